Source: an optimization exercise on an open RTL-to-GDS flow (aim: small area). Production flows keep margins and buffers that such runs may drop.
RTL that was checked went through simulation tests only; none was proved equivalent to the original.
The runs stand in the order in which they began. Some may have run side by side, so a run need not build on the results above it, and the first need not be the original design.
The series may have gaps, and a smaller design here may also do less where the tests do not look.
Only the layout flow was run in runs 2, 7, 18, 22, 24, 25, 27, 29 and 31; the RTL was not checked for function there.
In runs 5 to 31 the design's own scripts or RTL, not TritonCTS, make the clock network.
No driver is modelled on the clock port, so clock power and skew are understated where the tree is cut down; a real chip needs a root buffer or a tree.

[flow/run.sh]
#!/bin/bash
# synth_recipe.tcl (not shown) runs the flow's synth.tcl, then flattens the netlist and writes it again
# the make line also repeats each setting of config.mk as NAME=value (left out here)
make -C /OpenROAD-flow-scripts/flow DESIGN_CONFIG=/design/flow/config.mk WORK_HOME=/design/flow/orfs CLKGATE_MAP_FILE= SYNTH_SCRIPT=/design/flow/synth_recipe.tcl finish
[flow/config.mk]
export PLATFORM = sky130hd
export DESIGN_NAME = top_bcd
export DESIGN_NICKNAME = top_bcd
export VERILOG_FILES = /design/flow/design.v
export SDC_FILE = /design/flow/constraint.sdc
export NUM_CORES = 4
export LEC_CHECK = 0
export CAP_MARGIN = 20
export CORE_MARGIN = 2
export CORE_UTILIZATION = 40
export SLEW_MARGIN = 20
[flow/constraint.sdc]
create_clock -name core_clock -period 100.0 [get_ports {clk}]
set_input_delay 20.0000 -clock core_clock [delete_from_list [all_inputs] [get_ports {clk}]]
set_output_delay 20.0000 -clock core_clock [all_outputs]
set_load 0.01 [all_outputs]
[flow/design.v]
module counter(
    input clk,rst,
    output reg tick_1
);
    reg [26:0]count;
    parameter count_max=27'd99; 
     always@(posedge clk or posedge rst)
     begin
        if(rst)
        begin
            count<=27'd0000_0000;
            tick_1<=1'b0;
        end
        else if(count==count_max) 
        begin
            count<=27'd0000000;
            tick_1<=1'b1;
        end
        else begin
            count<=count+1;
            tick_1<=1'b0;
        end
     end
endmodule
module bcd(
    input wire clk,
    input wire reset,
    input wire button,
    output wire [3:0] tens,
    output wire [3:0] units,
    output wire [3:0] hund,
    output wire [3:0] thous
);
wire tick_1;
counter tick_gen (
        .clk(clk),
        .rst(reset),
        .tick_1(tick_1)
    );
    reg [15:0]count1;
    reg counting_down;
    reg reaction_done;
  always@(posedge clk or posedge reset)
    begin
        if(reset)
        begin   
            count1<=16'd3000;
            counting_down<=1'b1;
            reaction_done<=1'b1;
        end
        else if(tick_1==1'b1)
            begin
                 if(counting_down)
                 begin
                        if(count1==16'd0000)begin
                            counting_down<=1'b0;
                            count1<=16'd0000;
                        end
                        else 
                            count1<=count1-1;
                 end
                 else if(reaction_done)
                 begin
                            if(button==1'b1)
                            begin
                                reaction_done<=1'b0;
                            end
                            else if (count1<16'd9999)
                            begin
                                  count1<=count1+1;
                            end
                 end
        end
    end
   assign thous = (count1 / 1000) % 10;   
assign hund  = (count1 / 100) % 10;    
assign tens  = (count1 / 10) % 10;     
assign units = count1 % 10;            
endmodule
module top_bcd(
input clk,rst,button,
output reg[6:0]seg,
output reg[3:0] an
);
    wire [3:0] tens,units,hund,thous;
    bcd BC1(.clk(clk),.reset(rst),.button(button),.tens(tens),.units(units),.hund(hund),.thous(thous));
    reg [3:0]current_digits;
    reg [9:0] refresh;
    wire [1:0]scan;
    always@(posedge clk or posedge rst)
        if(rst)begin
            refresh<=10'd0;
        end
        else begin
            refresh<=refresh+1'b1;  
        end
     assign scan=refresh[9:8]; 
  always @(*) begin
        case(scan)
            2'b00: begin
                an = 4'b1110;
                current_digits = units;
            end
            2'b01: begin
                an = 4'b1101;
                current_digits = tens;
            end
            2'b10: begin
                an = 4'b1011;
                current_digits = hund;
            end
            2'b11: begin
                an = 4'b0111;
                current_digits = thous;
            end
        endcase
        seg=digit_seg(current_digits);
       end
    function [6:0] digit_seg;
        input [3:0] digit;
        reg  [6:0] seg;
         begin   
            case (digit)
            4'b0001 : seg = 7'b1111001;    
            4'b0010 : seg = 7'b0100100;    
            4'b0011 : seg = 7'b0110000;    
            4'b0100 : seg = 7'b0011001;    
            4'b0101 : seg = 7'b0010010;    
            4'b0110 : seg = 7'b0000010;    
            4'b0111 : seg = 7'b1111000;    
            4'b1000 : seg = 7'b0000000;    
            4'b1001 : seg = 7'b0010000;    
            default : seg = 7'b1000000;    
            endcase
            digit_seg=seg;
        end
   endfunction
endmodule
==> impl_results.rst, run 1 <==
.. list-table::
   :header-rows: 1

   * - Metric
     - Value
   * - Routed wire length per instance
     - approximately 20 um
   * - Die Outline Area
     - just under 80000 um2
   * - Total clock sinks
     - 56
   * - Floorplan row count
     - 100
   * - Global-route usage over all layers
     - 0.254
   * - Total negative setup slack
     - 0 ns
   * - X dimension of the die
     - between 200 and 300 um
   * - Worst-margin pin slew
     - roughly 1.0 ns
   * - Number of input and output port buffers inserted
     - 13
   * - Distinct cell type count after synthesis
     - ~170
   * - Total CTS buffers
     - 5
   * - Post-DR vias/cell
     - around 6.5
   * - Number of synthesized register bits
     - 56
   * - Drc violations
     - 0
   * - Outcome
     - complete, no violations
   * - Iteration-0 DRC count of the detailed router
     - approximately 3500
   * - Net count of the finished layout
     - 4515
   * - Crit-path slowest cell
     - sky130_fd_sc_hd__or4b_1
   * - Required time worst endpoint
     - roughly 80 ns
   * - Reported max-cap violation count
     - 0
   * - Reg2Reg Capture Point
     - BC1.count1[5]
   * - ANT cells
     - 0
   * - Data arrival, critical path
     - ~74 ns
   * - Initial core utilization
     - 0.404
   * - Commonest cells after routing, fill and taps aside
     - sky130_fd_sc_hd__nor2_1 (425), sky130_fd_sc_hd__nand2_1 (365), sky130_fd_sc_hd__a21oi_1 (318)
   * - Setup slack, reg-to-reg
     - 96.77 ns
   * - Hold Path End
     - BC1.reaction_done
   * - Clock skew
     - 0.0171 ns
   * - Yosys warnings
     - 3
   * - Final-report max-slew violation count
     - 0
   * - Maximum clock insertion buffer count
     - 2
   * - Leading cell type in the layout, fill and taps excluded
     - sky130_fd_sc_hd__nor2_1
   * - Fill cell instance count of the final layout
     - 7811
   * - Overall via count from detail_route
     - approximately 34000
   * - FMAX
     - ~0.011 GHz
   * - Worst-case headroom to the max-slew limit
     - 0.295
   * - Root buffer cell
     - sky130_fd_sc_hd__clkbuf_16
   * - Depth of the CTS H-tree
     - 2
   * - Seq. cell area
     - 1410 um2
   * - Setup violation total in the final timing report
     - 0
   * - Count of cells along the worst register-to-register path
     - 8
   * - Number of cells on the worst hold path
     - 1
   * - Iteration count of the initial detailed-routing pass
     - 6
   * - Maximum fanout count along the critical path
     - 29
   * - Period utilisation layout
     - 0.944
   * - Cells after synthesis
     - 4356
   * - Most common flop cell mapped by yosys
     - sky130_fd_sc_hd__dfrtp_1
   * - Routed wire length
     - just over 100000 um
   * - Largest delay share family, worst path
     - compound AO/OA/AOI/OAI gates
   * - Final hold vios
     - 0
   * - CTS hold repair buffers
     - 0
   * - TritonCTS clock tree
     - yes
   * - Count of nets left with antenna violations after detail routing
     - 0
   * - Area leader, netlist
     - sky130_fd_sc_hd__ha_1
   * - Post-synthesis area per instance
     - slightly below 7 um2
   * - Vias in the first global route
     - 31300
   * - Clk latency of the worst-skew pair
     - 0.31 ns
   * - Highest cell delay on the worst timing path
     - about 0.61 ns
   * - Total core area
     - approximately 74000 um2
   * - Worst Setup Path Type
     - flop to output pin
   * - Layout area overhead
     - 5.43%
   * - Remaining global-route overflow
     - 0
   * - Worst hold-check path type
     - flop to flop
   * - Critical Path End Type
     - output pin
   * - Post-synthesis cell area
     - 30000 um2
   * - Footprint of the multi-input gates
     - between 20000 and 30000 um2
   * - Library cell appearing most often on the critical path
     - sky130_fd_sc_hd__ha_1
   * - Clock-pin slew on the worst setup and hold paths
     - 0.09 ns
   * - Final weighted congestion in routability-driven placement
     - about 0.96
   * - Detailed placer's ending HPWL
     - 81300 um
   * - Worst Setup Start Kind
     - flop
   * - Share of post-route cells with drive strength above 1
     - 0.103
   * - Pin count of the biggest net entering global routing
     - between 50 and 60
   * - Hold_sp
     - BC1.reaction_done
   * - Startpoint of the worst register-to-register path
     - BC1.count1[6]
   * - Buffering stage count on the worst path with inverters included
     - 25
   * - Async set-reset flop share out of synthesis
     - 1.00
   * - Top area cells in the synthesized netlist
     - sky130_fd_sc_hd__ha_1 (9.4%), sky130_fd_sc_hd__a21oi_1 (5.5%), sky130_fd_sc_hd__nor2_1 (5.5%)
   * - Tmin final
     - 94.44 ns
   * - Global-route wire length before repair
     - 166000 um
   * - Number of enable flip-flop cells after synthesis
     - 0
   * - Die height
     - roughly 280 um
   * - I/O Pins
     - 14
   * - Share of the yosys chip area belonging to registers
     - 0.0471
   * - Share of Yosys cell area claimed by the top area cell type
     - 0.0939
   * - Antenna violations before repair
     - 0
## area by class of cell
cell class              instances  area share
clock buffers                   5     0.00396
clock inverters                 3    0.000712
inverters                     131      0.0156
multi-input cells            3993       0.872
flip-flops and latches         56      0.0447
well taps                     969      0.0383
repair buffers                100      0.0248
## worst max-delay path by stage
stage,startpoint,to,slack (ns),cells after the start
global route,refresh[9],seg[3],-0.09,335
global placement,refresh[9],seg[0],-0.42,317
detailed placement,refresh[8],seg[3],-1.36,306
finish,refresh[9],seg[3],5.56,324
CTS,refresh[9],seg[3],0.23,313
floorplan,refresh[9],seg[0],8.45,360
## metrics by stage
step / area (um2) / cells / worst slack, ns / hold slack (ns) / util
after floorplan: 30000 / 4371 / 8.45 / 0.410 / -
after global placement: 30800 / 5209 / -0.425 / 0.443 / 0.414
after detailed placement: 30800 / 5209 / -1.36 / 0.451 / 0.414
after CTS: 31000 / 5221 / 0.226 / 0.463 / 0.417
after global routing: 31600 / 5257 / -0.0859 / 0.475 / 0.425
final: 31600 / 5257 / 5.56 / 0.460 / 0.425
## Yosys cell counts (34+ instances only)
| master | count |
|---|---|
| sky130_fd_sc_hd__mux2_2 | 44 |
| sky130_fd_sc_hd__o211ai_1 | 68 |
| sky130_fd_sc_hd__o21ai_0 | 228 |
| sky130_fd_sc_hd__o21ai_1 | 44 |
| sky130_fd_sc_hd__nor2_1 | 437 |
| sky130_fd_sc_hd__nor3_1 | 166 |
| sky130_fd_sc_hd__xor2_1 | 82 |
| sky130_fd_sc_hd__nand2_1 | 372 |
| sky130_fd_sc_hd__inv_1 | 129 |
| sky130_fd_sc_hd__a31oi_1 | 73 |
| sky130_fd_sc_hd__and3_1 | 63 |
| sky130_fd_sc_hd__nand3_1 | 190 |
| sky130_fd_sc_hd__xnor2_1 | 182 |
| sky130_fd_sc_hd__nand4_1 | 78 |
| sky130_fd_sc_hd__and2_1 | 66 |
| sky130_fd_sc_hd__buf_2 | 40 |
| sky130_fd_sc_hd__or3_1 | 55 |
| sky130_fd_sc_hd__mux2i_1 | 64 |
| sky130_fd_sc_hd__or2_2 | 34 |
| sky130_fd_sc_hd__nand2b_1 | 62 |
| sky130_fd_sc_hd__ha_1 | 225 |
| sky130_fd_sc_hd__a21oi_1 | 328 |
| sky130_fd_sc_hd__a21o_1 | 105 |
| sky130_fd_sc_hd__dfrtp_1 | 47 |
| sky130_fd_sc_hd__clkbuf_1 | 101 |
| sky130_fd_sc_hd__nor4_1 | 45 |
| sky130_fd_sc_hd__a211oi_1 | 57 |
| sky130_fd_sc_hd__o21a_1 | 86 |
| sky130_fd_sc_hd__nor2b_1 | 45 |
| sky130_fd_sc_hd__o31ai_1 | 44 |
## flip-flops by register name, summed over array words and instances (netlist names)
name	flops
BC1.counting_down	1
BC1.count1	16
BC1.reaction_done	1
BC1.tick_gen.count	27
refresh	10
BC1.tick_gen.tick_1	1
## layer usage
layer	global-route usage	part of all wire	up-vias
met3	0.0184	0.064	176
met4	0.0674	0.024	0
met5	0	0	-
li1	-	-	16600
met1	0.365	0.47	16200
met2	0.406	0.44	1394
## repair_timing
item | CTS | global route
cloned | 0 | 1
gates resized for setup | 8 | 87
buffers inserted | 4 | 35
pin swaps | 1 | 13
endpoints found under the setup margin | 7 | 7
## cells by family after synthesis
| kind of cell | synth area share |
|---|---|
| AOI/OAI and AO/OA | 0.369 |
| xor gates and xnor gates | 0.0782 |
| adders and majority gates | 0.0939 |
| buffers and inverters | 0.0497 |
| DFF | 0.0471 |
| muxes | 0.0416 |
| other | 0.000125 |
| and+or+nand+nor | 0.320 |
Power of run 1 is left out: the tool's default activity adds up to more than one toggle a clock period on the data nets, which glitch-free logic cannot reach.
==> run 2, diff against run 1 <==
==> flow/design.v (replaced) <==
module counter(
    input clk, rst,
    output tick_1
);
    reg [6:0] s;
    assign tick_1 = s[6] & s[4] & s[3] & ~s[2] & ~s[1] & s[0];
    wire fb = ~(s[6] ^ s[3]) ^ tick_1;
    always @(posedge clk or posedge rst)
        if (rst) s <= 7'b0011001;
        else     s <= {s[5:0], fb};
endmodule
module bcd(
    input wire clk,
    input wire reset,
    input wire button,
    output wire [15:0] d,
    output wire down
);
    wire tick_1;
    counter tick_gen(.clk(clk), .rst(reset), .tick_1(tick_1));
    reg [3:0] d0, d1, d2, d3;
    reg counting_down, armed;
    assign d = {d3, d2, d1, d0};
    assign down = counting_down;
    wire n0 = d0 == 4'd9;
    wire n1 = d1 == 4'd9;
    wire n2 = d2 == 4'd9;
    wire n3 = d3 == 4'd9;
    wire all9 = n0 & n1 & n2 & n3;
    wire inc = tick_1 & (counting_down | (armed & ~button & ~all9));
    wire e1 = inc & n0;
    wire e2 = e1 & n1;
    wire e3 = e2 & n2;
    always @(posedge clk or posedge reset)
        if (reset) begin
            d0 <= 4'd9; d1 <= 4'd9; d2 <= 4'd9; d3 <= 4'd6;
            counting_down <= 1'b1;
            armed <= 1'b1;
        end else begin
            if (inc) d0 <= n0 ? 4'd0 : d0 + 4'd1;
            if (e1)  d1 <= n1 ? 4'd0 : d1 + 4'd1;
            if (e2)  d2 <= n2 ? 4'd0 : d2 + 4'd1;
            if (e3)  d3 <= n3 ? 4'd0 : d3 + 4'd1;
            if (tick_1 & counting_down & all9) counting_down <= 1'b0;
            if (tick_1 & ~counting_down & button) armed <= 1'b0;
        end
endmodule
module top_bcd(
    input clk, rst, button,
    output reg [6:0] seg,
    output reg [3:0] an
);
    wire [15:0] d;
    wire down;
    bcd BC1(.clk(clk), .reset(rst), .button(button), .d(d), .down(down));
    reg [9:0] refresh;
    always @(posedge clk or posedge rst)
        if (rst) refresh <= 10'd0;
        else     refresh <= refresh + 1'b1;
    wire [1:0] scan = refresh[9:8];
    reg [3:0] digit;
    always @(*) begin
        case (scan)
            2'b00: begin an = 4'b1110; digit = d[3:0];   end
            2'b01: begin an = 4'b1101; digit = d[7:4];   end
            2'b10: begin an = 4'b1011; digit = d[11:8];  end
            default: begin an = 4'b0111; digit = d[15:12]; end
        endcase
        case ({down, digit})
            5'h01, 5'h18: seg = 7'b1111001;
            5'h02, 5'h17: seg = 7'b0100100;
            5'h03, 5'h16: seg = 7'b0110000;
            5'h04, 5'h15: seg = 7'b0011001;
            5'h05, 5'h14: seg = 7'b0010010;
            5'h06, 5'h13: seg = 7'b0000010;
            5'h07, 5'h12: seg = 7'b1111000;
            5'h08, 5'h11: seg = 7'b0000000;
            5'h09, 5'h10: seg = 7'b0010000;
            default:      seg = 7'b1000000;
        endcase
    end
endmodule
==> run 2 against run 1 <==
  * Worst setup slack better by 72 ns
  * Global-route usage down 10 points
  * Utilization up 3.1 points
  * Critical path type unchanged
  * Non-clock buffer count down 86
  * Area after synthesis down 93%
  * Clock skew down 0.014 ns
  * Highest routed layer unchanged
  * Via count down 96%
  * Cell count down 94%
==> impl_results.rst, run 2 <==
.. list-table::
   :header-rows: 1

   * - Metric
     - Value
   * - Flip-flop count of the largest register after layout
     - 10 (-63%)
   * - Dominant cell by count in the synthesized netlist
     - sky130_fd_sc_hd__dfrtp_1
   * - X dimension of the die
     - 76.1 um (-73%)
   * - Crit-path slowest cell
     - sky130_fd_sc_hd__mux4_2
   * - Worst hold-check path type
     - flop to flop
   * - Required time worst endpoint
     - 80.00 ns (about the same)
   * - Post-synthesis area per instance
     - 10.1 um2 (+46%)
   * - Vias in the first global route
     - 1419 (-95%)
   * - Setup slack, reg-to-reg
     - 97.92 ns (+1.15 ns)
   * - Number of enable flip-flop cells after synthesis
     - 0 (unchanged)
   * - Final weighted congestion in routability-driven placement
     - 0.814 (-15%)
   * - Post-route core utilization
     - 0.457 (+0.0314)
   * - Number of input and output port buffers inserted
     - 13 (unchanged)
   * - Clock-pin slew on the worst setup and hold paths
     - 0.07 ns (-0.02 ns)
   * - Post-synthesis cell area
     - 2080 um2 (-93%)
   * - Area leader, netlist
     - sky130_fd_sc_hd__dfrtp_1
   * - TritonCTS clock tree
     - yes
   * - Total clock sinks
     - 35 (-38%)
   * - Period utilisation layout
     - 0.228 (-0.717)
   * - Routed wire length per instance
     - 13.3 um (-32%)
   * - Yosys warnings
     - 3 (unchanged)
   * - Final hold vios
     - 0 (unchanged)
   * - Global-route usage over all layers
     - 0.149 (-0.105)
   * - Pin count of the biggest net entering global routing
     - 36 (-37%)
   * - Iteration-0 DRC count of the detailed router
     - 102 (-97%)
   * - FMAX
     - 0.0439 GHz (+310%)
   * - Total negative setup slack
     - 0 ns (unchanged)
   * - Clock skew
     - 0.00321 ns (-0.0139 ns)
   * - Drc violations
     - 0 (unchanged)
   * - Leading cell type in the layout, fill and taps excluded
     - sky130_fd_sc_hd__dfrtp_1
   * - Depth of the CTS H-tree
     - 2 (unchanged)
   * - Root buffer cell
     - sky130_fd_sc_hd__clkbuf_8
   * - DR WL met2
     - 1740 um (-96%)
   * - Fill cell instance count of the final layout
     - 504 (-94%)
   * - Reported max-cap violation count
     - 0 (unchanged)
   * - Setup violation total in the final timing report
     - 0 (unchanged)
   * - Iteration count of the initial detailed-routing pass
     - 4 (-2)
   * - Critical Path End Type
     - output pin
   * - Worst Setup Path Type
     - flop to output pin
   * - Routed wire length
     - 3860 um (-96%)
   * - Outcome
     - complete, no violations
   * - Maximum clock insertion buffer count
     - 2 (unchanged)
   * - Setup fix buffers added after clock tree synthesis
     - 0 (-4)
   * - Reg2Reg Capture Point
     - BC1.d3[1]
   * - Floorplan row count
     - 26 (-74%)
   * - Top area cells in the synthesized netlist
     - sky130_fd_sc_hd__dfrtp_1 (26%), sky130_fd_sc_hd__dfstp_2 (16%), sky130_fd_sc_hd__xnor2_1 (5.1%)
   * - Worst Setup Start Kind
     - flop
   * - Die Outline Area
     - 5800 um2 (-92%)
   * - Highest cell delay on the worst timing path
     - 0.69 ns (+0.08 ns)
   * - Setup ws final
     - 77.21 ns (+71.65 ns)
   * - CP cell instances
     - mux4_2 -> nand2b_1 -> a21oi_2 -> nor3_1 -> o31ai_1 -> clkdlybuf4s50_1
   * - Final-report max-slew violation count
     - 0 (unchanged)
   * - Commonest cells after routing, fill and taps aside
     - sky130_fd_sc_hd__dfrtp_1 (22), sky130_fd_sc_hd__nand2_1 (17), sky130_fd_sc_hd__nor2_1 (14)
   * - Post-CTS resize count
     - 0 (-8)
   * - Count of nets left with antenna violations after detail routing
     - 0 (unchanged)
   * - Clk latency of the worst-skew pair
     - 0.28 ns (-0.03 ns)
   * - Net count of the finished layout
     - 223 (-95%)
   * - Die height
     - 76.1 um (-73%)
   * - Setup slack at placement
     - 77.50 ns (+78.85 ns)
   * - RSZ-0062 raised after global routing
     - no
   * - ANT cells
     - 0 (unchanged)
   * - Number of synthesized register bits
     - 35 (-38%)
   * - Overall via count from detail_route
     - 1543 (-96%)
   * - Total core area
     - 5070 um2 (-93%)
   * - Startpoint of the worst register-to-register path
     - BC1.d0[3]
   * - Async set-reset flop share out of synthesis
     - 1.00 (unchanged)
   * - I/O Pins
     - 14 (unchanged)
   * - Post-DR vias/cell
     - 5.32 (-19%)
   * - Worst-margin pin slew
     - 0.491 ns (-0.556 ns)
   * - Biggest registers after layout
     - refresh: 10 flops, BC1.tick_gen.s: 7 flops
   * - Initial core utilization
     - 0.410 (+0.00647)
   * - Reg with most FFs
     - refresh
   * - Met3 routed WL
     - 184 um (-97%)
   * - Ranking of synthesized cells by instance count
     - sky130_fd_sc_hd__dfrtp_1 (22), sky130_fd_sc_hd__nand2_1 (17), sky130_fd_sc_hd__nor2_1 (14)
   * - Tmin final
     - 22.79 ns (-71.65 ns)
   * - Share of post-route cells with drive strength above 1
     - 0.155 (+0.0515)
   * - Cells after synthesis
     - 207 (-95%)
   * - Share of the yosys chip area belonging to registers
     - 0.429 (+0.382)
   * - Total CTS buffers
     - 5 (unchanged)
   * - Detailed placer's ending HPWL
     - 2780 um (-97%)
   * - Worst-case headroom to the max-slew limit
     - 0.670 (+0.375)
   * - Remaining global-route overflow
     - 0 (unchanged)
   * - Global-route wire length before repair
     - 6930 um (-96%)
   * - Antenna violations before repair
     - 0 (unchanged)
   * - CTS hold repair buffers
     - 0 (unchanged)
   * - Routed metal-1 wire length
     - 1880 um (-96%)
   * - Most common flop cell mapped by yosys
     - sky130_fd_sc_hd__dfrtp_1
   * - Highest routing layer actually used
     - met4
   * - Start point of the critical path
     - refresh[8]
   * - Distinct cell type count after synthesis
     - 53 (-69%)
   * - Data arrival, critical path
     - 2.79 ns (-71.65 ns)
   * - Share of Yosys cell area claimed by the top area cell type
     - 0.265 (+0.171)
   * - Layout area overhead
     - 11.4%
   * - CP Capture Point
     - seg[3]
   * - Maximum fanout count along the critical path
     - 11 (-62%)
   * - Worst hold slack after final layout
     - 0.353 ns (-0.106 ns)
   * - Count of cells along the worst register-to-register path
     - 5 (-3)
[run 2: cell families (layout without fill, tap and decap cells)]
family	Yosys count	count (layout)	share of synthesized area
flops	35	35	0.429
fa+ha+maj	1	1	0.00601
compound gates	42	42	0.149
buf+inv	19	32	0.0529
simple gates	83	83	0.219
mux	8	8	0.0643
xor+xnor	19	19	0.0800
[run 2: worst min path at each step]
stage | start | end | slack (ns) | cells past startpoint
floorplan | BC1.tick_gen.s[5] | BC1.tick_gen.s[6] | 0.33 | 0
global placement | BC1.tick_gen.s[5] | BC1.tick_gen.s[6] | 0.33 | 0
detailed placement | BC1.tick_gen.s[5] | BC1.tick_gen.s[6] | 0.34 | 0
CTS | BC1.tick_gen.s[5] | BC1.tick_gen.s[6] | 0.36 | 0
global route | BC1.tick_gen.s[1] | BC1.tick_gen.s[2] | 0.38 | 0
finish | BC1.tick_gen.s[5] | BC1.tick_gen.s[6] | 0.35 | 0
[run 2: worst max-delay path: cells and delay by family (launching register included)]
kind / cells / cell delay, ns
and+or+nand+nor: 2 / 0.31
AOI/OAI and AO/OA: 2 / 0.37
buffers and inverters: 1 / 0.56
muxes: 1 / 0.69
DFF: 1 / 0.57
[run 2: area by class of cell]
class | count | area, um2 | area share
Inverter | 10 | 37.5 | 0.0162
Multi-Input combinational cell | 153 | 1080 | 0.465
Tap cell | 70 | 87.6 | 0.0378
Clock inverter | 2 | 12.5 | 0.00540
Clock buffer | 6 | 72.6 | 0.0313
Timing Repair Buffer | 14 | 138 | 0.0594
Sequential cell | 35 | 892 | 0.385
[run 2: through the flow]
stage	cells	cell area (um2)
6_report	290	2320
5_1_grt	290	2320
4_1_cts	290	2320
3_5_place_dp	282	2230
3_3_place_gp	282	2230
2_1_floorplan	207	2080
[run 2: layer usage]
metal  global-route usage  up-vias
li1                     -      766
met1                0.210      742
met2                0.227       30
met3               0.0355        5
met4               0.0491        0
met5                    0        -
Power of run 2 is not shown: the default activity estimate is doubtful for this run.
==> run 3, diff against run 2 <==
==> flow/design.v (replaced) <==
module counter(
    input clk, rst,
    output tick_1
);
    reg [6:0] s;
    assign tick_1 = s[6] & s[4] & s[3] & ~s[2] & ~s[1] & s[0];
    wire fb = ~(s[6] ^ s[3]) ^ tick_1;
    always @(posedge clk or posedge rst)
        if (rst) s <= 7'b0011001;
        else     s <= {s[5:0], fb};
endmodule
module bcd_digit(
    input clk, reset,
    input e,                 
    output reg [3:0] d,
    output nine
);
    parameter [3:0] INIT = 4'd9;
    wire a = e & d[0];
    assign nine = d[3] & d[0];    
    always @(posedge clk or posedge reset)
        if (reset) d <= INIT;
        else begin
            d[0] <= d[0] ^ e;
            d[1] <= d[1] ^ (a & ~d[3]);
            d[2] <= d[2] ^ (a & d[1]);
            d[3] <= a ? (~d[3] & d[1] & d[2]) : d[3];
        end
endmodule
module bcd(
    input wire clk,
    input wire reset,
    input wire button,
    output wire [15:0] d,
    output wire down
);
    wire tick_1;
    counter tick_gen(.clk(clk), .rst(reset), .tick_1(tick_1));
    reg counting_down, armed;
    assign down = counting_down;
    wire n0, n1, n2, n3;
    wire all9 = n0 & n1 & n2 & n3;
    wire inc = tick_1 & (counting_down | (armed & ~button & ~all9));
    wire e1 = inc & n0;
    wire e2 = e1 & n1;
    wire e3 = e2 & n2;
    bcd_digit #(4'd9) u0(.clk(clk), .reset(reset), .e(inc), .d(d[3:0]),   .nine(n0));
    bcd_digit #(4'd9) u1(.clk(clk), .reset(reset), .e(e1),  .d(d[7:4]),   .nine(n1));
    bcd_digit #(4'd9) u2(.clk(clk), .reset(reset), .e(e2),  .d(d[11:8]),  .nine(n2));
    bcd_digit #(4'd6) u3(.clk(clk), .reset(reset), .e(e3),  .d(d[15:12]), .nine(n3));
    always @(posedge clk or posedge reset)
        if (reset) begin
            counting_down <= 1'b1;
            armed <= 1'b1;
        end else begin
            if (tick_1 & counting_down & all9) counting_down <= 1'b0;
            if (tick_1 & ~counting_down & button) armed <= 1'b0;
        end
endmodule
module top_bcd(
    input clk, rst, button,
    output [6:0] seg,
    output [3:0] an
);
    wire [15:0] d;
    wire down;
    bcd BC1(.clk(clk), .reset(rst), .button(button), .d(d), .down(down));
    reg [7:0] r;
    reg [1:0] scan;
    wire z = ~|r[6:0];
    wire fb = r[7] ^ r[5] ^ r[4] ^ r[3] ^ z;
    wire wrap = r[7] & z;        
    always @(posedge clk or posedge rst)
        if (rst) begin
            r <= 8'd0;
            scan <= 2'd0;
        end else begin
            r <= {r[6:0], fb};
            scan[0] <= scan[0] ^ wrap;
            scan[1] <= scan[1] ^ (wrap & scan[0]);
        end
    assign an[0] = ~(~scan[1] & ~scan[0]);
    assign an[1] = ~(~scan[1] &  scan[0]);
    assign an[2] = ~( scan[1] & ~scan[0]);
    assign an[3] = ~( scan[1] &  scan[0]);
    wire [3:0] v = (d[3:0] | {4{an[0]}}) & (d[7:4] | {4{an[1]}})
                 & (d[11:8] | {4{an[2]}}) & (d[15:12] | {4{an[3]}});
    wire [3:0] x;
    assign x[0] = v[0] ^ down;
    assign x[1] = v[1];
    assign x[2] = v[2] ^ (down & v[1]);
    assign x[3] = down ? ~(v[3] | v[2] | v[1]) : v[3];
    reg [6:0] s;
    always @(*)
        case (x)
            4'd1: s = 7'b1111001;
            4'd2: s = 7'b0100100;
            4'd3: s = 7'b0110000;
            4'd4: s = 7'b0011001;
            4'd5: s = 7'b0010010;
            4'd6: s = 7'b0000010;
            4'd7: s = 7'b1111000;
            4'd8: s = 7'b0000000;
            4'd9: s = 7'b0010000;
            4'd0: s = 7'b1000000;
            default: s = 7'bx;
        endcase
    assign seg = s;
endmodule
==> flow/flow/run.sh (new file) <==
#!/bin/bash
bash standard.sh > standard.log 2>&1
==> flow/standard.sh (new file) <==
#!/bin/bash
# synth_recipe.tcl (not shown) runs the flow's synth.tcl, then flattens the netlist and writes it again
# the make line also repeats each setting of config.mk as NAME=value (left out here)
make -C /OpenROAD-flow-scripts/flow DESIGN_CONFIG=/design/flow/config.mk WORK_HOME=/design/flow/orfs CLKGATE_MAP_FILE= SYNTH_SCRIPT=/design/flow/synth_recipe.tcl "${@:-finish}"
removed: flow/run.sh
==> run 3 against run 2 <==
  * Global-route usage decreased by 0.52 points
  * Cell count decreased by 25%
  * Synthesized cell count fell by 29%
==> impl_results.rst, run 3 <==
.. list-table::
   :header-rows: 1

   * - Metric
     - Value
   * - Share of the yosys chip area belonging to registers
     - 0.497 (+0.0681)
   * - Setup fix buffers added after clock tree synthesis
     - 0 (unchanged)
   * - Post-DR vias/cell
     - 5.26 (-1.1%)
   * - Fill cell instance count of the final layout
     - 413 (-18%)
   * - FMAX
     - 0.0432 GHz (-1.6%)
   * - Antenna violations before repair
     - 0 (unchanged)
   * - Flip-flop count of the largest register after layout
     - 8 (-2)
   * - Post-synthesis area per instance
     - 12.1 um2 (+21%)
   * - Global-route usage over all layers
     - 0.144 (-0.00525)
   * - Cells after synthesis
     - 148 (-29%)
   * - Required time worst endpoint
     - 80.00 ns (about the same)
   * - CTS hold repair buffers
     - 0 (unchanged)
   * - RSZ-0062 raised after global routing
     - no
   * - Detailed placer's ending HPWL
     - 2430 um (-12%)
   * - TritonCTS clock tree
     - yes
   * - Count of nets left with antenna violations after detail routing
     - 0 (unchanged)
   * - Reg with most FFs
     - r
   * - Top area cells in the synthesized netlist
     - sky130_fd_sc_hd__dfrtp_1 (31%), sky130_fd_sc_hd__dfstp_2 (19%), sky130_fd_sc_hd__ha_1 (7.7%)
   * - Remaining global-route overflow
     - 0 (unchanged)
   * - Yosys warnings
     - 5 (+2)
   * - Dominant cell by count in the synthesized netlist
     - sky130_fd_sc_hd__dfrtp_1
   * - Leading cell type in the layout, fill and taps excluded
     - sky130_fd_sc_hd__dfrtp_1
   * - Root buffer cell
     - sky130_fd_sc_hd__clkbuf_8
   * - Net count of the finished layout
     - 179 (-20%)
   * - Post-place instance area
     - 1970 um2 (-12%)
   * - Async set-reset flop share out of synthesis
     - 1.00 (unchanged)
   * - Share of post-route cells with drive strength above 1
     - 0.217 (+0.0623)
   * - Worst hold-check path type
     - flop to flop
   * - Total CTS buffers
     - 5 (unchanged)
   * - Setup violation total in the final timing report
     - 0 (unchanged)
   * - Worst-margin pin slew
     - 0.441 ns (-0.0498 ns)
   * - Final weighted congestion in routability-driven placement
     - 0.845 (+3.8%)
   * - Maximum clock insertion buffer count
     - 2 (unchanged)
   * - Routed wire length
     - 3200 um (-17%)
   * - DR WL met2
     - 1610 um (-7.8%)
   * - I/O Pins
     - 14 (unchanged)
   * - Global-route wire length before repair
     - 5620 um (-19%)
   * - Initial core utilization
     - 0.415 (+0.00521)
   * - Total negative setup slack
     - 0 ns (unchanged)
   * - Total core area
     - 4320 um2 (-15%)
   * - Iteration count of the initial detailed-routing pass
     - 4 (unchanged)
   * - Share of Yosys cell area claimed by the top area cell type
     - 0.307 (+0.0420)
   * - Final hold vios
     - 0 (unchanged)
   * - Period utilisation layout
     - 0.232 (+0.00364)
   * - Biggest registers after layout
     - r: 8 flops, BC1.tick_gen.s: 7 flops
   * - Tmin final
     - 23.15 ns (+0.364 ns)
   * - Ranking of synthesized cells by instance count
     - sky130_fd_sc_hd__dfrtp_1 (22), sky130_fd_sc_hd__dfstp_2 (13), sky130_fd_sc_hd__nand2_1 (12)
   * - Commonest cells after routing, fill and taps aside
     - sky130_fd_sc_hd__dfrtp_1 (22), sky130_fd_sc_hd__dfstp_2 (13), sky130_fd_sc_hd__clkdlybuf4s50_1 (13)
   * - Number of synthesized register bits
     - 35 (unchanged)
   * - Floorplan row count
     - 24 (-7.7%)
   * - Final-report max-slew violation count
     - 0 (unchanged)
   * - Post-route core utilization
     - 0.482 (+0.0252)
   * - Overall via count from detail_route
     - 1147 (-26%)
   * - Pin count of the biggest net entering global routing
     - 35 (-2.8%)
   * - Outcome
     - complete, no violations
   * - Routed wire length per instance
     - 14.7 um (+10%)
   * - Number of input and output port buffers inserted
     - 13 (unchanged)
   * - Clk latency of the worst-skew pair
     - 0.28 ns (about the same)
   * - Number of enable flip-flop cells after synthesis
     - 0 (unchanged)
   * - Total clock sinks
     - 35 (unchanged)
   * - Worst Setup Start Kind
     - flop
   * - Die height
     - 71.0 um (-6.7%)
   * - Area leader, netlist
     - sky130_fd_sc_hd__dfrtp_1
   * - X dimension of the die
     - 71.0 um (-6.7%)
   * - Distinct cell type count after synthesis
     - 45 (-15%)
   * - Worst Setup Path Type
     - flop to output pin
   * - Vias in the first global route
     - 1213 (-15%)
   * - Post-synthesis cell area
     - 1800 um2 (-14%)
   * - ANT cells
     - 0 (unchanged)
   * - Routed metal-1 wire length
     - 1430 um (-24%)
   * - Clock-pin slew on the worst setup and hold paths
     - 0.07 ns (about the same)
   * - Met3 routed WL
     - 100 um (-46%)
   * - Most common flop cell mapped by yosys
     - sky130_fd_sc_hd__dfrtp_1
   * - Post-CTS resize count
     - 0 (unchanged)
   * - Reported max-cap violation count
     - 0 (unchanged)
   * - Clock skew
     - 0.00722 ns (+0.00401 ns)
   * - Drc violations
     - 0 (unchanged)
   * - Maximum fanout count along the critical path
     - 9 (-2)
   * - Iteration-0 DRC count of the detailed router
     - 37 (-64%)
   * - Data arrival, critical path
     - 3.15 ns (+0.36 ns)
   * - Depth of the CTS H-tree
     - 2 (unchanged)
   * - Highest routing layer actually used
     - met4
   * - Critical Path End Type
     - output pin
   * - Worst-case headroom to the max-slew limit
     - 0.704 (+0.0338)
   * - Die Outline Area
     - 5040 um2 (-13%)
   * - Layout area overhead
     - 16.1%
   * - Cell area after layout
     - 2080 um2 (-10%)
[run 3: path summary, 6_finish.rpt]
path | from | to | slack (ns) | depth (start not counted)
max in group asynchronous | rst | BC1.u1.d[0] | 79.51 | 3
worst min-delay path | BC1.tick_gen.s[5] | BC1.tick_gen.s[6] | 0.36 | 0
worst max-delay path | scan[0] | seg[3] | 76.85 | 7
worst min register to register | BC1.tick_gen.s[5] | BC1.tick_gen.s[6] | 0.36 | 0
worst max register to register | BC1.tick_gen.s[0] | BC1.u3.d[3] | 97.94 | 7
min in group asynchronous | rst | BC1.armed | 20.03 | 2
[run 3: worst max-delay path, cell delays in order, from the launching register on]
cell and delay (ns):
sky130_fd_sc_hd__dfrtp_1 0.52, sky130_fd_sc_hd__mux4_1 0.67, sky130_fd_sc_hd__xnor2_1 0.41, sky130_fd_sc_hd__ha_1 0.32
sky130_fd_sc_hd__inv_1 0.11, sky130_fd_sc_hd__mux2i_1 0.10, sky130_fd_sc_hd__o221ai_1 0.18, sky130_fd_sc_hd__clkdlybuf4s50_1 0.56
[run 3: layout make-up]
type                            instances  area, um2  share of cell area
Clock buffer                            6       82.6              0.0396
Multi-Input combinational cell        102        846               0.406
Sequential cell                        35        892               0.428
Inverter                                7       26.3              0.0126
Tap cell                               52       65.1              0.0312
Timing Repair Buffer                   14        138              0.0660
Clock inverter                          2       35.0              0.0168
[run 3: per-stage QoR]
stage | cells | worst slack [ns] | hold WS [ns]
final | 218 | 76.85 | 0.364
after global routing | 218 | 76.63 | 0.373
after CTS | 218 | 76.83 | 0.370
after detailed placement | 210 | 77.16 | 0.354
after global placement | 210 | 77.31 | 0.338
after floorplan | 148 | 77.92 | 0.331
[run 3: cells by family after synthesis]
kind of cell | count (synthesis) | share of synthesized area
compound gates | 21 | 0.0892
buf+inv | 11 | 0.0321
xor+xnor | 12 | 0.0627
fa+ha+maj | 11 | 0.0767
mux | 10 | 0.0913
flops | 35 | 0.497
simple gates | 48 | 0.151
[run 3: layer usage]
metal,track usage,vias to the layer above
met3,0.0399,8
met2,0.237,17
met5,0,-
met1,0.176,568
li1,-,554
met4,0.0650,0
Power of run 3 is not shown: the default activity estimate is doubtful for this run.
==> run 4, diff against run 3 <==
==> flow/flow/run.sh (replaced) <==
#!/bin/bash
# Own layout flow: the standard ORFS flow with three changes
#  - ABC maps the logic with an area-oriented script (flow/area.abc); the
#    rest of the synthesis (and so every register) is the standard flow's own
#  - input and output ports are buffered with buf_1
#  - CTS builds the tree from a small buffer list, without dummy loads
# Each tool's output goes to standard.log; ORFS's own logs are under orfs/.
set -uo pipefail
W=$PWD
F=$W/flow
{
  echo 'proc abc {args} {'
  echo '  set i [lsearch -exact $args -script]'
  echo "  if {\$i >= 0} { lset args [expr {\$i + 1}] $F/area.abc }"
  echo '  yosys abc {*}$args'
  echo '}'
  cat $W/synth_recipe.tcl
} > $W/my_synth.tcl
CTS="-sink_clustering_enable -repair_clock_nets -dont_use_dummy_load"
[ -f $F/cts_args ] && CTS=$(cat $F/cts_args)
bash $W/standard.sh SYNTH_SCRIPT=$W/my_synth.tcl \
  "BUFFER_PORTS_ARGS=-buffer_cell sky130_fd_sc_hd__buf_1" \
  "CTS_ARGS=$CTS" finish > $W/standard.log 2>&1
==> flow/flow/area.abc (new file) <==
&get -n; &st; &dch -f; &nf -R 1000; &put; topo
==> flow/flow/cts_args (new file) <==
-sink_clustering_enable -repair_clock_nets -dont_use_dummy_load -buf_list sky130_fd_sc_hd__clkbuf_8 -sink_clustering_size 50 -sink_clustering_max_diameter 500
==> run 4 against run 3 <==
  * Cell area is 17% lower
  * Critical endpoint is now seg[5]
  * Synthesized cell count is 10% lower
  * Critical path type unchanged
  * Worst hold slack worse by 0.015 ns
  * Worst setup slack improved by 0.36 ns
  * Cell count is 8.7% lower
  * Register-to-register slack worse by 0.17 ns
  * Fmax up 1.6%
  * Sequential cell count did not move
==> impl_results.rst, run 4 <==
.. list-table::
   :header-rows: 1

   * - Metric
     - Value
   * - Highest cell delay on the worst timing path
     - 0.42 ns (-0.25 ns)
   * - Routed wire length
     - 2830 um (-12%)
   * - Outcome
     - complete, no violations
   * - Clock-pin slew on the worst setup and hold paths
     - 0.06 ns (about the same)
   * - Final-report max-slew violation count
     - 0 (unchanged)
   * - Async set-reset flop share out of synthesis
     - 1.00 (unchanged)
   * - CTS hold repair buffers
     - 0 (unchanged)
   * - Data arrival, critical path
     - 2.79 ns (-0.36 ns)
   * - Maximum clock insertion buffer count
     - 2 (unchanged)
   * - Total negative setup slack
     - 0 ns (unchanged)
   * - Share of Yosys cell area claimed by the top area cell type
     - 0.357 (+0.0499)
   * - Crit-path slowest cell
     - sky130_fd_sc_hd__dfrtp_1
   * - Antenna violations before repair
     - 0 (unchanged)
   * - Pin count of the biggest net entering global routing
     - 36 (+2.9%)
   * - Iteration-0 DRC count of the detailed router
     - 39 (+5.4%)
   * - Iteration count of the initial detailed-routing pass
     - 4 (unchanged)
   * - Finished Layout Cells
     - 199 (-8.7%)
   * - FMAX
     - 0.0439 GHz (+1.6%)
   * - I/O Pins
     - 14 (unchanged)
   * - Remaining global-route overflow
     - 0 (unchanged)
   * - Leading cell type in the layout, fill and taps excluded
     - sky130_fd_sc_hd__dfrtp_1
   * - Count of nets left with antenna violations after detail routing
     - 0 (unchanged)
   * - Share of post-route cells with drive strength above 1
     - 0.126 (-0.0910)
   * - Post-place instance area
     - 1650 um2 (-16%)
   * - Period utilisation layout
     - 0.228 (-0.00356)
   * - ANT cells
     - 0 (unchanged)
   * - Biggest registers after layout
     - r: 8 flops, BC1.tick_gen.s: 7 flops
   * - Post-CTS resize count
     - 0 (unchanged)
   * - Total CTS buffers
     - 5 (unchanged)
   * - Worst-case headroom to the max-slew limit
     - 0.613 (-0.0915)
   * - Global-route wire length before repair
     - 4940 um (-12%)
   * - Drc violations
     - 0 (unchanged)
   * - Final weighted congestion in routability-driven placement
     - 0.761 (-9.9%)
   * - Die height
     - 66.1 um (-6.9%)
   * - TritonCTS clock tree
     - yes
   * - Cell area after layout
     - 1720 um2 (-17%)
   * - Total core area
     - 3690 um2 (-15%)
   * - Floorplan row count
     - 22 (-8.3%)
   * - Number of synthesized register bits
     - 35 (unchanged)
   * - Commonest cells after routing, fill and taps aside
     - sky130_fd_sc_hd__dfrtp_1 (22), sky130_fd_sc_hd__dfstp_2 (13), sky130_fd_sc_hd__xnor2_1 (13), sky130_fd_sc_hd__buf_1 (13), sky130_fd_sc_hd__ha_1 (11)
   * - Depth of the CTS H-tree
     - 2 (unchanged)
   * - Ranking of synthesized cells by instance count
     - sky130_fd_sc_hd__dfrtp_1 (22), sky130_fd_sc_hd__dfstp_2 (13), sky130_fd_sc_hd__xnor2_1 (13)
   * - Reported max-cap violation count
     - 0 (unchanged)
   * - Initial core utilization
     - 0.419 (+0.00337)
   * - Distinct cell type count after synthesis
     - 20 (-56%)
   * - Dominant cell by count in the synthesized netlist
     - sky130_fd_sc_hd__dfrtp_1
   * - Final hold vios
     - 0 (unchanged)
   * - Clk latency of the worst-skew pair
     - 0.29 ns (about the same)
   * - Post-DR vias/cell
     - 5.10 (-3.1%)
   * - Worst Setup Start Kind
     - flop
   * - Number of cells after detailed placement
     - 194 (-7.6%)
   * - Vias in the first global route
     - 1042 (-14%)
   * - Tmin final
     - 22.79 ns (-0.356 ns)
   * - Most common flop cell mapped by yosys
     - sky130_fd_sc_hd__dfrtp_1
   * - Worst hold slack after final layout
     - 0.348 ns (-0.0154 ns)
   * - Net count of the finished layout
     - 167 (-6.7%)
   * - Top area cells in the synthesized netlist
     - sky130_fd_sc_hd__dfrtp_1 (36%), sky130_fd_sc_hd__dfstp_2 (22%), sky130_fd_sc_hd__ha_1 (8.9%)
   * - Layout area overhead
     - 11.6%
   * - Number of input and output port buffers inserted
     - 13 (unchanged)
   * - Share of the yosys chip area belonging to registers
     - 0.578 (+0.0809)
   * - Area leader, netlist
     - sky130_fd_sc_hd__dfrtp_1
   * - Die Outline Area
     - 4370 um2 (-13%)
   * - Worst hold-check path type
     - flop to flop
   * - Cells after synthesis
     - 133 (-10%)
   * - Yosys warnings
     - 5 (unchanged)
   * - Overall via count from detail_route
     - 1015 (-12%)
   * - Clock skew
     - 0.0198 ns (+0.0126 ns)
   * - Global-route usage over all layers
     - 0.155 (+0.0109)
   * - Setup violation total in the final timing report
     - 0 (unchanged)
   * - Root buffer cell
     - sky130_fd_sc_hd__clkbuf_8
   * - Worst Setup Path Type
     - flop to output pin
   * - Worst-margin pin slew
     - 0.581 ns (+0.140 ns)
   * - Setup fix buffers added after clock tree synthesis
     - 0 (unchanged)
   * - Post-synthesis area per instance
     - 11.6 um2 (-4.3%)
   * - Flip-flop count of the largest register after layout
     - 8 (unchanged)
   * - Reg with most FFs
     - r
   * - Required time worst endpoint
     - 80.00 ns (about the same)
   * - CP cell instances
     - or2_0 -> o22a_1 -> o221ai_1 -> clkinv_1 -> nand2_1 -> xor2_1 -> o21ai_0 -> a21oi_1 -> buf_1
   * - Total clock sinks
     - 35 (unchanged)
   * - RSZ-0062 raised after global routing
     - no
   * - Maximum fanout count along the critical path
     - 6 (-3)
   * - Number of enable flip-flop cells after synthesis
     - 0 (unchanged)
   * - Routed wire length per instance
     - 14.2 um (-3.2%)
   * - X dimension of the die
     - 66.1 um (-6.9%)
   * - Post-synthesis cell area
     - 1540 um2 (-14%)
   * - Detailed placer's ending HPWL
     - 2030 um (-16%)
   * - Critical Path End Type
     - output pin
[run 4: changes by cell type after synthesis, sizes merged, moves of 4 or more]
cell,delta
a31oi,+4
a21oi,+4
o22ai,+6
inv,-7
clkinv,+6
nor2,+4
buf,-4
mux2i,-4
mux4,-4
[run 4: metal layers]
metal	GRT usage	up-vias	wire [um]
met3	0.0579	6	106
met1	0.184	495	1300
li1	-	496	-
met4	0.0689	0	57
met5	0	-	0
met2	0.249	18	1360
[run 4: worst max-delay path: cells and delay by family (launching register included)]
kind | cells | cell delay [ns]
AO/OA/AOI/OAI | 4 | 0.80
XOR/XNOR | 1 | 0.33
buffers and inverters | 2 | 0.45
flip-flops | 1 | 0.42
AND/OR/NAND/NOR | 2 | 0.51
[run 4: logic make-up (layout without fill, tap and decap cells)]
kind of cell               after synthesis  count (layout)  share of synthesized area
buffers and inverters                    6              24                     0.0146
DFF                                     35              35                      0.578
adders and majority gates               11              11                     0.0891
AOI/OAI and AO/OA                       25              25                     0.0940
xor gates and xnor gates                17              17                     0.0964
and+or+nand+nor                         39              39                      0.128
[run 4: path summary, 6_finish.rpt]
kind                            slack (ns)                 to         startpoint  cells past startpoint
worst min register to register        0.35  BC1.tick_gen.s[6]  BC1.tick_gen.s[5]                      0
worst min-delay path                  0.35  BC1.tick_gen.s[6]  BC1.tick_gen.s[5]                      0
worst max register to register       97.77        BC1.u3.d[3]  BC1.tick_gen.s[3]                      8
worst max-delay path                 77.21             seg[5]            scan[1]                      9
max in group asynchronous            79.87          BC1.armed                rst                      2
min in group asynchronous            19.73        BC1.u2.d[2]                rst                      2
[run 4: layout make-up]
class | count | area (um2)
well taps | 48 | 60.1
clock buffers | 5 | 68.8
flip-flops and latches | 35 | 892
inverters | 6 | 23.8
multi-input cells | 92 | 629
fillers | 361 | 1970
repair buffers | 13 | 48.8
[run 4: stage by stage]
stage               setup WS, ns   util
finish                     77.21  0.467
global route               76.99  0.467
CTS                        77.22  0.467
detailed placement         77.57  0.448
global placement           77.80  0.448
floorplan                  77.91      -
Power of run 4 is not shown: the default activity estimate is doubtful for this run.
==> run 5, diff against run 4 <==
==> flow/flow/run.sh (replaced) <==
#!/bin/bash
# Own layout flow: the standard ORFS flow (standard.sh) with these changes
#  - ABC maps the logic with an area-oriented script (flow/area.abc); the
#    rest of the synthesis, and so every register, is the standard flow's own
#  - input and output ports are buffered with buf_1
#  - the clock tree is a few clock buffers fed straight from the clock port,
#    each driving a cluster of registers (flow/kbuf.tcl, flow/pre_cts.tcl)
# settings come from flow/settings.sh. Each tool's output goes to standard.log
# in this folder; ORFS's own per-step logs are under orfs/logs.
set -uo pipefail
W=$PWD
F=$W/flow
export MY_FLOW_DIR=$F
MY_CLKBUF=sky130_fd_sc_hd__clkbuf_8
MY_NCLKBUF=3
EXTRA=()
[ -f $F/settings.sh ] && source $F/settings.sh
export MY_CLKBUF MY_NCLKBUF
{
  echo 'proc abc {args} {'
  echo '  set i [lsearch -exact $args -script]'
  echo "  if {\$i >= 0} { lset args [expr {\$i + 1}] $F/area.abc }"
  echo '  yosys abc {*}$args'
  echo '}'
  cat $W/synth_recipe.tcl
} > $W/my_synth.tcl
bash $W/standard.sh SYNTH_SCRIPT=$W/my_synth.tcl \
  "BUFFER_PORTS_ARGS=-buffer_cell sky130_fd_sc_hd__buf_1" \
  PRE_CTS_TCL=$F/pre_cts.tcl "${EXTRA[@]}" finish > $W/standard.log 2>&1
==> flow/flow/kbuf.tcl (new file) <==
proc kbuf_clock_tree {cell k} {
  set block [ord::get_db_block]
  set clk_net [$block findNet clk]
  set master [[ord::get_db] findMaster $cell]
  set pts {}
  foreach it [$clk_net getITerms] {
    set bb [[$it getInst] getBBox]
    lappend pts [list $it [expr {([$bb xMin] + [$bb xMax]) / 2}] [expr {([$bb yMin] + [$bb yMax]) / 2}]]
  }
  set pts [lsort -integer -index 1 $pts]
  set n [llength $pts]
  # initial centres: spread along x
  set cs {}
  for {set j 0} {$j < $k} {incr j} {
    set p [lindex $pts [expr {int(($j + 0.5) * $n / $k)}]]
    lappend cs [list [lindex $p 1] [lindex $p 2]]
  }
  for {set iter 0} {$iter < 20} {incr iter} {
    set groups {}
    for {set j 0} {$j < $k} {incr j} { lappend groups {} }
    foreach p $pts {
      set best 0; set bd 1e30
      for {set j 0} {$j < $k} {incr j} {
        set c [lindex $cs $j]
        set d [expr {abs([lindex $p 1] - [lindex $c 0]) + abs([lindex $p 2] - [lindex $c 1])}]
        if {$d < $bd} { set bd $d; set best $j }
      }
      lset groups $best [concat [lindex $groups $best] [list $p]]
    }
    set cs {}
    foreach g $groups {
      set sx 0; set sy 0
      foreach p $g { set sx [expr {$sx + [lindex $p 1]}]; set sy [expr {$sy + [lindex $p 2]}] }
      set m [llength $g]
      if {$m == 0} { set m 1 }
      lappend cs [list [expr {$sx / $m}] [expr {$sy / $m}]]
    }
  }
  for {set j 0} {$j < $k} {incr j} {
    set g [lindex $groups $j]
    if {[llength $g] == 0} { continue }
    set inst [odb::dbInst_create $block $master clkbuf_leaf_$j]
    set net [odb::dbNet_create $block clknet_leaf_$j]
    $net setSigType CLOCK
    foreach p $g {
      set it [lindex $p 0]
      $it disconnect
      $it connect $net
    }
    [$inst findITerm A] connect $clk_net
    [$inst findITerm X] connect $net
    set c [lindex $cs $j]
    $inst setLocation [lindex $c 0] [lindex $c 1]
    $inst setPlacementStatus PLACED
    puts "kbuf_clock_tree: $cell $j drives [llength $g] clock pins"
  }
}
==> flow/flow/pre_cts.tcl (new file) <==
# Replaces TritonCTS for this small design: see kbuf.tcl.
source $::env(MY_FLOW_DIR)/kbuf.tcl
rename clock_tree_synthesis _tritoncts_unused
proc clock_tree_synthesis {args} {
  kbuf_clock_tree $::env(MY_CLKBUF) $::env(MY_NCLKBUF)
  set_propagated_clock [all_clocks]
}
==> flow/flow/settings.sh (new file) <==
MY_CLKBUF=sky130_fd_sc_hd__clkbuf_8
MY_NCLKBUF=3
EXTRA=(ADDER_MAP_FILE=)
--- a/flow/config.mk
+++ b/flow/config.mk
@@ -9,3 +9,4 @@
 export CORE_MARGIN = 2
-export CORE_UTILIZATION = 40
+export CORE_UTILIZATION = 70
+export PLACE_DENSITY = 0.8
 export SLEW_MARGIN = 20
removed: flow/flow/cts_args
==> run 5 against run 4 <==
  * Still clean
  * First-iteration DRC count shrank 44%
  * Utilization rose by 35 points
  * Via count rose by 9.0%
  * Routed wire length is 1.1% higher
  * Sequential share of layout area increased by 3.1 points
  * Fmax grew 2.0%
  * Cell area fell by 5.6%
  * Clock skew increased by 0.0061 ns
  * Cell count down 7.5%
  * Sequential cell count unchanged
  * Critical path type unchanged
  * Critical endpoint is now seg[6]
==> impl_results.rst, run 5 <==
.. list-table::
   :header-rows: 1

   * - Metric
     - Value
   * - Total core area
     - 1980 um2 (-46%)
   * - FMAX
     - 0.0448 GHz (+2.0%)
   * - Final-report max-slew violation count
     - 0 (unchanged)
   * - Iteration count of the initial detailed-routing pass
     - 4 (unchanged)
   * - Routed wire length
     - 2860 um (+1.1%)
   * - Layout area overhead
     - 10.3%
   * - Number of input and output port buffers inserted
     - 13 (unchanged)
   * - Drc violations
     - 0 (unchanged)
   * - Global-route wire length before repair
     - 5160 um (+4.5%)
   * - Pin count of the biggest net entering global routing
     - 20 (-44%)
   * - Floorplan row count
     - 16 (-27%)
   * - Reg with most FFs
     - r
   * - Detailed placer's ending HPWL
     - 2150 um (+5.6%)
   * - Finished Layout Cells
     - 184 (-7.5%)
   * - Area leader, netlist
     - sky130_fd_sc_hd__dfrtp_1
   * - I/O Pins
     - 14 (unchanged)
   * - Number of cells after detailed placement
     - 181 (-6.7%)
   * - Buffering stage count on the worst path with inverters included
     - 1 (-1)
   * - Commonest cells after routing, fill and taps aside
     - sky130_fd_sc_hd__nor2_1 (23), sky130_fd_sc_hd__dfrtp_1 (22), sky130_fd_sc_hd__nand2_1 (16)
   * - Worst Setup Start Kind
     - flop
   * - Global-route usage over all layers
     - 0.267 (+0.112)
   * - RSZ-0062 raised after global routing
     - no
   * - Routed wire length per instance
     - 15.5 um (+9.3%)
   * - Post-DR vias/cell
     - 6.01 (+18%)
   * - Share of post-route cells with drive strength above 1
     - 0.108 (-0.0175)
   * - Ranking of synthesized cells by instance count
     - sky130_fd_sc_hd__nor2_1 (23), sky130_fd_sc_hd__dfrtp_1 (22), sky130_fd_sc_hd__nand2_1 (16)
   * - Crit-path slowest cell
     - sky130_fd_sc_hd__dfrtp_1
   * - Startpoint of the worst register-to-register path
     - BC1.tick_gen.s[3]
   * - Final hold vios
     - 0 (unchanged)
   * - Clock skew
     - 0.0259 ns (+0.00608 ns)
   * - Setup fix buffers added after clock tree synthesis
     - 0 (unchanged)
   * - Share of the yosys chip area belonging to registers
     - 0.605 (+0.0270)
   * - Yosys warnings
     - 5 (unchanged)
   * - Post-CTS resize count
     - 0 (unchanged)
   * - Iteration-0 DRC count of the detailed router
     - 22 (-44%)
   * - Number of cells on the worst hold path
     - 0 (unchanged)
   * - Distinct cell type count after synthesis
     - 25 (+25%)
   * - Largest delay share family, worst path
     - simple AND/OR/NAND/NOR gates
   * - Async set-reset flop share out of synthesis
     - 1.00 (unchanged)
   * - Top area cells in the synthesized netlist
     - sky130_fd_sc_hd__dfrtp_1 (37%), sky130_fd_sc_hd__dfstp_2 (23%), sky130_fd_sc_hd__xnor2_1 (5.9%)
   * - ANT cells
     - 0 (unchanged)
   * - Total negative setup slack
     - 0 ns (unchanged)
   * - Clk latency of the worst-skew pair
     - 0.15 ns (-0.14 ns)
   * - Worst-case headroom to the max-slew limit
     - 0.580 (-0.0323)
   * - Remaining global-route overflow
     - 0 (unchanged)
   * - Reg2Reg Capture Point
     - BC1.u3.d[3]
   * - Antenna violations before repair
     - 0 (unchanged)
   * - Cells after synthesis
     - 140 (+5.3%)
   * - Critical Path End Type
     - output pin
   * - Dominant cell by count in the synthesized netlist
     - sky130_fd_sc_hd__nor2_1
   * - Period utilisation layout
     - 0.223 (-0.00448)
   * - Worst-margin pin slew
     - 0.626 ns (+0.0453 ns)
   * - Count of nets left with antenna violations after detail routing
     - 0 (unchanged)
   * - Worst hold-check path type
     - flop to flop
   * - Setup slack, reg-to-reg
     - 97.45 ns (-0.32 ns)
   * - Worst Setup Path Type
     - flop to output pin
   * - Post-synthesis area per instance
     - 10.5 um2 (-9.2%)
   * - Die Outline Area
     - 2490 um2 (-43%)
   * - Leading cell type in the layout, fill and taps excluded
     - sky130_fd_sc_hd__nor2_1
   * - Hold_sp
     - BC1.tick_gen.s[5]
   * - Outcome
     - complete, no violations
   * - Count of cells along the worst register-to-register path
     - 9 (+1)
   * - Data arrival, critical path
     - 2.35 ns (-0.44 ns)
   * - Maximum fanout count along the critical path
     - 6 (unchanged)
   * - Most common flop cell mapped by yosys
     - sky130_fd_sc_hd__dfrtp_1
   * - Final weighted congestion in routability-driven placement
     - 0.835 (+9.7%)
   * - Vias in the first global route
     - 1119 (+7.4%)
   * - Biggest registers after layout
     - r: 8 flops, BC1.tick_gen.s: 7 flops
   * - Highest cell delay on the worst timing path
     - 0.44 ns (+0.02 ns)
   * - Fill cell instance count of the final layout
     - 123 (-66%)
   * - Hold Path End
     - BC1.tick_gen.s[6]
   * - Initial core utilization
     - 0.744 (+0.326)
   * - Required time worst endpoint
     - 80.00 ns (about the same)
   * - Share of Yosys cell area claimed by the top area cell type
     - 0.373 (+0.0166)
   * - Flip-flop count of the largest register after layout
     - 8 (unchanged)
   * - Tmin final
     - 22.35 ns (-0.448 ns)
   * - Number of synthesized register bits
     - 35 (unchanged)
   * - Cell area after layout
     - 1630 um2 (-5.6%)
   * - Clock-pin slew on the worst setup and hold paths
     - 0.09 ns (+0.03 ns)
   * - Post-synthesis cell area
     - 1480 um2 (-4.5%)
   * - Net count of the finished layout
     - 162 (-3.0%)
   * - Setup violation total in the final timing report
     - 0 (unchanged)
   * - X dimension of the die
     - 49.9 um (-25%)
   * - Reported max-cap violation count
     - 0 (unchanged)
   * - CTS hold repair buffers
     - 0 (unchanged)
   * - Number of enable flip-flop cells after synthesis
     - 0 (unchanged)
   * - CP cell instances
     - or2_0 -> o22ai_1 -> or3_1 -> nor2_1 -> xnor2_1 -> o21bai_1 -> nand2_1 -> a21oi_1 -> buf_1
   * - Overall via count from detail_route
     - 1106 (+9.0%)
   * - Die height
     - 49.9 um (-25%)
   * - Post-place instance area
     - 1590 um2 (-4.2%)
run 5: cell types whose count changed after synthesis, moves of 5 or more:
cell | before | now
sky130_fd_sc_hd__a21oi_1 | 8 | 3
sky130_fd_sc_hd__ha_1 | 11 | 0
sky130_fd_sc_hd__nand2_1 | 9 | 16
sky130_fd_sc_hd__nand2b_1 | 8 | 2
sky130_fd_sc_hd__nand3_1 | 0 | 8
sky130_fd_sc_hd__nor2_1 | 8 | 23
sky130_fd_sc_hd__xor2_1 | 4 | 9
run 5: cell type report:
class / instances / area (um2) / area share
buffer: 3 / 41.3 / 0.0254
inverter: 3 / 11.3 / 0.00692
multi-input combinational: 102 / 572 / 0.352
sequential: 35 / 892 / 0.548
tap: 27 / 33.8 / 0.0208
timing repair buffer: 14 / 76.3 / 0.0469
run 5: how the worst max path moves through the flow:
stage | start | to | cells past startpoint | slack, ns
final | scan[0] | seg[6] | 9 | 77.65
after global routing | scan[0] | seg[6] | 9 | 77.40
after CTS | scan[0] | seg[6] | 9 | 77.68
after detailed placement | scan[0] | seg[6] | 9 | 77.86
after global placement | scan[0] | seg[6] | 9 | 77.99
after floorplan | scan[0] | seg[1] | 7 | 78.01
run 5: stage by stage:
stage | util | hold WS, ns | worst slack [ns]
detailed placement | 0.800 | 0.360 | 77.86
floorplan | - | 0.331 | 78.01
finish | 0.821 | 0.367 | 77.65
CTS | 0.821 | 0.373 | 77.68
global placement | 0.786 | 0.339 | 77.99
global route | 0.821 | 0.385 | 77.40
run 5: cells by family after synthesis:
logic type	Yosys count	synth area share
AND/OR/NAND/NOR	68	0.212
XOR/XNOR	19	0.113
AO/OA/AOI/OAI	15	0.0628
buffers and inverters	3	0.00763
flip-flops	35	0.605
run 5: metal layers:
layer | vias up | routed length (um) | GRT usage
li1 | 512 | - | -
met1 | 555 | 1210 | 0.367
met2 | 33 | 1440 | 0.467
met3 | 6 | 164 | 0.0364
met4 | 0 | 44 | 0.0324
met5 | - | 0 | 0
Power of run 5 is not shown: the default activity estimate is doubtful for this run.
==> run 6, diff against run 5 <==
--- a/flow/config.mk
+++ b/flow/config.mk
@@ -9,4 +9,3 @@
 export CORE_MARGIN = 2
-export CORE_UTILIZATION = 70
-export PLACE_DENSITY = 0.8
+export CORE_UTILIZATION = 40
 export SLEW_MARGIN = 20
==> run 6 against run 5 <==
  * First-iteration DRC count increased by 120%
  * Critical path depth unchanged
  * Synthesized cell count unchanged
  * Fmax about the same
  * Die area increased by 68%
  * Clock skew increased by 0.00084 ns
==> impl_results.rst, run 6 <==
.. list-table::
   :header-rows: 1

   * - Metric
     - Value
   * - Final weighted congestion in routability-driven placement
     - 0.837 (+0.30%)
   * - Crit-path slowest cell
     - sky130_fd_sc_hd__dfrtp_1
   * - Distinct cell type count after synthesis
     - 25 (unchanged)
   * - Iteration-0 DRC count of the detailed router
     - 48 (+120%)
   * - Global-route wire length before repair
     - 4740 um (-8.2%)
   * - Reported max-cap violation count
     - 0 (unchanged)
   * - Reg with most FFs
     - r
   * - Met2 layer usage reported by global route
     - 0.238 (-0.228)
   * - Global routing usage on met3
     - 0.0104 (-0.0259)
   * - Overall via count from detail_route
     - 1039 (-6.1%)
   * - Cells after synthesis
     - 140 (unchanged)
   * - Busiest metal layer after global routing
     - met2
   * - Count of nets left with antenna violations after detail routing
     - 0 (unchanged)
   * - Post-synthesis area per instance
     - 10.5 um2 (unchanged)
   * - Net count of the finished layout
     - 161 (-0.62%)
   * - Routed wire length
     - 2620 um (-8.3%)
   * - Outcome
     - complete, no violations
   * - Die height
     - 64.7 um (+30%)
   * - Top area cells in the synthesized netlist
     - sky130_fd_sc_hd__dfrtp_1 (37%), sky130_fd_sc_hd__dfstp_2 (23%), sky130_fd_sc_hd__xnor2_1 (5.9%)
   * - Iteration count of the initial detailed-routing pass
     - 4 (unchanged)
   * - Flip-flop count of the largest register after layout
     - 8 (unchanged)
   * - Period utilisation layout
     - 0.223 (about the same)
   * - X dimension of the die
     - 64.7 um (+30%)
   * - Commonest cells after routing, fill and taps aside
     - sky130_fd_sc_hd__nor2_1 (23), sky130_fd_sc_hd__dfrtp_1 (22), sky130_fd_sc_hd__nand2_1 (16)
   * - Worst-margin pin slew
     - 0.610 ns (-0.0155 ns)
   * - Highest cell delay on the worst timing path
     - 0.43 ns (about the same)
   * - Worst-case headroom to the max-slew limit
     - 0.589 (+0.00916)
   * - Setup slack, reg-to-reg
     - 97.66 ns (+0.21 ns)
   * - Die Outline Area
     - 4190 um2 (+68%)
   * - Clock-pin slew on the worst setup and hold paths
     - 0.09 ns (about the same)
   * - CTS hold repair buffers
     - 0 (unchanged)
   * - Number of synthesized register bits
     - 35 (unchanged)
   * - Pin count of the biggest net entering global routing
     - 36 (+80%)
   * - Antenna violations before repair
     - 0 (unchanged)
   * - Share of the yosys chip area belonging to registers
     - 0.605 (unchanged)
   * - ANT cells
     - 0 (unchanged)
   * - Share of post-route cells with drive strength above 1
     - 0.109 (+0.000694)
   * - Number of enable flip-flop cells after synthesis
     - 0 (unchanged)
   * - Global-route usage over all layers
     - 0.136 (-0.131)
   * - Footprint of the multi-input gates
     - 572 um2 (unchanged)
   * - Layout area overhead
     - 10.3% (unchanged)
   * - Biggest registers after layout
     - r: 8 flops, BC1.tick_gen.s: 7 flops
   * - Routed wire length per instance
     - 12.8 um (-17%)
   * - RSZ-0062 raised after global routing
     - no
   * - Number of input and output port buffers inserted
     - 13 (unchanged)
   * - Async set-reset flop share out of synthesis
     - 1.00 (unchanged)
   * - Grt met1 use
     - 0.191 (-0.176)
   * - Setup ws final
     - 77.66 ns (+0.00120 ns)
   * - Leading cell type in the layout, fill and taps excluded
     - sky130_fd_sc_hd__nor2_1
   * - Ranking of synthesized cells by instance count
     - sky130_fd_sc_hd__nor2_1 (23), sky130_fd_sc_hd__dfrtp_1 (22), sky130_fd_sc_hd__nand2_1 (16)
   * - Drc violations
     - 0 (unchanged)
   * - Clock skew
     - 0.0268 ns (+0.000839 ns)
   * - Maximum fanout count along the critical path
     - 6 (unchanged)
   * - Worst Setup Start Kind
     - flop
   * - Setup violation total in the final timing report
     - 0 (unchanged)
   * - Final hold vios
     - 0 (unchanged)
   * - Total core area
     - 3610 um2 (+82%)
   * - Dominant cell by count in the synthesized netlist
     - sky130_fd_sc_hd__nor2_1
   * - Seq. cell area
     - 892 um2 (unchanged)
   * - Data arrival, critical path
     - 2.35 ns (about the same)
   * - Final-report max-slew violation count
     - 0 (unchanged)
   * - Setup slack at placement
     - 77.83 ns (-0.0330 ns)
   * - Critical Path End Type
     - output pin
   * - Yosys warnings
     - 5 (unchanged)
   * - Fill cell instance count of the final layout
     - 362 (+190%)
   * - Detailed placer's ending HPWL
     - 1970 um (-8.5%)
   * - Clk latency of the worst-skew pair
     - 0.15 ns (about the same)
   * - Area leader, netlist
     - sky130_fd_sc_hd__dfrtp_1
   * - Vias in the first global route
     - 1064 (-4.9%)
   * - Total negative setup slack
     - 0 ns (unchanged)
   * - Remaining global-route overflow
     - 0 (unchanged)
   * - Share of Yosys cell area claimed by the top area cell type
     - 0.373 (unchanged)
   * - Tmin final
     - 22.35 ns (-0.00120 ns)
   * - FMAX
     - 0.0448 GHz (about the same)
   * - Floorplan row count
     - 22 (+6)
   * - CP cell instances
     - or2_0 -> o22ai_1 -> or3_1 -> nor2_1 -> xnor2_1 -> o21bai_1 -> nand2_1 -> a21oi_1 -> buf_1
   * - Worst Setup Path Type
     - flop to output pin
   * - Worst hold-check path type
     - flop to flop
   * - I/O Pins
     - 14 (unchanged)
   * - Post-DR vias/cell
     - 5.09 (-15%)
   * - Required time worst endpoint
     - 80.00 ns (about the same)
   * - Most common flop cell mapped by yosys
     - sky130_fd_sc_hd__dfrtp_1
   * - Post-synthesis cell area
     - 1480 um2 (unchanged)
   * - Post-CTS resize count
     - 0 (unchanged)
   * - Setup fix buffers added after clock tree synthesis
     - 0 (unchanged)
   * - Initial core utilization
     - 0.409 (-0.335)
[run 6: logic make-up (layout without fill, tap and decap cells)]
group                     after synthesis  in the layout  synth area share
AOI/OAI and AO/OA                      15             15            0.0628
and+or+nand+nor                        68             68             0.212
buffers and inverters                   3             19           0.00763
xor gates and xnor gates               19             19             0.113
DFF                                    35             35             0.605
[run 6: final timing paths]
kind / from / end / cells past startpoint
max: scan[0] / seg[6] / 9
max in group asynchronous: rst / BC1.u2.d[0] / 2
max reg2reg: BC1.tick_gen.s[3] / BC1.u3.d[3] / 9
min reg2reg: BC1.tick_gen.s[5] / BC1.tick_gen.s[6] / 0
min in group asynchronous: rst / BC1.u0.d[2] / 2
min: BC1.tick_gen.s[5] / BC1.tick_gen.s[6] / 0
[run 6: worst max-delay path: cells and delay by family (launching register included)]
kind / cells / cell delay (ns)
xor gates and xnor gates: 1 / 0.22
AOI/OAI and AO/OA: 3 / 0.48
DFF: 1 / 0.43
and+or+nand+nor: 4 / 0.92
buffers and inverters: 1 / 0.16
[run 6: final cells by class]
| type | count | area share |
|---|---|---|
| Sequential cell | 35 | 0.548 |
| Multi-Input combinational cell | 102 | 0.352 |
| Tap cell | 48 | 0.0369 |
| Timing Repair Buffer | 13 | 0.0300 |
| Buffer | 3 | 0.0254 |
| Inverter | 3 | 0.00769 |
[run 6: metrics by stage]
stage	util	cells	hold slack, ns	cell area [um2]
floorplan	-	140	0.331	1480
global placement	0.439	201	0.333	1580
detailed placement	0.440	201	0.340	1590
CTS	0.451	204	0.367	1630
global route	0.451	204	0.379	1630
finish	0.451	204	0.362	1630
[run 6: routing by layer]
layer | vias to the layer above | share of wire
li1 | 511 | -
met1 | 502 | 0.48
met2 | 22 | 0.47
met3 | 4 | 0.036
met4 | 0 | 0.013
met5 | - | 0
Power of run 6 is not shown: the default activity estimate is doubtful for this run.
==> run 7, diff against run 6 <==
--- a/flow/design.v
+++ b/flow/design.v
@@ -17,3 +17,2 @@
 );
-    parameter [3:0] INIT = 4'd9;
     wire a = e & d[0];
@@ -21,3 +20,3 @@
     always @(posedge clk or posedge reset)
-        if (reset) d <= INIT;
+        if (reset) d <= 4'd9;
         else begin
@@ -38,7 +37,8 @@
     counter tick_gen(.clk(clk), .rst(reset), .tick_1(tick_1));
-    reg counting_down, armed;
-    assign down = counting_down;
-    wire n0, n1, n2, n3;
-    wire all9 = n0 & n1 & n2 & n3;
-    wire inc = tick_1 & (counting_down | (armed & ~button & ~all9));
+    reg [3:0] t;
+    reg armed;
+    assign down = t[3] & (t[2] | t[1]);
+    wire n0, n1, n2;
+    wire all9 = n0 & n1 & n2 & t[3] & t[0];
+    wire inc = tick_1 & (down | (armed & ~button & ~all9));
     wire e1 = inc & n0;
@@ -46,13 +46,14 @@
     wire e3 = e2 & n2;
-    bcd_digit #(4'd9) u0(.clk(clk), .reset(reset), .e(inc), .d(d[3:0]),   .nine(n0));
-    bcd_digit #(4'd9) u1(.clk(clk), .reset(reset), .e(e1),  .d(d[7:4]),   .nine(n1));
-    bcd_digit #(4'd9) u2(.clk(clk), .reset(reset), .e(e2),  .d(d[11:8]),  .nine(n2));
-    bcd_digit #(4'd6) u3(.clk(clk), .reset(reset), .e(e3),  .d(d[15:12]), .nine(n3));
+    bcd_digit u0(.clk(clk), .reset(reset), .e(inc), .d(d[3:0]),  .nine(n0));
+    bcd_digit u1(.clk(clk), .reset(reset), .e(e1),  .d(d[7:4]),  .nine(n1));
+    bcd_digit u2(.clk(clk), .reset(reset), .e(e2),  .d(d[11:8]), .nine(n2));
+    assign d[15:12] = t;
+    wire k9 = t[3] & t[2] & t[0];
     always @(posedge clk or posedge reset)
         if (reset) begin
-            counting_down <= 1'b1;
+            t <= 4'b1010;
             armed <= 1'b1;
         end else begin
-            if (tick_1 & counting_down & all9) counting_down <= 1'b0;
-            if (tick_1 & ~counting_down & button) armed <= 1'b0;
+            if (e3) t <= k9 ? 4'd0 : t + 4'd1;
+            if (tick_1 & ~down & button) armed <= 1'b0;
         end
@@ -69,5 +70,5 @@
     reg [1:0] scan;
-    wire z = ~|r[6:0];
-    wire fb = r[7] ^ r[5] ^ r[4] ^ r[3] ^ z;
-    wire wrap = r[7] & z;        
+    wire z = ~(r[1] | r[2] | r[3] | r[5] | r[6]);
+    wire fb = r[7] ^ (r[0] | r[4] | z);
+    wire wrap = r[7] & ~r[0] & ~r[4] & z;    
     always @(posedge clk or posedge rst)
@@ -90,3 +91,3 @@
     assign x[1] = v[1];
-    assign x[2] = v[2] ^ (down & v[1]);
+    assign x[2] = down ? (v[2] ^ v[1]) & ~v[3] : v[2];
     assign x[3] = down ? ~(v[3] | v[2] | v[1]) : v[3];
--- a/flow/flow/run.sh
+++ b/flow/flow/run.sh
@@ -2,3 +2,4 @@
 # Own layout flow: the standard ORFS flow (standard.sh) with these changes
-#  - ABC maps the logic with an area-oriented script (flow/area.abc); the
+#  - ABC maps the logic with each of a few area-oriented scripts
+#    (flow/abc*.abc) and the smallest result is kept (flow/abc_pick.tcl); the
 #    rest of the synthesis, and so every register, is the standard flow's own
@@ -19,7 +20,3 @@
 {
-  echo 'proc abc {args} {'
-  echo '  set i [lsearch -exact $args -script]'
-  echo "  if {\$i >= 0} { lset args [expr {\$i + 1}] $F/area.abc }"
-  echo '  yosys abc {*}$args'
-  echo '}'
+  echo "source $F/abc_pick.tcl"
   cat $W/synth_recipe.tcl
==> flow/flow/abc1.abc (new file) <==
&get -n; &st; &dch -f; &nf -R 1000; &put; topo
==> flow/flow/abc2.abc (new file) <==
&get -n; &st; &dch -f; &nf -R 1000; &put; strash; &get -n; &st; &dch -f; &nf -R 1000; &put; topo
==> flow/flow/abc3.abc (new file) <==
&get -n; &st; &dc2; &dc2; &dch -f; &nf -R 1000 -a; &put; topo
==> flow/flow/abc4.abc (new file) <==
strash; dch; map -a; topo
==> flow/flow/abc5.abc (new file) <==
&get -n; &st; &dc2; &dch -f; &nf -R 1000; &put; topo
==> flow/flow/abc_pick.tcl (new file) <==
# Replaces yosys's abc command in the standard flow's synthesis script: the logic is
# mapped with each ABC script in $::env(MY_FLOW_DIR)/abc*.abc and the
# smallest result (by liberty cell area) is kept. Only the combinational
# logic changes; registers are mapped before abc runs and are left alone.
proc abc {args} {
  set i [lsearch -exact $args -script]
  set libargs {}
  foreach {k v} $args { if {$k eq "-liberty"} { lappend libargs -liberty $v } }
  set scripts [lsort [glob $::env(MY_FLOW_DIR)/abc*.abc]]
  yosys design -save pre_abc
  set best ""
  set best_area 1e30
  foreach s $scripts {
    yosys design -load pre_abc
    set a $args
    lset a [expr {$i + 1}] $s
    yosys abc {*}$a
    set txt [yosys tee -q -s result.string stat {*}$libargs]
    set area 1e30
    foreach {m v} [regexp -all -inline {Chip area for [^:]*: ([0-9.]+)} $txt] { set area $v }
    puts "abc_pick: $s area $area"
    if {$area < $best_area} { set best_area $area; set best $s }
  }
  yosys design -load pre_abc
  set a $args
  lset a [expr {$i + 1}] $best
  puts "abc_pick: using $best ($best_area)"
  yosys abc {*}$a
}
removed: flow/flow/area.abc
==> run 7 against run 6 <==
  * Still clean
  * Sequential cell count shrank 1
  * Cell area shrank 1.5%
  * Fmax shrank 1.4%
  * Global-route usage shrank 0.091 points
  * Clock skew shrank 0.0044 ns
  * Worst hold slack lost 0.0072 ns
  * Critical path type unchanged
  * Largest cell class unchanged
  * Highest routed layer unchanged
==> impl_results.rst, run 7 <==
.. list-table::
   :header-rows: 1

   * - Metric
     - Value
   * - Remaining global-route overflow
     - 0 (unchanged)
   * - Yosys warnings
     - 4 (-1)
   * - Number of input and output port buffers inserted
     - 13 (unchanged)
   * - Top area cells in the synthesized netlist
     - sky130_fd_sc_hd__dfrtp_1 (38%), sky130_fd_sc_hd__dfstp_2 (22%), sky130_fd_sc_hd__xor2_1 (6.6%)
   * - RSZ-0062 raised after global routing
     - no
   * - Number of synthesized register bits
     - 34 (-2.9%)
   * - Buffering stage count on the worst path with inverters included
     - 2 (+1)
   * - Number of enable flip-flop cells after synthesis
     - 0 (unchanged)
   * - Iteration-0 DRC count of the detailed router
     - 76 (+58%)
   * - FMAX
     - 0.0441 GHz (-1.4%)
   * - Most common flop cell mapped by yosys
     - sky130_fd_sc_hd__dfrtp_1
   * - Biggest registers after layout
     - r: 8 flops, BC1.tick_gen.s: 7 flops
   * - Worst Setup Path Type
     - flop to output pin
   * - Worst Setup Start Kind
     - flop
   * - Async set-reset flop share out of synthesis
     - 1.00 (unchanged)
   * - Total negative setup slack
     - 0 ns (unchanged)
   * - Crit-path slowest cell
     - sky130_fd_sc_hd__dfrtp_1
   * - Global routing usage on met3
     - 0.0123 (+0.00191)
   * - Commonest cells after routing, fill and taps aside
     - sky130_fd_sc_hd__dfrtp_1 (22), sky130_fd_sc_hd__nor2_1 (18), sky130_fd_sc_hd__buf_1 (13)
   * - Distinct cell type count after synthesis
     - 26 (+4.0%)
   * - Total core area
     - 3420 um2 (-5.3%)
   * - Final hold vios
     - 0 (unchanged)
   * - Iteration count of the initial detailed-routing pass
     - 4 (unchanged)
   * - Setup violation total in the final timing report
     - 0 (unchanged)
   * - Highest cell delay on the worst timing path
     - 0.43 ns (about the same)
   * - Worst hold-check path type
     - flop to flop
   * - Worst-case headroom to the max-slew limit
     - 0.530 (-0.0598)
   * - Clk latency of the worst-skew pair
     - 0.15 ns (about the same)
   * - Routed wire length per instance
     - 12.7 um (-1.5%)
   * - Final-report max-slew violation count
     - 0 (unchanged)
   * - Overall via count from detail_route
     - 1035 (-0.38%)
   * - Cells after synthesis
     - 137 (-2.1%)
   * - CTS hold repair buffers
     - 0 (unchanged)
   * - Post-CTS resize count
     - 0 (unchanged)
   * - Count of nets left with antenna violations after detail routing
     - 0 (unchanged)
   * - CP cell instances
     - or2_0 -> o22ai_1 -> nor2_1 -> clkinv_1 -> nor2_1 -> xor2_1 -> o21ai_0 -> a21oi_1 -> nor2b_1 -> nor2b_1 -> buf_1
   * - Detailed placer's ending HPWL
     - 1870 um (-4.8%)
   * - Die Outline Area
     - 4130 um2 (-1.4%)
   * - Critical Path End Type
     - output pin
   * - Outcome
     - complete, no violations
   * - Post-synthesis area per instance
     - 10.6 um2 (+0.72%)
   * - Busiest metal layer after global routing
     - met2
   * - Share of the yosys chip area belonging to registers
     - 0.596 (-0.00922)
   * - I/O Pins
     - 14 (unchanged)
   * - Worst-margin pin slew
     - 0.698 ns (+0.0880 ns)
   * - Share of post-route cells with drive strength above 1
     - 0.105 (-0.00440)
   * - Initial core utilization
     - 0.426 (+0.0165)
   * - Area leader, netlist
     - sky130_fd_sc_hd__dfrtp_1
   * - X dimension of the die
     - 64.3 um (-0.68%)
   * - Flip-flop count of the largest register after layout
     - 8 (unchanged)
   * - Die height
     - 64.3 um (-0.68%)
   * - Clock skew
     - 0.0224 ns (-0.00437 ns)
   * - Setup fix buffers added after clock tree synthesis
     - 0 (unchanged)
   * - Routed wire length
     - 2520 um (-3.9%)
   * - Drc violations
     - 0 (unchanged)
   * - Net count of the finished layout
     - 158 (-1.9%)
   * - Met2 layer usage reported by global route
     - 0.232 (-0.00663)
   * - Data arrival, critical path
     - 2.67 ns (+0.32 ns)
   * - Vias in the first global route
     - 1027 (-3.5%)
   * - ANT cells
     - 0 (unchanged)
   * - Antenna violations before repair
     - 0 (unchanged)
   * - Global-route wire length before repair
     - 4710 um (-0.59%)
   * - Tmin final
     - 22.67 ns (+0.321 ns)
   * - Final weighted congestion in routability-driven placement
     - 0.789 (-5.7%)
   * - Floorplan row count
     - 21 (-4.5%)
   * - Global-route usage over all layers
     - 0.135 (-0.000907)
   * - Pin count of the biggest net entering global routing
     - 35 (-2.8%)
   * - Post-DR vias/cell
     - 5.20 (+2.1%)
   * - Ranking of synthesized cells by instance count
     - sky130_fd_sc_hd__dfrtp_1 (22), sky130_fd_sc_hd__nor2_1 (18), sky130_fd_sc_hd__dfstp_2 (12), sky130_fd_sc_hd__nand2_1 (12), sky130_fd_sc_hd__xor2_1 (11)
   * - Largest delay share family, worst path
     - simple AND/OR/NAND/NOR gates
   * - Clock-pin slew on the worst setup and hold paths
     - 0.09 ns (about the same)
   * - Period utilisation layout
     - 0.227 (+0.00321)
   * - Required time worst endpoint
     - 80.00 ns (about the same)
   * - Reg with most FFs
     - r
   * - Share of Yosys cell area claimed by the top area cell type
     - 0.379 (+0.00546)
   * - Grt met1 use
     - 0.192 (+0.00179)
   * - Dominant cell by count in the synthesized netlist
     - sky130_fd_sc_hd__dfrtp_1
   * - Reported max-cap violation count
     - 0 (unchanged)
   * - Layout area overhead
     - 10.2% (about the same)
   * - Maximum fanout count along the critical path
     - 6 (unchanged)
   * - Leading cell type in the layout, fill and taps excluded
     - sky130_fd_sc_hd__dfrtp_1
   * - Post-synthesis cell area
     - 1450 um2 (-1.4%)
[run 7: metal layers]
layer  vias to the layer above  wire [um]
met4                         0         38
met1                       495       1230
met3                         5        110
met2                        21       1140
li1                        514          -
met5                         -          0
[run 7: final cells by class]
class / count / area, um2
Buffer: 3 / 41.3
Fill cell: 333 / 1810
Multi-Input combinational cell: 100 / 577
Timing Repair Buffer: 13 / 48.8
Sequential cell: 34 / 866
Tap cell: 46 / 57.6
Inverter: 3 / 12.5
[run 7: worst paths after layout]
check,from,end,slack [ns],cells after the start
hold reg to reg,BC1.tick_gen.s[5],BC1.tick_gen.s[6],0.35,0
setup reg to reg,BC1.tick_gen.s[3],BC1.t[1],97.28,8
min in group asynchronous,rst,BC1.tick_gen.s[6],19.86,2
setup / recovery,scan[0],seg[1],77.33,11
max in group asynchronous,rst,BC1.u2.d[0],79.74,2
hold / removal,BC1.tick_gen.s[5],BC1.tick_gen.s[6],0.35,0
[run 7: kinds of logic after synthesis]
group / synth area share
flip-flops: 0.596
XOR/XNOR: 0.102
buffers and inverters: 0.00774
AND/OR/NAND/NOR: 0.200
AO/OA/AOI/OAI: 0.0947
[run 7: stage by stage]
step | area (um2) | utilization | hold slack [ns] | worst slack, ns | cells
2_1_floorplan | 1450 | - | 0.331 | 77.79 | 137
3_3_place_gp | 1560 | 0.457 | 0.338 | 77.73 | 196
3_5_place_dp | 1560 | 0.457 | 0.345 | 77.53 | 196
4_1_cts | 1600 | 0.469 | 0.355 | 77.35 | 199
5_1_grt | 1600 | 0.469 | 0.362 | 77.01 | 199
6_report | 1600 | 0.469 | 0.354 | 77.33 | 199
Power of run 7 is not shown: the default activity estimate is doubtful for this run.
==> run 8, diff against run 7 <==
--- a/flow/design.v
+++ b/flow/design.v
@@ -2,2 +2,3 @@
     input clk, rst,
+    input freeze,
     output tick_1
@@ -5,6 +6,7 @@
     reg [6:0] s;
-    assign tick_1 = s[6] & s[4] & s[3] & ~s[2] & ~s[1] & s[0];
-    wire fb = ~(s[6] ^ s[3]) ^ tick_1;
+    assign tick_1 = ~s[6] & s[5] & s[4] & s[3] & s[2] & s[1] & s[0];
+    wire jump = s[6] & ~s[5] & s[3] & ~s[2] & ~s[1] & s[0];
+    wire fb = (~(s[6] ^ s[3]) ^ jump) | freeze;
     always @(posedge clk or posedge rst)
-        if (rst) s <= 7'b0011001;
+        if (rst) s <= 7'b0010011;
         else     s <= {s[5:0], fb};
@@ -35,10 +37,10 @@
 );
+    reg [3:0] t;
+    assign down = t[3] & (t[2] | t[1]);
     wire tick_1;
-    counter tick_gen(.clk(clk), .rst(reset), .tick_1(tick_1));
-    reg [3:0] t;
-    reg armed;
-    assign down = t[3] & (t[2] | t[1]);
+    counter tick_gen(.clk(clk), .rst(reset), .freeze(tick_1 & ~down & button),
+                     .tick_1(tick_1));
     wire n0, n1, n2;
     wire all9 = n0 & n1 & n2 & t[3] & t[0];
-    wire inc = tick_1 & (down | (armed & ~button & ~all9));
+    wire inc = tick_1 & (down | (~button & ~all9));
     wire e1 = inc & n0;
@@ -52,9 +54,4 @@
     always @(posedge clk or posedge reset)
-        if (reset) begin
-            t <= 4'b1010;
-            armed <= 1'b1;
-        end else begin
-            if (e3) t <= k9 ? 4'd0 : t + 4'd1;
-            if (tick_1 & ~down & button) armed <= 1'b0;
-        end
+        if (reset) t <= 4'b1010;
+        else if (e3) t <= k9 ? 4'd0 : t + 4'd1;
 endmodule
==> run 8 against run 7 <==
  * Still clean on timing, DRC and antenna
  * Area after synthesis fell by 1.9%
  * Worst setup slack gained 0.30 ns
  * Via count increased by 4.3%
  * Worst hold slack better by 0.022 ns
  * Largest cell class unchanged
  * Global-route usage grew 0.44 points
  * Clock skew shrank 0.0056 ns
==> impl_results.rst, run 8 <==
.. list-table::
   :header-rows: 1

   * - Metric
     - Value
   * - Outcome
     - complete, no violations
   * - Most common flop cell mapped by yosys
     - sky130_fd_sc_hd__dfrtp_1
   * - Commonest cells after routing, fill and taps aside
     - sky130_fd_sc_hd__dfrtp_1 (22), sky130_fd_sc_hd__nor2_1 (21), sky130_fd_sc_hd__buf_1 (13)
   * - Tmin final
     - 22.36 ns (-0.303 ns)
   * - I/O Pins
     - 14 (unchanged)
   * - Ranking of synthesized cells by instance count
     - sky130_fd_sc_hd__dfrtp_1 (22), sky130_fd_sc_hd__nor2_1 (21), sky130_fd_sc_hd__nand2_1 (12)
   * - Clock skew
     - 0.0168 ns (-0.00561 ns)
   * - Post-DR vias/cell
     - 5.40 (+3.8%)
   * - Start point of the critical path
     - scan[0]
   * - Final-report max-slew violation count
     - 0 (unchanged)
   * - Required time worst endpoint
     - 80.00 ns (about the same)
   * - Setup violation total in the final timing report
     - 0 (unchanged)
   * - Biggest registers after layout
     - r: 8 flops, BC1.tick_gen.s: 7 flops
   * - Count of cells along the worst register-to-register path
     - 8 (unchanged)
   * - X dimension of the die
     - 63.7 um (-0.89%)
   * - Post-synthesis area per instance
     - 10.3 um2 (-2.6%)
   * - Hold_sp
     - r[2]
   * - Vias in the first global route
     - 1048 (+2.0%)
   * - Remaining global-route overflow
     - 0 (unchanged)
   * - Layout area overhead
     - 10.4% (about the same)
   * - Highest cell delay on the worst timing path
     - 0.44 ns (about the same)
   * - Data arrival, critical path
     - 2.36 ns (-0.31 ns)
   * - Initial core utilization
     - 0.421 (-0.00482)
   * - Dominant cell by count in the synthesized netlist
     - sky130_fd_sc_hd__dfrtp_1
   * - Clock-pin slew on the worst setup and hold paths
     - 0.07 ns (-0.02 ns)
   * - Period utilisation layout
     - 0.224 (-0.00303)
   * - Number of input and output port buffers inserted
     - 13 (unchanged)
   * - Number of enable flip-flop cells after synthesis
     - 0 (unchanged)
   * - Net count of the finished layout
     - 159 (+0.63%)
   * - Total core area
     - 3390 um2 (-0.77%)
   * - Finished Layout Cells
     - 200 (+0.50%)
   * - Cells after synthesis
     - 138 (+0.73%)
   * - Drc violations
     - 0 (unchanged)
   * - Clk latency of the worst-skew pair
     - 0.14 ns (about the same)
   * - Area leader, netlist
     - sky130_fd_sc_hd__dfrtp_1
   * - Reported max-cap violation count
     - 0 (unchanged)
   * - Reg2Reg Capture Point
     - BC1.t[2]
   * - Post-synthesis cell area
     - 1430 um2 (-1.9%)
   * - Number of cells after detailed placement
     - 197 (+0.51%)
   * - Share of Yosys cell area claimed by the top area cell type
     - 0.386 (+0.00731)
   * - Global-route wire length before repair
     - 4700 um (-0.30%)
   * - Distinct cell type count after synthesis
     - 26 (unchanged)
   * - Number of synthesized register bits
     - 33 (-2.9%)
   * - CP Capture Point
     - seg[1]
   * - Yosys warnings
     - 4 (unchanged)
   * - Total negative setup slack
     - 0 ns (unchanged)
   * - Async set-reset flop share out of synthesis
     - 1.00 (unchanged)
   * - Setup slack, reg-to-reg
     - 97.27 ns (about the same)
   * - Startpoint of the worst register-to-register path
     - BC1.t[2]
   * - CP cell instances
     - or2_0 -> nor2_1 -> or3_1 -> nor2_1 -> o22a_1 -> o21ai_0 -> nor2_1 -> and2_0 -> buf_1
   * - Pin count of the biggest net entering global routing
     - 34 (-2.9%)
   * - Floorplan row count
     - 21 (unchanged)
   * - Share of post-route cells with drive strength above 1
     - 0.0974 (-0.00717)
   * - Global-route usage over all layers
     - 0.140 (+0.00435)
   * - Final hold vios
     - 0 (unchanged)
   * - Setup fix buffers added after clock tree synthesis
     - 0 (unchanged)
   * - Reg with most FFs
     - r
   * - Iteration-0 DRC count of the detailed router
     - 64 (-16%)
   * - Worst Setup Path Type
     - flop to output pin
   * - Largest delay share family, worst path
     - simple AND/OR/NAND/NOR gates
   * - Top area cells in the synthesized netlist
     - sky130_fd_sc_hd__dfrtp_1 (39%), sky130_fd_sc_hd__dfstp_2 (20%), sky130_fd_sc_hd__nor2_1 (5.5%)
   * - Critical Path End Type
     - output pin
   * - Final weighted congestion in routability-driven placement
     - 0.839 (+6.3%)
   * - Antenna violations before repair
     - 0 (unchanged)
   * - ANT cells
     - 0 (unchanged)
   * - Routed wire length per instance
     - 13.4 um (+5.5%)
   * - Maximum fanout count along the critical path
     - 6 (unchanged)
   * - Post-CTS resize count
     - 0 (unchanged)
   * - Share of the yosys chip area belonging to registers
     - 0.589 (-0.00693)
   * - Routed wire length
     - 2670 um (+6.0%)
   * - Crit-path slowest cell
     - sky130_fd_sc_hd__dfrtp_1
   * - Count of nets left with antenna violations after detail routing
     - 0 (unchanged)
   * - RSZ-0062 raised after global routing
     - no
   * - Overall via count from detail_route
     - 1080 (+4.3%)
   * - Post-route core utilization
     - 0.464 (-0.00485)
   * - Die Outline Area
     - 4060 um2 (-1.8%)
   * - Worst hold-check path type
     - flop to flop
   * - Buffering stage count on the worst path with inverters included
     - 1 (-1)
   * - Total number of cells along the worst setup path
     - 9 (-2)
   * - Worst-margin pin slew
     - 0.732 ns (+0.0341 ns)
   * - Detailed placer's ending HPWL
     - 2000 um (+6.6%)
   * - Flip-flop count of the largest register after layout
     - 8 (unchanged)
   * - Worst-case headroom to the max-slew limit
     - 0.507 (-0.0230)
   * - Die height
     - 63.7 um (-0.89%)
   * - FMAX
     - 0.0447 GHz (+1.4%)
   * - Iteration count of the initial detailed-routing pass
     - 4 (unchanged)
   * - CTS hold repair buffers
     - 0 (unchanged)
   * - Leading cell type in the layout, fill and taps excluded
     - sky130_fd_sc_hd__dfrtp_1
   * - Library cell appearing most often on the critical path
     - sky130_fd_sc_hd__nor2_1
   * - Worst Setup Start Kind
     - flop
==> run 8: changes by cell type in the layout (fill, tap and decap cells not counted), moves of 3 or more <==
cell / before / now
sky130_fd_sc_hd__and2_0: 0 / 3
sky130_fd_sc_hd__xor2_1: 11 / 7
sky130_fd_sc_hd__nor2_1: 18 / 21
sky130_fd_sc_hd__a21oi_1: 2 / 5
sky130_fd_sc_hd__and3_1: 2 / 5
==> run 8: routing by layer <==
| metal | part of all wire | up-vias | track usage |
|---|---|---|---|
| met4 | 0.013 | 0 | 0.0136 |
| met5 | 0 | - | 0 |
| li1 | - | 519 | - |
| met3 | 0.054 | 4 | 0.0179 |
| met2 | 0.48 | 27 | 0.245 |
| met1 | 0.45 | 530 | 0.191 |
==> run 8: cell families after synthesis <==
family / share of synthesized area
AOI/OAI and AO/OA: 0.102
xor gates and xnor gates: 0.0860
buffers and inverters: 0.00527
DFF: 0.589
and+or+nand+nor: 0.218
==> run 8: worst min path at each step <==
stage / slack [ns] / end / depth (start not counted)
2_1_floorplan: 0.35 / r[6] / 0
3_3_place_gp: 0.35 / r[3] / 0
3_5_place_dp: 0.36 / r[6] / 0
4_1_cts: 0.38 / r[3] / 0
5_1_grt: 0.39 / r[3] / 0
6_report: 0.38 / r[3] / 0
==> run 8: final cells by class <==
cell class,count,area (um2)
inverter,2,7.51
buffer,3,41.3
sequential,33,840
multi-input combinational,103,579
tap,46,57.6
timing repair buffer,13,48.8
fill,333,1820
==> run 8: worst register-to-register path: cells and delay by family, from the launching register on <==
family          cells  cell delay [ns]
compound gates      3             0.94
simple gates        5             1.24
flops               1             0.43
==> run 8: metrics by stage <==
step                      area [um2]  setup slack (ns)  hold WS (ns)
after floorplan                 1430             78.14         0.346
after global placement          1530             77.94         0.354
after detailed placement        1530             77.80         0.357
after CTS                       1570             77.63         0.378
after global routing            1570             77.43         0.390
final                           1570             77.64         0.376
Power of run 8 is not shown: the default activity estimate is doubtful for this run.
==> run 9, diff against run 8 <==
==> flow/flow/settings.sh (replaced) <==
MY_CLKBUF=sky130_fd_sc_hd__clkbuf_16
MY_NCLKBUF=1
EXTRA=(ADDER_MAP_FILE=)
==> run 9 against run 8 <==
  * Largest cell class unchanged
  * Worst setup slack lost 0.051 ns
  * Register-to-register slack is essentially flat
  * Routed wire length shrank 1.2%
  * First-iteration DRC count shrank 6.3%
  * Cell area shrank 1.0%
  * Global-route usage shrank 0.23 points
==> impl_results.rst, run 9 <==
.. list-table::
   :header-rows: 1

   * - Metric
     - Value
   * - Outcome
     - complete, no violations
   * - Final hold vios
     - 0 (unchanged)
   * - Busiest metal layer after global routing
     - met2
   * - Crit-path slowest cell
     - sky130_fd_sc_hd__dfrtp_1
   * - Die height
     - 63.7 um (unchanged)
   * - Initial core utilization
     - 0.421 (unchanged)
   * - Biggest registers after layout
     - r: 8 flops, BC1.tick_gen.s: 7 flops
   * - Die Outline Area
     - 4060 um2 (unchanged)
   * - Adder-cell share of the synthesized area
     - 0 (unchanged)
   * - Worst hold-check path type
     - flop to flop
   * - Leading cell type in the layout, fill and taps excluded
     - sky130_fd_sc_hd__dfrtp_1
   * - Fill cell instance count of the final layout
     - 328 (-1.5%)
   * - Highest cell delay on the worst timing path
     - 0.46 ns (+0.02 ns)
   * - RSZ-0062 raised after global routing
     - no
   * - Remaining global-route overflow
     - 0 (unchanged)
   * - Library cell appearing most often on the critical path
     - sky130_fd_sc_hd__nor2_1
   * - Start point of the critical path
     - scan[0]
   * - Grt met1 use
     - 0.186 (-0.00580)
   * - Worst Setup Path Type
     - flop to output pin
   * - Final-report max-slew violation count
     - 0 (unchanged)
   * - FMAX
     - 0.0446 GHz (-0.23%)
   * - Reported max-cap violation count
     - 0 (unchanged)
   * - Required time worst endpoint
     - 80.00 ns (about the same)
   * - Clock skew
     - 0.00614 ns (-0.0106 ns)
   * - Critical Path End Type
     - output pin
   * - Startpoint of the worst register-to-register path
     - BC1.t[2]
   * - Number of cells after detailed placement
     - 197 (unchanged)
   * - Post-synthesis share of cell area spent on and, or, nand and nor gates
     - 0.218 (unchanged)
   * - Post-synthesis cell area
     - 1430 um2 (unchanged)
   * - Number of synthesized register bits
     - 33 (unchanged)
   * - Flip-flop count of the largest register after layout
     - 8 (unchanged)
   * - Antenna violations before repair
     - 0 (unchanged)
   * - Net count of the finished layout
     - 157 (-1.3%)
   * - Ranking of synthesized cells by instance count
     - sky130_fd_sc_hd__dfrtp_1 (22), sky130_fd_sc_hd__nor2_1 (21), sky130_fd_sc_hd__nand2_1 (12)
   * - Cells after synthesis
     - 138 (unchanged)
   * - Worst-case headroom to the max-slew limit
     - 0.511 (+0.00490)
   * - Number of enable flip-flop cells after synthesis
     - 0 (unchanged)
   * - Proportion of synthesized area in mux cells
     - 0 (unchanged)
   * - Footprint of the multi-input gates
     - 579 um2 (unchanged)
   * - Data arrival, critical path
     - 2.41 ns (+0.05 ns)
   * - Reg with most FFs
     - r
   * - Iteration count of the initial detailed-routing pass
     - 4 (unchanged)
   * - Commonest cells after routing, fill and taps aside
     - sky130_fd_sc_hd__dfrtp_1 (22), sky130_fd_sc_hd__nor2_1 (21), sky130_fd_sc_hd__buf_1 (13)
   * - Overall via count from detail_route
     - 1067 (-1.2%)
   * - Routed wire length per instance
     - 13.3 um (-0.20%)
   * - Setup violation total in the final timing report
     - 0 (unchanged)
   * - Final weighted congestion in routability-driven placement
     - 0.839 (unchanged)
   * - Post-CTS resize count
     - 0 (unchanged)
   * - Finished Layout Cells
     - 198 (-1.0%)
   * - Largest family of logic cells by synthesized area
     - simple AND/OR/NAND/NOR gates
   * - Count of nets left with antenna violations after detail routing
     - 0 (unchanged)
   * - Post-synthesis area per instance
     - 10.3 um2 (unchanged)
   * - Routed wire length
     - 2640 um (-1.2%)
   * - Layout area overhead
     - 9.21%
   * - Global-route usage over all layers
     - 0.137 (-0.00229)
   * - Vias in the first global route
     - 1052 (+0.38%)
   * - Period utilisation layout
     - 0.224 (+0.000514)
   * - Tmin final
     - 22.41 ns (+0.0514 ns)
   * - CTS hold repair buffers
     - 0 (unchanged)
   * - Pin count of the biggest net entering global routing
     - 34 (unchanged)
   * - Area leader, netlist
     - sky130_fd_sc_hd__dfrtp_1
   * - Maximum fanout count along the critical path
     - 6 (unchanged)
   * - Setup fix buffers added after clock tree synthesis
     - 0 (unchanged)
   * - Global routing usage on met3
     - 0.0107 (-0.00714)
   * - Worst Setup Start Kind
     - flop
   * - Seq. cell area
     - 840 um2 (unchanged)
   * - Global-route wire length before repair
     - 4640 um (-1.3%)
   * - CP cell instances
     - or2_0 -> nor2_1 -> or3_1 -> nor2_1 -> o22a_1 -> o21ai_0 -> nor2_1 -> and2_0 -> buf_1
   * - Distinct cell type count after synthesis
     - 26 (unchanged)
   * - I/O Pins
     - 14 (unchanged)
   * - Detailed placer's ending HPWL
     - 2000 um (unchanged)
   * - Dominant cell by count in the synthesized netlist
     - sky130_fd_sc_hd__dfrtp_1
   * - Most common flop cell mapped by yosys
     - sky130_fd_sc_hd__dfrtp_1
   * - Clk latency of the worst-skew pair
     - 0.18 ns (+0.04 ns)
   * - Clock-pin slew on the worst setup and hold paths
     - 0.12 ns (+0.05 ns)
   * - Worst-margin pin slew
     - 0.725 ns (-0.00728 ns)
   * - Share of Yosys cell area claimed by the top area cell type
     - 0.386 (unchanged)
   * - Share of the yosys chip area belonging to registers
     - 0.589 (unchanged)
   * - Number of input and output port buffers inserted
     - 13 (unchanged)
   * - Top area cells in the synthesized netlist
     - sky130_fd_sc_hd__dfrtp_1 (39%), sky130_fd_sc_hd__dfstp_2 (20%), sky130_fd_sc_hd__nor2_1 (5.5%)
   * - Post-DR vias/cell
     - 5.39 (-0.21%)
   * - ANT cells
     - 0 (unchanged)
   * - Hold_sp
     - BC1.tick_gen.s[0]
   * - Async set-reset flop share out of synthesis
     - 1.00 (unchanged)
   * - Total core area
     - 3390 um2 (unchanged)
   * - Drc violations
     - 0 (unchanged)
   * - Yosys warnings
     - 4 (unchanged)
   * - Synth Area in Compound Gates
     - 0.102 (unchanged)
   * - Met2 layer usage reported by global route
     - 0.243 (-0.00132)
   * - X dimension of the die
     - 63.7 um (unchanged)
   * - Total negative setup slack
     - 0 ns (unchanged)
   * - Share of post-route cells with drive strength above 1
     - 0.0855 (-0.0119)
   * - Iteration-0 DRC count of the detailed router
     - 60 (-6.3%)
   * - Floorplan row count
     - 21 (unchanged)
   * - Post-Synth XOR/XNOR Area
     - 0.0860 (unchanged)
[run 9: layout make-up]
cell class	count	area share
Buffer	1	0.0161
Tap cell	46	0.0369
Inverter	2	0.00482
Multi-Input combinational cell	103	0.372
Sequential cell	33	0.539
Timing Repair Buffer	13	0.0313
[run 9: per-stage QoR]
step	area (um2)	setup slack (ns)	util	hold WS [ns]
after floorplan	1430	78.14	-	0.346
after global placement	1530	77.94	0.452	0.354
after detailed placement	1530	77.80	0.452	0.357
after CTS	1560	77.58	0.460	0.388
after global routing	1560	77.38	0.460	0.400
final	1560	77.59	0.460	0.386
[run 9: cell families after synthesis]
| family | after synthesis |
|---|---|
| buffers and inverters | 2 |
| AND/OR/NAND/NOR | 66 |
| flip-flops | 33 |
| AO/OA/AOI/OAI | 23 |
| XOR/XNOR | 14 |
[run 9: layer usage]
metal  up-vias  wire (um)
li1        515          -
met1       524       1220
met2        24       1270
met3         4        106
met4         0         44
met5         -          0
[run 9: worst paths after layout]
path                       cells after the start                 to  slack [ns]
setup / recovery                               9             seg[1]       77.59
hold / removal                                 0  BC1.tick_gen.s[1]        0.39
setup reg to reg                               8           BC1.t[2]       97.27
hold reg to reg                                0  BC1.tick_gen.s[1]        0.39
max in group asynchronous                      2  BC1.tick_gen.s[3]       79.68
min in group asynchronous                      2               r[4]       19.88
[run 9: worst max-delay path, delay by kind of cell, from the launching register on]
family                 cells  cell delay [ns]
AOI/OAI and AO/OA          2             0.35
buffers and inverters      1             0.15
DFF                        1             0.46
and+or+nand+nor            6             1.28
Power of run 9 is not shown: the default activity estimate is doubtful for this run.
==> run 10, diff against run 9 <==
==> flow/flow/settings.sh (replaced) <==
MY_CLKBUF=sky130_fd_sc_hd__clkbuf_8
MY_NCLKBUF=2
EXTRA=(ADDER_MAP_FILE=)
==> run 10 against run 9 <==
  * Worst setup slack better by 0.011 ns
  * Die area stayed put
  * Synthesized cell count stayed put
  * Critical endpoint unchanged
  * Via count hardly changed
  * Routed wire length hardly changed
  * Sequential share of layout area is 0.087 points lower
  * Utilization is 0.074 points higher
  * Global-route usage is 0.076 points higher
  * Critical path type unchanged
  * Highest routed layer unchanged
  * Still clean on timing, DRC and antenna
  * First-iteration DRC count is 1.7% higher
  * Clock skew is 0.0020 ns higher
  * Largest cell class unchanged
==> impl_results.rst, run 10 <==
.. list-table::
   :header-rows: 1

   * - Metric
     - Value
   * - Remaining global-route overflow
     - 0 (unchanged)
   * - Initial core utilization
     - 0.421 (unchanged)
   * - Data arrival, critical path
     - 2.40 ns (about the same)
   * - Distinct cell type count after synthesis
     - 26 (unchanged)
   * - Die Outline Area
     - 4060 um2 (unchanged)
   * - Count of nets left with antenna violations after detail routing
     - 0 (unchanged)
   * - Biggest registers after layout
     - r: 8 flops, BC1.tick_gen.s: 7 flops
   * - Worst Setup Start Kind
     - flop
   * - ANT cells
     - 0 (unchanged)
   * - Final-report max-slew violation count
     - 0 (unchanged)
   * - Total core area
     - 3390 um2 (unchanged)
   * - Total negative setup slack
     - 0 ns (unchanged)
   * - Number of synthesized register bits
     - 33 (unchanged)
   * - Global-route usage over all layers
     - 0.138 (+0.000763)
   * - Maximum fanout count along the critical path
     - 6 (unchanged)
   * - Tmin final
     - 22.40 ns (-0.0114 ns)
   * - Number of input and output port buffers inserted
     - 13 (unchanged)
   * - Post-synthesis area per instance
     - 10.3 um2 (unchanged)
   * - FMAX
     - 0.0446 GHz (about the same)
   * - Reg with most FFs
     - r
   * - Iteration count of the initial detailed-routing pass
     - 4 (unchanged)
   * - Detailed placer's ending HPWL
     - 2000 um (unchanged)
   * - Layout area overhead
     - 9.39%
   * - Cells after synthesis
     - 138 (unchanged)
   * - Outcome
     - complete, no violations
   * - Post-synthesis cell area
     - 1430 um2 (unchanged)
   * - Top area cells in the synthesized netlist
     - sky130_fd_sc_hd__dfrtp_1 (39%), sky130_fd_sc_hd__dfstp_2 (20%), sky130_fd_sc_hd__nor2_1 (5.5%)
   * - Dominant cell by count in the synthesized netlist
     - sky130_fd_sc_hd__dfrtp_1
   * - Most common flop cell mapped by yosys
     - sky130_fd_sc_hd__dfrtp_1
   * - Worst hold-check path type
     - flop to flop
   * - Number of enable flip-flop cells after synthesis
     - 0 (unchanged)
   * - Overall via count from detail_route
     - 1066 (-0.094%)
   * - RSZ-0062 raised after global routing
     - no
   * - I/O Pins
     - 14 (unchanged)
   * - Post-DR vias/cell
     - 5.36 (-0.60%)
   * - Drc violations
     - 0 (unchanged)
   * - Worst-case headroom to the max-slew limit
     - 0.512 (+0.000837)
   * - Async set-reset flop share out of synthesis
     - 1.00 (unchanged)
   * - Clock skew
     - 0.00809 ns (+0.00195 ns)
   * - Net count of the finished layout
     - 158 (+0.64%)
   * - Clock-pin slew on the worst setup and hold paths
     - 0.10 ns (-0.02 ns)
   * - Global-route wire length before repair
     - 4680 um (+0.91%)
   * - Reported max-cap violation count
     - 0 (unchanged)
   * - Ranking of synthesized cells by instance count
     - sky130_fd_sc_hd__dfrtp_1 (22), sky130_fd_sc_hd__nor2_1 (21), sky130_fd_sc_hd__nand2_1 (12)
   * - Yosys warnings
     - 4 (unchanged)
   * - Required time worst endpoint
     - 80.00 ns (about the same)
   * - Leading cell type in the layout, fill and taps excluded
     - sky130_fd_sc_hd__dfrtp_1
   * - CTS hold repair buffers
     - 0 (unchanged)
   * - Final hold vios
     - 0 (unchanged)
   * - Clk latency of the worst-skew pair
     - 0.16 ns (-0.02 ns)
   * - Share of post-route cells with drive strength above 1
     - 0.0915 (+0.00598)
   * - Worst-margin pin slew
     - 0.724 ns (-0.00124 ns)
   * - X dimension of the die
     - 63.7 um (unchanged)
   * - Commonest cells after routing, fill and taps aside
     - sky130_fd_sc_hd__dfrtp_1 (22), sky130_fd_sc_hd__nor2_1 (21), sky130_fd_sc_hd__buf_1 (13)
   * - Setup fix buffers added after clock tree synthesis
     - 0 (unchanged)
   * - Setup violation total in the final timing report
     - 0 (unchanged)
   * - Share of Yosys cell area claimed by the top area cell type
     - 0.386 (unchanged)
   * - Post-CTS resize count
     - 0 (unchanged)
   * - Flip-flop count of the largest register after layout
     - 8 (unchanged)
   * - Antenna violations before repair
     - 0 (unchanged)
   * - Iteration-0 DRC count of the detailed router
     - 61 (+1.7%)
   * - Period utilisation layout
     - 0.224 (about the same)
   * - Critical Path End Type
     - output pin
   * - Final weighted congestion in routability-driven placement
     - 0.839 (unchanged)
   * - Area leader, netlist
     - sky130_fd_sc_hd__dfrtp_1
   * - Pin count of the biggest net entering global routing
     - 34 (unchanged)
   * - Routed wire length
     - 2640 um (about the same)
   * - Floorplan row count
     - 21 (unchanged)
   * - Share of the yosys chip area belonging to registers
     - 0.589 (unchanged)
   * - Routed wire length per instance
     - 13.3 um (-0.43%)
   * - Worst Setup Path Type
     - flop to output pin
   * - Vias in the first global route
     - 1060 (+0.76%)
   * - Die height
     - 63.7 um (unchanged)
## run 10: cell counts after synthesis
Identical to the previous run, type by type.
## run 10: cell type report
type / count / area (um2)
inverter: 2 / 7.51
timing repair buffer: 13 / 48.8
tap: 46 / 57.6
fill: 327 / 1830
multi-input combinational: 103 / 579
sequential: 33 / 840
buffer: 2 / 27.5
## run 10: cell families after synthesis
kind of cell	share of synthesized area
compound gates	0.102
simple gates	0.218
xor+xnor	0.0860
flops	0.589
buf+inv	0.00527
## run 10: path summary, 6_finish.rpt
kind | depth (start not counted) | slack, ns | end | from
setup reg to reg | 8 | 97.27 | BC1.t[2] | BC1.t[2]
min in group asynchronous | 2 | 19.90 | r[4] | rst
setup / recovery | 9 | 77.60 | seg[1] | scan[0]
hold reg to reg | 0 | 0.38 | BC1.tick_gen.s[1] | BC1.tick_gen.s[0]
hold / removal | 0 | 0.38 | BC1.tick_gen.s[1] | BC1.tick_gen.s[0]
max in group asynchronous | 2 | 79.66 | BC1.tick_gen.s[6] | rst
## run 10: per-layer routing
metal | up-vias | GRT usage | wire, um
met5 | - | 0 | 0
met4 | 0 | 0.0136 | 23
met3 | 4 | 0.0161 | 125
li1 | 515 | - | -
met1 | 525 | 0.188 | 1220
met2 | 22 | 0.245 | 1270
## run 10: metrics by stage
step | instances | worst slack, ns | hold WS (ns) | utilization | instance area [um2]
after global routing | 199 | 77.39 | 0.398 | 0.460 | 1560
after CTS | 199 | 77.60 | 0.385 | 0.460 | 1560
after global placement | 197 | 77.94 | 0.354 | 0.452 | 1530
after detailed placement | 197 | 77.80 | 0.357 | 0.452 | 1530
final | 199 | 77.60 | 0.382 | 0.460 | 1560
after floorplan | 138 | 78.14 | 0.346 | - | 1430
## run 10: worst max-delay path, cell delays in order (launching register included)
cell and delay (ns):
sky130_fd_sc_hd__dfrtp_1 0.46, sky130_fd_sc_hd__or2_0 0.32, sky130_fd_sc_hd__nor2_1 0.11, sky130_fd_sc_hd__or3_1 0.41, sky130_fd_sc_hd__nor2_1 0.13, sky130_fd_sc_hd__o22a_1 0.21, sky130_fd_sc_hd__o21ai_0 0.14, sky130_fd_sc_hd__nor2_1 0.17
sky130_fd_sc_hd__and2_0 0.15, sky130_fd_sc_hd__buf_1 0.15
Power of run 10 is not shown: the default activity estimate is doubtful for this run.
==> run 11, diff against run 10 <==
--- a/flow/design.v
+++ b/flow/design.v
@@ -38,3 +38,3 @@
     reg [3:0] t;
-    assign down = t[3] & (t[2] | t[1]);
+    assign down = t[3] & t[2];
     wire tick_1;
@@ -52,6 +52,5 @@
     assign d[15:12] = t;
-    wire k9 = t[3] & t[2] & t[0];
     always @(posedge clk or posedge reset)
-        if (reset) t <= 4'b1010;
-        else if (e3) t <= k9 ? 4'd0 : t + 4'd1;
+        if (reset) t <= 4'b1100;
+        else if (e3) t <= t + 4'd1;
 endmodule
@@ -87,3 +86,3 @@
     assign x[0] = v[0] ^ down;
-    assign x[1] = v[1];
+    assign x[1] = v[1] ^ (down & v[3] & v[2]);
     assign x[2] = down ? (v[2] ^ v[1]) & ~v[3] : v[2];
--- a/flow/flow/run.sh
+++ b/flow/flow/run.sh
@@ -3,3 +3,3 @@
 #  - ABC maps the logic with each of a few area-oriented scripts
-#    (flow/abc*.abc) and the smallest result is kept (flow/abc_pick.tcl); the
+#    (flow/abc_scripts.txt) and the smallest result is kept (flow/abc_pick.tcl); the
 #    rest of the synthesis, and so every register, is the standard flow's own
--- a/flow/flow/abc_pick.tcl
+++ b/flow/flow/abc_pick.tcl
@@ -1,5 +1,5 @@
 # Replaces yosys's abc command in the standard flow's synthesis script: the logic is
-# mapped with each ABC script in $::env(MY_FLOW_DIR)/abc*.abc and the
-# smallest result (by liberty cell area) is kept. Only the combinational
-# logic changes; registers are mapped before abc runs and are left alone.
+# mapped with each ABC script listed in $::env(MY_FLOW_DIR)/abc_scripts.txt
+# (one per line) and the smallest result by liberty cell area is kept. Only
+# the combinational logic changes: registers are mapped before abc runs.
 proc abc {args} {
@@ -8,3 +8,13 @@
   foreach {k v} $args { if {$k eq "-liberty"} { lappend libargs -liberty $v } }
-  set scripts [lsort [glob $::env(MY_FLOW_DIR)/abc*.abc]]
+  set fh [open $::env(MY_FLOW_DIR)/abc_scripts.txt]
+  set lines [split [string trim [read $fh]] "\n"]
+  close $fh
+  set scripts {}
+  set n 0
+  foreach l $lines {
+    incr n
+    set f [file join $::env(OBJECTS_DIR) "abc_script_$n.abc"]
+    set o [open $f w]; puts $o $l; close $o
+    lappend scripts $f
+  }
   yosys design -save pre_abc
@@ -16,3 +26,3 @@
     lset a [expr {$i + 1}] $s
-    yosys abc {*}$a
+    if {[catch {yosys abc {*}$a} err]} { puts "abc_pick: $s failed: $err"; continue }
     set txt [yosys tee -q -s result.string stat {*}$libargs]
==> flow/flow/abc_scripts.txt (new file) <==
&get -n; &st; &dch -f; &nf -R 1000; &put; topo
&get -n; &st; &dch -f; &nf -R 1000; &put; strash; &get -n; &st; &dch -f; &nf -R 1000; &put; topo
&get -n; &st; &dc2; &dc2; &dch -f; &nf -R 1000 -a; &put; topo
&get -n; &st; &dc2; &dch -f; &nf -R 1000; &put; topo
&get -n; &st; &synch2; &dch -f; &nf -R 1000; &put; topo
&get -n; &st; &syn2; &dch -f; &nf -R 1000; &put; topo
&get -n; &st; &syn3; &dch -f; &nf -R 1000; &put; topo
&get -n; &st; &dch; &nf -R 1000; &put; topo
&get -n; &st; &dch -x; &nf -R 1000; &put; topo
&get -n; &st; &if -K 4; &st; &dch -f; &nf -R 1000; &put; topo
&get -n; &st; &if -K 6; &mfs; &st; &dch -f; &nf -R 1000; &put; topo
strash; balance; rewrite; refactor; balance; rewrite; rewrite -z; balance; refactor -z; rewrite -z; balance; &get -n; &st; &dch -f; &nf -R 1000; &put; topo
strash; balance; rewrite; refactor; balance; rewrite; rewrite -z; balance; refactor -z; rewrite -z; balance; balance; rewrite; refactor; balance; rewrite; rewrite -z; balance; refactor -z; rewrite -z; balance; &get -n; &st; &dch -f; &nf -R 1000; &put; topo
strash; dc2; balance; rewrite; refactor; &get -n; &st; &dch -f; &nf -R 1000; &put; topo
&get -n; &st; &dch -f; &nf -R 1000 -E 10; &put; topo
&get -n; &st; &dch -f; &nf -R 1000 -Q 10; &put; topo
&get -n; &st; &dc2; &dch -f; &nf -R 1000; &put; strash; &get -n; &st; &dc2; &dch -f; &nf -R 1000; &put; topo
&get -n; &st; &b; &dch -f; &nf -R 1000; &put; topo
&get -n; &st; &dsdb; &dch -f; &nf -R 1000; &put; topo
&get -n; &st; &dch -f; &nf -R 1000 -p; &put; topo
&get -n; &st; &dc2; &syn2; &dch -f; &nf -R 1000; &put; topo
&get -n; &st; &synch2; &dc2; &dch -f; &nf -R 1000; &put; strash; &get -n; &st; &dch -f; &nf -R 1000; &put; topo
strash; dch -f; map -a; strash; &get -n; &st; &dch -f; &nf -R 1000; &put; topo
strash; balance; rewrite; refactor; balance; rewrite; rewrite -z; balance; refactor -z; rewrite -z; balance; dch -f; map -a; topo
removed: flow/flow/abc1.abc
removed: flow/flow/abc2.abc
removed: flow/flow/abc3.abc
removed: flow/flow/abc4.abc
removed: flow/flow/abc5.abc
==> run 11 against run 10 <==
  * Die area shrank 1.2%
  * Cell count down 1.5%
  * Area after synthesis shrank 1.2%
  * Global-route usage is 0.10 points higher
  * Utilization is 0.66 points higher
  * Via count shrank 3.8%
  * Worst setup slack worse by 0.065 ns
==> impl_results.rst, run 11 <==
.. list-table::
   :header-rows: 1

   * - Metric
     - Value
   * - Total core area
     - 3360 um2 (-0.78%)
   * - Leading cell type in the layout, fill and taps excluded
     - sky130_fd_sc_hd__dfrtp_1
   * - Worst-margin pin slew
     - 0.526 ns (-0.198 ns)
   * - Routed wire length
     - 2530 um (-4.1%)
   * - Global routing usage on met3
     - 0.00536 (-0.0107)
   * - Number of cells on the worst hold path
     - 0 (unchanged)
   * - Antenna violations before repair
     - 0 (unchanged)
   * - Pin count of the biggest net entering global routing
     - 22 (-35%)
   * - CP cell instances
     - or2_0 -> o22ai_1 -> nor3_1 -> nand2_1 -> xor2_1 -> clkinv_1 -> a21oi_1 -> nand2_1 -> a21oi_1 -> buf_1
   * - Final hold vios
     - 0 (unchanged)
   * - Tmin final
     - 22.47 ns (+0.0653 ns)
   * - Maximum fanout count along the critical path
     - 6 (unchanged)
   * - Die Outline Area
     - 4010 um2 (-1.2%)
   * - Detailed placer's ending HPWL
     - 1980 um (-0.82%)
   * - Total number of cells along the worst setup path
     - 10 (+1)
   * - Initial core utilization
     - 0.419 (-0.00192)
   * - Top area cells in the synthesized netlist
     - sky130_fd_sc_hd__dfrtp_1 (39%), sky130_fd_sc_hd__dfstp_2 (21%), sky130_fd_sc_hd__xnor2_1 (7.5%)
   * - Buffering stage count on the worst path with inverters included
     - 2 (+1)
   * - Clock-pin slew on the worst setup and hold paths
     - 0.10 ns (about the same)
   * - Net count of the finished layout
     - 155 (-1.9%)
   * - Post-synthesis share of cell area spent on and, or, nand and nor gates
     - 0.187 (-0.0319)
   * - Count of cells along the worst register-to-register path
     - 8 (unchanged)
   * - Commonest cells after routing, fill and taps aside
     - sky130_fd_sc_hd__dfrtp_1 (22), sky130_fd_sc_hd__nor2_1 (16), sky130_fd_sc_hd__buf_1 (13)
   * - Proportion of synthesized area in mux cells
     - 0 (unchanged)
   * - Area leader, netlist
     - sky130_fd_sc_hd__dfrtp_1
   * - Iteration count of the initial detailed-routing pass
     - 4 (unchanged)
   * - Biggest registers after layout
     - r: 8 flops, BC1.tick_gen.s: 7 flops
   * - Layout area overhead
     - 11.5%
   * - Worst hold-check path type
     - flop to flop
   * - I/O Pins
     - 14 (unchanged)
   * - Worst Setup Path Type
     - flop to output pin
   * - Post-DR vias/cell
     - 5.23 (-2.4%)
   * - Flip-flop count of the largest register after layout
     - 8 (unchanged)
   * - Worst-case headroom to the max-slew limit
     - 0.646 (+0.133)
   * - RSZ-0062 raised after global routing
     - no
   * - Routed wire length per instance
     - 12.9 um (-2.7%)
   * - Vias in the first global route
     - 1001 (-5.6%)
   * - Period utilisation layout
     - 0.225 (+0.000653)
   * - Busiest metal layer after global routing
     - met2
   * - Final-report max-slew violation count
     - 0 (unchanged)
   * - Outcome
     - complete, no violations
   * - Global-route usage over all layers
     - 0.139 (+0.00103)
   * - Post-CTS resize count
     - 0 (unchanged)
   * - Largest family of logic cells by synthesized area
     - simple AND/OR/NAND/NOR gates
   * - Fill cell instance count of the final layout
     - 353 (+8.0%)
   * - Number of input and output port buffers inserted
     - 13 (unchanged)
   * - Crit-path slowest cell
     - sky130_fd_sc_hd__dfrtp_1
   * - X dimension of the die
     - 63.3 um (-0.58%)
   * - Cell area after layout
     - 1570 um2 (+0.64%)
   * - Remaining global-route overflow
     - 0 (unchanged)
   * - ANT cells
     - 0 (unchanged)
   * - CTS hold repair buffers
     - 0 (unchanged)
   * - Post-synthesis area per instance
     - 10.5 um2 (+1.7%)
   * - Overall via count from detail_route
     - 1025 (-3.8%)
   * - Drc violations
     - 0 (unchanged)
   * - Highest cell delay on the worst timing path
     - 0.44 ns (-0.02 ns)
   * - Worst Setup Start Kind
     - flop
   * - Synth Area in Compound Gates
     - 0.116 (+0.0146)
   * - FMAX
     - 0.0445 GHz (-0.29%)
   * - Floorplan row count
     - 21 (unchanged)
   * - Most common flop cell mapped by yosys
     - sky130_fd_sc_hd__dfrtp_1
   * - Die height
     - 63.3 um (-0.58%)
   * - Largest delay share family, worst path
     - simple AND/OR/NAND/NOR gates
   * - Critical Path End Type
     - output pin
   * - Iteration-0 DRC count of the detailed router
     - 56 (-8.2%)
   * - Global-route wire length before repair
     - 4650 um (-0.60%)
   * - Reg with most FFs
     - r
   * - Post-Synth XOR/XNOR Area
     - 0.0933 (+0.00729)
   * - Reported max-cap violation count
     - 0 (unchanged)
   * - Share of post-route cells with drive strength above 1
     - 0.0933 (+0.00183)
   * - Post-synthesis cell area
     - 1410 um2 (-1.2%)
   * - Share of the yosys chip area belonging to registers
     - 0.596 (+0.00732)
   * - Number of enable flip-flop cells after synthesis
     - 0 (unchanged)
   * - Met2 layer usage reported by global route
     - 0.232 (-0.0132)
   * - Required time worst endpoint
     - 80.00 ns (about the same)
   * - Clock skew
     - 0.00606 ns (-0.00202 ns)
   * - Adder-cell share of the synthesized area
     - 0 (unchanged)
   * - Cells after synthesis
     - 134 (-2.9%)
   * - Setup fix buffers added after clock tree synthesis
     - 0 (unchanged)
   * - Setup violation total in the final timing report
     - 0 (unchanged)
   * - Total negative setup slack
     - 0 ns (unchanged)
   * - Data arrival, critical path
     - 2.47 ns (+0.07 ns)
   * - Async set-reset flop share out of synthesis
     - 1.00 (unchanged)
   * - Dominant cell by count in the synthesized netlist
     - sky130_fd_sc_hd__dfrtp_1
   * - Final weighted congestion in routability-driven placement
     - 0.758 (-9.6%)
   * - Distinct cell type count after synthesis
     - 23 (-12%)
   * - Number of synthesized register bits
     - 33 (unchanged)
   * - Share of Yosys cell area claimed by the top area cell type
     - 0.391 (+0.00480)
   * - Post-place instance area
     - 1540 um2 (+0.65%)
   * - Grt met1 use
     - 0.208 (+0.0198)
   * - Yosys warnings
     - 4 (unchanged)
   * - Count of nets left with antenna violations after detail routing
     - 0 (unchanged)
   * - Clk latency of the worst-skew pair
     - 0.16 ns (about the same)
   * - Ranking of synthesized cells by instance count
     - sky130_fd_sc_hd__dfrtp_1 (22), sky130_fd_sc_hd__nor2_1 (16), sky130_fd_sc_hd__nand2_1 (12), sky130_fd_sc_hd__xnor2_1 (12), sky130_fd_sc_hd__dfstp_2 (11)
[run 11: changes by cell type in the layout (fill, tap and decap cells not counted), moves of 3 or more]
| cell | previous run | this run |
|---|---|---|
| sky130_fd_sc_hd__a21oi_1 | 5 | 10 |
| sky130_fd_sc_hd__a31oi_1 | 0 | 3 |
| sky130_fd_sc_hd__nand2b_1 | 2 | 5 |
| sky130_fd_sc_hd__nand3_1 | 11 | 4 |
| sky130_fd_sc_hd__nor2_1 | 21 | 16 |
| sky130_fd_sc_hd__xnor2_1 | 7 | 12 |
| sky130_fd_sc_hd__xor2_1 | 7 | 3 |
[run 11: path summary, 6_finish.rpt]
| kind | end | from | slack [ns] |
|---|---|---|---|
| min in group asynchronous | BC1.tick_gen.s[2] | rst | 19.78 |
| max in group asynchronous | BC1.u2.d[3] | rst | 79.71 |
| min | BC1.tick_gen.s[1] | BC1.tick_gen.s[0] | 0.38 |
| min reg2reg | BC1.tick_gen.s[1] | BC1.tick_gen.s[0] | 0.38 |
| max | seg[0] | scan[0] | 77.53 |
| max reg2reg | BC1.t[3] | BC1.t[2] | 97.48 |
[run 11: kinds of logic after synthesis]
family / Yosys count
buffers and inverters: 3
XOR/XNOR: 15
flip-flops: 33
AO/OA/AOI/OAI: 28
AND/OR/NAND/NOR: 55
[run 11: layer usage]
layer,vias up,part of all wire
li1,499,-
met1,497,0.48
met2,24,0.47
met3,5,0.030
met4,0,0.015
met5,-,0
[run 11: cell type report]
| cell class | instances | area (um2) | area share |
|---|---|---|---|
| Sequential cell | 33 | 840 | 0.535 |
| Multi-Input combinational cell | 98 | 558 | 0.355 |
| Timing Repair Buffer | 14 | 76.3 | 0.0486 |
| Tap cell | 46 | 57.6 | 0.0367 |
| Buffer | 2 | 27.5 | 0.0175 |
| Inverter | 3 | 11.3 | 0.00717 |
[run 11: stage by stage]
stage | setup WS (ns) | instances | hold WS (ns) | util
after global placement | 77.86 | 193 | 0.357 | 0.451
final | 77.53 | 196 | 0.382 | 0.467
after CTS | 77.55 | 196 | 0.383 | 0.467
after detailed placement | 77.74 | 194 | 0.364 | 0.459
after global routing | 77.14 | 196 | 0.396 | 0.467
after floorplan | 77.99 | 134 | 0.346 | -
[run 11: worst register-to-register path: cells and delay by family (launching register included)]
kind	cells	cell delay, ns
AND/OR/NAND/NOR	6	1.55
flip-flops	1	0.57
XOR/XNOR	1	0.18
AO/OA/AOI/OAI	1	0.15
Power of run 11 is not shown: the default activity estimate is doubtful for this run.
==> run 12, diff against run 11 <==
--- a/flow/design.v
+++ b/flow/design.v
@@ -38,3 +38,3 @@
     reg [3:0] t;
-    assign down = t[3] & t[2];
+    assign down = t[3] & (t[2] | t[1]);
     wire tick_1;
@@ -52,5 +52,6 @@
     assign d[15:12] = t;
+    wire k9 = t[3] & t[2] & t[0];
     always @(posedge clk or posedge reset)
-        if (reset) t <= 4'b1100;
-        else if (e3) t <= t + 4'd1;
+        if (reset) t <= 4'b1010;
+        else if (e3) t <= k9 ? 4'd0 : t + 4'd1;
 endmodule
@@ -86,3 +87,3 @@
     assign x[0] = v[0] ^ down;
-    assign x[1] = v[1] ^ (down & v[3] & v[2]);
+    assign x[1] = v[1];
     assign x[2] = down ? (v[2] ^ v[1]) & ~v[3] : v[2];
==> run 12 against run 11 <==
  * Sequential cell count is the same
  * Die area grew 0.76%
  * Register-to-register slack gained 0.07 ns
  * Area after synthesis grew 0.80%
  * Fmax shrank 0.70%
  * First-iteration DRC count grew 110%
  * Routed wire length grew 4.2%
  * Cell area grew 0.72%
  * Utilization grew 0.33 points
  * Cell count grew 0.51%
  * Critical path type unchanged
==> impl_results.rst, run 12 <==
.. list-table::
   :header-rows: 1

   * - Metric
     - Value
   * - Commonest cells after routing, fill and taps aside
     - sky130_fd_sc_hd__dfrtp_1 (22), sky130_fd_sc_hd__nand2_1 (18), sky130_fd_sc_hd__nor2_1 (15)
   * - Initial core utilization
     - 0.422 (+0.00335)
   * - Tmin final
     - 22.63 ns (+0.159 ns)
   * - Setup slack, reg-to-reg
     - 97.55 ns (+0.07 ns)
   * - Post-DR vias/cell
     - 5.22 (-0.12%)
   * - Share of post-route cells with drive strength above 1
     - 0.0927 (-0.000618)
   * - Required time worst endpoint
     - 80.00 ns (about the same)
   * - Worst hold-check path type
     - flop to flop
   * - Drc violations
     - 0 (unchanged)
   * - Period utilisation layout
     - 0.226 (+0.00159)
   * - RSZ-0062 raised after global routing
     - no
   * - Leading cell type in the layout, fill and taps excluded
     - sky130_fd_sc_hd__dfrtp_1
   * - Total negative setup slack
     - 0 ns (unchanged)
   * - Detailed placer's ending HPWL
     - 2010 um (+1.7%)
   * - X dimension of the die
     - 63.6 um (+0.38%)
   * - Layout area overhead
     - 11.4% (about the same)
   * - Finished Layout Cells
     - 197 (+0.51%)
   * - Final-report max-slew violation count
     - 0 (unchanged)
   * - Global-route wire length before repair
     - 4870 um (+4.8%)
   * - Pin count of the biggest net entering global routing
     - 23 (+4.5%)
   * - Clk latency of the worst-skew pair
     - 0.16 ns (about the same)
   * - ANT cells
     - 0 (unchanged)
   * - Fill cell instance count of the final layout
     - 355 (+0.57%)
   * - Share of the yosys chip area belonging to registers
     - 0.591 (-0.00473)
   * - Dominant cell by count in the synthesized netlist
     - sky130_fd_sc_hd__dfrtp_1
   * - Biggest registers after layout
     - r: 8 flops, BC1.tick_gen.s: 7 flops
   * - Maximum fanout count along the critical path
     - 6 (unchanged)
   * - Hold Path End
     - r[3]
   * - Overall via count from detail_route
     - 1029 (+0.39%)
   * - Remaining global-route overflow
     - 0 (unchanged)
   * - Reg with most FFs
     - r
   * - Distinct cell type count after synthesis
     - 30 (+30%)
   * - Hold_sp
     - r[2]
   * - Most common flop cell mapped by yosys
     - sky130_fd_sc_hd__dfrtp_1
   * - Post-synthesis area per instance
     - 10.5 um2 (about the same)
   * - Die height
     - 63.6 um (+0.38%)
   * - Critical Path End Type
     - output pin
   * - Worst-case headroom to the max-slew limit
     - 0.552 (-0.0934)
   * - Clock skew
     - 0.0155 ns (+0.00943 ns)
   * - Flip-flop count of the largest register after layout
     - 8 (unchanged)
   * - Iteration-0 DRC count of the detailed router
     - 119 (+110%)
   * - Number of enable flip-flop cells after synthesis
     - 0 (unchanged)
   * - Routed wire length per instance
     - 13.4 um (+3.7%)
   * - Area leader, netlist
     - sky130_fd_sc_hd__dfrtp_1
   * - Setup fix buffers added after clock tree synthesis
     - 0 (unchanged)
   * - Floorplan row count
     - 21 (unchanged)
   * - Antenna violations before repair
     - 0 (unchanged)
   * - Async set-reset flop share out of synthesis
     - 1.00 (unchanged)
   * - Clock-pin slew on the worst setup and hold paths
     - 0.11 ns (about the same)
   * - Data arrival, critical path
     - 2.63 ns (+0.16 ns)
   * - Routed wire length
     - 2640 um (+4.2%)
   * - Worst-margin pin slew
     - 0.666 ns (+0.140 ns)
   * - Reg2Reg Capture Point
     - BC1.u2.d[1]
   * - Worst Setup Path Type
     - flop to output pin
   * - Busiest metal layer after global routing
     - met2
   * - Number of cells after detailed placement
     - 195 (+0.52%)
   * - Share of Yosys cell area claimed by the top area cell type
     - 0.388 (-0.00310)
   * - Number of cells on the worst hold path
     - 0 (unchanged)
   * - Total core area
     - 3360 um2 (unchanged)
   * - Post-CTS resize count
     - 0 (unchanged)
   * - Die Outline Area
     - 4040 um2 (+0.76%)
   * - Met2 layer usage reported by global route
     - 0.264 (+0.0329)
   * - Yosys warnings
     - 4 (unchanged)
   * - Final hold vios
     - 0 (unchanged)
   * - Net count of the finished layout
     - 156 (+0.65%)
   * - Top area cells in the synthesized netlist
     - sky130_fd_sc_hd__dfrtp_1 (39%), sky130_fd_sc_hd__dfstp_2 (20%), sky130_fd_sc_hd__xnor2_1 (6.2%)
   * - Reported max-cap violation count
     - 0 (unchanged)
   * - Outcome
     - complete, no violations
   * - Setup violation total in the final timing report
     - 0 (unchanged)
   * - Iteration count of the initial detailed-routing pass
     - 4 (unchanged)
   * - Number of input and output port buffers inserted
     - 13 (unchanged)
   * - Startpoint of the worst register-to-register path
     - BC1.u1.d[0]
   * - Global routing usage on met3
     - 0.00893 (+0.00357)
   * - Number of synthesized register bits
     - 33 (unchanged)
   * - I/O Pins
     - 14 (unchanged)
   * - Final weighted congestion in routability-driven placement
     - 0.783 (+3.3%)
   * - Global-route usage over all layers
     - 0.146 (+0.00677)
   * - Count of cells along the worst register-to-register path
     - 11 (+3)
   * - Count of nets left with antenna violations after detail routing
     - 0 (unchanged)
   * - Worst Setup Start Kind
     - flop
   * - Vias in the first global route
     - 1020 (+1.9%)
   * - FMAX
     - 0.0442 GHz (-0.70%)
   * - Ranking of synthesized cells by instance count
     - sky130_fd_sc_hd__dfrtp_1 (22), sky130_fd_sc_hd__nand2_1 (18), sky130_fd_sc_hd__nor2_1 (15)
   * - Grt met1 use
     - 0.201 (-0.00630)
   * - Post-synthesis cell area
     - 1420 um2 (+0.80%)
   * - Cells after synthesis
     - 135 (+0.75%)
   * - CTS hold repair buffers
     - 0 (unchanged)
## run 12: stage by stage
stage | area (um2) | util | worst slack [ns] | hold WS (ns)
6_report | 1580 | 0.470 | 77.37 | 0.386
5_1_grt | 1580 | 0.470 | 77.01 | 0.394
3_3_place_gp | 1530 | 0.454 | 77.76 | 0.359
4_1_cts | 1580 | 0.470 | 77.37 | 0.389
3_5_place_dp | 1550 | 0.462 | 77.60 | 0.363
2_1_floorplan | 1420 | - | 77.85 | 0.346
## run 12: final cells by class
type	instances	area (um2)	share of cell area
timing repair buffer	14	76.3	0.0483
buffer	2	27.5	0.0174
multi-input combinational	98	566	0.358
tap	46	57.6	0.0364
inverter	4	15.0	0.00949
sequential	33	840	0.531
## run 12: logic make-up after synthesis
family,share of synthesized area
simple gates,0.201
flops,0.591
compound gates,0.117
xor+xnor,0.0802
buf+inv,0.0106
## run 12: worst max path at each step
stage / start / to / slack [ns]
CTS: scan[0] / seg[3] / 77.37
finish: scan[0] / seg[3] / 77.37
floorplan: scan[1] / seg[1] / 77.85
global route: scan[0] / seg[3] / 77.01
detailed placement: scan[0] / seg[3] / 77.60
global placement: scan[1] / seg[3] / 77.76
## run 12: layer usage
metal,part of all wire,up-vias
li1,-,512
met2,0.49,17
met1,0.47,498
met5,0,-
met4,0.0072,0
met3,0.030,2
## run 12: critical path, stage by stage (launching register included)
cell	delay, ns
sky130_fd_sc_hd__dfrtp_1	0.45
sky130_fd_sc_hd__or2_0	0.30
sky130_fd_sc_hd__o221ai_1	0.42
sky130_fd_sc_hd__clkinv_1	0.22
sky130_fd_sc_hd__nor2_1	0.18
sky130_fd_sc_hd__o21ai_0	0.12
sky130_fd_sc_hd__o31a_1	0.20
sky130_fd_sc_hd__xnor2_1	0.17
sky130_fd_sc_hd__nand2_1	0.09
sky130_fd_sc_hd__a21oi_1	0.16
sky130_fd_sc_hd__buf_1	0.16
Power of run 12 is not shown: the default activity estimate is doubtful for this run.
==> run 13, diff against run 12 <==
--- a/flow/flow/abc_pick.tcl
+++ b/flow/flow/abc_pick.tcl
@@ -38,2 +38,7 @@
   yosys abc {*}$a
+  # inv_2 has the area of inv_1 and clkinv_1 and drives more: use it for
+  # every inverter, so the one on the reset, which drives every register,
+  # needs no buffer from repair_design
+  yosys chtype -map sky130_fd_sc_hd__inv_1 sky130_fd_sc_hd__inv_2 t:sky130_fd_sc_hd__inv_1
+  yosys chtype -map sky130_fd_sc_hd__clkinv_1 sky130_fd_sc_hd__inv_2 t:sky130_fd_sc_hd__clkinv_1
 }
==> run 13 against run 12 <==
  * Routed wire length shrank 0.11%
  * Clock skew grew 0.0013 ns
  * Fmax is 0.57% higher
  * Cell count shrank 0.51%
  * Cell area shrank 1.7%
  * Synthesized cell count unchanged
  * Worst hold slack got worse by 0.026 ns
  * Sequential cell count is the same
  * Register-to-register slack worse by 0.03 ns
  * Critical path depth stayed put
  * Sequential share of layout area rose by 0.94 points
  * Critical endpoint unchanged
  * Highest routed layer unchanged
==> impl_results.rst, run 13 <==
.. list-table::
   :header-rows: 1

   * - Metric
     - Value
   * - Final weighted congestion in routability-driven placement
     - 0.803 (+2.5%)
   * - Routed wire length
     - 2640 um (-0.11%)
   * - Leading cell type in the layout, fill and taps excluded
     - sky130_fd_sc_hd__dfrtp_1
   * - Detailed placer's ending HPWL
     - 2000 um (-0.63%)
   * - Flip-flop count of the largest register after layout
     - 8 (unchanged)
   * - Die height
     - 63.6 um (unchanged)
   * - Fill cell instance count of the final layout
     - 342 (-3.7%)
   * - Clock skew
     - 0.0168 ns (+0.00130 ns)
   * - Top area cells in the synthesized netlist
     - sky130_fd_sc_hd__dfrtp_1 (39%), sky130_fd_sc_hd__dfstp_2 (20%), sky130_fd_sc_hd__xnor2_1 (6.2%)
   * - Layout area overhead
     - 9.43%
   * - Post-synthesis share of cell area spent on and, or, nand and nor gates
     - 0.201 (unchanged)
   * - Yosys warnings
     - 4 (unchanged)
   * - Antenna violations before repair
     - 0 (unchanged)
   * - Distinct cell type count after synthesis
     - 30 (unchanged)
   * - Clock-pin slew on the worst setup and hold paths
     - 0.11 ns (about the same)
   * - Footprint of the multi-input gates
     - 566 um2 (unchanged)
   * - Iteration count of the initial detailed-routing pass
     - 4 (unchanged)
   * - Post-synthesis area per instance
     - 10.5 um2 (unchanged)
   * - Total negative setup slack
     - 0 ns (unchanged)
   * - Most common flop cell mapped by yosys
     - sky130_fd_sc_hd__dfrtp_1
   * - Tmin final
     - 22.50 ns (-0.129 ns)
   * - Ranking of synthesized cells by instance count
     - sky130_fd_sc_hd__dfrtp_1 (22), sky130_fd_sc_hd__nand2_1 (18), sky130_fd_sc_hd__nor2_1 (15)
   * - I/O Pins
     - 14 (unchanged)
   * - Net count of the finished layout
     - 155 (-0.64%)
   * - Outcome
     - complete, no violations
   * - Worst Setup Path Type
     - flop to output pin
   * - Area leader, netlist
     - sky130_fd_sc_hd__dfrtp_1
   * - FMAX
     - 0.0444 GHz (+0.57%)
   * - Worst hold-check path type
     - flop to flop
   * - Final-report max-slew violation count
     - 0 (unchanged)
   * - Synth Area in Compound Gates
     - 0.117 (unchanged)
   * - Share of Yosys cell area claimed by the top area cell type
     - 0.388 (unchanged)
   * - Iteration-0 DRC count of the detailed router
     - 101 (-15%)
   * - Share of post-route cells with drive strength above 1
     - 0.113 (+0.0206)
   * - Remaining global-route overflow
     - 0 (unchanged)
   * - Count of nets left with antenna violations after detail routing
     - 0 (unchanged)
   * - Worst hold slack after final layout
     - 0.360 ns (-0.0261 ns)
   * - Data arrival, critical path
     - 2.50 ns (-0.13 ns)
   * - Number of input and output port buffers inserted
     - 13 (unchanged)
   * - Total core area
     - 3360 um2 (unchanged)
   * - Floorplan row count
     - 21 (unchanged)
   * - X dimension of the die
     - 63.6 um (unchanged)
   * - Clk latency of the worst-skew pair
     - 0.16 ns (about the same)
   * - Die Outline Area
     - 4040 um2 (unchanged)
   * - Cells after synthesis
     - 135 (unchanged)
   * - Period utilisation layout
     - 0.225 (-0.00129)
   * - Worst-margin pin slew
     - 0.685 ns (+0.0191 ns)
   * - Overall via count from detail_route
     - 1061 (+3.1%)
   * - Drc violations
     - 0 (unchanged)
   * - Required time worst endpoint
     - 80.00 ns (about the same)
   * - Adder-cell share of the synthesized area
     - 0 (unchanged)
   * - Post-DR vias/cell
     - 5.41 (+3.6%)
   * - Finished Layout Cells
     - 196 (-0.51%)
   * - Dominant cell by count in the synthesized netlist
     - sky130_fd_sc_hd__dfrtp_1
   * - Initial core utilization
     - 0.422 (unchanged)
   * - CTS hold repair buffers
     - 0 (unchanged)
   * - Async set-reset flop share out of synthesis
     - 1.00 (unchanged)
   * - Vias in the first global route
     - 990 (-2.9%)
   * - Setup fix buffers added after clock tree synthesis
     - 0 (unchanged)
   * - Global-route wire length before repair
     - 4790 um (-1.7%)
   * - Largest family of logic cells by synthesized area
     - simple AND/OR/NAND/NOR gates
   * - Global-route usage over all layers
     - 0.142 (-0.00409)
   * - Number of cells after detailed placement
     - 194 (-0.51%)
   * - Final hold vios
     - 0 (unchanged)
   * - Share of the yosys chip area belonging to registers
     - 0.591 (unchanged)
   * - Worst-case headroom to the max-slew limit
     - 0.538 (-0.0138)
   * - Commonest cells after routing, fill and taps aside
     - sky130_fd_sc_hd__dfrtp_1 (22), sky130_fd_sc_hd__nand2_1 (18), sky130_fd_sc_hd__nor2_1 (15)
   * - Critical Path End Type
     - output pin
   * - Reg with most FFs
     - r
   * - Reported max-cap violation count
     - 0 (unchanged)
   * - Seq. cell area
     - 840 um2 (unchanged)
   * - Post-CTS resize count
     - 0 (unchanged)
   * - Post-synthesis cell area
     - 1420 um2 (unchanged)
   * - Worst Setup Start Kind
     - flop
   * - Number of enable flip-flop cells after synthesis
     - 0 (unchanged)
   * - RSZ-0062 raised after global routing
     - no
   * - Maximum fanout count along the critical path
     - 6 (unchanged)
   * - ANT cells
     - 0 (unchanged)
   * - Pin count of the biggest net entering global routing
     - 34 (+48%)
   * - Setup violation total in the final timing report
     - 0 (unchanged)
   * - Biggest registers after layout
     - r: 8 flops, BC1.tick_gen.s: 7 flops
   * - Number of synthesized register bits
     - 33 (unchanged)
   * - Proportion of synthesized area in mux cells
     - 0 (unchanged)
   * - Routed wire length per instance
     - 13.4 um (+0.40%)
   * - Post-Synth XOR/XNOR Area
     - 0.0802 (unchanged)
run 13: cell count changes in the layout (fill, tap and decap cells not counted), sizes merged:
cell    change
clkinv      -4
buf         -1
inv         +4
run 13: cells by family (layout without fill, tap and decap cells):
group / count (synthesis) / after routing
buf+inv: 4 / 19
flops: 33 / 33
simple gates: 59 / 59
xor+xnor: 13 / 13
compound gates: 26 / 26
run 13: worst paths after layout:
kind / slack, ns / from / to / cells past startpoint
worst max-delay path: 77.50 / scan[0] / seg[3] / 10
worst min-delay path: 0.36 / r[5] / r[6] / 0
worst max register to register: 97.52 / BC1.t[1] / BC1.u2.d[1] / 8
worst min register to register: 0.36 / r[5] / r[6] / 0
max in group asynchronous: 79.65 / rst / BC1.u1.d[1] / 2
min in group asynchronous: 19.90 / rst / BC1.tick_gen.s[5] / 2
run 13: layout make-up:
type	count	share of cell area
Tap cell	46	0.0370
Inverter	4	0.00966
Multi-Input combinational cell	98	0.364
Sequential cell	33	0.540
Timing Repair Buffer	13	0.0314
Buffer	2	0.0177
run 13: metrics by stage:
step / utilization / instance area [um2] / setup slack, ns
after floorplan: - / 1420 / 77.93
after global placement: 0.454 / 1530 / 77.87
after detailed placement: 0.454 / 1530 / 77.71
after CTS: 0.462 / 1550 / 77.51
after global routing: 0.462 / 1550 / 77.30
final: 0.462 / 1550 / 77.50
run 13: metal layers:
layer	track usage	part of all wire	up-vias
met4	0.0136	0.013	0
met5	0	0	-
met2	0.242	0.49	21
li1	-	-	509
met1	0.207	0.46	527
met3	0.00714	0.031	4
run 13: critical path, stage by stage, from the launching register on:
cell and delay, ns:
sky130_fd_sc_hd__dfrtp_1 0.44, sky130_fd_sc_hd__or2_0 0.31, sky130_fd_sc_hd__o221ai_1 0.45, sky130_fd_sc_hd__inv_2 0.10, sky130_fd_sc_hd__nor2_1 0.16, sky130_fd_sc_hd__o21ai_0 0.12, sky130_fd_sc_hd__o31a_1 0.20, sky130_fd_sc_hd__xnor2_1 0.17
sky130_fd_sc_hd__nand2_1 0.09, sky130_fd_sc_hd__a21oi_1 0.15, sky130_fd_sc_hd__buf_1 0.16
Power of run 13 is not shown: the default activity estimate is doubtful for this run.
==> run 14, diff against run 13 <==
--- a/flow/design.v
+++ b/flow/design.v
@@ -38,3 +38,3 @@
     reg [3:0] t;
-    assign down = t[3] & (t[2] | t[1]);
+    assign down = t[3] & t[2];
     wire tick_1;
@@ -52,6 +52,5 @@
     assign d[15:12] = t;
-    wire k9 = t[3] & t[2] & t[0];
     always @(posedge clk or posedge reset)
-        if (reset) t <= 4'b1010;
-        else if (e3) t <= k9 ? 4'd0 : t + 4'd1;
+        if (reset) t <= 4'b1100;
+        else if (e3) t <= t + 4'd1;
 endmodule
@@ -87,3 +86,3 @@
     assign x[0] = v[0] ^ down;
-    assign x[1] = v[1];
+    assign x[1] = v[1] ^ (down & v[3] & v[2]);
     assign x[2] = down ? (v[2] ^ v[1]) & ~v[3] : v[2];
==> run 14 against run 13 <==
  * Via count down 4.7%
  * Clock skew up 0.020 ns
  * Die area down 0.75%
  * Cell area down 0.72%
  * Largest cell class unchanged
  * Synthesized cell count down 0.74%
  * Fmax up 0.15%
  * Sequential share of layout area up 0.39 points
  * Routed wire length down 1.7%
  * Cell count down 0.51%
  * Critical path depth unchanged
  * Sequential cell count unchanged
  * Critical endpoint is now seg[1]
  * Area after synthesis down 0.79%
  * Still clean
==> impl_results.rst, run 14 <==
.. list-table::
   :header-rows: 1

   * - Metric
     - Value
   * - X dimension of the die
     - 63.3 um (-0.38%)
   * - Commonest cells after routing, fill and taps aside
     - sky130_fd_sc_hd__dfrtp_1 (22), sky130_fd_sc_hd__nor2_1 (16), sky130_fd_sc_hd__buf_1 (13)
   * - Leading cell type in the layout, fill and taps excluded
     - sky130_fd_sc_hd__dfrtp_1
   * - CP cell instances
     - or2_0 -> o22ai_1 -> nor3_1 -> nand2_1 -> xor2_1 -> nor2_1 -> nor2_1 -> nand2_1 -> nor2_1 -> buf_1
   * - Pin count of the biggest net entering global routing
     - 34 (unchanged)
   * - Flip-flop count of the largest register after layout
     - 8 (unchanged)
   * - Final-report max-slew violation count
     - 0 (unchanged)
   * - Area leader, netlist
     - sky130_fd_sc_hd__dfrtp_1
   * - Crit-path slowest cell
     - sky130_fd_sc_hd__dfrtp_1
   * - Outcome
     - complete, no violations
   * - Number of cells after detailed placement
     - 193 (-0.52%)
   * - Finished Layout Cells
     - 195 (-0.51%)
   * - Dominant cell by count in the synthesized netlist
     - sky130_fd_sc_hd__dfrtp_1
   * - FMAX
     - 0.0445 GHz (+0.15%)
   * - Reg with most FFs
     - r
   * - Die height
     - 63.3 um (-0.38%)
   * - Number of enable flip-flop cells after synthesis
     - 0 (unchanged)
   * - Share of the yosys chip area belonging to registers
     - 0.596 (+0.00473)
   * - Worst-margin pin slew
     - 0.662 ns (-0.0235 ns)
   * - Data arrival, critical path
     - 2.47 ns (-0.03 ns)
   * - Clk latency of the worst-skew pair
     - 0.17 ns (about the same)
   * - Clock-pin slew on the worst setup and hold paths
     - 0.12 ns (about the same)
   * - Critical Path End Type
     - output pin
   * - Highest cell delay on the worst timing path
     - 0.44 ns (about the same)
   * - Count of nets left with antenna violations after detail routing
     - 0 (unchanged)
   * - Setup fix buffers added after clock tree synthesis
     - 0 (unchanged)
   * - Floorplan row count
     - 21 (unchanged)
   * - Vias in the first global route
     - 1022 (+3.2%)
   * - Top area cells in the synthesized netlist
     - sky130_fd_sc_hd__dfrtp_1 (39%), sky130_fd_sc_hd__dfstp_2 (21%), sky130_fd_sc_hd__xnor2_1 (7.5%)
   * - CTS hold repair buffers
     - 0 (unchanged)
   * - Buffering stage count on the worst path with inverters included
     - 1 (-1)
   * - Post-synthesis area per instance
     - 10.5 um2 (about the same)
   * - RSZ-0062 raised after global routing
     - no
   * - I/O Pins
     - 14 (unchanged)
   * - Worst-case headroom to the max-slew limit
     - 0.558 (+0.0199)
   * - Layout area overhead
     - 9.50% (about the same)
   * - Distinct cell type count after synthesis
     - 23 (-23%)
   * - Largest delay share family, worst path
     - simple AND/OR/NAND/NOR gates
   * - Maximum fanout count along the critical path
     - 6 (unchanged)
   * - Clock skew
     - 0.0373 ns (+0.0205 ns)
   * - Tmin final
     - 22.47 ns (-0.0330 ns)
   * - Yosys warnings
     - 4 (unchanged)
   * - Iteration count of the initial detailed-routing pass
     - 4 (unchanged)
   * - Worst hold-check path type
     - flop to flop
   * - Cell area after layout
     - 1540 um2 (-0.72%)
   * - Global-route usage over all layers
     - 0.136 (-0.00568)
   * - Ranking of synthesized cells by instance count
     - sky130_fd_sc_hd__dfrtp_1 (22), sky130_fd_sc_hd__nor2_1 (16), sky130_fd_sc_hd__nand2_1 (12), sky130_fd_sc_hd__xnor2_1 (12), sky130_fd_sc_hd__dfstp_2 (11)
   * - Most common flop cell mapped by yosys
     - sky130_fd_sc_hd__dfrtp_1
   * - Post-synthesis cell area
     - 1410 um2 (-0.79%)
   * - Reported max-cap violation count
     - 0 (unchanged)
   * - Die Outline Area
     - 4010 um2 (-0.75%)
   * - Post-place instance area
     - 1520 um2 (-0.74%)
   * - Initial core utilization
     - 0.419 (-0.00335)
   * - Detailed placer's ending HPWL
     - 1950 um (-2.7%)
   * - Overall via count from detail_route
     - 1011 (-4.7%)
   * - Biggest registers after layout
     - r: 8 flops, BC1.tick_gen.s: 7 flops
   * - Post-DR vias/cell
     - 5.18 (-4.2%)
   * - Share of Yosys cell area claimed by the top area cell type
     - 0.391 (+0.00310)
   * - Post-CTS resize count
     - 0 (unchanged)
   * - Total negative setup slack
     - 0 ns (unchanged)
   * - Global-route wire length before repair
     - 4590 um (-4.2%)
   * - Number of input and output port buffers inserted
     - 13 (unchanged)
   * - ANT cells
     - 0 (unchanged)
   * - Period utilisation layout
     - 0.225 (-0.000330)
   * - Worst Setup Path Type
     - flop to output pin
   * - Antenna violations before repair
     - 0 (unchanged)
   * - Post-route core utilization
     - 0.459 (-0.00335)
   * - Total core area
     - 3360 um2 (unchanged)
   * - Number of synthesized register bits
     - 33 (unchanged)
   * - Share of post-route cells with drive strength above 1
     - 0.107 (-0.00595)
   * - Async set-reset flop share out of synthesis
     - 1.00 (unchanged)
   * - Routed wire length per instance
     - 13.3 um (-1.2%)
   * - Routed wire length
     - 2590 um (-1.7%)
   * - Final weighted congestion in routability-driven placement
     - 0.741 (-7.7%)
   * - Cells after synthesis
     - 134 (-0.74%)
   * - Drc violations
     - 0 (unchanged)
   * - Worst Setup Start Kind
     - flop
   * - Iteration-0 DRC count of the detailed router
     - 29 (-71%)
   * - Setup violation total in the final timing report
     - 0 (unchanged)
   * - Net count of the finished layout
     - 154 (-0.65%)
   * - Final hold vios
     - 0 (unchanged)
   * - Library cell appearing most often on the critical path
     - sky130_fd_sc_hd__nor2_1
   * - Required time worst endpoint
     - 80.00 ns (about the same)
   * - Remaining global-route overflow
     - 0 (unchanged)
## run 14: cell count changes after synthesis, moves of 2 or more
cell | previous run | this run
sky130_fd_sc_hd__nand2b_1 | 3 | 5
sky130_fd_sc_hd__nand3_1 | 6 | 4
sky130_fd_sc_hd__nor3_1 | 3 | 5
sky130_fd_sc_hd__and3_1 | 1 | 3
sky130_fd_sc_hd__nand2_1 | 18 | 12
sky130_fd_sc_hd__o221ai_1 | 2 | 0
sky130_fd_sc_hd__nor4_1 | 2 | 0
sky130_fd_sc_hd__nor2b_1 | 0 | 3
sky130_fd_sc_hd__xnor2_1 | 10 | 12
sky130_fd_sc_hd__a21oi_1 | 6 | 10
## run 14: cell type report
type / instances / area (um2)
Inverter: 3 / 11.3
Sequential cell: 33 / 840
Buffer: 2 / 27.5
Fill cell: 353 / 1820
Tap cell: 46 / 57.6
Timing Repair Buffer: 13 / 48.8
Multi-Input combinational cell: 98 / 558
## run 14: layer usage
metal | part of all wire | GRT usage | vias up
met4 | 0.012 | 0.0163 | 0
li1 | - | - | 497
met3 | 0.035 | 0.0125 | 5
met1 | 0.47 | 0.186 | 486
met2 | 0.48 | 0.242 | 23
met5 | 0 | 0 | -
## run 14: per-stage QoR
stage	setup slack, ns	hold WS, ns
after global placement	77.92	0.356
final	77.53	0.386
after detailed placement	77.76	0.363
after floorplan	78.05	0.346
after global routing	77.25	0.393
after CTS	77.54	0.387
## run 14: worst paths after layout
check | slack [ns] | cells after the start | startpoint | endpoint
setup reg to reg | 97.42 | 8 | BC1.t[2] | BC1.t[3]
max in group asynchronous | 79.64 | 2 | rst | BC1.t[0]
setup / recovery | 77.53 | 10 | scan[0] | seg[1]
min in group asynchronous | 19.88 | 2 | rst | BC1.tick_gen.s[3]
hold reg to reg | 0.39 | 0 | BC1.tick_gen.s[0] | BC1.tick_gen.s[1]
hold / removal | 0.39 | 0 | BC1.tick_gen.s[0] | BC1.tick_gen.s[1]
## run 14: cell families (layout without fill, tap and decap cells)
| family | after synthesis | after routing | synth area share |
|---|---|---|---|
| xor gates and xnor gates | 15 | 15 | 0.0933 |
| AOI/OAI and AO/OA | 28 | 28 | 0.116 |
| and+or+nand+nor | 55 | 55 | 0.187 |
| DFF | 33 | 33 | 0.596 |
| buffers and inverters | 3 | 18 | 0.00799 |
Power of run 14 is not shown: the default activity estimate is doubtful for this run.
==> run 15, diff against run 14 <==
--- a/flow/flow/run.sh
+++ b/flow/flow/run.sh
@@ -15,6 +15,7 @@
 MY_CLKBUF=sky130_fd_sc_hd__clkbuf_8
-MY_NCLKBUF=3
+MY_NCLKBUF=2
+MY_CLK_SLEW=0.080
 EXTRA=()
 [ -f $F/settings.sh ] && source $F/settings.sh
-export MY_CLKBUF MY_NCLKBUF
+export MY_CLKBUF MY_NCLKBUF MY_CLK_SLEW
 {
--- a/flow/flow/kbuf.tcl
+++ b/flow/flow/kbuf.tcl
@@ -38,2 +38,3 @@
   }
+  set made {}
   for {set j 0} {$j < $k} {incr j} {
@@ -54,4 +55,33 @@
     $inst setPlacementStatus PLACED
+    lappend made [list $inst $net]
     puts "kbuf_clock_tree: $cell $j drives [llength $g] clock pins"
   }
+  return $made
 }
+
+# Undo kbuf_clock_tree: reconnect the clock pins to the clock port's net and
+# delete the buffers and their nets.
+proc kbuf_undo {made} {
+  set block [ord::get_db_block]
+  set clk_net [$block findNet clk]
+  foreach m $made {
+    lassign $m inst net
+    foreach it [$net getITerms] {
+      if {[$it getInst] ne $inst} { $it disconnect; $it connect $clk_net }
+    }
+    odb::dbInst_destroy $inst
+    odb::dbNet_destroy $net
+  }
+}
+
+# Largest slew (ns) at a register clock pin, with placement parasitics.
+proc kbuf_max_clk_slew {} {
+  estimate_parasitics -placement
+  set mx 0
+  foreach p [get_pins -of_objects [get_nets clknet_leaf_*]] {
+    if {[get_property $p direction] ne "input"} { continue }
+    set s [get_property $p slew_max]
+    if {$s > $mx} { set mx $s }
+  }
+  return $mx
+}
==> flow/flow/pre_cts.tcl (replaced) <==
# Replaces TritonCTS for this small design (see kbuf.tcl): the fewest
# buffers of $::env(MY_CLKBUF), from $::env(MY_NCLKBUF) up to 4, whose
# largest clock-pin slew with placement parasitics is at most
# $::env(MY_CLK_SLEW) ns.
source $::env(MY_FLOW_DIR)/kbuf.tcl
rename clock_tree_synthesis _tritoncts_unused
proc clock_tree_synthesis {args} {
  set_propagated_clock [all_clocks]
  for {set k $::env(MY_NCLKBUF)} {$k <= 4} {incr k} {
    set made [kbuf_clock_tree $::env(MY_CLKBUF) $k]
    set s [kbuf_max_clk_slew]
    puts "kbuf: $k buffers, largest clock-pin slew $s ns"
    if {$s <= $::env(MY_CLK_SLEW) || $k == 4} { break }
    kbuf_undo $made
  }
}
==> flow/flow/settings.sh (replaced) <==
MY_CLKBUF=sky130_fd_sc_hd__clkbuf_8
MY_NCLKBUF=2
EXTRA=(ADDER_MAP_FILE=)
MY_CLK_SLEW=1.0
==> run 15 against run 14 <==
  * Still clean on timing, DRC and antenna
  * First-iteration DRC count unchanged
  * Worst setup slack unchanged
  * Utilization unchanged
  * Critical path type unchanged
==> impl_results.rst, run 15 <==
.. list-table::
   :header-rows: 1

   * - Metric
     - Value
   * - Critical Path End Type
     - output pin
   * - Initial core utilization
     - 0.419 (unchanged)
   * - Cells after synthesis
     - 134 (unchanged)
   * - Layout area overhead
     - 9.50% (unchanged)
   * - Final hold vios
     - 0 (unchanged)
   * - Final weighted congestion in routability-driven placement
     - 0.741 (unchanged)
   * - Setup fix buffers added after clock tree synthesis
     - 0 (unchanged)
   * - Tmin final
     - 22.47 ns (unchanged)
   * - Yosys warnings
     - 4 (unchanged)
   * - Pin count of the biggest net entering global routing
     - 34 (unchanged)
   * - Number of input and output port buffers inserted
     - 13 (unchanged)
   * - Total negative setup slack
     - 0 ns (unchanged)
   * - Seq. cell area
     - 840 um2 (unchanged)
   * - Clock-pin slew on the worst setup and hold paths
     - 0.12 ns (about the same)
   * - Worst hold-check path type
     - flop to flop
   * - CTS hold repair buffers
     - 0 (unchanged)
   * - Setup slack at placement
     - 77.76 ns (unchanged)
   * - Iteration count of the initial detailed-routing pass
     - 4 (unchanged)
   * - Data arrival, critical path
     - 2.47 ns (about the same)
   * - Global-route wire length before repair
     - 4590 um (unchanged)
   * - Area leader, netlist
     - sky130_fd_sc_hd__dfrtp_1
   * - Worst-margin pin slew
     - 0.662 ns (unchanged)
   * - Post-synthesis cell area
     - 1410 um2 (unchanged)
   * - Iteration-0 DRC count of the detailed router
     - 29 (unchanged)
   * - Share of the yosys chip area belonging to registers
     - 0.596 (unchanged)
   * - I/O Pins
     - 14 (unchanged)
   * - Worst hold slack after final layout
     - 0.386 ns (unchanged)
   * - Routed wire length
     - 2590 um (unchanged)
   * - Post-synthesis area per instance
     - 10.5 um2 (unchanged)
   * - Fill cell instance count of the final layout
     - 353 (unchanged)
   * - Number of enable flip-flop cells after synthesis
     - 0 (unchanged)
   * - Top area cells in the synthesized netlist
     - sky130_fd_sc_hd__dfrtp_1 (39%), sky130_fd_sc_hd__dfstp_2 (21%), sky130_fd_sc_hd__xnor2_1 (7.5%)
   * - Vias in the first global route
     - 1022 (unchanged)
   * - Maximum fanout count along the critical path
     - 6 (unchanged)
   * - Leading cell type in the layout, fill and taps excluded
     - sky130_fd_sc_hd__dfrtp_1
   * - Number of synthesized register bits
     - 33 (unchanged)
   * - Biggest registers after layout
     - r: 8 flops, BC1.tick_gen.s: 7 flops
   * - Global-route usage over all layers
     - 0.136 (unchanged)
   * - Outcome
     - complete, no violations
   * - Die Outline Area
     - 4010 um2 (unchanged)
   * - Share of post-route cells with drive strength above 1
     - 0.107 (unchanged)
   * - FMAX
     - 0.0445 GHz (unchanged)
   * - Drc violations
     - 0 (unchanged)
   * - Ranking of synthesized cells by instance count
     - sky130_fd_sc_hd__dfrtp_1 (22), sky130_fd_sc_hd__nor2_1 (16), sky130_fd_sc_hd__nand2_1 (12), sky130_fd_sc_hd__xnor2_1 (12), sky130_fd_sc_hd__dfstp_2 (11)
   * - Final-report max-slew violation count
     - 0 (unchanged)
   * - X dimension of the die
     - 63.3 um (unchanged)
   * - Most common flop cell mapped by yosys
     - sky130_fd_sc_hd__dfrtp_1
   * - Total core area
     - 3360 um2 (unchanged)
   * - Remaining global-route overflow
     - 0 (unchanged)
   * - Clock skew
     - 0.0373 ns (unchanged)
   * - ANT cells
     - 0 (unchanged)
   * - Library cell appearing most often on the critical path
     - sky130_fd_sc_hd__nor2_1
   * - Post-CTS resize count
     - 0 (unchanged)
   * - Reported max-cap violation count
     - 0 (unchanged)
   * - Async set-reset flop share out of synthesis
     - 1.00 (unchanged)
   * - Flip-flop count of the largest register after layout
     - 8 (unchanged)
   * - Post-place instance area
     - 1520 um2 (unchanged)
   * - Reg with most FFs
     - r
   * - Highest cell delay on the worst timing path
     - 0.44 ns (about the same)
   * - Crit-path slowest cell
     - sky130_fd_sc_hd__dfrtp_1
   * - Setup ws final
     - 77.53 ns (unchanged)
   * - Clk latency of the worst-skew pair
     - 0.17 ns (about the same)
   * - Required time worst endpoint
     - 80.00 ns (about the same)
   * - Overall via count from detail_route
     - 1011 (unchanged)
   * - Detailed placer's ending HPWL
     - 1950 um (unchanged)
   * - Count of nets left with antenna violations after detail routing
     - 0 (unchanged)
   * - Share of Yosys cell area claimed by the top area cell type
     - 0.391 (unchanged)
   * - Worst Setup Path Type
     - flop to output pin
   * - Net count of the finished layout
     - 154 (unchanged)
   * - Worst-case headroom to the max-slew limit
     - 0.558 (unchanged)
   * - RSZ-0062 raised after global routing
     - no
   * - Dominant cell by count in the synthesized netlist
     - sky130_fd_sc_hd__dfrtp_1
   * - Footprint of the multi-input gates
     - 558 um2 (unchanged)
   * - CP cell instances
     - or2_0 -> o22ai_1 -> nor3_1 -> nand2_1 -> xor2_1 -> nor2_1 -> nor2_1 -> nand2_1 -> nor2_1 -> buf_1
   * - Cell area after layout
     - 1540 um2 (unchanged)
   * - Post-DR vias/cell
     - 5.18 (unchanged)
   * - Setup violation total in the final timing report
     - 0 (unchanged)
   * - Die height
     - 63.3 um (unchanged)
   * - Distinct cell type count after synthesis
     - 23 (unchanged)
   * - Routed wire length per instance
     - 13.3 um (unchanged)
   * - Period utilisation layout
     - 0.225 (unchanged)
   * - Commonest cells after routing, fill and taps aside
     - sky130_fd_sc_hd__dfrtp_1 (22), sky130_fd_sc_hd__nor2_1 (16), sky130_fd_sc_hd__buf_1 (13)
   * - Floorplan row count
     - 21 (unchanged)
   * - Antenna violations before repair
     - 0 (unchanged)
   * - Worst Setup Start Kind
     - flop
run 15: cell counts after synthesis:
Identical to the previous run, type by type.
run 15: final timing paths:
check / to / cells after the start / startpoint / slack [ns]
max: seg[1] / 10 / scan[0] / 77.53
max reg2reg: BC1.t[3] / 8 / BC1.t[2] / 97.42
min reg2reg: BC1.tick_gen.s[1] / 0 / BC1.tick_gen.s[0] / 0.39
min: BC1.tick_gen.s[1] / 0 / BC1.tick_gen.s[0] / 0.39
max in group asynchronous: BC1.t[0] / 2 / rst / 79.64
min in group asynchronous: BC1.tick_gen.s[3] / 2 / rst / 19.88
run 15: worst max-delay path: cells and delay by family, from the launching register on:
family / cells / cell delay (ns)
xor+xnor: 1 / 0.34
simple gates: 7 / 1.22
buf+inv: 1 / 0.15
flops: 1 / 0.44
compound gates: 1 / 0.14
run 15: final cells by class:
cell class,count,share of cell area
flip-flops and latches,33,0.544
multi-input cells,98,0.362
well taps,46,0.0373
repair buffers,13,0.0316
plain buffers,2,0.0178
inverters,3,0.00730
run 15: stage by stage:
| step | std cells | util |
|---|---|---|
| CTS | 195 | 0.459 |
| floorplan | 134 | - |
| finish | 195 | 0.459 |
| detailed placement | 193 | 0.451 |
| global placement | 193 | 0.451 |
| global route | 195 | 0.459 |
run 15: cell families (layout without fill, tap and decap cells):
group           Yosys count  in the layout  synth area share
flops                    33             33             0.596
compound gates           28             28             0.116
simple gates             55             55             0.187
buf+inv                   3             18           0.00799
xor+xnor                 15             15            0.0933
run 15: layer usage:
layer,GRT usage,part of all wire,vias up
met2,0.242,0.48,23
met5,0,0,-
met1,0.186,0.47,486
met3,0.0125,0.035,5
met4,0.0163,0.012,0
li1,-,-,497
Power of run 15 is not shown: the default activity estimate is doubtful for this run.
==> run 16, diff against run 15 <==
--- a/flow/design.v
+++ b/flow/design.v
@@ -38,3 +38,3 @@
     reg [3:0] t;
-    assign down = t[3] & t[2];
+    assign down = t[3] & (t[2] | t[1]);
     wire tick_1;
@@ -52,5 +52,6 @@
     assign d[15:12] = t;
+    wire k9 = t[3] & t[2] & t[0];
     always @(posedge clk or posedge reset)
-        if (reset) t <= 4'b1100;
-        else if (e3) t <= t + 4'd1;
+        if (reset) t <= 4'b1010;
+        else if (e3) t <= k9 ? 4'd0 : t + 4'd1;
 endmodule
@@ -86,3 +87,3 @@
     assign x[0] = v[0] ^ down;
-    assign x[1] = v[1] ^ (down & v[3] & v[2]);
+    assign x[1] = v[1];
     assign x[2] = down ? (v[2] ^ v[1]) & ~v[3] : v[2];
--- a/flow/flow/run.sh
+++ b/flow/flow/run.sh
@@ -16,3 +16,3 @@
 MY_NCLKBUF=2
-MY_CLK_SLEW=0.080
+MY_CLK_SLEW=0.110
 EXTRA=()
--- a/flow/flow/kbuf.tcl
+++ b/flow/flow/kbuf.tcl
@@ -1 +1,15 @@
+proc kbuf_split {pts k} {
+  if {$k <= 1} { return [list $pts] }
+  set xs [lmap p $pts {lindex $p 1}]
+  set ys [lmap p $pts {lindex $p 2}]
+  set dx [expr {[tcl::mathfunc::max {*}$xs] - [tcl::mathfunc::min {*}$xs]}]
+  set dy [expr {[tcl::mathfunc::max {*}$ys] - [tcl::mathfunc::min {*}$ys]}]
+  set idx [expr {$dx >= $dy ? 1 : 2}]
+  set pts [lsort -integer -index $idx $pts]
+  set k1 [expr {$k / 2}]
+  set cut [expr {int(round(double([llength $pts]) * $k1 / $k))}]
+  return [concat [kbuf_split [lrange $pts 0 [expr {$cut - 1}]] $k1] \
+                 [kbuf_split [lrange $pts $cut end] [expr {$k - $k1}]]]
+}
+
 proc kbuf_clock_tree {cell k} {
@@ -9,30 +23,10 @@
   }
-  set pts [lsort -integer -index 1 $pts]
-  set n [llength $pts]
-  # initial centres: spread along x
+  set groups [kbuf_split $pts $k]
   set cs {}
-  for {set j 0} {$j < $k} {incr j} {
-    set p [lindex $pts [expr {int(($j + 0.5) * $n / $k)}]]
-    lappend cs [list [lindex $p 1] [lindex $p 2]]
-  }
-  for {set iter 0} {$iter < 20} {incr iter} {
-    set groups {}
-    for {set j 0} {$j < $k} {incr j} { lappend groups {} }
-    foreach p $pts {
-      set best 0; set bd 1e30
-      for {set j 0} {$j < $k} {incr j} {
-        set c [lindex $cs $j]
-        set d [expr {abs([lindex $p 1] - [lindex $c 0]) + abs([lindex $p 2] - [lindex $c 1])}]
-        if {$d < $bd} { set bd $d; set best $j }
-      }
-      lset groups $best [concat [lindex $groups $best] [list $p]]
-    }
-    set cs {}
-    foreach g $groups {
-      set sx 0; set sy 0
-      foreach p $g { set sx [expr {$sx + [lindex $p 1]}]; set sy [expr {$sy + [lindex $p 2]}] }
-      set m [llength $g]
-      if {$m == 0} { set m 1 }
-      lappend cs [list [expr {$sx / $m}] [expr {$sy / $m}]]
-    }
+  foreach g $groups {
+    set sx 0; set sy 0
+    foreach p $g { set sx [expr {$sx + [lindex $p 1]}]; set sy [expr {$sy + [lindex $p 2]}] }
+    set m [llength $g]
+    if {$m == 0} { set m 1 }
+    lappend cs [list [expr {$sx / $m}] [expr {$sy / $m}]]
   }
==> flow/flow/settings.sh (replaced) <==
MY_CLKBUF=sky130_fd_sc_hd__clkbuf_8
MY_NCLKBUF=2
EXTRA=(ADDER_MAP_FILE=)
==> run 16 against run 15 <==
  * Area after synthesis increased by 0.80%
  * Worst hold slack worse by 0.0081 ns
  * Worst setup slack got worse by 0.044 ns
==> impl_results.rst, run 16 <==
.. list-table::
   :header-rows: 1

   * - Metric
     - Value
   * - Post-CTS resize count
     - 0 (unchanged)
   * - I/O Pins
     - 14 (unchanged)
   * - Iteration-0 DRC count of the detailed router
     - 77 (+170%)
   * - Outcome
     - complete, no violations
   * - Post-DR vias/cell
     - 5.38 (+3.8%)
   * - Routed wire length
     - 2620 um (+1.3%)
   * - Number of enable flip-flop cells after synthesis
     - 0 (unchanged)
   * - CP cell instances
     - or2_0 -> o221ai_1 -> inv_2 -> nor2_1 -> o21ai_0 -> o31a_1 -> xnor2_1 -> nand2_1 -> a21oi_1 -> buf_1
   * - Worst hold slack after final layout
     - 0.378 ns (-0.00809 ns)
   * - Share of post-route cells with drive strength above 1
     - 0.113 (+0.00595)
   * - Cells after synthesis
     - 135 (+0.75%)
   * - Data arrival, critical path
     - 2.51 ns (+0.04 ns)
   * - Total negative setup slack
     - 0 ns (unchanged)
   * - Floorplan row count
     - 21 (unchanged)
   * - Maximum fanout count along the critical path
     - 6 (unchanged)
   * - Finished Layout Cells
     - 196 (+0.51%)
   * - Clk latency of the worst-skew pair
     - 0.16 ns (about the same)
   * - Final weighted congestion in routability-driven placement
     - 0.803 (+8.3%)
   * - Final hold vios
     - 0 (unchanged)
   * - Number of synthesized register bits
     - 33 (unchanged)
   * - Worst Setup Path Type
     - flop to output pin
   * - Clock skew
     - 0.00291 ns (-0.0344 ns)
   * - Required time worst endpoint
     - 80.00 ns (about the same)
   * - Reg with most FFs
     - r
   * - Crit-path slowest cell
     - sky130_fd_sc_hd__dfrtp_1
   * - Pin count of the biggest net entering global routing
     - 34 (unchanged)
   * - Die Outline Area
     - 4040 um2 (+0.76%)
   * - Cell area after layout
     - 1550 um2 (+0.73%)
   * - Top area cells in the synthesized netlist
     - sky130_fd_sc_hd__dfrtp_1 (39%), sky130_fd_sc_hd__dfstp_2 (20%), sky130_fd_sc_hd__xnor2_1 (6.2%)
   * - Net count of the finished layout
     - 155 (+0.65%)
   * - Seq. cell area
     - 840 um2 (unchanged)
   * - Critical Path End Type
     - output pin
   * - Drc violations
     - 0 (unchanged)
   * - Antenna violations before repair
     - 0 (unchanged)
   * - Largest delay share family, worst path
     - compound AO/OA/AOI/OAI gates
   * - Count of nets left with antenna violations after detail routing
     - 0 (unchanged)
   * - Ranking of synthesized cells by instance count
     - sky130_fd_sc_hd__dfrtp_1 (22), sky130_fd_sc_hd__nand2_1 (18), sky130_fd_sc_hd__nor2_1 (15)
   * - Area leader, netlist
     - sky130_fd_sc_hd__dfrtp_1
   * - Buffering stage count on the worst path with inverters included
     - 2 (+1)
   * - Most common flop cell mapped by yosys
     - sky130_fd_sc_hd__dfrtp_1
   * - Share of the yosys chip area belonging to registers
     - 0.591 (-0.00473)
   * - Die height
     - 63.6 um (+0.38%)
   * - Number of input and output port buffers inserted
     - 13 (unchanged)
   * - RSZ-0062 raised after global routing
     - no
   * - Leading cell type in the layout, fill and taps excluded
     - sky130_fd_sc_hd__dfrtp_1
   * - Clock-pin slew on the worst setup and hold paths
     - 0.10 ns (-0.02 ns)
   * - Distinct cell type count after synthesis
     - 30 (+30%)
   * - Dominant cell by count in the synthesized netlist
     - sky130_fd_sc_hd__dfrtp_1
   * - Worst-case headroom to the max-slew limit
     - 0.537 (-0.0209)
   * - Remaining global-route overflow
     - 0 (unchanged)
   * - Post-synthesis area per instance
     - 10.5 um2 (about the same)
   * - Total core area
     - 3360 um2 (unchanged)
   * - Yosys warnings
     - 4 (unchanged)
   * - ANT cells
     - 0 (unchanged)
   * - Worst Setup Start Kind
     - flop
   * - Commonest cells after routing, fill and taps aside
     - sky130_fd_sc_hd__dfrtp_1 (22), sky130_fd_sc_hd__nand2_1 (18), sky130_fd_sc_hd__nor2_1 (15)
   * - Final-report max-slew violation count
     - 0 (unchanged)
   * - Routed wire length per instance
     - 13.4 um (+0.76%)
   * - Setup violation total in the final timing report
     - 0 (unchanged)
   * - Vias in the first global route
     - 987 (-3.4%)
   * - Post-synthesis cell area
     - 1420 um2 (+0.80%)
   * - CTS hold repair buffers
     - 0 (unchanged)
   * - Global-route usage over all layers
     - 0.142 (+0.00568)
   * - Initial core utilization
     - 0.422 (+0.00335)
   * - Detailed placer's ending HPWL
     - 2000 um (+2.7%)
   * - Tmin final
     - 22.51 ns (+0.0437 ns)
   * - FMAX
     - 0.0444 GHz (-0.19%)
   * - Worst-margin pin slew
     - 0.687 ns (+0.0250 ns)
   * - Flip-flop count of the largest register after layout
     - 8 (unchanged)
   * - Worst hold-check path type
     - flop to flop
   * - Setup slack, reg-to-reg
     - 97.54 ns (+0.12 ns)
   * - Post-place instance area
     - 1530 um2 (+0.74%)
   * - Share of Yosys cell area claimed by the top area cell type
     - 0.388 (-0.00310)
   * - Period utilisation layout
     - 0.225 (+0.000437)
   * - Highest cell delay on the worst timing path
     - 0.45 ns (about the same)
   * - Footprint of the multi-input gates
     - 566 um2 (+1.3%)
   * - Reported max-cap violation count
     - 0 (unchanged)
   * - Async set-reset flop share out of synthesis
     - 1.00 (unchanged)
   * - Number of cells after detailed placement
     - 194 (+0.52%)
   * - X dimension of the die
     - 63.6 um (+0.38%)
   * - Iteration count of the initial detailed-routing pass
     - 4 (unchanged)
   * - Layout area overhead
     - 9.43% (about the same)
   * - Overall via count from detail_route
     - 1055 (+4.4%)
   * - Global-route wire length before repair
     - 4780 um (+4.2%)
   * - Biggest registers after layout
     - r: 8 flops, BC1.tick_gen.s: 7 flops
   * - Setup fix buffers added after clock tree synthesis
     - 0 (unchanged)
   * - Fill cell instance count of the final layout
     - 341 (-3.4%)
## run 16: cell types whose count changed after synthesis, sizes merged, moves of 2 or more
cell,before,now
nand2,12,18
a21oi,10,6
nor2b,3,0
and3,3,1
nand2b,5,3
nand3,4,6
nor3,5,3
nor4,0,2
o221ai,0,2
xnor2,12,10
## run 16: logic make-up after synthesis
group	synth area share
AND/OR/NAND/NOR	0.201
flip-flops	0.591
AO/OA/AOI/OAI	0.117
buffers and inverters	0.0106
XOR/XNOR	0.0802
## run 16: per-stage QoR
| step | utilization | setup WS [ns] |
|---|---|---|
| 2_1_floorplan | - | 77.93 |
| 3_3_place_gp | 0.454 | 77.87 |
| 3_5_place_dp | 0.454 | 77.71 |
| 4_1_cts | 0.462 | 77.50 |
| 5_1_grt | 0.462 | 77.29 |
| 6_report | 0.462 | 77.49 |
## run 16: worst reg2reg max path, cell delays in order (launching register included)
cell	delay, ns
sky130_fd_sc_hd__dfstp_2	0.41
sky130_fd_sc_hd__nand2_1	0.08
sky130_fd_sc_hd__nor2_1	0.08
sky130_fd_sc_hd__and3_1	0.19
sky130_fd_sc_hd__a31o_1	0.20
sky130_fd_sc_hd__a21oi_1	0.17
sky130_fd_sc_hd__and2_0	0.44
sky130_fd_sc_hd__nand2_1	0.15
sky130_fd_sc_hd__nor2_1	0.24
sky130_fd_sc_hd__nand2_1	0.11
sky130_fd_sc_hd__nor2_1	0.16
sky130_fd_sc_hd__xor2_1	0.16
## run 16: final cells by class
type                            instances  share of cell area
Buffer                                  2              0.0177
Inverter                                4             0.00966
Multi-Input combinational cell         98               0.364
Sequential cell                        33               0.540
Tap cell                               46              0.0370
Timing Repair Buffer                   13              0.0314
## run 16: path summary, 6_finish.rpt
path	startpoint	endpoint	cells after the start
worst max-delay path	scan[0]	seg[3]	10
worst min-delay path	r[5]	r[6]	0
worst max register to register	BC1.u1.d[0]	BC1.u2.d[1]	11
worst min register to register	r[5]	r[6]	0
max in group asynchronous	rst	BC1.u1.d[1]	2
min in group asynchronous	rst	BC1.tick_gen.s[5]	2
## run 16: routing by layer
metal  GRT usage  vias to the layer above  part of all wire
li1            -                      510                 -
met1       0.205                      527              0.47
met2       0.245                       16              0.49
met3     0.00714                        2             0.029
met4      0.0136                        0             0.011
met5           0                        -                 0
Power of run 16 is not shown: the default activity estimate is doubtful for this run.
==> run 17, diff against run 16 <==
--- a/flow/design.v
+++ b/flow/design.v
@@ -38,3 +38,3 @@
     reg [3:0] t;
-    assign down = t[3] & (t[2] | t[1]);
+    assign down = t[3] & t[2];
     wire tick_1;
@@ -52,6 +52,5 @@
     assign d[15:12] = t;
-    wire k9 = t[3] & t[2] & t[0];
     always @(posedge clk or posedge reset)
-        if (reset) t <= 4'b1010;
-        else if (e3) t <= k9 ? 4'd0 : t + 4'd1;
+        if (reset) t <= 4'b1100;
+        else if (e3) t <= t + 4'd1;
 endmodule
@@ -87,3 +86,3 @@
     assign x[0] = v[0] ^ down;
-    assign x[1] = v[1];
+    assign x[1] = v[1] ^ (down & v[3] & v[2]);
     assign x[2] = down ? (v[2] ^ v[1]) & ~v[3] : v[2];
==> run 17 against run 16 <==
  * Still clean on timing, DRC and antenna
  * Register-to-register slack lost 0.07 ns
  * Global-route usage shrank 0.57 points
  * Cell area shrank 0.72%
  * First-iteration DRC count shrank 48%
  * Sequential cell count is the same
  * Die area shrank 0.75%
  * Worst setup slack gained 0.078 ns
  * Worst hold slack gained 0.0059 ns
  * Via count shrank 3.9%
  * Critical path type unchanged
  * Critical endpoint is now seg[1]
==> impl_results.rst, run 17 <==
.. list-table::
   :header-rows: 1

   * - Metric
     - Value
   * - Outcome
     - complete, no violations
   * - Routed wire length
     - 2570 um (-1.9%)
   * - Period utilisation layout
     - 0.224 (-0.000781)
   * - CTS hold repair buffers
     - 0 (unchanged)
   * - Worst-margin pin slew
     - 0.666 ns (-0.0206 ns)
   * - Clk latency of the worst-skew pair
     - 0.16 ns (about the same)
   * - Biggest registers after layout
     - r: 8 flops, BC1.tick_gen.s: 7 flops
   * - Number of cells on the worst hold path
     - 0 (unchanged)
   * - Top area cells in the synthesized netlist
     - sky130_fd_sc_hd__dfrtp_1 (39%), sky130_fd_sc_hd__dfstp_2 (21%), sky130_fd_sc_hd__xnor2_1 (7.5%)
   * - Worst Setup Start Kind
     - flop
   * - Worst hold-check path type
     - flop to flop
   * - Post-synthesis cell area
     - 1410 um2 (-0.79%)
   * - Setup slack, reg-to-reg
     - 97.47 ns (-0.07 ns)
   * - Pin count of the biggest net entering global routing
     - 34 (unchanged)
   * - Maximum fanout count along the critical path
     - 6 (unchanged)
   * - CP cell instances
     - or2_0 -> o22ai_1 -> nor3_1 -> nand2_1 -> xor2_1 -> nor2_1 -> nor2_1 -> nand2_1 -> nor2_1 -> buf_1
   * - Post-synthesis area per instance
     - 10.5 um2 (about the same)
   * - Worst-case headroom to the max-slew limit
     - 0.555 (+0.0179)
   * - Highest routing layer actually used
     - met4
   * - Final hold vios
     - 0 (unchanged)
   * - Die Outline Area
     - 4010 um2 (-0.75%)
   * - Number of input and output port buffers inserted
     - 13 (unchanged)
   * - Share of the yosys chip area belonging to registers
     - 0.596 (+0.00473)
   * - Post-DR vias/cell
     - 5.20 (-3.4%)
   * - Reg2Reg Capture Point
     - BC1.t[2]
   * - Count of cells along the worst register-to-register path
     - 8 (-3)
   * - Share of post-route cells with drive strength above 1
     - 0.107 (-0.00595)
   * - Area leader, netlist
     - sky130_fd_sc_hd__dfrtp_1
   * - Routed wire length per instance
     - 13.2 um (-1.4%)
   * - Reported max-cap violation count
     - 0 (unchanged)
   * - Async set-reset flop share out of synthesis
     - 1.00 (unchanged)
   * - Commonest cells after routing, fill and taps aside
     - sky130_fd_sc_hd__dfrtp_1 (22), sky130_fd_sc_hd__nor2_1 (16), sky130_fd_sc_hd__buf_1 (13)
   * - Antenna violations before repair
     - 0 (unchanged)
   * - FMAX
     - 0.0446 GHz (+0.35%)
   * - Iteration-0 DRC count of the detailed router
     - 40 (-48%)
   * - Final weighted congestion in routability-driven placement
     - 0.741 (-7.7%)
   * - Fill cell instance count of the final layout
     - 352 (+3.2%)
   * - Count of nets left with antenna violations after detail routing
     - 0 (unchanged)
   * - Global-route usage over all layers
     - 0.136 (-0.00568)
   * - Leading cell type in the layout, fill and taps excluded
     - sky130_fd_sc_hd__dfrtp_1
   * - Share of Yosys cell area claimed by the top area cell type
     - 0.391 (+0.00310)
   * - Met3 routed WL
     - 65 um (-14%)
   * - Post-CTS resize count
     - 0 (unchanged)
   * - Cell area after layout
     - 1540 um2 (-0.72%)
   * - Setup violation total in the final timing report
     - 0 (unchanged)
   * - Yosys warnings
     - 4 (unchanged)
   * - RSZ-0062 raised after global routing
     - no
   * - Number of enable flip-flop cells after synthesis
     - 0 (unchanged)
   * - Flip-flop count of the largest register after layout
     - 8 (unchanged)
   * - Finished Layout Cells
     - 195 (-0.51%)
   * - Data arrival, critical path
     - 2.43 ns (-0.08 ns)
   * - Remaining global-route overflow
     - 0 (unchanged)
   * - Layout area overhead
     - 9.50% (about the same)
   * - Dominant cell by count in the synthesized netlist
     - sky130_fd_sc_hd__dfrtp_1
   * - Highest cell delay on the worst timing path
     - 0.43 ns (-0.02 ns)
   * - Startpoint of the worst register-to-register path
     - BC1.t[2]
   * - Die height
     - 63.3 um (-0.38%)
   * - Distinct cell type count after synthesis
     - 23 (-23%)
   * - Routed metal-1 wire length
     - 1240 um (+0.40%)
   * - Critical Path End Type
     - output pin
   * - Most common flop cell mapped by yosys
     - sky130_fd_sc_hd__dfrtp_1
   * - Required time worst endpoint
     - 80.00 ns (about the same)
   * - Global-route wire length before repair
     - 4600 um (-3.7%)
   * - Total number of cells along the worst setup path
     - 10 (unchanged)
   * - Crit-path slowest cell
     - sky130_fd_sc_hd__dfrtp_1
   * - Start point of the critical path
     - scan[0]
   * - Net count of the finished layout
     - 154 (-0.65%)
   * - Hold Path End
     - BC1.tick_gen.s[1]
   * - Clock skew
     - 0.00550 ns (+0.00258 ns)
   * - Total negative setup slack
     - 0 ns (unchanged)
   * - Hold_sp
     - BC1.tick_gen.s[0]
   * - Floorplan row count
     - 21 (unchanged)
   * - Detailed placer's ending HPWL
     - 1950 um (-2.7%)
   * - Number of synthesized register bits
     - 33 (unchanged)
   * - Ranking of synthesized cells by instance count
     - sky130_fd_sc_hd__dfrtp_1 (22), sky130_fd_sc_hd__nor2_1 (16), sky130_fd_sc_hd__nand2_1 (12), sky130_fd_sc_hd__xnor2_1 (12), sky130_fd_sc_hd__dfstp_2 (11)
   * - I/O Pins
     - 14 (unchanged)
   * - Overall via count from detail_route
     - 1014 (-3.9%)
   * - Worst Setup Path Type
     - flop to output pin
   * - Library cell appearing most often on the critical path
     - sky130_fd_sc_hd__nor2_1
   * - Largest delay share family, worst path
     - simple AND/OR/NAND/NOR gates
   * - Reg with most FFs
     - r
   * - Setup fix buffers added after clock tree synthesis
     - 0 (unchanged)
   * - Initial core utilization
     - 0.419 (-0.00335)
   * - ANT cells
     - 0 (unchanged)
   * - Cells after synthesis
     - 134 (-0.74%)
   * - Buffering stage count on the worst path with inverters included
     - 1 (-1)
   * - Vias in the first global route
     - 1034 (+4.8%)
   * - Drc violations
     - 0 (unchanged)
   * - Post-place instance area
     - 1520 um2 (-0.74%)
   * - Final-report max-slew violation count
     - 0 (unchanged)
   * - Total core area
     - 3360 um2 (unchanged)
   * - Iteration count of the initial detailed-routing pass
     - 4 (unchanged)
   * - X dimension of the die
     - 63.3 um (-0.38%)
   * - Tmin final
     - 22.43 ns (-0.0781 ns)
   * - DR WL met2
     - 1220 um (-4.5%)
   * - Number of cells after detailed placement
     - 193 (-0.52%)
   * - Clock-pin slew on the worst setup and hold paths
     - 0.10 ns (about the same)
run 17: changes by cell type after synthesis, sizes merged, moves of 2 or more:
cell	delta
nor2b	+3
nand3	-2
xnor2	+2
nand2b	+2
nand2	-6
a21oi	+4
nor3	+2
and3	+2
o221ai	-2
nor4	-2
run 17: cell families after synthesis:
| logic type | after synthesis | synth area share |
|---|---|---|
| AO/OA/AOI/OAI | 28 | 0.116 |
| flip-flops | 33 | 0.596 |
| AND/OR/NAND/NOR | 55 | 0.187 |
| XOR/XNOR | 15 | 0.0933 |
| buffers and inverters | 3 | 0.00799 |
run 17: layout make-up:
cell class / count / area [um2] / share of cell area
sequential: 33 / 840 / 0.544
multi-input combinational: 98 / 558 / 0.362
tap: 46 / 57.6 / 0.0373
timing repair buffer: 13 / 48.8 / 0.0316
buffer: 2 / 27.5 / 0.0178
inverter: 3 / 11.3 / 0.00730
run 17: worst max-delay path by stage:
stage / to / slack, ns
after CTS: seg[1] / 77.57
after floorplan: seg[0] / 78.05
after global placement: seg[0] / 77.92
after detailed placement: seg[1] / 77.76
final: seg[1] / 77.57
after global routing: seg[1] / 77.28
run 17: routing by layer:
metal  track usage  vias up
met4        0.0217        0
met5             0        -
met3       0.00714        6
li1              -      497
met2         0.237       23
met1         0.192      488
run 17: stage by stage:
stage,hold WS (ns),util,setup slack (ns)
detailed placement,0.363,0.451,77.76
CTS,0.385,0.459,77.57
floorplan,0.346,-,78.05
global route,0.391,0.459,77.28
finish,0.384,0.459,77.57
global placement,0.356,0.451,77.92
Power of run 17 is not shown: the default activity estimate is doubtful for this run.
==> run 18, diff against run 17 <==
--- a/flow/design.v
+++ b/flow/design.v
@@ -16,5 +16,7 @@
     input e,                 
-    output reg [3:0] d,
+    output [3:0] d,
     output nine
 );
+    reg [3:0] q;
+    assign d = q ^ 4'b1001;
     wire a = e & d[0];
@@ -22,8 +24,8 @@
     always @(posedge clk or posedge reset)
-        if (reset) d <= 4'd9;
+        if (reset) q <= 4'b0000;
         else begin
-            d[0] <= d[0] ^ e;
-            d[1] <= d[1] ^ (a & ~d[3]);
-            d[2] <= d[2] ^ (a & d[1]);
-            d[3] <= a ? (~d[3] & d[1] & d[2]) : d[3];
+            q[0] <= q[0] ^ e;
+            q[1] <= q[1] ^ (a & ~d[3]);
+            q[2] <= q[2] ^ (a & d[1]);
+            q[3] <= a ? ~(~d[3] & d[1] & d[2]) : q[3];
         end
@@ -37,3 +39,4 @@
 );
-    reg [3:0] t;
+    reg [3:0] tq;
+    wire [3:0] t = tq ^ 4'b1100;
     assign down = t[3] & t[2];
@@ -53,4 +56,4 @@
     always @(posedge clk or posedge reset)
-        if (reset) t <= 4'b1100;
-        else if (e3) t <= t + 4'd1;
+        if (reset) tq <= 4'b0000;
+        else if (e3) tq <= (t + 4'd1) ^ 4'b1100;
 endmodule
==> run 18 against run 17 <==
  * Via count is 0.49% lower
  * Critical path type unchanged
  * Die area is 1.5% higher
  * Cell count is 1.0% higher
  * Still clean on timing, DRC and antenna
  * Worst hold slack worse by 0.0065 ns
  * Synthesized cell count is 1.5% higher
  * Critical path depth is 2 higher
  * Clock skew is 0.0039 ns lower
  * Critical endpoint is now seg[3]
  * Sequential cell count stayed put
  * Utilization is 0.31 points higher
  * First-iteration DRC count is 55% lower
  * Routed wire length is 0.62% lower
==> impl_results.rst, run 18 <==
.. list-table::
   :header-rows: 1

   * - Metric
     - Value
   * - Number of cells on the worst hold path
     - 0 (unchanged)
   * - Count of nets left with antenna violations after detail routing
     - 0 (unchanged)
   * - Critical Path End Type
     - output pin
   * - Share of Yosys cell area claimed by the top area cell type
     - 0.524 (+0.134)
   * - I/O Pins
     - 14 (unchanged)
   * - Setup violation total in the final timing report
     - 0 (unchanged)
   * - Global-route wire length before repair
     - 4640 um (+0.74%)
   * - Flip-flop count of the largest register after layout
     - 8 (unchanged)
   * - Share of the yosys chip area belonging to registers
     - 0.580 (-0.0164)
   * - Clk latency of the worst-skew pair
     - 0.15 ns (about the same)
   * - Ranking of synthesized cells by instance count
     - sky130_fd_sc_hd__dfrtp_1 (30), sky130_fd_sc_hd__nor2_1 (20), sky130_fd_sc_hd__nand2_1 (15)
   * - Dominant cell by count in the synthesized netlist
     - sky130_fd_sc_hd__dfrtp_1
   * - Reg with most FFs
     - r
   * - Setup fix buffers added after clock tree synthesis
     - 0 (unchanged)
   * - Clock-pin slew on the worst setup and hold paths
     - 0.09 ns (about the same)
   * - Final-report max-slew violation count
     - 0 (unchanged)
   * - Number of input and output port buffers inserted
     - 13 (unchanged)
   * - Leading cell type in the layout, fill and taps excluded
     - sky130_fd_sc_hd__dfrtp_1
   * - Overall via count from detail_route
     - 1009 (-0.49%)
   * - Post-CTS resize count
     - 0 (unchanged)
   * - Post-synthesis cell area
     - 1430 um2 (+1.6%)
   * - Routed wire length
     - 2560 um (-0.62%)
   * - Outcome
     - complete, no violations
   * - Commonest cells after routing, fill and taps aside
     - sky130_fd_sc_hd__dfrtp_1 (30), sky130_fd_sc_hd__nor2_1 (20), sky130_fd_sc_hd__nand2_1 (15)
   * - Share of post-route cells with drive strength above 1
     - 0.0530 (-0.0544)
   * - Number of enable flip-flop cells after synthesis
     - 0 (unchanged)
   * - Highest routing layer actually used
     - met4
   * - DR WL met2
     - 1210 um (-0.74%)
   * - Maximum fanout count along the critical path
     - 8 (+2)
   * - Worst hold-check path type
     - flop to flop
   * - X dimension of the die
     - 63.8 um (+0.75%)
   * - Distinct cell type count after synthesis
     - 29 (+26%)
   * - Hold Path End
     - r[6]
   * - Biggest registers after layout
     - r: 8 flops, BC1.tick_gen.s: 7 flops
   * - Routed metal-1 wire length
     - 1250 um (+0.40%)
   * - Finished Layout Cells
     - 197 (+1.0%)
   * - Routed wire length per instance
     - 13.0 um (-1.6%)
   * - Number of cells after detailed placement
     - 195 (+1.0%)
   * - Total core area
     - 3390 um2 (+0.78%)
   * - CTS hold repair buffers
     - 0 (unchanged)
   * - Hold_sp
     - r[5]
   * - Yosys warnings
     - 4 (unchanged)
   * - Global-route usage over all layers
     - 0.139 (+0.00271)
   * - Worst-margin pin slew
     - 0.661 ns (-0.00504 ns)
   * - Net count of the finished layout
     - 156 (+1.3%)
   * - Die height
     - 63.8 um (+0.75%)
   * - Reported max-cap violation count
     - 0 (unchanged)
   * - Initial core utilization
     - 0.422 (+0.00340)
   * - Worst Setup Start Kind
     - flop
   * - Required time worst endpoint
     - 80.00 ns (about the same)
   * - Startpoint of the worst register-to-register path
     - BC1.tick_gen.s[0]
   * - Most common flop cell mapped by yosys
     - sky130_fd_sc_hd__dfrtp_1
   * - Vias in the first global route
     - 972 (-6.0%)
   * - Layout area overhead
     - 9.35%
   * - Post-route core utilization
     - 0.462 (+0.00309)
   * - Floorplan row count
     - 21 (unchanged)
   * - Count of cells along the worst register-to-register path
     - 9 (+1)
   * - Pin count of the biggest net entering global routing
     - 34 (unchanged)
   * - FMAX
     - 0.0443 GHz (-0.57%)
   * - Remaining global-route overflow
     - 0 (unchanged)
   * - Met3 routed WL
     - 63 um (-3.1%)
   * - Tmin final
     - 22.56 ns (+0.129 ns)
   * - Drc violations
     - 0 (unchanged)
   * - Final weighted congestion in routability-driven placement
     - 0.762 (+2.8%)
   * - Setup slack, reg-to-reg
     - 97.73 ns (+0.26 ns)
   * - Post-DR vias/cell
     - 5.12 (-1.5%)
   * - Antenna violations before repair
     - 0 (unchanged)
   * - Worst-case headroom to the max-slew limit
     - 0.559 (+0.00336)
   * - Worst Setup Path Type
     - flop to output pin
   * - Start point of the critical path
     - scan[0]
   * - Die Outline Area
     - 4070 um2 (+1.5%)
   * - Period utilisation layout
     - 0.226 (+0.00129)
   * - Clock skew
     - 0.00163 ns (-0.00387 ns)
   * - Async set-reset flop share out of synthesis
     - 1.00 (unchanged)
   * - Total negative setup slack
     - 0 ns (unchanged)
   * - RSZ-0062 raised after global routing
     - no
   * - Data arrival, critical path
     - 2.56 ns (+0.13 ns)
   * - Reg2Reg Capture Point
     - BC1.tq[3]
   * - Iteration-0 DRC count of the detailed router
     - 18 (-55%)
   * - Detailed placer's ending HPWL
     - 1970 um (+1.3%)
   * - Fill cell instance count of the final layout
     - 325 (-7.7%)
   * - Top area cells in the synthesized netlist
     - sky130_fd_sc_hd__dfrtp_1 (52%), sky130_fd_sc_hd__xnor2_1 (8.0%), sky130_fd_sc_hd__dfstp_2 (5.5%)
   * - Iteration count of the initial detailed-routing pass
     - 4 (unchanged)
   * - ANT cells
     - 0 (unchanged)
   * - Final hold vios
     - 0 (unchanged)
   * - Post-synthesis area per instance
     - 10.5 um2 (+0.10%)
   * - Cells after synthesis
     - 136 (+1.5%)
   * - Area leader, netlist
     - sky130_fd_sc_hd__dfrtp_1
   * - Number of synthesized register bits
     - 33 (unchanged)
[run 18: changes by cell type in the layout (fill, tap and decap cells not counted), moves of 3 or more]
| cell | previous run | this run |
|---|---|---|
| sky130_fd_sc_hd__a21oi_1 | 10 | 3 |
| sky130_fd_sc_hd__xor2_1 | 3 | 6 |
| sky130_fd_sc_hd__o22ai_1 | 7 | 3 |
| sky130_fd_sc_hd__nor2_1 | 16 | 20 |
| sky130_fd_sc_hd__dfstp_2 | 11 | 3 |
| sky130_fd_sc_hd__nand2_1 | 12 | 15 |
| sky130_fd_sc_hd__dfrtp_1 | 22 | 30 |
| sky130_fd_sc_hd__nor3_1 | 5 | 9 |
[run 18: metal layers]
layer  vias up  track usage
met5         -            0
met4         0       0.0136
met3         4      0.00880
met2        10        0.232
met1       488        0.207
li1        507            -
[run 18: per-stage QoR]
| stage | worst slack (ns) | area [um2] | hold WS, ns |
|---|---|---|---|
| after floorplan | 77.65 | 1430 | 0.346 |
| after global placement | 77.66 | 1540 | 0.356 |
| after detailed placement | 77.62 | 1540 | 0.357 |
| after CTS | 77.42 | 1570 | 0.380 |
| after global routing | 77.05 | 1570 | 0.389 |
| final | 77.44 | 1570 | 0.377 |
[run 18: cell type report]
class                      instances  area [um2]  share of cell area
buffer                             2        27.5              0.0176
inverter                           3        11.3             0.00719
multi-input combinational        100         591               0.377
sequential                        33         830               0.530
tap                               46        57.6              0.0368
timing repair buffer              13        48.8              0.0312
[run 18: logic make-up after synthesis]
logic type,after synthesis,synth area share
buffers and inverters,3,0.00787
AND/OR/NAND/NOR,62,0.205
AO/OA/AOI/OAI,19,0.0918
flip-flops,33,0.580
XOR/XNOR,19,0.116
[run 18: worst max path at each step]
stage               endpoint  depth (start not counted)
detailed placement    seg[3]                         12
floorplan             seg[1]                          8
global route          seg[1]                          9
CTS                   seg[3]                         12
global placement      seg[1]                          9
finish                seg[3]                         12
[run 18: critical path: stages (launching register included)]
cell                       delay [ns]
sky130_fd_sc_hd__dfrtp_1         0.47
sky130_fd_sc_hd__or2_0           0.29
sky130_fd_sc_hd__nor2_1          0.08
sky130_fd_sc_hd__nor3_1          0.39
sky130_fd_sc_hd__a21oi_1         0.12
sky130_fd_sc_hd__or3_1           0.39
sky130_fd_sc_hd__inv_2           0.09
sky130_fd_sc_hd__nand2_1         0.06
sky130_fd_sc_hd__nand2b_1        0.11
sky130_fd_sc_hd__nor2_1          0.04
sky130_fd_sc_hd__a31oi_1         0.17
sky130_fd_sc_hd__nor2_1          0.05
sky130_fd_sc_hd__buf_1           0.14
Power of run 18 is not shown: the default activity estimate is doubtful for this run.
==> run 19, diff against run 18 <==
--- a/flow/design.v
+++ b/flow/design.v
@@ -6,7 +6,7 @@
     reg [6:0] s;
-    assign tick_1 = ~s[6] & s[5] & s[4] & s[3] & s[2] & s[1] & s[0];
-    wire jump = s[6] & ~s[5] & s[3] & ~s[2] & ~s[1] & s[0];
-    wire fb = (~(s[6] ^ s[3]) ^ jump) | freeze;
+    assign tick_1 = ~s[6] & s[5] & s[4] & s[3] & s[2] & s[0];
+    wire jump = s[6] & s[5] & s[4] & ~s[3] & s[2] & s[1];
+    wire fb = (~(s[6] ^ s[5]) ^ jump) | freeze;
     always @(posedge clk or posedge rst)
-        if (rst) s <= 7'b0010011;
+        if (rst) s <= 7'b1000011;
         else     s <= {s[5:0], fb};
@@ -16,7 +16,5 @@
     input e,                 
-    output [3:0] d,
+    output reg [3:0] d,
     output nine
 );
-    reg [3:0] q;
-    assign d = q ^ 4'b1001;
     wire a = e & d[0];
@@ -24,8 +22,8 @@
     always @(posedge clk or posedge reset)
-        if (reset) q <= 4'b0000;
+        if (reset) d <= 4'd9;
         else begin
-            q[0] <= q[0] ^ e;
-            q[1] <= q[1] ^ (a & ~d[3]);
-            q[2] <= q[2] ^ (a & d[1]);
-            q[3] <= a ? ~(~d[3] & d[1] & d[2]) : q[3];
+            d[0] <= d[0] ^ e;
+            d[1] <= d[1] ^ (a & ~d[3]);
+            d[2] <= d[2] ^ (a & d[1]);
+            d[3] <= a ? (~d[3] & d[1] & d[2]) : d[3];
         end
@@ -39,4 +37,3 @@
 );
-    reg [3:0] tq;
-    wire [3:0] t = tq ^ 4'b1100;
+    reg [3:0] t;
     assign down = t[3] & t[2];
@@ -56,4 +53,4 @@
     always @(posedge clk or posedge reset)
-        if (reset) tq <= 4'b0000;
-        else if (e3) tq <= (t + 4'd1) ^ 4'b1100;
+        if (reset) t <= 4'b1100;
+        else if (e3) t <= t + 4'd1;
 endmodule
==> run 19 against run 18 <==
  * Worst setup slack better by 0.16 ns
  * Critical endpoint unchanged
  * Cell count is 2.0% lower
  * Still clean
  * Critical path type unchanged
  * Cell area is 1.7% lower
  * Critical path depth is 2 lower
==> impl_results.rst, run 19 <==
.. list-table::
   :header-rows: 1

   * - Metric
     - Value
   * - Outcome
     - complete, no violations
   * - ANT cells
     - 0 (unchanged)
   * - Highest cell delay on the worst timing path
     - 0.44 ns (-0.03 ns)
   * - Drc violations
     - 0 (unchanged)
   * - CP cell instances
     - or2_0 -> o22ai_1 -> nor3_1 -> nand2_1 -> xor2_1 -> inv_2 -> a21oi_1 -> nand2_1 -> a21oi_1 -> buf_1
   * - Cells after synthesis
     - 132 (-2.9%)
   * - Setup slack, reg-to-reg
     - 97.55 ns (-0.18 ns)
   * - Share of post-route cells with drive strength above 1
     - 0.109 (+0.0559)
   * - Startpoint of the worst register-to-register path
     - BC1.t[2]
   * - I/O Pins
     - 14 (unchanged)
   * - Final-report max-slew violation count
     - 0 (unchanged)
   * - Antenna violations before repair
     - 0 (unchanged)
   * - Reported max-cap violation count
     - 0 (unchanged)
   * - Pin count of the biggest net entering global routing
     - 34 (unchanged)
   * - Global-route wire length before repair
     - 4500 um (-3.0%)
   * - Yosys warnings
     - 4 (unchanged)
   * - Count of nets left with antenna violations after detail routing
     - 0 (unchanged)
   * - Die height
     - 63.3 um (-0.86%)
   * - Top area cells in the synthesized netlist
     - sky130_fd_sc_hd__dfrtp_1 (39%), sky130_fd_sc_hd__dfstp_2 (21%), sky130_fd_sc_hd__xnor2_1 (7.5%)
   * - Layout area overhead
     - 9.53%
   * - Floorplan row count
     - 21 (unchanged)
   * - Iteration count of the initial detailed-routing pass
     - 4 (unchanged)
   * - Clk latency of the worst-skew pair
     - 0.16 ns (about the same)
   * - Setup violation total in the final timing report
     - 0 (unchanged)
   * - Hold Path End
     - BC1.tick_gen.s[1]
   * - RSZ-0062 raised after global routing
     - no
   * - Initial core utilization
     - 0.418 (-0.00451)
   * - Share of the yosys chip area belonging to registers
     - 0.598 (+0.0180)
   * - Tmin final
     - 22.40 ns (-0.164 ns)
   * - Iteration-0 DRC count of the detailed router
     - 44 (+26)
   * - Overall via count from detail_route
     - 988 (-2.1%)
   * - Biggest registers after layout
     - r: 8 flops, BC1.tick_gen.s: 7 flops
   * - CTS hold repair buffers
     - 0 (unchanged)
   * - FMAX
     - 0.0447 GHz (+0.73%)
   * - Routed wire length
     - 2490 um (-2.7%)
   * - Most common flop cell mapped by yosys
     - sky130_fd_sc_hd__dfrtp_1
   * - Worst-case headroom to the max-slew limit
     - 0.556 (-0.00253)
   * - Final hold vios
     - 0 (unchanged)
   * - Net count of the finished layout
     - 152 (-2.6%)
   * - Vias in the first global route
     - 959 (-1.3%)
   * - Dominant cell by count in the synthesized netlist
     - sky130_fd_sc_hd__dfrtp_1
   * - X dimension of the die
     - 63.3 um (-0.86%)
   * - Detailed placer's ending HPWL
     - 1890 um (-4.1%)
   * - Post-DR vias/cell
     - 5.12 (about the same)
   * - Flip-flop count of the largest register after layout
     - 8 (unchanged)
   * - Reg with most FFs
     - r
   * - Number of cells on the worst hold path
     - 0 (unchanged)
   * - Post-CTS resize count
     - 0 (unchanged)
   * - Hold_sp
     - BC1.tick_gen.s[0]
   * - Ranking of synthesized cells by instance count
     - sky130_fd_sc_hd__dfrtp_1 (22), sky130_fd_sc_hd__nor2_1 (15), sky130_fd_sc_hd__nand2_1 (13)
   * - Distinct cell type count after synthesis
     - 24 (-17%)
   * - Worst hold-check path type
     - flop to flop
   * - Total negative setup slack
     - 0 ns (unchanged)
   * - Post-synthesis area per instance
     - 10.6 um2 (+1.1%)
   * - Routed wire length per instance
     - 12.9 um (-0.72%)
   * - Remaining global-route overflow
     - 0 (unchanged)
   * - Crit-path slowest cell
     - sky130_fd_sc_hd__dfrtp_1
   * - Number of input and output port buffers inserted
     - 13 (unchanged)
   * - Number of enable flip-flop cells after synthesis
     - 0 (unchanged)
   * - Critical Path End Type
     - output pin
   * - Reg2Reg Capture Point
     - BC1.t[3]
   * - Die Outline Area
     - 4000 um2 (-1.7%)
   * - Clock-pin slew on the worst setup and hold paths
     - 0.10 ns (about the same)
   * - Share of Yosys cell area claimed by the top area cell type
     - 0.392 (-0.133)
   * - Worst Setup Path Type
     - flop to output pin
   * - Area leader, netlist
     - sky130_fd_sc_hd__dfrtp_1
   * - Worst Setup Start Kind
     - flop
   * - Final weighted congestion in routability-driven placement
     - 0.773 (+1.5%)
   * - Number of synthesized register bits
     - 33 (unchanged)
   * - Global-route usage over all layers
     - 0.134 (-0.00436)
   * - Leading cell type in the layout, fill and taps excluded
     - sky130_fd_sc_hd__dfrtp_1
   * - Post-synthesis cell area
     - 1410 um2 (-1.8%)
   * - Worst-margin pin slew
     - 0.665 ns (+0.00379 ns)
   * - Data arrival, critical path
     - 2.40 ns (-0.16 ns)
   * - Total core area
     - 3360 um2 (-0.78%)
   * - Clock skew
     - 0.00600 ns (+0.00437 ns)
   * - Period utilisation layout
     - 0.224 (-0.00164)
   * - Async set-reset flop share out of synthesis
     - 1.00 (unchanged)
   * - Fill cell instance count of the final layout
     - 352 (+8.3%)
   * - Setup fix buffers added after clock tree synthesis
     - 0 (unchanged)
   * - Commonest cells after routing, fill and taps aside
     - sky130_fd_sc_hd__dfrtp_1 (22), sky130_fd_sc_hd__nor2_1 (15), sky130_fd_sc_hd__nand2_1 (13), sky130_fd_sc_hd__buf_1 (13), sky130_fd_sc_hd__xnor2_1 (12)
   * - Count of cells along the worst register-to-register path
     - 8 (-1)
   * - Required time worst endpoint
     - 80.00 ns (about the same)
   * - Maximum fanout count along the critical path
     - 6 (-2)
==> run 19: changes by cell type after synthesis, moves of 2 or more <==
cell,previous run,this run
sky130_fd_sc_hd__xor2_1,6,3
sky130_fd_sc_hd__dfrtp_1,30,22
sky130_fd_sc_hd__nor3b_1,2,0
sky130_fd_sc_hd__and3_1,1,3
sky130_fd_sc_hd__nand2b_1,3,6
sky130_fd_sc_hd__nor3_1,9,5
sky130_fd_sc_hd__o22ai_1,3,7
sky130_fd_sc_hd__dfstp_2,3,11
sky130_fd_sc_hd__o31ai_1,0,2
sky130_fd_sc_hd__o21a_1,2,0
sky130_fd_sc_hd__a21oi_1,3,9
sky130_fd_sc_hd__nor2_1,20,15
sky130_fd_sc_hd__nand2_1,15,13
==> run 19: final cells by class <==
| cell class | instances | area [um2] | area share |
|---|---|---|---|
| sequential | 33 | 840 | 0.546 |
| multi-input combinational | 96 | 554 | 0.360 |
| tap | 46 | 57.6 | 0.0374 |
| timing repair buffer | 13 | 48.8 | 0.0317 |
| buffer | 2 | 27.5 | 0.0179 |
| inverter | 3 | 11.3 | 0.00732 |
==> run 19: how the worst max path moves through the flow <==
stage                       start      to  slack, ns  depth (start not counted)
after detailed placement  scan[0]  seg[3]      77.80                         10
final                     scan[0]  seg[3]      77.60                         10
after global placement    scan[0]  seg[0]      77.93                         10
after CTS                 scan[0]  seg[3]      77.59                         10
after global routing      scan[0]  seg[1]      77.31                         10
after floorplan           scan[0]  seg[0]      78.05                          9
==> run 19: per-layer routing <==
metal  part of all wire  track usage  vias up
li1                   -            -      496
met1               0.48        0.185      475
met2               0.47        0.242       15
met3              0.029      0.00714        2
met4              0.017       0.0163        0
met5                  0            0        -
==> run 19: through the flow <==
step                cell area, um2  worst slack (ns)  hold WS [ns]  utilization  instances
floorplan                     1410             78.05         0.346            -        132
global placement              1510             77.93         0.358        0.449        191
detailed placement            1510             77.80         0.365        0.449        191
CTS                           1540             77.59         0.380        0.458        193
global route                  1540             77.31         0.386        0.458        193
finish                        1540             77.60         0.379        0.458        193
==> run 19: kinds of logic (layout without fill, tap and decap cells) <==
family | count (synthesis) | count (layout) | share of synthesized area
AO/OA/AOI/OAI | 26 | 26 | 0.110
XOR/XNOR | 15 | 15 | 0.0935
buffers and inverters | 3 | 18 | 0.00801
flip-flops | 33 | 33 | 0.598
AND/OR/NAND/NOR | 55 | 55 | 0.191
==> run 19: critical path, delay by kind of cell, from the launching register on <==
family | cells | cell delay [ns]
AND/OR/NAND/NOR | 4 | 0.77
buffers and inverters | 2 | 0.24
flip-flops | 1 | 0.44
AO/OA/AOI/OAI | 3 | 0.46
XOR/XNOR | 1 | 0.34
Power of run 19 is not shown: the default activity estimate is doubtful for this run.
==> run 20, diff against run 19 <==
--- a/flow/flow/run.sh
+++ b/flow/flow/run.sh
@@ -14,4 +14,3 @@
 export MY_FLOW_DIR=$F
-MY_CLKBUF=sky130_fd_sc_hd__clkbuf_8
-MY_NCLKBUF=2
+MY_CLK_OPTIONS="clkbuf_8:2 clkbuf_8:3 clkbuf_8:4"
 MY_CLK_SLEW=0.110
@@ -19,3 +18,3 @@
 [ -f $F/settings.sh ] && source $F/settings.sh
-export MY_CLKBUF MY_NCLKBUF MY_CLK_SLEW
+export MY_CLK_OPTIONS MY_CLK_SLEW
 {
==> flow/flow/pre_cts.tcl (replaced) <==
source $::env(MY_FLOW_DIR)/kbuf.tcl
rename clock_tree_synthesis _tritoncts_unused
proc clock_tree_synthesis {args} {
  set_propagated_clock [all_clocks]
  set opts $::env(MY_CLK_OPTIONS)
  set n [llength $opts]
  for {set i 0} {$i < $n} {incr i} {
    lassign [split [lindex $opts $i] :] cell k
    set made [kbuf_clock_tree sky130_fd_sc_hd__$cell $k]
    set s [kbuf_max_clk_slew]
    puts "kbuf: $k x $cell, largest clock-pin slew $s ns"
    if {$s <= $::env(MY_CLK_SLEW) || $i == $n - 1} { break }
    kbuf_undo $made
  }
}
==> flow/flow/settings.sh (replaced) <==
EXTRA=(ADDER_MAP_FILE=)
MY_CLK_OPTIONS="clkbuf_4:3 clkbuf_16:1 clkbuf_8:2 clkbuf_8:3"
--- a/flow/config.mk
+++ b/flow/config.mk
@@ -10,2 +10,3 @@
 export CORE_UTILIZATION = 40
+export PLACE_DENSITY = 0.9
 export SLEW_MARGIN = 20
==> run 20 against run 19 <==
  * Global-route usage decreased by 1.6 points
  * Die area unchanged
  * Worst hold slack got worse by 0.0074 ns
  * Routed wire length fell by 8.3%
  * Via count shrank 0.40%
  * Fmax grew 0.20%
  * First-iteration DRC count is 6.8% lower
  * Critical path type unchanged
  * Critical endpoint is now seg[1]
==> impl_results.rst, run 20 <==
.. list-table::
   :header-rows: 1

   * - Metric
     - Value
   * - Outcome
     - complete, no violations
   * - ANT cells
     - 0 (unchanged)
   * - Remaining global-route overflow
     - 0 (unchanged)
   * - Final weighted congestion in routability-driven placement
     - 0.715 (-7.6%)
   * - Post-synthesis area per instance
     - 10.6 um2 (unchanged)
   * - FMAX
     - 0.0447 GHz (+0.20%)
   * - Worst Setup Path Type
     - flop to output pin
   * - Data arrival, critical path
     - 2.35 ns (-0.05 ns)
   * - Yosys warnings
     - 4 (unchanged)
   * - Antenna violations before repair
     - 0 (unchanged)
   * - Tmin final
     - 22.35 ns (-0.0457 ns)
   * - Synth Area in Compound Gates
     - 0.110 (unchanged)
   * - Fill cell instance count of the final layout
     - 327 (-7.1%)
   * - Highest cell delay on the worst timing path
     - 0.45 ns (about the same)
   * - Proportion of synthesized area in mux cells
     - 0 (unchanged)
   * - Critical Path End Type
     - output pin
   * - Pin count of the biggest net entering global routing
     - 34 (unchanged)
   * - Count of cells along the worst register-to-register path
     - 8 (unchanged)
   * - Biggest registers after layout
     - r: 8 flops, BC1.tick_gen.s: 7 flops
   * - Clk latency of the worst-skew pair
     - 0.16 ns (about the same)
   * - RSZ-0062 raised after global routing
     - no
   * - Routed wire length per instance
     - 11.8 um (-8.3%)
   * - Library cell appearing most often on the critical path
     - sky130_fd_sc_hd__nor2_1
   * - Floorplan row count
     - 21 (unchanged)
   * - Worst-margin pin slew
     - 0.637 ns (-0.0281 ns)
   * - Iteration count of the initial detailed-routing pass
     - 4 (unchanged)
   * - Area leader, netlist
     - sky130_fd_sc_hd__dfrtp_1
   * - Global-route wire length before repair
     - 4030 um (-10%)
   * - Final hold vios
     - 0 (unchanged)
   * - Overall via count from detail_route
     - 984 (-0.40%)
   * - Worst hold-check path type
     - flop to flop
   * - Largest family of logic cells by synthesized area
     - simple AND/OR/NAND/NOR gates
   * - Async set-reset flop share out of synthesis
     - 1.00 (unchanged)
   * - Number of cells after detailed placement
     - 191 (unchanged)
   * - Share of Yosys cell area claimed by the top area cell type
     - 0.392 (unchanged)
   * - Drc violations
     - 0 (unchanged)
   * - Number of cells on the worst hold path
     - 0 (unchanged)
   * - Iteration-0 DRC count of the detailed router
     - 41 (-6.8%)
   * - Total core area
     - 3360 um2 (unchanged)
   * - Top area cells in the synthesized netlist
     - sky130_fd_sc_hd__dfrtp_1 (39%), sky130_fd_sc_hd__dfstp_2 (21%), sky130_fd_sc_hd__xnor2_1 (7.5%)
   * - Crit-path slowest cell
     - sky130_fd_sc_hd__dfrtp_1
   * - CTS hold repair buffers
     - 0 (unchanged)
   * - Startpoint of the worst register-to-register path
     - BC1.t[2]
   * - Distinct cell type count after synthesis
     - 24 (unchanged)
   * - Setup slack, reg-to-reg
     - 97.51 ns (-0.04 ns)
   * - Net count of the finished layout
     - 152 (unchanged)
   * - I/O Pins
     - 14 (unchanged)
   * - Adder-cell share of the synthesized area
     - 0 (unchanged)
   * - Reported max-cap violation count
     - 0 (unchanged)
   * - Post-CTS resize count
     - 0 (unchanged)
   * - Die height
     - 63.3 um (unchanged)
   * - Clock skew
     - 0.00816 ns (+0.00217 ns)
   * - Period utilisation layout
     - 0.223 (-0.000457)
   * - Share of post-route cells with drive strength above 1
     - 0.109 (unchanged)
   * - Setup violation total in the final timing report
     - 0 (unchanged)
   * - Maximum fanout count along the critical path
     - 6 (unchanged)
   * - Clock-pin slew on the worst setup and hold paths
     - 0.10 ns (about the same)
   * - Leading cell type in the layout, fill and taps excluded
     - sky130_fd_sc_hd__dfrtp_1
   * - Hold Path End
     - BC1.tick_gen.s[1]
   * - Most common flop cell mapped by yosys
     - sky130_fd_sc_hd__dfrtp_1
   * - Commonest cells after routing, fill and taps aside
     - sky130_fd_sc_hd__dfrtp_1 (22), sky130_fd_sc_hd__nor2_1 (15), sky130_fd_sc_hd__nand2_1 (13), sky130_fd_sc_hd__buf_1 (13), sky130_fd_sc_hd__xnor2_1 (12)
   * - Vias in the first global route
     - 928 (-3.2%)
   * - Reg2Reg Capture Point
     - BC1.t[3]
   * - Routed wire length
     - 2280 um (-8.3%)
   * - Number of input and output port buffers inserted
     - 13 (unchanged)
   * - Die Outline Area
     - 4000 um2 (unchanged)
   * - Dominant cell by count in the synthesized netlist
     - sky130_fd_sc_hd__dfrtp_1
   * - Share of the yosys chip area belonging to registers
     - 0.598 (unchanged)
   * - CP cell instances
     - or2_0 -> o22ai_1 -> nor3_1 -> nand2_1 -> xor2_1 -> nor2_1 -> nor2_1 -> nand2_1 -> nor2_1 -> buf_1
   * - Reg with most FFs
     - r
   * - Required time worst endpoint
     - 80.00 ns (about the same)
   * - Post-Synth XOR/XNOR Area
     - 0.0935 (unchanged)
   * - Post-DR vias/cell
     - 5.10 (-0.40%)
   * - Ranking of synthesized cells by instance count
     - sky130_fd_sc_hd__dfrtp_1 (22), sky130_fd_sc_hd__nor2_1 (15), sky130_fd_sc_hd__nand2_1 (13)
   * - Layout area overhead
     - 9.53% (unchanged)
   * - Worst Setup Start Kind
     - flop
   * - Number of synthesized register bits
     - 33 (unchanged)
   * - Flip-flop count of the largest register after layout
     - 8 (unchanged)
   * - Final-report max-slew violation count
     - 0 (unchanged)
   * - Post-synthesis share of cell area spent on and, or, nand and nor gates
     - 0.191 (unchanged)
   * - Post-synthesis cell area
     - 1410 um2 (unchanged)
   * - Total negative setup slack
     - 0 ns (unchanged)
   * - Cells after synthesis
     - 132 (unchanged)
   * - Count of nets left with antenna violations after detail routing
     - 0 (unchanged)
   * - Initial core utilization
     - 0.418 (unchanged)
   * - Setup fix buffers added after clock tree synthesis
     - 0 (unchanged)
   * - Finished Layout Cells
     - 193 (unchanged)
   * - Number of enable flip-flop cells after synthesis
     - 0 (unchanged)
   * - Detailed placer's ending HPWL
     - 1710 um (-9.5%)
   * - Global-route usage over all layers
     - 0.118 (-0.0162)
   * - X dimension of the die
     - 63.3 um (unchanged)
   * - Worst-case headroom to the max-slew limit
     - 0.575 (+0.0188)
   * - Hold_sp
     - BC1.tick_gen.s[0]
[run 20: cell counts after synthesis]
Identical to the previous run, type by type.
[run 20: worst max-delay path: cells and delay by family, from the launching register on]
family / cells / cell delay [ns]
XOR/XNOR: 1 / 0.33
flip-flops: 1 / 0.45
buffers and inverters: 1 / 0.15
AND/OR/NAND/NOR: 7 / 1.12
AO/OA/AOI/OAI: 1 / 0.14
[run 20: layout make-up]
cell class | instances | area, um2 | share of cell area
tap | 46 | 57.6 | 0.0374
multi-input combinational | 96 | 554 | 0.360
sequential | 33 | 840 | 0.546
timing repair buffer | 13 | 48.8 | 0.0317
inverter | 3 | 11.3 | 0.00732
buffer | 2 | 27.5 | 0.0179
[run 20: worst max path at each step]
| stage | startpoint | end | slack (ns) | depth (start not counted) |
|---|---|---|---|---|
| 5_1_grt | scan[0] | seg[1] | 77.31 | 10 |
| 3_5_place_dp | scan[0] | seg[0] | 77.86 | 10 |
| 4_1_cts | scan[0] | seg[0] | 77.67 | 10 |
| 3_3_place_gp | BC1.t[2] | seg[3] | 77.92 | 9 |
| 2_1_floorplan | scan[0] | seg[0] | 78.05 | 9 |
| 6_report | scan[0] | seg[1] | 77.65 | 10 |
[run 20: cells by family after synthesis]
kind of cell / after synthesis
AO/OA/AOI/OAI: 26
XOR/XNOR: 15
buffers and inverters: 3
flip-flops: 33
AND/OR/NAND/NOR: 55
[run 20: metal layers]
| layer | vias up | global-route usage | part of all wire | wire (um) |
|---|---|---|---|---|
| li1 | 493 | - | - | - |
| met1 | 472 | 0.159 | 0.49 | 1110 |
| met2 | 17 | 0.213 | 0.47 | 1080 |
| met3 | 2 | 0.0125 | 0.033 | 76 |
| met4 | 0 | 0.0136 | 0.0079 | 18 |
| met5 | - | 0 | 0 | 0 |
[run 20: through the flow]
| step | worst slack (ns) | util | area [um2] | hold slack, ns |
|---|---|---|---|---|
| after floorplan | 78.05 | - | 1410 | 0.346 |
| after CTS | 77.67 | 0.458 | 1540 | 0.375 |
| after global routing | 77.31 | 0.458 | 1540 | 0.378 |
| final | 77.65 | 0.458 | 1540 | 0.372 |
| after global placement | 77.92 | 0.449 | 1510 | 0.354 |
| after detailed placement | 77.86 | 0.449 | 1510 | 0.362 |
Power of run 20 is not shown: the default activity estimate is doubtful for this run.
==> run 21, diff against run 20 <==
--- a/flow/config.mk
+++ b/flow/config.mk
@@ -10,3 +10,2 @@
 export CORE_UTILIZATION = 40
-export PLACE_DENSITY = 0.9
 export SLEW_MARGIN = 20
==> run 21 against run 20 <==
  * Fmax down 0.20%
  * Cell area unchanged
  * Utilization unchanged
  * Still clean on timing, DRC and antenna
  * Routed wire length up 9.0%
  * Die area unchanged
  * Worst hold slack better by 0.0074 ns
  * Synthesized cell count unchanged
  * Sequential share of layout area unchanged
  * Worst setup slack worse by 0.046 ns
  * Clock skew down 0.0022 ns
  * Register-to-register slack better by 0.04 ns
  * Sequential cell count unchanged
==> impl_results.rst, run 21 <==
.. list-table::
   :header-rows: 1

   * - Metric
     - Value
   * - Flip-flop count of the largest register after layout
     - 8 (unchanged)
   * - Outcome
     - complete, no violations
   * - Total negative setup slack
     - 0 ns (unchanged)
   * - Number of enable flip-flop cells after synthesis
     - 0 (unchanged)
   * - Worst hold slack after final layout
     - 0.379 ns (+0.00735 ns)
   * - Hold_sp
     - BC1.tick_gen.s[0]
   * - Cells after synthesis
     - 132 (unchanged)
   * - Post-DR vias/cell
     - 5.12 (+0.41%)
   * - Share of post-route cells with drive strength above 1
     - 0.109 (unchanged)
   * - CTS hold repair buffers
     - 0 (unchanged)
   * - Post-synthesis area per instance
     - 10.6 um2 (unchanged)
   * - Final weighted congestion in routability-driven placement
     - 0.773 (+8.2%)
   * - Required time worst endpoint
     - 80.00 ns (about the same)
   * - Clock skew
     - 0.00599 ns (-0.00217 ns)
   * - FMAX
     - 0.0447 GHz (-0.20%)
   * - Start point of the critical path
     - scan[0]
   * - Worst Setup Path Type
     - flop to output pin
   * - Routed wire length per instance
     - 12.9 um (+9.0%)
   * - Number of input and output port buffers inserted
     - 13 (unchanged)
   * - Layout area overhead
     - 9.53% (unchanged)
   * - Die height
     - 63.3 um (unchanged)
   * - Iteration-0 DRC count of the detailed router
     - 45 (+9.8%)
   * - Clk latency of the worst-skew pair
     - 0.16 ns (about the same)
   * - Dominant cell by count in the synthesized netlist
     - sky130_fd_sc_hd__dfrtp_1
   * - Routed wire length
     - 2490 um (+9.0%)
   * - Setup slack, reg-to-reg
     - 97.55 ns (+0.04 ns)
   * - Critical Path End Type
     - output pin
   * - Worst-case headroom to the max-slew limit
     - 0.556 (-0.0188)
   * - Distinct cell type count after synthesis
     - 24 (unchanged)
   * - Top area cells in the synthesized netlist
     - sky130_fd_sc_hd__dfrtp_1 (39%), sky130_fd_sc_hd__dfstp_2 (21%), sky130_fd_sc_hd__xnor2_1 (7.5%)
   * - Remaining global-route overflow
     - 0 (unchanged)
   * - Floorplan row count
     - 21 (unchanged)
   * - Fill cell instance count of the final layout
     - 352 (+7.6%)
   * - Vias in the first global route
     - 959 (+3.3%)
   * - Reg2Reg Capture Point
     - BC1.t[3]
   * - Pin count of the biggest net entering global routing
     - 34 (unchanged)
   * - Worst Setup Start Kind
     - flop
   * - Share of Yosys cell area claimed by the top area cell type
     - 0.392 (unchanged)
   * - Clock-pin slew on the worst setup and hold paths
     - 0.10 ns (about the same)
   * - Leading cell type in the layout, fill and taps excluded
     - sky130_fd_sc_hd__dfrtp_1
   * - ANT cells
     - 0 (unchanged)
   * - Number of synthesized register bits
     - 33 (unchanged)
   * - Iteration count of the initial detailed-routing pass
     - 4 (unchanged)
   * - Final-report max-slew violation count
     - 0 (unchanged)
   * - Cell area after layout
     - 1540 um2 (unchanged)
   * - Total core area
     - 3360 um2 (unchanged)
   * - Async set-reset flop share out of synthesis
     - 1.00 (unchanged)
   * - X dimension of the die
     - 63.3 um (unchanged)
   * - Share of the yosys chip area belonging to registers
     - 0.598 (unchanged)
   * - Biggest registers after layout
     - r: 8 flops, BC1.tick_gen.s: 7 flops
   * - Antenna violations before repair
     - 0 (unchanged)
   * - Net count of the finished layout
     - 152 (unchanged)
   * - Ranking of synthesized cells by instance count
     - sky130_fd_sc_hd__dfrtp_1 (22), sky130_fd_sc_hd__nor2_1 (15), sky130_fd_sc_hd__nand2_1 (13)
   * - Post-place instance area
     - 1510 um2 (unchanged)
   * - Detailed placer's ending HPWL
     - 1890 um (+10%)
   * - Setup fix buffers added after clock tree synthesis
     - 0 (unchanged)
   * - Area leader, netlist
     - sky130_fd_sc_hd__dfrtp_1
   * - Worst hold-check path type
     - flop to flop
   * - Count of cells along the worst register-to-register path
     - 8 (unchanged)
   * - Yosys warnings
     - 4 (unchanged)
   * - I/O Pins
     - 14 (unchanged)
   * - Maximum fanout count along the critical path
     - 6 (unchanged)
   * - Worst-margin pin slew
     - 0.665 ns (+0.0281 ns)
   * - Post-synthesis cell area
     - 1410 um2 (unchanged)
   * - Global-route wire length before repair
     - 4500 um (+12%)
   * - Commonest cells after routing, fill and taps aside
     - sky130_fd_sc_hd__dfrtp_1 (22), sky130_fd_sc_hd__nor2_1 (15), sky130_fd_sc_hd__nand2_1 (13), sky130_fd_sc_hd__buf_1 (13), sky130_fd_sc_hd__xnor2_1 (12)
   * - CP Capture Point
     - seg[3]
   * - Reported max-cap violation count
     - 0 (unchanged)
   * - Drc violations
     - 0 (unchanged)
   * - Number of cells after detailed placement
     - 191 (unchanged)
   * - Post-CTS resize count
     - 0 (unchanged)
   * - Final hold vios
     - 0 (unchanged)
   * - Most common flop cell mapped by yosys
     - sky130_fd_sc_hd__dfrtp_1
   * - Count of nets left with antenna violations after detail routing
     - 0 (unchanged)
   * - Global-route usage over all layers
     - 0.134 (+0.0162)
   * - Reg with most FFs
     - r
   * - Startpoint of the worst register-to-register path
     - BC1.t[2]
   * - Initial core utilization
     - 0.418 (unchanged)
   * - Period utilisation layout
     - 0.224 (+0.000458)
   * - Finished Layout Cells
     - 193 (unchanged)
   * - Die Outline Area
     - 4000 um2 (unchanged)
   * - RSZ-0062 raised after global routing
     - no
   * - Setup violation total in the final timing report
     - 0 (unchanged)
   * - Tmin final
     - 22.40 ns (+0.0458 ns)
   * - Data arrival, critical path
     - 2.40 ns (+0.05 ns)
   * - Overall via count from detail_route
     - 988 (+0.41%)
## run 21: cell counts in the layout (fill, tap and decap cells not counted)
No cell type changed its count.
## run 21: kinds of logic after synthesis
family	share of synthesized area
AO/OA/AOI/OAI	0.110
flip-flops	0.598
AND/OR/NAND/NOR	0.191
XOR/XNOR	0.0935
buffers and inverters	0.00801
## run 21: worst min path at each step
stage,depth (start not counted),end,slack [ns]
floorplan,0,r[6],0.35
global placement,0,r[6],0.36
detailed placement,0,BC1.tick_gen.s[1],0.36
CTS,0,BC1.tick_gen.s[1],0.38
global route,0,BC1.tick_gen.s[1],0.39
finish,0,BC1.tick_gen.s[1],0.38
## run 21: critical path: stages (launching register included)
cell and delay [ns]:
sky130_fd_sc_hd__dfrtp_1 0.44, sky130_fd_sc_hd__or2_0 0.29, sky130_fd_sc_hd__o22ai_1 0.14, sky130_fd_sc_hd__nor3_1 0.28, sky130_fd_sc_hd__nand2_1 0.11, sky130_fd_sc_hd__xor2_1 0.34, sky130_fd_sc_hd__inv_2 0.07, sky130_fd_sc_hd__a21oi_1 0.18
sky130_fd_sc_hd__nand2_1 0.09, sky130_fd_sc_hd__a21oi_1 0.14, sky130_fd_sc_hd__buf_1 0.17
## run 21: through the flow
step,setup WS (ns),util
floorplan,78.05,-
global placement,77.93,0.449
detailed placement,77.80,0.449
CTS,77.59,0.458
global route,77.31,0.458
finish,77.60,0.458
## run 21: cell type report
class / instances / area [um2] / area share
tap: 46 / 57.6 / 0.0374
timing repair buffer: 13 / 48.8 / 0.0317
sequential: 33 / 840 / 0.546
inverter: 3 / 11.3 / 0.00732
multi-input combinational: 96 / 554 / 0.360
buffer: 2 / 27.5 / 0.0179
## run 21: per-layer routing
| layer | share of wire | vias up | global-route usage |
|---|---|---|---|
| met5 | 0 | - | 0 |
| met4 | 0.017 | 0 | 0.0163 |
| met3 | 0.029 | 2 | 0.00714 |
| met2 | 0.47 | 15 | 0.242 |
| met1 | 0.48 | 475 | 0.185 |
| li1 | - | 496 | - |
Power of run 21 is not shown: the default activity estimate is doubtful for this run.
==> run 22, diff against run 21 <==
--- a/flow/design.v
+++ b/flow/design.v
@@ -39,8 +39,10 @@
     assign down = t[3] & t[2];
+    wire n0, n1, n2;
+    wire units8 = d[3] & ~d[0];   
+    wire to9999 = units8 & n1 & n2 & t[3] & t[0];   
     wire tick_1;
-    counter tick_gen(.clk(clk), .rst(reset), .freeze(tick_1 & ~down & button),
+    counter tick_gen(.clk(clk), .rst(reset),
+                     .freeze(tick_1 & ~down & (button | to9999)),
                      .tick_1(tick_1));
-    wire n0, n1, n2;
-    wire all9 = n0 & n1 & n2 & t[3] & t[0];
-    wire inc = tick_1 & (down | (~button & ~all9));
+    wire inc = tick_1 & (down | ~button);
     wire e1 = inc & n0;
--- a/flow/flow/abc_scripts.txt
+++ b/flow/flow/abc_scripts.txt
@@ -24 +24,16 @@
 strash; balance; rewrite; refactor; balance; rewrite; rewrite -z; balance; refactor -z; rewrite -z; balance; dch -f; map -a; topo
+&get -n; &st; &dch -f; &nf -R 1000 -F 5 -A 5; &put; topo
+&get -n; &st; &dch -f; &nf -R 1000 -C 30; &put; topo
+&get -n; &st; &dch -f -C 5000; &nf -R 2000; &put; topo
+&get -n; &st; &dch -f -W 10; &nf -R 1000; &put; topo
+&get -n; &st; &dch -f; &nf -R 1000 -L 20; &put; topo
+strash; dc2; balance; rewrite; refactor; dc2; &get -n; &st; &dch -f; &nf -R 1000; &put; topo
+strash; dc2; balance; rewrite; refactor; &get -n; &st; &dc2; &dch -f; &nf -R 1000; &put; topo
+strash; dc2; balance; rewrite; refactor; &get -n; &st; &dch -f; &nf -R 1000 -p; &put; topo
+strash; dc2; balance; rewrite; refactor; &get -n; &st; &dch -x; &nf -R 1000; &put; topo
+strash; dc2; balance; rewrite -z; refactor -z; &get -n; &st; &dch -f; &nf -R 1000; &put; topo
+strash; refactor; rewrite; dc2; &get -n; &st; &dch -f; &nf -R 1000; &put; topo
+strash; dc2; balance; rewrite; refactor; &get -n; &st; &dch -f; &nf -R 1000; &put; strash; dc2; balance; rewrite; refactor; &get -n; &st; &dch -f; &nf -R 1000; &put; topo
+strash; dc2; balance; rewrite; refactor; dch -f; map -a; topo
+&get -n; &st; &if -K 5; &st; &dch -f; &nf -R 1000; &put; topo
+&get -n; &st; &if -K 3; &st; &dch -f; &nf -R 1000; &put; topo
==> flow/flow/settings.sh (replaced) <==
EXTRA=(ADDER_MAP_FILE=)
==> run 22 against run 21 <==
  * Via count grew 0.51%
  * Worst hold slack lost 0.012 ns
  * Synthesized cell count is 0.76% higher
  * Worst setup slack better by 0.066 ns
  * Register-to-register slack got worse by 0.25 ns
  * Critical path depth did not move
  * Die area increased by 0.74%
==> impl_results.rst, run 22 <==
.. list-table::
   :header-rows: 1

   * - Metric
     - Value
   * - Post-DR vias/cell
     - 5.12 (about the same)
   * - Final-report max-slew violation count
     - 0 (unchanged)
   * - Number of enable flip-flop cells after synthesis
     - 0 (unchanged)
   * - Worst-margin pin slew
     - 0.654 ns (-0.0106 ns)
   * - Area leader, netlist
     - sky130_fd_sc_hd__dfrtp_1
   * - Crit-path slowest cell
     - sky130_fd_sc_hd__dfrtp_1
   * - Leading cell type in the layout, fill and taps excluded
     - sky130_fd_sc_hd__dfrtp_1
   * - Number of synthesized register bits
     - 33 (unchanged)
   * - Largest delay share family, worst path
     - simple AND/OR/NAND/NOR gates
   * - Detailed placer's ending HPWL
     - 1890 um (-0.24%)
   * - Data arrival, critical path
     - 2.33 ns (-0.07 ns)
   * - Pin count of the biggest net entering global routing
     - 34 (unchanged)
   * - Overall via count from detail_route
     - 993 (+0.51%)
   * - Top area cells in the synthesized netlist
     - sky130_fd_sc_hd__dfrtp_1 (39%), sky130_fd_sc_hd__dfstp_2 (20%), sky130_fd_sc_hd__xnor2_1 (6.8%)
   * - Required time worst endpoint
     - 80.00 ns (about the same)
   * - Floorplan row count
     - 21 (unchanged)
   * - Antenna violations before repair
     - 0 (unchanged)
   * - Vias in the first global route
     - 973 (+1.5%)
   * - Tmin final
     - 22.33 ns (-0.0656 ns)
   * - Worst hold-check path type
     - flop to flop
   * - Total negative setup slack
     - 0 ns (unchanged)
   * - Drc violations
     - 0 (unchanged)
   * - Final hold vios
     - 0 (unchanged)
   * - Routed wire length
     - 2480 um (-0.28%)
   * - Post-synthesis cell area
     - 1420 um2 (+0.80%)
   * - Maximum fanout count along the critical path
     - 5 (-1)
   * - Yosys warnings
     - 4 (unchanged)
   * - FMAX
     - 0.0448 GHz (+0.29%)
   * - Ranking of synthesized cells by instance count
     - sky130_fd_sc_hd__dfrtp_1 (22), sky130_fd_sc_hd__nor2_1 (17), sky130_fd_sc_hd__dfstp_2 (11), sky130_fd_sc_hd__nand2_1 (11), sky130_fd_sc_hd__xnor2_1 (11)
   * - Worst Setup Path Type
     - flop to output pin
   * - Most common flop cell mapped by yosys
     - sky130_fd_sc_hd__dfrtp_1
   * - Total core area
     - 3360 um2 (unchanged)
   * - CP cell instances
     - nand2_1 -> o22a_1 -> o221ai_1 -> nor2_1 -> nand2_1 -> xnor2_1 -> nand2_1 -> a21o_1 -> a21oi_1 -> buf_1
   * - Async set-reset flop share out of synthesis
     - 1.00 (unchanged)
   * - Global-route wire length before repair
     - 4410 um (-2.0%)
   * - Post-synthesis area per instance
     - 10.6 um2 (about the same)
   * - Count of nets left with antenna violations after detail routing
     - 0 (unchanged)
   * - Clock-pin slew on the worst setup and hold paths
     - 0.10 ns (about the same)
   * - Final weighted congestion in routability-driven placement
     - 0.837 (+8.3%)
   * - Iteration-0 DRC count of the detailed router
     - 46 (+2.2%)
   * - Period utilisation layout
     - 0.223 (-0.000656)
   * - Distinct cell type count after synthesis
     - 28 (+17%)
   * - Share of the yosys chip area belonging to registers
     - 0.593 (-0.00475)
   * - X dimension of the die
     - 63.5 um (+0.37%)
   * - Post-CTS resize count
     - 0 (unchanged)
   * - Setup fix buffers added after clock tree synthesis
     - 0 (unchanged)
   * - Iteration count of the initial detailed-routing pass
     - 5 (+1)
   * - Commonest cells after routing, fill and taps aside
     - sky130_fd_sc_hd__dfrtp_1 (22), sky130_fd_sc_hd__nor2_1 (17), sky130_fd_sc_hd__buf_1 (13)
   * - Die height
     - 63.5 um (+0.37%)
   * - RSZ-0062 raised after global routing
     - no
   * - Routed wire length per instance
     - 12.8 um (-0.80%)
   * - Number of input and output port buffers inserted
     - 13 (unchanged)
   * - Buffering stage count on the worst path with inverters included
     - 1 (-1)
   * - Flip-flop count of the largest register after layout
     - 8 (unchanged)
   * - ANT cells
     - 0 (unchanged)
   * - Die Outline Area
     - 4030 um2 (+0.74%)
   * - Highest cell delay on the worst timing path
     - 0.44 ns (about the same)
   * - Layout area overhead
     - 9.45% (about the same)
   * - Net count of the finished layout
     - 153 (+0.66%)
   * - Biggest registers after layout
     - r: 8 flops, BC1.tick_gen.s: 7 flops
   * - Initial core utilization
     - 0.421 (+0.00335)
   * - Critical Path End Type
     - output pin
   * - CTS hold repair buffers
     - 0 (unchanged)
   * - Reg with most FFs
     - r
   * - Cells after synthesis
     - 133 (+0.76%)
   * - Fill cell instance count of the final layout
     - 360 (+2.3%)
   * - Setup violation total in the final timing report
     - 0 (unchanged)
   * - Dominant cell by count in the synthesized netlist
     - sky130_fd_sc_hd__dfrtp_1
   * - Global-route usage over all layers
     - 0.131 (-0.00371)
   * - Library cell appearing most often on the critical path
     - sky130_fd_sc_hd__nand2_1
   * - Share of post-route cells with drive strength above 1
     - 0.108 (-0.000735)
   * - Clock skew
     - 0.00579 ns (-0.000205 ns)
   * - Share of Yosys cell area claimed by the top area cell type
     - 0.389 (-0.00312)
   * - Worst Setup Start Kind
     - flop
   * - I/O Pins
     - 14 (unchanged)
   * - Worst-case headroom to the max-slew limit
     - 0.563 (+0.00705)
   * - Reported max-cap violation count
     - 0 (unchanged)
   * - Remaining global-route overflow
     - 0 (unchanged)
   * - Clk latency of the worst-skew pair
     - 0.15 ns (about the same)
   * - Outcome
     - complete, no violations
[run 22: cell count changes after synthesis, sizes merged, moves of 2 or more]
cell and delta:
nand4 -4, nor3 -3, nand2 -2, nand3 +2, nor2 +2, o31ai -2
[run 22: area by class of cell]
cell class	instances	area, um2	share of cell area
Sequential cell	33	840	0.542
Buffer	2	27.5	0.0178
Inverter	3	11.3	0.00726
Tap cell	46	57.6	0.0371
Multi-Input combinational cell	97	566	0.365
Timing Repair Buffer	13	48.8	0.0315
[run 22: kinds of logic (layout without fill, tap and decap cells)]
logic type	Yosys count	count (layout)	share of synthesized area
DFF	33	33	0.593
AOI/OAI and AO/OA	29	29	0.124
xor gates and xnor gates	15	15	0.0928
and+or+nand+nor	53	53	0.183
buffers and inverters	3	18	0.00795
[run 22: per-stage QoR]
step	cell area [um2]	worst slack, ns	util	hold WS (ns)	cells
floorplan	1420	78.11	-	0.346	133
global placement	1520	77.95	0.453	0.352	192
detailed placement	1520	77.90	0.453	0.355	192
CTS	1550	77.69	0.461	0.369	194
global route	1550	77.42	0.461	0.377	194
finish	1550	77.67	0.461	0.368	194
[run 22: path summary, 6_finish.rpt]
kind,slack [ns],depth (start not counted),start,endpoint
max in group asynchronous,79.67,2,rst,BC1.u1.d[2]
min in group asynchronous,19.90,2,rst,BC1.t[0]
min,0.37,0,BC1.tick_gen.s[0],BC1.tick_gen.s[1]
max,77.67,10,scan[0],seg[6]
min reg2reg,0.37,0,BC1.tick_gen.s[0],BC1.tick_gen.s[1]
max reg2reg,97.30,9,BC1.t[2],BC1.t[3]
[run 22: layer usage]
metal,up-vias,part of all wire,global-route usage,wire length (um)
li1,492,-,-,-
met1,475,0.49,0.198,1230
met2,23,0.45,0.213,1120
met3,3,0.039,0.00536,97
met4,0,0.013,0.0190,33
met5,-,0,0,0
Power of run 22 is not shown: the default activity estimate is doubtful for this run.
==> run 23, diff against run 22 <==
--- a/flow/design.v
+++ b/flow/design.v
@@ -39,10 +39,8 @@
     assign down = t[3] & t[2];
+    wire tick_1;
+    counter tick_gen(.clk(clk), .rst(reset), .freeze(tick_1 & ~down & button),
+                     .tick_1(tick_1));
     wire n0, n1, n2;
-    wire units8 = d[3] & ~d[0];   
-    wire to9999 = units8 & n1 & n2 & t[3] & t[0];   
-    wire tick_1;
-    counter tick_gen(.clk(clk), .rst(reset),
-                     .freeze(tick_1 & ~down & (button | to9999)),
-                     .tick_1(tick_1));
-    wire inc = tick_1 & (down | ~button);
+    wire all9 = n0 & n1 & n2 & t[3] & t[0];
+    wire inc = tick_1 & (down | (~button & ~all9));
     wire e1 = inc & n0;
==> run 23 against run 22 <==
  * Cell area decreased by 0.81%
  * Register-to-register slack improved by 0.20 ns
  * Worst hold slack gained 0.0075 ns
  * Clock skew down 0.0030 ns
  * First-iteration DRC count fell by 61%
  * Utilization is 0.37 points lower
  * Synthesized cell count is the same
  * Still clean on timing, DRC and antenna
  * Critical path type unchanged
  * Die area down 0.83%
  * Cell count unchanged
==> impl_results.rst, run 23 <==
.. list-table::
   :header-rows: 1

   * - Metric
     - Value
   * - Outcome
     - complete, no violations
   * - X dimension of the die
     - 63.2 um (-0.42%)
   * - Library cell appearing most often on the critical path
     - sky130_fd_sc_hd__nor2_1
   * - Clock-pin slew on the worst setup and hold paths
     - 0.10 ns (about the same)
   * - Iteration count of the initial detailed-routing pass
     - 4 (-1)
   * - Share of post-route cells with drive strength above 1
     - 0.101 (-0.00676)
   * - Total core area
     - 3360 um2 (unchanged)
   * - Largest delay share family, worst path
     - simple AND/OR/NAND/NOR gates
   * - Cells after synthesis
     - 133 (unchanged)
   * - Buffering stage count on the worst path with inverters included
     - 1 (unchanged)
   * - Post-CTS resize count
     - 0 (unchanged)
   * - Worst Setup Start Kind
     - flop
   * - RSZ-0062 raised after global routing
     - no
   * - Total negative setup slack
     - 0 ns (unchanged)
   * - Adder-cell share of the synthesized area
     - 0 (unchanged)
   * - Async set-reset flop share out of synthesis
     - 1.00 (unchanged)
   * - Dominant cell by count in the synthesized netlist
     - sky130_fd_sc_hd__dfrtp_1
   * - CP Capture Point
     - seg[1]
   * - Area leader, netlist
     - sky130_fd_sc_hd__dfrtp_1
   * - Share of the yosys chip area belonging to registers
     - 0.598 (+0.00528)
   * - FMAX
     - 0.0449 GHz (+0.27%)
   * - Routed wire length per instance
     - 12.8 um (-0.16%)
   * - Count of cells along the worst register-to-register path
     - 8 (-1)
   * - Post-DR vias/cell
     - 5.20 (+1.6%)
   * - Start point of the critical path
     - scan[1]
   * - Antenna violations before repair
     - 0 (unchanged)
   * - Post-synthesis area per instance
     - 10.6 um2 (-0.88%)
   * - Biggest registers after layout
     - r: 8 flops, BC1.tick_gen.s: 7 flops
   * - Commonest cells after routing, fill and taps aside
     - sky130_fd_sc_hd__dfrtp_1 (22), sky130_fd_sc_hd__nor2_1 (17), sky130_fd_sc_hd__nand2_1 (13), sky130_fd_sc_hd__buf_1 (13), sky130_fd_sc_hd__dfstp_2 (11)
   * - Global-route usage over all layers
     - 0.126 (-0.00480)
   * - CTS hold repair buffers
     - 0 (unchanged)
   * - Tmin final
     - 22.27 ns (-0.0599 ns)
   * - Final hold vios
     - 0 (unchanged)
   * - Startpoint of the worst register-to-register path
     - BC1.t[3]
   * - Clk latency of the worst-skew pair
     - 0.16 ns (about the same)
   * - Reported max-cap violation count
     - 0 (unchanged)
   * - Synth Area in Compound Gates
     - 0.109 (-0.0149)
   * - Drc violations
     - 0 (unchanged)
   * - Overall via count from detail_route
     - 1009 (+1.6%)
   * - Fill cell instance count of the final layout
     - 352 (-2.2%)
   * - Setup violation total in the final timing report
     - 0 (unchanged)
   * - Required time worst endpoint
     - 80.00 ns (about the same)
   * - Worst Setup Path Type
     - flop to output pin
   * - Ranking of synthesized cells by instance count
     - sky130_fd_sc_hd__dfrtp_1 (22), sky130_fd_sc_hd__nor2_1 (17), sky130_fd_sc_hd__nand2_1 (13)
   * - Detailed placer's ending HPWL
     - 1870 um (-0.71%)
   * - Yosys warnings
     - 4 (unchanged)
   * - Net count of the finished layout
     - 153 (unchanged)
   * - Setup fix buffers added after clock tree synthesis
     - 0 (unchanged)
   * - Global-route wire length before repair
     - 4290 um (-2.7%)
   * - Die Outline Area
     - 4000 um2 (-0.83%)
   * - Leading cell type in the layout, fill and taps excluded
     - sky130_fd_sc_hd__dfrtp_1
   * - Distinct cell type count after synthesis
     - 23 (-18%)
   * - Maximum fanout count along the critical path
     - 5 (unchanged)
   * - CP cell instances
     - or2_0 -> o22ai_1 -> nor3_1 -> nand2_1 -> xor2_1 -> nor2_1 -> nor2_1 -> nand2_1 -> nor2_1 -> buf_1
   * - Worst hold-check path type
     - flop to flop
   * - Count of nets left with antenna violations after detail routing
     - 0 (unchanged)
   * - Crit-path slowest cell
     - sky130_fd_sc_hd__dfrtp_1
   * - Highest cell delay on the worst timing path
     - 0.42 ns (-0.02 ns)
   * - Total number of cells along the worst setup path
     - 10 (unchanged)
   * - Period utilisation layout
     - 0.223 (-0.000599)
   * - I/O Pins
     - 14 (unchanged)
   * - Worst-case headroom to the max-slew limit
     - 0.571 (+0.00754)
   * - Routed wire length
     - 2480 um (-0.16%)
   * - Flip-flop count of the largest register after layout
     - 8 (unchanged)
   * - Top area cells in the synthesized netlist
     - sky130_fd_sc_hd__dfrtp_1 (39%), sky130_fd_sc_hd__dfstp_2 (21%), sky130_fd_sc_hd__xnor2_1 (5.6%)
   * - Final-report max-slew violation count
     - 0 (unchanged)
   * - Remaining global-route overflow
     - 0 (unchanged)
   * - Clock skew
     - 0.00280 ns (-0.00299 ns)
   * - Most common flop cell mapped by yosys
     - sky130_fd_sc_hd__dfrtp_1
   * - Post-Synth XOR/XNOR Area
     - 0.0811 (-0.0117)
   * - ANT cells
     - 0 (unchanged)
   * - Number of synthesized register bits
     - 33 (unchanged)
   * - Vias in the first global route
     - 961 (-1.2%)
   * - Reg2Reg Capture Point
     - BC1.t[3]
   * - Final weighted congestion in routability-driven placement
     - 0.791 (-5.5%)
   * - Share of Yosys cell area claimed by the top area cell type
     - 0.392 (+0.00346)
   * - Layout area overhead
     - 9.54% (about the same)
   * - Post-synthesis cell area
     - 1400 um2 (-0.88%)
   * - Reg with most FFs
     - r
   * - Iteration-0 DRC count of the detailed router
     - 18 (-61%)
   * - Proportion of synthesized area in mux cells
     - 0 (unchanged)
   * - Post-synthesis share of cell area spent on and, or, nand and nor gates
     - 0.207 (+0.0239)
   * - Largest family of logic cells by synthesized area
     - simple AND/OR/NAND/NOR gates
   * - Worst-margin pin slew
     - 0.643 ns (-0.0113 ns)
   * - Floorplan row count
     - 21 (unchanged)
   * - Pin count of the biggest net entering global routing
     - 34 (unchanged)
   * - Data arrival, critical path
     - 2.27 ns (-0.06 ns)
   * - Initial core utilization
     - 0.417 (-0.00372)
   * - Setup slack, reg-to-reg
     - 97.50 ns (+0.20 ns)
   * - Number of enable flip-flop cells after synthesis
     - 0 (unchanged)
   * - Critical Path End Type
     - output pin
   * - Number of input and output port buffers inserted
     - 13 (unchanged)
   * - Die height
     - 63.2 um (-0.42%)
==> run 23: changes by cell type after synthesis, moves of 3 or more <==
cell / delta
sky130_fd_sc_hd__nand3_1: -4
sky130_fd_sc_hd__nor3_1: +4
sky130_fd_sc_hd__nand4_1: +4
sky130_fd_sc_hd__nor2b_1: +3
==> run 23: layout make-up <==
cell class / count / area [um2] / area share
sequential: 33 / 840 / 0.546
multi-input combinational: 98 / 557 / 0.362
tap: 46 / 57.6 / 0.0374
timing repair buffer: 13 / 48.8 / 0.0317
buffer: 2 / 27.5 / 0.0179
inverter: 2 / 7.51 / 0.00488
==> run 23: worst min-delay path by stage <==
stage / start / cells after the start / to / slack, ns
floorplan: r[5] / 0 / r[6] / 0.35
global placement: r[2] / 0 / r[3] / 0.36
detailed placement: r[5] / 0 / r[6] / 0.36
CTS: r[5] / 0 / r[6] / 0.38
global route: r[5] / 0 / r[6] / 0.38
finish: BC1.tick_gen.s[0] / 0 / BC1.tick_gen.s[1] / 0.38
==> run 23: layer usage <==
metal	wire (um)	up-vias	track usage
met5	0	-	0
met2	1160	13	0.211
met3	64	2	0.00714
met1	1220	497	0.188
li1	-	497	-
met4	28	0	0.0136
==> run 23: kinds of logic after synthesis <==
kind of cell / count (synthesis)
and+or+nand+nor: 59
DFF: 33
AOI/OAI and AO/OA: 26
xor gates and xnor gates: 13
buffers and inverters: 2
==> run 23: per-stage QoR <==
step           utilization  area [um2]  hold WS, ns  worst slack [ns]  cells
2_1_floorplan            -        1400        0.346             78.12    133
3_3_place_gp         0.449        1510        0.359             78.04    192
3_5_place_dp         0.449        1510        0.355             77.92    192
4_1_cts              0.457        1540        0.377             77.73    194
5_1_grt              0.457        1540        0.381             77.49    194
6_report             0.457        1540        0.375             77.73    194
Power of run 23 is not shown: the default activity estimate is doubtful for this run.
==> run 24, diff against run 23 <==
--- a/flow/design.v
+++ b/flow/design.v
@@ -16,5 +16,7 @@
     input e,                 
-    output reg [3:0] d,
+    output [3:0] d,
     output nine
 );
+    reg [3:0] q;
+    assign d = q ^ 4'b1001;
     wire a = e & d[0];
@@ -22,8 +24,8 @@
     always @(posedge clk or posedge reset)
-        if (reset) d <= 4'd9;
+        if (reset) q <= 4'b0000;
         else begin
-            d[0] <= d[0] ^ e;
-            d[1] <= d[1] ^ (a & ~d[3]);
-            d[2] <= d[2] ^ (a & d[1]);
-            d[3] <= a ? (~d[3] & d[1] & d[2]) : d[3];
+            q[0] <= q[0] ^ e;
+            q[1] <= q[1] ^ (a & ~d[3]);
+            q[2] <= q[2] ^ (a & d[1]);
+            q[3] <= a ? ~(~d[3] & d[1] & d[2]) : q[3];
         end
@@ -37,3 +39,4 @@
 );
-    reg [3:0] t;
+    reg [3:0] tq;
+    wire [3:0] t = tq ^ 4'b1100;
     assign down = t[3] & t[2];
@@ -53,4 +56,4 @@
     always @(posedge clk or posedge reset)
-        if (reset) t <= 4'b1100;
-        else if (e3) t <= t + 4'd1;
+        if (reset) tq <= 4'b0000;
+        else if (e3) tq <= (t + 4'd1) ^ 4'b1100;
 endmodule
==> run 24 against run 23 <==
  * Worst hold slack got worse by 0.0052 ns
  * First-iteration DRC count increased by 44%
  * Worst setup slack got worse by 0.25 ns
  * Sequential share of layout area decreased by 1.2 points
  * Synthesized cell count decreased by 0.75%
  * Critical path depth decreased by 1
  * Cell count decreased by 0.52%
  * Utilization increased by 0.48 points
  * Largest cell class unchanged
  * Critical endpoint is now seg[3]
  * Fmax decreased by 1.1%
  * Global-route usage decreased by 0.33 points
  * Die area increased by 1.1%
==> impl_results.rst, run 24 <==
.. list-table::
   :header-rows: 1

   * - Metric
     - Value
   * - Dominant cell by count in the synthesized netlist
     - sky130_fd_sc_hd__dfrtp_1
   * - Vias in the first global route
     - 891 (-7.3%)
   * - Final-report max-slew violation count
     - 0 (unchanged)
   * - Clock skew
     - 0.00604 ns (+0.00325 ns)
   * - Count of cells along the worst register-to-register path
     - 9 (+1)
   * - Ranking of synthesized cells by instance count
     - sky130_fd_sc_hd__dfrtp_1 (30), sky130_fd_sc_hd__nor2_1 (16), sky130_fd_sc_hd__nand2_1 (13)
   * - Count of nets left with antenna violations after detail routing
     - 0 (unchanged)
   * - Share of post-route cells with drive strength above 1
     - 0.0816 (-0.0197)
   * - FMAX
     - 0.0444 GHz (-1.1%)
   * - Initial core utilization
     - 0.422 (+0.00484)
   * - Most common flop cell mapped by yosys
     - sky130_fd_sc_hd__dfrtp_1
   * - Net count of the finished layout
     - 152 (-0.65%)
   * - Routed wire length per instance
     - 12.1 um (-5.3%)
   * - Leading cell type in the layout, fill and taps excluded
     - sky130_fd_sc_hd__dfrtp_1
   * - Post-synthesis area per instance
     - 10.8 um2 (+1.9%)
   * - Pin count of the biggest net entering global routing
     - 34 (unchanged)
   * - Maximum fanout count along the critical path
     - 8 (+3)
   * - Highest cell delay on the worst timing path
     - 0.53 ns (+0.11 ns)
   * - Flip-flop count of the largest register after layout
     - 8 (unchanged)
   * - Global-route wire length before repair
     - 4130 um (-3.7%)
   * - Number of cells on the worst hold path
     - 0 (unchanged)
   * - Setup violation total in the final timing report
     - 0 (unchanged)
   * - Global-route usage over all layers
     - 0.123 (-0.00331)
   * - Post-DR vias/cell
     - 4.94 (-5.0%)
   * - Final weighted congestion in routability-driven placement
     - 0.776 (-1.9%)
   * - Post-CTS resize count
     - 0 (unchanged)
   * - CTS hold repair buffers
     - 0 (unchanged)
   * - Overall via count from detail_route
     - 954 (-5.5%)
   * - Data arrival, critical path
     - 2.52 ns (+0.25 ns)
   * - Post-place instance area
     - 1530 um2 (+1.1%)
   * - Routed wire length
     - 2330 um (-5.8%)
   * - I/O Pins
     - 14 (unchanged)
   * - Detailed placer's ending HPWL
     - 1790 um (-4.6%)
   * - Clk latency of the worst-skew pair
     - 0.15 ns (about the same)
   * - Number of synthesized register bits
     - 33 (unchanged)
   * - Number of enable flip-flop cells after synthesis
     - 0 (unchanged)
   * - Required time worst endpoint
     - 80.00 ns (about the same)
   * - Number of input and output port buffers inserted
     - 13 (unchanged)
   * - Floorplan row count
     - 21 (unchanged)
   * - Cells after synthesis
     - 132 (-0.75%)
   * - Period utilisation layout
     - 0.225 (+0.00249)
   * - Share of Yosys cell area claimed by the top area cell type
     - 0.529 (+0.136)
   * - Share of the yosys chip area belonging to registers
     - 0.584 (-0.0139)
   * - Iteration-0 DRC count of the detailed router
     - 26 (+8)
   * - X dimension of the die
     - 63.6 um (+0.55%)
   * - Crit-path slowest cell
     - sky130_fd_sc_hd__dfrtp_1
   * - Worst hold-check path type
     - flop to flop
   * - Library cell appearing most often on the critical path
     - sky130_fd_sc_hd__nor2_1
   * - Yosys warnings
     - 4 (unchanged)
   * - Post-synthesis cell area
     - 1420 um2 (+1.2%)
   * - Setup slack at placement
     - 77.66 ns (-0.257 ns)
   * - Commonest cells after routing, fill and taps aside
     - sky130_fd_sc_hd__dfrtp_1 (30), sky130_fd_sc_hd__nor2_1 (16), sky130_fd_sc_hd__nand2_1 (13), sky130_fd_sc_hd__buf_1 (13), sky130_fd_sc_hd__xnor2_1 (9)
   * - Tmin final
     - 22.52 ns (+0.249 ns)
   * - Die height
     - 63.6 um (+0.55%)
   * - Reg with most FFs
     - r
   * - Final hold vios
     - 0 (unchanged)
   * - Setup fix buffers added after clock tree synthesis
     - 0 (unchanged)
   * - Drc violations
     - 0 (unchanged)
   * - Biggest registers after layout
     - r: 8 flops, BC1.tick_gen.s: 7 flops
   * - RSZ-0062 raised after global routing
     - no
   * - Worst-case headroom to the max-slew limit
     - 0.555 (-0.0159)
   * - Total negative setup slack
     - 0 ns (unchanged)
   * - Die Outline Area
     - 4040 um2 (+1.1%)
   * - Cell area after layout
     - 1550 um2 (+1.1%)
   * - Distinct cell type count after synthesis
     - 28 (+22%)
   * - Remaining global-route overflow
     - 0 (unchanged)
   * - CP cell instances
     - or2_0 -> o22ai_1 -> a311oi_1 -> nand2_1 -> xor2_1 -> and2_0 -> nor2_1 -> nor2_1 -> buf_1
   * - Area leader, netlist
     - sky130_fd_sc_hd__dfrtp_1
   * - Clock-pin slew on the worst setup and hold paths
     - 0.10 ns (about the same)
   * - ANT cells
     - 0 (unchanged)
   * - Reported max-cap violation count
     - 0 (unchanged)
   * - Critical Path End Type
     - output pin
   * - Async set-reset flop share out of synthesis
     - 1.00 (unchanged)
   * - Worst Setup Start Kind
     - flop
   * - Top area cells in the synthesized netlist
     - sky130_fd_sc_hd__dfrtp_1 (53%), sky130_fd_sc_hd__dfstp_2 (5.6%), sky130_fd_sc_hd__xnor2_1 (5.6%)
   * - Outcome
     - complete, no violations
   * - Total core area
     - 3360 um2 (unchanged)
   * - Antenna violations before repair
     - 0 (unchanged)
   * - Layout area overhead
     - 9.43% (about the same)
   * - Worst hold slack after final layout
     - 0.370 ns (-0.00522 ns)
   * - Worst-margin pin slew
     - 0.667 ns (+0.0238 ns)
   * - Worst Setup Path Type
     - flop to output pin
   * - Iteration count of the initial detailed-routing pass
     - 4 (unchanged)
   * - Setup ws final
     - 77.48 ns (-0.249 ns)
-- run 24: critical path, delay by kind of cell (launching register included) --
family	cells	cell delay [ns]
AO/OA/AOI/OAI	2	0.57
XOR/XNOR	1	0.27
buffers and inverters	1	0.16
flip-flops	1	0.53
AND/OR/NAND/NOR	5	0.83
-- run 24: cell type report --
class / instances / area, um2
Buffer: 2 / 27.5
Fill cell: 326 / 1810
Inverter: 5 / 18.8
Multi-Input combinational cell: 94 / 572
Sequential cell: 33 / 830
Tap cell: 46 / 57.6
Timing Repair Buffer: 13 / 48.8
-- run 24: layer usage --
metal | routed length, um | vias up | GRT usage
met5 | 0 | - | 0
li1 | - | 489 | -
met2 | 976 | 14 | 0.195
met1 | 1230 | 448 | 0.189
met3 | 87 | 3 | 0.0107
met4 | 33 | 0 | 0.0136
-- run 24: metrics by stage --
step	utilization	instances
after floorplan	-	132
after global placement	0.454	191
after detailed placement	0.454	191
after CTS	0.462	193
after global routing	0.462	193
final	0.462	193
-- run 24: cell families (layout without fill, tap and decap cells) --
family	after synthesis	in the layout	synth area share
buf+inv	5	20	0.0132
compound gates	19	19	0.0811
mux	2	2	0.0317
flops	33	33	0.584
simple gates	59	59	0.204
xor+xnor	14	14	0.0863
-- run 24: worst paths after layout --
kind / from / to / slack, ns
setup / recovery: scan[0] / seg[3] / 77.48
hold / removal: BC1.tick_gen.s[0] / BC1.tick_gen.s[1] / 0.37
setup reg to reg: BC1.tick_gen.s[5] / BC1.tq[2] / 97.45
hold reg to reg: BC1.tick_gen.s[0] / BC1.tick_gen.s[1] / 0.37
max in group asynchronous: rst / r[4] / 79.66
min in group asynchronous: rst / BC1.u1.q[0] / 19.92
Power of run 24 is not shown: the default activity estimate is doubtful for this run.
==> run 25, diff against run 24 <==
--- a/flow/design.v
+++ b/flow/design.v
@@ -16,7 +16,5 @@
     input e,                 
-    output [3:0] d,
+    output reg [3:0] d,
     output nine
 );
-    reg [3:0] q;
-    assign d = q ^ 4'b1001;
     wire a = e & d[0];
@@ -24,8 +22,8 @@
     always @(posedge clk or posedge reset)
-        if (reset) q <= 4'b0000;
+        if (reset) d <= 4'd9;
         else begin
-            q[0] <= q[0] ^ e;
-            q[1] <= q[1] ^ (a & ~d[3]);
-            q[2] <= q[2] ^ (a & d[1]);
-            q[3] <= a ? ~(~d[3] & d[1] & d[2]) : q[3];
+            d[0] <= d[0] ^ e;
+            d[1] <= d[1] ^ (a & ~d[3]);
+            d[2] <= d[2] ^ (a & d[1]);
+            d[3] <= a ? (~d[3] & d[1] & d[2]) : d[3];
         end
@@ -39,5 +37,4 @@
 );
-    reg [3:0] tq;
-    wire [3:0] t = tq ^ 4'b1100;
-    assign down = t[3] & t[2];
+    reg [3:0] t;
+    assign down = t[3] & (t[2] | t[1]);
     wire tick_1;
@@ -55,5 +52,6 @@
     assign d[15:12] = t;
+    wire k9 = t[3] & t[2] & t[0];
     always @(posedge clk or posedge reset)
-        if (reset) tq <= 4'b0000;
-        else if (e3) tq <= (t + 4'd1) ^ 4'b1100;
+        if (reset) t <= 4'b1010;
+        else if (e3) t <= k9 ? 4'd0 : t + 4'd1;
 endmodule
@@ -89,3 +87,3 @@
     assign x[0] = v[0] ^ down;
-    assign x[1] = v[1] ^ (down & v[3] & v[2]);
+    assign x[1] = v[1];
     assign x[2] = down ? (v[2] ^ v[1]) & ~v[3] : v[2];
==> run 25 against run 24 <==
  * Sequential share of layout area up 0.084 points
  * Worst hold slack worse by 0.0011 ns
  * Fmax up 1.2%
  * Routed wire length up 12%
  * Sequential cell count unchanged
  * Clock skew up 0.0026 ns
  * Via count up 8.7%
  * Critical endpoint is now seg[1]
  * Highest routed layer unchanged
==> impl_results.rst, run 25 <==
.. list-table::
   :header-rows: 1

   * - Metric
     - Value
   * - Required time worst endpoint
     - 80.00 ns (about the same)
   * - Worst-case headroom to the max-slew limit
     - 0.464 (-0.0904)
   * - Post-synthesis cell area
     - 1420 um2 (+0.18%)
   * - Count of nets left with antenna violations after detail routing
     - 0 (unchanged)
   * - Outcome
     - complete, no violations
   * - Clock-pin slew on the worst setup and hold paths
     - 0.07 ns (-0.03 ns)
   * - CTS hold repair buffers
     - 0 (unchanged)
   * - Floorplan row count
     - 21 (unchanged)
   * - Dominant cell by count in the synthesized netlist
     - sky130_fd_sc_hd__dfrtp_1
   * - Routed wire length
     - 2600 um (+12%)
   * - Total negative setup slack
     - 0 ns (unchanged)
   * - Library cell appearing most often on the critical path
     - sky130_fd_sc_hd__nor2_1
   * - Area leader, netlist
     - sky130_fd_sc_hd__dfrtp_1
   * - Top area cells in the synthesized netlist
     - sky130_fd_sc_hd__dfrtp_1 (39%), sky130_fd_sc_hd__dfstp_2 (20%), sky130_fd_sc_hd__xor2_1 (4.9%)
   * - Post-route core utilization
     - 0.467 (+0.00484)
   * - Overall via count from detail_route
     - 1037 (+8.7%)
   * - Cell area after layout
     - 1570 um2 (+1.0%)
   * - Number of enable flip-flop cells after synthesis
     - 0 (unchanged)
   * - Maximum fanout count along the critical path
     - 6 (-2)
   * - Routed wire length per instance
     - 13.2 um (+9.4%)
   * - Worst Setup Path Type
     - flop to output pin
   * - Post-synthesis area per instance
     - 10.5 um2 (-2.0%)
   * - Setup slack at placement
     - 77.91 ns (+0.254 ns)
   * - X dimension of the die
     - 63.6 um (about the same)
   * - Distinct cell type count after synthesis
     - 28 (unchanged)
   * - Footprint of the multi-input gates
     - 576 um2 (+0.66%)
   * - Hold_sp
     - r[3]
   * - Iteration count of the initial detailed-routing pass
     - 4 (unchanged)
   * - Start point of the critical path
     - scan[0]
   * - Count of cells along the worst register-to-register path
     - 7 (-2)
   * - Async set-reset flop share out of synthesis
     - 1.00 (unchanged)
   * - Critical Path End Type
     - output pin
   * - I/O Pins
     - 14 (unchanged)
   * - Iteration-0 DRC count of the detailed router
     - 78 (+200%)
   * - Antenna violations before repair
     - 0 (unchanged)
   * - Net count of the finished layout
     - 156 (+2.6%)
   * - Global-route wire length before repair
     - 4670 um (+13%)
   * - Highest cell delay on the worst timing path
     - 0.43 ns (-0.10 ns)
   * - Final weighted congestion in routability-driven placement
     - 0.830 (+6.9%)
   * - Post-CTS resize count
     - 0 (unchanged)
   * - ANT cells
     - 0 (unchanged)
   * - Number of cells on the worst hold path
     - 0 (unchanged)
   * - Worst Setup Start Kind
     - flop
   * - Die Outline Area
     - 4050 um2 (+0.16%)
   * - Pin count of the biggest net entering global routing
     - 34 (unchanged)
   * - Startpoint of the worst register-to-register path
     - BC1.t[2]
   * - Setup violation total in the final timing report
     - 0 (unchanged)
   * - Setup fix buffers added after clock tree synthesis
     - 0 (unchanged)
   * - Tmin final
     - 22.25 ns (-0.267 ns)
   * - Die height
     - 63.6 um (about the same)
   * - Biggest registers after layout
     - r: 8 flops, BC1.tick_gen.s: 7 flops
   * - Global-route usage over all layers
     - 0.137 (+0.0143)
   * - Setup ws final
     - 77.75 ns (+0.267 ns)
   * - Vias in the first global route
     - 1034 (+16%)
   * - CP cell instances
     - nand2b_1 -> o22ai_1 -> or3_1 -> nor2_1 -> o22a_1 -> o21ai_0 -> nor2_1 -> and2_0 -> buf_1
   * - Data arrival, critical path
     - 2.25 ns (-0.27 ns)
   * - Final hold vios
     - 0 (unchanged)
   * - Detailed placer's ending HPWL
     - 1930 um (+7.9%)
   * - Worst hold-check path type
     - flop to flop
   * - Reported max-cap violation count
     - 0 (unchanged)
   * - Worst-margin pin slew
     - 0.795 ns (+0.128 ns)
   * - Post-DR vias/cell
     - 5.26 (+6.5%)
   * - Clk latency of the worst-skew pair
     - 0.14 ns (about the same)
   * - FMAX
     - 0.0449 GHz (+1.2%)
   * - Initial core utilization
     - 0.423 (+0.000744)
   * - Share of post-route cells with drive strength above 1
     - 0.106 (+0.0243)
   * - Ranking of synthesized cells by instance count
     - sky130_fd_sc_hd__dfrtp_1 (22), sky130_fd_sc_hd__nor2_1 (18), sky130_fd_sc_hd__nand2_1 (12)
   * - Number of synthesized register bits
     - 33 (unchanged)
   * - Period utilisation layout
     - 0.223 (-0.00267)
   * - Number of input and output port buffers inserted
     - 13 (unchanged)
   * - RSZ-0062 raised after global routing
     - no
   * - Clock skew
     - 0.00861 ns (+0.00257 ns)
   * - Leading cell type in the layout, fill and taps excluded
     - sky130_fd_sc_hd__dfrtp_1
   * - Seq. cell area
     - 840 um2 (+1.2%)
   * - Remaining global-route overflow
     - 0 (unchanged)
   * - Final-report max-slew violation count
     - 0 (unchanged)
   * - Share of the yosys chip area belonging to registers
     - 0.590 (+0.00601)
   * - Share of Yosys cell area claimed by the top area cell type
     - 0.387 (-0.142)
   * - Flip-flop count of the largest register after layout
     - 8 (unchanged)
   * - Drc violations
     - 0 (unchanged)
   * - Reg with most FFs
     - r
   * - Fill cell instance count of the final layout
     - 339 (+4.0%)
   * - Cells after synthesis
     - 135 (+2.3%)
   * - Total core area
     - 3360 um2 (unchanged)
   * - Post-place instance area
     - 1530 um2 (+0.16%)
   * - Yosys warnings
     - 4 (unchanged)
   * - Commonest cells after routing, fill and taps aside
     - sky130_fd_sc_hd__dfrtp_1 (22), sky130_fd_sc_hd__nor2_1 (18), sky130_fd_sc_hd__buf_1 (13)
   * - Crit-path slowest cell
     - sky130_fd_sc_hd__dfrtp_1
   * - Layout area overhead
     - 10.4%
   * - Most common flop cell mapped by yosys
     - sky130_fd_sc_hd__dfrtp_1
run 25: worst paths after layout:
path	slack, ns	end
min in group asynchronous	19.94	scan[1]
max in group asynchronous	79.63	BC1.tick_gen.s[3]
min reg2reg	0.37	r[4]
min	0.37	r[4]
max	77.75	seg[1]
max reg2reg	97.47	BC1.t[3]
run 25: area by class of cell:
cell class	count	area share
timing repair buffer	13	0.0311
multi-input combinational	100	0.367
buffer	3	0.0263
inverter	2	0.00478
sequential	33	0.535
tap	46	0.0367
run 25: logic make-up after synthesis:
kind of cell,after synthesis,share of synthesized area
simple gates,61,0.208
buf+inv,2,0.00528
compound gates,25,0.111
xor+xnor,14,0.0862
flops,33,0.590
run 25: metal layers:
layer	vias to the layer above	track usage	routed length, um
li1	506	-	-
met1	504	0.195	1220
met5	-	0	0
met4	0	0.0136	42
met2	22	0.234	1250
met3	5	0.0143	92
run 25: stage by stage:
stage | instances | hold WS, ns
3_5_place_dp | 194 | 0.360
4_1_cts | 197 | 0.375
5_1_grt | 197 | 0.383
3_3_place_gp | 194 | 0.351
6_report | 197 | 0.369
2_1_floorplan | 135 | 0.346
run 25: worst max-delay path, delay by kind of cell, from the launching register on:
| family | cells | cell delay (ns) |
|---|---|---|
| AOI/OAI and AO/OA | 3 | 0.48 |
| buffers and inverters | 1 | 0.15 |
| DFF | 1 | 0.43 |
| and+or+nand+nor | 5 | 1.06 |
Power of run 25 is not shown: the default activity estimate is doubtful for this run.
==> run 26, diff against run 25 <==
--- a/flow/design.v
+++ b/flow/design.v
@@ -38,3 +38,3 @@
     reg [3:0] t;
-    assign down = t[3] & (t[2] | t[1]);
+    assign down = t[3] & t[2];
     wire tick_1;
@@ -52,6 +52,5 @@
     assign d[15:12] = t;
-    wire k9 = t[3] & t[2] & t[0];
     always @(posedge clk or posedge reset)
-        if (reset) t <= 4'b1010;
-        else if (e3) t <= k9 ? 4'd0 : t + 4'd1;
+        if (reset) t <= 4'b1100;
+        else if (e3) t <= t + 4'd1;
 endmodule
@@ -87,21 +86,13 @@
     assign x[0] = v[0] ^ down;
-    assign x[1] = v[1];
+    assign x[1] = v[1] ^ (down & v[3] & v[2]);
     assign x[2] = down ? (v[2] ^ v[1]) & ~v[3] : v[2];
     assign x[3] = down ? ~(v[3] | v[2] | v[1]) : v[3];
-    reg [6:0] s;
-    always @(*)
-        case (x)
-            4'd1: s = 7'b1111001;
-            4'd2: s = 7'b0100100;
-            4'd3: s = 7'b0110000;
-            4'd4: s = 7'b0011001;
-            4'd5: s = 7'b0010010;
-            4'd6: s = 7'b0000010;
-            4'd7: s = 7'b1111000;
-            4'd8: s = 7'b0000000;
-            4'd9: s = 7'b0010000;
-            4'd0: s = 7'b1000000;
-            default: s = 7'bx;
-        endcase
-    assign seg = s;
+    wire n32 = ~x[3] & ~x[2];
+    assign seg[0] = ~x[1] & ((x[2] & ~x[0]) | (n32 & x[0]));            
+    assign seg[1] = x[2] & (x[1] ^ x[0]);                                  
+    assign seg[2] = ~x[2] & x[1] & ~x[0];                                  
+    assign seg[3] = (x[2] & ~(x[1] ^ x[0])) | (n32 & ~x[1] & x[0]);       
+    assign seg[4] = x[0] | (x[2] & ~x[1]);                                 
+    assign seg[5] = (x[1] & x[0]) | (n32 & (x[1] | x[0]));                
+    assign seg[6] = (n32 & ~x[1]) | (x[2] & x[1] & x[0]);                 
 endmodule
==> run 26 against run 25 <==
  * Worst hold slack better by 0.014 ns
  * Global-route usage shrank 0.66 points
  * Worst setup slack got worse by 0.072 ns
  * Cell count fell by 1.0%
  * Area after synthesis is 1.1% lower
  * Routed wire length down 2.8%
  * Critical path type unchanged
  * Register-to-register slack gained 0.04 ns
  * Largest cell class unchanged
  * Sequential share of layout area rose by 1.0 points
  * Via count is 1.2% lower
  * Cell area is 1.9% lower
==> impl_results.rst, run 26 <==
.. list-table::
   :header-rows: 1

   * - Metric
     - Value
   * - Clk latency of the worst-skew pair
     - 0.16 ns (+0.02 ns)
   * - Iteration-0 DRC count of the detailed router
     - 55 (-29%)
   * - Die height
     - 63.3 um (-0.53%)
   * - Die Outline Area
     - 4010 um2 (-1.1%)
   * - Final hold vios
     - 0 (unchanged)
   * - Async set-reset flop share out of synthesis
     - 1.00 (unchanged)
   * - Flip-flop count of the largest register after layout
     - 8 (unchanged)
   * - Number of input and output port buffers inserted
     - 13 (unchanged)
   * - Commonest cells after routing, fill and taps aside
     - sky130_fd_sc_hd__dfrtp_1 (22), sky130_fd_sc_hd__nor2_1 (18), sky130_fd_sc_hd__nand2_1 (15)
   * - Global-route usage over all layers
     - 0.130 (-0.00665)
   * - Clock-pin slew on the worst setup and hold paths
     - 0.10 ns (+0.03 ns)
   * - CP cell instances
     - nand2b_1 -> o22ai_1 -> nor2_1 -> o21ai_0 -> nor2_1 -> nand2_1 -> xnor2_1 -> nand2_1 -> nor2b_1 -> o21ai_0 -> buf_1
   * - Count of nets left with antenna violations after detail routing
     - 0 (unchanged)
   * - Final weighted congestion in routability-driven placement
     - 0.768 (-7.4%)
   * - Overall via count from detail_route
     - 1025 (-1.2%)
   * - Number of enable flip-flop cells after synthesis
     - 0 (unchanged)
   * - Yosys warnings
     - 4 (unchanged)
   * - Cells after synthesis
     - 134 (-0.74%)
   * - I/O Pins
     - 14 (unchanged)
   * - Share of post-route cells with drive strength above 1
     - 0.0940 (-0.0120)
   * - Maximum fanout count along the critical path
     - 6 (unchanged)
   * - Iteration count of the initial detailed-routing pass
     - 4 (unchanged)
   * - Share of the yosys chip area belonging to registers
     - 0.597 (+0.00683)
   * - Worst hold-check path type
     - flop to flop
   * - X dimension of the die
     - 63.3 um (-0.53%)
   * - Distinct cell type count after synthesis
     - 22 (-21%)
   * - Reg with most FFs
     - r
   * - Setup violation total in the final timing report
     - 0 (unchanged)
   * - Fill cell instance count of the final layout
     - 355 (+4.7%)
   * - Routed wire length per instance
     - 13.0 um (-1.8%)
   * - Post-synthesis area per instance
     - 10.5 um2 (-0.41%)
   * - Drc violations
     - 0 (unchanged)
   * - Post-DR vias/cell
     - 5.26 (-0.14%)
   * - Clock skew
     - 0.00711 ns (-0.00150 ns)
   * - Final-report max-slew violation count
     - 0 (unchanged)
   * - Outcome
     - complete, no violations
   * - Remaining global-route overflow
     - 0 (unchanged)
   * - Number of synthesized register bits
     - 33 (unchanged)
   * - Global-route wire length before repair
     - 4420 um (-5.5%)
   * - Tmin final
     - 22.32 ns (+0.0716 ns)
   * - Largest delay share family, worst path
     - simple AND/OR/NAND/NOR gates
   * - Biggest registers after layout
     - r: 8 flops, BC1.tick_gen.s: 7 flops
   * - Total core area
     - 3360 um2 (unchanged)
   * - Crit-path slowest cell
     - sky130_fd_sc_hd__dfrtp_1
   * - Antenna violations before repair
     - 0 (unchanged)
   * - RSZ-0062 raised after global routing
     - no
   * - CTS hold repair buffers
     - 0 (unchanged)
   * - ANT cells
     - 0 (unchanged)
   * - Setup fix buffers added after clock tree synthesis
     - 0 (unchanged)
   * - Reported max-cap violation count
     - 0 (unchanged)
   * - Ranking of synthesized cells by instance count
     - sky130_fd_sc_hd__dfrtp_1 (22), sky130_fd_sc_hd__nor2_1 (18), sky130_fd_sc_hd__nand2_1 (15)
   * - Layout area overhead
     - 9.52%
   * - Top area cells in the synthesized netlist
     - sky130_fd_sc_hd__dfrtp_1 (39%), sky130_fd_sc_hd__dfstp_2 (21%), sky130_fd_sc_hd__xnor2_1 (7.5%)
   * - Pin count of the biggest net entering global routing
     - 34 (unchanged)
   * - Post-synthesis cell area
     - 1410 um2 (-1.1%)
   * - Data arrival, critical path
     - 2.32 ns (+0.07 ns)
   * - Routed wire length
     - 2530 um (-2.8%)
   * - Dominant cell by count in the synthesized netlist
     - sky130_fd_sc_hd__dfrtp_1
   * - Highest cell delay on the worst timing path
     - 0.43 ns (about the same)
   * - Period utilisation layout
     - 0.223 (+0.000716)
   * - Vias in the first global route
     - 1001 (-3.2%)
   * - Buffering stage count on the worst path with inverters included
     - 1 (unchanged)
   * - Required time worst endpoint
     - 80.00 ns (about the same)
   * - Worst-margin pin slew
     - 0.653 ns (-0.142 ns)
   * - Worst-case headroom to the max-slew limit
     - 0.564 (+0.0996)
   * - Most common flop cell mapped by yosys
     - sky130_fd_sc_hd__dfrtp_1
   * - Worst Setup Start Kind
     - flop
   * - FMAX
     - 0.0448 GHz (-0.32%)
   * - Leading cell type in the layout, fill and taps excluded
     - sky130_fd_sc_hd__dfrtp_1
   * - Floorplan row count
     - 21 (unchanged)
   * - Critical Path End Type
     - output pin
   * - Net count of the finished layout
     - 154 (-1.3%)
   * - Detailed placer's ending HPWL
     - 1830 um (-4.9%)
   * - Initial core utilization
     - 0.418 (-0.00484)
   * - Share of Yosys cell area claimed by the top area cell type
     - 0.391 (+0.00448)
   * - Post-CTS resize count
     - 0 (unchanged)
   * - Total negative setup slack
     - 0 ns (unchanged)
   * - Area leader, netlist
     - sky130_fd_sc_hd__dfrtp_1
   * - Worst Setup Path Type
     - flop to output pin
==> run 26: layout make-up <==
cell class | instances | area, um2 | share of cell area
inverter | 1 | 3.75 | 0.00244
tap | 46 | 57.6 | 0.0374
timing repair buffer | 13 | 48.8 | 0.0317
multi-input combinational | 100 | 563 | 0.366
buffer | 2 | 27.5 | 0.0179
sequential | 33 | 840 | 0.545
==> run 26: worst reg2reg max path, stage by stage (launching register included) <==
cell                      delay (ns)
sky130_fd_sc_hd__dfstp_2        0.59
sky130_fd_sc_hd__nand2_1        0.15
sky130_fd_sc_hd__o21ai_0        0.14
sky130_fd_sc_hd__and3_1         0.32
sky130_fd_sc_hd__and3_1         0.33
sky130_fd_sc_hd__and3_1         0.28
sky130_fd_sc_hd__and2_0         0.30
sky130_fd_sc_hd__nand4_1        0.17
sky130_fd_sc_hd__nor2b_1        0.16
==> run 26: per-stage QoR <==
stage	std cells	hold slack [ns]	cell area (um2)	utilization	setup slack [ns]
floorplan	134	0.346	1410	-	78.03
global placement	193	0.361	1510	0.450	77.95
detailed placement	193	0.356	1510	0.450	77.89
CTS	195	0.389	1540	0.458	77.69
global route	195	0.397	1540	0.458	77.46
finish	195	0.383	1540	0.458	77.68
==> run 26: kinds of logic (layout without fill, tap and decap cells) <==
group,Yosys count,in the layout,share of synthesized area
simple gates,59,59,0.203
flops,33,33,0.597
compound gates,27,27,0.110
xor+xnor,14,14,0.0872
buf+inv,1,16,0.00267
==> run 26: per-layer routing <==
metal  track usage  up-vias  share of wire
met3       0.00893        6          0.033
li1              -      500              -
met1         0.177      499           0.47
met4        0.0272        0          0.021
met5             0        -              0
met2         0.230       20           0.47
==> run 26: path summary, 6_finish.rpt <==
| check | from | end | slack (ns) | depth (start not counted) |
|---|---|---|---|---|
| worst max register to register | BC1.t[2] | BC1.t[2] | 97.51 | 8 |
| worst max-delay path | scan[0] | seg[3] | 77.68 | 11 |
| worst min register to register | r[2] | r[3] | 0.38 | 0 |
| worst min-delay path | r[2] | r[3] | 0.38 | 0 |
| min in group asynchronous | rst | BC1.u0.d[1] | 19.90 | 2 |
| max in group asynchronous | rst | scan[0] | 79.67 | 2 |
Power of run 26 is not shown: the default activity estimate is doubtful for this run.
==> run 27, diff against run 26 <==
--- a/flow/design.v
+++ b/flow/design.v
@@ -84,3 +84,3 @@
                  & (d[11:8] | {4{an[2]}}) & (d[15:12] | {4{an[3]}});
-    wire [3:0] x;
+    wire [2:0] x;
     assign x[0] = v[0] ^ down;
@@ -88,4 +88,3 @@
     assign x[2] = down ? (v[2] ^ v[1]) & ~v[3] : v[2];
-    assign x[3] = down ? ~(v[3] | v[2] | v[1]) : v[3];
-    wire n32 = ~x[3] & ~x[2];
+    wire n32 = down ? (v[3] | (v[2] & v[1])) : ~(v[3] | v[2]);
     assign seg[0] = ~x[1] & ((x[2] & ~x[0]) | (n32 & x[0]));            
==> run 27 against run 26 <==
  * Clock skew shrank 0.0032 ns
  * Still clean on timing, DRC and antenna
  * Critical path type unchanged
  * Cell count is 3.1% lower
  * Worst setup slack got worse by 0.025 ns
  * Largest cell class unchanged
  * Sequential cell count unchanged
  * Critical path depth is 2 lower
==> impl_results.rst, run 27 <==
.. list-table::
   :header-rows: 1

   * - Metric
     - Value
   * - Most common flop cell mapped by yosys
     - sky130_fd_sc_hd__dfrtp_1
   * - Maximum fanout count along the critical path
     - 6 (unchanged)
   * - Overall via count from detail_route
     - 961 (-6.2%)
   * - Worst hold-check path type
     - flop to flop
   * - Total core area
     - 3360 um2 (unchanged)
   * - Commonest cells after routing, fill and taps aside
     - sky130_fd_sc_hd__dfrtp_1 (22), sky130_fd_sc_hd__nand2_1 (13), sky130_fd_sc_hd__nor2_1 (13), sky130_fd_sc_hd__buf_1 (13), sky130_fd_sc_hd__dfstp_2 (11)
   * - Die Outline Area
     - 4000 um2 (about the same)
   * - Floorplan row count
     - 21 (unchanged)
   * - Worst-margin pin slew
     - 0.658 ns (+0.00490 ns)
   * - Net count of the finished layout
     - 148 (-3.9%)
   * - Post-synthesis area per instance
     - 11.0 um2 (+4.6%)
   * - Share of the yosys chip area belonging to registers
     - 0.598 (about the same)
   * - Setup violation total in the final timing report
     - 0 (unchanged)
   * - Number of enable flip-flop cells after synthesis
     - 0 (unchanged)
   * - RSZ-0062 raised after global routing
     - no
   * - Distinct cell type count after synthesis
     - 28 (+27%)
   * - Global-route usage over all layers
     - 0.129 (-0.00133)
   * - Startpoint of the worst register-to-register path
     - BC1.u0.d[3]
   * - Yosys warnings
     - 4 (unchanged)
   * - Top area cells in the synthesized netlist
     - sky130_fd_sc_hd__dfrtp_1 (39%), sky130_fd_sc_hd__dfstp_2 (21%), sky130_fd_sc_hd__xnor2_1 (6.2%)
   * - Pin count of the biggest net entering global routing
     - 34 (unchanged)
   * - Setup slack, reg-to-reg
     - 97.82 ns (+0.31 ns)
   * - Count of cells along the worst register-to-register path
     - 8 (unchanged)
   * - Global-route wire length before repair
     - 4330 um (-2.0%)
   * - Flip-flop count of the largest register after layout
     - 8 (unchanged)
   * - Vias in the first global route
     - 978 (-2.3%)
   * - Initial core utilization
     - 0.418 (about the same)
   * - Ranking of synthesized cells by instance count
     - sky130_fd_sc_hd__dfrtp_1 (22), sky130_fd_sc_hd__nand2_1 (13), sky130_fd_sc_hd__nor2_1 (13)
   * - Hold_sp
     - BC1.tick_gen.s[0]
   * - Final-report max-slew violation count
     - 0 (unchanged)
   * - Worst-case headroom to the max-slew limit
     - 0.561 (-0.00327)
   * - Routed wire length
     - 2390 um (-5.4%)
   * - Period utilisation layout
     - 0.223 (+0.000251)
   * - Layout area overhead
     - 9.53% (about the same)
   * - Outcome
     - complete, no violations
   * - Share of post-route cells with drive strength above 1
     - 0.112 (+0.0179)
   * - Final hold vios
     - 0 (unchanged)
   * - Reported max-cap violation count
     - 0 (unchanged)
   * - Dominant cell by count in the synthesized netlist
     - sky130_fd_sc_hd__dfrtp_1
   * - Crit-path slowest cell
     - sky130_fd_sc_hd__dfrtp_1
   * - Die height
     - 63.3 um (about the same)
   * - Iteration count of the initial detailed-routing pass
     - 4 (unchanged)
   * - Worst Setup Path Type
     - flop to output pin
   * - Fill cell instance count of the final layout
     - 336 (-5.4%)
   * - Area leader, netlist
     - sky130_fd_sc_hd__dfrtp_1
   * - Post-synthesis cell area
     - 1410 um2 (about the same)
   * - CP cell instances
     - or2_0 -> o22ai_1 -> nor2_1 -> o21ai_0 -> a32o_1 -> a21o_1 -> a21boi_0 -> nand2b_1 -> buf_1
   * - Iteration-0 DRC count of the detailed router
     - 38 (-31%)
   * - ANT cells
     - 0 (unchanged)
   * - Number of input and output port buffers inserted
     - 13 (unchanged)
   * - Leading cell type in the layout, fill and taps excluded
     - sky130_fd_sc_hd__dfrtp_1
   * - Share of Yosys cell area claimed by the top area cell type
     - 0.392 (about the same)
   * - I/O Pins
     - 14 (unchanged)
   * - Routed wire length per instance
     - 12.7 um (-2.4%)
   * - Tmin final
     - 22.35 ns (+0.0251 ns)
   * - Setup fix buffers added after clock tree synthesis
     - 0 (unchanged)
   * - X dimension of the die
     - 63.3 um (about the same)
   * - FMAX
     - 0.0447 GHz (-0.11%)
   * - Highest cell delay on the worst timing path
     - 0.44 ns (about the same)
   * - Antenna violations before repair
     - 0 (unchanged)
   * - Post-DR vias/cell
     - 5.08 (-3.3%)
   * - Final weighted congestion in routability-driven placement
     - 0.728 (-5.3%)
   * - Number of cells on the worst hold path
     - 0 (unchanged)
   * - Required time worst endpoint
     - 80.00 ns (about the same)
   * - Worst hold slack after final layout
     - 0.373 ns (-0.00936 ns)
   * - Cells after synthesis
     - 128 (-4.5%)
   * - Drc violations
     - 0 (unchanged)
   * - Number of synthesized register bits
     - 33 (unchanged)
   * - Post-CTS resize count
     - 0 (unchanged)
   * - Total negative setup slack
     - 0 ns (unchanged)
   * - CTS hold repair buffers
     - 0 (unchanged)
   * - Detailed placer's ending HPWL
     - 1840 um (+0.21%)
   * - Clk latency of the worst-skew pair
     - 0.15 ns (about the same)
   * - Count of nets left with antenna violations after detail routing
     - 0 (unchanged)
   * - Data arrival, critical path
     - 2.35 ns (+0.03 ns)
   * - Biggest registers after layout
     - r: 8 flops, BC1.tick_gen.s: 7 flops
   * - Clock skew
     - 0.00390 ns (-0.00321 ns)
   * - Clock-pin slew on the worst setup and hold paths
     - 0.10 ns (about the same)
   * - Worst Setup Start Kind
     - flop
   * - Remaining global-route overflow
     - 0 (unchanged)
   * - Critical Path End Type
     - output pin
   * - Reg2Reg Capture Point
     - BC1.u1.d[1]
   * - Reg with most FFs
     - r
   * - Hold Path End
     - BC1.tick_gen.s[1]
   * - Async set-reset flop share out of synthesis
     - 1.00 (unchanged)
run 27: changes by cell type after synthesis, moves of 2 or more:
cell                      delta
sky130_fd_sc_hd__nand2_1     -2
sky130_fd_sc_hd__nand3_1     +5
sky130_fd_sc_hd__nor2b_1     -4
sky130_fd_sc_hd__inv_2       +2
sky130_fd_sc_hd__nor2_1      -5
sky130_fd_sc_hd__xnor2_1     -2
sky130_fd_sc_hd__a21oi_1     -5
sky130_fd_sc_hd__and2_0      +2
sky130_fd_sc_hd__a31oi_1     -3
sky130_fd_sc_hd__nand4_1     -2
sky130_fd_sc_hd__xor2_1      +3
run 27: per-stage QoR:
step	utilization	instance area (um2)	cells	setup WS, ns
global placement	0.449	1510	187	78.02
finish	0.458	1540	189	77.65
floorplan	-	1410	128	77.86
detailed placement	0.449	1510	187	77.89
CTS	0.458	1540	189	77.68
global route	0.458	1540	189	77.41
run 27: worst max-delay path by stage:
stage	start	end	slack (ns)	cells past startpoint
finish	scan[0]	seg[3]	77.65	9
global route	scan[0]	seg[3]	77.41	9
CTS	scan[0]	seg[3]	77.68	9
detailed placement	scan[0]	seg[3]	77.89	9
global placement	scan[0]	seg[3]	78.02	9
floorplan	scan[1]	seg[3]	77.86	8
run 27: kinds of logic (layout without fill, tap and decap cells):
logic type | after synthesis | in the layout | synth area share
XOR/XNOR | 15 | 15 | 0.0935
adder cells (fa/ha/maj) | 1 | 1 | 0.00712
buffers and inverters | 3 | 18 | 0.00801
multiplexers | 1 | 1 | 0.00712
AO/OA/AOI/OAI | 23 | 23 | 0.103
AND/OR/NAND/NOR | 52 | 52 | 0.183
flip-flops | 33 | 33 | 0.598
run 27: final cells by class:
type                            count  area [um2]  share of cell area
Inverter                            3        11.3             0.00732
Timing Repair Buffer               13        48.8              0.0317
Tap cell                           46        57.6              0.0374
Sequential cell                    33         840               0.546
Multi-Input combinational cell     92         554               0.360
Buffer                              2        27.5              0.0179
run 27: critical path, delay by kind of cell (launching register included):
family | cells | cell delay [ns]
and+or+nand+nor | 3 | 0.53
DFF | 1 | 0.44
AOI/OAI and AO/OA | 5 | 1.07
buffers and inverters | 1 | 0.15
run 27: routing by layer:
metal / global-route usage / up-vias / share of wire
met5: 0 / - / 0
met2: 0.237 / 10 / 0.49
met3: 0.00893 / 4 / 0.025
met1: 0.174 / 472 / 0.47
met4: 0.0109 / 0 / 0.011
li1: - / 475 / -
Power of run 27 is not shown: the default activity estimate is doubtful for this run.
==> run 28, diff against run 27 <==
--- a/flow/design.v
+++ b/flow/design.v
@@ -38,3 +38,3 @@
     reg [3:0] t;
-    assign down = t[3] & t[2];
+    assign down = t[3] & (t[2] | t[1]);
     wire tick_1;
@@ -52,5 +52,6 @@
     assign d[15:12] = t;
+    wire k9 = t[3] & t[2] & t[0];
     always @(posedge clk or posedge reset)
-        if (reset) t <= 4'b1100;
-        else if (e3) t <= t + 4'd1;
+        if (reset) t <= 4'b1010;
+        else if (e3) t <= k9 ? 4'd0 : t + 4'd1;
 endmodule
@@ -86,3 +87,3 @@
     assign x[0] = v[0] ^ down;
-    assign x[1] = v[1] ^ (down & v[3] & v[2]);
+    assign x[1] = v[1];
     assign x[2] = down ? (v[2] ^ v[1]) & ~v[3] : v[2];
==> run 28 against run 27 <==
  * Worst setup slack better by 0.022 ns
  * Clock skew rose by 0.0058 ns
  * Utilization is essentially flat
  * Critical path depth is the same
  * Sequential share of layout area up 0.45 points
  * Still clean on timing, DRC and antenna
  * Register-to-register slack worse by 0.27 ns
  * Global-route usage fell by 0.42 points
  * Cell area is 0.81% lower
  * Critical endpoint unchanged
  * Fmax is essentially flat
==> impl_results.rst, run 28 <==
.. list-table::
   :header-rows: 1

   * - Metric
     - Value
   * - Outcome
     - complete, no violations
   * - Final-report max-slew violation count
     - 0 (unchanged)
   * - Footprint of the multi-input gates
     - 542 um2 (-2.3%)
   * - Pin count of the biggest net entering global routing
     - 34 (unchanged)
   * - Highest cell delay on the worst timing path
     - 0.44 ns (about the same)
   * - Cells after synthesis
     - 130 (+1.6%)
   * - Critical Path End Type
     - output pin
   * - Number of enable flip-flop cells after synthesis
     - 0 (unchanged)
   * - Seq. cell area
     - 840 um2 (unchanged)
   * - Area leader, netlist
     - sky130_fd_sc_hd__dfrtp_1
   * - Dominant cell by count in the synthesized netlist
     - sky130_fd_sc_hd__dfrtp_1
   * - Distinct cell type count after synthesis
     - 25 (-11%)
   * - Floorplan row count
     - 21 (unchanged)
   * - Post-synthesis area per instance
     - 10.7 um2 (-2.4%)
   * - Worst hold slack after final layout
     - 0.374 ns (+0.00123 ns)
   * - Number of input and output port buffers inserted
     - 13 (unchanged)
   * - Reported max-cap violation count
     - 0 (unchanged)
   * - Total negative setup slack
     - 0 ns (unchanged)
   * - Reg with most FFs
     - r
   * - Maximum fanout count along the critical path
     - 6 (unchanged)
   * - Biggest registers after layout
     - r: 8 flops, BC1.tick_gen.s: 7 flops
   * - Period utilisation layout
     - 0.223 (about the same)
   * - Number of synthesized register bits
     - 33 (unchanged)
   * - Routed wire length per instance
     - 12.4 um (-1.9%)
   * - Share of the yosys chip area belonging to registers
     - 0.603 (+0.00537)
   * - Global-route usage over all layers
     - 0.125 (-0.00417)
   * - Ranking of synthesized cells by instance count
     - sky130_fd_sc_hd__dfrtp_1 (22), sky130_fd_sc_hd__nor2_1 (19), sky130_fd_sc_hd__dfstp_2 (11), sky130_fd_sc_hd__o22ai_1 (11), sky130_fd_sc_hd__xnor2_1 (8)
   * - Worst-margin pin slew
     - 0.695 ns (+0.0373 ns)
   * - CP cell instances
     - or2_0 -> o22ai_1 -> nor2_1 -> a211oi_1 -> a21o_1 -> a21oi_1 -> o21ai_0 -> o22ai_1 -> buf_1
   * - Overall via count from detail_route
     - 988 (+2.8%)
   * - Library cell appearing most often on the critical path
     - sky130_fd_sc_hd__o22ai_1
   * - Post-route core utilization
     - 0.457 (about the same)
   * - Crit-path slowest cell
     - sky130_fd_sc_hd__dfrtp_1
   * - Setup ws final
     - 77.67 ns (+0.0219 ns)
   * - CTS hold repair buffers
     - 0 (unchanged)
   * - Detailed placer's ending HPWL
     - 1770 um (-3.5%)
   * - Iteration-0 DRC count of the detailed router
     - 38 (unchanged)
   * - Flip-flop count of the largest register after layout
     - 8 (unchanged)
   * - Async set-reset flop share out of synthesis
     - 1.00 (unchanged)
   * - Clk latency of the worst-skew pair
     - 0.16 ns (about the same)
   * - Global-route wire length before repair
     - 4220 um (-2.4%)
   * - Most common flop cell mapped by yosys
     - sky130_fd_sc_hd__dfrtp_1
   * - Layout area overhead
     - 9.61% (about the same)
   * - Clock-pin slew on the worst setup and hold paths
     - 0.09 ns (about the same)
   * - Share of Yosys cell area claimed by the top area cell type
     - 0.395 (+0.00352)
   * - ANT cells
     - 0 (unchanged)
   * - Post-CTS resize count
     - 0 (unchanged)
   * - Antenna violations before repair
     - 0 (unchanged)
   * - Remaining global-route overflow
     - 0 (unchanged)
   * - Final hold vios
     - 0 (unchanged)
   * - RSZ-0062 raised after global routing
     - no
   * - X dimension of the die
     - 63.0 um (-0.42%)
   * - Setup fix buffers added after clock tree synthesis
     - 0 (unchanged)
   * - Post-synthesis cell area
     - 1390 um2 (-0.89%)
   * - Setup slack at placement
     - 77.90 ns (+0.00370 ns)
   * - Clock skew
     - 0.00970 ns (+0.00580 ns)
   * - Net count of the finished layout
     - 150 (+1.4%)
   * - FMAX
     - 0.0448 GHz (about the same)
   * - Top area cells in the synthesized netlist
     - sky130_fd_sc_hd__dfrtp_1 (40%), sky130_fd_sc_hd__dfstp_2 (21%), sky130_fd_sc_hd__nor2_1 (5.1%)
   * - Worst Setup Path Type
     - flop to output pin
   * - Drc violations
     - 0 (unchanged)
   * - Data arrival, critical path
     - 2.33 ns (-0.02 ns)
   * - Iteration count of the initial detailed-routing pass
     - 4 (unchanged)
   * - Die height
     - 63.0 um (-0.42%)
   * - Die Outline Area
     - 3970 um2 (-0.84%)
   * - Setup violation total in the final timing report
     - 0 (unchanged)
   * - Required time worst endpoint
     - 80.00 ns (about the same)
   * - Vias in the first global route
     - 943 (-3.6%)
   * - Worst hold-check path type
     - flop to flop
   * - Routed wire length
     - 2370 um (-0.88%)
   * - Post-DR vias/cell
     - 5.17 (+1.7%)
   * - Initial core utilization
     - 0.417 (-0.000460)
   * - Leading cell type in the layout, fill and taps excluded
     - sky130_fd_sc_hd__dfrtp_1
   * - Tmin final
     - 22.33 ns (-0.0219 ns)
   * - Worst-case headroom to the max-slew limit
     - 0.532 (-0.0291)
   * - Yosys warnings
     - 4 (unchanged)
   * - Commonest cells after routing, fill and taps aside
     - sky130_fd_sc_hd__dfrtp_1 (22), sky130_fd_sc_hd__nor2_1 (19), sky130_fd_sc_hd__buf_1 (13)
   * - Share of post-route cells with drive strength above 1
     - 0.110 (-0.00154)
   * - Fill cell instance count of the final layout
     - 335 (-0.30%)
   * - Final weighted congestion in routability-driven placement
     - 0.747 (+2.6%)
   * - Total core area
     - 3340 um2 (-0.78%)
   * - I/O Pins
     - 14 (unchanged)
   * - Count of nets left with antenna violations after detail routing
     - 0 (unchanged)
   * - Worst Setup Start Kind
     - flop
[run 28: cell families (layout without fill, tap and decap cells)]
logic type	after synthesis	count (layout)	share of synthesized area
AND/OR/NAND/NOR	52	52	0.187
flip-flops	33	33	0.603
AO/OA/AOI/OAI	31	31	0.133
XOR/XNOR	11	11	0.0692
buffers and inverters	3	18	0.00809
[run 28: critical path: cells and delay by family, from the launching register on]
| kind | cells | cell delay (ns) |
|---|---|---|
| AO/OA/AOI/OAI | 6 | 0.98 |
| buffers and inverters | 1 | 0.17 |
| flip-flops | 1 | 0.44 |
| AND/OR/NAND/NOR | 2 | 0.59 |
[run 28: path summary, 6_finish.rpt]
| kind | startpoint | end | slack, ns | depth (start not counted) |
|---|---|---|---|---|
| max reg2reg | BC1.t[3] | BC1.t[3] | 97.55 | 7 |
| max in group asynchronous | rst | scan[1] | 79.67 | 2 |
| min reg2reg | r[3] | r[4] | 0.37 | 0 |
| max | scan[0] | seg[3] | 77.67 | 9 |
| min in group asynchronous | rst | BC1.u0.d[2] | 19.90 | 2 |
| min | r[3] | r[4] | 0.37 | 0 |
[run 28: per-stage QoR]
stage / std cells / area (um2)
finish: 191 / 1530
global route: 191 / 1530
CTS: 191 / 1530
detailed placement: 189 / 1500
global placement: 189 / 1500
floorplan: 130 / 1390
[run 28: per-layer routing]
metal	track usage	vias up	routed length [um]
li1	-	498	-
met1	0.183	473	1160
met2	0.210	15	1110
met3	0.0108	2	86
met4	0.00833	0	19
met5	0	-	0
[run 28: cell type report]
type	instances	area share
flip-flops and latches	33	0.550
plain buffers	2	0.0180
inverters	3	0.00738
multi-input cells	94	0.355
repair buffers	13	0.0320
well taps	46	0.0377
Power of run 28 is not shown: the default activity estimate is doubtful for this run.
==> run 29, diff against run 28 <==
--- a/flow/design.v
+++ b/flow/design.v
@@ -19,12 +19,9 @@
 );
-    wire a = e & d[0];
     assign nine = d[3] & d[0];    
+    wire t1 = d[0] & ~d[3];           
+    wire t2 = d[0] & d[1];            
+    wire t3 = nine | (t2 & d[2]);     
     always @(posedge clk or posedge reset)
         if (reset) d <= 4'd9;
-        else begin
-            d[0] <= d[0] ^ e;
-            d[1] <= d[1] ^ (a & ~d[3]);
-            d[2] <= d[2] ^ (a & d[1]);
-            d[3] <= a ? (~d[3] & d[1] & d[2]) : d[3];
-        end
+        else d <= d ^ ({t3, t2, t1, 1'b1} & {4{e}});
 endmodule
@@ -52,6 +49,8 @@
     assign d[15:12] = t;
-    wire k9 = t[3] & t[2] & t[0];
+    wire t1 = t[0] & ~(t[3] & t[2]);
+    wire t2 = t[0] & (t[1] | t[3]);
+    wire t3 = t2 & t[2];
     always @(posedge clk or posedge reset)
         if (reset) t <= 4'b1010;
-        else if (e3) t <= k9 ? 4'd0 : t + 4'd1;
+        else t <= t ^ ({t3, t2, t1, 1'b1} & {4{e3}});
 endmodule
==> run 29 against run 28 <==
  * Still clean on timing, DRC and antenna
  * First-iteration DRC count grew 130%
  * Sequential cell count did not move
  * Register-to-register slack got worse by 0.35 ns
  * Critical path type unchanged
==> impl_results.rst, run 29 <==
.. list-table::
   :header-rows: 1

   * - Metric
     - Value
   * - X dimension of the die
     - 63.0 um (about the same)
   * - Clk latency of the worst-skew pair
     - 0.16 ns (about the same)
   * - Total negative setup slack
     - 0 ns (unchanged)
   * - Detailed placer's ending HPWL
     - 1850 um (+4.2%)
   * - Initial core utilization
     - 0.417 (-0.000750)
   * - Layout area overhead
     - 9.63% (about the same)
   * - Startpoint of the worst register-to-register path
     - BC1.t[3]
   * - Maximum fanout count along the critical path
     - 6 (unchanged)
   * - Distinct cell type count after synthesis
     - 23 (-8.0%)
   * - Total core area
     - 3340 um2 (unchanged)
   * - Flip-flop count of the largest register after layout
     - 8 (unchanged)
   * - CTS hold repair buffers
     - 0 (unchanged)
   * - Worst Setup Start Kind
     - flop
   * - Share of Yosys cell area claimed by the top area cell type
     - 0.396 (+0.000712)
   * - Tmin final
     - 22.66 ns (+0.331 ns)
   * - Area leader, netlist
     - sky130_fd_sc_hd__dfrtp_1
   * - Final hold vios
     - 0 (unchanged)
   * - Async set-reset flop share out of synthesis
     - 1.00 (unchanged)
   * - Worst-case headroom to the max-slew limit
     - 0.514 (-0.0174)
   * - Crit-path slowest cell
     - sky130_fd_sc_hd__dfrtp_1
   * - Most common flop cell mapped by yosys
     - sky130_fd_sc_hd__dfrtp_1
   * - Data arrival, critical path
     - 2.66 ns (+0.33 ns)
   * - Start point of the critical path
     - scan[0]
   * - Outcome
     - complete, no violations
   * - Iteration-0 DRC count of the detailed router
     - 87 (+130%)
   * - Fill cell instance count of the final layout
     - 344 (+2.7%)
   * - Die Outline Area
     - 3960 um2 (-0.17%)
   * - Overall via count from detail_route
     - 1005 (+1.7%)
   * - ANT cells
     - 0 (unchanged)
   * - Reported max-cap violation count
     - 0 (unchanged)
   * - Post-synthesis area per instance
     - 10.9 um2 (+1.4%)
   * - Final-report max-slew violation count
     - 0 (unchanged)
   * - Vias in the first global route
     - 1001 (+6.2%)
   * - Iteration count of the initial detailed-routing pass
     - 4 (unchanged)
   * - RSZ-0062 raised after global routing
     - no
   * - Library cell appearing most often on the critical path
     - sky130_fd_sc_hd__o22ai_1
   * - Number of synthesized register bits
     - 33 (unchanged)
   * - Share of post-route cells with drive strength above 1
     - 0.105 (-0.00545)
   * - Commonest cells after routing, fill and taps aside
     - sky130_fd_sc_hd__dfrtp_1 (22), sky130_fd_sc_hd__nor2_1 (14), sky130_fd_sc_hd__xnor2_1 (13), sky130_fd_sc_hd__buf_1 (13), sky130_fd_sc_hd__dfstp_2 (11)
   * - Period utilisation layout
     - 0.227 (+0.00331)
   * - Routed wire length per instance
     - 13.3 um (+6.8%)
   * - Hold_sp
     - BC1.tick_gen.s[0]
   * - Post-DR vias/cell
     - 5.32 (+2.8%)
   * - CP cell instances
     - or2_0 -> o22ai_1 -> nor2_1 -> a211oi_1 -> a21oi_1 -> a21boi_0 -> o21ai_0 -> o22ai_1 -> buf_1
   * - Worst-margin pin slew
     - 0.721 ns (+0.0258 ns)
   * - Antenna violations before repair
     - 0 (unchanged)
   * - Routed wire length
     - 2510 um (+5.7%)
   * - Post-CTS resize count
     - 0 (unchanged)
   * - Ranking of synthesized cells by instance count
     - sky130_fd_sc_hd__dfrtp_1 (22), sky130_fd_sc_hd__nor2_1 (14), sky130_fd_sc_hd__xnor2_1 (13)
   * - Number of enable flip-flop cells after synthesis
     - 0 (unchanged)
   * - Remaining global-route overflow
     - 0 (unchanged)
   * - Post-route core utilization
     - 0.457 (-0.000750)
   * - Critical Path End Type
     - output pin
   * - Largest delay share family, worst path
     - compound AO/OA/AOI/OAI gates
   * - FMAX
     - 0.0441 GHz (-1.5%)
   * - Setup fix buffers added after clock tree synthesis
     - 0 (unchanged)
   * - Count of nets left with antenna violations after detail routing
     - 0 (unchanged)
   * - Worst Setup Path Type
     - flop to output pin
   * - Global-route usage over all layers
     - 0.137 (+0.0122)
   * - Drc violations
     - 0 (unchanged)
   * - Reg with most FFs
     - r
   * - Die height
     - 63.0 um (about the same)
   * - Post-synthesis cell area
     - 1390 um2 (-0.18%)
   * - Dominant cell by count in the synthesized netlist
     - sky130_fd_sc_hd__dfrtp_1
   * - Highest cell delay on the worst timing path
     - 0.43 ns (about the same)
   * - Required time worst endpoint
     - 80.00 ns (about the same)
   * - Net count of the finished layout
     - 148 (-1.3%)
   * - Setup violation total in the final timing report
     - 0 (unchanged)
   * - Share of the yosys chip area belonging to registers
     - 0.604 (+0.00109)
   * - I/O Pins
     - 14 (unchanged)
   * - Floorplan row count
     - 21 (unchanged)
   * - Worst hold-check path type
     - flop to flop
   * - Top area cells in the synthesized netlist
     - sky130_fd_sc_hd__dfrtp_1 (40%), sky130_fd_sc_hd__dfstp_2 (21%), sky130_fd_sc_hd__xnor2_1 (8.2%)
   * - Number of input and output port buffers inserted
     - 13 (unchanged)
   * - Cells after synthesis
     - 128 (-1.5%)
   * - Leading cell type in the layout, fill and taps excluded
     - sky130_fd_sc_hd__dfrtp_1
   * - Pin count of the biggest net entering global routing
     - 34 (unchanged)
   * - Setup ws final
     - 77.34 ns (-0.331 ns)
   * - Global-route wire length before repair
     - 4560 um (+8.0%)
   * - Yosys warnings
     - 4 (unchanged)
   * - Final weighted congestion in routability-driven placement
     - 0.831 (+11%)
   * - Buffering stage count on the worst path with inverters included
     - 1 (unchanged)
   * - Clock-pin slew on the worst setup and hold paths
     - 0.10 ns (about the same)
   * - Biggest registers after layout
     - r: 8 flops, BC1.tick_gen.s: 7 flops
   * - Clock skew
     - 0.00564 ns (-0.00407 ns)
   * - Setup slack at placement
     - 77.57 ns (-0.327 ns)
-- run 29: changes by cell type after synthesis, sizes merged, moves of 2 or more --
cell,delta
xor2,-3
or3,+2
a21oi,+4
nor2,-5
and2,-3
xnor2,+5
nand2,+2
nor3,+2
-- run 29: path summary, 6_finish.rpt --
check                                    end  slack, ns  cells past startpoint
max in group asynchronous        BC1.u1.d[2]      79.68                      2
min                        BC1.tick_gen.s[1]       0.38                      0
max reg2reg                         BC1.t[2]      97.20                      9
min in group asynchronous  BC1.tick_gen.s[4]      19.90                      2
min reg2reg                BC1.tick_gen.s[1]       0.38                      0
max                                   seg[3]      77.34                      9
-- run 29: through the flow --
step                cell area, um2  hold WS, ns  std cells
global route                  1520        0.385        189
global placement              1500        0.361        187
CTS                           1520        0.377        189
floorplan                     1390        0.346        128
finish                        1520        0.378        189
detailed placement            1500        0.361        187
-- run 29: kinds of logic after synthesis --
group | count (synthesis) | synth area share
and+or+nand+nor | 47 | 0.169
buffers and inverters | 2 | 0.00540
DFF | 33 | 0.604
xor gates and xnor gates | 13 | 0.0819
AOI/OAI and AO/OA | 33 | 0.140
-- run 29: cell type report --
class	instances	area, um2	share of cell area
buffer	2	27.5	0.0181
inverter	2	7.51	0.00493
multi-input combinational	93	543	0.356
sequential	33	840	0.551
tap	46	57.6	0.0378
timing repair buffer	13	48.8	0.0320
-- run 29: per-layer routing --
metal / global-route usage / wire length (um)
met1: 0.184 / 1180
met2: 0.250 / 1220
met3: 0.00901 / 73
met4: 0.0139 / 30
met5: 0 / 0
Power of run 29 is not shown: the default activity estimate is doubtful for this run.
==> run 30, diff against run 29 <==
--- a/flow/design.v
+++ b/flow/design.v
@@ -19,9 +19,12 @@
 );
+    wire a = e & d[0];
     assign nine = d[3] & d[0];    
-    wire t1 = d[0] & ~d[3];           
-    wire t2 = d[0] & d[1];            
-    wire t3 = nine | (t2 & d[2]);     
     always @(posedge clk or posedge reset)
         if (reset) d <= 4'd9;
-        else d <= d ^ ({t3, t2, t1, 1'b1} & {4{e}});
+        else begin
+            d[0] <= d[0] ^ e;
+            d[1] <= d[1] ^ (a & ~d[3]);
+            d[2] <= d[2] ^ (a & d[1]);
+            d[3] <= a ? (~d[3] & d[1] & d[2]) : d[3];
+        end
 endmodule
==> run 30 against run 29 <==
  * Critical path type unchanged
  * Critical path depth fell by 1
  * Utilization fell by 0.26 points
  * Sequential share of layout area rose by 0.32 points
  * Still clean
  * Die area fell by 0.59%
  * Sequential cell count did not move
  * Largest cell class unchanged
==> impl_results.rst, run 30 <==
.. list-table::
   :header-rows: 1

   * - Metric
     - Value
   * - Floorplan row count
     - 21 (unchanged)
   * - Hold_sp
     - BC1.tick_gen.s[0]
   * - I/O Pins
     - 14 (unchanged)
   * - Setup violation total in the final timing report
     - 0 (unchanged)
   * - Iteration count of the initial detailed-routing pass
     - 4 (unchanged)
   * - Net count of the finished layout
     - 147 (-0.68%)
   * - Routed wire length per instance
     - 12.7 um (-4.1%)
   * - Number of enable flip-flop cells after synthesis
     - 0 (unchanged)
   * - Post-DR vias/cell
     - 5.20 (-2.2%)
   * - Final hold vios
     - 0 (unchanged)
   * - Required time worst endpoint
     - 80.00 ns (about the same)
   * - Total negative setup slack
     - 0 ns (unchanged)
   * - Clk latency of the worst-skew pair
     - 0.15 ns (about the same)
   * - Post-route core utilization
     - 0.454 (-0.00262)
   * - Dominant cell by count in the synthesized netlist
     - sky130_fd_sc_hd__dfrtp_1
   * - Biggest registers after layout
     - r: 8 flops, BC1.tick_gen.s: 7 flops
   * - Die Outline Area
     - 3940 um2 (-0.59%)
   * - Proportion of synthesized area in mux cells
     - 0 (unchanged)
   * - Reg with most FFs
     - r
   * - Layout area overhead
     - 9.69% (about the same)
   * - Initial core utilization
     - 0.414 (-0.00262)
   * - Global-route wire length before repair
     - 4370 um (-4.2%)
   * - Post-place instance area
     - 1490 um2 (-0.59%)
   * - Period utilisation layout
     - 0.223 (-0.00323)
   * - Die height
     - 62.8 um (-0.29%)
   * - Tmin final
     - 22.33 ns (-0.323 ns)
   * - Largest family of logic cells by synthesized area
     - simple AND/OR/NAND/NOR gates
   * - Post-Synth XOR/XNOR Area
     - 0.0888 (+0.00686)
   * - Startpoint of the worst register-to-register path
     - BC1.t[3]
   * - Worst hold-check path type
     - flop to flop
   * - Number of input and output port buffers inserted
     - 13 (unchanged)
   * - Clock-pin slew on the worst setup and hold paths
     - 0.10 ns (about the same)
   * - Global-route usage over all layers
     - 0.132 (-0.00505)
   * - Pin count of the biggest net entering global routing
     - 34 (unchanged)
   * - FMAX
     - 0.0448 GHz (+1.4%)
   * - Clock skew
     - 0.00407 ns (-0.00156 ns)
   * - X dimension of the die
     - 62.8 um (-0.29%)
   * - Iteration-0 DRC count of the detailed router
     - 78 (-10%)
   * - Post-CTS resize count
     - 0 (unchanged)
   * - Post-synthesis share of cell area spent on and, or, nand and nor gates
     - 0.171 (+0.00198)
   * - Crit-path slowest cell
     - sky130_fd_sc_hd__dfrtp_1
   * - Count of nets left with antenna violations after detail routing
     - 0 (unchanged)
   * - ANT cells
     - 0 (unchanged)
   * - Synth Area in Compound Gates
     - 0.127 (-0.0127)
   * - Yosys warnings
     - 4 (unchanged)
   * - Worst Setup Path Type
     - flop to output pin
   * - Worst hold slack after final layout
     - 0.372 ns (-0.00578 ns)
   * - CTS hold repair buffers
     - 0 (unchanged)
   * - Final weighted congestion in routability-driven placement
     - 0.782 (-5.9%)
   * - CP cell instances
     - or2_0 -> o22ai_1 -> nor2_1 -> a211oi_1 -> a21o_1 -> o21ai_0 -> and3_1 -> buf_1
   * - Final-report max-slew violation count
     - 0 (unchanged)
   * - Share of post-route cells with drive strength above 1
     - 0.106 (+0.000739)
   * - Cell area after layout
     - 1520 um2 (-0.57%)
   * - Routed wire length
     - 2390 um (-4.6%)
   * - Data arrival, critical path
     - 2.33 ns (-0.33 ns)
   * - Top area cells in the synthesized netlist
     - sky130_fd_sc_hd__dfrtp_1 (40%), sky130_fd_sc_hd__dfstp_2 (21%), sky130_fd_sc_hd__xnor2_1 (5.7%)
   * - Post-synthesis cell area
     - 1380 um2 (-0.63%)
   * - Highest cell delay on the worst timing path
     - 0.44 ns (about the same)
   * - Detailed placer's ending HPWL
     - 1740 um (-5.8%)
   * - Worst Setup Start Kind
     - flop
   * - Number of synthesized register bits
     - 33 (unchanged)
   * - Area leader, netlist
     - sky130_fd_sc_hd__dfrtp_1
   * - Commonest cells after routing, fill and taps aside
     - sky130_fd_sc_hd__dfrtp_1 (22), sky130_fd_sc_hd__nor2_1 (17), sky130_fd_sc_hd__buf_1 (13)
   * - Post-synthesis area per instance
     - 10.9 um2 (+0.15%)
   * - Reported max-cap violation count
     - 0 (unchanged)
   * - Antenna violations before repair
     - 0 (unchanged)
   * - Ranking of synthesized cells by instance count
     - sky130_fd_sc_hd__dfrtp_1 (22), sky130_fd_sc_hd__nor2_1 (17), sky130_fd_sc_hd__dfstp_2 (11)
   * - Worst-margin pin slew
     - 0.675 ns (-0.0457 ns)
   * - Share of Yosys cell area claimed by the top area cell type
     - 0.399 (+0.00251)
   * - Total core area
     - 3340 um2 (unchanged)
   * - Cells after synthesis
     - 127 (-0.78%)
   * - Worst-case headroom to the max-slew limit
     - 0.545 (+0.0308)
   * - Overall via count from detail_route
     - 978 (-2.7%)
   * - Drc violations
     - 0 (unchanged)
   * - RSZ-0062 raised after global routing
     - no
   * - Maximum fanout count along the critical path
     - 7 (+1)
   * - Leading cell type in the layout, fill and taps excluded
     - sky130_fd_sc_hd__dfrtp_1
   * - Vias in the first global route
     - 960 (-4.1%)
   * - Critical Path End Type
     - output pin
   * - Share of the yosys chip area belonging to registers
     - 0.608 (+0.00383)
   * - Start point of the critical path
     - scan[0]
   * - Flip-flop count of the largest register after layout
     - 8 (unchanged)
   * - Async set-reset flop share out of synthesis
     - 1.00 (unchanged)
   * - Setup fix buffers added after clock tree synthesis
     - 0 (unchanged)
   * - Remaining global-route overflow
     - 0 (unchanged)
   * - Distinct cell type count after synthesis
     - 25 (+8.7%)
   * - Adder-cell share of the synthesized area
     - 0 (unchanged)
   * - Most common flop cell mapped by yosys
     - sky130_fd_sc_hd__dfrtp_1
   * - Outcome
     - complete, no violations
-- run 30: metal layers --
layer  GRT usage  share of wire  routed length (um)  up-vias
met4      0.0139         0.0079                  19        0
met5           0              0                   0        -
li1            -              -                   -      478
met1       0.192           0.48                1140      470
met2       0.226           0.47                1130       28
met3     0.00901          0.046                 109        2
-- run 30: logic make-up after synthesis --
group | after synthesis
compound gates | 30
simple gates | 48
flops | 33
buf+inv | 2
xor+xnor | 14
-- run 30: final timing paths --
check / slack [ns] / to / cells after the start
worst max-delay path: 77.67 / seg[2] / 8
min in group asynchronous: 19.91 / BC1.tick_gen.s[3] / 2
worst max register to register: 97.19 / BC1.t[3] / 10
worst min register to register: 0.37 / BC1.tick_gen.s[1] / 0
worst min-delay path: 0.37 / BC1.tick_gen.s[1] / 0
max in group asynchronous: 79.66 / BC1.t[0] / 2
-- run 30: per-stage QoR --
stage / setup slack [ns] / std cells
final: 77.67 / 188
after global routing: 77.43 / 188
after CTS: 77.71 / 188
after detailed placement: 77.90 / 186
after global placement: 77.99 / 186
after floorplan: 78.13 / 127
-- run 30: worst max-delay path, delay by kind of cell, from the launching register on --
kind                   cells  cell delay (ns)
flip-flops                 1             0.44
AND/OR/NAND/NOR            3             0.86
buffers and inverters      1             0.15
AO/OA/AOI/OAI              4             0.73
-- run 30: cell type report --
| type | count | area, um2 |
|---|---|---|
| fill | 332 | 1820 |
| tap | 46 | 57.6 |
| timing repair buffer | 13 | 48.8 |
| inverter | 2 | 7.51 |
| sequential | 33 | 840 |
| buffer | 2 | 27.5 |
| multi-input combinational | 92 | 534 |
Power of run 30 is not shown: the default activity estimate is doubtful for this run.
==> run 31, diff against run 30 <==
--- a/flow/design.v
+++ b/flow/design.v
@@ -39,8 +39,10 @@
     assign down = t[3] & (t[2] | t[1]);
+    wire n0, n1, n2;
+    wire units8 = d[3] & ~d[0];   
+    wire to9999 = units8 & n1 & n2 & t[3] & t[0];   
     wire tick_1;
-    counter tick_gen(.clk(clk), .rst(reset), .freeze(tick_1 & ~down & button),
+    counter tick_gen(.clk(clk), .rst(reset),
+                     .freeze(tick_1 & ~down & (button | to9999)),
                      .tick_1(tick_1));
-    wire n0, n1, n2;
-    wire all9 = n0 & n1 & n2 & t[3] & t[0];
-    wire inc = tick_1 & (down | (~button & ~all9));
+    wire inc = tick_1 & (down | ~button);
     wire e1 = inc & n0;
==> run 31 against run 30 <==
  * Still clean on timing, DRC and antenna
  * Area after synthesis grew 0.91%
  * Sequential cell count is the same
  * Routed wire length grew 6.2%
  * Worst setup slack lost 0.076 ns
  * Register-to-register slack lost 0.02 ns
  * Cell area grew 0.83%
  * Via count grew 2.9%
  * Fmax shrank 0.34%
  * Cell count grew 0.53%
  * Sequential share of layout area shrank 0.45 points
  * Critical path type unchanged
  * Critical endpoint is now seg[0]
==> impl_results.rst, run 31 <==
.. list-table::
   :header-rows: 1

   * - Metric
     - Value
   * - Routed wire length per instance
     - 13.4 um (+5.6%)
   * - Reg with most FFs
     - r
   * - Final weighted congestion in routability-driven placement
     - 0.750 (-4.0%)
   * - FMAX
     - 0.0446 GHz (-0.34%)
   * - Number of enable flip-flop cells after synthesis
     - 0 (unchanged)
   * - Post-synthesis area per instance
     - 10.9 um2 (+0.12%)
   * - Worst Setup Path Type
     - flop to output pin
   * - Die Outline Area
     - 3970 um2 (+0.85%)
   * - Biggest registers after layout
     - r: 8 flops, BC1.tick_gen.s: 7 flops
   * - Layout area overhead
     - 9.61% (about the same)
   * - Pin count of the biggest net entering global routing
     - 34 (unchanged)
   * - Iteration-0 DRC count of the detailed router
     - 46 (-41%)
   * - Ranking of synthesized cells by instance count
     - sky130_fd_sc_hd__dfrtp_1 (22), sky130_fd_sc_hd__nor2_1 (14), sky130_fd_sc_hd__nand2_1 (12)
   * - Most common flop cell mapped by yosys
     - sky130_fd_sc_hd__dfrtp_1
   * - Fill cell instance count of the final layout
     - 342 (+3.0%)
   * - Die height
     - 63.0 um (+0.42%)
   * - X dimension of the die
     - 63.0 um (+0.42%)
   * - Area leader, netlist
     - sky130_fd_sc_hd__dfrtp_1
   * - Total negative setup slack
     - 0 ns (unchanged)
   * - Maximum fanout count along the critical path
     - 9 (+2)
   * - Cells after synthesis
     - 128 (+0.79%)
   * - Buffering stage count on the worst path with inverters included
     - 1 (unchanged)
   * - Share of Yosys cell area claimed by the top area cell type
     - 0.395 (-0.00358)
   * - Worst Setup Start Kind
     - flop
   * - Tmin final
     - 22.41 ns (+0.0762 ns)
   * - Clock skew
     - 0.00735 ns (+0.00328 ns)
   * - Top area cells in the synthesized netlist
     - sky130_fd_sc_hd__dfrtp_1 (39%), sky130_fd_sc_hd__dfstp_2 (21%), sky130_fd_sc_hd__xnor2_1 (6.9%)
   * - Antenna violations before repair
     - 0 (unchanged)
   * - Async set-reset flop share out of synthesis
     - 1.00 (unchanged)
   * - Clk latency of the worst-skew pair
     - 0.16 ns (about the same)
   * - Data arrival, critical path
     - 2.41 ns (+0.08 ns)
   * - Reported max-cap violation count
     - 0 (unchanged)
   * - Required time worst endpoint
     - 80.00 ns (about the same)
   * - CP cell instances
     - or2_0 -> o22ai_1 -> nor2_1 -> a211oi_1 -> a21o_1 -> a21o_1 -> nor2_1 -> nand2_1 -> o31ai_1 -> buf_1
   * - Setup violation total in the final timing report
     - 0 (unchanged)
   * - Distinct cell type count after synthesis
     - 29 (+16%)
   * - Overall via count from detail_route
     - 1006 (+2.9%)
   * - Total core area
     - 3340 um2 (unchanged)
   * - Share of the yosys chip area belonging to registers
     - 0.602 (-0.00546)
   * - Drc violations
     - 0 (unchanged)
   * - RSZ-0062 raised after global routing
     - no
   * - Net count of the finished layout
     - 148 (+0.68%)
   * - Post-DR vias/cell
     - 5.32 (+2.3%)
   * - Finished Layout Cells
     - 189 (+0.53%)
   * - Post-route core utilization
     - 0.458 (+0.00375)
   * - I/O Pins
     - 14 (unchanged)
   * - Period utilisation layout
     - 0.224 (+0.000762)
   * - Post-CTS resize count
     - 0 (unchanged)
   * - CTS hold repair buffers
     - 0 (unchanged)
   * - Dominant cell by count in the synthesized netlist
     - sky130_fd_sc_hd__dfrtp_1
   * - Crit-path slowest cell
     - sky130_fd_sc_hd__dfrtp_1
   * - Seq. cell area
     - 840 um2 (unchanged)
   * - Number of synthesized register bits
     - 33 (unchanged)
   * - Count of nets left with antenna violations after detail routing
     - 0 (unchanged)
   * - Iteration count of the initial detailed-routing pass
     - 4 (unchanged)
   * - Yosys warnings
     - 4 (unchanged)
   * - Share of post-route cells with drive strength above 1
     - 0.0979 (-0.00773)
   * - Final-report max-slew violation count
     - 0 (unchanged)
   * - Flip-flop count of the largest register after layout
     - 8 (unchanged)
   * - Floorplan row count
     - 21 (unchanged)
   * - Worst hold slack after final layout
     - 0.381 ns (+0.00896 ns)
   * - Setup slack, reg-to-reg
     - 97.17 ns (-0.02 ns)
   * - Worst-case headroom to the max-slew limit
     - 0.484 (-0.0608)
   * - Global-route usage over all layers
     - 0.140 (+0.00769)
   * - Worst hold-check path type
     - flop to flop
   * - Outcome
     - complete, no violations
   * - Number of input and output port buffers inserted
     - 13 (unchanged)
   * - Clock-pin slew on the worst setup and hold paths
     - 0.10 ns (about the same)
   * - Commonest cells after routing, fill and taps aside
     - sky130_fd_sc_hd__dfrtp_1 (22), sky130_fd_sc_hd__nor2_1 (14), sky130_fd_sc_hd__buf_1 (13)
   * - Remaining global-route overflow
     - 0 (unchanged)
   * - Number of cells after detailed placement
     - 187 (+0.54%)
   * - Vias in the first global route
     - 989 (+3.0%)
   * - Highest cell delay on the worst timing path
     - 0.44 ns (about the same)
   * - Worst-margin pin slew
     - 0.765 ns (+0.0903 ns)
   * - Largest delay share family, worst path
     - simple AND/OR/NAND/NOR gates
   * - Final hold vios
     - 0 (unchanged)
   * - Critical Path End Type
     - output pin
   * - Setup fix buffers added after clock tree synthesis
     - 0 (unchanged)
   * - Leading cell type in the layout, fill and taps excluded
     - sky130_fd_sc_hd__dfrtp_1
   * - Routed wire length
     - 2540 um (+6.2%)
   * - Global-route wire length before repair
     - 4620 um (+5.7%)
   * - ANT cells
     - 0 (unchanged)
   * - Footprint of the multi-input gates
     - 551 um2 (+3.0%)
   * - Initial core utilization
     - 0.418 (+0.00375)
   * - Detailed placer's ending HPWL
     - 1840 um (+5.7%)
   * - Post-synthesis cell area
     - 1390 um2 (+0.91%)
run 31: worst register-to-register path, stage by stage (launching register included):
cell                      delay, ns
sky130_fd_sc_hd__dfstp_2       0.60
sky130_fd_sc_hd__o21ai_0       0.30
sky130_fd_sc_hd__nand2_1       0.19
sky130_fd_sc_hd__and3_1        0.25
sky130_fd_sc_hd__and2_0        0.39
sky130_fd_sc_hd__and4_1        0.41
sky130_fd_sc_hd__and3_1        0.29
sky130_fd_sc_hd__o21ai_0       0.15
sky130_fd_sc_hd__xnor2_1       0.15
run 31: worst paths after layout:
path,startpoint,endpoint,depth (start not counted)
max in group asynchronous,rst,BC1.t[0],2
max,scan[0],seg[0],10
max reg2reg,BC1.t[3],BC1.t[2],8
min reg2reg,BC1.tick_gen.s[0],BC1.tick_gen.s[1],0
min,BC1.tick_gen.s[0],BC1.tick_gen.s[1],0
min in group asynchronous,rst,BC1.tick_gen.s[2],2
run 31: stage by stage:
| step | instance area, um2 | worst slack (ns) |
|---|---|---|
| after floorplan | 1390 | 78.03 |
| after global placement | 1500 | 77.96 |
| after detailed placement | 1500 | 77.82 |
| after CTS | 1530 | 77.62 |
| after global routing | 1530 | 77.31 |
| final | 1530 | 77.59 |
run 31: cell families after synthesis:
kind of cell,synth area share
simple gates,0.171
compound gates,0.143
buf+inv,0.00269
xor+xnor,0.0817
flops,0.602
run 31: cell type report:
type | count | area share
Tap cell | 46 | 0.0377
Timing Repair Buffer | 13 | 0.0319
Multi-Input combinational cell | 94 | 0.360
Sequential cell | 33 | 0.550
Buffer | 2 | 0.0180
Inverter | 1 | 0.00246
run 31: per-layer routing:
metal | routed length [um] | global-route usage | up-vias | part of all wire
met5 | 0 | 0 | - | 0
met4 | 34 | 0.0167 | 0 | 0.013
met3 | 79 | 0.00721 | 2 | 0.031
met2 | 1180 | 0.239 | 16 | 0.47
met1 | 1240 | 0.202 | 497 | 0.49
li1 | - | - | 491 | -
Power of run 31 is not shown: the default activity estimate is doubtful for this run.

-- afterwards: timing with drivers on the ports --
In the flow no input, the clock included, has a driving cell. The finished layouts below were timed again as built, in two steps. Step 1, drivers: a clkbuf_16 drives clk and a buf_2 each remaining input, both assumed. Step 2 moves the port delays by t, midway between the first and last clock arrival at a register: inputs arrive t later, outputs are due t later. That takes back most of the time a late clock gives input paths. Three values: no drivers, after step 1, after step 2; two values: the first two.
run	t (ns)	setup WS [ns]	slew at the worst register clock pin (ns)
run 1	0.371	5.561 / 5.496 / 5.867	0.09 / 0.09
run 2	0.306	77.214 / 77.190 / 77.496	0.07 / 0.07
run 3	0.303	76.850 / 76.825 / 77.128	0.07 / 0.07
run 4	0.304	77.206 / 77.181 / 77.485	0.07 / 0.07
run 5	0.183	77.654 / 77.607 / 77.790	0.09 / 0.09
run 6	0.180	77.655 / 77.610 / 77.791	0.09 / 0.09
run 7	0.177	77.334 / 77.292 / 77.469	0.09 / 0.09
run 8	0.179	77.637 / 77.591 / 77.771	0.08 / 0.08
run 9	0.206	77.586 / 77.553 / 77.758	0.12 / 0.12
run 10	0.188	77.597 / 77.563 / 77.751	0.10 / 0.10
run 11	0.183	77.532 / 77.502 / 77.685	0.10 / 0.10
run 12	0.184	77.373 / 77.342 / 77.526	0.11 / 0.11
run 13	0.188	77.502 / 77.468 / 77.656	0.11 / 0.11
run 14	0.188	77.535 / 77.500 / 77.688	0.12 / 0.12
run 15	0.188	77.535 / 77.500 / 77.688	0.12 / 0.12
run 16	0.189	77.491 / 77.458 / 77.646	0.10 / 0.10
run 17	0.184	77.569 / 77.539 / 77.724	0.10 / 0.10
run 18	0.185	77.441 / 77.407 / 77.592	0.09 / 0.09
run 19	0.192	77.605 / 77.568 / 77.759	0.10 / 0.10
run 20	0.185	77.651 / 77.619 / 77.804	0.10 / 0.10
run 21	0.192	77.605 / 77.568 / 77.759	0.10 / 0.10
run 22	0.183	77.670 / 77.639 / 77.822	0.10 / 0.10
run 23	0.188	77.730 / 77.697 / 77.885	0.10 / 0.10
run 24	0.182	77.481 / 77.449 / 77.631	0.10 / 0.10
run 25	0.174	77.748 / 77.705 / 77.879	0.07 / 0.07
run 26	0.188	77.677 / 77.643 / 77.830	0.10 / 0.10
run 27	0.184	77.652 / 77.619 / 77.803	0.10 / 0.10
run 28	0.184	77.673 / 77.642 / 77.826	0.10 / 0.10
run 29	0.191	77.343 / 77.306 / 77.497	0.10 / 0.10
run 30	0.183	77.666 / 77.635 / 77.818	0.10 / 0.10
run 31	0.190	77.590 / 77.556 / 77.745	0.10 / 0.10
After both steps setup and hold are still met in every run listed.
